Background: an optimization exercise with open tools, aiming at small area, a short achievable clock period and few clock cycles. Do not read the settings as production practice.
RTL that was checked went through simulation tests only; none was proved equivalent to the original.
The runs stand in the order in which they began. Some may have run side by side, so a run need not build on the results above it, and the first need not be the original design.
The series may have gaps, and a smaller design here may also do less where the tests do not look.
Only the layout flow was run in runs 3 to 5, 9, 10, 12 to 17, 26, 28 and 33; the RTL was not checked for function there.
In runs 27 to 33 the design's own scripts or RTL, not TritonCTS, make the clock network.
No driver is modelled on the clock port, so clock power and skew are understated where the tree is cut down; a real chip needs a root buffer or a tree.

File: flow/config.mk
export PLATFORM = sky130hd
export DESIGN_NAME = HT_TOP
export DESIGN_NICKNAME = HT_TOP
export VERILOG_FILES = /design/flow/design.v
export SDC_FILE = /design/flow/constraint.sdc
export NUM_CORES = 4
export LEC_CHECK = 0
export CAP_MARGIN = 20
export CORE_MARGIN = 2
export CORE_UTILIZATION = 40
export SLEW_MARGIN = 20
File: flow/constraint.sdc
create_clock -name core_clock -period 32.0 [get_ports {clk}]
set_input_delay 6.4000 -clock core_clock [delete_from_list [all_inputs] [get_ports {clk}]]
set_output_delay 6.4000 -clock core_clock [all_outputs]
set_load 0.01 [all_outputs]
File: flow/design.v
module COMP2 #(
    parameter W_W = 7
)(
    input  [3:0]     A_char,
    input  [W_W-1:0] A_w,
    input  [3:0]     B_char,
    input  [W_W-1:0] B_w,
    output [3:0]     O0_char,
    output [W_W-1:0] O0_w,
    output [3:0]     O1_char,
    output [W_W-1:0] O1_w
);
    wire do_swap;
    assign do_swap = (A_w < B_w) ||
                     (A_w == B_w && A_char > B_char);
    assign O0_char = do_swap ? B_char : A_char;
    assign O0_w    = do_swap ? B_w    : A_w;
    assign O1_char = do_swap ? A_char : B_char;
    assign O1_w    = do_swap ? A_w    : B_w;
endmodule
module SORT_IP #(
    parameter IP_WIDTH = 8,
    parameter WEIGHT_W = 7
)(
    input  [IP_WIDTH*4-1:0]        IN_character,
    input  [IP_WIDTH*WEIGHT_W-1:0] IN_weight,
    output [IP_WIDTH*4-1:0]        OUT_character
);
    localparam PASSES = IP_WIDTH;
    localparam STAGES = PASSES + 1;
    wire [STAGES*IP_WIDTH*4-1:0]        S_CHAR;
    wire [STAGES*IP_WIDTH*WEIGHT_W-1:0] S_W;
    genvar s, i;
    generate
        for (i = 0; i < IP_WIDTH; i = i + 1) begin : UNPACK
            assign S_CHAR[(i*4) +: 4] =
                   IN_character[((IP_WIDTH-1-i)*4) +: 4];
            assign S_W[(i*WEIGHT_W) +: WEIGHT_W] =
                   IN_weight[((IP_WIDTH-1-i)*WEIGHT_W) +: WEIGHT_W];
        end
    endgenerate
    generate
        for (s = 0; s < STAGES-1; s = s + 1) begin : STAGE_LOOP
            if ((s & 1) == 0) begin : EVEN_STAGE
                for (i = 0; i < IP_WIDTH; i = i + 2) begin : EVEN_PAIR
                    if (i+1 < IP_WIDTH) begin
                        COMP2 #(.W_W(WEIGHT_W)) u_cmp (
                            .A_char(S_CHAR[((s*IP_WIDTH+i)*4) +: 4]),
                            .A_w   (S_W   [((s*IP_WIDTH+i)*WEIGHT_W) +: WEIGHT_W]),
                            .B_char(S_CHAR[((s*IP_WIDTH+i+1)*4) +: 4]),
                            .B_w   (S_W   [((s*IP_WIDTH+i+1)*WEIGHT_W) +: WEIGHT_W]),
                            .O0_char(S_CHAR[(((s+1)*IP_WIDTH+i)*4) +: 4]),
                            .O0_w   (S_W   [(((s+1)*IP_WIDTH+i)*WEIGHT_W) +: WEIGHT_W]),
                            .O1_char(S_CHAR[(((s+1)*IP_WIDTH+i+1)*4) +: 4]),
                            .O1_w   (S_W   [(((s+1)*IP_WIDTH+i+1)*WEIGHT_W) +: WEIGHT_W])
                        );
                    end
                    else begin
                        assign S_CHAR[(((s+1)*IP_WIDTH+i)*4) +: 4] =
                               S_CHAR[((s*IP_WIDTH+i)*4) +: 4];
                        assign S_W[(((s+1)*IP_WIDTH+i)*WEIGHT_W) +: WEIGHT_W] =
                               S_W[((s*IP_WIDTH+i)*WEIGHT_W) +: WEIGHT_W];
                    end
                end
            end
            else begin : ODD_STAGE
                assign S_CHAR[(((s+1)*IP_WIDTH)*4) +: 4] =
                       S_CHAR[((s*IP_WIDTH)*4) +: 4];
                assign S_W[(((s+1)*IP_WIDTH)*WEIGHT_W) +: WEIGHT_W] =
                       S_W[((s*IP_WIDTH)*WEIGHT_W) +: WEIGHT_W];
                for (i = 1; i < IP_WIDTH; i = i + 2) begin : ODD_PAIR
                    if (i+1 < IP_WIDTH) begin
                        COMP2 #(.W_W(WEIGHT_W)) u_cmp_o (
                            .A_char(S_CHAR[((s*IP_WIDTH+i)*4) +: 4]),
                            .A_w   (S_W   [((s*IP_WIDTH+i)*WEIGHT_W) +: WEIGHT_W]),
                            .B_char(S_CHAR[((s*IP_WIDTH+i+1)*4) +: 4]),
                            .B_w   (S_W   [((s*IP_WIDTH+i+1)*WEIGHT_W) +: WEIGHT_W]),
                            .O0_char(S_CHAR[(((s+1)*IP_WIDTH+i)*4) +: 4]),
                            .O0_w   (S_W   [(((s+1)*IP_WIDTH+i)*WEIGHT_W) +: WEIGHT_W]),
                            .O1_char(S_CHAR[(((s+1)*IP_WIDTH+i+1)*4) +: 4]),
                            .O1_w   (S_W   [(((s+1)*IP_WIDTH+i+1)*WEIGHT_W) +: WEIGHT_W])
                        );
                    end
                    else begin
                        assign S_CHAR[(((s+1)*IP_WIDTH+i)*4) +: 4] =
                               S_CHAR[((s*IP_WIDTH+i)*4) +: 4];
                        assign S_W[(((s+1)*IP_WIDTH+i)*WEIGHT_W) +: WEIGHT_W] =
                               S_W[((s*IP_WIDTH+i)*WEIGHT_W) +: WEIGHT_W];
                    end
                end
            end
        end
    endgenerate
    generate
        for (i = 0; i < IP_WIDTH; i = i + 1) begin : PACK
            assign OUT_character[((IP_WIDTH-1-i)*4) +: 4] =
                   S_CHAR[(((STAGES-1)*IP_WIDTH+i)*4) +: 4];
        end
    endgenerate
endmodule
`timescale 1ns/1ps
module HT_TOP #(
    parameter IP_WIDTH = 8,
    parameter W_W      = 7,
    parameter ID_W     = 4,
    parameter MAX_NODE = 15
)(
    input  wire            clk,
    input  wire            rst_n,
    input  wire            in_valid,
    input  wire [2:0]  in_weight,
    input  wire            out_mode,
    output reg             out_valid,
    output reg           out_code
);
localparam S_IDLE     = 4'd0,
           S_IN       = 4'd1,
           S_SORT     = 4'd2,
           S_PICK     = 4'd3,
           S_UPDATE   = 4'd4,
           S_DFS_INIT = 4'd5,
           S_DFS_RUN  = 4'd6,
           S_PREP_OUT = 4'd7,
           S_OUT      = 4'd8;
reg [3:0] state, next_state;
reg [W_W:0]  node_w     [0:MAX_NODE-1];
reg            node_valid [0:MAX_NODE-1];
reg [ID_W-1:0] node_l     [0:MAX_NODE-1];
reg [ID_W-1:0] node_r     [0:MAX_NODE-1];
reg [ID_W-1:0] next_node;
reg [ID_W-1:0] active_cnt;
reg out_done;
reg [ID_W-1:0] stack_node  [0:MAX_NODE-1];
reg [7:0]      stack_code  [0:MAX_NODE-1];
reg [3:0]      stack_depth [0:MAX_NODE-1];
reg [3:0]      sp;
reg [7:0] code_table [0:IP_WIDTH-1];
reg [3:0] code_len   [0:IP_WIDTH-1];
reg [3:0]      sp_next;
reg            dfs_pop;
reg            dfs_push;
reg            dfs_leaf;
reg [ID_W-1:0] cur_node;
reg [7:0]      cur_code;
reg [3:0]      cur_depth;
wire dfs_done;
assign dfs_done = (state == S_DFS_RUN) &&
                  dfs_pop &&
                  dfs_leaf &&
                  (sp == 1);
reg  [MAX_NODE*ID_W-1:0] si_char;
reg  [MAX_NODE*W_W-1:0]  si_weight;
wire [MAX_NODE*ID_W-1:0] so_char;
SORT_IP #(
    .IP_WIDTH (MAX_NODE),
    .WEIGHT_W (W_W)
) u_sort (
    .IN_character (si_char),
    .IN_weight    (si_weight),
    .OUT_character(so_char)
);
integer i;
always @(*) begin
    for (i = 0; i < MAX_NODE; i = i + 1) begin
        si_char[(MAX_NODE-1-i)*ID_W +: ID_W] = i[ID_W-1:0];
        if (i < next_node && node_valid[i])
            si_weight[(MAX_NODE-1-i)*W_W +: W_W] = node_w[i];
        else
            si_weight[(MAX_NODE-1-i)*W_W +: W_W] = {W_W{1'b1}};
    end
end
always @(*) begin
    next_state = state;
    case (state)
        S_IDLE     : if (in_valid)       next_state = S_IN;
        S_IN       : if (!in_valid)      next_state = S_SORT;
        S_SORT     :                     next_state = S_PICK;
        S_PICK     :                     next_state = S_UPDATE;
        S_UPDATE   : if (active_cnt > 1) next_state = S_SORT;
                     else                next_state = S_DFS_INIT;
        S_DFS_INIT :                     next_state = S_DFS_RUN;
        S_DFS_RUN  : if (dfs_done)         next_state = S_PREP_OUT;
        S_PREP_OUT :                     next_state = S_OUT;
        S_OUT      : if (out_done)        next_state = S_IDLE;
    endcase
end
always @(posedge clk or negedge rst_n)
    if (!rst_n) state <= S_IDLE;
    else        state <= next_state;
reg [ID_W-1:0] p0, p1;
always @(posedge clk)
    if (state == S_PICK) begin
        p0 <= so_char[ID_W-1:0];
        p1 <= so_char[2*ID_W-1:ID_W];
    end
wire p0_is_left =
    (node_w[p0] > node_w[p1]) ||
    ((node_w[p0] == node_w[p1]) && (p0 < p1));
reg [3:0] in_cnt;
always @(posedge clk or negedge rst_n) begin
    if (!rst_n) begin
        in_cnt <= 0;
        next_node <= 0;
        active_cnt <= 0;
        for (i = 0; i < MAX_NODE; i = i + 1) begin
            node_valid[i] <= 0;
            node_w[i] <= 0;
            node_l[i] <= {ID_W{1'b0}};
            node_r[i] <= {ID_W{1'b0}};
        end
    end
    else if (in_valid) begin
        node_w[in_cnt] <= in_weight;
        node_valid[in_cnt] <= 1'b1;
        in_cnt <= in_cnt + 1'b1;
    end
    else if (state == S_IDLE) begin
        for (i = 0; i < MAX_NODE; i = i + 1) begin
            node_valid[i] <= 0;
            node_w[i] <= 0;
            node_l[i] <= {ID_W{1'b0}};
            node_r[i] <= {ID_W{1'b0}};
        end
        in_cnt <= 0;
        next_node <= IP_WIDTH;
        active_cnt <= IP_WIDTH;
    end
    else if (state == S_UPDATE) begin
        node_valid[p0] <= 1'b0;
        node_valid[p1] <= 1'b0;
        node_valid[next_node] <= 1'b1;
        node_w[next_node] <= node_w[p0] + node_w[p1];
        if (p0_is_left) begin
            node_l[next_node] <= p0;
            node_r[next_node] <= p1;
        end else begin
            node_l[next_node] <= p1;
            node_r[next_node] <= p0;
        end
        if(next_node < MAX_NODE) begin
            next_node <= next_node + 1'b1;
        end
        active_cnt <= active_cnt - 1'b1;
    end
end
always @(*) begin
    dfs_pop  = 1'b0;
    dfs_push = 1'b0;
    dfs_leaf = 1'b0;
    sp_next  = sp;
    cur_node  = {ID_W{1'b0}};
    cur_code  = 8'd0;
    cur_depth = 4'd0;
    if (state == S_DFS_RUN && sp != 0) begin
        dfs_pop  = 1'b1;
        cur_node  = stack_node[sp-1];
        cur_code  = stack_code[sp-1];
        cur_depth = stack_depth[sp-1];
        if (cur_node < IP_WIDTH) begin
            dfs_leaf = 1'b1;
            sp_next  = sp - 1;           
        end
        else begin
            dfs_push = 1'b1;
            sp_next  = sp - 1 + 2;       
        end
    end
end
always @(posedge clk or negedge rst_n) begin
    if (!rst_n) begin
        sp <= 0;
    end
    else if (state == S_DFS_INIT) begin
        sp <= 1;
    end
    else if (state == S_IDLE) begin
        sp <= 0;
    end 
    else if (state == S_DFS_RUN && dfs_pop) begin
        sp <= sp_next;
    end
end
always @(posedge clk) begin
    if (state == S_DFS_INIT) begin
        stack_node[0]  <= next_node - 1;
        stack_code[0]  <= 8'd0;
        stack_depth[0] <= 4'd0;
    end
    else if (state == S_DFS_RUN && dfs_pop) begin
        if (dfs_leaf) begin
            code_table[cur_node] <= cur_code;
            code_len  [cur_node] <= cur_depth;
        end
        else if (dfs_push) begin
            stack_node[sp-1]  <= node_r[cur_node];
            stack_code[sp-1]  <= (cur_code << 1) | 1'b1;
            stack_depth[sp-1] <= cur_depth + 1;
            stack_node[sp]    <= node_l[cur_node];
            stack_code[sp]    <= (cur_code << 1);
            stack_depth[sp]   <= cur_depth + 1;
        end
    end
end
reg out_active;   
reg start_valid;
localparam IDX_A=0, IDX_B=1, IDX_C=2, IDX_E=3,
           IDX_I=4, IDX_L=5, IDX_O=6, IDX_V=7;
reg [2:0] out_char_idx;    
reg [3:0] out_bit_idx;
reg [3:0] cur_len;
reg [7:0] cur_code1;
wire [2:0] char_sel [0:4];
assign char_sel[0] = IDX_I;
assign char_sel[1] = out_mode ? IDX_C : IDX_L;
assign char_sel[2] = out_mode ? IDX_L : IDX_O;
assign char_sel[3] = out_mode ? IDX_A : IDX_V;
assign char_sel[4] = out_mode ? IDX_B : IDX_E;
wire last_bit  = (out_bit_idx  == cur_len - 1);
wire last_char = (out_char_idx == 3'd4);
always @(posedge clk or negedge rst_n) begin
    if (!rst_n) begin
        out_valid    <= 1'b0;
        out_active   <= 1'b0;
        out_code     <= 1'b0;
        out_done     <= 1'b0;
        out_char_idx <= 3'd0;
        out_bit_idx  <= 4'd0;
        cur_len      <= 4'd0;
        cur_code1    <= 8'd0;
        start_valid    <= 1'b0;
    end
    else if (state == S_PREP_OUT) begin
        out_char_idx <= 3'd0;
        out_bit_idx  <= 4'd0;
        cur_code1    <= code_table[char_sel[0]];
        cur_len      <= code_len  [char_sel[0]];
        out_active   <= 1'b1;   
        start_valid    <= 1'b1;
        out_done     <= 1'b0;
    end
    else if (state == S_OUT && out_active) begin
        out_code <= cur_code1[cur_len - 1 - out_bit_idx];
        if (start_valid)begin
            out_valid <= 1;
            end
        if (last_bit) begin
            out_bit_idx <= 4'd0;
            if (!last_char) begin
                out_char_idx <= out_char_idx + 1'b1;
                cur_code1    <= code_table[char_sel[out_char_idx + 1'b1]];
                cur_len      <= code_len  [char_sel[out_char_idx + 1'b1]];
            end
            else begin
                out_active <= 1'b0;  
                out_done   <= 1'b1;
            end
        end
        else begin
            out_bit_idx <= out_bit_idx + 1'b1;
        end
    end
    else begin
        out_valid <= out_active;  
        out_done  <= 1'b0;
        out_code <= 1'b0;
        start_valid    <= 1'b0;
            end
end      
endmodule    
File: flow/run.sh
#!/bin/bash
# synth_recipe.tcl (not shown) runs the flow's synth.tcl, then flattens the netlist and writes it again
# the make line also repeats each setting of config.mk as NAME=value (left out here)
make -C /OpenROAD-flow-scripts/flow DESIGN_CONFIG=/design/flow/config.mk WORK_HOME=/design/flow/orfs CLKGATE_MAP_FILE= SYNTH_SCRIPT=/design/flow/synth_recipe.tcl finish
==> summary.txt, run 1 <==
======================================================================================
Required @ worst endpoint                                                     32.41 ns
GP Congestion                                                                    0.989
Number of buffers inserted by hold repair at cts                                     0
Least-Margin Pin Slew                                                          1.18 ns
Synthesis-to-finish area growth                                                  12.8%
Total gr overflow                                                                    0
Top library cells by usage in the layout, fill and taps aside             nor2_1, nand2_1, o21ai_0
Setup violators final                                                                0
Iteration count of the initial detailed-routing pass                                 8
Core area                                                                   156000 um2
Cell area after layout                                                       70900 um2
Total number of yosys warnings                                                       5
Sequential area share after synthesis                                            0.280
Post-placement cell area                                                     67000 um2
I/O Pins                                                                             9
Routed vias                                                                      60700
Clock slew at the register clock pins of the worst setup and hold paths        0.06 ns
Die outline width                                                               401 um
Number of global-route vias before repair                                        56600
Share of synthesized registers carrying an async set or reset                    0.463
Share of post-route cells with drive strength above 1                            0.138
Synthesized instance count                                                        7557
Worst Hold Class                                                          flip-flop to flip-flop
Class of the most critical setup path                                     flip-flop to flip-flop
Stage delay of the slowest cell on the critical path                           0.69 ns
Placed cell count                                                                 9586
Worst-path fanout max                                                               22
Antenna violations before repair                                                     7
Critical Path AT                                                              30.60 ns
All-layer global routing usage                                                   0.285
Wire length per cell                                                           24.3 um
Kind of capture point of the worst setup path                                flip-flop
Tightest slew margin relative to the limit                                       0.212
Number of standard-cell rows in the floorplan                                      145
Element type at the critical path start                                      flip-flop
Maxcap violations                                                                    0
Max Transition Viols Final                                                           0
Clock Sink Count                                                                   640
Final Net Count                                                                   8309
Achievable Freq                                                               33.1 MHz
DRT antenna net count                                                                0
Worst skew pair latency                                                        0.66 ns
Cell mode on critical path                                                        ha_1
First-pass GRT wire length                                                   356000 um
Via density                                                                       6.21
Maximum buffer depth of the clock tree                                               3
Skew final                                                                   0.0325 ns
Status                                                                    complete, no violations
Post-synth cell types                                                              121
FF+latch count, synth                                                              640
Port buffer count                                                                    8
Clock buffer count from CTS                                                         70
Number of standard cells in the layout, taps in and fillers out                   9774
Post-synthesis instance area                                                 62900 um2
Crit-path slowest cell                                                         mux2i_1
DRT Wirelength                                                               238000 um
Vertical extent of the die                                                      401 um
Fin crit share                                                                   0.944
Floorplan die area                                                          160000 um2
Most used flip-flop cell after synthesis                                      edfxtp_1
Commonest non-fill, non-tap cell in the layout                                  nor2_1
Clock root buffer                                                            clkbuf_16
Final hold viol count                                                                0
Starting density of the core                                                     0.403
Drt first-iter violations                                                         6184
CTS H-tree depth                                                                     3
Largest net degree at the start of global routing                                   81
Mapped Avg Cell Area                                                          8.32 um2
TritonCTS clock tree                                                             built
Post-synth EDFFs                                                                   329
Number of remaining DRC errors                                                       0
HPWL after DPL                                                               184000 um
Fin crit period                                                               30.19 ns
======================================================================================
==> timing repair <==
item                                    4_1_cts  5_1_grt
gates cloned                                  0        2
pin swaps                                     0       22
buffers inserted                              0       54
resized for setup                             7      263
endpoints found under the setup margin        3        8
==> critical path: cells and delay by family, from the launching register on <==
kind                       cells  cell delay [ns]
muxes                          9             3.69
adders and majority gates     15             4.44
AOI/OAI and AO/OA             58            11.85
DFF                            1             0.44
buffers and inverters         19             3.43
and+or+nand+nor               36             6.07
==> registers in the layout, indices dropped and copies added (netlist names), 3 cells and up <==
name          flops
stack_node       60
out_bit_idx       4
stack_depth      60
p1                4
stack_code      120
code_table       64
node_r           57
next_node         4
sp                4
cur_code1         8
p0                4
state             4
node_valid       15
active_cnt        4
cur_len           4
out_char_idx      3
code_len         32
node_l           60
in_cnt            4
node_w          120
==> layer usage <==
| layer | part of all wire | GRT usage | vias up |
|---|---|---|---|
| met5 | 0.000055 | 0 | - |
| met4 | 0.031 | 0.0855 | 2 |
| met3 | 0.073 | 0.0383 | 379 |
| met2 | 0.43 | 0.432 | 2351 |
| met1 | 0.46 | 0.417 | 29700 |
| li1 | - | - | 28200 |
==> area by class of cell <==
cell class / instances / area (um2)
clock inverters: 39 / 403
diodes: 3 / 7.51
multi-input cells: 6087 / 43500
fillers: 15300 / 85300
clock buffers: 91 / 1960
well taps: 2058 / 2570
repair buffers: 405 / 3130
inverters: 451 / 1710
flip-flops and latches: 640 / 17600
==> synth_stat cells, drive strengths merged, types with 68 or more instances <==
library cell | instances | share of area
nor2 | 781 | 0.047
o21ai | 769 | 0.061
nand2 | 736 | 0.044
ha | 645 | 0.13
a21oi | 562 | 0.045
inv | 448 | 0.027
mux2i | 392 | 0.063
edfxtp | 329 | 0.16
clkbuf | 313 | 0.019
dfrtp | 296 | 0.12
nand3 | 166 | 0.013
o21a | 141 | 0.017
nor2b | 139 | 0.014
mux2 | 135 | 0.024
nand2b | 130 | 0.013
a22oi | 120 | 0.014
nor3 | 103 | 0.0084
nand4 | 99 | 0.0098
a211oi | 87 | 0.011
a21o | 84 | 0.010
mux4 | 76 | 0.027
buf | 68 | 0.0047
==> metrics by stage <==
stage / TNS, ns / setup WS, ns / util / hold slack [ns]
after floorplan: 0 / 0.0307 / - / 0.435
after detailed placement: -0.379 / -0.179 / 0.429 / 0.453
after CTS: 0 / 0.0143 / 0.444 / 0.467
after global routing: -0.255 / -0.150 / 0.454 / 0.478
final: 0 / 1.81 / 0.454 / 0.467
after global placement: -0.385 / -0.202 / 0.428 / 0.446
==> path summary, 6_finish.rpt <==
check	start	to	slack [ns]	depth (start not counted)
worst max register to register	next_node[1]	p1[2]	1.81	137
min in group asynchronous	rst_n	node_w[6][0]	5.76	1
worst min register to register	stack_code[1][0]	stack_code[1][0]	0.47	1
max in group asynchronous	rst_n	node_w[12][7]	23.89	3
worst max-delay path	next_node[1]	p1[2]	1.81	137
worst min-delay path	stack_code[1][0]	stack_code[1][0]	0.47	1
==> logic make-up (layout without fill, tap and decap cells) <==
group / count (synthesis) / after routing / share of synthesized area
other cells: 0 / 3 / 0
simple gates: 2396 / 2397 / 0.175
flops: 640 / 640 / 0.280
buf+inv: 832 / 986 / 0.0504
xor+xnor: 29 / 29 / 0.00404
compound gates: 2403 / 2404 / 0.247
fa+ha+maj: 654 / 654 / 0.130
mux: 603 / 603 / 0.114
Testbench counts, summed over its fixed seeds: cycles 22,225.
Power of run 1 is not shown: the default activity estimate is doubtful for this run.
==> inputs of run 2 (changes only) <==
==> flow/design.v (replaced) <==
module HT_OP (
    input         merge,
    input  [47:0] wl,
    input  [2:0]  xin,
    input  [4:0]  newslot,
    input  [14:0] pin,
    input  [39:0] cin,
    output [47:0] wo,
    output [14:0] po,
    output [39:0] co
);
    wire [5:0] w [0:7];
    wire [5:0] r [0:7];
    wire [7:0] c;
    wire [5:0] x;
    genvar i, s;
    generate
        for (i = 0; i < 8; i = i + 1) begin : UNP
            assign w[i] = wl[6*i +: 6];
        end
        for (i = 0; i < 8; i = i + 1) begin : REM
            if (i < 6) begin : SH
                assign r[i] = merge ? w[i+2] : w[i];
            end else begin : TL
                assign r[i] = merge ? 6'd63 : w[i];
            end
            assign c[i] = (r[i] < x);
        end
    endgenerate
    assign x = merge ? (w[0] + w[1]) : {3'b000, xin};
    wire [2:0] k;
    assign k[2] = c[3];
    assign k[1] = (c[1] & ~c[3]) | c[5];
    assign k[0] = (c[0] & ~c[1]) | (c[2] & ~c[3]) | (c[4] & ~c[5]) | c[6];
    generate
        for (i = 0; i < 8; i = i + 1) begin : INS
            if (i == 0) begin : F
                assign wo[6*i +: 6] = c[i] ? r[i] : x;
            end else begin : N
                assign wo[6*i +: 6] = c[i] ? r[i] : (c[i-1] ? x : r[i-1]);
            end
        end
        for (s = 0; s < 5; s = s + 1) begin : SLOT
            wire [2:0] p   = pin[3*s +: 3];
            wire [7:0] cd  = cin[8*s +: 8];
            wire [2:0] j   = merge ? (p - 3'd2) : p;
            wire       hit = merge ? (p[2:1] == 2'b00) : newslot[s];
            assign po[3*s +: 3] = hit ? k : (j + {2'b00, ~c[j]});
            assign co[8*s +: 8] = (merge & hit)     ? {cd[6:0], ~p[0]} :
                                  (~merge & newslot[s]) ? 8'd1 : cd;
        end
    endgenerate
endmodule
`timescale 1ns/1ps
module HT_TOP (
    input  wire       clk,
    input  wire       rst_n,
    input  wire       in_valid,
    input  wire [2:0] in_weight,
    input  wire       out_mode,
    output reg        out_valid,
    output reg        out_code
);
localparam S_IDLE = 2'd0,
           S_MRG  = 2'd1,
           S_OUT  = 2'd2;
reg  [1:0]  state;
reg  [1:0]  mcnt;
reg         pend;
reg  [2:0]  xq;
reg         mode_q;
reg  [2:0]  idx;
reg  [47:0] wl;
reg  [14:0] ptr;
reg  [39:0] code;
wire [4:0] newslot;
assign newslot[0] = (idx == 3'd4);
assign newslot[1] = mode_q ? (idx == 3'd2) : (idx == 3'd5);
assign newslot[2] = mode_q ? (idx == 3'd5) : (idx == 3'd6);
assign newslot[3] = mode_q ? (idx == 3'd0) : (idx == 3'd7);
assign newslot[4] = mode_q ? (idx == 3'd1) : (idx == 3'd3);
wire in_mrg = (state == S_MRG);
wire [47:0] wa, wb;
wire [14:0] pa, pb;
wire [39:0] ca, cb;
HT_OP u_a (
    .merge(in_mrg), .wl(wl), .xin(xq), .newslot(newslot),
    .pin(ptr), .cin(code), .wo(wa), .po(pa), .co(ca)
);
HT_OP u_b (
    .merge(1'b1), .wl(wa), .xin(3'd0), .newslot(5'd0),
    .pin(pa), .cin(ca), .wo(wb), .po(pb), .co(cb)
);
wire do_b = in_mrg | (idx == 3'd7);
wire [7:0] c0 = code[7:0];
wire       c0_last = (c0[7:2] == 6'd0);
wire       all_done = c0_last & (code[15:8] == 8'd0);
wire [39:0] code_sh = c0_last ? {8'd0, code[39:8]} : {code[39:8], 1'b0, c0[7:1]};
wire fin_mrg = in_mrg & (mcnt == 2'd2);
wire [39:0] code_d = (state == S_OUT) ? code_sh : (do_b ? cb : ca);
wire        ov_d   = fin_mrg | ((state == S_OUT) & ~all_done);
always @(posedge clk) begin
    xq     <= in_weight;
    mode_q <= out_mode;
    ptr    <= do_b ? pb : pa;
    code   <= code_d;
    if (state == S_IDLE && !pend) begin
        wl  <= {48{1'b1}};
        idx <= 3'd0;
    end else begin
        wl  <= do_b ? wb : wa;
        idx <= idx + 3'd1;
    end
end
always @(posedge clk or negedge rst_n) begin
    if (!rst_n) begin
        state     <= S_IDLE;
        mcnt      <= 2'd0;
        pend      <= 1'b0;
        out_valid <= 1'b0;
        out_code  <= 1'b0;
    end else begin
        pend      <= in_valid;
        out_valid <= ov_d;
        out_code  <= ov_d & code_d[0];
        case (state)
            S_IDLE: begin
                mcnt <= 2'd0;
                if (pend && idx == 3'd7) state <= S_MRG;
            end
            S_MRG: begin
                mcnt <= mcnt + 2'd1;
                if (fin_mrg) state <= S_OUT;
            end
            default: begin
                if (all_done) state <= S_IDLE;
            end
        endcase
    end
end
endmodule
==> run 2 against run 1 <==
  * Highest routed layer is now met4
  * Via count decreased by 82%
  * Maximum frequency increased to 3.1 times the previous value
  * Final cell count decreased by 82%
  * Sequential share of layout area decreased by 2.6 points
  * Utilization decreased by 1.3 points
  * Register-to-register slack improved by 21 ns
  * Worst setup slack improved by 21 ns
  * First-iteration DRC count decreased by 81%
  * Critical path type unchanged
  * Clock skew decreased by 0.023 ns
  * Non-clock buffer count decreased by 370
  * Count of clock-buffer cells in the layout decreased by 74
==> summary.txt, run 2 <==
======================================================================================
Status                                                                    complete, no violations
Storage cell area                                                             2700 um2   -85%
Synthesis-to-finish area growth                                                  9.25%
Port buffer count                                                                    8   unchanged
Max reg flops                                                                       48
Hold Path End                                                                   idx[0]
Clock slew at the register clock pins of the worst setup and hold paths        0.06 ns   about the same
Antenna violations before repair                                                     0   -7
Post-placement cell area                                                     11600 um2   -83%
Clock Sink Count                                                                   117   -82%
Number of standard cells in the layout, taps in and fillers out                   1733   -82%
Fin crit share                                                                   0.301   -0.643
Clock buffer count from CTS                                                         17   -76%
Combinational family with the most area after synthesis                   compound AO/OA/AOI/OAI gates
Sequential area share after synthesis                                            0.242   -0.0372
Clock root buffer                                                            clkbuf_16
Wire length per cell                                                           21.1 um   -13%
Largest net degree at the start of global routing                                   53   -35%
Least-Margin Pin Slew                                                          1.00 ns   -0.175 ns
CP delay by family, top                                                   compound AO/OA/AOI/OAI gates
Share of post-route cells with drive strength above 1                           0.0967   -0.0414
Synthesized instance count                                                        1364   -82%
FF+latch count, synth                                                              117   -82%
Achievable Freq                                                                104 MHz   +210%
XOR/XNOR Fraction of Synth Area                                                 0.0256   +0.0216
Kind of capture point of the worst setup path                                flip-flop
Vertical extent of the die                                                      171 um   -57%
Number of buffers inserted by hold repair at cts                                     0   unchanged
Fin crit period                                                                9.63 ns   -20.57 ns
Final hold viol count                                                                0   unchanged
Maximum buffer depth of the clock tree                                               2   -1
Routed vias                                                                      10800   -82%
Skew final                                                                  0.00914 ns   -0.0234 ns
Critical Path AT                                                               9.94 ns   -20.66 ns
Total buffers and inverters traversed by the critical path                           4   -15
Floorplan die area                                                           29200 um2   -82%
Iteration count of the initial detailed-routing pass                                 7   -1
Total negative setup slack                                                        0 ns   unchanged
Multiplexer share of the synthesized area                                        0.121   +0.00745
Top library cells by usage in the layout, fill and taps aside             a21oi_1, nand2_1, nor2_1
Count of filler cells inserted in the layout                                      2761   -82%
Crit-path slowest cell                                                          o31a_1
GP Congestion                                                                    0.931   -5.9%
Worst reg-to-reg setup slack                                                  22.37 ns   +20.57 ns
Worst-path fanout max                                                               48   +120%
Adder and majority cell fraction of the synthesized area                         0.113   -0.0174
Class of the most critical setup path                                     flip-flop to flip-flop
Cell depth of the worst min-delay path                                               1   unchanged
Post-synthesis instance area                                                 11100 um2   -82%
Placed cell count                                                                 1700   -82%
Stage delay of the slowest cell on the critical path                           0.78 ns   +0.09 ns
Setup violators final                                                                0   unchanged
List of most frequent post-synthesis cells                                a21oi_1, nand2_1, nor2_1
Required @ worst endpoint                                                     32.31 ns   -0.10 ns
Post-synth EDFFs                                                                    32   -90%
Total gr overflow                                                                    0   unchanged
Total number of yosys warnings                                                       2   -3
Area fraction in and, or, nand and nor cells after synthesis                     0.157   -0.0182
Number of global-route vias before repair                                         9917   -82%
DRT antenna net count                                                                0   unchanged
Drt first-iter violations                                                         1179   -81%
Core area                                                                    27600 um2   -82%
Commonest non-fill, non-tap cell in the layout                                 a21oi_1
I/O Pins                                                                             9   unchanged
HPWL after DPL                                                                27100 um   -85%
Final Net Count                                                                   1446   -83%
Mapped Avg Cell Area                                                          8.16 um2   -2.0%
TritonCTS clock tree                                                             built
Element type at the critical path start                                      flip-flop
Library cell with the largest summed area after synthesis                      dfxtp_1
Min-delay src                                                                   idx[0]
Max Transition Viols Final                                                           0   unchanged
Tightest slew margin relative to the limit                                       0.330   +0.118
Reg-to-reg critical path endpoint                                              ptr[11]
Number of buffers inserted to repair setup after CTS                                 0   unchanged
Hold Slack                                                                    0.472 ns   +0.00564 ns
Complex-gate fraction of the synthesized area                                    0.285   +0.0385
Most used flip-flop cell after synthesis                                       dfxtp_1
Number of remaining DRC errors                                                       0   unchanged
Share of synthesized registers carrying an async set or reset                   0.0598   -0.403
Worst Hold Class                                                          flip-flop to flip-flop
Starting density of the core                                                     0.404   +0.00115
Antenna cell count                                                                   0   -3
Top post-synthesis cells by area                                          dfxtp_1, ha_1, edfxtp_1, mux2i_1, a21oi_1
CTS H-tree depth                                                                     4   +1
Launching point of the worst reg2reg path                                     state[1]
Library cell with the highest instance count after synthesis                   a21oi_1
First-pass GRT wire length                                                    57300 um   -84%
Total of cells resized after clock tree synthesis                                    0   -7
Setup repair after global routing missed its margin                                 no
Via density                                                                       6.24   +0.56%
Post-synth cell types                                                               98   -19%
Register bank with the most flops                                                   wl
All-layer global routing usage                                                   0.255   -0.0292
Number of standard-cell rows in the floorplan                                       61   -58%
Maxcap violations                                                                    0   unchanged
DRT Wirelength                                                                36600 um   -85%
Worst skew pair latency                                                        0.44 ns   -0.22 ns
Area used by multi-input combinational logic                                  7850 um2   -82%
Cell mode on critical path                                                        ha_1
Length in cells of the worst reg-to-reg path                                        34   -75%
Fraction of post-synthesis cell area in the top cell type by area                0.140   -0.0167
Cell area after layout                                                       12200 um2   -83%
Die outline width                                                               171 um   -57%
======================================================================================
[run 2: cell types whose count changed in the layout (fill, tap and decap cells not counted), sizes merged, moves of 133 or more]
cell	change
o21ai	-679
nor2	-663
nand2	-603
ha	-550
a21oi	-423
buf	-371
inv	-367
mux2i	-302
edfxtp	-297
dfrtp	-289
nor2b	-133
[run 2: layout make-up]
cell class / instances / area share
multi-input cells: 1092 / 0.646
well taps: 378 / 0.0389
clock buffers: 17 / 0.0350
flip-flops and latches: 117 / 0.222
clock inverters: 15 / 0.0105
repair buffers: 35 / 0.0231
inverters: 79 / 0.0244
[run 2: cells by family (layout without fill, tap and decap cells)]
| family | after synthesis | in the layout |
|---|---|---|
| flip-flops | 117 | 117 |
| XOR/XNOR | 30 | 30 |
| buffers and inverters | 155 | 146 |
| AND/OR/NAND/NOR | 380 | 380 |
| adder cells (fa/ha/maj) | 99 | 99 |
| AO/OA/AOI/OAI | 464 | 464 |
| multiplexers | 119 | 119 |
[run 2: how the worst max path moves through the flow]
stage | slack [ns] | end | start | cells past startpoint
finish | 22.37 | ptr[11] | state[1] | 34
global route | 21.65 | ptr[5] | state[1] | 34
CTS | 22.42 | ptr[11] | state[0] | 33
detailed placement | 22.42 | ptr[11] | state[0] | 33
global placement | 22.75 | ptr[5] | state[1] | 34
floorplan | 23.43 | ptr[5] | state[1] | 40
[run 2: through the flow]
step / setup slack, ns / util
final: 22.37 / 0.441
after global routing: 21.65 / 0.441
after CTS: 22.42 / 0.441
after detailed placement: 22.42 / 0.421
after global placement: 22.75 / 0.421
after floorplan: 23.43 / -
[run 2: metal layers]
layer / wire length [um] / GRT usage
met3: 3250 / 0.0490
met4: 825 / 0.0829
met5: 0 / 0
met2: 15400 / 0.370
met1: 17100 / 0.377
Testbench counts for the RTL of run 2, summed over its fixed seeds: cycles 9,745.
Power of run 2 is left out: the tool's default activity adds up to more than one toggle a clock period on the data nets, which glitch-free logic cannot reach.
==> inputs of run 3 (changes only) <==
==> flow/design.v (replaced) <==
module HT_OP (
    input         merge,
    input  [47:0] wl,
    input  [2:0]  xin,
    input  [7:0]  vld,
    input  [4:0]  newslot,
    input  [14:0] pin,
    input  [39:0] cin,
    output [47:0] wo,
    output [14:0] po,
    output [39:0] co
);
    wire [5:0] w [0:7];
    wire [5:0] r [0:7];
    wire [7:0] c;
    wire [5:0] x;
    genvar i, s;
    generate
        for (i = 0; i < 8; i = i + 1) begin : UNP
            assign w[i] = wl[6*i +: 6];
        end
        for (i = 0; i < 8; i = i + 1) begin : REM
            if (i < 6) begin : SH
                assign r[i] = merge ? w[i+2] : {3'b000, w[i][2:0]};
            end else begin : TL
                assign r[i] = {3'b000, w[i][2:0]};
            end
            assign c[i] = vld[i] & (r[i] < x);
        end
    endgenerate
    assign x = merge ? (w[0] + w[1]) : {3'b000, xin};
    wire [2:0] k;
    assign k[2] = c[3];
    assign k[1] = (c[1] & ~c[3]) | c[5];
    assign k[0] = (c[0] & ~c[1]) | (c[2] & ~c[3]) | (c[4] & ~c[5]) | c[6];
    generate
        for (i = 0; i < 8; i = i + 1) begin : INS
            if (i == 0) begin : F
                assign wo[6*i +: 6] = c[i] ? r[i] : x;
            end else begin : N
                assign wo[6*i +: 6] = c[i] ? r[i] : (c[i-1] ? x : r[i-1]);
            end
        end
        for (s = 0; s < 5; s = s + 1) begin : SLOT
            wire [2:0] p   = pin[3*s +: 3];
            wire [7:0] cd  = cin[8*s +: 8];
            wire [2:0] j   = merge ? (p - 3'd2) : p;
            wire       hit = merge ? (p[2:1] == 2'b00) : newslot[s];
            assign po[3*s +: 3] = hit ? k : (j + {2'b00, ~c[j]});
            assign co[8*s +: 8] = (merge & hit) ? {cd[6:0], ~p[0]} : cd;
        end
    endgenerate
endmodule
`timescale 1ns/1ps
module HT_TOP (
    input  wire       clk,
    input  wire       rst_n,
    input  wire       in_valid,
    input  wire [2:0] in_weight,
    input  wire       out_mode,
    output reg        out_valid,
    output reg        out_code
);
reg  [3:0]  t;
reg         pend;
reg  [2:0]  xq;
reg         mode_q;
reg  [14:0] ptr;
reg  [39:0] code;
reg  [4:0]  w0, w1, w2;
reg  [3:0]  w3, w4, w5, w6;
reg  [2:0]  w7;
wire [47:0] wl = {3'd0, w7, 2'd0, w6, 2'd0, w5, 2'd0, w4, 2'd0, w3,
                  1'b0, w2, 1'b0, w1, 1'b0, w0};
wire       merge = t[3];
wire [2:0] u     = t[2:0];
wire [4:0] newslot;
assign newslot[0] = (u == 3'd4);
assign newslot[1] = mode_q ? (u == 3'd2) : (u == 3'd5);
assign newslot[2] = mode_q ? (u == 3'd5) : (u == 3'd6);
assign newslot[3] = mode_q ? (u == 3'd0) : (u == 3'd7);
assign newslot[4] = mode_q ? (u == 3'd1) : (u == 3'd3);
wire [7:0] vld;
genvar v;
generate
    for (v = 0; v < 8; v = v + 1) begin : VLD
        assign vld[v] = merge ? (u + v < 6) : (u > v);
    end
endgenerate
wire [47:0] wa;
wire [14:0] pa;
wire [39:0] ca;
HT_OP u_a (
    .merge(merge), .wl(wl), .xin(xq), .vld(vld), .newslot(newslot),
    .pin(ptr), .cin(code), .wo(wa), .po(pa), .co(ca)
);
wire [7:0]  c0       = code[7:0];
wire        c0_last  = (c0[7:2] == 6'd0);
wire        all_done = c0_last & (code[15:8] == 8'd0);
wire [39:0] code_sh  = c0_last ? {8'd0, code[39:8]} : {code[39:8], 1'b0, c0[7:1]};
wire idle   = ~merge & ~pend & ~out_valid;
wire fin    = (t == 4'd14);
wire ov_d   = fin | (out_valid & ~all_done);
wire [39:0] code_d = out_valid ? code_sh : idle ? {5{8'd1}} : ca;
always @(posedge clk) begin
    xq     <= in_weight;
    mode_q <= out_mode;
    ptr    <= pa;
    code   <= code_d;
    {w7, w6, w5, w4, w3, w2, w1, w0} <=
        {wa[44:42], wa[39:36], wa[33:30], wa[27:24], wa[21:18],
         wa[16:12], wa[10:6], wa[4:0]};
end
always @(posedge clk or negedge rst_n) begin
    if (!rst_n) begin
        t         <= 4'd0;
        pend      <= 1'b0;
        out_valid <= 1'b0;
        out_code  <= 1'b0;
    end else begin
        pend      <= in_valid;
        out_valid <= ov_d;
        out_code  <= ov_d & code_d[0];
        if (out_valid | idle)
            t <= 4'd0;
        else if (!fin)
            t <= t + 4'd1;
    end
end
endmodule
--- a/flow/config.mk
+++ b/flow/config.mk
@@ -5,6 +5,7 @@
 export SDC_FILE = /design/flow/constraint.sdc
 export NUM_CORES = 4
 export LEC_CHECK = 0
+export ABC_AREA = 1
 export CAP_MARGIN = 20
 export CORE_MARGIN = 2
 export CORE_UTILIZATION = 40
==> run 3 against run 2 <==
  * Still clean on timing, DRC and antenna
  * Non-clock buffer count down 25
  * Flip-flop and latch count decreased by 17
  * First-iteration DRC count down 69%
  * Synthesized cell count decreased by 41%
  * Count of clock-buffer cells in the layout fell by 8
  * Register-to-register slack improved by 5.7 ns
  * Largest cell class unchanged
  * Highest routed layer unchanged
==> summary.txt, run 3 <==
======================================================================================
Top post-synthesis cells by area                                          edfxtp_1, dfxtp_1, nand2_1, ha_1, inv_1
Share of post-route cells with drive strength above 1                           0.0646   -0.0321
Class of the most critical setup path                                     flip-flop to output pin
Commonest non-fill, non-tap cell in the layout                                 nand2_1
Mapped Avg Cell Area                                                          7.87 um2   -3.5%
GP Congestion                                                                    0.814   -13%
Core area                                                                    15700 um2   -43%
Clock root buffer                                                            clkbuf_16
Post-synth EDFFs                                                                    45   +41%
Worst slack at placement                                                      24.50 ns   +2.07 ns
Element type at the critical path start                                      flip-flop
First-pass GRT wire length                                                    22200 um   -61%
Core occupancy in the finished layout                                            0.434   -0.00757
Achievable Freq                                                                127 MHz   +22%
Synthesis-to-finish area growth                                                  7.02%
Maxcap violations                                                                    0   unchanged
Total number of yosys warnings                                                       2   unchanged
Register bank with the most flops                                                 code
Top library cells by usage in the layout, fill and taps aside             nand2_1, inv_1, o21ai_0
TritonCTS clock tree                                                             built
Skew final                                                                   0.0119 ns   +0.00281 ns
Count of filler cells inserted in the layout                                      1633   -41%
Synthesized instance count                                                         809   -41%
Sequential area share after synthesis                                            0.391   +0.148
Final Net Count                                                                    857   -41%
DRT Wirelength                                                                13900 um   -62%
Setup violators final                                                                0   unchanged
Worst-path fanout max                                                                9   -81%
Clock slew at the register clock pins of the worst setup and hold paths        0.08 ns   +0.02 ns
Chain of cells forming the critical path                                  clkdlybuf4s50_1
Final hold viol count                                                                0   unchanged
Total negative setup slack                                                        0 ns   unchanged
Required @ worst endpoint                                                     25.60 ns   -6.71 ns
Maximum buffer depth of the clock tree                                               2   unchanged
FF+latch count, synth                                                              100   -15%
Die outline width                                                               130 um   -24%
CTS H-tree depth                                                                     3   -1
Setup repair after global routing missed its margin                                 no
Starting density of the core                                                     0.405   +0.00133
Fraction of post-synthesis cell area in the top cell type by area                0.212   +0.0719
HPWL after DPL                                                                 9780 um   -64%
Max reg flops                                                                       40   -17%
Port buffer count                                                                    8   unchanged
Stage delay of the slowest cell on the critical path                           0.60 ns   -0.18 ns
Fin crit period                                                                7.89 ns   -1.74 ns
Worst skew pair latency                                                        0.36 ns   -0.08 ns
Total buffers and inverters traversed by the critical path                           1   -3
Drt first-iter violations                                                          365   -69%
Critical Path AT                                                               1.49 ns   -8.45 ns
Status                                                                    complete, no violations
Number of buffers inserted by hold repair at cts                                     0   unchanged
Wire length per cell                                                           13.6 um   -36%
Routed vias                                                                       5037   -53%
CP delay by family, top                                                   buffers and inverters
Worst-case setup margin in the final layout                                   24.11 ns   +1.74 ns
Most used flip-flop cell after synthesis                                       dfxtp_1
Number of standard-cell rows in the floorplan                                       46   -25%
Least-Margin Pin Slew                                                         0.856 ns   -0.144 ns
Fin crit share                                                                   0.247   -0.0543
Post-synth cell types                                                               53   -46%
Iteration count of the initial detailed-routing pass                                 5   -2
Antenna violations before repair                                                     1   +1
Largest net degree at the start of global routing                                   65   +23%
List of most frequent post-synthesis cells                                nand2_1, inv_1, o21ai_0
Number of global-route vias before repair                                         4419   -55%
Crit-path slowest cell                                                    clkdlybuf4s50_1
DRT antenna net count                                                                0   unchanged
Worst Hold Class                                                          flip-flop to flip-flop
Vertical extent of the die                                                      130 um   -24%
All-layer global routing usage                                                   0.170   -0.0857
Number of remaining DRC errors                                                       0   unchanged
Share of synthesized registers carrying an async set or reset                   0.0700   +0.0102
Antenna cell count                                                                   0   unchanged
Total gr overflow                                                                    0   unchanged
Number of buffers inserted to repair setup after CTS                                 0   unchanged
I/O Pins                                                                             9   unchanged
Max Transition Viols Final                                                           0   unchanged
Kind of capture point of the worst setup path                               output pin
Library cell with the highest instance count after synthesis                   nand2_1
Total of cells resized after clock tree synthesis                                    0   unchanged
Clock Sink Count                                                                   100   -15%
Floorplan die area                                                           16900 um2   -42%
Post-synthesis instance area                                                  6360 um2   -43%
Clock buffer count from CTS                                                          9   -8
Library cell with the largest summed area after synthesis                     edfxtp_1
Tightest slew margin relative to the limit                                       0.429   +0.0992
Via density                                                                       4.93   -21%
======================================================================================
## run 3: cell type report
class                      instances  area [um2]  share of cell area
clock buffer                       9         225              0.0331
clock inverter                     7        67.6             0.00992
inverter                         131         494              0.0726
multi-input combinational        548        3170               0.465
sequential                       100        2490               0.365
tap                              216         270              0.0397
timing repair buffer              10        95.1              0.0140
## run 3: path summary, 6_finish.rpt
path	start	depth (start not counted)	to	slack, ns
min reg2reg	w6[3]	2	w4[3]	0.50
max	out_valid	1	out_valid	24.11
min	w6[3]	2	w4[3]	0.50
max reg2reg	w1[0]	19	ptr[11]	28.08
max in group asynchronous	rst_n	1	t[3]	25.43
min in group asynchronous	rst_n	1	t[1]	6.30
## run 3: cells by family after synthesis
logic type	share of synthesized area
and+or+nand+nor	0.237
adders and majority gates	0.0995
muxes	0.00157
DFF	0.391
AOI/OAI and AO/OA	0.144
xor gates and xnor gates	0.0165
buffers and inverters	0.111
## run 3: routing by layer
metal	vias up	GRT usage	routed length [um]
met5	-	0	0
met4	0	0.0455	154
met1	2303	0.237	6880
met2	65	0.269	6320
li1	2656	-	-
met3	13	0.0324	558
## run 3: through the flow
step	std cells	hold slack (ns)	cell area [um2]
floorplan	809	0.463	6360
global placement	1005	0.494	6520
detailed placement	1005	0.492	6520
CTS	1021	0.500	6810
global route	1021	0.532	6810
finish	1021	0.505	6810
Power of run 3 is not shown: the default activity estimate is doubtful for this run.
==> inputs of run 4 (changes only) <==
--- a/flow/design.v
+++ b/flow/design.v
@@ -10,6 +10,17 @@
     output [14:0] po,
     output [39:0] co
 );
+    function lt6;
+        input [5:0] a, b;
+        integer n;
+        reg res;
+        begin
+            res = 1'b0;
+            for (n = 0; n < 6; n = n + 1)
+                res = (~a[n] & b[n]) | ((~a[n] | b[n]) & res);
+            lt6 = res;
+        end
+    endfunction
     wire [5:0] w [0:7];
     wire [5:0] r [0:7];
     wire [7:0] c;
@@ -25,7 +36,7 @@
             end else begin : TL
                 assign r[i] = {3'b000, w[i][2:0]};
             end
-            assign c[i] = vld[i] & (r[i] < x);
+            assign c[i] = vld[i] & lt6(r[i], x);
         end
     endgenerate
     assign x = merge ? (w[0] + w[1]) : {3'b000, xin};
@@ -98,10 +109,11 @@
 wire        c0_last  = (c0[7:2] == 6'd0);
 wire        all_done = c0_last & (code[15:8] == 8'd0);
 wire [39:0] code_sh  = c0_last ? {8'd0, code[39:8]} : {code[39:8], 1'b0, c0[7:1]};
-wire idle   = ~merge & ~pend & ~out_valid;
+wire snd    = (t == 4'd15);
+wire idle   = ~merge & ~pend;
 wire fin    = (t == 4'd14);
-wire ov_d   = fin | (out_valid & ~all_done);
-wire [39:0] code_d = out_valid ? code_sh : idle ? {5{8'd1}} : ca;
+wire ov_d   = fin | (snd & ~all_done);
+wire [39:0] code_d = snd ? code_sh : idle ? {5{8'd1}} : ca;
 always @(posedge clk) begin
     xq     <= in_weight;
     mode_q <= out_mode;
@@ -121,9 +133,9 @@
         pend      <= in_valid;
         out_valid <= ov_d;
         out_code  <= ov_d & code_d[0];
-        if (out_valid | idle)
+        if ((snd & all_done) | idle)
             t <= 4'd0;
-        else if (!fin)
+        else if (!snd)
             t <= t + 4'd1;
     end
 end
--- a/flow/config.mk
+++ b/flow/config.mk
@@ -9,4 +9,5 @@
 export CAP_MARGIN = 20
 export CORE_MARGIN = 2
 export CORE_UTILIZATION = 40
+export CTS_BUF_LIST = sky130_fd_sc_hd__clkbuf_8
 export SLEW_MARGIN = 20
==> run 4 against run 3 <==
  * Hold slack lost 0.0084 ns
  * Cell area fell by 3.9%
  * Non-clock buffer count is the same
  * Final cell count rose by 1.4%
  * Critical path type unchanged
  * Critical endpoint is now out_code
==> summary.txt, run 4 <==
======================================================================================
Total buffers and inverters traversed by the critical path                           1   unchanged
Max reg flops                                                                       40   unchanged
Crit-path slowest cell                                                    clkdlybuf4s50_1
Reg-to-reg critical path endpoint                                               ptr[5]
Share of synthesized registers carrying an async set or reset                   0.0700   unchanged
Fraction of post-synthesis cell area in the top cell type by area                0.215   +0.00236
Wire length per cell                                                           13.3 um   -2.7%
Vertical extent of the die                                                      129 um   -0.54%
Hold Path End                                                                    w0[4]
Clock Sink Count                                                                   100   unchanged
Cell depth of the worst min-delay path                                               2   unchanged
Most used flip-flop cell after synthesis                                       dfxtp_1
Worst reg-to-reg setup slack                                                  28.31 ns   +0.23 ns
Required @ worst endpoint                                                     25.60 ns   about the same
Iteration count of the initial detailed-routing pass                                 5   unchanged
Commonest non-fill, non-tap cell in the layout                                 nand2_1
First-pass GRT wire length                                                    22800 um   +2.7%
TritonCTS clock tree                                                             built
Largest net degree at the start of global routing                                   76   +17%
Fin crit period                                                                7.64 ns   -0.247 ns
Top library cells by usage in the layout, fill and taps aside             nand2_1, inv_1, nand3_1
Drt first-iter violations                                                          439   +20%
Least-Margin Pin Slew                                                         0.845 ns   -0.0109 ns
Tightest slew margin relative to the limit                                       0.437   +0.00729
GP Congestion                                                                    0.795   -2.3%
Critical Path AT                                                               1.24 ns   -0.25 ns
Launching point of the worst reg2reg path                                         t[3]
Total of cells resized after clock tree synthesis                                    0   unchanged
Number of global-route vias before repair                                         4580   +3.6%
Clock buffer count from CTS                                                          9   unchanged
Core occupancy in the finished layout                                            0.427   -0.00614
Antenna violations before repair                                                     0   -1
DRT antenna net count                                                                0   unchanged
Post-synthesis instance area                                                  6290 um2   -1.1%
Synthesis-to-finish area growth                                                  3.98%
Number of buffers inserted to repair setup after CTS                                 0   unchanged
Max Transition Viols Final                                                           0   unchanged
Maxcap violations                                                                    0   unchanged
Number of standard-cell rows in the floorplan                                       45   -2.2%
Clock slew at the register clock pins of the worst setup and hold paths        0.10 ns   +0.02 ns
Mapped Avg Cell Area                                                          7.55 um2   -4.1%
Fin crit share                                                                   0.239   -0.00771
All-layer global routing usage                                                   0.174   +0.00407
Worst Hold Class                                                          flip-flop to flip-flop
Worst skew pair latency                                                        0.39 ns   +0.03 ns
Final Net Count                                                                    854   -0.35%
FF+latch count, synth                                                              100   unchanged
Total number of yosys warnings                                                       2   unchanged
Antenna cell count                                                                   0   unchanged
Synthesized instance count                                                         834   +3.1%
Register bank with the most flops                                                 code
Via density                                                                       4.91   -0.55%
Area used by multi-input combinational logic                                  3080 um2   -2.9%
Starting density of the core                                                     0.411   +0.00595
Routed vias                                                                       5078   +0.81%
Status                                                                    complete, no violations
List of most frequent post-synthesis cells                                nand2_1, inv_1, nand3_1
I/O Pins                                                                             9   unchanged
Setup violators final                                                                0   unchanged
Class of the most critical setup path                                     flip-flop to output pin
DRT Wirelength                                                                13700 um   -1.4%
HPWL after DPL                                                                 9760 um   -0.26%
Stage delay of the slowest cell on the critical path                           0.52 ns   -0.08 ns
Post-synth cell types                                                               45   -15%
Chain of cells forming the critical path                                  clkdlybuf4s50_1
Count of filler cells inserted in the layout                                      1609   -1.5%
Die outline width                                                               129 um   -0.54%
Storage cell area                                                             2490 um2   unchanged
Min-delay src                                                                    w2[4]
Number of buffers inserted by hold repair at cts                                     0   unchanged
Number of remaining DRC errors                                                       0   unchanged
Total gr overflow                                                                    0   unchanged
Setup repair after global routing missed its margin                                 no
Kind of capture point of the worst setup path                               output pin
Port buffer count                                                                    8   unchanged
Sequential area share after synthesis                                            0.395   +0.00435
Share of post-route cells with drive strength above 1                           0.0692   +0.00458
Skew final                                                                   0.0116 ns   -0.000342 ns
Library cell with the largest summed area after synthesis                     edfxtp_1
Length in cells of the worst reg-to-reg path                                        17   -2
Top post-synthesis cells by area                                          edfxtp_1, dfxtp_1, nand2_1, inv_1, ha_1
Maximum buffer depth of the clock tree                                               2   unchanged
Achievable Freq                                                                131 MHz   +3.2%
Clock root buffer                                                             clkbuf_8
Core area                                                                    15300 um2   -2.5%
Worst-path fanout max                                                                1   -8
CP delay by family, top                                                   buffers and inverters
Total negative setup slack                                                        0 ns   unchanged
Element type at the critical path start                                      flip-flop
Floorplan die area                                                           16800 um2   -1.1%
Library cell with the highest instance count after synthesis                   nand2_1
CTS H-tree depth                                                                     3   unchanged
Final hold viol count                                                                0   unchanged
Post-synth EDFFs                                                                    45   unchanged
======================================================================================
[run 4: changes by cell type after synthesis, moves of 8 or more]
| cell | before | now |
|---|---|---|
| o21ai_0 | 53 | 45 |
| o21ai_1 | 21 | 47 |
| nor2_1 | 26 | 39 |
| nand2_2 | 4 | 14 |
| o211ai_1 | 11 | 1 |
| o22ai_1 | 19 | 5 |
| nand3_1 | 36 | 56 |
| inv_1 | 126 | 113 |
| a21oi_1 | 22 | 39 |
| ha_1 | 49 | 28 |
| or2_1 | 0 | 8 |
| o32ai_1 | 0 | 13 |
[run 4: kinds of logic after synthesis]
family,Yosys count,synth area share
AND/OR/NAND/NOR,360,0.245
buffers and inverters,156,0.116
AO/OA/AOI/OAI,180,0.175
flip-flops,100,0.395
adder cells (fa/ha/maj),28,0.0557
XOR/XNOR,10,0.0139
[run 4: final cells by class]
| cell class | count | area share |
|---|---|---|
| timing repair buffer | 10 | 0.0145 |
| inverter | 120 | 0.0692 |
| tap | 211 | 0.0403 |
| sequential | 100 | 0.380 |
| multi-input combinational | 578 | 0.470 |
| clock buffer | 9 | 0.0189 |
| clock inverter | 7 | 0.00650 |
[run 4: per-stage QoR]
step                      std cells  worst slack (ns)  hold WS, ns  instance area [um2]
after global placement         1019             24.78        0.494                 6380
after detailed placement       1019             24.78        0.496                 6380
after floorplan                 834             25.22        0.470                 6290
after global routing           1035             24.26        0.522                 6550
after CTS                      1035             24.34        0.501                 6550
final                          1035             24.36        0.496                 6550
[run 4: how the worst max path moves through the flow]
| stage | from | cells past startpoint | endpoint |
|---|---|---|---|
| after CTS | out_code | 1 | out_code |
| after detailed placement | out_code | 1 | out_code |
| final | out_code | 1 | out_code |
| after global routing | out_valid | 1 | out_valid |
| after floorplan | out_code | 0 | out_code |
| after global placement | out_valid | 1 | out_valid |
[run 4: layer usage]
metal | track usage | part of all wire
met5 | 0 | 0
met4 | 0.0531 | 0.016
met3 | 0.0450 | 0.027
met2 | 0.254 | 0.42
met1 | 0.251 | 0.54
[run 4: worst min-delay path, stage by stage, from the launching register on]
cell and delay, ns:
dfxtp_1 0.33, nand2_1 0.08, o21ai_1 0.06
Power of run 4 is not shown: the default activity estimate is doubtful for this run.
==> inputs of run 5 (changes only) <==
--- a/flow/config.mk
+++ b/flow/config.mk
@@ -5,7 +5,6 @@
 export SDC_FILE = /design/flow/constraint.sdc
 export NUM_CORES = 4
 export LEC_CHECK = 0
-export ABC_AREA = 1
 export CAP_MARGIN = 20
 export CORE_MARGIN = 2
 export CORE_UTILIZATION = 40
==> run 5 against run 4 <==
  * Die area decreased by 0.19%
  * Global-route usage increased by 2.1 points
  * First-iteration DRC count increased by 43%
  * Synthesized area decreased by 0.20%
  * Largest cell class unchanged
  * Highest routed layer unchanged
  * Still clean
  * Flip-flop and latch count unchanged
  * Register-to-register slack got worse by 1.1 ns
  * Critical path depth unchanged
==> summary.txt, run 5 <==
======================================================================================
Stage delay of the slowest cell on the critical path                           0.52 ns   about the same
Total gr overflow                                                                    0   unchanged
Tightest slew margin relative to the limit                                       0.318   -0.119
Required @ worst endpoint                                                     25.60 ns   about the same
Final hold viol count                                                                0   unchanged
Library cell with the highest instance count after synthesis                   a21oi_1
All-layer global routing usage                                                   0.195   +0.0211
Crit-path slowest cell                                                    clkdlybuf4s50_1
Setup repair after global routing missed its margin                                 no
GP Congestion                                                                    0.890   +12%
Final Net Count                                                                    685   -20%
Routed vias                                                                       5100   +0.43%
Count of filler cells inserted in the layout                                      1479   -8.1%
Clock root buffer                                                             clkbuf_8
Status                                                                    complete, no violations
Area fraction in and, or, nand and nor cells after synthesis                     0.140   -0.105
Floorplan die area                                                           16700 um2   -0.19%
Register bank with the most flops                                                 code
Post-synth cell types                                                               74   +64%
Vertical extent of the die                                                      129 um   about the same
Max reg flops                                                                       40   unchanged
Via density                                                                       5.89   +20%
Top post-synthesis cells by area                                          edfxtp_1, dfxtp_1, ha_1, mux2i_1, a21oi_1
Total of cells resized after clock tree synthesis                                    0   unchanged
Commonest non-fill, non-tap cell in the layout                                 a21oi_1
Wire length per cell                                                           18.2 um   +38%
Largest net degree at the start of global routing                                   57   -25%
Fin crit share                                                                   0.239   about the same
Multiplexer share of the synthesized area                                       0.0906   +0.0906
Top library cells by usage in the layout, fill and taps aside             a21oi_1, dfxtp_1, nor2_1
Iteration count of the initial detailed-routing pass                                 5   unchanged
Least-Margin Pin Slew                                                          1.02 ns   +0.176 ns
Worst Hold Class                                                          flip-flop to flip-flop
Number of buffers inserted by hold repair at cts                                     0   unchanged
Post-placement cell area                                                      6480 um2   +1.6%
Synthesis-to-finish area growth                                                  6.59%
Library cell with the largest summed area after synthesis                     edfxtp_1
DRT antenna net count                                                                0   unchanged
Length in cells of the worst reg-to-reg path                                        14   -3
Combinational family with the most area after synthesis                   compound AO/OA/AOI/OAI gates
Most used flip-flop cell after synthesis                                       dfxtp_1
Clock Sink Count                                                                   100   unchanged
FF+latch count, synth                                                              100   unchanged
Chain of cells forming the critical path                                  clkdlybuf4s50_1
Antenna violations before repair                                                     0   unchanged
Max Transition Viols Final                                                           0   unchanged
Clock slew at the register clock pins of the worst setup and hold paths        0.10 ns   about the same
I/O Pins                                                                             9   unchanged
Fraction of post-synthesis cell area in the top cell type by area                0.215   +0.000428
Adder and majority cell fraction of the synthesized area                        0.0737   +0.0180
Sequential area share after synthesis                                            0.396   +0.000787
Post-synth EDFFs                                                                    45   unchanged
Setup violators final                                                                0   unchanged
Number of remaining DRC errors                                                       0   unchanged
Maximum buffer depth of the clock tree                                               2   unchanged
Total number of yosys warnings                                                       2   unchanged
Worst skew pair latency                                                        0.39 ns   about the same
Kind of capture point of the worst setup path                               output pin
Drt first-iter violations                                                          628   +43%
Number of buffers inserted to repair setup after CTS                                 0   unchanged
Cell area after layout                                                        6700 um2   +2.3%
Port buffer count                                                                    8   unchanged
HPWL after DPL                                                                11100 um   +14%
CTS H-tree depth                                                                     3   unchanged
Critical Path AT                                                               1.24 ns   about the same
Post-synthesis instance area                                                  6280 um2   -0.20%
Antenna cell count                                                                   0   unchanged
Achievable Freq                                                                131 MHz   about the same
Element type at the critical path start                                      flip-flop
Maxcap violations                                                                    0   unchanged
Synthesized instance count                                                         667   -20%
Complex-gate fraction of the synthesized area                                    0.226   +0.0511
List of most frequent post-synthesis cells                                a21oi_1, dfxtp_1, nor2_1
Class of the most critical setup path                                     flip-flop to output pin
Share of synthesized registers carrying an async set or reset                   0.0700   unchanged
Total negative setup slack                                                        0 ns   unchanged
Die outline width                                                               129 um   about the same
Number of global-route vias before repair                                         4797   +4.7%
TritonCTS clock tree                                                             built
First-pass GRT wire length                                                    25300 um   +11%
Skew final                                                                   0.0139 ns   +0.00230 ns
Mapped Avg Cell Area                                                          9.42 um2   +25%
Total stage count of the critical path                                               1   unchanged
Share of post-route cells with drive strength above 1                           0.0992   +0.0301
Cell depth of the worst min-delay path                                               1   -1
Fin crit period                                                                7.64 ns   -0.00220 ns
Starting density of the core                                                     0.412   +0.000697
Number of standard-cell rows in the floorplan                                       45   unchanged
Clock buffer count from CTS                                                          9   unchanged
XOR/XNOR Fraction of Synth Area                                                 0.0223   +0.00839
Total buffers and inverters traversed by the critical path                           1   unchanged
DRT Wirelength                                                                15800 um   +15%
Worst-path fanout max                                                                1   unchanged
CP delay by family, top                                                   buffers and inverters
Core area                                                                    15300 um2   -0.37%
======================================================================================
## run 5: cell types whose count changed after synthesis, moves of 13 or more
cell / previous run / this run
a21oi_1: 39 / 55
a22o_1: 0 / 22
clkbuf_1: 3 / 24
inv_1: 113 / 26
mux2_2: 0 / 23
mux2i_1: 0 / 31
nand2_1: 225 / 39
nand2_2: 14 / 0
nand3_1: 56 / 28
o21ai_0: 45 / 32
o21ai_1: 47 / 1
## run 5: logic make-up (layout without fill, tap and decap cells)
logic type | after synthesis | after routing
adders and majority gates | 39 | 39
AOI/OAI and AO/OA | 208 | 208
muxes | 54 | 54
DFF | 100 | 100
xor gates and xnor gates | 16 | 16
and+or+nand+nor | 179 | 179
buffers and inverters | 71 | 59
## run 5: area by class of cell
| class | count | area (um2) | area share |
|---|---|---|---|
| sequential | 100 | 2490 | 0.372 |
| clock inverter | 7 | 92.6 | 0.0138 |
| tap | 211 | 264 | 0.0394 |
| multi-input combinational | 496 | 3480 | 0.520 |
| clock buffer | 9 | 124 | 0.0185 |
| timing repair buffer | 16 | 140 | 0.0209 |
| inverter | 27 | 101 | 0.0151 |
## run 5: path summary, 6_finish.rpt
kind | slack, ns | to | start
min reg2reg | 0.54 | code[31] | code[39]
max | 24.36 | out_code | out_code
max reg2reg | 27.24 | ptr[14] | t[3]
min in group asynchronous | 6.26 | out_code | rst_n
max in group asynchronous | 25.49 | t[3] | rst_n
min | 0.54 | code[31] | code[39]
## run 5: per-stage QoR
stage               hold WS, ns  instances  utilization  setup WS, ns
CTS                       0.546        866        0.439         24.33
global placement          0.519        850        0.425         24.77
floorplan                 0.484        667            -         25.22
finish                    0.542        866        0.439         24.36
detailed placement        0.522        850        0.425         24.76
global route              0.565        866        0.439         24.30
## run 5: metal layers
| metal | part of all wire | routed length, um | GRT usage | up-vias |
|---|---|---|---|---|
| met5 | 0 | 0 | 0 | - |
| met4 | 0.016 | 253 | 0.0748 | 0 |
| met3 | 0.055 | 874 | 0.0297 | 20 |
| met2 | 0.43 | 6720 | 0.286 | 187 |
| met1 | 0.50 | 7940 | 0.287 | 2431 |
| li1 | - | - | - | 2462 |
Power of run 5 is not shown: the default activity estimate is doubtful for this run.
==> inputs of run 6 (changes only) <==
--- a/flow/design.v
+++ b/flow/design.v
@@ -57,7 +57,7 @@
             wire [7:0] cd  = cin[8*s +: 8];
             wire [2:0] j   = merge ? (p - 3'd2) : p;
             wire       hit = merge ? (p[2:1] == 2'b00) : newslot[s];
-            assign po[3*s +: 3] = hit ? k : (j + {2'b00, ~c[j]});
+            assign po[3*s +: 3] = hit ? k : (j + {2'b00, (j >= k)});
             assign co[8*s +: 8] = (merge & hit) ? {cd[6:0], ~p[0]} : cd;
         end
     endgenerate
@@ -74,7 +74,6 @@
 );
 reg  [3:0]  t;
 reg         pend;
-reg  [2:0]  xq;
 reg         mode_q;
 reg  [14:0] ptr;
 reg  [39:0] code;
@@ -102,7 +101,7 @@
 wire [14:0] pa;
 wire [39:0] ca;
 HT_OP u_a (
-    .merge(merge), .wl(wl), .xin(xq), .vld(vld), .newslot(newslot),
+    .merge(merge), .wl(wl), .xin(w7), .vld(vld), .newslot(newslot),
     .pin(ptr), .cin(code), .wo(wa), .po(pa), .co(ca)
 );
 wire [7:0]  c0       = code[7:0];
@@ -115,12 +114,12 @@
 wire ov_d   = fin | (snd & ~all_done);
 wire [39:0] code_d = snd ? code_sh : idle ? {5{8'd1}} : ca;
 always @(posedge clk) begin
-    xq     <= in_weight;
     mode_q <= out_mode;
     ptr    <= pa;
     code   <= code_d;
-    {w7, w6, w5, w4, w3, w2, w1, w0} <=
-        {wa[44:42], wa[39:36], wa[33:30], wa[27:24], wa[21:18],
+    w7     <= in_valid ? in_weight : wa[44:42];
+    {w6, w5, w4, w3, w2, w1, w0} <=
+        {wa[39:36], wa[33:30], wa[27:24], wa[21:18],
          wa[16:12], wa[10:6], wa[4:0]};
 end
 always @(posedge clk or negedge rst_n) begin
--- a/flow/config.mk
+++ b/flow/config.mk
@@ -5,6 +5,7 @@
 export SDC_FILE = /design/flow/constraint.sdc
 export NUM_CORES = 4
 export LEC_CHECK = 0
+export ABC_AREA = 1
 export CAP_MARGIN = 20
 export CORE_MARGIN = 2
 export CORE_UTILIZATION = 40
==> run 6 against run 5 <==
  * Utilization shrank 1.1 points
  * Worst setup slack lost 0.0057 ns
  * Clock skew shrank 0.0012 ns
  * Cell area shrank 4.0%
  * Via count shrank 3.9%
  * Global-route usage shrank 2.1 points
  * Hold slack lost 0.016 ns
  * Critical path type unchanged
==> summary.txt, run 6 <==
======================================================================================
Total buffers and inverters traversed by the critical path                           1   unchanged
Max Transition Viols Final                                                           0   unchanged
Crit-path slowest cell                                                    clkdlybuf4s50_1
I/O Pins                                                                             9   unchanged
Area used by multi-input combinational logic                                  3020 um2   -13%
Total negative setup slack                                                        0 ns   unchanged
Routed vias                                                                       4902   -3.9%
Drt first-iter violations                                                          428   -32%
DRT antenna net count                                                                0   unchanged
Largest net degree at the start of global routing                                   65   +14%
Antenna violations before repair                                                     0   unchanged
Least-Margin Pin Slew                                                          1.07 ns   +0.0440 ns
Post-synth EDFFs                                                                    45   unchanged
Clock buffer count from CTS                                                          9   unchanged
Library cell with the highest instance count after synthesis                   nand2_1
Antenna cell count                                                                   0   unchanged
CTS H-tree depth                                                                     3   unchanged
Share of post-route cells with drive strength above 1                           0.0711   -0.0282
Register bank with the most flops                                                 code
All-layer global routing usage                                                   0.173   -0.0213
Critical Path AT                                                               1.25 ns   about the same
Min-delay src                                                                    w2[3]
Fin crit period                                                                7.65 ns   +0.00570 ns
Setup repair after global routing missed its margin                                 no
Synthesized instance count                                                         779   +17%
Iteration count of the initial detailed-routing pass                                 4   -1
Tightest slew margin relative to the limit                                       0.289   -0.0287
FF+latch count, synth                                                               97   -3.0%
Stage delay of the slowest cell on the critical path                           0.53 ns   about the same
Clock slew at the register clock pins of the worst setup and hold paths        0.10 ns   about the same
Worst skew pair latency                                                        0.39 ns   about the same
Count of filler cells inserted in the layout                                      1464   -1.0%
Maximum buffer depth of the clock tree                                               2   unchanged
Maxcap violations                                                                    0   unchanged
Via density                                                                       5.10   -13%
Sequential area share after synthesis                                            0.398   +0.00160
Clock root buffer                                                             clkbuf_8
Launching point of the worst reg2reg path                                         t[3]
Clock Sink Count                                                                    97   -3.0%
Multiplexer share of the synthesized area                                            0   -0.0906
Complex-gate fraction of the synthesized area                                    0.167   -0.0586
Combinational family with the most area after synthesis                   simple AND/OR/NAND/NOR gates
Top post-synthesis cells by area                                          edfxtp_1, dfxtp_1, nand2_1, ha_1, inv_1
Worst Hold Class                                                          flip-flop to flip-flop
Required @ worst endpoint                                                     25.60 ns   about the same
Port buffer count                                                                    8   unchanged
Top library cells by usage in the layout, fill and taps aside             nand2_1, inv_1, o21ai_0
Adder and majority cell fraction of the synthesized area                        0.0893   +0.0157
Post-synthesis instance area                                                  6110 um2   -2.8%
Wire length per cell                                                           13.7 um   -25%
Mapped Avg Cell Area                                                          7.84 um2   -17%
DRT Wirelength                                                                13200 um   -16%
Origin of the worst setup path                                               out_valid
Share of synthesized registers carrying an async set or reset                   0.0722   +0.00216
Achievable Freq                                                                131 MHz   about the same
Total gr overflow                                                                    0   unchanged
First-pass GRT wire length                                                    22700 um   -11%
Die outline width                                                               128 um   -1.4%
Number of buffers inserted to repair setup after CTS                                 0   unchanged
Element type at the critical path start                                      flip-flop
Commonest non-fill, non-tap cell in the layout                                 nand2_1
Library cell with the largest summed area after synthesis                     edfxtp_1
HPWL after DPL                                                                 9290 um   -17%
XOR/XNOR Fraction of Synth Area                                                 0.0158   -0.00653
Number of buffers inserted by hold repair at cts                                     0   unchanged
Fin crit share                                                                   0.239   about the same
Most used flip-flop cell after synthesis                                      edfxtp_1
Number of remaining DRC errors                                                       0   unchanged
Setup violators final                                                                0   unchanged
Chain of cells forming the critical path                                  clkdlybuf4s50_1
Floorplan die area                                                           16300 um2   -2.7%
Core area                                                                    15000 um2   -1.5%
Worst-path fanout max                                                                1   unchanged
Final Net Count                                                                    819   +20%
TritonCTS clock tree                                                             built
Final hold viol count                                                                0   unchanged
GP Congestion                                                                    0.854   -4.1%
Class of the most critical setup path                                     flip-flop to output pin
Status                                                                    complete, no violations
Kind of capture point of the worst setup path                               output pin
Max reg flops                                                                       40   unchanged
Storage cell area                                                             2430 um2   -2.5%
Starting density of the core                                                     0.406   -0.00557
Post-synth cell types                                                               40   -46%
List of most frequent post-synthesis cells                                nand2_1, inv_1, o21ai_0
Number of global-route vias before repair                                         4596   -4.2%
Synthesis-to-finish area growth                                                  5.25%
Vertical extent of the die                                                      128 um   -1.4%
Area fraction in and, or, nand and nor cells after synthesis                     0.222   +0.0821
Fraction of post-synthesis cell area in the top cell type by area                0.221   +0.00621
Post-placement cell area                                                      6220 um2   -4.0%
Number of standard-cell rows in the floorplan                                       45   unchanged
Total number of yosys warnings                                                       2   unchanged
Cell area after layout                                                        6430 um2   -4.0%
Total of cells resized after clock tree synthesis                                    0   unchanged
Skew final                                                                   0.0127 ns   -0.00119 ns
CP delay by family, top                                                   buffers and inverters
======================================================================================
-- run 6: cell types whose count changed in the layout (fill, tap and decap cells not counted), moves of 12 or more --
cell      before  now
a211oi_1      12    0
a21oi_1       54   23
a22o_1        22    0
ha_1          28   42
inv_1         27  115
mux2_2        23    0
mux2i_1       31    0
nand2_1       39  208
nand3_1       28   47
nor2_1        47   25
o21ai_0       32   55
o21ai_1        1   19
o32ai_1        1   18
-- run 6: metal layers --
metal / vias to the layer above / wire [um] / share of wire / GRT usage
li1: 2595 / - / - / -
met1: 2221 / 6780 / 0.51 / 0.252
met2: 72 / 5790 / 0.44 / 0.255
met3: 14 / 444 / 0.034 / 0.0327
met4: 0 / 196 / 0.015 / 0.0659
met5: - / 0 / 0 / 0
-- run 6: final cells by class --
cell class,count,area share
flip-flops and latches,97,0.378
clock buffers,9,0.0193
clock inverters,7,0.0125
multi-input cells,531,0.469
repair buffers,9,0.0136
inverters,121,0.0707
well taps,188,0.0366
-- run 6: final timing paths --
check | endpoint | slack (ns) | depth (start not counted)
hold reg to reg | w0[3] | 0.53 | 2
max in group asynchronous | t[3] | 25.36 | 1
hold / removal | w0[3] | 0.53 | 2
setup / recovery | out_valid | 24.35 | 1
setup reg to reg | ptr[8] | 27.57 | 18
min in group asynchronous | t[3] | 6.31 | 1
-- run 6: kinds of logic after synthesis --
logic type | after synthesis
adders and majority gates | 43
xor gates and xnor gates | 11
DFF | 97
buffers and inverters | 151
AOI/OAI and AO/OA | 163
and+or+nand+nor | 314
-- run 6: metrics by stage --
step | worst slack (ns) | std cells | hold slack, ns | utilization
floorplan | 25.15 | 779 | 0.480 | -
global placement | 24.46 | 946 | 0.516 | 0.414
detailed placement | 24.41 | 946 | 0.518 | 0.414
CTS | 24.32 | 962 | 0.525 | 0.427
global route | 24.30 | 962 | 0.543 | 0.427
finish | 24.35 | 962 | 0.526 | 0.427
Testbench counts for the RTL of run 6, summed over its fixed seeds: cycles 11,025.
Power of run 6 is not shown: the default activity estimate is doubtful for this run.
==> inputs of run 7 (changes only) <==
==> flow/flow/run.sh (new file) <==
#!/bin/bash
# Layout: the standard ORFS flow (standard.sh), with two changes:
#  - synthesis does not extract half/full adder cells (ADDER_MAP_FILE
#    empty), so ABC maps that logic with the rest;
#  - ports are buffered with buf_2 cells instead of the default choice.
# make's full output goes to standard.log; ORFS keeps each step's log under
# orfs/logs.
set -uo pipefail
bash standard.sh ADDER_MAP_FILE= \
    "BUFFER_PORTS_ARGS=-buffer_cell sky130_fd_sc_hd__buf_2" \
    finish > standard.log 2>&1
status=$?
tail -n 30 standard.log
exit $status
==> flow/standard.sh (new file) <==
#!/bin/bash
# synth_recipe.tcl (not shown) runs the flow's synth.tcl, then flattens the netlist and writes it again
# the make line also repeats each setting of config.mk as NAME=value (left out here)
make -C /OpenROAD-flow-scripts/flow DESIGN_CONFIG=/design/flow/config.mk WORK_HOME=/design/flow/orfs CLKGATE_MAP_FILE= SYNTH_SCRIPT=/design/flow/synth_recipe.tcl "${@:-finish}"
removed: flow/run.sh
==> run 7 against run 6 <==
  * Via count increased by 2.0%
  * First-iteration DRC count decreased by 23%
  * Count of clock-buffer cells in the layout unchanged
  * Critical path type unchanged
  * Critical path depth unchanged
  * Hold slack got worse by 0.028 ns
  * Sequential share of layout area increased by 1.2 points
  * Die area decreased by 3.6%
  * Synthesized area decreased by 3.7%
==> summary.txt, run 7 <==
======================================================================================
Post-synthesis instance area                                                  5880 um2   -3.7%
Synthesized instance count                                                         813   +4.4%
Routed length on met2                                                          5930 um   +2.3%
Fin crit period                                                                7.27 ns   -0.376 ns
TritonCTS clock tree                                                             built
Required @ worst endpoint                                                     25.60 ns   about the same
Core occupancy in the finished layout                                            0.432   +0.00426
Total number of yosys warnings                                                       2   unchanged
Starting density of the core                                                     0.408   +0.00137
Stage delay of the slowest cell on the critical path                           0.36 ns   -0.17 ns
Maximum buffer depth of the clock tree                                               2   unchanged
Met1 Wirelength                                                                6230 um   -8.1%
Antenna cell count                                                                   0   unchanged
Mapped Avg Cell Area                                                          7.23 um2   -7.8%
Max Transition Viols Final                                                           0   unchanged
Floorplan die area                                                           15700 um2   -3.6%
Status                                                                    complete, no violations
Top post-synthesis cells by area                                          edfxtp_1, dfxtp_1, nand2_1, inv_1, o21ai_0
FF+latch count, synth                                                               97   unchanged
Via density                                                                       4.99   -2.2%
Iteration count of the initial detailed-routing pass                                 5   +1
Class of the most critical setup path                                     flip-flop to output pin
Skew final                                                                   0.0132 ns   +0.000483 ns
All-layer global routing usage                                                   0.172   -0.00172
Max reg flops                                                                       40   unchanged
Core area                                                                    14400 um2   -4.1%
Number of standard-cell rows in the floorplan                                       44   -2.2%
Element type at the critical path start                                      flip-flop
Worst-path fanout max                                                                1   unchanged
Post-synth cell types                                                               42   +5.0%
Library cell with the highest instance count after synthesis                   nand2_1
Die outline width                                                               125 um   -1.8%
Routed vias                                                                       5000   +2.0%
Drt first-iter violations                                                          328   -23%
Total negative setup slack                                                        0 ns   unchanged
Final Net Count                                                                    821   +0.24%
DRT Wirelength                                                                12900 um   -2.3%
Count of filler cells inserted in the layout                                      1530   +4.5%
Number of buffers inserted by hold repair at cts                                     0   unchanged
DRT antenna net count                                                                0   unchanged
Wire length on met3                                                             571 um   +29%
Number of buffers inserted to repair setup after CTS                                 0   unchanged
First-pass GRT wire length                                                    21900 um   -3.2%
Wire length per cell                                                           12.9 um   -6.3%
Library cell with the largest summed area after synthesis                     edfxtp_1
Hold Slack                                                                    0.499 ns   -0.0277 ns
Fin crit share                                                                   0.227   -0.0117
Port buffer count                                                                    8   unchanged
Worst Hold Class                                                          flip-flop to flip-flop
Tightest slew margin relative to the limit                                       0.526   +0.237
Final hold viol count                                                                0   unchanged
Worst skew pair latency                                                        0.39 ns   about the same
Clock slew at the register clock pins of the worst setup and hold paths        0.10 ns   about the same
Length in cells of the worst reg-to-reg path                                        22   +4
CP delay by family, top                                                     flip-flops
Clock root buffer                                                             clkbuf_8
Total gr overflow                                                                    0   unchanged
I/O Pins                                                                             9   unchanged
Setup violators final                                                                0   unchanged
Clock Sink Count                                                                    97   unchanged
Total stage count of the critical path                                               1   unchanged
Total of cells resized after clock tree synthesis                                    0   unchanged
Crit-path slowest cell                                                         dfrtp_1
Setup repair after global routing missed its margin                                 no
Fraction of post-synthesis cell area in the top cell type by area                0.230   +0.00857
Post-synth EDFFs                                                                    45   unchanged
Synthesis-to-finish area growth                                                  5.94%
Commonest non-fill, non-tap cell in the layout                                 nand2_1
Achievable Freq                                                                138 MHz   +5.2%
Least-Margin Pin Slew                                                         0.709 ns   -0.357 ns
Most used flip-flop cell after synthesis                                      edfxtp_1
Kind of capture point of the worst setup path                               output pin
Total buffers and inverters traversed by the critical path                           1   unchanged
Top library cells by usage in the layout, fill and taps aside             nand2_1, inv_1, o21ai_0
CTS H-tree depth                                                                     3   unchanged
Register bank with the most flops                                                 code
Antenna violations before repair                                                     0   unchanged
HPWL after DPL                                                                 9280 um   -0.12%
Number of remaining DRC errors                                                       0   unchanged
Number of global-route vias before repair                                         4446   -3.3%
Share of synthesized registers carrying an async set or reset                   0.0722   unchanged
Chain of cells forming the critical path                                         buf_2
Clock buffer count from CTS                                                          9   unchanged
List of most frequent post-synthesis cells                                nand2_1, inv_1, o21ai_0
Critical Path AT                                                               0.87 ns   -0.38 ns
Uppermost routed layer                                                            met4
Largest net degree at the start of global routing                                   57   -12%
Sequential area share after synthesis                                            0.413   +0.0154
Vertical extent of the die                                                      125 um   -1.8%
Cell depth of the worst min-delay path                                               2   unchanged
Share of post-route cells with drive strength above 1                            0.122   +0.0510
Maxcap violations                                                                    0   unchanged
GP Congestion                                                                    0.781   -8.5%
======================================================================================
-- run 7: changes by cell type after synthesis, moves of 9 or more --
cell,previous run,this run
o22ai_1,8,21
ha_1,42,0
o21ai_0,55,85
o32ai_1,18,0
nor2_1,25,61
nand2_1,208,217
a21oi_1,23,34
o211ai_1,17,3
-- run 7: metal layers --
| layer | global-route usage | vias to the layer above |
|---|---|---|
| li1 | - | 2651 |
| met1 | 0.237 | 2255 |
| met2 | 0.275 | 81 |
| met3 | 0.0295 | 13 |
| met4 | 0.0556 | 0 |
| met5 | 0 | - |
-- run 7: cell families (layout without fill, tap and decap cells) --
kind of cell / after synthesis / in the layout / synth area share
AOI/OAI and AO/OA: 173 / 173 / 0.169
buffers and inverters: 150 / 154 / 0.107
other: 1 / 3 / 0.000638
muxes: 1 / 1 / 0.00170
DFF: 97 / 97 / 0.413
and+or+nand+nor: 384 / 384 / 0.297
xor gates and xnor gates: 7 / 7 / 0.0130
-- run 7: worst reg2reg max path, stage by stage, from the launching register on --
cell and delay [ns]:
dfrtp_2 0.35, buf_4 0.50, inv_2 0.39, nand2_1 0.17
nand2_2 0.19, nand2_1 0.11, nand2_1 0.05, nand2_1 0.06
nand2_1 0.06, nand2_1 0.06, nand2_1 0.05, nand2_1 0.07
nand2_2 0.07, nand2_4 0.23, clkinv_1 0.58, nor2_1 0.26
nor2_1 0.10, nand2_2 0.10, nand3_2 0.07, nand2_1 0.07
nand2_1 0.05, nand2_1 0.05, nand2_1 0.05
-- run 7: worst paths after layout --
check	start	endpoint	slack [ns]
worst max-delay path	out_valid	out_valid	24.73
worst min-delay path	w6[3]	w5[3]	0.50
worst max register to register	t[3]	ptr[2]	28.24
worst min register to register	w6[3]	w5[3]	0.50
max in group asynchronous	rst_n	t[3]	26.00
min in group asynchronous	rst_n	out_code	5.84
-- run 7: metrics by stage --
| stage | instances | cell area [um2] | setup slack, ns |
|---|---|---|---|
| detailed placement | 987 | 6030 | 24.96 |
| global placement | 987 | 6030 | 24.97 |
| global route | 1003 | 6230 | 24.68 |
| CTS | 1003 | 6230 | 24.70 |
| floorplan | 815 | 5890 | 25.21 |
| finish | 1003 | 6230 | 24.73 |
-- run 7: area by class of cell --
type | count | area, um2 | share of cell area
multi-input combinational | 568 | 2830 | 0.455
sequential | 97 | 2430 | 0.390
inverter | 128 | 480 | 0.0772
tap | 184 | 230 | 0.0370
clock buffer | 9 | 124 | 0.0199
clock inverter | 7 | 77.6 | 0.0125
timing repair buffer | 10 | 55.1 | 0.00884
Power of run 7 is not shown: the default activity estimate is doubtful for this run.
==> inputs of run 8 (changes only) <==
==> flow/flow/run.sh (replaced) <==
#!/bin/bash
# Layout: the standard ORFS flow (standard.sh), with these changes:
#  - synthesis: no half/full adder cell extraction (ADDER_MAP_FILE empty),
#    and ABC maps with flow/area.abc (see flow/own_synth.tcl);
#  - ports are buffered with buf_2 cells instead of the default choice.
# make's full output goes to standard.log; ORFS keeps each step's log under
# orfs/logs.
set -uo pipefail
export OWN_WORK_DIR=$PWD
export OWN_FLOW_DIR=$PWD/flow
bash standard.sh "SYNTH_SCRIPT=$OWN_FLOW_DIR/own_synth.tcl" ADDER_MAP_FILE= \
    "BUFFER_PORTS_ARGS=-buffer_cell sky130_fd_sc_hd__buf_2" \
    finish > standard.log 2>&1
status=$?
tail -n 30 standard.log
exit $status
==> flow/flow/area.abc (new file) <==
strash
&get -n
&fraig -x
&put
scorr
dc2
strash
&get -n
&dch -f
&nf -R 1000
&put
==> flow/flow/own_synth.tcl (new file) <==
# The standard flow's synthesis (synth_recipe.tcl in the work folder), with one change:
# ABC maps the logic with flow/area.abc instead of ORFS's abc_area.script.
# Registers are mapped before ABC runs, so they are the same as the standard flow's.
proc abc {args} {
  set i [lsearch -exact $args -script]
  if {$i >= 0} {
    lset args [expr {$i + 1}] [file join $::env(OWN_FLOW_DIR) area.abc]
  }
  yosys abc {*}$args
}
source [file join $::env(OWN_WORK_DIR) synth_recipe.tcl]
==> run 8 against run 7 <==
  * Still clean
  * Register-to-register slack got worse by 1.7 ns
  * Non-clock buffer count increased by 8
  * Clock skew increased by 0.0030 ns
  * Maximum frequency about the same
  * Critical path depth unchanged
  * Via count decreased by 19%
  * Critical path type unchanged
  * Critical endpoint is now out_code
==> summary.txt, run 8 <==
======================================================================================
Status                                                                    complete, no violations
Critical Path AT                                                               0.87 ns   about the same
Starting density of the core                                                     0.411   +0.00367
Largest net degree at the start of global routing                                   74   +30%
Total gr overflow                                                                    0   unchanged
Floorplan die area                                                           13300 um2   -15%
Wire length per cell                                                           15.3 um   +19%
Synthesized instance count                                                         525   -35%
Clock root buffer                                                             clkbuf_8
DRT antenna net count                                                                0   unchanged
Number of standard-cell rows in the floorplan                                       40   -9.1%
Achievable Freq                                                                137 MHz   about the same
Tightest slew margin relative to the limit                                       0.390   -0.136
Launching point of the worst reg2reg path                                         t[3]
Cell depth of the worst min-delay path                                               2   unchanged
I/O Pins                                                                             9   unchanged
Setup violators final                                                                0   unchanged
Port buffer count                                                                    8   unchanged
Commonest non-fill, non-tap cell in the layout                                 nand2_1
Iteration count of the initial detailed-routing pass                                 5   unchanged
Number of standard cells in the layout, taps in and fillers out                    729   -27%
Met1 Wirelength                                                                5670 um   -9.0%
Share of post-route cells with drive strength above 1                           0.0713   -0.0508
Number of global-route vias before repair                                         3747   -16%
TritonCTS clock tree                                                             built
Origin of the worst setup path                                                out_code
Routed length on met2                                                          4980 um   -16%
Library cell with the largest summed area after synthesis                     edfxtp_1
Worst-path fanout max                                                                1   unchanged
Wire length on met3                                                             351 um   -39%
Worst reg-to-reg setup slack                                                  26.52 ns   -1.72 ns
Post-synth EDFFs                                                                    45   unchanged
Maxcap violations                                                                    0   unchanged
Reg-to-reg critical path endpoint                                               ptr[2]
Share of synthesized registers carrying an async set or reset                   0.0722   unchanged
Sequential area share after synthesis                                            0.489   +0.0765
Crit-path slowest cell                                                         dfrtp_1
FF+latch count, synth                                                               97   unchanged
Register bank with the most flops                                                 code
GP Congestion                                                                    0.821   +5.1%
Fraction of post-synthesis cell area in the top cell type by area                0.272   +0.0426
Post-placement cell area                                                      5310 um2   -12%
Mapped Avg Cell Area                                                          9.45 um2   +31%
Fin crit period                                                                7.27 ns   +0.00280 ns
Worst Hold Class                                                          flip-flop to flip-flop
Clock slew at the register clock pins of the worst setup and hold paths        0.10 ns   about the same
Via density                                                                       5.55   +11%
Top post-synthesis cells by area                                          edfxtp_1, dfxtp_1, nand2_1, o21ai_0, a21oi_1
Chain of cells forming the critical path                                         buf_2
Clock buffer count from CTS                                                          9   unchanged
Final hold viol count                                                                0   unchanged
Number of buffers inserted to repair setup after CTS                                 0   unchanged
Max Transition Viols Final                                                           0   unchanged
Top library cells by usage in the layout, fill and taps aside             nand2_1, o21ai_0, a21oi_1
HPWL after DPL                                                                 7640 um   -18%
Antenna violations before repair                                                     0   unchanged
Vertical extent of the die                                                      115 um   -7.9%
Kind of capture point of the worst setup path                               output pin
Number of remaining DRC errors                                                       0   unchanged
Most used flip-flop cell after synthesis                                      edfxtp_1
Post-synthesis instance area                                                  4960 um2   -16%
Core area                                                                    12100 um2   -16%
Cell area after layout                                                        5520 um2   -11%
Total buffers and inverters traversed by the critical path                           1   unchanged
Max reg flops                                                                       40   unchanged
Drt first-iter violations                                                          351   +7.0%
Stage delay of the slowest cell on the critical path                           0.36 ns   about the same
Total of cells resized after clock tree synthesis                                    0   unchanged
Clock Sink Count                                                                    97   unchanged
Least-Margin Pin Slew                                                         0.912 ns   +0.204 ns
List of most frequent post-synthesis cells                                nand2_1, o21ai_0, a21oi_1
Placed cell count                                                                  713   -28%
All-layer global routing usage                                                   0.176   +0.00459
Post-synth cell types                                                               42   unchanged
Final Net Count                                                                    563   -31%
Total negative setup slack                                                        0 ns   unchanged
Skew final                                                                   0.0162 ns   +0.00301 ns
Routed vias                                                                       4048   -19%
Antenna cell count                                                                   0   unchanged
Maximum buffer depth of the clock tree                                               2   unchanged
DRT Wirelength                                                                11100 um   -14%
Synthesis-to-finish area growth                                                  11.2%
Setup repair after global routing missed its margin                                 no
Die outline width                                                               115 um   -7.9%
Number of buffers inserted by hold repair at cts                                     0   unchanged
Length in cells of the worst reg-to-reg path                                        20   -9.1%
CP delay by family, top                                                     flip-flops
Element type at the critical path start                                      flip-flop
CTS H-tree depth                                                                     3   unchanged
Fin crit share                                                                   0.227   about the same
Worst skew pair latency                                                        0.39 ns   about the same
Required @ worst endpoint                                                     25.60 ns   about the same
Hold Path End                                                                    w3[3]
Total number of yosys warnings                                                       2   unchanged
Uppermost routed layer                                                            met4
Library cell with the highest instance count after synthesis                   nand2_1
Min-delay src                                                                    w5[3]
First-pass GRT wire length                                                    18500 um   -16%
Class of the most critical setup path                                     flip-flop to output pin
Hold Slack                                                                    0.533 ns   +0.0342 ns
======================================================================================
run 8: how the worst max path moves through the flow:
stage	endpoint	slack [ns]	cells past startpoint
2_1_floorplan	out_code	25.22	0
3_3_place_gp	w7[1]	25.06	3
3_5_place_dp	w7[1]	25.03	3
4_1_cts	out_code	24.70	1
5_1_grt	out_code	24.66	1
6_report	out_code	24.73	1
run 8: final cells by class:
type | count | area [um2]
clock inverters | 7 | 77.6
well taps | 168 | 210
repair buffers | 18 | 115
multi-input cells | 415 | 2500
inverters | 15 | 56.3
clock buffers | 9 | 124
flip-flops and latches | 97 | 2430
fillers | 1151 | 6550
run 8: through the flow:
stage / setup WS (ns) / util
2_1_floorplan: 25.22 / -
5_1_grt: 24.66 / 0.457
4_1_cts: 24.70 / 0.457
3_5_place_dp: 25.03 / 0.440
6_report: 24.73 / 0.457
3_3_place_gp: 25.06 / 0.440
run 8: layer usage:
layer | up-vias | global-route usage
met4 | 0 | 0.0586
met5 | - | 0
met1 | 1950 | 0.263
li1 | 2022 | -
met3 | 10 | 0.0385
met2 | 66 | 0.253
run 8: kinds of logic (layout without fill, tap and decap cells):
group	Yosys count	after routing	synth area share
compound gates	187	187	0.240
xor+xnor	26	26	0.0459
fa+ha+maj	8	8	0.0161
buf+inv	15	49	0.0114
flops	97	97	0.489
mux	24	24	0.0492
other cells	1	3	0.000756
simple gates	167	167	0.148
Power of run 8 is not shown: the default activity estimate is doubtful for this run.
==> inputs of run 9 (changes only) <==
--- a/flow/design.v
+++ b/flow/design.v
@@ -5,10 +5,9 @@
     input  [7:0]  vld,
     input  [4:0]  newslot,
     input  [14:0] pin,
-    input  [39:0] cin,
     output [47:0] wo,
     output [14:0] po,
-    output [39:0] co
+    output [2:0]  k
 );
     function lt6;
         input [5:0] a, b;
@@ -40,7 +39,6 @@
         end
     endgenerate
     assign x = merge ? (w[0] + w[1]) : {3'b000, xin};
-    wire [2:0] k;
     assign k[2] = c[3];
     assign k[1] = (c[1] & ~c[3]) | c[5];
     assign k[0] = (c[0] & ~c[1]) | (c[2] & ~c[3]) | (c[4] & ~c[5]) | c[6];
@@ -53,14 +51,45 @@
             end
         end
         for (s = 0; s < 5; s = s + 1) begin : SLOT
-            wire [2:0] p   = pin[3*s +: 3];
-            wire [7:0] cd  = cin[8*s +: 8];
-            wire [2:0] j   = merge ? (p - 3'd2) : p;
-            wire       hit = merge ? (p[2:1] == 2'b00) : newslot[s];
-            assign po[3*s +: 3] = hit ? k : (j + {2'b00, (j >= k)});
-            assign co[8*s +: 8] = (merge & hit) ? {cd[6:0], ~p[0]} : cd;
+            wire [2:0] p = pin[3*s +: 3];
+            assign po[3*s +: 3] = newslot[s] ? k : (p + {2'b00, (p >= k)});
         end
     endgenerate
+endmodule
+module HT_PATH (
+    input  [2:0] p,
+    input  [2:0] k1, k2, k3,
+    input  [1:0] k4, k5,
+    input        k6,
+    output [7:1] h,
+    output [7:1] b
+);
+    function [2:0] step;
+        input [2:0] q, km;
+        reg   [2:0] j;
+        begin
+            j = q - 3'd2;
+            if (q[2:1] == 2'b00)
+                step = km;
+            else
+                step = j + {2'b00, (j >= km)};
+        end
+    endfunction
+    wire [2:0] q1 = p;
+    wire [2:0] q2 = step(q1, k1);
+    wire [2:0] q3 = step(q2, k2);
+    wire [2:0] q4 = step(q3, k3);
+    wire [1:0] q5 = step(q4, {1'b0, k4});
+    wire [1:0] q6 = step({1'b0, q5}, {1'b0, k5});
+    wire       q7 = step({1'b0, q6}, {2'b00, k6});
+    assign h[1] = (q1[2:1] == 2'b00);
+    assign h[2] = (q2[2:1] == 2'b00);
+    assign h[3] = (q3[2:1] == 2'b00);
+    assign h[4] = (q4[2:1] == 2'b00);
+    assign h[5] = ~q5[1];
+    assign h[6] = ~q6[1];
+    assign h[7] = 1'b1;
+    assign b = {~q7, ~q6[0], ~q5[0], ~q4[0], ~q3[0], ~q2[0], ~q1[0]};
 endmodule
 `timescale 1ns/1ps
 module HT_TOP (
@@ -76,7 +105,8 @@
 reg         pend;
 reg         mode_q;
 reg  [14:0] ptr;
-reg  [39:0] code;
+reg  [2:0]  sc;       
+reg  [2:0]  m;        
 reg  [4:0]  w0, w1, w2;
 reg  [3:0]  w3, w4, w5, w6;
 reg  [2:0]  w7;
@@ -99,28 +129,69 @@
 endgenerate
 wire [47:0] wa;
 wire [14:0] pa;
-wire [39:0] ca;
+wire [2:0]  ka;
 HT_OP u_a (
     .merge(merge), .wl(wl), .xin(w7), .vld(vld), .newslot(newslot),
-    .pin(ptr), .cin(code), .wo(wa), .po(pa), .co(ca)
-);
-wire [7:0]  c0       = code[7:0];
-wire        c0_last  = (c0[7:2] == 6'd0);
-wire        all_done = c0_last & (code[15:8] == 8'd0);
-wire [39:0] code_sh  = c0_last ? {8'd0, code[39:8]} : {code[39:8], 1'b0, c0[7:1]};
-wire snd    = (t == 4'd15);
-wire idle   = ~merge & ~pend;
-wire fin    = (t == 4'd14);
-wire ov_d   = fin | (snd & ~all_done);
-wire [39:0] code_d = snd ? code_sh : idle ? {5{8'd1}} : ca;
+    .pin(ptr), .wo(wa), .po(pa), .k(ka)
+);
+reg [2:0] ps;
+always @(*) begin
+    case (sc)
+        3'd0:    ps = ptr[2:0];
+        3'd1:    ps = ptr[5:3];
+        3'd2:    ps = ptr[8:6];
+        3'd3:    ps = ptr[11:9];
+        default: ps = ptr[14:12];
+    endcase
+end
+wire [7:1] h, b;
+HT_PATH u_path (.p(ps), .k1(w2[2:0]), .k2(w3[2:0]), .k3(w4[2:0]),
+                .k4(w5[1:0]), .k5(w6[1:0]), .k6(w7[0]), .h(h), .b(b));
+wire [7:1] rest = h & ((7'd1 << (m - 3'd1)) - 7'd1);
+reg  [2:0] mn;
+always @(*) begin
+    casez (rest)
+        7'b?1?????: mn = 3'd6;
+        7'b?01????: mn = 3'd5;
+        7'b?001???: mn = 3'd4;
+        7'b?0001??: mn = 3'd3;
+        7'b?00001?: mn = 3'd2;
+        7'b?000001: mn = 3'd1;
+        default:    mn = 3'd7;
+    endcase
+end
+wire more = (rest != 7'd0);
+wire bit_m = b[m];
+wire snd  = (t == 4'd15);
+wire keep = merge & u[2] & u[1];
+wire idle = ~merge & ~pend;
+wire fin  = (t == 4'd14);
+wire emit = fin | snd;
+wire last = ~more & (sc == 3'd4);
 always @(posedge clk) begin
     mode_q <= out_mode;
-    ptr    <= pa;
-    code   <= code_d;
-    w7     <= in_valid ? in_weight : wa[44:42];
-    {w6, w5, w4, w3, w2, w1, w0} <=
-        {wa[39:36], wa[33:30], wa[27:24], wa[21:18],
-         wa[16:12], wa[10:6], wa[4:0]};
+    if (!merge)
+        ptr <= pa;
+    if (emit) begin
+        m  <= mn;
+        sc <= more ? sc : sc + 3'd1;
+    end else begin
+        m  <= 3'd7;
+        sc <= 3'd0;
+    end
+    if (in_valid)
+        w7 <= in_weight;
+    else begin
+        w7[2:1] <= merge ? ka[2:1] : wa[44:43];
+        if (!keep)
+            w7[0] <= merge ? ka[0] : wa[42];
+    end
+    if (!keep)
+        {w6[1:0], w5[1:0], w4[2:0], w3[2:0], w2[2:0]} <=
+            {wa[37:36], wa[31:30], wa[26:24], wa[20:18], wa[14:12]};
+    {w6[3:2], w5[3:2], w4[3], w3[3], w2[4:3]} <=
+        {wa[39:38], wa[33:32], wa[27], wa[21], wa[16:15]};
+    {w1, w0} <= {wa[10:6], wa[4:0]};
 end
 always @(posedge clk or negedge rst_n) begin
     if (!rst_n) begin
@@ -130,9 +201,9 @@
         out_code  <= 1'b0;
     end else begin
         pend      <= in_valid;
-        out_valid <= ov_d;
-        out_code  <= ov_d & code_d[0];
-        if ((snd & all_done) | idle)
+        out_valid <= emit;
+        out_code  <= emit & bit_m;
+        if ((snd & last) | idle)
             t <= 4'd0;
         else if (!snd)
             t <= t + 4'd1;
==> run 9 against run 8 <==
  * Synthesized area decreased by 14%
  * Flip-flop and latch count is 34 lower
  * Global-route usage grew 3.4 points
  * Cell area down 14%
  * Highest routed layer unchanged
  * Utilization is 0.12 points higher
  * Critical path depth up 33
  * Sequential share of layout area shrank 9.9 points
  * Final cell count down 5.5%
  * Synthesized cell count is 0.76% lower
  * Via count fell by 1.2%
==> summary.txt, run 9 <==
======================================================================================
Maximum buffer depth of the clock tree                                               2   unchanged
First-pass GRT wire length                                                    18900 um   +2.1%
Sequential area share after synthesis                                            0.381   -0.108
Wire length per cell                                                           16.5 um   +8.3%
Length in cells of the worst reg-to-reg path                                        34   +70%
Tightest slew margin relative to the limit                                       0.257   -0.132
Worst skew pair latency                                                        0.36 ns   -0.03 ns
DRT Wirelength                                                                11400 um   +2.3%
Floorplan die area                                                           11400 um2   -14%
Antenna cell count                                                                   0   unchanged
Met3 routing resource usage after global routing                                0.0274   -0.0111
Global-route met1 utilization                                                    0.290   +0.0268
Library cell with the highest instance count after synthesis                   nand2_1
Stage delay of the slowest cell on the critical path                           0.54 ns   +0.18 ns
Global-route layer with the greatest usage                                        met2
Cell mode on critical path                                                      nor2_1
Starting density of the core                                                     0.411   about the same
All-layer global routing usage                                                   0.210   +0.0341
Clock slew at the register clock pins of the worst setup and hold paths        0.08 ns   -0.02 ns
Total of cells resized after clock tree synthesis                                    0   unchanged
Count of filler cells inserted in the layout                                      1029   -11%
Origin of the worst setup path                                                   sc[1]
Clock Sink Count                                                                    63   -35%
Total negative setup slack                                                        0 ns   unchanged
Status                                                                    complete, no violations
Die outline width                                                               107 um   -7.2%
Setup violators final                                                                0   unchanged
Number of global-route vias before repair                                         3672   -2.0%
Crit-path slowest cell                                                         a32oi_1
Maxcap violations                                                                    0   unchanged
Kind of capture point of the worst setup path                                flip-flop
Mapped Avg Cell Area                                                          8.14 um2   -14%
Fin crit period                                                                7.85 ns   +0.574 ns
Drt first-iter violations                                                          341   -2.8%
GR Util met2                                                                     0.328   +0.0758
Post-synth EDFFs                                                                    32   -29%
Register bank with the most flops                                                  ptr
Synthesis-to-finish area growth                                                  11.6%
Core area                                                                    10300 um2   -14%
Clock buffer count from CTS                                                          9   unchanged
Number of standard-cell rows in the floorplan                                       37   -7.5%
Largest net degree at the start of global routing                                   55   -26%
Antenna violations before repair                                                     0   unchanged
Final Net Count                                                                    555   -1.4%
Post-synth cell types                                                               45   +7.1%
Top post-synthesis cells by area                                          edfxtp_1, dfxtp_1, o21ai_0, nand2_1, mux2i_1
Class of the most critical setup path                                     flip-flop to flip-flop
Top library cells by usage in the layout, fill and taps aside             nand2_1, o21ai_0, nor2_1
GP Congestion                                                                    0.866   +5.5%
List of most frequent post-synthesis cells                                nand2_1, o21ai_0, nor2_1
End point of the critical path                                                   sc[2]
DRT antenna net count                                                                0   unchanged
Least-Margin Pin Slew                                                          1.11 ns   +0.202 ns
Total gr overflow                                                                    0   unchanged
Via density                                                                       5.81   +4.6%
Library cell with the largest summed area after synthesis                     edfxtp_1
Final hold viol count                                                                0   unchanged
Number of remaining DRC errors                                                       0   unchanged
I/O Pins                                                                             9   unchanged
Total number of yosys warnings                                                       3   +1
Achievable Freq                                                                127 MHz   -7.3%
Critical Path AT                                                               8.06 ns   +7.19 ns
TritonCTS clock tree                                                             built
Post-synthesis instance area                                                  4240 um2   -14%
Setup repair after global routing missed its margin                                 no
Worst reg-to-reg setup slack                                                  24.15 ns   -2.37 ns
Required @ worst endpoint                                                     32.21 ns   +6.61 ns
Iteration count of the initial detailed-routing pass                                 5   unchanged
Skew final                                                                   0.0127 ns   -0.00350 ns
Max Transition Viols Final                                                           0   unchanged
Element type at the critical path start                                      flip-flop
Number of buffers inserted by hold repair at cts                                     0   unchanged
Port buffer count                                                                    8   unchanged
Reg-to-reg critical path endpoint                                                sc[2]
Fraction of post-synthesis cell area in the top cell type by area                0.226   -0.0460
Commonest non-fill, non-tap cell in the layout                                 nand2_1
Max reg flops                                                                       15   -63%
Number of buffers inserted to repair setup after CTS                                 0   unchanged
Clock root buffer                                                             clkbuf_8
Worst-path fanout max                                                               11   +10
HPWL after DPL                                                                 8020 um   +5.0%
Routed vias                                                                       4001   -1.2%
Most used flip-flop cell after synthesis                                      edfxtp_1
Synthesized instance count                                                         521   -0.76%
FF+latch count, synth                                                               63   -35%
Worst Hold Class                                                          flip-flop to flip-flop
Launching point of the worst reg2reg path                                        sc[1]
Vertical extent of the die                                                      107 um   -7.2%
CTS H-tree depth                                                                     3   unchanged
Fin crit share                                                                   0.245   +0.0180
Share of synthesized registers carrying an async set or reset                    0.111   +0.0389
Share of post-route cells with drive strength above 1                           0.0561   -0.0152
======================================================================================
run 9: cell count changes after synthesis, moves of 7 or more:
cell,change
dfxtp_1,-21
mux2i_1,+7
o211ai_1,+12
nand3_1,+9
nor2_1,+9
and2_0,-7
xor2_1,-7
a22o_1,-23
nor3_1,+11
a21oi_1,-13
edfxtp_1,-13
o21ai_0,+16
run 9: cell type report:
| class | count | area (um2) | share of cell area |
|---|---|---|---|
| flip-flops and latches | 63 | 1620 | 0.342 |
| repair buffers | 15 | 92.6 | 0.0196 |
| clock inverters | 6 | 85.1 | 0.0180 |
| inverters | 16 | 60.1 | 0.0127 |
| clock buffers | 10 | 138 | 0.0291 |
| multi-input cells | 443 | 2570 | 0.543 |
| well taps | 136 | 170 | 0.0360 |
run 9: worst min-delay path by stage:
stage          start    end  slack [ns]  cells after the start
2_1_floorplan  w3[3]  w1[3]        0.48                      2
3_5_place_dp   w2[4]  w1[4]        0.52                      2
3_3_place_gp   w5[3]  w3[3]        0.51                      2
4_1_cts        w2[4]  w1[4]        0.53                      2
6_report       w6[3]  w5[3]        0.54                      2
5_1_grt        w3[3]  w1[3]        0.55                      2
run 9: kinds of logic (layout without fill, tap and decap cells):
kind of cell	Yosys count	after routing	share of synthesized area
simple gates	209	209	0.223
compound gates	175	175	0.251
flops	63	63	0.381
mux	31	31	0.0740
xor+xnor	19	19	0.0392
buf+inv	16	47	0.0142
fa+ha+maj	7	7	0.0165
other cells	1	2	0.000884
run 9: layer usage:
metal	vias to the layer above	share of wire
li1	2001	-
met1	1888	0.47
met2	95	0.47
met3	17	0.036
met4	0	0.021
met5	-	0
run 9: stage by stage:
step	worst slack (ns)	hold slack, ns	std cells	area, um2	utilization
global placement	24.75	0.510	672	4500	0.436
finish	24.15	0.538	689	4730	0.458
global route	23.14	0.555	689	4730	0.458
floorplan	25.06	0.477	522	4250	-
CTS	24.04	0.533	688	4730	0.458
detailed placement	24.14	0.516	672	4500	0.436
run 9: critical path, delay by kind of cell (launching register included):
kind            cells  cell delay, ns
compound gates     12            2.96
xor+xnor            3            0.67
mux                 1            0.28
flops               1            0.50
simple gates       16            2.81
fa+ha+maj           1            0.41
buf+inv             1            0.08
Power of run 9 is not shown: default switching activity piles up to over one toggle a cycle in this logic, so the estimate is an artifact.
==> inputs of run 10 (changes only) <==
--- a/flow/design.v
+++ b/flow/design.v
@@ -4,6 +4,7 @@
     input  [2:0]  xin,
     input  [7:0]  vld,
     input  [4:0]  newslot,
+    input         hold,
     input  [14:0] pin,
     output [47:0] wo,
     output [14:0] po,
@@ -52,7 +53,7 @@
         end
         for (s = 0; s < 5; s = s + 1) begin : SLOT
             wire [2:0] p = pin[3*s +: 3];
-            assign po[3*s +: 3] = newslot[s] ? k : (p + {2'b00, (p >= k)});
+            assign po[3*s +: 3] = newslot[s] ? k : (p + {2'b00, ~hold & (p >= k)});
         end
     endgenerate
 endmodule
@@ -112,26 +113,28 @@
 reg  [2:0]  w7;
 wire [47:0] wl = {3'd0, w7, 2'd0, w6, 2'd0, w5, 2'd0, w4, 2'd0, w3,
                   1'b0, w2, 1'b0, w1, 1'b0, w0};
-wire       merge = t[3];
 wire [2:0] u     = t[2:0];
+wire       merge = t[3] & ~(u[2] & u[1]);
+wire       keep  = t[3] & u[2] & u[1];
 wire [4:0] newslot;
-assign newslot[0] = (u == 3'd4);
-assign newslot[1] = mode_q ? (u == 3'd2) : (u == 3'd5);
-assign newslot[2] = mode_q ? (u == 3'd5) : (u == 3'd6);
-assign newslot[3] = mode_q ? (u == 3'd0) : (u == 3'd7);
-assign newslot[4] = mode_q ? (u == 3'd1) : (u == 3'd3);
+assign newslot[0] = ~t[3] & (u == 3'd4);
+assign newslot[1] = ~t[3] & (mode_q ? (u == 3'd2) : (u == 3'd5));
+assign newslot[2] = ~t[3] & (mode_q ? (u == 3'd5) : (u == 3'd6));
+assign newslot[3] = ~t[3] & (mode_q ? (u == 3'd0) : (u == 3'd7));
+assign newslot[4] = ~t[3] & (mode_q ? (u == 3'd1) : (u == 3'd3));
 wire [7:0] vld;
 genvar v;
 generate
     for (v = 0; v < 8; v = v + 1) begin : VLD
-        assign vld[v] = merge ? (u + v < 6) : (u > v);
+        assign vld[v] = keep | (merge ? (u + v < 6) : (u > v));
     end
 endgenerate
 wire [47:0] wa;
 wire [14:0] pa;
 wire [2:0]  ka;
 HT_OP u_a (
-    .merge(merge), .wl(wl), .xin(w7), .vld(vld), .newslot(newslot),
+    .merge(merge), .wl(wl), .xin(keep ? 3'd7 : w7), .vld(vld),
+    .newslot(newslot), .hold(t[3]),
     .pin(ptr), .wo(wa), .po(pa), .k(ka)
 );
 reg [2:0] ps;
@@ -163,15 +166,13 @@
 wire more = (rest != 7'd0);
 wire bit_m = b[m];
 wire snd  = (t == 4'd15);
-wire keep = merge & u[2] & u[1];
-wire idle = ~merge & ~pend;
+wire idle = ~t[3] & ~pend;
 wire fin  = (t == 4'd14);
 wire emit = fin | snd;
 wire last = ~more & (sc == 3'd4);
 always @(posedge clk) begin
     mode_q <= out_mode;
-    if (!merge)
-        ptr <= pa;
+    ptr <= pa;
     if (emit) begin
         m  <= mn;
         sc <= more ? sc : sc + 3'd1;
@@ -179,18 +180,9 @@
         m  <= 3'd7;
         sc <= 3'd0;
     end
-    if (in_valid)
-        w7 <= in_weight;
-    else begin
-        w7[2:1] <= merge ? ka[2:1] : wa[44:43];
-        if (!keep)
-            w7[0] <= merge ? ka[0] : wa[42];
-    end
-    if (!keep)
-        {w6[1:0], w5[1:0], w4[2:0], w3[2:0], w2[2:0]} <=
-            {wa[37:36], wa[31:30], wa[26:24], wa[20:18], wa[14:12]};
-    {w6[3:2], w5[3:2], w4[3], w3[3], w2[4:3]} <=
-        {wa[39:38], wa[33:32], wa[27], wa[21], wa[16:15]};
+    w7 <= in_valid ? in_weight : merge ? ka : wa[44:42];
+    {w6, w5, w4, w3, w2} <=
+        {wa[39:36], wa[33:30], wa[27:24], wa[21:18], wa[16:12]};
     {w1, w0} <= {wa[10:6], wa[4:0]};
 end
 always @(posedge clk or negedge rst_n) begin
==> run 10 against run 9 <==
  * Cell area fell by 4.7%
  * Clock skew shrank 0.0063 ns
  * Flip-flop and latch count is the same
  * Final cell count is 0.44% higher
  * Non-clock buffer count rose by 1
  * First-iteration DRC count fell by 21%
  * Utilization grew 0.11 points
  * Critical path type unchanged
==> summary.txt, run 10 <==
======================================================================================
Worst skew pair latency                                                        0.36 ns   about the same
Area used by multi-input combinational logic                                  2650 um2   +3.3%
Share of synthesized registers carrying an async set or reset                    0.111   unchanged
Clock buffer count from CTS                                                          9   unchanged
Starting density of the core                                                     0.413   +0.00161
First-pass GRT wire length                                                    18600 um   -1.4%
Max reg flops                                                                       15   unchanged
Required @ worst endpoint                                                     32.23 ns   +0.02 ns
Mapped Avg Cell Area                                                          7.69 um2   -5.6%
Post-synthesis instance area                                                  4050 um2   -4.5%
HPWL after DPL                                                                 7990 um   -0.33%
Maxcap violations                                                                    0   unchanged
Library cell with the largest summed area after synthesis                      dfxtp_1
Antenna cell count                                                                   0   unchanged
Floorplan die area                                                           10900 um2   -4.3%
Class of the most critical setup path                                     flip-flop to flip-flop
I/O Pins                                                                             9   unchanged
Skew final                                                                  0.00645 ns   -0.00625 ns
Via density                                                                       5.83   +0.41%
Fin crit period                                                                8.49 ns   +0.639 ns
Storage cell area                                                             1360 um2   -16%
Stage delay of the slowest cell on the critical path                           0.67 ns   +0.13 ns
Crit-path slowest cell                                                        a311oi_1
Post-synth EDFFs                                                                     6   -81%
Achievable Freq                                                                118 MHz   -7.5%
Top library cells by usage in the layout, fill and taps aside             nand2_1, o21ai_0, a21oi_1
Iteration count of the initial detailed-routing pass                                 4   -1
Total number of yosys warnings                                                       3   unchanged
Number of remaining DRC errors                                                       0   unchanged
Routed vias                                                                       4035   +0.85%
GP Congestion                                                                    0.861   -0.59%
Register bank with the most flops                                                  ptr
Clock slew at the register clock pins of the worst setup and hold paths        0.08 ns   about the same
Max Transition Viols Final                                                           0   unchanged
Tightest slew margin relative to the limit                                       0.387   +0.130
Setup repair after global routing missed its margin                                 no
Number of buffers inserted by hold repair at cts                                     0   unchanged
All-layer global routing usage                                                   0.208   -0.00267
Top post-synthesis cells by area                                          dfxtp_1, o21ai_0, a21oi_1, mux2i_1, nand2_1
Element type at the critical path start                                      flip-flop
Fraction of post-synthesis cell area in the top cell type by area                0.247   +0.0206
Number of buffers inserted to repair setup after CTS                                 0   unchanged
Largest net degree at the start of global routing                                   45   -18%
Sequential area share after synthesis                                            0.335   -0.0462
Most used flip-flop cell after synthesis                                       dfxtp_1
Maximum buffer depth of the clock tree                                               2   unchanged
FF+latch count, synth                                                               63   unchanged
Total of cells resized after clock tree synthesis                                    0   unchanged
CTS H-tree depth                                                                     3   unchanged
Synthesized instance count                                                         527   +1.2%
Post-synth cell types                                                               44   -2.2%
Worst-path fanout max                                                               10   -1
Setup violators final                                                                0   unchanged
Core area                                                                     9820 um2   -4.9%
Total gr overflow                                                                    0   unchanged
Share of post-route cells with drive strength above 1                           0.0572   +0.00119
Fin crit share                                                                   0.265   +0.0200
Cell mode on critical path                                                     o21ai_0
Clock Sink Count                                                                    63   unchanged
Kind of capture point of the worst setup path                                flip-flop
Die outline width                                                               105 um   -2.2%
DRT antenna net count                                                                0   unchanged
Synthesis-to-finish area growth                                                  11.4%
Wire length per cell                                                           16.0 um   -3.0%
Antenna violations before repair                                                     0   unchanged
DRT Wirelength                                                                11100 um   -2.6%
Total negative setup slack                                                        0 ns   unchanged
Count of filler cells inserted in the layout                                      1043   +1.4%
Number of standard-cell rows in the floorplan                                       36   -2.7%
Status                                                                    complete, no violations
Drt first-iter violations                                                          269   -21%
Port buffer count                                                                    8   unchanged
Worst Hold Class                                                          flip-flop to flip-flop
Clock root buffer                                                             clkbuf_8
Least-Margin Pin Slew                                                         0.907 ns   -0.207 ns
List of most frequent post-synthesis cells                                nand2_1, o21ai_0, a21oi_1
TritonCTS clock tree                                                             built
Final Net Count                                                                    561   +1.1%
Final hold viol count                                                                0   unchanged
Number of global-route vias before repair                                         3729   +1.6%
Vertical extent of the die                                                      105 um   -2.2%
Critical Path AT                                                               8.71 ns   +0.65 ns
======================================================================================
[run 10: worst max-delay path, delay by kind of cell, from the launching register on]
family / cells / cell delay [ns]
buf+inv: 2 / 0.31
xor+xnor: 4 / 0.79
mux: 2 / 0.64
fa+ha+maj: 1 / 0.38
simple gates: 13 / 2.29
compound gates: 14 / 3.40
flops: 1 / 0.53
[run 10: layout make-up]
type / count / area share
multi-input cells: 451 / 0.588
inverters: 13 / 0.0108
well taps: 133 / 0.0369
clock inverters: 7 / 0.0141
flip-flops and latches: 63 / 0.301
repair buffers: 16 / 0.0222
clock buffers: 9 / 0.0274
[run 10: cell families after synthesis]
group                    count (synthesis)  share of synthesized area
flip-flops                              63                      0.335
multiplexers                            26                     0.0645
AO/OA/AOI/OAI                          213                      0.317
adder cells (fa/ha/maj)                  9                     0.0222
buffers and inverters                   13                     0.0120
XOR/XNOR                                20                     0.0432
AND/OR/NAND/NOR                        183                      0.206
[run 10: routing by layer]
| metal | track usage | wire length (um) | vias up |
|---|---|---|---|
| met3 | 0.0405 | 517 | 18 |
| met2 | 0.332 | 5070 | 68 |
| li1 | - | - | 2054 |
| met5 | 0 | 0 | - |
| met1 | 0.279 | 5340 | 1895 |
| met4 | 0.0762 | 173 | 0 |
[run 10: worst paths after layout]
check / start / to / slack [ns] / cells after the start
worst max-delay path: sc[2] / t[1] / 23.51 / 36
min in group asynchronous: rst_n / pend / 5.86 / 1
max in group asynchronous: rst_n / t[3] / 25.98 / 1
worst min register to register: w2[3] / w0[3] / 0.52 / 2
worst max register to register: sc[2] / t[1] / 23.51 / 36
worst min-delay path: w2[3] / w0[3] / 0.52 / 2
[run 10: through the flow]
step	utilization	cells	hold slack, ns	setup slack [ns]	instance area, um2
6_report	0.460	692	0.521	23.51	4510
5_1_grt	0.460	692	0.537	22.55	4510
4_1_cts	0.459	692	0.518	23.62	4510
3_5_place_dp	0.440	676	0.504	23.65	4320
3_3_place_gp	0.440	676	0.502	24.16	4320
2_1_floorplan	-	527	0.469	24.81	4050
Power of run 10 is left out for the same reason.
==> inputs of run 11 (changes only) <==
--- a/flow/design.v
+++ b/flow/design.v
@@ -65,32 +65,49 @@
     output [7:1] h,
     output [7:1] b
 );
-    function [2:0] step;
-        input [2:0] q, km;
-        reg   [2:0] j;
-        begin
-            j = q - 3'd2;
-            if (q[2:1] == 2'b00)
-                step = km;
-            else
-                step = j + {2'b00, (j >= km)};
-        end
-    endfunction
-    wire [2:0] q1 = p;
-    wire [2:0] q2 = step(q1, k1);
-    wire [2:0] q3 = step(q2, k2);
-    wire [2:0] q4 = step(q3, k3);
-    wire [1:0] q5 = step(q4, {1'b0, k4});
-    wire [1:0] q6 = step({1'b0, q5}, {1'b0, k5});
-    wire       q7 = step({1'b0, q6}, {2'b00, k6});
-    assign h[1] = (q1[2:1] == 2'b00);
-    assign h[2] = (q2[2:1] == 2'b00);
-    assign h[3] = (q3[2:1] == 2'b00);
-    assign h[4] = (q4[2:1] == 2'b00);
-    assign h[5] = ~q5[1];
-    assign h[6] = ~q6[1];
-    assign h[7] = 1'b1;
-    assign b = {~q7, ~q6[0], ~q5[0], ~q4[0], ~q3[0], ~q2[0], ~q1[0]};
+    wire [7:0] q1 = 8'd1 << p;
+    wire [6:0] q2;
+    wire [5:0] q3;
+    wire [4:0] q4;
+    wire [3:0] q5;
+    wire [2:0] q6;
+    wire [1:0] q7;
+    genvar i;
+    generate
+        for (i = 0; i < 7; i = i + 1) begin : S1
+            wire gt = (i > k1);
+            wire eq = (i == k1);
+            assign q2[i] = eq ? (q1[0] | q1[1]) : gt ? q1[i+1] : q1[i+2];
+        end
+        for (i = 0; i < 6; i = i + 1) begin : S2
+            wire gt = (i > k2);
+            wire eq = (i == k2);
+            assign q3[i] = eq ? (q2[0] | q2[1]) : gt ? q2[i+1] : q2[i+2];
+        end
+        for (i = 0; i < 5; i = i + 1) begin : S3
+            wire gt = (i > k3);
+            wire eq = (i == k3);
+            assign q4[i] = eq ? (q3[0] | q3[1]) : gt ? q3[i+1] : q3[i+2];
+        end
+        for (i = 0; i < 4; i = i + 1) begin : S4
+            wire gt = (i > k4);
+            wire eq = (i == k4);
+            assign q5[i] = eq ? (q4[0] | q4[1]) : gt ? q4[i+1] : q4[i+2];
+        end
+        for (i = 0; i < 3; i = i + 1) begin : S5
+            wire gt = (i > k5);
+            wire eq = (i == k5);
+            assign q6[i] = eq ? (q5[0] | q5[1]) : gt ? q5[i+1] : q5[i+2];
+        end
+        for (i = 0; i < 2; i = i + 1) begin : S6
+            wire gt = (i > k6);
+            wire eq = (i == k6);
+            assign q7[i] = eq ? (q6[0] | q6[1]) : gt ? q6[i+1] : q6[i+2];
+        end
+    endgenerate
+    assign h = {1'b1, q6[0] | q6[1], q5[0] | q5[1], q4[0] | q4[1],
+                q3[0] | q3[1], q2[0] | q2[1], q1[0] | q1[1]};
+    assign b = {q7[0], q6[0], q5[0], q4[0], q3[0], q2[0], q1[0]};
 endmodule
 `timescale 1ns/1ps
 module HT_TOP (
==> run 11 against run 10 <==
  * Synthesized cell count rose by 5.3%
  * Largest cell class unchanged
  * Critical path type is now flip-flop to output pin
  * Worst setup slack improved by 1.2 ns
  * Final cell count rose by 4.8%
  * Clock skew rose by 0.0080 ns
  * Maximum frequency rose by 17%
  * Non-clock buffer count rose by 2
==> summary.txt, run 11 <==
======================================================================================
Complex-gate fraction of the synthesized area                                    0.273   -0.0447
Kind of capture point of the worst setup path                               output pin
Core area                                                                    10300 um2   +4.7%
Port buffer count                                                                    8   unchanged
Clock Sink Count                                                                    63   unchanged
Crit-path slowest cell                                                         dfrtp_1
Chain of cells forming the critical path                                         buf_2
Placed cell count                                                                  709   +4.9%
Commonest non-fill, non-tap cell in the layout                                  nor2_1
Status                                                                    complete, no violations
Total of cells resized after clock tree synthesis                                    0   unchanged
Clock slew at the register clock pins of the worst setup and hold paths        0.07 ns   about the same
Core occupancy in the finished layout                                            0.456   -0.00404
Stage delay of the slowest cell on the critical path                           0.37 ns   -0.30 ns
List of most frequent post-synthesis cells                                nor2_1, a21oi_1, nand2_1
Final Net Count                                                                    591   +5.3%
CP delay by family, top                                                     flip-flops
XOR/XNOR Fraction of Synth Area                                                 0.0311   -0.0121
Total buffers and inverters traversed by the critical path                           1   -1
Starting density of the core                                                     0.411   -0.00158
FF+latch count, synth                                                               63   unchanged
Routed vias                                                                       4111   +1.9%
Fin crit period                                                                7.25 ns   -1.24 ns
Number of buffers inserted to repair setup after CTS                                 0   unchanged
Number of global-route vias before repair                                         3700   -0.78%
Max reg flops                                                                       15   unchanged
Area fraction in and, or, nand and nor cells after synthesis                     0.251   +0.0449
Number of remaining DRC errors                                                       0   unchanged
Antenna violations before repair                                                     0   unchanged
Total gr overflow                                                                    0   unchanged
Fraction of post-synthesis cell area in the top cell type by area                0.237   -0.0101
Number of standard-cell rows in the floorplan                                       37   +2.8%
GP Congestion                                                                    0.834   -3.1%
Vertical extent of the die                                                      107 um   +2.0%
Synthesized instance count                                                         555   +5.3%
Element type at the critical path start                                      flip-flop
Library cell with the largest summed area after synthesis                      dfxtp_1
Origin of the worst setup path                                               out_valid
Fin crit share                                                                   0.227   -0.0387
Synthesis-to-finish area growth                                                  10.8%
Class of the most critical setup path                                     flip-flop to output pin
Setup repair after global routing missed its margin                                 no
I/O Pins                                                                             9   unchanged
Share of synthesized registers carrying an async set or reset                    0.111   unchanged
TritonCTS clock tree                                                             built
Critical Path AT                                                               0.85 ns   -7.86 ns
Number of buffers inserted by hold repair at cts                                     0   unchanged
Combinational family with the most area after synthesis                   compound AO/OA/AOI/OAI gates
First-pass GRT wire length                                                    18400 um   -0.89%
Worst slack at placement                                                      24.73 ns   +1.08 ns
Most used flip-flop cell after synthesis                                       dfxtp_1
Launching point of the worst reg2reg path                                        sc[0]
Drt first-iter violations                                                          350   +30%
Setup violators final                                                                0   unchanged
Top library cells by usage in the layout, fill and taps aside             nor2_1, a21oi_1, nand2_1
Share of post-route cells with drive strength above 1                           0.0577   +0.000480
Total number of yosys warnings                                                       8   +5
Post-synthesis instance area                                                  4220 um2   +4.3%
Min-delay src                                                                    w2[4]
Worst-path fanout max                                                                1   -9
Skew final                                                                   0.0144 ns   +0.00796 ns
Count of filler cells inserted in the layout                                      1061   +1.7%
Largest net degree at the start of global routing                                   42   -6.7%
Die outline width                                                               107 um   +2.0%
Area used by multi-input combinational logic                                  2820 um2   +6.4%
Antenna cell count                                                                   0   unchanged
CTS H-tree depth                                                                     3   unchanged
Least-Margin Pin Slew                                                         0.991 ns   +0.0837 ns
Number of standard cells in the layout, taps in and fillers out                    725   +4.8%
Sequential area share after synthesis                                            0.321   -0.0137
Clock buffer count from CTS                                                          9   unchanged
Register bank with the most flops                                                  ptr
Final hold viol count                                                                0   unchanged
DRT Wirelength                                                                11100 um   +0.35%
Via density                                                                       5.67   -2.8%
Storage cell area                                                             1360 um2   unchanged
Clock root buffer                                                             clkbuf_8
Required @ worst endpoint                                                     25.60 ns   -6.63 ns
Iteration count of the initial detailed-routing pass                                 5   +1
Top post-synthesis cells by area                                          dfxtp_1, a21oi_1, mux2i_1, nor2_1, o21ai_0
Tightest slew margin relative to the limit                                       0.339   -0.0479
Library cell with the highest instance count after synthesis                    nor2_1
Post-synth EDFFs                                                                     6   unchanged
Maximum buffer depth of the clock tree                                               2   unchanged
DRT antenna net count                                                                0   unchanged
Max Transition Viols Final                                                           0   unchanged
Floorplan die area                                                           11400 um2   +4.1%
Worst-case setup margin in the final layout                                   24.75 ns   +1.24 ns
Multiplexer share of the synthesized area                                       0.0844   +0.0199
Worst Hold Class                                                          flip-flop to flip-flop
All-layer global routing usage                                                   0.202   -0.00545
Maxcap violations                                                                    0   unchanged
Wire length per cell                                                           15.4 um   -4.2%
Worst skew pair latency                                                        0.35 ns   about the same
Total negative setup slack                                                        0 ns   unchanged
HPWL after DPL                                                                 8000 um   about the same
Achievable Freq                                                                138 MHz   +17%
Post-synth cell types                                                               45   +2.3%
Mapped Avg Cell Area                                                          7.61 um2   -1.0%
Adder and majority cell fraction of the synthesized area                        0.0284   +0.00620
======================================================================================
## run 11: cell type report
type / instances / area share
multi-input combinational: 479 / 0.603
sequential: 63 / 0.290
timing repair buffer: 18 / 0.0246
clock inverter: 6 / 0.00641
tap: 136 / 0.0363
inverter: 13 / 0.0104
clock buffer: 10 / 0.0294
## run 11: path summary, 6_finish.rpt
path,end,slack (ns),depth (start not counted)
setup / recovery,out_valid,24.75,1
hold / removal,w1[4],0.49,2
setup reg to reg,t[0],26.40,24
hold reg to reg,w1[4],0.49,2
max in group asynchronous,out_valid,25.91,1
min in group asynchronous,pend,5.90,1
## run 11: per-stage QoR
step | instance area, um2 | hold WS, ns
after detailed placement | 4510 | 0.484
after floorplan | 4220 | 0.460
after CTS | 4680 | 0.495
after global placement | 4510 | 0.484
after global routing | 4680 | 0.523
final | 4680 | 0.490
## run 11: layer usage
layer  vias up  global-route usage  wire (um)
met1      1893               0.284       5450
met5         -                   0          0
met4         0              0.0659        128
met2        82               0.320       5100
li1       2129                   -          -
met3         7              0.0286        453
## run 11: cells by family after synthesis
group	count (synthesis)
AND/OR/NAND/NOR	226
adder cells (fa/ha/maj)	12
flip-flops	63
XOR/XNOR	15
buffers and inverters	13
multiplexers	35
AO/OA/AOI/OAI	191
Testbench counts for the RTL of run 11, summed over its fixed seeds: cycles 11,025.
Power of run 11 is not shown: the default activity estimate is doubtful for this run.
==> inputs of run 12 (changes only) <==
--- a/flow/design.v
+++ b/flow/design.v
@@ -36,10 +36,15 @@
             end else begin : TL
                 assign r[i] = {3'b000, w[i][2:0]};
             end
-            assign c[i] = vld[i] & lt6(r[i], x);
+            if (i < 6) begin : CM
+                assign c[i] = vld[i] & lt6(r[i], x);
+            end else begin : CI
+                assign c[i] = vld[i] & lt6(r[i], {3'b000, xin});
+            end
         end
     endgenerate
-    assign x = merge ? (w[0] + w[1]) : {3'b000, xin};
+    wire [4:0] sum = w[0][4:0] + w[1][4:0];
+    assign x = merge ? {1'b0, sum} : {3'b000, xin};
     assign k[2] = c[3];
     assign k[1] = (c[1] & ~c[3]) | c[5];
     assign k[0] = (c[0] & ~c[1]) | (c[2] & ~c[3]) | (c[4] & ~c[5]) | c[6];
--- a/flow/config.mk
+++ b/flow/config.mk
@@ -6,8 +6,8 @@
 export NUM_CORES = 4
 export LEC_CHECK = 0
 export ABC_AREA = 1
-export CAP_MARGIN = 20
+export CAP_MARGIN = 0
 export CORE_MARGIN = 2
 export CORE_UTILIZATION = 40
 export CTS_BUF_LIST = sky130_fd_sc_hd__clkbuf_8
-export SLEW_MARGIN = 20
+export SLEW_MARGIN = 0
==> run 12 against run 11 <==
  * Still clean
  * Die area fell by 2.1%
  * Final cell count shrank 2.2%
  * Critical path depth unchanged
  * Sequential share of layout area up 0.80 points
  * Non-clock buffer count decreased by 3
  * Via count is 0.34% lower
  * Synthesized area down 2.2%
  * Flip-flop and latch count unchanged
  * Hold slack better by 0.010 ns
  * Utilization decreased by 0.81 points
  * Cell area is 2.7% lower
  * Count of clock-buffer cells in the layout is 1 higher
  * Highest routed layer unchanged
==> summary.txt, run 12 <==
======================================================================================
Number of remaining DRC errors                                                       0   unchanged
Required @ worst endpoint                                                     25.60 ns   about the same
Vertical extent of the die                                                      106 um   -1.1%
Total stage count of the critical path                                               1   unchanged
Routed length on met2                                                          5000 um   -2.1%
List of most frequent post-synthesis cells                                nor2_1, nand2_1, a21oi_1
Post-synth cell types                                                               46   +2.2%
Total number of yosys warnings                                                       8   unchanged
Routed vias                                                                       4097   -0.34%
Final Net Count                                                                    577   -2.4%
Share of synthesized registers carrying an async set or reset                    0.111   unchanged
Post-synth EDFFs                                                                     6   unchanged
DRT antenna net count                                                                0   unchanged
Commonest non-fill, non-tap cell in the layout                                  nor2_1
Most used flip-flop cell after synthesis                                       dfxtp_1
Maximum buffer depth of the clock tree                                               2   unchanged
Synthesis-to-finish area growth                                                  10.3%
Tightest slew margin relative to the limit                                       0.273   -0.0665
Skew final                                                                  0.00991 ns   -0.00450 ns
Setup violators final                                                                0   unchanged
Stage delay of the slowest cell on the critical path                           0.35 ns   -0.02 ns
All-layer global routing usage                                                   0.208   +0.00598
Max Transition Viols Final                                                           0   unchanged
Chain of cells forming the critical path                                         buf_2
Worst Hold Class                                                          flip-flop to flip-flop
Core area                                                                    10200 um2   -0.90%
Achievable Freq                                                                138 MHz   +0.38%
Cell depth of the worst min-delay path                                               2   unchanged
HPWL after DPL                                                                 8060 um   +0.73%
Floorplan die area                                                           11200 um2   -2.1%
Met1 Wirelength                                                                5420 um   -0.59%
FF+latch count, synth                                                               63   unchanged
Total buffers and inverters traversed by the critical path                           1   unchanged
Port buffer count                                                                    8   unchanged
DRT Wirelength                                                                11100 um   -0.59%
Iteration count of the initial detailed-routing pass                                 5   unchanged
Fin crit share                                                                   0.226   -0.000859
Setup repair after global routing missed its margin                                 no
Total negative setup slack                                                        0 ns   unchanged
Worst skew pair latency                                                        0.34 ns   about the same
I/O Pins                                                                             9   unchanged
GP Congestion                                                                    0.843   +1.1%
Top post-synthesis cells by area                                          dfxtp_1, mux2i_1, a21oi_1, o21ai_0, nor2_1
Library cell with the largest summed area after synthesis                      dfxtp_1
Status                                                                    complete, no violations
Die outline width                                                               106 um   -1.1%
Number of buffers inserted by hold repair at cts                                     0   unchanged
Number of standard-cell rows in the floorplan                                       37   unchanged
Wire length on met3                                                             475 um   +4.9%
Worst-path fanout max                                                                1   unchanged
Library cell with the highest instance count after synthesis                    nor2_1
Synthesized instance count                                                         544   -2.0%
Post-synthesis instance area                                                  4130 um2   -2.2%
Uppermost routed layer                                                            met4
Clock slew at the register clock pins of the worst setup and hold paths        0.07 ns   about the same
Clock buffer count from CTS                                                          9   unchanged
Length in cells of the worst reg-to-reg path                                        17   -29%
Kind of capture point of the worst setup path                               output pin
First-pass GRT wire length                                                    18800 um   +1.9%
Via density                                                                       5.78   +1.9%
Worst slack at placement                                                      24.80 ns   +0.0719 ns
TritonCTS clock tree                                                             built
Class of the most critical setup path                                     flip-flop to output pin
Number of global-route vias before repair                                         3833   +3.6%
CP delay by family, top                                                     flip-flops
Mapped Avg Cell Area                                                          7.59 um2   -0.24%
Largest net degree at the start of global routing                                   34   -19%
Least-Margin Pin Slew                                                          1.09 ns   +0.0998 ns
Top library cells by usage in the layout, fill and taps aside             nor2_1, nand2_1, a21oi_1
CTS H-tree depth                                                                     3   unchanged
Crit-path slowest cell                                                         dfrtp_1
Total of cells resized after clock tree synthesis                                    0   unchanged
Wire length per cell                                                           15.6 um   +1.7%
Final hold viol count                                                                0   unchanged
Register bank with the most flops                                                  ptr
Clock Sink Count                                                                    63   unchanged
Critical Path AT                                                               0.82 ns   -0.03 ns
Fraction of post-synthesis cell area in the top cell type by area                0.242   +0.00538
Worst-case setup margin in the final layout                                   24.78 ns   +0.0275 ns
Sequential area share after synthesis                                            0.328   +0.00730
Number of buffers inserted to repair setup after CTS                                 0   unchanged
Fin crit period                                                                7.22 ns   -0.0275 ns
Clock root buffer                                                             clkbuf_8
Drt first-iter violations                                                          245   -30%
Antenna cell count                                                                   0   unchanged
Maxcap violations                                                                    0   unchanged
Max reg flops                                                                       15   unchanged
Element type at the critical path start                                      flip-flop
Starting density of the core                                                     0.406   -0.00548
Antenna violations before repair                                                     0   unchanged
Share of post-route cells with drive strength above 1                           0.0471   -0.0106
Total gr overflow                                                                    0   unchanged
======================================================================================
## run 12: cell count changes in the layout (fill, tap and decap cells not counted), moves of 6 or more
cell,delta
nand2_1,+11
o21ai_0,+9
nor2b_1,-7
a21o_1,-6
a22oi_1,+6
maj3_1,-6
nor2_1,-6
## run 12: logic make-up after synthesis
logic type | synth area share
DFF | 0.328
buffers and inverters | 0.00818
AOI/OAI and AO/OA | 0.280
muxes | 0.0903
and+or+nand+nor | 0.238
xor gates and xnor gates | 0.0403
adders and majority gates | 0.0145
## run 12: layer usage
layer | global-route usage | vias up
met2 | 0.317 | 91
met5 | 0 | -
met4 | 0.0639 | 0
li1 | - | 2076
met1 | 0.299 | 1914
met3 | 0.0383 | 16
## run 12: path summary, 6_finish.rpt
path	from	to	slack (ns)
min	w3[3]	w1[3]	0.50
max reg2reg	t[1]	ptr[13]	26.50
max in group asynchronous	rst_n	t[2]	25.91
max	out_code	out_code	24.78
min reg2reg	w3[3]	w1[3]	0.50
min in group asynchronous	rst_n	t[1]	5.91
## run 12: per-stage QoR
stage / util / instance area [um2] / hold slack, ns / instances
2_1_floorplan: - / 4130 / 0.454 / 544
3_3_place_gp: 0.431 / 4390 / 0.477 / 695
3_5_place_dp: 0.431 / 4390 / 0.497 / 695
4_1_cts: 0.447 / 4560 / 0.505 / 709
5_1_grt: 0.447 / 4560 / 0.546 / 709
6_report: 0.447 / 4560 / 0.501 / 709
## run 12: area by class of cell
class | instances | area [um2]
clock buffers | 11 | 151
clock inverters | 3 | 12.5
fillers | 1063 | 5630
inverters | 9 | 33.8
multi-input cells | 472 | 2740
flip-flops and latches | 63 | 1360
well taps | 136 | 170
repair buffers | 15 | 92.6
Power of run 12 is not shown: the default activity estimate is doubtful for this run.
==> inputs of run 13 (changes only) <==
==> flow/flow/run.sh (replaced) <==
#!/bin/bash
# Layout: the standard ORFS flow (standard.sh), with these changes:
#  - synthesis: no half/full adder cell extraction (ADDER_MAP_FILE empty),
#    and ABC maps with flow/area.abc (see flow/own_synth.tcl);
#  - ports are buffered with buf_2 cells instead of the default choice;
#  - clock tree: clkbuf_8 buffers, up to 16 flip-flops per leaf buffer, and
#    no dummy loads.
# make's full output goes to standard.log; ORFS keeps each step's log under
# orfs/logs.
set -uo pipefail
export OWN_WORK_DIR=$PWD
export OWN_FLOW_DIR=$PWD/flow
bash standard.sh "SYNTH_SCRIPT=$OWN_FLOW_DIR/own_synth.tcl" ADDER_MAP_FILE= \
    "BUFFER_PORTS_ARGS=-buffer_cell sky130_fd_sc_hd__buf_2" \
    "CTS_ARGS=-sink_clustering_enable -repair_clock_nets -buf_list sky130_fd_sc_hd__clkbuf_8 -sink_clustering_size 16 -sink_clustering_max_diameter 100 -dont_use_dummy_load" \
    finish > standard.log 2>&1
status=$?
tail -n 30 standard.log
exit $status
--- a/flow/config.mk
+++ b/flow/config.mk
@@ -9,5 +9,5 @@
 export CAP_MARGIN = 0
 export CORE_MARGIN = 2
 export CORE_UTILIZATION = 40
-export CTS_BUF_LIST = sky130_fd_sc_hd__clkbuf_8
+export GPL_TIMING_DRIVEN = 0
 export SLEW_MARGIN = 0
==> run 13 against run 12 <==
  * Non-clock buffer count decreased by 5
  * Sequential share of layout area up 0.38 points
  * Final cell count shrank 1.4%
  * Critical path type unchanged
  * Global-route usage shrank 0.65 points
  * Routed wire length decreased by 0.67%
  * Still clean
  * Critical path depth is the same
  * Synthesized area unchanged
  * Cell area fell by 1.3%
==> summary.txt, run 13 <==
======================================================================================
Chain of cells forming the critical path                                         buf_2
All-layer global routing usage                                                   0.202   -0.00652
Share of synthesized registers carrying an async set or reset                    0.111   unchanged
Via density                                                                       5.88   +1.8%
Final Net Count                                                                    572   -0.87%
Library cell with the highest instance count after synthesis                    nor2_1
I/O Pins                                                                             9   unchanged
TritonCTS clock tree                                                             built
Synthesis-to-finish area growth                                                  8.94%
Wire length per cell                                                           15.7 um   +0.75%
Maxcap violations                                                                    0   unchanged
Top library cells by usage in the layout, fill and taps aside             nor2_1, nand2_1, a21oi_1
Vertical extent of the die                                                      106 um   unchanged
Number of standard-cell rows in the floorplan                                       37   unchanged
Routed vias                                                                       4111   +0.34%
Setup violators final                                                                0   unchanged
Share of post-route cells with drive strength above 1                           0.0337   -0.0134
DRT antenna net count                                                                0   unchanged
Total number of yosys warnings                                                       8   unchanged
Least-Margin Pin Slew                                                          1.29 ns   +0.195 ns
Achievable Freq                                                                138 MHz   -0.24%
Max Transition Viols Final                                                           0   unchanged
Tightest slew margin relative to the limit                                       0.143   -0.130
Origin of the worst setup path                                                out_code
HPWL after DPL                                                                 8030 um   -0.40%
CTS H-tree depth                                                                     3   unchanged
Worst Hold Class                                                          flip-flop to flip-flop
Reg-to-reg critical path endpoint                                               ptr[8]
Required @ worst endpoint                                                     25.60 ns   about the same
Number of remaining DRC errors                                                       0   unchanged
CP delay by family, top                                                     flip-flops
Fin crit share                                                                   0.226   +0.000553
Library cell with the largest summed area after synthesis                      dfxtp_1
Starting density of the core                                                     0.406   unchanged
Floorplan die area                                                           11200 um2   unchanged
Fraction of post-synthesis cell area in the top cell type by area                0.242   unchanged
Die outline width                                                               106 um   unchanged
Total of cells resized after clock tree synthesis                                    0   unchanged
Fin crit period                                                                7.24 ns   +0.0177 ns
Most used flip-flop cell after synthesis                                       dfxtp_1
Total buffers and inverters traversed by the critical path                           1   unchanged
Critical Path AT                                                               0.84 ns   +0.02 ns
Clock Sink Count                                                                    63   unchanged
Antenna violations before repair                                                     0   unchanged
Antenna cell count                                                                   0   unchanged
GP Congestion                                                                    0.843   about the same
List of most frequent post-synthesis cells                                nor2_1, nand2_1, a21oi_1
Drt first-iter violations                                                          284   +16%
FF+latch count, synth                                                               63   unchanged
Skew final                                                                   0.0208 ns   +0.0109 ns
Worst reg-to-reg setup slack                                                  24.90 ns   -1.60 ns
First-pass GRT wire length                                                    18000 um   -4.3%
Class of the most critical setup path                                     flip-flop to output pin
End point of the critical path                                                out_code
Storage cell area                                                             1360 um2   unchanged
Stage delay of the slowest cell on the critical path                           0.36 ns   about the same
Element type at the critical path start                                      flip-flop
Launching point of the worst reg2reg path                                         t[3]
Largest net degree at the start of global routing                                   31   -8.8%
Count of filler cells inserted in the layout                                      1077   +1.3%
Status                                                                    complete, no violations
Top post-synthesis cells by area                                          dfxtp_1, mux2i_1, a21oi_1, o21ai_0, nor2_1
Commonest non-fill, non-tap cell in the layout                                  nor2_1
Total stage count of the critical path                                               1   unchanged
Sequential area share after synthesis                                            0.328   unchanged
Total gr overflow                                                                    0   unchanged
Worst skew pair latency                                                        0.35 ns   about the same
Kind of capture point of the worst setup path                               output pin
Iteration count of the initial detailed-routing pass                                 5   unchanged
Maximum buffer depth of the clock tree                                               2   unchanged
Clock slew at the register clock pins of the worst setup and hold paths        0.07 ns   about the same
Post-synth EDFFs                                                                     6   unchanged
Worst-path fanout max                                                                1   unchanged
Max reg flops                                                                       15   unchanged
Length in cells of the worst reg-to-reg path                                        14   -3
Port buffer count                                                                    8   unchanged
Final hold viol count                                                                0   unchanged
Core area                                                                    10200 um2   unchanged
Number of buffers inserted by hold repair at cts                                     0   unchanged
Post-synth cell types                                                               46   unchanged
Clock buffer count from CTS                                                          9   unchanged
Total negative setup slack                                                        0 ns   unchanged
Synthesized instance count                                                         544   unchanged
Crit-path slowest cell                                                         dfrtp_1
Number of buffers inserted to repair setup after CTS                                 0   unchanged
Number of global-route vias before repair                                         3610   -5.8%
DRT Wirelength                                                                11000 um   -0.67%
Post-synthesis instance area                                                  4130 um2   unchanged
Mapped Avg Cell Area                                                          7.59 um2   unchanged
Clock root buffer                                                             clkbuf_8
Area used by multi-input combinational logic                                  2740 um2   unchanged
Register bank with the most flops                                                  ptr
Setup repair after global routing missed its margin                                 no
======================================================================================
run 13: metal layers:
metal,part of all wire,global-route usage,up-vias
li1,-,-,2066
met1,0.50,0.286,1945
met2,0.44,0.310,88
met3,0.042,0.0315,12
met4,0.014,0.0733,0
met5,0,0,-
run 13: area by class of cell:
cell class | count | share of cell area
inverters | 9 | 0.00751
flip-flops and latches | 63 | 0.301
well taps | 136 | 0.0378
repair buffers | 10 | 0.0167
clock buffers | 9 | 0.0275
multi-input cells | 472 | 0.609
run 13: per-stage QoR:
stage | cell area [um2] | setup slack [ns] | utilization | cells | hold WS, ns
after global placement | 4340 | 24.66 | 0.426 | 688 | 0.480
after detailed placement | 4380 | 24.79 | 0.430 | 690 | 0.493
after floorplan | 4130 | 25.00 | - | 544 | 0.454
final | 4500 | 24.76 | 0.442 | 699 | 0.491
after global routing | 4500 | 24.35 | 0.442 | 699 | 0.520
after CTS | 4500 | 24.74 | 0.442 | 699 | 0.499
run 13: worst min-delay path by stage:
stage	start	endpoint	slack, ns	depth (start not counted)
floorplan	w3[3]	w1[3]	0.45	2
global placement	ptr[14]	ptr[14]	0.48	1
detailed placement	w3[3]	w1[3]	0.49	2
CTS	w2[4]	w1[4]	0.50	2
global route	w2[4]	w0[4]	0.52	2
finish	w3[3]	w1[3]	0.49	2
run 13: cells by family after synthesis:
logic type / share of synthesized area
compound gates: 0.280
xor+xnor: 0.0403
fa+ha+maj: 0.0145
buf+inv: 0.00818
flops: 0.328
mux: 0.0903
simple gates: 0.238
Power of run 13 is not shown: the default activity estimate is doubtful for this run.
==> inputs of run 14 (changes only) <==
--- a/flow/design.v
+++ b/flow/design.v
@@ -82,32 +82,38 @@
         for (i = 0; i < 7; i = i + 1) begin : S1
             wire gt = (i > k1);
             wire eq = (i == k1);
-            assign q2[i] = eq ? (q1[0] | q1[1]) : gt ? q1[i+1] : q1[i+2];
+            assign q2[i] = eq ? (q1[0] | q1[1]) : gt ? q1[i+1] :
+                           (i + 2 < 8) ? q1[(i + 2) % 8] : 1'b0;
         end
         for (i = 0; i < 6; i = i + 1) begin : S2
             wire gt = (i > k2);
             wire eq = (i == k2);
-            assign q3[i] = eq ? (q2[0] | q2[1]) : gt ? q2[i+1] : q2[i+2];
+            assign q3[i] = eq ? (q2[0] | q2[1]) : gt ? q2[i+1] :
+                           (i + 2 < 7) ? q2[(i + 2) % 7] : 1'b0;
         end
         for (i = 0; i < 5; i = i + 1) begin : S3
             wire gt = (i > k3);
             wire eq = (i == k3);
-            assign q4[i] = eq ? (q3[0] | q3[1]) : gt ? q3[i+1] : q3[i+2];
+            assign q4[i] = eq ? (q3[0] | q3[1]) : gt ? q3[i+1] :
+                           (i + 2 < 6) ? q3[(i + 2) % 6] : 1'b0;
         end
         for (i = 0; i < 4; i = i + 1) begin : S4
             wire gt = (i > k4);
             wire eq = (i == k4);
-            assign q5[i] = eq ? (q4[0] | q4[1]) : gt ? q4[i+1] : q4[i+2];
+            assign q5[i] = eq ? (q4[0] | q4[1]) : gt ? q4[i+1] :
+                           (i + 2 < 5) ? q4[(i + 2) % 5] : 1'b0;
         end
         for (i = 0; i < 3; i = i + 1) begin : S5
             wire gt = (i > k5);
             wire eq = (i == k5);
-            assign q6[i] = eq ? (q5[0] | q5[1]) : gt ? q5[i+1] : q5[i+2];
+            assign q6[i] = eq ? (q5[0] | q5[1]) : gt ? q5[i+1] :
+                           (i + 2 < 4) ? q5[(i + 2) % 4] : 1'b0;
         end
         for (i = 0; i < 2; i = i + 1) begin : S6
             wire gt = (i > k6);
             wire eq = (i == k6);
-            assign q7[i] = eq ? (q6[0] | q6[1]) : gt ? q6[i+1] : q6[i+2];
+            assign q7[i] = eq ? (q6[0] | q6[1]) : gt ? q6[i+1] :
+                           (i + 2 < 3) ? q6[(i + 2) % 3] : 1'b0;
         end
     endgenerate
     assign h = {1'b1, q6[0] | q6[1], q5[0] | q5[1], q4[0] | q4[1],
@@ -126,7 +132,6 @@
 );
 reg  [3:0]  t;
 reg         pend;
-reg         mode_q;
 reg  [14:0] ptr;
 reg  [2:0]  sc;       
 reg  [2:0]  m;        
@@ -140,10 +145,10 @@
 wire       keep  = t[3] & u[2] & u[1];
 wire [4:0] newslot;
 assign newslot[0] = ~t[3] & (u == 3'd4);
-assign newslot[1] = ~t[3] & (mode_q ? (u == 3'd2) : (u == 3'd5));
-assign newslot[2] = ~t[3] & (mode_q ? (u == 3'd5) : (u == 3'd6));
-assign newslot[3] = ~t[3] & (mode_q ? (u == 3'd0) : (u == 3'd7));
-assign newslot[4] = ~t[3] & (mode_q ? (u == 3'd1) : (u == 3'd3));
+assign newslot[1] = ~t[3] & (out_mode ? (u == 3'd2) : (u == 3'd5));
+assign newslot[2] = ~t[3] & (out_mode ? (u == 3'd5) : (u == 3'd6));
+assign newslot[3] = ~t[3] & (out_mode ? (u == 3'd0) : (u == 3'd7));
+assign newslot[4] = ~t[3] & (out_mode ? (u == 3'd1) : (u == 3'd3));
 wire [7:0] vld;
 genvar v;
 generate
@@ -193,7 +198,6 @@
 wire emit = fin | snd;
 wire last = ~more & (sc == 3'd4);
 always @(posedge clk) begin
-    mode_q <= out_mode;
     ptr <= pa;
     if (emit) begin
         m  <= mn;
==> flow/flow/run.sh (replaced) <==
#!/bin/bash
# Layout: the standard ORFS flow (standard.sh), with these changes:
#  - synthesis: no half/full adder cell extraction (ADDER_MAP_FILE empty),
#    and ABC maps with flow/area.abc (see flow/own_synth.tcl);
#  - ports are buffered with buf_2 cells instead of the default choice.
# make's full output goes to standard.log; ORFS keeps each step's log under
# orfs/logs.
set -uo pipefail
export OWN_WORK_DIR=$PWD
export OWN_FLOW_DIR=$PWD/flow
bash standard.sh "SYNTH_SCRIPT=$OWN_FLOW_DIR/own_synth.tcl" ADDER_MAP_FILE= \
    "BUFFER_PORTS_ARGS=-buffer_cell sky130_fd_sc_hd__buf_2" \
    finish > standard.log 2>&1
status=$?
tail -n 30 standard.log
exit $status
--- a/flow/config.mk
+++ b/flow/config.mk
@@ -9,5 +9,5 @@
 export CAP_MARGIN = 0
 export CORE_MARGIN = 2
 export CORE_UTILIZATION = 40
-export GPL_TIMING_DRIVEN = 0
+export CTS_BUF_LIST = sky130_fd_sc_hd__clkbuf_8
 export SLEW_MARGIN = 0
==> run 14 against run 13 <==
  * First-iteration DRC count grew 4.9%
  * Register-to-register slack better by 1.6 ns
  * Count of clock-buffer cells in the layout grew 2
  * Via count rose by 0.49%
  * Synthesized area fell by 1.4%
  * Utilization increased by 2.5 points
  * Clock skew decreased by 0.011 ns
  * Routed wire length grew 1.6%
  * Flip-flop and latch count decreased by 1
  * Maximum frequency about the same
  * Critical path type unchanged
  * Highest routed layer unchanged
==> summary.txt, run 14 <==
======================================================================================
Worst Hold Class                                                          flip-flop to flip-flop
Die outline width                                                               105 um   -0.66%
Achievable Freq                                                                138 MHz   about the same
Chain of cells forming the critical path                                         buf_2
Worst slack at placement                                                      24.46 ns   -0.329 ns
Total buffers and inverters traversed by the critical path                           1   unchanged
All-layer global routing usage                                                   0.211   +0.00966
Mapped Avg Cell Area                                                          7.39 um2   -2.6%
Max Transition Viols Final                                                           0   unchanged
Wire length per cell                                                           15.5 um   -1.2%
Worst reg-to-reg setup slack                                                  26.48 ns   +1.58 ns
Count of filler cells inserted in the layout                                      1014   -5.8%
Hold Path End                                                                    w5[3]
Clock buffer count from CTS                                                          9   unchanged
Number of buffers inserted by hold repair at cts                                     0   unchanged
Class of the most critical setup path                                     flip-flop to output pin
Final Net Count                                                                    588   +2.8%
Maximum buffer depth of the clock tree                                               2   unchanged
Iteration count of the initial detailed-routing pass                                 5   unchanged
Max reg flops                                                                       15   unchanged
Skew final                                                                   0.0101 ns   -0.0107 ns
Vertical extent of the die                                                      105 um   -0.66%
Post-synthesis instance area                                                  4070 um2   -1.4%
Cell area after layout                                                        4580 um2   +1.8%
Final hold viol count                                                                0   unchanged
CTS H-tree depth                                                                     3   unchanged
Total number of yosys warnings                                                       2   -6
Library cell with the largest summed area after synthesis                      dfxtp_1
Critical Path AT                                                               0.83 ns   about the same
Launching point of the worst reg2reg path                                        sc[2]
Commonest non-fill, non-tap cell in the layout                                  nor2_1
Maxcap violations                                                                    0   unchanged
Element type at the critical path start                                      flip-flop
Stage delay of the slowest cell on the critical path                           0.36 ns   about the same
Post-synth cell types                                                               50   +8.7%
DRT antenna net count                                                                0   unchanged
Number of global-route vias before repair                                         3765   +4.3%
Number of remaining DRC errors                                                       0   unchanged
Worst-case setup margin in the final layout                                   24.77 ns   +0.00500 ns
Setup violators final                                                                0   unchanged
Port buffer count                                                                    8   unchanged
Post-synth EDFFs                                                                     6   unchanged
Floorplan die area                                                           11000 um2   -1.3%
Top library cells by usage in the layout, fill and taps aside             nor2_1, nand2_1, o21ai_0
Routed vias                                                                       4131   +0.49%
Total gr overflow                                                                    0   unchanged
TritonCTS clock tree                                                             built
Share of synthesized registers carrying an async set or reset                    0.113   +0.00179
Length in cells of the worst reg-to-reg path                                        21   +7
Synthesized instance count                                                         551   +1.3%
Sequential area share after synthesis                                            0.328   -0.000376
Required @ worst endpoint                                                     25.60 ns   about the same
GP Congestion                                                                    0.839   -0.47%
Crit-path slowest cell                                                         dfrtp_1
Worst skew pair latency                                                        0.34 ns   about the same
Status                                                                    complete, no violations
FF+latch count, synth                                                               62   -1.6%
Fraction of post-synthesis cell area in the top cell type by area                0.241   -0.00156
Synthesis-to-finish area growth                                                  12.4%
Antenna violations before repair                                                     0   unchanged
Antenna cell count                                                                   0   unchanged
Worst-path fanout max                                                                1   unchanged
Fin crit share                                                                   0.226   about the same
Library cell with the highest instance count after synthesis                    nor2_1
Starting density of the core                                                     0.415   +0.00935
Register bank with the most flops                                                  ptr
Post-placement cell area                                                      4370 um2   -0.14%
Number of standard-cell rows in the floorplan                                       36   -2.7%
Core area                                                                     9820 um2   -3.6%
Largest net degree at the start of global routing                                   34   +9.7%
Setup repair after global routing missed its margin                                 no
HPWL after DPL                                                                 8110 um   +1.0%
CP delay by family, top                                                     flip-flops
Fin crit period                                                                7.23 ns   -0.00500 ns
Reg-to-reg critical path endpoint                                                 t[1]
First-pass GRT wire length                                                    18700 um   +4.1%
Clock root buffer                                                             clkbuf_8
Tightest slew margin relative to the limit                                       0.347   +0.205
Total of cells resized after clock tree synthesis                                    0   unchanged
Clock slew at the register clock pins of the worst setup and hold paths        0.07 ns   about the same
Core occupancy in the finished layout                                            0.466   +0.0246
Min-delay src                                                                    w6[3]
Number of buffers inserted to repair setup after CTS                                 0   unchanged
Kind of capture point of the worst setup path                               output pin
DRT Wirelength                                                                11200 um   +1.6%
List of most frequent post-synthesis cells                                nor2_1, nand2_1, o21ai_0
Total negative setup slack                                                        0 ns   unchanged
Least-Margin Pin Slew                                                         0.979 ns   -0.307 ns
Via density                                                                       5.75   -2.3%
Share of post-route cells with drive strength above 1                           0.0614   +0.0277
Clock Sink Count                                                                    62   -1.6%
Cell depth of the worst min-delay path                                               2   unchanged
Most used flip-flop cell after synthesis                                       dfxtp_1
Drt first-iter violations                                                          298   +4.9%
Top post-synthesis cells by area                                          dfxtp_1, o21ai_0, nor2_1, a21oi_1, nand2_1
I/O Pins                                                                             9   unchanged
======================================================================================
run 14: how the worst max path moves through the flow:
stage                end  slack, ns  cells past startpoint  startpoint
3_3_place_gp     ptr[11]      24.51                      5    out_mode
2_1_floorplan    ptr[11]      24.68                      4    out_mode
5_1_grt           ptr[9]      24.62                      6    out_mode
4_1_cts        out_valid      24.74                      1   out_valid
3_5_place_dp     ptr[11]      24.46                      5    out_mode
6_report       out_valid      24.77                      1   out_valid
run 14: layer usage:
| layer | share of wire | global-route usage |
|---|---|---|
| met1 | 0.50 | 0.301 |
| met2 | 0.45 | 0.330 |
| met3 | 0.036 | 0.0368 |
| met4 | 0.014 | 0.0552 |
| met5 | 0 | 0 |
run 14: worst reg2reg max path, cell delays in order (launching register included):
cell and delay, ns:
dfxtp_1 0.52, nor3b_1 0.13, a22oi_1 0.21, nand2_1 0.07, mux2i_1 0.43, or3_1 0.21, nor2_1 0.04, a211oi_1 0.65
nand2_1 0.09, o21ai_0 0.10, and2_0 0.32, o311a_1 0.29, nor3b_1 0.07, a311oi_1 0.32, o21ai_0 0.16, a21oi_1 0.23
a211o_1 0.18, o31ai_1 0.10, nor4b_1 0.59, nand3_1 0.27, o21ai_0 0.23, o21ai_0 0.17
run 14: cell type report:
type | instances | area [um2] | share of cell area
Clock inverter | 5 | 58.8 | 0.0128
Multi-Input combinational cell | 474 | 2690 | 0.587
Timing Repair Buffer | 19 | 123 | 0.0268
Tap cell | 133 | 166 | 0.0363
Clock buffer | 11 | 151 | 0.0331
Sequential cell | 62 | 1340 | 0.292
Inverter | 15 | 56.3 | 0.0123
run 14: logic make-up (layout without fill, tap and decap cells):
family,count (synthesis),after routing,synth area share
AND/OR/NAND/NOR,227,227,0.250
AO/OA/AOI/OAI,196,196,0.288
flip-flops,62,62,0.328
multiplexers,26,26,0.0639
XOR/XNOR,17,17,0.0365
buffers and inverters,15,50,0.0138
adder cells (fa/ha/maj),8,8,0.0197
run 14: through the flow:
stage | instances | hold WS, ns
2_1_floorplan | 551 | 0.465
3_3_place_gp | 703 | 0.488
3_5_place_dp | 703 | 0.487
4_1_cts | 719 | 0.497
5_1_grt | 719 | 0.551
6_report | 719 | 0.498
Power of run 14 is not shown: the default activity estimate is doubtful for this run.
==> inputs of run 15 (changes only) <==
==> flow/flow/run.sh (replaced) <==
#!/bin/bash
# Layout: the standard ORFS flow (standard.sh), with these changes:
#  - synthesis: no half/full adder cell extraction (ADDER_MAP_FILE empty),
#    and ABC maps with flow/area.abc (see flow/own_synth.tcl);
#  - ports are buffered with buf_2 cells instead of the default choice;
#  - clock tree: clkbuf_8 buffers, up to 32 flip-flops per leaf buffer, and
#    no dummy loads.
# make's full output goes to standard.log; ORFS keeps each step's log under
# orfs/logs.
set -uo pipefail
export OWN_WORK_DIR=$PWD
export OWN_FLOW_DIR=$PWD/flow
bash standard.sh "SYNTH_SCRIPT=$OWN_FLOW_DIR/own_synth.tcl" ADDER_MAP_FILE= \
    "BUFFER_PORTS_ARGS=-buffer_cell sky130_fd_sc_hd__buf_2" \
    "CTS_ARGS=-sink_clustering_enable -repair_clock_nets -buf_list sky130_fd_sc_hd__clkbuf_8 -sink_clustering_size 32 -sink_clustering_max_diameter 200 -dont_use_dummy_load" \
    finish > standard.log 2>&1
status=$?
tail -n 30 standard.log
exit $status
--- a/flow/config.mk
+++ b/flow/config.mk
@@ -9,5 +9,4 @@
 export CAP_MARGIN = 0
 export CORE_MARGIN = 2
 export CORE_UTILIZATION = 40
-export CTS_BUF_LIST = sky130_fd_sc_hd__clkbuf_8
 export SLEW_MARGIN = 0
==> run 15 against run 14 <==
  * Still clean on timing, DRC and antenna
  * Utilization fell by 0.88 points
  * Final cell count fell by 0.97%
  * Count of clock-buffer cells in the layout fell by 2
  * Critical path depth did not move
  * Synthesized cell count did not move
  * Synthesized area did not move
  * Non-clock buffer count did not move
  * Sequential share of layout area rose by 0.56 points
  * Global-route usage fell by 0.29 points
  * Critical path type unchanged
==> summary.txt, run 15 <==
======================================================================================
Status                                                                    complete, no violations
Antenna violations before repair                                                     0   unchanged
Commonest non-fill, non-tap cell in the layout                                  nor2_1
HPWL after DPL                                                                 8110 um   unchanged
CP delay by family, top                                                     flip-flops
Starting density of the core                                                     0.415   unchanged
Length in cells of the worst reg-to-reg path                                        21   unchanged
List of most frequent post-synthesis cells                                nor2_1, nand2_1, o21ai_0
Maximum buffer depth of the clock tree                                               2   unchanged
Total buffers and inverters traversed by the critical path                           1   unchanged
Post-synth cell types                                                               50   unchanged
Max reg flops                                                                       15   unchanged
TritonCTS clock tree                                                             built
DRT antenna net count                                                                0   unchanged
Fraction of post-synthesis cell area in the top cell type by area                0.241   unchanged
Largest net degree at the start of global routing                                   34   unchanged
Clock buffer count from CTS                                                          9   unchanged
Worst reg-to-reg setup slack                                                  26.47 ns   about the same
Wire length per cell                                                           15.7 um   +0.83%
Achievable Freq                                                                138 MHz   about the same
Floorplan die area                                                           11000 um2   unchanged
Clock slew at the register clock pins of the worst setup and hold paths        0.07 ns   about the same
Number of remaining DRC errors                                                       0   unchanged
Element type at the critical path start                                      flip-flop
FF+latch count, synth                                                               62   unchanged
Worst-path fanout max                                                                1   unchanged
Critical Path AT                                                               0.83 ns   about the same
Number of global-route vias before repair                                         3712   -1.4%
Vertical extent of the die                                                      105 um   unchanged
Skew final                                                                   0.0279 ns   +0.0178 ns
Number of standard-cell rows in the floorplan                                       36   unchanged
Top post-synthesis cells by area                                          dfxtp_1, o21ai_0, nor2_1, a21oi_1, nand2_1
Most used flip-flop cell after synthesis                                       dfxtp_1
Clock root buffer                                                             clkbuf_8
Final hold viol count                                                                0   unchanged
Iteration count of the initial detailed-routing pass                                 5   unchanged
Core area                                                                     9820 um2   unchanged
I/O Pins                                                                             9   unchanged
Setup repair after global routing missed its margin                                 no
Hold Path End                                                                    w5[3]
Stage delay of the slowest cell on the critical path                           0.36 ns   about the same
Synthesized instance count                                                         551   unchanged
Launching point of the worst reg2reg path                                        sc[2]
Via density                                                                       5.80   +0.96%
Synthesis-to-finish area growth                                                  10.3%
Final Net Count                                                                    588   unchanged
Sequential area share after synthesis                                            0.328   unchanged
Die outline width                                                               105 um   unchanged
Post-synth EDFFs                                                                     6   unchanged
Min-delay src                                                                    w6[3]
Library cell with the largest summed area after synthesis                      dfxtp_1
Register bank with the most flops                                                  ptr
Setup violators final                                                                0   unchanged
Share of synthesized registers carrying an async set or reset                    0.113   unchanged
Fin crit period                                                                7.23 ns   -0.00710 ns
CTS H-tree depth                                                                     3   unchanged
Antenna cell count                                                                   0   unchanged
Cell depth of the worst min-delay path                                               2   unchanged
Tightest slew margin relative to the limit                                       0.346   -0.00126
Drt first-iter violations                                                          301   +1.0%
Share of post-route cells with drive strength above 1                           0.0518   -0.00962
Port buffer count                                                                    8   unchanged
Post-synthesis instance area                                                  4070 um2   unchanged
All-layer global routing usage                                                   0.209   -0.00289
Chain of cells forming the critical path                                         buf_2
Total negative setup slack                                                        0 ns   unchanged
Fin crit share                                                                   0.226   about the same
Top library cells by usage in the layout, fill and taps aside             nor2_1, nand2_1, o21ai_0
Total number of yosys warnings                                                       2   unchanged
Max Transition Viols Final                                                           0   unchanged
Worst Hold Class                                                          flip-flop to flip-flop
Least-Margin Pin Slew                                                         0.981 ns   +0.00189 ns
Total gr overflow                                                                    0   unchanged
Library cell with the highest instance count after synthesis                    nor2_1
Worst skew pair latency                                                        0.35 ns   about the same
Total of cells resized after clock tree synthesis                                    0   unchanged
Required @ worst endpoint                                                     25.60 ns   about the same
Number of buffers inserted to repair setup after CTS                                 0   unchanged
DRT Wirelength                                                                11200 um   -0.15%
Kind of capture point of the worst setup path                               output pin
Number of buffers inserted by hold repair at cts                                     0   unchanged
Crit-path slowest cell                                                         dfrtp_1
Routed vias                                                                       4130   -0.024%
Class of the most critical setup path                                     flip-flop to output pin
Mapped Avg Cell Area                                                          7.39 um2   unchanged
GP Congestion                                                                    0.839   unchanged
Reg-to-reg critical path endpoint                                                 t[1]
Clock Sink Count                                                                    62   unchanged
First-pass GRT wire length                                                    18500 um   -0.93%
Maxcap violations                                                                    0   unchanged
======================================================================================
## run 15: cell counts after synthesis
Identical to the previous run, type by type.
## run 15: how the worst max path moves through the flow
stage                 to  depth (start not counted)  startpoint
5_1_grt           ptr[9]                          6    out_mode
6_report       out_valid                          1   out_valid
3_3_place_gp     ptr[11]                          5    out_mode
3_5_place_dp     ptr[11]                          5    out_mode
4_1_cts        out_valid                          1   out_valid
2_1_floorplan    ptr[11]                          4    out_mode
## run 15: through the flow
step	instances	hold slack (ns)	utilization	setup slack, ns	cell area [um2]
finish	712	0.496	0.458	24.77	4490
global route	712	0.549	0.458	24.60	4490
CTS	712	0.496	0.458	24.76	4490
detailed placement	703	0.487	0.445	24.46	4370
global placement	703	0.488	0.445	24.51	4370
floorplan	551	0.465	-	24.68	4070
## run 15: cell type report
cell class                 instances  area (um2)
multi-input combinational        474        2690
inverter                          15        56.3
fill                            1026        5330
tap                              133         166
sequential                        62        1340
clock buffer                       9         124
timing repair buffer              19         123
## run 15: worst reg2reg max path: stages (launching register included)
cell      delay (ns)
dfxtp_1         0.52
nor3b_1         0.13
a22oi_1         0.21
nand2_1         0.07
mux2i_1         0.43
or3_1           0.21
nor2_1          0.04
a211oi_1        0.66
nand2_1         0.09
o21ai_0         0.10
and2_0          0.32
o311a_1         0.29
nor3b_1         0.07
a311oi_1        0.31
o21ai_0         0.15
a21oi_1         0.23
a211o_1         0.18
o31ai_1         0.10
nor4b_1         0.59
nand3_1         0.28
o21ai_0         0.23
o21ai_0         0.17
## run 15: logic make-up after synthesis
group / count (synthesis) / share of synthesized area
mux: 26 / 0.0639
xor+xnor: 17 / 0.0365
fa+ha+maj: 8 / 0.0197
buf+inv: 15 / 0.0138
compound gates: 196 / 0.288
flops: 62 / 0.328
simple gates: 227 / 0.250
## run 15: per-layer routing
layer  track usage  up-vias  share of wire
met5             0        -              0
met4        0.0495        0          0.010
met3        0.0331       12          0.051
met2         0.325       99           0.44
met1         0.302     1911           0.49
li1              -     2108              -
Power of run 15 is not shown: the default activity estimate is doubtful for this run.
==> inputs of run 16 (changes only) <==
==> flow/flow/run.sh (replaced) <==
#!/bin/bash
# Layout: the standard ORFS flow (standard.sh), with these changes:
#  - synthesis: no half/full adder cell extraction (ADDER_MAP_FILE empty),
#    and ABC maps with flow/area.abc (see flow/own_synth.tcl);
#  - ports are buffered with buf_2 cells instead of the default choice;
#  - clock tree: clkbuf_16 buffers, up to 64 flip-flops per leaf buffer, and
#    no dummy loads.
# make's full output goes to standard.log; ORFS keeps each step's log under
# orfs/logs.
set -uo pipefail
export OWN_WORK_DIR=$PWD
export OWN_FLOW_DIR=$PWD/flow
bash standard.sh "SYNTH_SCRIPT=$OWN_FLOW_DIR/own_synth.tcl" ADDER_MAP_FILE= \
    "BUFFER_PORTS_ARGS=-buffer_cell sky130_fd_sc_hd__buf_2" \
    "CTS_ARGS=-sink_clustering_enable -repair_clock_nets -buf_list sky130_fd_sc_hd__clkbuf_16 -sink_clustering_size 64 -sink_clustering_max_diameter 500 -dont_use_dummy_load" \
    finish > standard.log 2>&1
status=$?
tail -n 30 standard.log
exit $status
==> run 16 against run 15 <==
  * Critical endpoint is now ptr[10]
  * Via count shrank 1.0%
  * Maximum frequency shrank 0.42%
  * Still clean
  * Cell area grew 2.3%
  * Largest cell class unchanged
==> summary.txt, run 16 <==
======================================================================================
Clock root buffer                                                            clkbuf_16
Core area                                                                     9820 um2   unchanged
Synthesis-to-finish area growth                                                  12.8%
Max reg flops                                                                       15   unchanged
Element type at the critical path start                                     input port
Clock slew at the register clock pins of the worst setup and hold paths        0.05 ns   -0.02 ns
Count of filler cells inserted in the layout                                      1019   -0.68%
Final Net Count                                                                    588   unchanged
Skew final                                                                   0.0183 ns   -0.00969 ns
Share of post-route cells with drive strength above 1                           0.0518   unchanged
Number of standard cells in the layout, taps in and fillers out                    712   unchanged
Vertical extent of the die                                                      105 um   unchanged
Placed cell count                                                                  703   unchanged
Library cell with the highest instance count after synthesis                    nor2_1
Worst skew pair latency                                                        0.33 ns   -0.02 ns
Number of standard-cell rows in the floorplan                                       36   unchanged
Floorplan die area                                                           11000 um2   unchanged
Worst slack at placement                                                      24.46 ns   unchanged
Number of global-route vias before repair                                         3736   +0.65%
List of most frequent post-synthesis cells                                nor2_1, nand2_1, o21ai_0
Mapped Avg Cell Area                                                          7.39 um2   unchanged
Drt first-iter violations                                                          291   -3.3%
Worst-path fanout max                                                                5   +4
Total negative setup slack                                                        0 ns   unchanged
HPWL after DPL                                                                 8110 um   unchanged
Commonest non-fill, non-tap cell in the layout                                  nor2_1
GP Congestion                                                                    0.839   unchanged
Via density                                                                       5.74   -1.0%
Share of synthesized registers carrying an async set or reset                    0.113   unchanged
Fraction of post-synthesis cell area in the top cell type by area                0.241   unchanged
Starting density of the core                                                     0.415   unchanged
Sequential area share after synthesis                                            0.328   unchanged
FF+latch count, synth                                                               62   unchanged
Worst Hold Class                                                          flip-flop to flip-flop
Wire length per cell                                                           15.7 um   +0.28%
Largest net degree at the start of global routing                                   34   unchanged
Least-Margin Pin Slew                                                         0.994 ns   +0.0127 ns
Antenna violations before repair                                                     0   unchanged
Clock Sink Count                                                                    62   unchanged
Cell area after layout                                                        4590 um2   +2.3%
Post-synth cell types                                                               50   unchanged
Post-synthesis instance area                                                  4070 um2   unchanged
Max Transition Viols Final                                                           0   unchanged
Number of buffers inserted by hold repair at cts                                     0   unchanged
Total number of yosys warnings                                                       2   unchanged
Library cell with the largest summed area after synthesis                      dfxtp_1
Antenna cell count                                                                   0   unchanged
Iteration count of the initial detailed-routing pass                                 5   unchanged
Fin crit period                                                                7.26 ns   +0.0305 ns
Total of cells resized after clock tree synthesis                                    0   unchanged
DRT Wirelength                                                                11200 um   +0.28%
Worst-case setup margin in the final layout                                   24.74 ns   -0.0305 ns
First-pass GRT wire length                                                    18600 um   +0.56%
Achievable Freq                                                                138 MHz   -0.42%
Routed vias                                                                       4088   -1.0%
Top post-synthesis cells by area                                          dfxtp_1, o21ai_0, nor2_1, a21oi_1, nand2_1
Clock buffer count from CTS                                                          9   unchanged
Kind of capture point of the worst setup path                                flip-flop
DRT antenna net count                                                                0   unchanged
Critical Path AT                                                               7.51 ns   +6.68 ns
TritonCTS clock tree                                                             built
Tightest slew margin relative to the limit                                       0.338   -0.00848
Required @ worst endpoint                                                     32.25 ns   +6.65 ns
Maximum buffer depth of the clock tree                                               2   unchanged
Top library cells by usage in the layout, fill and taps aside             nor2_1, nand2_1, o21ai_0
Setup violators final                                                                0   unchanged
Die outline width                                                               105 um   unchanged
Post-placement cell area                                                      4370 um2   unchanged
Port buffer count                                                                    8   unchanged
Most used flip-flop cell after synthesis                                       dfxtp_1
Setup repair after global routing missed its margin                                 no
Maxcap violations                                                                    0   unchanged
Status                                                                    complete, no violations
Fin crit share                                                                   0.227   +0.000953
Number of remaining DRC errors                                                       0   unchanged
Post-synth EDFFs                                                                     6   unchanged
Number of buffers inserted to repair setup after CTS                                 0   unchanged
Final hold viol count                                                                0   unchanged
Total gr overflow                                                                    0   unchanged
I/O Pins                                                                             9   unchanged
All-layer global routing usage                                                   0.209   +0.000789
Synthesized instance count                                                         551   unchanged
Class of the most critical setup path                                     input port to flip-flop
CTS H-tree depth                                                                     3   unchanged
Register bank with the most flops                                                  ptr
======================================================================================
-- run 16: cell counts after synthesis --
Identical to the previous run, type by type.
-- run 16: critical path, stage by stage --
cell     delay (ns)
buf_2          0.12
nor2b_1        0.24
a21oi_1        0.06
nor3_1         0.45
nor2_1         0.11
a21oi_1        0.14
-- run 16: layout make-up --
| cell class | count | area, um2 | share of cell area |
|---|---|---|---|
| clock buffers | 9 | 225 | 0.0490 |
| flip-flops and latches | 62 | 1340 | 0.291 |
| well taps | 133 | 166 | 0.0362 |
| repair buffers | 19 | 123 | 0.0267 |
| inverters | 15 | 56.3 | 0.0123 |
| multi-input cells | 474 | 2690 | 0.585 |
-- run 16: stage by stage --
stage                     utilization  hold WS (ns)
after global routing            0.468         0.546
after floorplan                     -         0.465
after detailed placement        0.445         0.487
after global placement          0.445         0.488
final                           0.468         0.494
after CTS                       0.468         0.494
-- run 16: worst paths after layout --
check | start | to | slack [ns] | depth (start not counted)
setup / recovery | out_mode | ptr[10] | 24.74 | 6
min in group asynchronous | rst_n | t[3] | 5.91 | 1
max in group asynchronous | rst_n | out_code | 25.89 | 1
hold / removal | w6[3] | w5[3] | 0.49 | 2
setup reg to reg | sc[2] | t[1] | 26.50 | 21
hold reg to reg | w6[3] | w5[3] | 0.49 | 2
-- run 16: cells by family (layout without fill, tap and decap cells) --
| family | after synthesis | after routing | share of synthesized area |
|---|---|---|---|
| multiplexers | 26 | 26 | 0.0639 |
| XOR/XNOR | 17 | 17 | 0.0365 |
| buffers and inverters | 15 | 43 | 0.0138 |
| flip-flops | 62 | 62 | 0.328 |
| adder cells (fa/ha/maj) | 8 | 8 | 0.0197 |
| AND/OR/NAND/NOR | 227 | 227 | 0.250 |
| AO/OA/AOI/OAI | 196 | 196 | 0.288 |
-- run 16: per-layer routing --
layer / vias to the layer above / share of wire / track usage
met2: 72 / 0.44 / 0.325
met1: 1895 / 0.51 / 0.304
met4: 0 / 0.0094 / 0.0571
met3: 10 / 0.036 / 0.0281
li1: 2111 / - / -
met5: - / 0 / 0
Power of run 16 is not shown: the default activity estimate is doubtful for this run.
==> inputs of run 17 (changes only) <==
--- a/flow/design.v
+++ b/flow/design.v
@@ -43,7 +43,7 @@
             end
         end
     endgenerate
-    wire [4:0] sum = w[0][4:0] + w[1][4:0];
+    wire [4:0] sum = w[0][3:0] + w[1][3:0];
     assign x = merge ? {1'b0, sum} : {3'b000, xin};
     assign k[2] = c[3];
     assign k[1] = (c[1] & ~c[3]) | c[5];
@@ -132,23 +132,24 @@
 );
 reg  [3:0]  t;
 reg         pend;
+reg         mode_q;
 reg  [14:0] ptr;
 reg  [2:0]  sc;       
 reg  [2:0]  m;        
-reg  [4:0]  w0, w1, w2;
-reg  [3:0]  w3, w4, w5, w6;
+reg  [3:0]  w0, w1, w3, w4, w5, w6;
+reg  [4:0]  w2;
 reg  [2:0]  w7;
 wire [47:0] wl = {3'd0, w7, 2'd0, w6, 2'd0, w5, 2'd0, w4, 2'd0, w3,
-                  1'b0, w2, 1'b0, w1, 1'b0, w0};
+                  1'b0, w2, 2'd0, w1, 2'd0, w0};
 wire [2:0] u     = t[2:0];
 wire       merge = t[3] & ~(u[2] & u[1]);
 wire       keep  = t[3] & u[2] & u[1];
 wire [4:0] newslot;
 assign newslot[0] = ~t[3] & (u == 3'd4);
-assign newslot[1] = ~t[3] & (out_mode ? (u == 3'd2) : (u == 3'd5));
-assign newslot[2] = ~t[3] & (out_mode ? (u == 3'd5) : (u == 3'd6));
-assign newslot[3] = ~t[3] & (out_mode ? (u == 3'd0) : (u == 3'd7));
-assign newslot[4] = ~t[3] & (out_mode ? (u == 3'd1) : (u == 3'd3));
+assign newslot[1] = ~t[3] & (mode_q ? (u == 3'd2) : (u == 3'd5));
+assign newslot[2] = ~t[3] & (mode_q ? (u == 3'd5) : (u == 3'd6));
+assign newslot[3] = ~t[3] & (mode_q ? (u == 3'd0) : (u == 3'd7));
+assign newslot[4] = ~t[3] & (mode_q ? (u == 3'd1) : (u == 3'd3));
 wire [7:0] vld;
 genvar v;
 generate
@@ -198,6 +199,7 @@
 wire emit = fin | snd;
 wire last = ~more & (sc == 3'd4);
 always @(posedge clk) begin
+    mode_q <= out_mode;
     ptr <= pa;
     if (emit) begin
         m  <= mn;
@@ -209,22 +211,19 @@
     w7 <= in_valid ? in_weight : merge ? ka : wa[44:42];
     {w6, w5, w4, w3, w2} <=
         {wa[39:36], wa[33:30], wa[27:24], wa[21:18], wa[16:12]};
-    {w1, w0} <= {wa[10:6], wa[4:0]};
+    {w1, w0} <= {wa[9:6], wa[3:0]};
+end
+always @(posedge clk) begin
+    pend      <= in_valid;
+    out_valid <= emit;
+    out_code  <= emit & bit_m;
 end
 always @(posedge clk or negedge rst_n) begin
-    if (!rst_n) begin
-        t         <= 4'd0;
-        pend      <= 1'b0;
-        out_valid <= 1'b0;
-        out_code  <= 1'b0;
-    end else begin
-        pend      <= in_valid;
-        out_valid <= emit;
-        out_code  <= emit & bit_m;
-        if ((snd & last) | idle)
-            t <= 4'd0;
-        else if (!snd)
-            t <= t + 4'd1;
-    end
+    if (!rst_n)
+        t <= 4'd0;
+    else if ((snd & last) | idle)
+        t <= 4'd0;
+    else if (!snd)
+        t <= t + 4'd1;
 end
 endmodule
==> flow/flow/run.sh (replaced) <==
#!/bin/bash
# Layout: the standard ORFS flow (standard.sh), with these changes:
#  - synthesis: no half/full adder cell extraction (ADDER_MAP_FILE empty),
#    and ABC maps with flow/area.abc (see flow/own_synth.tcl);
#  - ports are buffered with buf_2 cells instead of the default choice;
#  - clock tree: clkbuf_8 buffers, up to 32 flip-flops per leaf buffer, and
#    no dummy loads.
# make's full output goes to standard.log; ORFS keeps each step's log under
# orfs/logs.
set -uo pipefail
export OWN_WORK_DIR=$PWD
export OWN_FLOW_DIR=$PWD/flow
bash standard.sh "SYNTH_SCRIPT=$OWN_FLOW_DIR/own_synth.tcl" ADDER_MAP_FILE= \
    "BUFFER_PORTS_ARGS=-buffer_cell sky130_fd_sc_hd__buf_2" \
    "CTS_ARGS=-sink_clustering_enable -repair_clock_nets -buf_list sky130_fd_sc_hd__clkbuf_8 -sink_clustering_size 32 -sink_clustering_max_diameter 200 -dont_use_dummy_load" \
    finish > standard.log 2>&1
status=$?
tail -n 30 standard.log
exit $status
==> run 17 against run 16 <==
  * Die area shrank 0.65%
  * Synthesized area is 0.68% lower
  * Routed wire length decreased by 4.2%
  * Worst setup slack better by 0.096 ns
  * Critical path depth is 5 lower
  * Clock skew about the same
  * Still clean on timing, DRC and antenna
  * Sequential share of layout area is 0.096 points higher
  * Cell area down 2.9%
  * Register-to-register slack got worse by 0.20 ns
==> summary.txt, run 17 <==
======================================================================================
Status                                                                    complete, no violations
Top library cells by usage in the layout, fill and taps aside             nor2_1, nand2_1, a21oi_1
Via density                                                                       5.84   +1.7%
Fraction of post-synthesis cell area in the top cell type by area                0.252   +0.0115
Hold Slack                                                                    0.508 ns   +0.0137 ns
Total gr overflow                                                                    0   unchanged
Element type at the critical path start                                      flip-flop
Crit-path slowest cell                                                         dfxtp_1
Stage delay of the slowest cell on the critical path                           0.30 ns   -0.15 ns
Final hold viol count                                                                0   unchanged
Clock slew at the register clock pins of the worst setup and hold paths        0.07 ns   +0.02 ns
CTS H-tree depth                                                                     3   unchanged
Die outline width                                                               105 um   -0.32%
Iteration count of the initial detailed-routing pass                                 5   unchanged
Antenna cell count                                                                   0   unchanged
Drt first-iter violations                                                          270   -7.2%
Wire length per cell                                                           15.7 um   +0.11%
CP delay by family, top                                                     flip-flops
Mapped Avg Cell Area                                                          7.78 um2   +5.2%
Setup repair after global routing missed its margin                                 no
Total negative setup slack                                                        0 ns   unchanged
Worst-path fanout max                                                                1   -4
All-layer global routing usage                                                   0.199   -0.0100
Post-synth cell types                                                               54   +8.0%
Max Transition Viols Final                                                           0   unchanged
DRT Wirelength                                                                10700 um   -4.2%
DRT antenna net count                                                                0   unchanged
Synthesized instance count                                                         520   -5.6%
First-pass GRT wire length                                                    17800 um   -4.5%
Number of buffers inserted to repair setup after CTS                                 0   unchanged
Chain of cells forming the critical path                                         buf_2
Total buffers and inverters traversed by the critical path                           1   unchanged
Fin crit period                                                                7.16 ns   -0.0959 ns
Most used flip-flop cell after synthesis                                       dfxtp_1
Number of remaining DRC errors                                                       0   unchanged
Clock root buffer                                                             clkbuf_8
Clock Sink Count                                                                    61   -1.6%
Critical Path AT                                                               0.76 ns   -6.75 ns
GP Congestion                                                                    0.819   -2.3%
Number of global-route vias before repair                                         3605   -3.5%
Final Net Count                                                                    557   -5.3%
HPWL after DPL                                                                 7650 um   -5.7%
Routed vias                                                                       3978   -2.7%
Core area                                                                     9820 um2   unchanged
Achievable Freq                                                                140 MHz   +1.3%
Vertical extent of the die                                                      105 um   -0.32%
Largest net degree at the start of global routing                                   30   -12%
Synthesis-to-finish area growth                                                  10.2%
Class of the most critical setup path                                     flip-flop to output pin
Worst Hold Class                                                          flip-flop to flip-flop
Number of standard-cell rows in the floorplan                                       36   unchanged
Worst skew pair latency                                                        0.34 ns   about the same
Maxcap violations                                                                    0   unchanged
Max reg flops                                                                       15   unchanged
Required @ worst endpoint                                                     25.60 ns   -6.65 ns
Top post-synthesis cells by area                                          dfxtp_1, mux2i_1, a21oi_1, o21ai_0, nor2_1
Floorplan die area                                                           10900 um2   -0.65%
Number of buffers inserted by hold repair at cts                                     0   unchanged
Total number of yosys warnings                                                       2   unchanged
Skew final                                                                   0.0180 ns   -0.000278 ns
Library cell with the highest instance count after synthesis                    nor2_1
Kind of capture point of the worst setup path                               output pin
Share of post-route cells with drive strength above 1                           0.0511   -0.000719
Post-synth EDFFs                                                                     6   unchanged
Library cell with the largest summed area after synthesis                      dfxtp_1
Fin crit share                                                                   0.224   -0.00300
Commonest non-fill, non-tap cell in the layout                                  nor2_1
Least-Margin Pin Slew                                                          1.07 ns   +0.0759 ns
Setup violators final                                                                0   unchanged
List of most frequent post-synthesis cells                                nor2_1, nand2_1, a21oi_1
Area used by multi-input combinational logic                                  2730 um2   +1.4%
Tightest slew margin relative to the limit                                       0.287   -0.0506
FF+latch count, synth                                                               61   -1.6%
Share of synthesized registers carrying an async set or reset                   0.0656   -0.0473
Maximum buffer depth of the clock tree                                               2   unchanged
Starting density of the core                                                     0.412   -0.00280
Sequential area share after synthesis                                            0.322   -0.00643
Post-synthesis instance area                                                  4050 um2   -0.68%
Antenna violations before repair                                                     0   unchanged
Register bank with the most flops                                                  ptr
I/O Pins                                                                             9   unchanged
Clock buffer count from CTS                                                          9   unchanged
Port buffer count                                                                    8   unchanged
Count of filler cells inserted in the layout                                      1022   +0.29%
TritonCTS clock tree                                                             built
Total of cells resized after clock tree synthesis                                    0   unchanged
Storage cell area                                                             1300 um2   -2.6%
======================================================================================
[run 17: cell count changes in the layout (fill, tap and decap cells not counted), sizes merged, moves of 4 or more]
cell    before  now
a21o         0    4
clkinv      15    5
mux2i       26   35
nand2       71   57
nand2b       4   11
nand3       12   20
nand3b       1    5
nor2        80   60
nor3        21   13
nor3b        3    7
o21ai       63   54
o22ai       15    9
[run 17: stage by stage]
stage / setup slack (ns) / cells / cell area, um2 / util
floorplan: 25.00 / 520 / 4050 / -
global placement: 24.81 / 672 / 4340 / 0.442
detailed placement: 24.80 / 672 / 4340 / 0.442
CTS: 24.82 / 681 / 4460 / 0.454
global route: 24.80 / 681 / 4460 / 0.454
finish: 24.84 / 681 / 4460 / 0.454
[run 17: path summary, 6_finish.rpt]
check | slack (ns) | startpoint | end | depth (start not counted)
max in group asynchronous | 26.04 | rst_n | t[1] | 1
worst max register to register | 26.30 | sc[0] | t[1] | 22
worst min register to register | 0.51 | w6[3] | w5[3] | 2
worst max-delay path | 24.84 | out_valid | out_valid | 1
worst min-delay path | 0.51 | w6[3] | w5[3] | 2
min in group asynchronous | 5.85 | rst_n | t[0] | 1
[run 17: kinds of logic after synthesis]
| logic type | Yosys count | share of synthesized area |
|---|---|---|
| AOI/OAI and AO/OA | 187 | 0.284 |
| buffers and inverters | 5 | 0.00464 |
| adders and majority gates | 7 | 0.0173 |
| xor gates and xnor gates | 16 | 0.0346 |
| muxes | 38 | 0.0949 |
| and+or+nand+nor | 206 | 0.243 |
| DFF | 61 | 0.322 |
[run 17: layout make-up]
type | instances | area share
multi-input combinational | 454 | 0.611
sequential | 61 | 0.292
tap | 133 | 0.0373
clock buffer | 9 | 0.0278
timing repair buffer | 19 | 0.0275
inverter | 5 | 0.00421
[run 17: routing by layer]
layer / wire length, um / up-vias / GRT usage
li1: - / 2039 / -
met1: 5350 / 1839 / 0.276
met2: 4850 / 90 / 0.319
met3: 432 / 10 / 0.0462
met4: 78 / 0 / 0.0410
met5: 0 / - / 0
Power of run 17 is not shown: the default activity estimate is doubtful for this run.
==> inputs of run 18 (changes only) <==
--- a/flow/design.v
+++ b/flow/design.v
@@ -70,55 +70,37 @@
     output [7:1] h,
     output [7:1] b
 );
-    wire [7:0] q1 = 8'd1 << p;
-    wire [6:0] q2;
-    wire [5:0] q3;
-    wire [4:0] q4;
-    wire [3:0] q5;
-    wire [2:0] q6;
-    wire [1:0] q7;
+    function [6:1] step;
+        input [7:1] g;
+        input [2:0] km;
+        integer i;
+        begin
+            step = 6'd0;
+            for (i = 1; i <= 6; i = i + 1)
+                step[i] = (i <= km) ? (~g[2] | ((i + 2 <= 7) ? g[(i + 2) % 8] : 1'b0))
+                                    : g[i + 1];
+        end
+    endfunction
+    wire [7:1] g1;
     genvar i;
     generate
-        for (i = 0; i < 7; i = i + 1) begin : S1
-            wire gt = (i > k1);
-            wire eq = (i == k1);
-            assign q2[i] = eq ? (q1[0] | q1[1]) : gt ? q1[i+1] :
-                           (i + 2 < 8) ? q1[(i + 2) % 8] : 1'b0;
-        end
-        for (i = 0; i < 6; i = i + 1) begin : S2
-            wire gt = (i > k2);
-            wire eq = (i == k2);
-            assign q3[i] = eq ? (q2[0] | q2[1]) : gt ? q2[i+1] :
-                           (i + 2 < 7) ? q2[(i + 2) % 7] : 1'b0;
-        end
-        for (i = 0; i < 5; i = i + 1) begin : S3
-            wire gt = (i > k3);
-            wire eq = (i == k3);
-            assign q4[i] = eq ? (q3[0] | q3[1]) : gt ? q3[i+1] :
-                           (i + 2 < 6) ? q3[(i + 2) % 6] : 1'b0;
-        end
-        for (i = 0; i < 4; i = i + 1) begin : S4
-            wire gt = (i > k4);
-            wire eq = (i == k4);
-            assign q5[i] = eq ? (q4[0] | q4[1]) : gt ? q4[i+1] :
-                           (i + 2 < 5) ? q4[(i + 2) % 5] : 1'b0;
-        end
-        for (i = 0; i < 3; i = i + 1) begin : S5
-            wire gt = (i > k5);
-            wire eq = (i == k5);
-            assign q6[i] = eq ? (q5[0] | q5[1]) : gt ? q5[i+1] :
-                           (i + 2 < 4) ? q5[(i + 2) % 4] : 1'b0;
-        end
-        for (i = 0; i < 2; i = i + 1) begin : S6
-            wire gt = (i > k6);
-            wire eq = (i == k6);
-            assign q7[i] = eq ? (q6[0] | q6[1]) : gt ? q6[i+1] :
-                           (i + 2 < 3) ? q6[(i + 2) % 3] : 1'b0;
+        for (i = 1; i <= 7; i = i + 1) begin : T1
+            assign g1[i] = (p >= i);
         end
     endgenerate
-    assign h = {1'b1, q6[0] | q6[1], q5[0] | q5[1], q4[0] | q4[1],
-                q3[0] | q3[1], q2[0] | q2[1], q1[0] | q1[1]};
-    assign b = {q7[0], q6[0], q5[0], q4[0], q3[0], q2[0], q1[0]};
+    wire [6:1] g2 = step(g1, k1);
+    wire [6:1] g3w = step({1'b0, g2}, k2);
+    wire [5:1] g3 = g3w[5:1];
+    wire [6:1] g4w = step({2'b00, g3}, k3);
+    wire [6:1] g5w = step({3'b000, g4w[4:1]}, {1'b0, k4});
+    wire [6:1] g6w = step({4'b0000, g5w[3:1]}, {1'b0, k5});
+    wire [6:1] g7w = step({5'b00000, g6w[2:1]}, {2'b00, k6});
+    wire [4:1] g4 = g4w[4:1];
+    wire [3:1] g5 = g5w[3:1];
+    wire [2:1] g6 = g6w[2:1];
+    wire       g7 = g7w[1];
+    assign h = {1'b1, ~g6[2], ~g5[2], ~g4[2], ~g3[2], ~g2[2], ~g1[2]};
+    assign b = {~g7, ~g6[1], ~g5[1], ~g4[1], ~g3[1], ~g2[1], ~g1[1]};
 endmodule
 `timescale 1ns/1ps
 module HT_TOP (
==> run 18 against run 17 <==
  * Still clean on timing, DRC and antenna
  * Worst setup slack worse by 0.0061 ns
  * Flip-flop and latch count stayed put
  * Global-route usage is 1.0 points higher
  * Synthesized cell count is 6.0% lower
  * Non-clock buffer count is 3 lower
  * Cell area is 5.4% lower
  * Final cell count is 5.6% lower
  * Critical path type unchanged
  * Critical endpoint is now out_code
  * Highest routed layer unchanged
==> summary.txt, run 18 <==
======================================================================================
Status                                                                    complete, no violations
Class of the most critical setup path                                     flip-flop to output pin
Least-Margin Pin Slew                                                         0.950 ns   -0.120 ns
DRT antenna net count                                                                0   unchanged
Core area                                                                     9280 um2   -5.5%
Synthesized instance count                                                         489   -6.0%
Antenna violations before repair                                                     0   unchanged
Clock slew at the register clock pins of the worst setup and hold paths        0.07 ns   about the same
FF+latch count, synth                                                               61   unchanged
Post-synth cell types                                                               45   -17%
Clock buffer count from CTS                                                          9   unchanged
Library cell with the highest instance count after synthesis                   nand2_1
Die outline width                                                               102 um   -2.6%
Total number of yosys warnings                                                       3   +1
Number of standard-cell rows in the floorplan                                       35   -2.8%
Number of remaining DRC errors                                                       0   unchanged
Clock Sink Count                                                                    61   unchanged
Number of buffers inserted by hold repair at cts                                     0   unchanged
Largest net degree at the start of global routing                                   28   -6.7%
Sequential area share after synthesis                                            0.340   +0.0182
Mapped Avg Cell Area                                                          7.83 um2   +0.65%
Setup violators final                                                                0   unchanged
Register bank with the most flops                                                  ptr
Commonest non-fill, non-tap cell in the layout                                 nand2_1
DRT Wirelength                                                                10300 um   -4.0%
Achievable Freq                                                                140 MHz   about the same
Post-synth EDFFs                                                                     6   unchanged
Fin crit period                                                                7.17 ns   +0.00610 ns
Critical Path AT                                                               0.77 ns   about the same
Skew final                                                                   0.0240 ns   +0.00606 ns
Stage delay of the slowest cell on the critical path                           0.30 ns   about the same
Fin crit share                                                                   0.224   about the same
Setup repair after global routing missed its margin                                 no
Final Net Count                                                                    523   -6.1%
Floorplan die area                                                           10400 um2   -5.2%
Maximum buffer depth of the clock tree                                               2   unchanged
Element type at the critical path start                                      flip-flop
CP delay by family, top                                                     flip-flops
Worst skew pair latency                                                        0.34 ns   about the same
Synthesis-to-finish area growth                                                  10.2%   about the same
Wire length per cell                                                           16.0 um   +1.6%
Total gr overflow                                                                    0   unchanged
Total of cells resized after clock tree synthesis                                    0   unchanged
TritonCTS clock tree                                                             built
Total buffers and inverters traversed by the critical path                           1   unchanged
Core occupancy in the finished layout                                            0.454   about the same
Required @ worst endpoint                                                     25.60 ns   about the same
Starting density of the core                                                     0.413   +0.000454
GP Congestion                                                                    0.824   +0.56%
Worst-path fanout max                                                                1   unchanged
Most used flip-flop cell after synthesis                                       dfxtp_1
Routed vias                                                                       3740   -6.0%
Share of post-route cells with drive strength above 1                           0.0506   -0.000511
Final hold viol count                                                                0   unchanged
First-pass GRT wire length                                                    17200 um   -3.5%
Vertical extent of the die                                                      102 um   -2.6%
Crit-path slowest cell                                                         dfxtp_1
Share of synthesized registers carrying an async set or reset                   0.0656   unchanged
HPWL after DPL                                                                 7490 um   -2.1%
Number of buffers inserted to repair setup after CTS                                 0   unchanged
List of most frequent post-synthesis cells                                nand2_1, nor2_1, o21ai_0
Chain of cells forming the critical path                                         buf_2
Top library cells by usage in the layout, fill and taps aside             nand2_1, nor2_1, o21ai_0
Top post-synthesis cells by area                                          dfxtp_1, mux2i_1, o21ai_0, nand2_1, nor2_1
Library cell with the largest summed area after synthesis                      dfxtp_1
All-layer global routing usage                                                   0.210   +0.0102
Max Transition Viols Final                                                           0   unchanged
Iteration count of the initial detailed-routing pass                                 5   unchanged
Maxcap violations                                                                    0   unchanged
Total negative setup slack                                                        0 ns   unchanged
Kind of capture point of the worst setup path                               output pin
I/O Pins                                                                             9   unchanged
Post-synthesis instance area                                                  3830 um2   -5.3%
Clock root buffer                                                             clkbuf_8
Number of global-route vias before repair                                         3369   -6.5%
Max reg flops                                                                       15   unchanged
Fraction of post-synthesis cell area in the top cell type by area                0.267   +0.0143
Worst Hold Class                                                          flip-flop to flip-flop
CTS H-tree depth                                                                     3   unchanged
Drt first-iter violations                                                          245   -9.3%
Port buffer count                                                                    8   unchanged
Tightest slew margin relative to the limit                                       0.360   +0.0732
Antenna cell count                                                                   0   unchanged
Via density                                                                       5.82   -0.43%
======================================================================================
## run 18: cell type report
type                            instances  area, um2
Sequential cell                        61       1300
Clock buffer                            9        124
Tap cell                              129        161
Inverter                                6       22.5
Multi-Input combinational cell        422       2510
Timing Repair Buffer                   16        100
Fill cell                             975       5060
## run 18: metal layers
layer | track usage | routed length, um | vias to the layer above
li1 | - | - | 1887
met1 | 0.290 | 5150 | 1784
met2 | 0.337 | 4710 | 57
met3 | 0.0424 | 297 | 12
met4 | 0.0513 | 130 | 0
met5 | 0 | 0 | -
## run 18: path summary, 6_finish.rpt
check,start,to,slack (ns),depth (start not counted)
max in group asynchronous,rst_n,t[1],26.04,1
min reg2reg,ptr[14],ptr[14],0.50,1
min,ptr[14],ptr[14],0.50,1
max reg2reg,t[3],ptr[5],26.47,17
min in group asynchronous,rst_n,t[3],5.85,1
max,out_code,out_code,24.83,1
## run 18: logic make-up after synthesis
kind of cell	synth area share
simple gates	0.212
compound gates	0.282
flops	0.340
mux	0.107
xor+xnor	0.0320
fa+ha+maj	0.0209
buf+inv	0.00588
## run 18: through the flow
| stage | setup WS, ns | std cells | cell area [um2] | hold slack [ns] |
|---|---|---|---|---|
| floorplan | 25.04 | 489 | 3830 | 0.455 |
| global placement | 24.87 | 634 | 4100 | 0.479 |
| detailed placement | 24.81 | 634 | 4100 | 0.493 |
| CTS | 24.82 | 643 | 4220 | 0.502 |
| global route | 24.80 | 643 | 4220 | 0.511 |
| finish | 24.83 | 643 | 4220 | 0.504 |
Testbench counts for the RTL of run 18, summed over its fixed seeds: cycles 11,025.
Power of run 18 is not shown: the default activity estimate is doubtful for this run.
==> inputs of run 19 (changes only) <==
==> flow/flow/area.abc (replaced) <==
strash
&get -n
&fraig -x
&put
scorr
dc2
strash
&get -n
&dch -f
&nf -R 1000
&st
&dch -f
&nf -R 1000
&st
&dch -f
&nf -R 1000
&put
==> run 19 against run 18 <==
  * Synthesized cell count rose by 4.5%
  * Critical path depth did not move
  * Final cell count rose by 3.4%
  * Hold slack got worse by 0.0025 ns
  * Synthesized area did not move
  * Via count rose by 4.3%
  * Utilization barely moved
  * Flip-flop and latch count did not move
  * Die area did not move
  * Global-route usage rose by 0.48 points
  * Count of clock-buffer cells in the layout did not move
  * Critical path type unchanged
  * Highest routed layer unchanged
==> summary.txt, run 19 <==
======================================================================================
Library cell with the highest instance count after synthesis                    nor2_1
DRT Wirelength                                                                10600 um   +3.3%
Worst skew pair latency                                                        0.34 ns   about the same
Number of standard-cell rows in the floorplan                                       35   unchanged
GP Congestion                                                                    0.865   +5.0%
Clock slew at the register clock pins of the worst setup and hold paths        0.08 ns   about the same
CP delay by family, top                                                     flip-flops
Share of post-route cells with drive strength above 1                           0.0466   -0.00394
TritonCTS clock tree                                                             built
Launching point of the worst reg2reg path                                         t[3]
Vertical extent of the die                                                      102 um   unchanged
Cell area after layout                                                        4220 um2   about the same
Total number of yosys warnings                                                       3   unchanged
Fin crit share                                                                   0.224   about the same
Synthesis-to-finish area growth                                                  10.1%   about the same
CTS H-tree depth                                                                     3   unchanged
Total buffers and inverters traversed by the critical path                           1   unchanged
Status                                                                    complete, no violations
DRT antenna net count                                                                0   unchanged
Library cell with the largest summed area after synthesis                      dfxtp_1
Total negative setup slack                                                        0 ns   unchanged
Achievable Freq                                                                139 MHz   about the same
Number of global-route vias before repair                                         3479   +3.3%
Routed vias                                                                       3901   +4.3%
Max reg flops                                                                       15   unchanged
Fin crit period                                                                7.17 ns   +0.00600 ns
Mapped Avg Cell Area                                                          7.49 um2   -4.3%
Antenna cell count                                                                   0   unchanged
Floorplan die area                                                           10400 um2   unchanged
Largest net degree at the start of global routing                                   40   +43%
Top library cells by usage in the layout, fill and taps aside             nor2_1, nand2_1, o21ai_0
Iteration count of the initial detailed-routing pass                                 5   unchanged
Final Net Count                                                                    545   +4.2%
Post-placement cell area                                                      4090 um2   about the same
Number of buffers inserted to repair setup after CTS                                 0   unchanged
Port buffer count                                                                    8   unchanged
Cell depth of the worst min-delay path                                               1   unchanged
Length in cells of the worst reg-to-reg path                                        16   -1
Max Transition Viols Final                                                           0   unchanged
Core area                                                                     9280 um2   unchanged
Least-Margin Pin Slew                                                         0.960 ns   +0.00980 ns
Crit-path slowest cell                                                         dfxtp_1
Number of buffers inserted by hold repair at cts                                     0   unchanged
Tightest slew margin relative to the limit                                       0.358   -0.00221
Hold Path End                                                                  ptr[14]
Stage delay of the slowest cell on the critical path                           0.31 ns   about the same
Critical Path AT                                                               0.77 ns   about the same
Total gr overflow                                                                    0   unchanged
Starting density of the core                                                     0.413   unchanged
Reg-to-reg critical path endpoint                                              ptr[14]
Clock buffer count from CTS                                                          9   unchanged
Total of cells resized after clock tree synthesis                                    0   unchanged
Fraction of post-synthesis cell area in the top cell type by area                0.267   unchanged
Chain of cells forming the critical path                                         buf_2
Element type at the critical path start                                      flip-flop
Post-synth EDFFs                                                                     6   unchanged
Worst reg-to-reg setup slack                                                  26.59 ns   +0.12 ns
Drt first-iter violations                                                          302   +23%
Synthesized instance count                                                         511   +4.5%
Commonest non-fill, non-tap cell in the layout                                  nor2_1
Clock Sink Count                                                                    61   unchanged
List of most frequent post-synthesis cells                                nor2_1, nand2_1, o21ai_0
FF+latch count, synth                                                               61   unchanged
Share of synthesized registers carrying an async set or reset                   0.0656   unchanged
Sequential area share after synthesis                                            0.340   unchanged
Register bank with the most flops                                                  ptr
Class of the most critical setup path                                     flip-flop to output pin
Setup violators final                                                                0   unchanged
Antenna violations before repair                                                     0   unchanged
Kind of capture point of the worst setup path                               output pin
Post-synth cell types                                                               50   +11%
Post-synthesis instance area                                                  3830 um2   unchanged
Count of filler cells inserted in the layout                                       989   +1.4%
Most used flip-flop cell after synthesis                                       dfxtp_1
Maximum buffer depth of the clock tree                                               2   unchanged
Clock root buffer                                                             clkbuf_8
Worst Hold Class                                                          flip-flop to flip-flop
Number of remaining DRC errors                                                       0   unchanged
I/O Pins                                                                             9   unchanged
Die outline width                                                               102 um   unchanged
Required @ worst endpoint                                                     25.60 ns   about the same
Via density                                                                       5.87   +0.85%
All-layer global routing usage                                                   0.214   +0.00476
Setup repair after global routing missed its margin                                 no
Worst-path fanout max                                                                1   unchanged
Min-delay src                                                                  ptr[14]
Skew final                                                                   0.0304 ns   +0.00633 ns
First-pass GRT wire length                                                    17400 um   +1.5%
Wire length per cell                                                           16.0 um   -0.12%
HPWL after DPL                                                                 7670 um   +2.4%
Maxcap violations                                                                    0   unchanged
Top post-synthesis cells by area                                          dfxtp_1, nor2_1, o21ai_0, nand2_1, mux2i_1
Final hold viol count                                                                0   unchanged
======================================================================================
## run 19: changes by cell type in the layout (fill, tap and decap cells not counted), moves of 4 or more
cell,change
xnor2_1,+4
mux2i_1,-15
o211ai_1,+6
nor2_1,+21
nor2b_1,-6
clkinv_1,+4
nand2_1,+5
maj3_1,-7
xor2_1,-5
## run 19: worst max-delay path by stage
stage / from / end / slack [ns] / depth (start not counted)
global route: out_valid / out_valid / 24.79 / 1
global placement: in_valid / w7[0] / 24.84 / 2
floorplan: in_valid / w7[0] / 25.04 / 1
finish: out_valid / out_valid / 24.83 / 1
detailed placement: in_valid / w7[2] / 24.83 / 2
CTS: out_valid / out_valid / 24.82 / 1
## run 19: stage by stage
step / std cells / util / setup WS (ns) / hold slack (ns)
4_1_cts: 665 / 0.454 / 24.82 / 0.501
3_5_place_dp: 656 / 0.441 / 24.83 / 0.489
6_report: 665 / 0.454 / 24.83 / 0.501
3_3_place_gp: 656 / 0.441 / 24.84 / 0.479
2_1_floorplan: 511 / - / 25.04 / 0.456
5_1_grt: 665 / 0.454 / 24.79 / 0.543
## run 19: logic make-up after synthesis
kind of cell	share of synthesized area
flip-flops	0.340
adder cells (fa/ha/maj)	0.00261
AO/OA/AOI/OAI	0.309
AND/OR/NAND/NOR	0.244
buffers and inverters	0.00980
multiplexers	0.0653
XOR/XNOR	0.0297
## run 19: layout make-up
| class | count | area (um2) | share of cell area |
|---|---|---|---|
| Clock buffer | 9 | 124 | 0.0294 |
| Sequential cell | 61 | 1300 | 0.309 |
| Multi-Input combinational cell | 440 | 2490 | 0.591 |
| Timing Repair Buffer | 16 | 100 | 0.0237 |
| Tap cell | 129 | 161 | 0.0383 |
| Inverter | 10 | 37.5 | 0.00890 |
## run 19: routing by layer
| layer | track usage | share of wire | vias to the layer above |
|---|---|---|---|
| met4 | 0.0472 | 0.0087 | 0 |
| met2 | 0.334 | 0.45 | 84 |
| li1 | - | - | 1969 |
| met3 | 0.0390 | 0.046 | 10 |
| met5 | 0 | 0 | - |
| met1 | 0.311 | 0.49 | 1838 |
## run 19: worst reg2reg max path: stages, from the launching register on
cell,delay [ns]
dfrtp_1,0.69
nand3_1,0.48
clkinv_1,0.35
nor2_1,0.29
nor2_1,0.09
a31oi_1,0.70
a211oi_1,0.19
o41ai_1,0.57
nor2_1,0.37
o2111a_1,0.55
o22a_1,0.27
a221oi_1,0.21
nor3_1,0.10
nand2_1,0.17
nor2_1,0.07
o21ai_0,0.15
a21oi_1,0.05
Power of run 19 is not shown: the default activity estimate is doubtful for this run.
==> inputs of run 20 (changes only) <==
==> flow/flow/area.abc (replaced) <==
strash
&get -n
&fraig -x
&put
scorr
dc2
strash
&get -n
&dch -f
&nf -R 1000
&put
--- a/flow/config.mk
+++ b/flow/config.mk
@@ -9,4 +9,5 @@
 export CAP_MARGIN = 0
 export CORE_MARGIN = 2
 export CORE_UTILIZATION = 40
+export GPL_TIMING_DRIVEN = 0
 export SLEW_MARGIN = 0
==> run 20 against run 19 <==
  * Critical path type unchanged
  * Worst setup slack better by 0.0073 ns
  * Register-to-register slack got worse by 0.42 ns
  * Synthesized area stayed put
  * Die area stayed put
==> summary.txt, run 20 <==
======================================================================================
Status                                                                    complete, no violations
Synthesized instance count                                                         489   -4.3%
Total gr overflow                                                                    0   unchanged
Antenna cell count                                                                   0   unchanged
Share of post-route cells with drive strength above 1                           0.0450   -0.00163
Core occupancy in the finished layout                                            0.453   -0.00148
Critical Path AT                                                               0.77 ns   about the same
All-layer global routing usage                                                   0.202   -0.0124
Required @ worst endpoint                                                     25.60 ns   about the same
Clock Sink Count                                                                    61   unchanged
Drt first-iter violations                                                          277   -8.3%
Setup violators final                                                                0   unchanged
HPWL after DPL                                                                 7110 um   -7.2%
Total number of yosys warnings                                                       3   unchanged
Fin crit period                                                                7.17 ns   -0.00730 ns
Maximum buffer depth of the clock tree                                               2   unchanged
Vertical extent of the die                                                      102 um   unchanged
Final hold viol count                                                                0   unchanged
Total buffers and inverters traversed by the critical path                           1   unchanged
Clock root buffer                                                             clkbuf_8
Cell depth of the worst min-delay path                                               1   unchanged
Post-synth cell types                                                               45   -10%
Post-placement cell area                                                      4070 um2   -0.43%
Clock buffer count from CTS                                                          9   unchanged
Register bank with the most flops                                                  ptr
Fraction of post-synthesis cell area in the top cell type by area                0.267   unchanged
Area used by multi-input combinational logic                                  2510 um2   +0.80%
Starting density of the core                                                     0.413   unchanged
DRT antenna net count                                                                0   unchanged
Number of standard-cell rows in the floorplan                                       35   unchanged
Crit-path slowest cell                                                         dfxtp_1
Worst-path fanout max                                                                1   unchanged
Number of global-route vias before repair                                         3338   -4.1%
Stage delay of the slowest cell on the critical path                           0.31 ns   about the same
Least-Margin Pin Slew                                                         0.972 ns   +0.0127 ns
Worst Hold Class                                                          flip-flop to flip-flop
Maxcap violations                                                                    0   unchanged
List of most frequent post-synthesis cells                                nand2_1, nor2_1, o21ai_0
Iteration count of the initial detailed-routing pass                                 5   unchanged
Library cell with the largest summed area after synthesis                      dfxtp_1
Mapped Avg Cell Area                                                          7.83 um2   +4.5%
Number of buffers inserted by hold repair at cts                                     0   unchanged
CP delay by family, top                                                     flip-flops
Largest net degree at the start of global routing                                   40   unchanged
Skew final                                                                   0.0205 ns   -0.00990 ns
Class of the most critical setup path                                     flip-flop to output pin
Routed vias                                                                       3702   -5.1%
Port buffer count                                                                    8   unchanged
DRT Wirelength                                                                 9930 um   -6.5%
Final Net Count                                                                    520   -4.6%
Sequential area share after synthesis                                            0.340   unchanged
Via density                                                                       5.78   -1.4%
I/O Pins                                                                             9   unchanged
Number of buffers inserted to repair setup after CTS                                 0   unchanged
Clock slew at the register clock pins of the worst setup and hold paths        0.06 ns   -0.02 ns
Post-synth EDFFs                                                                     6   unchanged
Core area                                                                     9280 um2   unchanged
Storage cell area                                                             1300 um2   unchanged
Total of cells resized after clock tree synthesis                                    0   unchanged
Total negative setup slack                                                        0 ns   unchanged
Worst skew pair latency                                                        0.35 ns   about the same
Die outline width                                                               102 um   unchanged
Antenna violations before repair                                                     0   unchanged
Count of filler cells inserted in the layout                                       950   -3.9%
Number of remaining DRC errors                                                       0   unchanged
Share of synthesized registers carrying an async set or reset                   0.0656   unchanged
Max Transition Viols Final                                                           0   unchanged
Cell area after layout                                                        4200 um2   -0.33%
Achievable Freq                                                                140 MHz   +0.10%
Setup repair after global routing missed its margin                                 no
Tightest slew margin relative to the limit                                       0.352   -0.00610
Wire length per cell                                                           15.5 um   -2.8%
FF+latch count, synth                                                               61   unchanged
Max reg flops                                                                       15   unchanged
Top library cells by usage in the layout, fill and taps aside             nand2_1, nor2_1, o21ai_0
First-pass GRT wire length                                                    16600 um   -5.0%
Kind of capture point of the worst setup path                               output pin
Floorplan die area                                                           10400 um2   unchanged
Commonest non-fill, non-tap cell in the layout                                 nand2_1
Most used flip-flop cell after synthesis                                       dfxtp_1
Fin crit share                                                                   0.224   -0.000228
Library cell with the highest instance count after synthesis                   nand2_1
Element type at the critical path start                                      flip-flop
GP Congestion                                                                    0.863   -0.25%
Top post-synthesis cells by area                                          dfxtp_1, mux2i_1, o21ai_0, nand2_1, nor2_1
TritonCTS clock tree                                                             built
CTS H-tree depth                                                                     3   unchanged
Total stage count of the critical path                                               1   unchanged
Synthesis-to-finish area growth                                                  9.70%
Length in cells of the worst reg-to-reg path                                        16   unchanged
Chain of cells forming the critical path                                         buf_2
Post-synthesis instance area                                                  3830 um2   unchanged
======================================================================================
-- run 20: final timing paths --
check	from	endpoint	slack [ns]
worst max register to register	t[3]	ptr[8]	26.17
max in group asynchronous	rst_n	t[3]	26.04
min in group asynchronous	rst_n	t[1]	5.84
worst min register to register	ptr[14]	ptr[14]	0.50
worst max-delay path	out_code	out_code	24.83
worst min-delay path	ptr[14]	ptr[14]	0.50
-- run 20: kinds of logic after synthesis --
family,count (synthesis),synth area share
AOI/OAI and AO/OA,176,0.282
xor gates and xnor gates,14,0.0320
adders and majority gates,8,0.0209
buffers and inverters,6,0.00588
DFF,61,0.340
muxes,41,0.107
and+or+nand+nor,183,0.212
-- run 20: routing by layer --
layer / up-vias / wire (um) / global-route usage
met2: 80 / 4580 / 0.321
met5: - / 0 / 0
met3: 7 / 375 / 0.0472
met1: 1728 / 4890 / 0.274
met4: 0 / 83 / 0.0605
li1: 1887 / - / -
-- run 20: worst register-to-register path: cells and delay by family (launching register included) --
family	cells	cell delay, ns
AO/OA/AOI/OAI	5	1.82
AND/OR/NAND/NOR	5	1.53
flip-flops	1	0.85
adder cells (fa/ha/maj)	2	0.77
buffers and inverters	2	0.54
XOR/XNOR	1	0.13
multiplexers	1	0.08
-- run 20: per-stage QoR --
| stage | worst slack, ns | cells | hold slack [ns] |
|---|---|---|---|
| 6_report | 24.83 | 640 | 0.498 |
| 5_1_grt | 24.79 | 640 | 0.517 |
| 4_1_cts | 24.80 | 639 | 0.505 |
| 3_5_place_dp | 24.86 | 630 | 0.496 |
| 3_3_place_gp | 22.32 | 626 | 0.484 |
| 2_1_floorplan | 25.04 | 489 | 0.455 |
-- run 20: cell type report --
| cell class | instances | area share |
|---|---|---|
| multi-input cells | 422 | 0.598 |
| well taps | 129 | 0.0384 |
| flip-flops and latches | 61 | 0.310 |
| clock buffers | 9 | 0.0295 |
| inverters | 6 | 0.00536 |
| repair buffers | 13 | 0.0194 |
Power of run 20 is not shown: the default activity estimate is doubtful for this run.
==> inputs of run 21 (changes only) <==
--- a/flow/config.mk
+++ b/flow/config.mk
@@ -8,6 +8,6 @@
 export ABC_AREA = 1
 export CAP_MARGIN = 0
 export CORE_MARGIN = 2
-export CORE_UTILIZATION = 40
+export CORE_UTILIZATION = 75
 export GPL_TIMING_DRIVEN = 0
 export SLEW_MARGIN = 0
==> run 21 against run 20 <==
  * Sequential share of layout area grew 0.64 points
  * Highest routed layer unchanged
  * Utilization grew 37 points
  * Routed wire length up 3.8%
  * Still clean on timing, DRC and antenna
==> summary.txt, run 21 <==
======================================================================================
Status                                                                    complete, no violations
I/O Pins                                                                             9   unchanged
Count of filler cells inserted in the layout                                       346   -64%
CP delay by family, top                                                     flip-flops
HPWL after DPL                                                                 7090 um   -0.30%
Worst Hold Class                                                          flip-flop to flip-flop
Worst-path fanout max                                                                1   unchanged
Skew final                                                                   0.0275 ns   +0.00700 ns
Total gr overflow                                                                    0   unchanged
Starting density of the core                                                     0.764   +0.352
Number of remaining DRC errors                                                       0   unchanged
Stage delay of the slowest cell on the critical path                           0.31 ns   about the same
Maximum buffer depth of the clock tree                                               2   unchanged
Synthesized instance count                                                         489   unchanged
Share of synthesized registers carrying an async set or reset                   0.0656   unchanged
Total buffers and inverters traversed by the critical path                           1   unchanged
Number of global-route vias before repair                                         3484   +4.4%
Antenna violations before repair                                                     0   unchanged
Antenna cell count                                                                   0   unchanged
Post-synthesis instance area                                                  3830 um2   unchanged
Commonest non-fill, non-tap cell in the layout                                 nand2_1
Total stage count of the critical path                                               1   unchanged
Number of buffers inserted to repair setup after CTS                                 0   unchanged
Worst skew pair latency                                                        0.36 ns   about the same
Library cell with the highest instance count after synthesis                   nand2_1
Final Net Count                                                                    518   -0.38%
Fraction of post-synthesis cell area in the top cell type by area                0.267   unchanged
Wire length per cell                                                           17.8 um   +15%
Least-Margin Pin Slew                                                          1.23 ns   +0.253 ns
DRT antenna net count                                                                0   unchanged
Total negative setup slack                                                        0 ns   unchanged
Sequential area share after synthesis                                            0.340   unchanged
Largest net degree at the start of global routing                                   40   unchanged
Element type at the critical path start                                      flip-flop
Die outline width                                                              75.5 um   -26%
Max Transition Viols Final                                                           0   unchanged
Clock buffer count from CTS                                                          9   unchanged
Number of standard-cell rows in the floorplan                                       26   -26%
Cell depth of the worst min-delay path                                               1   unchanged
All-layer global routing usage                                                   0.375   +0.173
Share of post-route cells with drive strength above 1                           0.0432   -0.00179
Crit-path slowest cell                                                         dfxtp_1
Max reg flops                                                                       15   unchanged
Length in cells of the worst reg-to-reg path                                        16   unchanged
Achievable Freq                                                                140 MHz   about the same
GP Congestion                                                                    0.912   +5.7%
Class of the most critical setup path                                     flip-flop to output pin
Drt first-iter violations                                                          379   +37%
Clock root buffer                                                             clkbuf_8
Via density                                                                       6.97   +20%
Number of buffers inserted by hold repair at cts                                     0   unchanged
Required @ worst endpoint                                                     25.60 ns   about the same
Post-synth cell types                                                               45   unchanged
Synthesis-to-finish area growth                                                  7.48%
Chain of cells forming the critical path                                         buf_2
DRT Wirelength                                                                10300 um   +3.8%
CTS H-tree depth                                                                     3   unchanged
Total of cells resized after clock tree synthesis                                    0   unchanged
Library cell with the largest summed area after synthesis                      dfxtp_1
Kind of capture point of the worst setup path                               output pin
Maxcap violations                                                                    0   unchanged
Routed vias                                                                       4034   +9.0%
TritonCTS clock tree                                                             built
FF+latch count, synth                                                               61   unchanged
Iteration count of the initial detailed-routing pass                                 5   unchanged
List of most frequent post-synthesis cells                                nand2_1, nor2_1, o21ai_0
Port buffer count                                                                    8   unchanged
Fin crit share                                                                   0.224   about the same
Post-synth EDFFs                                                                     6   unchanged
Floorplan die area                                                            5690 um2   -45%
Clock Sink Count                                                                    61   unchanged
Final hold viol count                                                                0   unchanged
Vertical extent of the die                                                     75.5 um   -26%
Area used by multi-input combinational logic                                  2510 um2   unchanged
Clock slew at the register clock pins of the worst setup and hold paths        0.05 ns   about the same
Fin crit period                                                                7.17 ns   -0.00170 ns
Setup violators final                                                                0   unchanged
Setup repair after global routing missed its margin                                 no
Critical Path AT                                                               0.77 ns   about the same
Top post-synthesis cells by area                                          dfxtp_1, mux2i_1, o21ai_0, nand2_1, nor2_1
Register bank with the most flops                                                  ptr
Total number of yosys warnings                                                       3   unchanged
Mapped Avg Cell Area                                                          7.83 um2   unchanged
Storage cell area                                                             1300 um2   unchanged
Most used flip-flop cell after synthesis                                       dfxtp_1
Top library cells by usage in the layout, fill and taps aside             nand2_1, nor2_1, o21ai_0
Tightest slew margin relative to the limit                                       0.162   -0.190
Core area                                                                     5010 um2   -46%
First-pass GRT wire length                                                    16100 um   -2.5%
======================================================================================
-- run 21: cell counts after synthesis --
Identical to the previous run, type by type.
-- run 21: cell type report --
class | instances | share of cell area
multi-input cells | 422 | 0.610
flip-flops and latches | 61 | 0.316
clock buffers | 9 | 0.0301
well taps | 70 | 0.0213
repair buffers | 11 | 0.0170
inverters | 6 | 0.00547
-- run 21: metal layers --
metal / global-route usage / routed length (um) / up-vias
li1: - / - / 1880
met1: 0.449 / 4060 / 1890
met2: 0.650 / 5080 / 222
met3: 0.0992 / 844 / 42
met4: 0.129 / 310 / 0
met5: 0 / 0 / -
-- run 21: stage by stage --
step	cell area, um2	cells	setup slack, ns	hold WS (ns)	utilization
after floorplan	3830	489	25.04	0.455	-
after global placement	3960	567	22.52	0.477	0.790
after detailed placement	3990	570	24.85	0.492	0.797
after CTS	4120	579	24.81	0.502	0.822
after global routing	4120	579	24.78	0.531	0.822
final	4120	579	24.83	0.498	0.822
-- run 21: path summary, 6_finish.rpt --
check / start / endpoint / slack, ns
setup / recovery: out_code / out_code / 24.83
hold / removal: ptr[14] / ptr[14] / 0.50
setup reg to reg: t[3] / ptr[8] / 26.02
hold reg to reg: ptr[14] / ptr[14] / 0.50
max in group asynchronous: rst_n / t[0] / 26.03
min in group asynchronous: rst_n / t[1] / 5.84
-- run 21: cell families (layout without fill, tap and decap cells) --
kind of cell	Yosys count	count (layout)	synth area share
AND/OR/NAND/NOR	183	183	0.212
AO/OA/AOI/OAI	176	176	0.282
flip-flops	61	61	0.340
multiplexers	41	41	0.107
XOR/XNOR	14	14	0.0320
adder cells (fa/ha/maj)	8	8	0.0209
buffers and inverters	6	26	0.00588
Power of run 21 is not shown: the default activity estimate is doubtful for this run.
==> inputs of run 22 (changes only) <==
--- a/flow/config.mk
+++ b/flow/config.mk
@@ -8,6 +8,6 @@
 export ABC_AREA = 1
 export CAP_MARGIN = 0
 export CORE_MARGIN = 2
-export CORE_UTILIZATION = 75
+export CORE_UTILIZATION = 60
 export GPL_TIMING_DRIVEN = 0
 export SLEW_MARGIN = 0
==> run 22 against run 21 <==
  * Flip-flop and latch count unchanged
  * Synthesized cell count is the same
  * First-iteration DRC count shrank 13%
  * Utilization fell by 16 points
  * Maximum frequency grew 0.46%
  * Final cell count rose by 1.4%
  * Die area up 24%
  * Routed wire length fell by 5.6%
  * Critical path depth unchanged
  * Highest routed layer unchanged
==> summary.txt, run 22 <==
======================================================================================
Status                                                                    complete, no violations
CTS H-tree depth                                                                     3   unchanged
Count of filler cells inserted in the layout                                       566   +64%
Post-synthesis instance area                                                  3830 um2   unchanged
Number of buffers inserted to repair setup after CTS                                 0   unchanged
Worst slack at placement                                                      24.85 ns   -0.00300 ns
Critical Path AT                                                               0.73 ns   -0.04 ns
Die outline width                                                              83.9 um   +11%
Wire length per cell                                                           16.6 um   -6.8%
Commonest non-fill, non-tap cell in the layout                                 nand2_1
Synthesized instance count                                                         489   unchanged
Maximum buffer depth of the clock tree                                               2   unchanged
TritonCTS clock tree                                                             built
Share of post-route cells with drive strength above 1                           0.0451   +0.00188
Fraction of post-synthesis cell area in the top cell type by area                0.267   unchanged
Min-delay src                                                                    w3[3]
Mapped Avg Cell Area                                                          7.83 um2   unchanged
HPWL after DPL                                                                 7000 um   -1.3%
All-layer global routing usage                                                   0.287   -0.0872
Max reg flops                                                                       15   unchanged
Total gr overflow                                                                    0   unchanged
Top post-synthesis cells by area                                          dfxtp_1, mux2i_1, o21ai_0, nand2_1, nor2_1
Class of the most critical setup path                                     flip-flop to output pin
Chain of cells forming the critical path                                         buf_2
Stage delay of the slowest cell on the critical path                           0.29 ns   -0.02 ns
Cell depth of the worst min-delay path                                               2   +1
FF+latch count, synth                                                               61   unchanged
Clock Sink Count                                                                    61   unchanged
Total number of yosys warnings                                                       3   unchanged
Largest net degree at the start of global routing                                   40   unchanged
Sequential area share after synthesis                                            0.340   unchanged
Most used flip-flop cell after synthesis                                       dfxtp_1
Post-synth EDFFs                                                                     6   unchanged
I/O Pins                                                                             9   unchanged
Core area                                                                     6280 um2   +25%
Clock slew at the register clock pins of the worst setup and hold paths        0.07 ns   +0.02 ns
Iteration count of the initial detailed-routing pass                                 5   unchanged
Worst Hold Class                                                          flip-flop to flip-flop
Area used by multi-input combinational logic                                  2510 um2   about the same
Worst-path fanout max                                                                1   unchanged
List of most frequent post-synthesis cells                                nand2_1, nor2_1, o21ai_0
Tightest slew margin relative to the limit                                       0.345   +0.183
Share of synthesized registers carrying an async set or reset                   0.0656   unchanged
Launching point of the worst reg2reg path                                         t[3]
Starting density of the core                                                     0.610   -0.154
Routed vias                                                                       3777   -6.4%
Library cell with the highest instance count after synthesis                   nand2_1
Least-Margin Pin Slew                                                         0.980 ns   -0.245 ns
GP Congestion                                                                    0.873   -4.3%
Kind of capture point of the worst setup path                               output pin
Worst skew pair latency                                                        0.33 ns   -0.03 ns
Hold Path End                                                                    w1[3]
Required @ worst endpoint                                                     25.60 ns   about the same
Top library cells by usage in the layout, fill and taps aside             nand2_1, nor2_1, o21ai_0
DRT Wirelength                                                                 9730 um   -5.6%
Storage cell area                                                             1300 um2   unchanged
Maxcap violations                                                                    0   unchanged
CP delay by family, top                                                     flip-flops
Library cell with the largest summed area after synthesis                      dfxtp_1
Achievable Freq                                                                140 MHz   +0.46%
Number of remaining DRC errors                                                       0   unchanged
Via density                                                                       6.43   -7.6%
Skew final                                                                   0.0171 ns   -0.0104 ns
Floorplan die area                                                            7040 um2   +24%
Post-synth cell types                                                               45   unchanged
Length in cells of the worst reg-to-reg path                                        16   unchanged
Clock buffer count from CTS                                                          9   unchanged
Setup repair after global routing missed its margin                                 no
Final Net Count                                                                    519   +0.19%
Number of global-route vias before repair                                         3443   -1.2%
Number of standard-cell rows in the floorplan                                       29   +12%
Total buffers and inverters traversed by the critical path                           1   unchanged
Vertical extent of the die                                                     83.9 um   +11%
Number of buffers inserted by hold repair at cts                                     0   unchanged
Drt first-iter violations                                                          331   -13%
Register bank with the most flops                                                  ptr
Worst-case setup margin in the final layout                                   24.87 ns   +0.0328 ns
Crit-path slowest cell                                                         dfxtp_1
Fin crit period                                                                7.13 ns   -0.0328 ns
Final hold viol count                                                                0   unchanged
Clock root buffer                                                             clkbuf_8
Antenna cell count                                                                   0   unchanged
Total of cells resized after clock tree synthesis                                    0   unchanged
Port buffer count                                                                    8   unchanged
Synthesis-to-finish area growth                                                  7.94%
Reg-to-reg critical path endpoint                                               ptr[8]
First-pass GRT wire length                                                    16500 um   +2.3%
Worst reg-to-reg setup slack                                                  25.93 ns   -0.09 ns
Setup violators final                                                                0   unchanged
DRT antenna net count                                                                0   unchanged
Max Transition Viols Final                                                           0   unchanged
Element type at the critical path start                                      flip-flop
Fin crit share                                                                   0.223   -0.00102
Total negative setup slack                                                        0 ns   unchanged
Antenna violations before repair                                                     0   unchanged
======================================================================================
## run 22: worst max path at each step
stage,start,to,slack (ns),depth (start not counted)
detailed placement,in_valid,w7[0],24.85,2
global placement,t[3],ptr[8],22.44,12
floorplan,in_valid,w7[0],25.04,1
CTS,out_code,out_code,24.86,1
global route,out_code,out_code,24.84,1
finish,out_valid,out_valid,24.87,1
## run 22: through the flow
| step | utilization | hold WS, ns | std cells | cell area [um2] |
|---|---|---|---|---|
| 6_report | 0.659 | 0.495 | 587 | 4130 |
| 5_1_grt | 0.659 | 0.533 | 587 | 4130 |
| 4_1_cts | 0.658 | 0.498 | 587 | 4130 |
| 3_5_place_dp | 0.639 | 0.487 | 578 | 4010 |
| 3_3_place_gp | 0.632 | 0.481 | 574 | 3970 |
| 2_1_floorplan | - | 0.455 | 489 | 3830 |
## run 22: cells by family (layout without fill, tap and decap cells)
family | count (synthesis) | in the layout | share of synthesized area
and+or+nand+nor | 183 | 183 | 0.212
AOI/OAI and AO/OA | 176 | 176 | 0.282
DFF | 61 | 61 | 0.340
muxes | 41 | 41 | 0.107
xor gates and xnor gates | 14 | 14 | 0.0320
adders and majority gates | 8 | 8 | 0.0209
buffers and inverters | 6 | 27 | 0.00588
## run 22: final cells by class
type / count / share of cell area
Multi-Input combinational cell: 422 / 0.608
Sequential cell: 61 / 0.315
Inverter: 6 / 0.00545
Clock buffer: 9 / 0.0300
Tap cell: 77 / 0.0233
Timing Repair Buffer: 12 / 0.0188
## run 22: metal layers
| metal | wire length (um) | up-vias | track usage |
|---|---|---|---|
| li1 | - | 1880 | - |
| met1 | 4490 | 1771 | 0.385 |
| met2 | 4640 | 108 | 0.473 |
| met3 | 422 | 18 | 0.0415 |
| met4 | 184 | 0 | 0.104 |
| met5 | 0 | - | 0 |
Power of run 22 is not shown: the default activity estimate is doubtful for this run.
==> inputs of run 23 (changes only) <==
==> flow/flow/area.abc (replaced) <==
strash
&get -n
&st
&dch -f
&nf -a -R 1000
&put
==> run 23 against run 22 <==
  * Register-to-register slack lost 0.56 ns
  * Clock skew shrank 0.0015 ns
  * Die area shrank 0.25%
  * Largest cell class unchanged
  * Synthesized cell count rose by 4.1%
  * Cell area up 0.85%
  * Count of clock-buffer cells in the layout unchanged
  * Still clean on timing, DRC and antenna
  * Flip-flop and latch count did not move
  * Critical path type unchanged
  * Via count is 3.8% higher
==> summary.txt, run 23 <==
======================================================================================
Status                                                                    complete, no violations
Top post-synthesis cells by area                                          dfxtp_1, a21oi_1, nand2_1, mux2i_1, o21ai_0
Chain of cells forming the critical path                                         buf_2
Post-synth cell types                                                               40   -11%
Floorplan die area                                                            7020 um2   -0.25%
Clock slew at the register clock pins of the worst setup and hold paths        0.07 ns   about the same
Skew final                                                                   0.0156 ns   -0.00151 ns
Library cell with the largest summed area after synthesis                      dfxtp_1
Setup violators final                                                                0   unchanged
Max Transition Viols Final                                                           0   unchanged
Core occupancy in the finished layout                                            0.668   +0.00944
Worst Hold Class                                                          flip-flop to flip-flop
Number of standard-cell rows in the floorplan                                       29   unchanged
Port buffer count                                                                    8   unchanged
Top library cells by usage in the layout, fill and taps aside             nand2_1, nor2_1, a21oi_1
Total gr overflow                                                                    0   unchanged
Core area                                                                     6240 um2   -0.58%
Register bank with the most flops                                                  ptr
Commonest non-fill, non-tap cell in the layout                                 nand2_1
Maximum buffer depth of the clock tree                                               2   unchanged
Most used flip-flop cell after synthesis                                       dfxtp_1
Fin crit period                                                                7.17 ns   +0.0366 ns
Post-synth EDFFs                                                                     6   unchanged
Clock Sink Count                                                                    61   unchanged
Kind of capture point of the worst setup path                               output pin
CTS H-tree depth                                                                     3   unchanged
Required @ worst endpoint                                                     25.60 ns   about the same
CP delay by family, top                                                     flip-flops
Via density                                                                       6.44   about the same
Post-synthesis instance area                                                  3820 um2   -0.26%
Total buffers and inverters traversed by the critical path                           1   unchanged
Synthesized instance count                                                         509   +4.1%
Reg-to-reg critical path endpoint                                              ptr[11]
Vertical extent of the die                                                     83.8 um   -0.13%
HPWL after DPL                                                                 7250 um   +3.6%
Fin crit share                                                                   0.224   +0.00114
Final hold viol count                                                                0   unchanged
Die outline width                                                              83.8 um   -0.13%
Synthesis-to-finish area growth                                                  9.14%
Stage delay of the slowest cell on the critical path                           0.31 ns   +0.02 ns
Routed vias                                                                       3922   +3.8%
Count of filler cells inserted in the layout                                       575   +1.6%
Crit-path slowest cell                                                         dfxtp_1
Critical Path AT                                                               0.77 ns   +0.04 ns
Cell depth of the worst min-delay path                                               1   -1
Length in cells of the worst reg-to-reg path                                        16   unchanged
Max reg flops                                                                       15   unchanged
I/O Pins                                                                             9   unchanged
Total of cells resized after clock tree synthesis                                    0   unchanged
Antenna cell count                                                                   0   unchanged
Achievable Freq                                                                139 MHz   -0.51%
Clock root buffer                                                             clkbuf_8
Share of post-route cells with drive strength above 1                           0.0508   +0.00565
Fraction of post-synthesis cell area in the top cell type by area                0.267   +0.000699
Antenna violations before repair                                                     0   unchanged
Origin of the worst setup path                                               out_valid
Element type at the critical path start                                      flip-flop
Worst-case setup margin in the final layout                                   24.83 ns   -0.0366 ns
Drt first-iter violations                                                          339   +2.4%
Tightest slew margin relative to the limit                                       0.153   -0.193
Iteration count of the initial detailed-routing pass                                 6   +1
Number of buffers inserted by hold repair at cts                                     0   unchanged
Least-Margin Pin Slew                                                          1.26 ns   +0.278 ns
Number of global-route vias before repair                                         3393   -1.5%
Final Net Count                                                                    541   +4.2%
Worst slack at placement                                                      24.87 ns   +0.0182 ns
Min-delay src                                                                  ptr[14]
Mapped Avg Cell Area                                                          7.50 um2   -4.2%
Starting density of the core                                                     0.612   +0.00194
Number of remaining DRC errors                                                       0   unchanged
Sequential area share after synthesis                                            0.341   +0.000890
Total number of yosys warnings                                                       3   unchanged
TritonCTS clock tree                                                             built
Setup repair after global routing missed its margin                                 no
Library cell with the highest instance count after synthesis                   nand2_1
Total negative setup slack                                                        0 ns   unchanged
Worst-path fanout max                                                                1   unchanged
Launching point of the worst reg2reg path                                         t[3]
Number of buffers inserted to repair setup after CTS                                 0   unchanged
Share of synthesized registers carrying an async set or reset                   0.0656   unchanged
Largest net degree at the start of global routing                                   26   -35%
DRT Wirelength                                                                 9950 um   +2.3%
Clock buffer count from CTS                                                          9   unchanged
GP Congestion                                                                    0.895   +2.5%
DRT antenna net count                                                                0   unchanged
Worst skew pair latency                                                        0.34 ns   about the same
First-pass GRT wire length                                                    16400 um   -0.79%
List of most frequent post-synthesis cells                                nand2_1, nor2_1, a21oi_1
All-layer global routing usage                                                   0.291   +0.00340
Hold Path End                                                                  ptr[14]
Worst reg-to-reg setup slack                                                  25.37 ns   -0.56 ns
Wire length per cell                                                           16.3 um   -1.4%
Maxcap violations                                                                    0   unchanged
Class of the most critical setup path                                     flip-flop to output pin
FF+latch count, synth                                                               61   unchanged
======================================================================================
[run 23: changes by cell type in the layout (fill, tap and decap cells not counted), sizes merged, moves of 5 or more]
cell / change
a21oi: +19
a31oi: -7
clkinv: +5
mux2i: -11
nand2: +13
nor2: +6
nor2b: -5
nor3b: +5
o21ai: -6
o22ai: +12
[run 23: logic make-up (layout without fill, tap and decap cells)]
logic type | Yosys count | in the layout | synth area share
simple gates | 200 | 200 | 0.231
compound gates | 188 | 188 | 0.294
flops | 61 | 61 | 0.341
mux | 29 | 29 | 0.0760
xor+xnor | 16 | 16 | 0.0367
buf+inv | 11 | 34 | 0.0108
fa+ha+maj | 4 | 4 | 0.0105
[run 23: worst register-to-register path, delay by kind of cell (launching register included)]
| kind | cells | cell delay, ns |
|---|---|---|
| AOI/OAI and AO/OA | 10 | 3.75 |
| and+or+nand+nor | 4 | 0.99 |
| DFF | 1 | 0.86 |
| buffers and inverters | 2 | 0.87 |
[run 23: per-layer routing]
| metal | routed length (um) | global-route usage | vias to the layer above |
|---|---|---|---|
| li1 | - | - | 1949 |
| met4 | 258 | 0.111 | 0 |
| met1 | 4710 | 0.426 | 1811 |
| met3 | 647 | 0.0386 | 21 |
| met5 | 0 | 0 | - |
| met2 | 4340 | 0.436 | 141 |
[run 23: metrics by stage]
step | instance area [um2] | cells | hold slack (ns)
2_1_floorplan | 3820 | 509 | 0.456
3_3_place_gp | 3960 | 594 | 0.477
3_5_place_dp | 4040 | 600 | 0.488
4_1_cts | 4170 | 609 | 0.498
5_1_grt | 4170 | 609 | 0.519
6_report | 4170 | 609 | 0.490
[run 23: worst max-delay path by stage]
stage                end  slack, ns  depth (start not counted)
2_1_floorplan    ptr[11]      25.11                         16
3_3_place_gp      ptr[5]      22.07                         16
3_5_place_dp       w7[2]      24.87                          3
4_1_cts        out_valid      24.82                          1
5_1_grt           ptr[2]      24.79                         16
6_report       out_valid      24.83                          1
[run 23: final cells by class]
class / instances / area [um2] / area share
sequential: 61 / 1300 / 0.312
clock buffer: 9 / 124 / 0.0297
multi-input combinational: 437 / 2500 / 0.599
tap: 77 / 96.3 / 0.0231
inverter: 11 / 41.3 / 0.00990
timing repair buffer: 14 / 110 / 0.0264
Power of run 23 is not shown: the default activity estimate is doubtful for this run.
==> inputs of run 24 (changes only) <==
==> flow/flow/area.abc (replaced) <==
strash
&get -n
&fraig -x
&put
scorr
dc2
strash
&get -n
&st
&dc2
&dch -f
&nf -R 1000
&st
&dc2
&dch -f
&nf -R 1000
&st
&dc2
&dch -f
&nf -R 1000
&put
==> run 24 against run 23 <==
  * Final cell count is 1.1% lower
  * Die area is 0.66% higher
  * First-iteration DRC count is 19% lower
==> summary.txt, run 24 <==
======================================================================================
CP delay by family, top                                                     flip-flops
Port buffer count                                                                    8   unchanged
Setup violators final                                                                0   unchanged
Floorplan die area                                                            7070 um2   +0.66%
Worst skew pair latency                                                        0.34 ns   about the same
I/O Pins                                                                             9   unchanged
Max Transition Viols Final                                                           0   unchanged
Sequential area share after synthesis                                            0.338   -0.00233
Worst reg-to-reg setup slack                                                  25.50 ns   +0.13 ns
Class of the most critical setup path                                     flip-flop to output pin
Total buffers and inverters traversed by the critical path                           1   unchanged
Top library cells by usage in the layout, fill and taps aside             nand2_1, nor2_1, a21oi_1
Status                                                                    complete, no violations
Number of standard-cell rows in the floorplan                                       29   unchanged
FF+latch count, synth                                                               61   unchanged
Maximum buffer depth of the clock tree                                               2   unchanged
Stage delay of the slowest cell on the critical path                           0.30 ns   about the same
Launching point of the worst reg2reg path                                         t[3]
Cell area after layout                                                        4130 um2   -0.93%
Via density                                                                       6.45   about the same
Least-Margin Pin Slew                                                          1.37 ns   +0.117 ns
Worst-case setup margin in the final layout                                   24.84 ns   +0.00920 ns
First-pass GRT wire length                                                    16800 um   +2.2%
Share of post-route cells with drive strength above 1                           0.0400   -0.0108
Total stage count of the critical path                                               1   unchanged
Critical Path AT                                                               0.76 ns   about the same
Die outline width                                                              84.1 um   +0.33%
Worst slack at placement                                                      24.84 ns   -0.0280 ns
Final Net Count                                                                    534   -1.3%
Count of filler cells inserted in the layout                                       560   -2.6%
End point of the critical path                                               out_valid
Antenna cell count                                                                   0   unchanged
Kind of capture point of the worst setup path                               output pin
GP Congestion                                                                    0.877   -2.0%
Library cell with the largest summed area after synthesis                      dfxtp_1
Skew final                                                                   0.0130 ns   -0.00261 ns
Library cell with the highest instance count after synthesis                   nand2_1
Clock root buffer                                                             clkbuf_8
Commonest non-fill, non-tap cell in the layout                                 nand2_1
Crit-path slowest cell                                                         dfxtp_1
Element type at the critical path start                                      flip-flop
Number of global-route vias before repair                                         3410   +0.50%
Total negative setup slack                                                        0 ns   unchanged
Chain of cells forming the critical path                                         buf_2
Reg-to-reg critical path endpoint                                              ptr[13]
Register bank with the most flops                                                  ptr
TritonCTS clock tree                                                             built
All-layer global routing usage                                                   0.293   +0.00241
Origin of the worst setup path                                               out_valid
DRT Wirelength                                                                 9890 um   -0.58%
Starting density of the core                                                     0.613   +0.000648
DRT antenna net count                                                                0   unchanged
Drt first-iter violations                                                          273   -19%
Total number of yosys warnings                                                       3   unchanged
Max reg flops                                                                       15   unchanged
Largest net degree at the start of global routing                                   36   +38%
HPWL after DPL                                                                 7110 um   -1.9%
Share of synthesized registers carrying an async set or reset                   0.0656   unchanged
Core occupancy in the finished layout                                            0.658   -0.0100
Total gr overflow                                                                    0   unchanged
Total of cells resized after clock tree synthesis                                    0   unchanged
Fin crit period                                                                7.16 ns   -0.00920 ns
Clock Sink Count                                                                    61   unchanged
Iteration count of the initial detailed-routing pass                                 5   -1
Number of remaining DRC errors                                                       0   unchanged
Worst Hold Class                                                          flip-flop to flip-flop
Core area                                                                     6280 um2   +0.58%
Required @ worst endpoint                                                     25.60 ns   about the same
Number of buffers inserted to repair setup after CTS                                 0   unchanged
Final hold viol count                                                                0   unchanged
CTS H-tree depth                                                                     3   unchanged
Synthesized instance count                                                         506   -0.59%
Post-placement cell area                                                      4000 um2   -0.99%
Wire length per cell                                                           16.4 um   +0.57%
Most used flip-flop cell after synthesis                                       dfxtp_1
Worst-path fanout max                                                                1   unchanged
Length in cells of the worst reg-to-reg path                                        16   unchanged
Achievable Freq                                                                140 MHz   +0.13%
Tightest slew margin relative to the limit                                      0.0837   -0.0690
Post-synthesis instance area                                                  3850 um2   +0.69%
Fin crit share                                                                   0.224   -0.000287
Synthesis-to-finish area growth                                                  7.38%
Clock slew at the register clock pins of the worst setup and hold paths        0.07 ns   about the same
Post-synth EDFFs                                                                     6   unchanged
Top post-synthesis cells by area                                          dfxtp_1, a21oi_1, mux2i_1, nand2_1, o21ai_0
Vertical extent of the die                                                     84.1 um   +0.33%
Setup repair after global routing missed its margin                                 no
Number of buffers inserted by hold repair at cts                                     0   unchanged
Mapped Avg Cell Area                                                          7.60 um2   +1.3%
Antenna violations before repair                                                     0   unchanged
List of most frequent post-synthesis cells                                nand2_1, nor2_1, a21oi_1
Maxcap violations                                                                    0   unchanged
Clock buffer count from CTS                                                          9   unchanged
Routed vias                                                                       3880   -1.1%
Fraction of post-synthesis cell area in the top cell type by area                0.265   -0.00183
Post-synth cell types                                                               46   +15%
======================================================================================
==> run 24: cell families (layout without fill, tap and decap cells) <==
kind of cell,count (synthesis),in the layout,share of synthesized area
buffers and inverters,9,28,0.00878
AND/OR/NAND/NOR,194,194,0.221
adder cells (fa/ha/maj),7,7,0.0182
AO/OA/AOI/OAI,187,187,0.293
multiplexers,33,33,0.0872
XOR/XNOR,15,15,0.0342
flip-flops,61,61,0.338
==> run 24: stage by stage <==
stage               instances  hold WS [ns]
floorplan                 506         0.466
global placement          591         0.488
detailed placement        592         0.493
CTS                       601         0.505
global route              602         0.546
finish                    602         0.509
==> run 24: how the worst min path moves through the flow <==
stage	start	to	slack (ns)	depth (start not counted)
5_1_grt	w4[3]	w3[3]	0.55	2
4_1_cts	w3[3]	w1[3]	0.50	2
3_5_place_dp	w3[3]	w1[3]	0.49	2
2_1_floorplan	w6[3]	w5[3]	0.47	2
6_report	w3[3]	w1[3]	0.51	2
3_3_place_gp	w3[3]	w1[3]	0.49	2
==> run 24: final cells by class <==
type	instances	area [um2]	share of cell area
multi-input cells	436	2510	0.609
flip-flops and latches	61	1300	0.315
clock buffers	9	124	0.0300
well taps	77	96.3	0.0233
repair buffers	10	60.1	0.0145
inverters	9	33.8	0.00818
==> run 24: per-layer routing <==
layer,track usage,share of wire,vias to the layer above,wire length [um]
li1,-,-,1927,-
met1,0.420,0.48,1815,4780
met2,0.459,0.46,122,4520
met3,0.0504,0.048,16,470
met4,0.0748,0.012,0,120
met5,0,0,-,0
Power of run 24 is not shown: the default activity estimate is doubtful for this run.
==> inputs of run 25 (changes only) <==
--- a/flow/design.v
+++ b/flow/design.v
@@ -8,7 +8,8 @@
     input  [14:0] pin,
     output [47:0] wo,
     output [14:0] po,
-    output [2:0]  k
+    output [2:0]  k,
+    output [4:0]  sum
 );
     function lt6;
         input [5:0] a, b;
@@ -43,7 +44,7 @@
             end
         end
     endgenerate
-    wire [4:0] sum = w[0][3:0] + w[1][3:0];
+    assign sum = w[0][3:0] + w[1][3:0];
     assign x = merge ? {1'b0, sum} : {3'b000, xin};
     assign k[2] = c[3];
     assign k[1] = (c[1] & ~c[3]) | c[5];
@@ -124,8 +125,8 @@
 wire [47:0] wl = {3'd0, w7, 2'd0, w6, 2'd0, w5, 2'd0, w4, 2'd0, w3,
                   1'b0, w2, 2'd0, w1, 2'd0, w0};
 wire [2:0] u     = t[2:0];
-wire       merge = t[3] & ~(u[2] & u[1]);
-wire       keep  = t[3] & u[2] & u[1];
+wire       merge = t[3] & ~(u[2] & (u[1] | u[0]));
+wire       keep  = t[3] & u[2] & (u[1] | u[0]);
 wire [4:0] newslot;
 assign newslot[0] = ~t[3] & (u == 3'd4);
 assign newslot[1] = ~t[3] & (mode_q ? (u == 3'd2) : (u == 3'd5));
@@ -142,11 +143,13 @@
 wire [47:0] wa;
 wire [14:0] pa;
 wire [2:0]  ka;
+wire [4:0]  sa;
 HT_OP u_a (
     .merge(merge), .wl(wl), .xin(keep ? 3'd7 : w7), .vld(vld),
     .newslot(newslot), .hold(t[3]),
-    .pin(ptr), .wo(wa), .po(pa), .k(ka)
-);
+    .pin(ptr), .wo(wa), .po(pa), .k(ka), .sum(sa)
+);
+wire fin  = (t == 4'd13);
 reg [2:0] ps;
 always @(*) begin
     case (sc)
@@ -157,9 +160,11 @@
         default: ps = ptr[14:12];
     endcase
 end
+wire k6a = (w2 < sa);
+wire k6  = fin ? k6a : w0[0];
 wire [7:1] h, b;
-HT_PATH u_path (.p(ps), .k1(w2[2:0]), .k2(w3[2:0]), .k3(w4[2:0]),
-                .k4(w5[1:0]), .k5(w6[1:0]), .k6(w7[0]), .h(h), .b(b));
+HT_PATH u_path (.p(ps), .k1(w3[2:0]), .k2(w4[2:0]), .k3(w5[2:0]),
+                .k4(w6[1:0]), .k5(w7[1:0]), .k6(k6), .h(h), .b(b));
 wire [7:1] rest = h & ((7'd1 << (m - 3'd1)) - 7'd1);
 reg  [2:0] mn;
 always @(*) begin
@@ -175,9 +180,8 @@
 end
 wire more = (rest != 7'd0);
 wire bit_m = b[m];
-wire snd  = (t == 4'd15);
+wire snd  = (t == 4'd14);
 wire idle = ~t[3] & ~pend;
-wire fin  = (t == 4'd14);
 wire emit = fin | snd;
 wire last = ~more & (sc == 3'd4);
 always @(posedge clk) begin
@@ -193,7 +197,8 @@
     w7 <= in_valid ? in_weight : merge ? ka : wa[44:42];
     {w6, w5, w4, w3, w2} <=
         {wa[39:36], wa[33:30], wa[27:24], wa[21:18], wa[16:12]};
-    {w1, w0} <= {wa[9:6], wa[3:0]};
+    {w1, w0[3:1]} <= {wa[9:6], wa[3:1]};
+    w0[0] <= fin ? k6a : wa[0];
 end
 always @(posedge clk) begin
     pend      <= in_valid;
==> flow/flow/area.abc (replaced) <==
strash
&get -n
&fraig -x
&put
scorr
dc2
strash
&get -n
&dch -f
&nf -R 1000
&put
==> run 25 against run 24 <==
  * Non-clock buffer count unchanged
  * Utilization increased by 0.098 points
  * Count of clock-buffer cells in the layout unchanged
  * Maximum frequency about the same
  * First-iteration DRC count decreased by 7.7%
==> summary.txt, run 25 <==
======================================================================================
Length in cells of the worst reg-to-reg path                                        14   -2
Final hold viol count                                                                0   unchanged
Post-synth EDFFs                                                                     6   unchanged
Total gr overflow                                                                    0   unchanged
CTS H-tree depth                                                                     3   unchanged
Cell area after layout                                                        4160 um2   +0.73%
Sequential area share after synthesis                                            0.336   -0.00240
Reg-to-reg critical path endpoint                                               ptr[5]
Final Net Count                                                                    531   -0.56%
Antenna violations before repair                                                     0   unchanged
Worst reg-to-reg setup slack                                                  25.50 ns   about the same
Fin crit share                                                                   0.224   about the same
Chain of cells forming the critical path                                         buf_2
Antenna cell count                                                                   0   unchanged
Die outline width                                                              84.4 um   +0.34%
Maximum buffer depth of the clock tree                                               2   unchanged
TritonCTS clock tree                                                             built
Clock Sink Count                                                                    61   unchanged
Critical Path AT                                                               0.76 ns   about the same
Total buffers and inverters traversed by the critical path                           1   unchanged
Worst slack at placement                                                      24.90 ns   +0.0555 ns
Core area                                                                     6310 um2   +0.58%
Clock root buffer                                                             clkbuf_8
Library cell with the highest instance count after synthesis                    nor2_1
Placed cell count                                                                  590   -0.34%
Share of synthesized registers carrying an async set or reset                   0.0656   unchanged
Status                                                                    complete, no violations
Total stage count of the critical path                                               1   unchanged
DRT Wirelength                                                                 9890 um   about the same
DRT antenna net count                                                                0   unchanged
First-pass GRT wire length                                                    16700 um   -0.45%
Element type at the critical path start                                      flip-flop
Number of standard-cell rows in the floorplan                                       29   unchanged
Floorplan die area                                                            7110 um2   +0.68%
Drt first-iter violations                                                          252   -7.7%
Worst Hold Class                                                          flip-flop to flip-flop
Clock buffer count from CTS                                                          9   unchanged
Crit-path slowest cell                                                         dfxtp_1
Mapped Avg Cell Area                                                          7.70 um2   +1.3%
Stage delay of the slowest cell on the critical path                           0.30 ns   about the same
Top post-synthesis cells by area                                          dfxtp_1, a21oi_1, mux2i_1, nor2_1, o21ai_0
Routed vias                                                                       3857   -0.59%
All-layer global routing usage                                                   0.292   -0.000938
Max Transition Viols Final                                                           0   unchanged
Maxcap violations                                                                    0   unchanged
Number of global-route vias before repair                                         3394   -0.47%
Launching point of the worst reg2reg path                                         t[3]
Largest net degree at the start of global routing                                   31   -14%
HPWL after DPL                                                                 7010 um   -1.5%
Post-synthesis instance area                                                  3870 um2   +0.72%
Total number of yosys warnings                                                       3   unchanged
Most used flip-flop cell after synthesis                                       dfxtp_1
Required @ worst endpoint                                                     25.60 ns   about the same
End point of the critical path                                                out_code
Number of remaining DRC errors                                                       0   unchanged
Library cell with the largest summed area after synthesis                      dfxtp_1
Skew final                                                                   0.0133 ns   +0.000381 ns
Worst skew pair latency                                                        0.34 ns   about the same
Starting density of the core                                                     0.614   +0.000838
Commonest non-fill, non-tap cell in the layout                                  nor2_1
Setup violators final                                                                0   unchanged
Number of buffers inserted to repair setup after CTS                                 0   unchanged
Share of post-route cells with drive strength above 1                           0.0383   -0.00169
FF+latch count, synth                                                               61   unchanged
Class of the most critical setup path                                     flip-flop to output pin
Achievable Freq                                                                140 MHz   about the same
Worst-path fanout max                                                                1   unchanged
Clock slew at the register clock pins of the worst setup and hold paths        0.07 ns   about the same
List of most frequent post-synthesis cells                                nor2_1, a21oi_1, nand2_1
Kind of capture point of the worst setup path                               output pin
I/O Pins                                                                             9   unchanged
Total negative setup slack                                                        0 ns   unchanged
Post-placement cell area                                                      4040 um2   +0.88%
Register bank with the most flops                                                  ptr
Origin of the worst setup path                                                out_code
Top library cells by usage in the layout, fill and taps aside             nor2_1, a21oi_1, nand2_1
Fin crit period                                                                7.16 ns   +0.00390 ns
Worst-case setup margin in the final layout                                   24.84 ns   -0.00390 ns
Fraction of post-synthesis cell area in the top cell type by area                0.264   -0.00189
Least-Margin Pin Slew                                                          1.36 ns   -0.0156 ns
Iteration count of the initial detailed-routing pass                                 5   unchanged
Tightest slew margin relative to the limit                                      0.0941   +0.0104
Vertical extent of the die                                                     84.4 um   +0.34%
Wire length per cell                                                           16.5 um   +0.49%
Post-synth cell types                                                               51   +11%
Port buffer count                                                                    8   unchanged
Via density                                                                       6.44   about the same
Max reg flops                                                                       15   unchanged
CP delay by family, top                                                     flip-flops
Synthesis-to-finish area growth                                                  7.40%   about the same
Synthesized instance count                                                         503   -0.59%
Total of cells resized after clock tree synthesis                                    0   unchanged
GP Congestion                                                                    0.850   -3.1%
Setup repair after global routing missed its margin                                 no
Number of buffers inserted by hold repair at cts                                     0   unchanged
Number of standard cells in the layout, taps in and fillers out                    599   -0.50%
======================================================================================
-- run 25: final cells by class --
cell class | instances | area [um2]
clock buffer | 9 | 124
fill | 565 | 2150
inverter | 8 | 30.0
multi-input combinational | 434 | 2550
sequential | 61 | 1300
tap | 77 | 96.3
timing repair buffer | 10 | 60.1
-- run 25: metal layers --
metal	global-route usage	vias to the layer above	share of wire
met5	0	-	0
met4	0.105	0	0.016
met3	0.0472	16	0.058
met2	0.429	124	0.43
met1	0.435	1801	0.49
li1	-	1916	-
-- run 25: how the worst min path moves through the flow --
stage / from / endpoint / cells past startpoint
after floorplan: ptr[14] / ptr[14] / 1
after detailed placement: ptr[14] / ptr[14] / 1
after global routing: w6[3] / w4[3] / 2
after CTS: w6[3] / w4[3] / 2
after global placement: ptr[14] / ptr[14] / 1
final: w6[3] / w4[3] / 2
-- run 25: logic make-up (layout without fill, tap and decap cells) --
logic type / after synthesis / in the layout / share of synthesized area
muxes: 28 / 28 / 0.0727
buffers and inverters: 8 / 27 / 0.00775
adders and majority gates: 10 / 10 / 0.0258
DFF: 61 / 61 / 0.336
AOI/OAI and AO/OA: 184 / 184 / 0.291
and+or+nand+nor: 194 / 194 / 0.226
xor gates and xnor gates: 18 / 18 / 0.0407
-- run 25: stage by stage --
| stage | hold slack (ns) | utilization |
|---|---|---|
| final | 0.493 | 0.659 |
| after global routing | 0.538 | 0.659 |
| after CTS | 0.495 | 0.659 |
| after detailed placement | 0.487 | 0.639 |
| after global placement | 0.478 | 0.635 |
| after floorplan | 0.455 | - |
-- run 25: worst min-delay path: stages (launching register included) --
cell     delay (ns)
dfxtp_1        0.32
nand2_1        0.07
a21oi_1        0.06
Testbench counts for the RTL of run 25, summed over its fixed seeds: cycles 10,705.
Power of run 25 is not shown: the default activity estimate is doubtful for this run.
==> inputs of run 26 (changes only) <==
--- a/flow/design.v
+++ b/flow/design.v
@@ -114,7 +114,6 @@
     output reg        out_code
 );
 reg  [3:0]  t;
-reg         pend;
 reg         mode_q;
 reg  [14:0] ptr;
 reg  [2:0]  sc;       
@@ -181,7 +180,7 @@
 wire more = (rest != 7'd0);
 wire bit_m = b[m];
 wire snd  = (t == 4'd14);
-wire idle = ~t[3] & ~pend;
+wire idle = (t == 4'd15);
 wire emit = fin | snd;
 wire last = ~more & (sc == 3'd4);
 always @(posedge clk) begin
@@ -201,16 +200,13 @@
     w0[0] <= fin ? k6a : wa[0];
 end
 always @(posedge clk) begin
-    pend      <= in_valid;
     out_valid <= emit;
     out_code  <= emit & bit_m;
 end
 always @(posedge clk or negedge rst_n) begin
     if (!rst_n)
-        t <= 4'd0;
-    else if ((snd & last) | idle)
-        t <= 4'd0;
-    else if (!snd)
+        t <= 4'd15;
+    else if (idle ? in_valid : snd ? last : 1'b1)
         t <= t + 4'd1;
 end
 endmodule
==> run 26 against run 25 <==
  * Global-route usage is 0.16 points higher
  * Non-clock buffer count is 1 higher
  * Register-to-register slack better by 0.15 ns
  * Routed wire length is 0.76% higher
  * Cell area is 0.66% higher
  * Final cell count is 2.0% higher
  * Synthesized area is 0.52% lower
  * Via count is 1.4% higher
  * Count of clock-buffer cells in the layout stayed put
  * Maximum frequency is 0.35% higher
  * Die area is 0.50% lower
  * Critical path type unchanged
  * Largest cell class unchanged
==> summary.txt, run 26 <==
======================================================================================
DRT Wirelength                                                                 9970 um   +0.76%
Number of global-route vias before repair                                         3688   +8.7%
Post-synthesis instance area                                                  3850 um2   -0.52%
Library cell with the largest summed area after synthesis                      dfxtp_1
Tightest slew margin relative to the limit                                      0.0824   -0.0117
Total buffers and inverters traversed by the critical path                           1   unchanged
Setup violators final                                                                0   unchanged
All-layer global routing usage                                                   0.294   +0.00161
List of most frequent post-synthesis cells                                a21oi_1, nand2_1, nor2_1
Clock slew at the register clock pins of the worst setup and hold paths        0.06 ns   about the same
FF+latch count, synth                                                               60   -1.6%
Critical Path AT                                                               0.74 ns   -0.02 ns
Global-route met1 utilization                                                    0.369   -0.0658
Most used flip-flop cell after synthesis                                       dfxtp_1
Kind of capture point of the worst setup path                               output pin
Worst Hold Class                                                          flip-flop to flip-flop
Fraction of post-synthesis cell area in the top cell type by area                0.260   -0.00383
Starting density of the core                                                     0.614   about the same
DRT antenna net count                                                                0   unchanged
Skew final                                                                   0.0212 ns   +0.00785 ns
Sequential area share after synthesis                                            0.334   -0.00215
TritonCTS clock tree                                                             built
Total of cells resized after clock tree synthesis                                    0   unchanged
Antenna cell count                                                                   0   unchanged
Share of synthesized registers carrying an async set or reset                   0.0667   +0.00109
Maximum buffer depth of the clock tree                                               2   unchanged
Share of post-route cells with drive strength above 1                           0.0524   +0.0141
Total number of yosys warnings                                                       3   unchanged
Via density                                                                       6.40   -0.62%
Least-Margin Pin Slew                                                          1.38 ns   +0.0175 ns
Synthesis-to-finish area growth                                                  8.67%
Setup repair after global routing missed its margin                                 no
Vertical extent of the die                                                     84.1 um   -0.25%
I/O Pins                                                                             9   unchanged
GP Congestion                                                                    0.885   +4.1%
Mapped Avg Cell Area                                                          7.50 um2   -2.6%
Clock root buffer                                                             clkbuf_8
Number of remaining DRC errors                                                       0   unchanged
HPWL after DPL                                                                 7330 um   +4.5%
Floorplan die area                                                            7080 um2   -0.50%
Routed vias                                                                       3910   +1.4%
Required @ worst endpoint                                                     25.60 ns   about the same
First-pass GRT wire length                                                    16900 um   +1.1%
Placed cell count                                                                  602   +2.0%
Top post-synthesis cells by area                                          dfxtp_1, a21oi_1, o21ai_0, nand2_1, nor2_1
Status                                                                    complete, no violations
Total gr overflow                                                                    0   unchanged
Number of buffers inserted by hold repair at cts                                     0   unchanged
Number of standard-cell rows in the floorplan                                       29   unchanged
Number of standard cells in the layout, taps in and fillers out                    611   +2.0%
Global-route layer with the greatest usage                                        met2
Core area                                                                     6280 um2   -0.57%
Drt first-iter violations                                                          177   -30%
Post-synth EDFFs                                                                     6   unchanged
Port buffer count                                                                    8   unchanged
Total negative setup slack                                                        0 ns   unchanged
Die outline width                                                              84.1 um   -0.25%
Register bank with the most flops                                                  ptr
Post-synth cell types                                                               45   -12%
Fin crit period                                                                7.14 ns   -0.0246 ns
Max Transition Viols Final                                                           0   unchanged
Chain of cells forming the critical path                                         buf_2
Fin crit share                                                                   0.223   -0.000769
Synthesized instance count                                                         514   +2.2%
Iteration count of the initial detailed-routing pass                                 5   unchanged
Largest net degree at the start of global routing                                   29   -6.5%
Final Net Count                                                                    543   +2.3%
CTS H-tree depth                                                                     3   unchanged
GR Util met2                                                                     0.491   +0.0620
Hold Slack                                                                    0.530 ns   +0.0369 ns
Top library cells by usage in the layout, fill and taps aside             nand2_1, a21oi_1, nor2_1
Element type at the critical path start                                      flip-flop
Crit-path slowest cell                                                         dfxtp_1
Worst-path fanout max                                                                1   unchanged
CP delay by family, top                                                     flip-flops
Final hold viol count                                                                0   unchanged
Met3 routing resource usage after global routing                                0.0501   +0.00295
Maxcap violations                                                                    0   unchanged
Number of buffers inserted to repair setup after CTS                                 0   unchanged
Max reg flops                                                                       15   unchanged
Clock Sink Count                                                                    60   -1.6%
Worst skew pair latency                                                        0.34 ns   about the same
Wire length per cell                                                           16.3 um   -1.2%
Class of the most critical setup path                                     flip-flop to output pin
Clock buffer count from CTS                                                          9   unchanged
Stage delay of the slowest cell on the critical path                           0.29 ns   about the same
Antenna violations before repair                                                     0   unchanged
Achievable Freq                                                                140 MHz   +0.35%
======================================================================================
==> run 26: cell types whose count changed after synthesis, sizes merged, moves of 4 or more <==
cell    previous run  this run
nor3              15        22
maj3              10         5
nand3             12        17
a211oi            14        18
nor2              69        64
o22ai             14        18
dfrtp              4         0
dfstp              0         4
nand2b             9         4
nand2             55        65
a21oi             57        65
mux2i             27        21
==> run 26: path summary, 6_finish.rpt <==
kind                            from        end  slack [ns]  cells after the start
setup / recovery           out_valid  out_valid       24.86                      1
hold / removal                 w4[3]      w2[3]        0.53                      2
setup reg to reg                t[2]    ptr[13]       25.65                     16
hold reg to reg                w4[3]      w2[3]        0.53                      2
max in group asynchronous      rst_n       t[2]       25.94                      1
min in group asynchronous      rst_n       t[0]        6.04                      1
==> run 26: area by class of cell <==
| type | instances | area [um2] |
|---|---|---|
| fillers | 550 | 2090 |
| multi-input cells | 443 | 2550 |
| clock buffers | 9 | 124 |
| repair buffers | 11 | 93.8 |
| flip-flops and latches | 60 | 1290 |
| well taps | 77 | 96.3 |
| inverters | 11 | 41.3 |
==> run 26: per-layer routing <==
layer / routed length [um] / up-vias
li1: - / 1967
met1: 4490 / 1825
met2: 4800 / 90
met3: 402 / 28
met4: 276 / 0
met5: 0 / -
==> run 26: cell families (layout without fill, tap and decap cells) <==
logic type,Yosys count,in the layout,share of synthesized area
flip-flops,60,60,0.334
adder cells (fa/ha/maj),5,5,0.0130
multiplexers,23,23,0.0604
AND/OR/NAND/NOR,197,197,0.226
XOR/XNOR,20,20,0.0455
buffers and inverters,11,31,0.0107
AO/OA/AOI/OAI,198,198,0.311
==> run 26: through the flow <==
step / instance area, um2 / setup slack [ns] / utilization
2_1_floorplan: 3850 / 24.89 / -
3_3_place_gp: 3990 / 24.04 / 0.636
3_5_place_dp: 4060 / 24.59 / 0.647
4_1_cts: 4190 / 24.85 / 0.667
5_1_grt: 4190 / 24.78 / 0.667
6_report: 4190 / 24.86 / 0.667
Power of run 26 is not shown: default switching activity piles up to over one toggle a cycle in this logic, so the estimate is an artifact.
==> inputs of run 27 (changes only) <==
--- a/flow/design.v
+++ b/flow/design.v
@@ -114,6 +114,7 @@
     output reg        out_code
 );
 reg  [3:0]  t;
+reg         pend;
 reg         mode_q;
 reg  [14:0] ptr;
 reg  [2:0]  sc;       
@@ -180,7 +181,7 @@
 wire more = (rest != 7'd0);
 wire bit_m = b[m];
 wire snd  = (t == 4'd14);
-wire idle = (t == 4'd15);
+wire idle = ~t[3] & ~pend;
 wire emit = fin | snd;
 wire last = ~more & (sc == 3'd4);
 always @(posedge clk) begin
@@ -200,13 +201,16 @@
     w0[0] <= fin ? k6a : wa[0];
 end
 always @(posedge clk) begin
+    pend      <= in_valid;
     out_valid <= emit;
     out_code  <= emit & bit_m;
 end
 always @(posedge clk or negedge rst_n) begin
     if (!rst_n)
-        t <= 4'd15;
-    else if (idle ? in_valid : snd ? last : 1'b1)
+        t <= 4'd0;
+    else if ((snd & last) | idle)
+        t <= 4'd0;
+    else if (!snd)
         t <= t + 4'd1;
 end
 endmodule
==> flow/flow/run.sh (replaced) <==
#!/bin/bash
# Layout: the standard ORFS flow (standard.sh), with these changes:
#  - synthesis: no half/full adder cell extraction (ADDER_MAP_FILE empty),
#    and ABC maps with flow/area.abc (see flow/own_synth.tcl);
#  - ports are buffered with buf_2 cells instead of the default choice;
#  - clock tree: four clkbuf_16 cells fed by the clock port, one per
#    cluster of flip-flops (flow/own_cts.tcl, flow/own_clock.tcl), in place
#    of TritonCTS's H-tree.
# make's full output goes to standard.log; ORFS keeps each step's log under
# orfs/logs.
set -uo pipefail
export OWN_WORK_DIR=$PWD
export OWN_FLOW_DIR=$PWD/flow
bash standard.sh "SYNTH_SCRIPT=$OWN_FLOW_DIR/own_synth.tcl" ADDER_MAP_FILE= \
    "BUFFER_PORTS_ARGS=-buffer_cell sky130_fd_sc_hd__buf_2" \
    "PRE_CTS_TCL=$OWN_FLOW_DIR/own_cts.tcl" \
    finish > standard.log 2>&1
status=$?
tail -n 30 standard.log
exit $status
==> flow/flow/own_clock.tcl (new file) <==
# Clock tree of n buffers, each driving the flip-flops of one cluster
# (k-means on their placed locations), all fed from the clock port directly.
proc own_clock_tree {cell n} {
  set block [ord::get_db_block]
  set dbu [$block getDbUnitsPerMicron]
  set net [$block findNet clk]
  set pins {}
  foreach it [$net getITerms] {
    set inst [$it getInst]
    set loc [$inst getLocation]
    lappend pins [list [$inst getName] [[$it getMTerm] getName] [lindex $loc 0] [lindex $loc 1]]
  }
  # k-means on the sink locations, started from sinks spread along x+y
  set sorted [lsort -integer -index 2 [lmap p $pins {list [lindex $p 0] [lindex $p 1] [expr {[lindex $p 2] + [lindex $p 3]}] [lindex $p 2] [lindex $p 3]}]]
  set m [llength $sorted]
  set cx {}; set cy {}
  for {set c 0} {$c < $n} {incr c} {
    set p [lindex $sorted [expr {($m * (2 * $c + 1)) / (2 * $n)}]]
    lappend cx [lindex $p 3]; lappend cy [lindex $p 4]
  }
  for {set iter 0} {$iter < 20} {incr iter} {
    set groups {}
    for {set c 0} {$c < $n} {incr c} { lappend groups {} }
    foreach p $pins {
      set best 0; set bd -1
      for {set c 0} {$c < $n} {incr c} {
        set d [expr {abs([lindex $p 2] - [lindex $cx $c]) + abs([lindex $p 3] - [lindex $cy $c])}]
        if {$bd < 0 || $d < $bd} { set bd $d; set best $c }
      }
      lset groups $best [concat [lindex $groups $best] [list $p]]
    }
    set ncx {}; set ncy {}
    for {set c 0} {$c < $n} {incr c} {
      set g [lindex $groups $c]
      if {[llength $g] == 0} { lappend ncx [lindex $cx $c]; lappend ncy [lindex $cy $c]; continue }
      set sx 0; set sy 0
      foreach p $g { incr sx [lindex $p 2]; incr sy [lindex $p 3] }
      lappend ncx [expr {$sx / [llength $g]}]; lappend ncy [expr {$sy / [llength $g]}]
    }
    set cx $ncx; set cy $ncy
  }
  for {set c 0} {$c < $n} {incr c} {
    set g [lindex $groups $c]
    if {[llength $g] == 0} { continue }
    set loads [lmap p $g {get_pins "[lindex $p 0]/[lindex $p 1]"}]
    set x [expr {[lindex $cx $c] / double($dbu)}]
    set y [expr {[lindex $cy $c] / double($dbu)}]
    set b [insert_buffer -buffer_cell $cell -net clk -load_pins $loads \
             -location [list $x $y] -buffer_name clkleaf -net_name clkleaf]
    set binst [$block findInst [get_full_name $b]]
    foreach it [$binst getITerms] {
      if {[[$it getMTerm] getName] eq "X"} { [$it getNet] setSigType CLOCK }
    }
    puts "clock leaf [get_full_name $b]: [llength $g] sinks at $x $y"
  }
}
==> flow/flow/own_cts.tcl (new file) <==
# Runs before ORFS's cts.tcl (as PRE_CTS_TCL) and takes the place of
# TritonCTS: the clock port drives four clkbuf_16 cells directly, each
# driving one cluster of the flip-flops (see own_clock.tcl).  The rest of
# cts.tcl (legalisation, timing repair, writing the results) runs as usual.
source [file join $::env(OWN_FLOW_DIR) own_clock.tcl]
own_clock_tree sky130_fd_sc_hd__clkbuf_16 4
proc clock_tree_synthesis {args} {
  puts "clock tree made by flow/own_cts.tcl instead of clock_tree_synthesis $args"
}
==> run 27 against run 26 <==
  * Still clean on timing, DRC and antenna
  * Die area increased by 0.50%
  * Synthesized area grew 0.52%
  * Final cell count shrank 2.8%
  * Utilization shrank 1.2 points
  * Sequential share of layout area is 0.74 points higher
  * Hold slack lost 0.025 ns
  * Cell area down 1.2%
  * Critical path type is now input port to flip-flop
==> summary.txt, run 27 <==
======================================================================================
Routed vias                                                                       3775   -3.5%
Fraction of post-synthesis cell area in the top cell type by area                0.264   +0.00383
Maxcap violations                                                                    0   unchanged
Required @ worst endpoint                                                     31.87 ns   +6.27 ns
Achievable Freq                                                                144 MHz   +2.5%
Count of filler cells inserted in the layout                                       562   +2.2%
Iteration count of the initial detailed-routing pass                                 5   unchanged
Least-Margin Pin Slew                                                          1.29 ns   -0.0817 ns
Post-synth EDFFs                                                                     6   unchanged
Max Transition Viols Final                                                           0   unchanged
Fin crit period                                                                6.97 ns   -0.171 ns
Worst Hold Class                                                          flip-flop to flip-flop
Via density                                                                       6.36   -0.69%
Largest net degree at the start of global routing                                   31   +6.9%
Worst-path fanout max                                                                8   +7
Chain of cells forming the critical path                                  buf_2 -> a31oi_1 -> nand2_1
DRT Wirelength                                                                 9700 um   -2.7%
Worst skew pair latency                                                        0.14 ns   -0.20 ns
All-layer global routing usage                                                   0.274   -0.0200
Post-synthesis instance area                                                  3870 um2   +0.52%
Commonest non-fill, non-tap cell in the layout                                  nor2_1
Stage delay of the slowest cell on the critical path                           0.15 ns   -0.14 ns
Tightest slew margin relative to the limit                                       0.137   +0.0545
I/O Pins                                                                             9   unchanged
Sequential area share after synthesis                                            0.336   +0.00215
HPWL after DPL                                                                 7010 um   -4.3%
Status                                                                    complete, no violations
GP Congestion                                                                    0.850   -3.9%
Critical Path AT                                                               6.84 ns   +6.10 ns
Total gr overflow                                                                    0   unchanged
List of most frequent post-synthesis cells                                nor2_1, a21oi_1, nand2_1
DRT antenna net count                                                                0   unchanged
Most used flip-flop cell after synthesis                                       dfxtp_1
Number of buffers inserted by hold repair at cts                                     0   unchanged
Fin crit share                                                                   0.218   -0.00536
Register bank with the most flops                                                  ptr
Worst reg-to-reg setup slack                                                  25.57 ns   -0.08 ns
Total negative setup slack                                                        0 ns   unchanged
Core area                                                                     6310 um2   +0.58%
Skew final                                                                   0.0154 ns   -0.00581 ns
Share of post-route cells with drive strength above 1                           0.0290   -0.0234
Drt first-iter violations                                                          238   +34%
Vertical extent of the die                                                     84.4 um   +0.25%
Setup repair after global routing missed its margin                                 no
Max reg flops                                                                       15   unchanged
Setup violators final                                                                0   unchanged
Top post-synthesis cells by area                                          dfxtp_1, a21oi_1, mux2i_1, nor2_1, o21ai_0
Clock slew at the register clock pins of the worst setup and hold paths        0.06 ns   about the same
Post-synth cell types                                                               51   +13%
Number of buffers inserted to repair setup after CTS                                 0   unchanged
Starting density of the core                                                     0.614   about the same
Final hold viol count                                                                0   unchanged
Antenna cell count                                                                   0   unchanged
Top library cells by usage in the layout, fill and taps aside             nor2_1, a21oi_1, nand2_1
Share of synthesized registers carrying an async set or reset                   0.0656   -0.00109
Library cell with the highest instance count after synthesis                    nor2_1
Number of remaining DRC errors                                                       0   unchanged
Total number of yosys warnings                                                       3   unchanged
Floorplan die area                                                            7110 um2   +0.50%
Synthesis-to-finish area growth                                                  6.78%
Die outline width                                                              84.4 um   +0.25%
Antenna violations before repair                                                     0   unchanged
Library cell with the largest summed area after synthesis                      dfxtp_1
First-pass GRT wire length                                                    16400 um   -2.7%
Mapped Avg Cell Area                                                          7.70 um2   +2.7%
Final Net Count                                                                    526   -3.1%
Port buffer count                                                                    8   unchanged
Synthesized instance count                                                         503   -2.1%
Number of standard-cell rows in the floorplan                                       29   unchanged
Wire length per cell                                                           16.3 um   about the same
Element type at the critical path start                                     input port
Crit-path slowest cell                                                           buf_2
Number of global-route vias before repair                                         3379   -8.4%
Class of the most critical setup path                                     input port to flip-flop
Total of cells resized after clock tree synthesis                                    0   unchanged
FF+latch count, synth                                                               61   +1.7%
Kind of capture point of the worst setup path                                flip-flop
======================================================================================
==> run 27: path summary, 6_finish.rpt <==
kind,depth (start not counted),to,startpoint
max,3,w7[1],in_valid
min,2,w4[3],w6[3]
max reg2reg,14,ptr[5],t[3]
min reg2reg,2,w4[3],w6[3]
max in group asynchronous,1,t[3],rst_n
min in group asynchronous,1,t[1],rst_n
==> run 27: metrics by stage <==
stage               cells   util  instance area (um2)  hold slack, ns  setup slack (ns)
finish                594  0.655                 4140           0.505             25.03
floorplan             503      -                 3870           0.455             25.11
detailed placement    590  0.639                 4040           0.487             24.90
CTS                   594  0.655                 4140           0.497             24.89
global route          594  0.655                 4140           0.551             25.00
global placement      588  0.635                 4010           0.478             24.13
==> run 27: worst max-delay path: cells and delay by family <==
kind	cells	cell delay, ns
buffers and inverters	1	0.15
AND/OR/NAND/NOR	1	0.13
AO/OA/AOI/OAI	1	0.15
==> run 27: layout make-up, clock buffers not listed <==
class,instances,area [um2],share of cell area
inverters,8,30.0,0.00726
multi-input cells,434,2550,0.616
flip-flops and latches,61,1300,0.315
well taps,77,96.3,0.0233
repair buffers,10,60.1,0.0145
==> run 27: cell families (layout without fill, tap and decap cells) <==
logic type                 after synthesis  count (layout)  share of synthesized area
AOI/OAI and AO/OA                      184             184                      0.291
and+or+nand+nor                        194             194                      0.226
DFF                                     61              61                      0.336
adders and majority gates               10              10                     0.0258
buffers and inverters                    8              22                    0.00775
muxes                                   28              28                     0.0727
xor gates and xnor gates                18              18                     0.0407
==> run 27: per-layer routing <==
metal | GRT usage | routed length, um | share of wire | vias to the layer above
li1 | - | - | - | 1907
met4 | 0.0519 | 134 | 0.014 | 0
met3 | 0.0206 | 554 | 0.057 | 11
met5 | 0 | 0 | 0 | -
met1 | 0.422 | 4700 | 0.49 | 1749
met2 | 0.426 | 4300 | 0.44 | 108
Testbench counts for the RTL of run 27, summed over its fixed seeds: cycles 10,705.
Power of run 27 is not shown: the default activity estimate is doubtful for this run.
==> inputs of run 28 (changes only) <==
--- a/flow/design.v
+++ b/flow/design.v
@@ -114,7 +114,6 @@
     output reg        out_code
 );
 reg  [3:0]  t;
-reg         pend;
 reg         mode_q;
 reg  [14:0] ptr;
 reg  [2:0]  sc;       
@@ -181,7 +180,7 @@
 wire more = (rest != 7'd0);
 wire bit_m = b[m];
 wire snd  = (t == 4'd14);
-wire idle = ~t[3] & ~pend;
+wire idle = (t == 4'd15);
 wire emit = fin | snd;
 wire last = ~more & (sc == 3'd4);
 always @(posedge clk) begin
@@ -201,16 +200,13 @@
     w0[0] <= fin ? k6a : wa[0];
 end
 always @(posedge clk) begin
-    pend      <= in_valid;
     out_valid <= emit;
     out_code  <= emit & bit_m;
 end
 always @(posedge clk or negedge rst_n) begin
     if (!rst_n)
-        t <= 4'd0;
-    else if ((snd & last) | idle)
-        t <= 4'd0;
-    else if (!snd)
+        t <= 4'd15;
+    else if (idle ? in_valid : snd ? last : 1'b1)
         t <= t + 4'd1;
 end
 endmodule
==> run 28 against run 27 <==
  * Via count rose by 3.3%
  * Synthesized area down 0.52%
  * Critical endpoint is now t[2]
  * Utilization increased by 0.82 points
==> summary.txt, run 28 <==
======================================================================================
Post-synthesis instance area                                                  3850 um2   -0.52%
Status                                                                    complete, no violations
Chain of cells forming the critical path                                  buf_2 -> clkinv_1 -> o21ai_0 -> nor2_1 -> o21ai_0 -> a21bo_1
Clock slew at the register clock pins of the worst setup and hold paths        0.06 ns   about the same
Critical Path AT                                                               7.36 ns   +0.52 ns
Post-placement cell area                                                      4060 um2   +0.68%
Total negative setup slack                                                        0 ns   unchanged
Setup violators final                                                                0   unchanged
Worst skew pair latency                                                        0.15 ns   about the same
Top library cells by usage in the layout, fill and taps aside             nand2_1, a21oi_1, nor2_1
Total gr overflow                                                                    0   unchanged
Share of synthesized registers carrying an async set or reset                   0.0667   +0.00109
Drt first-iter violations                                                          174   -27%
Element type at the critical path start                                     input port
Skew final                                                                   0.0207 ns   +0.00535 ns
Wire length per cell                                                           16.3 um   +0.12%
Achievable Freq                                                                137 MHz   -4.5%
Required @ worst endpoint                                                     32.07 ns   +0.20 ns
Kind of capture point of the worst setup path                                flip-flop
Cell mode on critical path                                                     o21ai_0
Total of cells resized after clock tree synthesis                                    0   unchanged
Number of buffers inserted to repair setup after CTS                                 0   unchanged
Number of standard-cell rows in the floorplan                                       29   unchanged
Iteration count of the initial detailed-routing pass                                 4   -1
I/O Pins                                                                             9   unchanged
First-pass GRT wire length                                                    16700 um   +1.7%
Vertical extent of the die                                                     84.1 um   -0.25%
DRT Wirelength                                                                 9910 um   +2.1%
Number of remaining DRC errors                                                       0   unchanged
GP Congestion                                                                    0.885   +4.1%
Library cell with the largest summed area after synthesis                      dfxtp_1
Count of filler cells inserted in the layout                                       556   -1.1%
Core area                                                                     6280 um2   -0.57%
Maxcap violations                                                                    0   unchanged
Fin crit share                                                                   0.228   +0.0102
Routed vias                                                                       3898   +3.3%
Most used flip-flop cell after synthesis                                       dfxtp_1
DRT antenna net count                                                                0   unchanged
Starting density of the core                                                     0.614   about the same
List of most frequent post-synthesis cells                                a21oi_1, nand2_1, nor2_1
Synthesized instance count                                                         514   +2.2%
Mapped Avg Cell Area                                                          7.50 um2   -2.6%
Number of standard cells in the layout, taps in and fillers out                    606   +2.0%
HPWL after DPL                                                                 7330 um   +4.5%
Fin crit period                                                                7.30 ns   +0.328 ns
Floorplan die area                                                            7080 um2   -0.50%
Final Net Count                                                                    538   +2.3%
Placed cell count                                                                  602   +2.0%
Total number of yosys warnings                                                       3   unchanged
Number of global-route vias before repair                                         3633   +7.5%
FF+latch count, synth                                                               60   -1.6%
Class of the most critical setup path                                     input port to flip-flop
Hold Slack                                                                    0.541 ns   +0.0362 ns
Share of post-route cells with drive strength above 1                           0.0435   +0.0145
All-layer global routing usage                                                   0.277   +0.00353
Fraction of post-synthesis cell area in the top cell type by area                0.260   -0.00383
Antenna cell count                                                                   0   unchanged
Register bank with the most flops                                                  ptr
Post-synth cell types                                                               45   -12%
Setup repair after global routing missed its margin                                 no
Antenna violations before repair                                                     0   unchanged
Worst reg-to-reg setup slack                                                  25.62 ns   +0.05 ns
Max Transition Viols Final                                                           0   unchanged
Post-synth EDFFs                                                                     6   unchanged
Die outline width                                                              84.1 um   -0.25%
Stage delay of the slowest cell on the critical path                           0.24 ns   +0.09 ns
Least-Margin Pin Slew                                                          1.36 ns   +0.0668 ns
Worst Hold Class                                                          flip-flop to flip-flop
Port buffer count                                                                    8   unchanged
Top post-synthesis cells by area                                          dfxtp_1, a21oi_1, o21ai_0, nand2_1, nor2_1
Sequential area share after synthesis                                            0.334   -0.00215
Synthesis-to-finish area growth                                                  8.05%
Final hold viol count                                                                0   unchanged
Number of buffers inserted by hold repair at cts                                     0   unchanged
Max reg flops                                                                       15   unchanged
Via density                                                                       6.43   +1.2%
Crit-path slowest cell                                                         a21bo_1
Largest net degree at the start of global routing                                   29   -6.5%
Worst-path fanout max                                                                7   -1
Cell area after layout                                                        4160 um2   +0.67%
Tightest slew margin relative to the limit                                      0.0923   -0.0445
======================================================================================
-- run 28: area by class of cell, clock buffers not listed --
cell class	count	area, um2	area share
tap	77	96.3	0.0231
sequential	60	1290	0.309
timing repair buffer	11	93.8	0.0225
multi-input combinational	443	2550	0.611
inverter	11	41.3	0.00992
-- run 28: path summary, 6_finish.rpt --
| kind | startpoint | endpoint | depth (start not counted) |
|---|---|---|---|
| worst min register to register | w4[3] | w2[3] | 2 |
| max in group asynchronous | rst_n | t[0] | 1 |
| worst max-delay path | in_valid | t[2] | 6 |
| worst min-delay path | w4[3] | w2[3] | 2 |
| worst max register to register | t[2] | ptr[13] | 16 |
| min in group asynchronous | rst_n | t[1] | 1 |
-- run 28: through the flow --
step                      utilization  worst slack [ns]
after global placement          0.636             24.04
after CTS                       0.663             24.57
after detailed placement        0.647             24.59
after floorplan                     -             24.89
final                           0.663             24.70
after global routing            0.663             24.57
-- run 28: kinds of logic (layout without fill, tap and decap cells) --
group,Yosys count,count (layout),synth area share
mux,23,23,0.0604
compound gates,198,198,0.311
buf+inv,11,26,0.0107
flops,60,60,0.334
simple gates,197,197,0.226
xor+xnor,20,20,0.0455
fa+ha+maj,5,5,0.0130
-- run 28: layer usage --
metal,global-route usage,part of all wire,up-vias
met2,0.496,0.49,99
met3,0.0206,0.044,24
met1,0.362,0.44,1814
met4,0.0748,0.027,0
li1,-,-,1961
met5,0,0,-
-- run 28: worst max-delay path: cells and delay by family --
kind | cells | cell delay (ns)
AND/OR/NAND/NOR | 1 | 0.08
AO/OA/AOI/OAI | 3 | 0.60
buffers and inverters | 2 | 0.28
Power of run 28 is left out: the tool's default activity adds up to more than one toggle a clock period on the data nets, which glitch-free logic cannot reach.
==> inputs of run 29 (changes only) <==
--- a/flow/design.v
+++ b/flow/design.v
@@ -114,6 +114,7 @@
     output reg        out_code
 );
 reg  [3:0]  t;
+reg         pend;
 reg         mode_q;
 reg  [14:0] ptr;
 reg  [2:0]  sc;       
@@ -180,7 +181,7 @@
 wire more = (rest != 7'd0);
 wire bit_m = b[m];
 wire snd  = (t == 4'd14);
-wire idle = (t == 4'd15);
+wire idle = ~t[3] & ~pend;
 wire emit = fin | snd;
 wire last = ~more & (sc == 3'd4);
 always @(posedge clk) begin
@@ -200,13 +201,16 @@
     w0[0] <= fin ? k6a : wa[0];
 end
 always @(posedge clk) begin
+    pend      <= in_valid;
     out_valid <= emit;
     out_code  <= emit & bit_m;
 end
 always @(posedge clk or negedge rst_n) begin
     if (!rst_n)
-        t <= 4'd15;
-    else if (idle ? in_valid : snd ? last : 1'b1)
+        t <= 4'd0;
+    else if ((snd & last) | idle)
+        t <= 4'd0;
+    else if (!snd)
         t <= t + 4'd1;
 end
 endmodule
==> flow/flow/area.abc (replaced) <==
strash
&get -n
&fraig -x
&put
scorr
dc2
strash
dch -f
amap -F 4 -A 10 -x
==> run 29 against run 28 <==
  * Utilization is 0.73 points higher
  * Global-route usage is 1.8 points higher
  * Synthesized cell count is 3.5% higher
  * Still clean on timing, DRC and antenna
  * Critical path depth is 11 higher
  * Synthesized area is 2.4% lower
  * Critical path type is now flip-flop to flip-flop
  * Maximum frequency is 6.9% lower
  * Critical endpoint is now ptr[11]
  * Routed wire length is 9.6% higher
  * Sequential share of layout area is 1.5 points higher
==> summary.txt, run 29 <==
======================================================================================
Status                                                                    complete, no violations
CP delay by family, top                                                   compound AO/OA/AOI/OAI gates
Die outline width                                                              83.2 um   -1.2%
Element type at the critical path start                                      flip-flop
Total buffers and inverters traversed by the critical path                           5   +3
Register bank with the most flops                                                  ptr
Storage cell area                                                             1300 um2   +1.2%
Starting density of the core                                                     0.628   +0.0137
Number of remaining DRC errors                                                       0   unchanged
Post-synth cell types                                                               33   -27%
Worst Hold Class                                                          flip-flop to flip-flop
Core area                                                                     5990 um2   -4.6%
Number of global-route vias before repair                                         3668   +0.96%
Count of filler cells inserted in the layout                                       548   -1.4%
HPWL after DPL                                                                 8120 um   +11%
Cell mode on critical path                                                    clkinv_1
Top post-synthesis cells by area                                          dfxtp_1, o22ai_1, clkinv_1, o21ai_0, nor2_1
Fin crit share                                                                   0.245   +0.0170
Setup repair after global routing missed its margin                                 no
Port buffer count                                                                    8   unchanged
Final Net Count                                                                    554   +3.0%
All-layer global routing usage                                                   0.295   +0.0179
Skew final                                                                   0.0165 ns   -0.00424 ns
Maxcap violations                                                                    0   unchanged
Mapped Avg Cell Area                                                          7.07 um2   -5.7%
Worst skew pair latency                                                        0.14 ns   about the same
Number of buffers inserted to repair setup after CTS                                 0   unchanged
Clock slew at the register clock pins of the worst setup and hold paths        0.08 ns   +0.02 ns
Library cell with the highest instance count after synthesis                  clkinv_1
List of most frequent post-synthesis cells                                clkinv_1, o22ai_1, nor2_1, o21ai_0, dfxtp_1
Required @ worst endpoint                                                     31.99 ns   -0.08 ns
Area used by multi-input combinational logic                                  2110 um2   -17%
Stage delay of the slowest cell on the critical path                           1.00 ns   +0.76 ns
Number of buffers inserted by hold repair at cts                                     0   unchanged
Chain of cells forming the critical path                                  clkinv_1 -> nor2_2 -> clkinv_1 -> o22ai_1 -> clkinv_1 -> o221ai_1 -> o21ai_0 -> o221ai_2 -> clkinv_1 -> o21ai_1 -> a22oi_1 -> o221ai_1 -> nor2_1 -> nand2_1 -> clkinv_1 -> o221ai_1 -> o21ai_0
Kind of capture point of the worst setup path                                flip-flop
Number of standard-cell rows in the floorplan                                       28   -3.4%
Most used flip-flop cell after synthesis                                       dfxtp_1
Largest net degree at the start of global routing                                   27   -6.9%
Post-synth EDFFs                                                                     6   unchanged
Routed vias                                                                       4256   +9.2%
Total of cells resized after clock tree synthesis                                    0   unchanged
Commonest non-fill, non-tap cell in the layout                                clkinv_1
Crit-path slowest cell                                                         o21ai_1
Antenna cell count                                                                   0   unchanged
Total gr overflow                                                                    0   unchanged
Drt first-iter violations                                                          443   +150%
Fin crit period                                                                7.84 ns   +0.545 ns
Worst-path fanout max                                                               26   +19
Least-Margin Pin Slew                                                          1.12 ns   -0.240 ns
Synthesized instance count                                                         532   +3.5%
Library cell with the largest summed area after synthesis                      dfxtp_1
Class of the most critical setup path                                     flip-flop to flip-flop
Fraction of post-synthesis cell area in the top cell type by area                0.272   +0.0118
Max reg flops                                                                       15   unchanged
Total negative setup slack                                                        0 ns   unchanged
Via density                                                                       6.86   +6.7%
Hold Slack                                                                    0.502 ns   -0.0395 ns
DRT Wirelength                                                                10900 um   +9.6%
First-pass GRT wire length                                                    17500 um   +4.8%
Share of synthesized registers carrying an async set or reset                   0.0656   -0.00109
Vertical extent of the die                                                     83.2 um   -1.2%
Core occupancy in the finished layout                                            0.671   +0.00729
I/O Pins                                                                             9   unchanged
Top library cells by usage in the layout, fill and taps aside             clkinv_1, o22ai_1, nor2_1, o21ai_0, dfxtp_1
GP Congestion                                                                    0.941   +6.3%
Tightest slew margin relative to the limit                                       0.250   +0.158
Antenna violations before repair                                                     0   unchanged
Total number of yosys warnings                                                       3   unchanged
Critical Path AT                                                               7.84 ns   +0.48 ns
Synthesis-to-finish area growth                                                  6.86%
Max Transition Viols Final                                                           0   unchanged
Achievable Freq                                                                128 MHz   -6.9%
Post-synthesis instance area                                                  3760 um2   -2.4%
Sequential area share after synthesis                                            0.346   +0.0123
Setup violators final                                                                0   unchanged
Share of post-route cells with drive strength above 1                           0.0275   -0.0160
Floorplan die area                                                            6920 um2   -2.3%
Iteration count of the initial detailed-routing pass                                 6   +2
DRT antenna net count                                                                0   unchanged
Wire length per cell                                                           17.5 um   +7.2%
Final hold viol count                                                                0   unchanged
FF+latch count, synth                                                               61   +1.7%
======================================================================================
[run 29: worst paths after layout]
check	from	endpoint	slack [ns]	depth (start not counted)
worst min register to register	ptr[14]	ptr[14]	0.50	1
worst max-delay path	t[3]	ptr[11]	24.16	17
max in group asynchronous	rst_n	t[3]	25.83	1
min in group asynchronous	rst_n	t[1]	6.05	1
worst min-delay path	ptr[14]	ptr[14]	0.50	1
worst max register to register	t[3]	ptr[11]	24.16	17
[run 29: layout make-up, clock buffers not listed]
class	instances	area share
sequential	61	0.324
timing repair buffer	9	0.0137
tap	75	0.0234
inverter	94	0.0878
multi-input combinational	377	0.526
[run 29: per-stage QoR]
stage | cells | setup slack (ns) | instance area [um2]
after floorplan | 532 | 24.82 | 3760
after global placement | 615 | 21.73 | 3890
after detailed placement | 616 | 23.99 | 3920
after CTS | 620 | 24.04 | 4020
after global routing | 620 | 23.67 | 4020
final | 620 | 24.16 | 4020
[run 29: logic make-up after synthesis]
| group | after synthesis | share of synthesized area |
|---|---|---|
| buf+inv | 94 | 0.0938 |
| compound gates | 247 | 0.416 |
| flops | 61 | 0.346 |
| simple gates | 130 | 0.144 |
[run 29: layer usage]
metal | wire [um] | GRT usage
met5 | 0 | 0
met4 | 194 | 0.0507
met3 | 878 | 0.0258
met2 | 4920 | 0.487
met1 | 4870 | 0.429
Testbench counts for the RTL of run 29, summed over its fixed seeds: cycles 10,705.
Power of run 29 is not shown: the default activity estimate is doubtful for this run.
==> inputs of run 30 (changes only) <==
==> flow/flow/area.abc (replaced) <==
strash
&get -n
&fraig -x
&put
scorr
dc2
dc2
strash
dch -f
amap -F 4 -A 10 -m -x
==> run 30 against run 29 <==
  * Die area down 0.56%
  * Cell area about the same
  * Maximum frequency down 2.7%
  * Highest routed layer unchanged
  * Synthesized area down 0.60%
  * Flip-flop and latch count unchanged
  * Final cell count down 0.16%
  * First-iteration DRC count down 24%
  * Synthesized cell count down 0.75%
  * Critical path depth up 3
  * Global-route usage down 0.45 points
  * Register-to-register slack worse by 0.22 ns
  * Hold slack better by 0.024 ns
  * Largest cell class unchanged
==> summary.txt, run 30 <==
======================================================================================
Status                                                                    complete, no violations
Clock slew at the register clock pins of the worst setup and hold paths        0.09 ns   about the same
FF+latch count, synth                                                               61   unchanged
Total gr overflow                                                                    0   unchanged
Largest net degree at the start of global routing                                   27   unchanged
Commonest non-fill, non-tap cell in the layout                                  nor2_1
Achievable Freq                                                                124 MHz   -2.7%
Max reg flops                                                                       15   unchanged
Library cell with the highest instance count after synthesis                    nor2_1
Share of synthesized registers carrying an async set or reset                   0.0656   unchanged
Register bank with the most flops                                                  ptr
Fraction of post-synthesis cell area in the top cell type by area                0.273   +0.00164
Post-synth cell types                                                               36   +9.1%
Total number of yosys warnings                                                       3   unchanged
Skew final                                                                   0.0280 ns   +0.0115 ns
Setup repair after global routing missed its margin                                 no
Tightest slew margin relative to the limit                                       0.231   -0.0192
Number of global-route vias before repair                                         3655   -0.35%
Wire length per cell                                                           17.1 um   -2.3%
Worst Hold Class                                                          flip-flop to flip-flop
Total negative setup slack                                                        0 ns   unchanged
First-pass GRT wire length                                                    17100 um   -2.4%
Library cell with the largest summed area after synthesis                      dfxtp_1
Synthesis-to-finish area growth                                                  7.47%
Iteration count of the initial detailed-routing pass                                 8   +2
Mapped Avg Cell Area                                                          7.08 um2   +0.15%
Number of standard-cell rows in the floorplan                                       28   unchanged
Cell area after layout                                                        4020 um2   about the same
Drt first-iter violations                                                          337   -24%
Port buffer count                                                                    8   unchanged
Class of the most critical setup path                                     flip-flop to flip-flop
HPWL after DPL                                                                 7920 um   -2.4%
Critical Path AT                                                               8.08 ns   +0.24 ns
Die outline width                                                              82.9 um   -0.28%
Least-Margin Pin Slew                                                          1.15 ns   +0.0322 ns
Most used flip-flop cell after synthesis                                       dfxtp_1
DRT Wirelength                                                                10600 um   -2.4%
Top post-synthesis cells by area                                          dfxtp_1, o22ai_1, nor2_1, clkinv_1, o21ai_0
Final hold viol count                                                                0   unchanged
Required @ worst endpoint                                                     32.02 ns   +0.03 ns
Met3 routing resource usage after global routing                                0.0398   +0.0139
Maxcap violations                                                                    0   unchanged
Post-synthesis instance area                                                  3740 um2   -0.60%
Starting density of the core                                                     0.628   about the same
Core area                                                                     5960 um2   -0.58%
Fin crit share                                                                   0.252   +0.00680
Vertical extent of the die                                                     82.9 um   -0.28%
Number of buffers inserted by hold repair at cts                                     0   unchanged
Worst-path fanout max                                                               26   unchanged
Antenna violations before repair                                                     0   unchanged
Sequential area share after synthesis                                            0.348   +0.00209
DRT antenna net count                                                                0   unchanged
Post-placement cell area                                                      3910 um2   -0.32%
Routed vias                                                                       4183   -1.7%
GP Congestion                                                                    0.975   +3.6%
Post-synth EDFFs                                                                     6   unchanged
List of most frequent post-synthesis cells                                nor2_1, clkinv_1, o22ai_1
All-layer global routing usage                                                   0.291   -0.00445
Element type at the critical path start                                      flip-flop
Core occupancy in the finished layout                                            0.674   +0.00374
GR Util met2                                                                     0.486   -0.000733
Synthesized instance count                                                         528   -0.75%
Global-route layer with the greatest usage                                        met2
Via density                                                                       6.76   -1.6%
Count of filler cells inserted in the layout                                       530   -3.3%
Worst skew pair latency                                                        0.15 ns   about the same
Fin crit period                                                                8.06 ns   +0.218 ns
Antenna cell count                                                                   0   unchanged
Number of buffers inserted to repair setup after CTS                                 0   unchanged
Setup violators final                                                                0   unchanged
Max Transition Viols Final                                                           0   unchanged
Number of remaining DRC errors                                                       0   unchanged
I/O Pins                                                                             9   unchanged
Share of post-route cells with drive strength above 1                           0.0313   +0.00373
Total of cells resized after clock tree synthesis                                    0   unchanged
Global-route met1 utilization                                                    0.390   -0.0386
Top library cells by usage in the layout, fill and taps aside             nor2_1, clkinv_1, o22ai_1
Final Net Count                                                                    553   -0.18%
Kind of capture point of the worst setup path                                flip-flop
Floorplan die area                                                            6880 um2   -0.56%
======================================================================================
[run 30: cell type report, clock buffers not listed]
type	count	area, um2	share of cell area
flip-flops and latches	61	1300	0.324
repair buffers	12	75.1	0.0187
well taps	75	93.8	0.0234
multi-input cells	383	2130	0.531
inverters	84	315	0.0785
[run 30: per-layer routing]
layer	wire, um	vias up	share of wire
li1	-	2032	-
met1	4400	1877	0.41
met2	4870	235	0.46
met3	963	39	0.091
met4	372	0	0.035
met5	0	-	0
[run 30: logic make-up after synthesis]
family / count (synthesis) / share of synthesized area
AO/OA/AOI/OAI: 236 / 0.409
buffers and inverters: 84 / 0.0844
flip-flops: 61 / 0.348
AND/OR/NAND/NOR: 147 / 0.159
[run 30: final timing paths]
| kind | cells past startpoint | from | slack, ns | to |
|---|---|---|---|---|
| max in group asynchronous | 1 | rst_n | 25.81 | t[3] |
| hold / removal | 1 | ptr[14] | 0.53 | ptr[14] |
| hold reg to reg | 1 | ptr[14] | 0.53 | ptr[14] |
| setup / recovery | 20 | t[3] | 23.94 | ptr[5] |
| min in group asynchronous | 1 | rst_n | 6.07 | t[1] |
| setup reg to reg | 20 | t[3] | 23.94 | ptr[5] |
[run 30: per-stage QoR]
step | worst slack (ns) | std cells | hold WS [ns]
finish | 23.94 | 619 | 0.526
detailed placement | 24.32 | 614 | 0.499
global route | 23.42 | 619 | 0.566
global placement | 22.22 | 611 | 0.476
floorplan | 25.04 | 528 | 0.450
CTS | 24.34 | 618 | 0.499
[run 30: critical path, cell delays in order, from the launching register on]
cell,delay (ns)
dfrtp_1,0.62
clkinv_1,0.47
nor2_2,0.67
buf_8,0.24
clkinv_1,0.58
o22ai_1,1.07
clkinv_1,0.55
o21ai_0,0.27
o21ai_0,0.14
a31oi_1,0.68
clkinv_1,0.38
o21ai_0,0.53
clkinv_1,0.59
o22ai_1,0.30
o221ai_1,0.14
o211ai_1,0.17
nor2_1,0.10
nand2_1,0.12
clkinv_1,0.07
o221ai_1,0.16
o21ai_0,0.10
Power of run 30 is not shown: the default activity estimate is doubtful for this run.
==> inputs of run 31 (changes only) <==
==> flow/flow/area.abc (replaced) <==
strash
&get -n
&fraig -x
&put
scorr
dc2
strash
dch -f
amap -F 4 -A 10 -x
--- a/flow/config.mk
+++ b/flow/config.mk
@@ -10,4 +10,4 @@
 export CORE_MARGIN = 2
 export CORE_UTILIZATION = 60
 export GPL_TIMING_DRIVEN = 0
-export SLEW_MARGIN = 0
+export SLEW_MARGIN = 50
==> run 31 against run 30 <==
  * First-iteration DRC count rose by 45%
  * Routed wire length rose by 5.8%
  * Die area rose by 0.57%
  * Still clean on timing, DRC and antenna
  * Sequential share of layout area fell by 0.76 points
  * Clock skew fell by 0.018 ns
  * Critical endpoint is now w7[1]
  * Synthesized cell count rose by 0.76%
  * Highest routed layer unchanged
  * Cell area rose by 2.4%
==> summary.txt, run 31 <==
======================================================================================
Library cell with the highest instance count after synthesis                  clkinv_1
Share of post-route cells with drive strength above 1                           0.0494   +0.0181
Most used flip-flop cell after synthesis                                       dfxtp_1
Worst Hold Class                                                          flip-flop to flip-flop
Largest net degree at the start of global routing                                   27   unchanged
Multiplexer share of the synthesized area                                            0   unchanged
All-layer global routing usage                                                   0.304   +0.0135
Fin crit share                                                                   0.221   -0.0312
Crit-path slowest cell                                                        o311ai_1
Status                                                                    complete, no violations
Adder and majority cell fraction of the synthesized area                             0   unchanged
Number of buffers inserted by hold repair at cts                                     0   unchanged
Area fraction in and, or, nand and nor cells after synthesis                     0.144   -0.0149
Total of cells resized after clock tree synthesis                                    0   unchanged
Routed vias                                                                       4246   +1.5%
First-pass GRT wire length                                                    17900 um   +4.8%
Post-synth EDFFs                                                                     6   unchanged
Sequential area share after synthesis                                            0.346   -0.00209
Share of synthesized registers carrying an async set or reset                   0.0656   unchanged
Total gr overflow                                                                    0   unchanged
Wire length per cell                                                           18.0 um   +5.3%
Post-synthesis instance area                                                  3760 um2   +0.60%
Antenna cell count                                                                   0   unchanged
Chain of cells forming the critical path                                  buf_2 -> clkinv_1 -> o311ai_1
Number of standard cells in the layout, taps in and fillers out                    622   +0.48%
Critical Path AT                                                               6.84 ns   -1.24 ns
Placed cell count                                                                  617   +0.49%
Number of global-route vias before repair                                         3805   +4.1%
Final Net Count                                                                    556   +0.54%
Port buffer count                                                                    8   unchanged
Drt first-iter violations                                                          490   +45%
Mapped Avg Cell Area                                                          7.07 um2   -0.15%
Iteration count of the initial detailed-routing pass                                 5   -3
Total number of yosys warnings                                                       3   unchanged
Synthesis-to-finish area growth                                                  9.38%
Element type at the critical path start                                     input port
Max Transition Viols Final                                                           0   unchanged
Final hold viol count                                                                0   unchanged
Clock slew at the register clock pins of the worst setup and hold paths        0.07 ns   -0.02 ns
Library cell with the largest summed area after synthesis                      dfxtp_1
DRT antenna net count                                                                0   unchanged
Fraction of post-synthesis cell area in the top cell type by area                0.272   -0.00164
Required @ worst endpoint                                                     31.78 ns   -0.24 ns
Stage delay of the slowest cell on the critical path                           0.17 ns   -0.90 ns
Core area                                                                     5990 um2   +0.59%
Achievable Freq                                                                142 MHz   +14%
Total negative setup slack                                                        0 ns   unchanged
Top library cells by usage in the layout, fill and taps aside             clkinv_1, o22ai_1, nor2_1
Worst slack at placement                                                      24.81 ns   +0.495 ns
Skew final                                                                   0.0100 ns   -0.0179 ns
Setup violators final                                                                0   unchanged
DRT Wirelength                                                                11200 um   +5.8%
Vertical extent of the die                                                     83.2 um   +0.28%
Number of remaining DRC errors                                                       0   unchanged
Antenna violations before repair                                                     0   unchanged
Count of filler cells inserted in the layout                                       524   -1.1%
List of most frequent post-synthesis cells                                clkinv_1, o22ai_1, nor2_1, o21ai_0, dfxtp_1
Die outline width                                                              83.2 um   +0.28%
Number of buffers inserted to repair setup after CTS                                 0   unchanged
Setup repair after global routing missed its margin                                 no
Max reg flops                                                                       15   unchanged
Class of the most critical setup path                                     input port to flip-flop
Combinational family with the most area after synthesis                   compound AO/OA/AOI/OAI gates
Complex-gate fraction of the synthesized area                                    0.416   +0.00753
I/O Pins                                                                             9   unchanged
Via density                                                                       6.83   +1.0%
Maxcap violations                                                                    0   unchanged
HPWL after DPL                                                                 8280 um   +4.5%
Synthesized instance count                                                         532   +0.76%
Starting density of the core                                                     0.628   about the same
Worst-path fanout max                                                                6   -77%
Register bank with the most flops                                                  ptr
Commonest non-fill, non-tap cell in the layout                                clkinv_1
Kind of capture point of the worst setup path                                flip-flop
Top post-synthesis cells by area                                          dfxtp_1, o22ai_1, clkinv_1, o21ai_0, nor2_1
Worst-case setup margin in the final layout                                   24.94 ns   +1.00 ns
GP Congestion                                                                    0.941   -3.5%
Least-Margin Pin Slew                                                         0.687 ns   -0.466 ns
Worst skew pair latency                                                        0.14 ns   about the same
Post-synth cell types                                                               33   -8.3%
FF+latch count, synth                                                               61   unchanged
Number of standard-cell rows in the floorplan                                       28   unchanged
Floorplan die area                                                            6920 um2   +0.57%
Fin crit period                                                                7.06 ns   -1.00 ns
XOR/XNOR Fraction of Synth Area                                                      0   unchanged
Tightest slew margin relative to the limit                                       0.540   +0.309
======================================================================================
==> run 31: changes by cell type after synthesis, sizes merged, moves of 3 or more <==
cell / previous run / this run
nor2: 89 / 62
clkinv: 84 / 94
a21oi: 31 / 39
o21ai: 54 / 62
a22oi: 11 / 17
o211ai: 9 / 3
a211oi: 6 / 2
nor3: 13 / 17
a31oi: 6 / 9
nand2: 34 / 37
o22ai: 70 / 67
or3: 0 / 3
==> run 31: layout make-up, clock buffers not listed <==
cell class | instances | area (um2) | share of cell area
sequential | 61 | 1300 | 0.316
inverter | 94 | 354 | 0.0861
multi-input combinational | 377 | 2180 | 0.530
tap | 75 | 93.8 | 0.0228
timing repair buffer | 11 | 83.8 | 0.0204
==> run 31: worst paths after layout <==
kind | from | cells after the start | slack [ns] | end
max | in_valid | 3 | 24.94 | w7[1]
min | ptr[14] | 1 | 0.52 | ptr[14]
max reg2reg | t[3] | 18 | 25.64 | ptr[11]
min reg2reg | ptr[14] | 1 | 0.52 | ptr[14]
max in group asynchronous | rst_n | 1 | 25.84 | t[3]
min in group asynchronous | rst_n | 1 | 6.05 | t[1]
==> run 31: kinds of logic (layout without fill, tap and decap cells) <==
| logic type | count (synthesis) | count (layout) |
|---|---|---|
| simple gates | 130 | 130 |
| flops | 61 | 61 |
| compound gates | 247 | 247 |
| buf+inv | 94 | 109 |
==> run 31: worst max-delay path, delay by kind of cell <==
kind	cells	cell delay (ns)
buffers and inverters	2	0.27
AO/OA/AOI/OAI	1	0.17
==> run 31: through the flow <==
step / util / hold WS (ns) / instance area, um2
5_1_grt: 0.687 / 0.527 / 4110
2_1_floorplan: - / 0.455 / 3760
3_5_place_dp: 0.666 / 0.493 / 3990
6_report: 0.687 / 0.516 / 4110
4_1_cts: 0.683 / 0.498 / 4090
3_3_place_gp: 0.650 / 0.482 / 3890
==> run 31: layer usage <==
metal	vias up	GRT usage	wire length (um)
li1	2036	-	-
met1	1954	0.421	4860
met2	229	0.506	5150
met3	27	0.0368	924
met4	0	0.0775	285
met5	-	0	0
Power of run 31 is not shown: the default activity estimate is doubtful for this run.
==> inputs of run 32 (changes only) <==
--- a/flow/config.mk
+++ b/flow/config.mk
@@ -10,4 +10,4 @@
 export CORE_MARGIN = 2
 export CORE_UTILIZATION = 60
 export GPL_TIMING_DRIVEN = 0
-export SLEW_MARGIN = 50
+export SLEW_MARGIN = 70
==> run 32 against run 31 <==
  * Still clean
  * Hold slack better by 0.0046 ns
  * Utilization increased by 5.2 points
  * Sequential share of layout area fell by 2.2 points
==> summary.txt, run 32 <==
======================================================================================
Area used by multi-input combinational logic                                  2460 um2   +13%
Floorplan die area                                                            6920 um2   unchanged
Cell depth of the worst min-delay path                                               1   unchanged
Wire length per cell                                                           18.5 um   +2.9%
List of most frequent post-synthesis cells                                clkinv_1, o22ai_1, nor2_1, o21ai_0, dfxtp_1
Met1 Wirelength                                                                4880 um   +0.51%
Clock slew at the register clock pins of the worst setup and hold paths        0.08 ns   about the same
Drt first-iter violations                                                          424   -13%
Port buffer count                                                                    8   unchanged
Library cell with the largest summed area after synthesis                      dfxtp_1
Largest net degree at the start of global routing                                   27   unchanged
Total gr overflow                                                                    0   unchanged
Number of buffers inserted to repair setup after CTS                                 0   unchanged
Routed length on met2                                                          5240 um   +1.7%
Synthesis-to-finish area growth                                                  17.6%
Number of standard-cell rows in the floorplan                                       28   unchanged
Share of synthesized registers carrying an async set or reset                   0.0656   unchanged
GP Congestion                                                                    0.941   unchanged
Antenna violations before repair                                                     0   unchanged
Maxcap violations                                                                    0   unchanged
Total of cells resized after clock tree synthesis                                    0   unchanged
Class of the most critical setup path                                     input port to flip-flop
Kind of capture point of the worst setup path                                flip-flop
Synthesized instance count                                                         532   unchanged
Element type at the critical path start                                     input port
Total buffers and inverters traversed by the critical path                           2   unchanged
Number of remaining DRC errors                                                       0   unchanged
Worst-path fanout max                                                                6   unchanged
Uppermost routed layer                                                            met4
Iteration count of the initial detailed-routing pass                                 7   +2
FF+latch count, synth                                                               61   unchanged
CP delay by family, top                                                   buffers and inverters
Length in cells of the worst reg-to-reg path                                        20   +2
Chain of cells forming the critical path                                  buf_2 -> clkinv_1 -> o311ai_2
Number of global-route vias before repair                                         3923   +3.1%
Final Net Count                                                                    561   +0.90%
First-pass GRT wire length                                                    18600 um   +4.0%
Wire length on met3                                                            1000 um   +8.4%
Total negative setup slack                                                        0 ns   unchanged
Required @ worst endpoint                                                     31.82 ns   +0.04 ns
Fraction of post-synthesis cell area in the top cell type by area                0.272   unchanged
Stage delay of the slowest cell on the critical path                           0.14 ns   -0.03 ns
Mapped Avg Cell Area                                                          7.07 um2   unchanged
DRT antenna net count                                                                0   unchanged
Post-synth cell types                                                               33   unchanged
I/O Pins                                                                             9   unchanged
Achievable Freq                                                                143 MHz   +1.2%
Skew final                                                                   0.0166 ns   +0.00656 ns
Total number of yosys warnings                                                       3   unchanged
Worst skew pair latency                                                        0.14 ns   about the same
Tightest slew margin relative to the limit                                       0.704   +0.165
Number of buffers inserted by hold repair at cts                                     0   unchanged
Library cell with the highest instance count after synthesis                  clkinv_1
Total stage count of the critical path                                               3   unchanged
Storage cell area                                                             1300 um2   +0.19%
Setup violators final                                                                0   unchanged
Post-synth EDFFs                                                                     6   unchanged
Vertical extent of the die                                                     83.2 um   unchanged
HPWL after DPL                                                                 8690 um   +4.9%
Core area                                                                     5990 um2   unchanged
Max Transition Viols Final                                                           0   unchanged
Via density                                                                       6.92   +1.3%
Die outline width                                                              83.2 um   unchanged
Top post-synthesis cells by area                                          dfxtp_1, o22ai_1, clkinv_1, o21ai_0, nor2_1
Crit-path slowest cell                                                           buf_2
Antenna cell count                                                                   0   unchanged
Worst Hold Class                                                          flip-flop to flip-flop
Routed vias                                                                       4337   +2.1%
Final hold viol count                                                                0   unchanged
Sequential area share after synthesis                                            0.346   unchanged
Register bank with the most flops                                                  ptr
Count of filler cells inserted in the layout                                       479   -8.6%
Top library cells by usage in the layout, fill and taps aside             clkinv_1, nor2_1, o21ai_0
Post-synthesis instance area                                                  3760 um2   unchanged
Setup repair after global routing missed its margin                                 no
Critical Path AT                                                               6.79 ns   -0.05 ns
Most used flip-flop cell after synthesis                                       dfxtp_1
Fin crit share                                                                   0.218   -0.00268
Max reg flops                                                                       15   unchanged
Starting density of the core                                                     0.628   unchanged
Share of post-route cells with drive strength above 1                            0.130   +0.0811
Worst reg-to-reg setup slack                                                  26.01 ns   +0.37 ns
Reg-to-reg critical path endpoint                                               ptr[8]
Least-Margin Pin Slew                                                         0.442 ns   -0.245 ns
Hold Slack                                                                    0.521 ns   +0.00465 ns
Min-delay src                                                                  ptr[14]
Hold Path End                                                                  ptr[14]
DRT Wirelength                                                                11600 um   +3.7%
Status                                                                    complete, no violations
Launching point of the worst reg2reg path                                         t[3]
Commonest non-fill, non-tap cell in the layout                                clkinv_1
All-layer global routing usage                                                   0.318   +0.0136
Fin crit period                                                                6.97 ns   -0.0859 ns
======================================================================================
-- run 32: changes by cell type in the layout (fill, tap and decap cells not counted), moves of 3 or more --
cell and change:
o22ai_2 +15, a21oi_4 +3, o22ai_1 -18, o22ai_4 +3
buf_4 +5, nor3_2 +3, o21ai_0 -5, nor3_1 -3
o21ai_1 +3, clkinv_1 -3
-- run 32: cell families after synthesis --
family,count (synthesis),synth area share
AND/OR/NAND/NOR,130,0.144
flip-flops,61,0.346
AO/OA/AOI/OAI,247,0.416
buffers and inverters,94,0.0938
-- run 32: worst max path at each step --
stage	start	endpoint	slack (ns)
3_5_place_dp	in_valid	w7[1]	24.88
2_1_floorplan	t[3]	ptr[11]	24.82
4_1_cts	in_valid	w7[1]	24.87
6_report	in_valid	w7[1]	25.03
5_1_grt	out_code	out_code	25.00
3_3_place_gp	t[3]	ptr[11]	21.73
-- run 32: metrics by stage --
step                      utilization  setup WS [ns]  cells  instance area (um2)
after floorplan                     -          24.82    532                 3760
after global placement          0.650          21.73    615                 3890
after detailed placement        0.716          24.88    622                 4290
after CTS                       0.733          24.87    626                 4390
after global routing            0.738          25.00    627                 4420
final                           0.738          25.03    627                 4420
-- run 32: layer usage --
layer / vias to the layer above / GRT usage
li1: 2055 / -
met5: - / 0
met1: 1981 / 0.438
met3: 52 / 0.0288
met2: 249 / 0.518
met4: 0 / 0.124
-- run 32: worst register-to-register path, stage by stage (launching register included) --
cell and delay, ns:
dfrtp_2 0.60, clkinv_2 0.34, nor2_4 0.33, buf_4 0.25
buf_4 0.24, buf_6 0.18, clkinv_4 0.25, o22ai_4 0.41
clkinv_1 0.38, o221ai_1 0.32, o21ai_0 0.14, o22ai_2 0.33
clkinv_1 0.39, a21oi_1 0.36, o221ai_4 0.23, a22oi_1 0.22
o221ai_1 0.20, nor3_1 0.39, nand2_1 0.11, o21ai_0 0.11
o22ai_1 0.10
-- run 32: cell type report, clock buffers not listed --
cell class,count,area share
Inverter,94,0.0826
Tap cell,75,0.0212
Sequential cell,61,0.295
Multi-Input combinational cell,377,0.556
Timing Repair Buffer,16,0.0224
Power of run 32 is not shown: the default activity estimate is doubtful for this run.
==> inputs of run 33 (changes only) <==
--- a/flow/design.v
+++ b/flow/design.v
@@ -194,7 +194,7 @@
         m  <= 3'd7;
         sc <= 3'd0;
     end
-    w7 <= in_valid ? in_weight : merge ? ka : wa[44:42];
+    w7 <= (~t[3] & (u != 3'd7)) ? in_weight : merge ? ka : wa[44:42];
     {w6, w5, w4, w3, w2} <=
         {wa[39:36], wa[33:30], wa[27:24], wa[21:18], wa[16:12]};
     {w1, w0[3:1]} <= {wa[9:6], wa[3:1]};
==> flow/flow/area.abc (replaced) <==
strash
&get -n
&fraig -x
&put
scorr
dc2
strash
&get -n
&dch -f
&nf -R 1000
&put
--- a/flow/config.mk
+++ b/flow/config.mk
@@ -10,4 +10,4 @@
 export CORE_MARGIN = 2
 export CORE_UTILIZATION = 60
 export GPL_TIMING_DRIVEN = 0
-export SLEW_MARGIN = 70
+export SLEW_MARGIN = 0
==> run 33 against run 32 <==
  * Via count decreased by 12%
  * Critical path depth shrank 2
  * Register-to-register slack worse by 0.84 ns
  * Sequential share of layout area grew 1.8 points
  * Synthesized area up 3.3%
  * Maximum frequency increased by 0.37%
  * Hold slack improved by 0.0084 ns
  * Highest routed layer unchanged
  * Utilization decreased by 7.8 points
  * First-iteration DRC count fell by 4.2%
  * Clock skew decreased by 0.00073 ns
  * Cell area fell by 5.8%
  * Final cell count down 3.7%
==> summary.txt, run 33 <==
======================================================================================
Status                                                                    complete, no violations
Count of filler cells inserted in the layout                                       557   +16%
Achievable Freq                                                                144 MHz   +0.37%
Total buffers and inverters traversed by the critical path                           1   -1
Required @ worst endpoint                                                     25.60 ns   -6.22 ns
Total negative setup slack                                                        0 ns   unchanged
Drt first-iter violations                                                          406   -4.2%
Worst reg-to-reg setup slack                                                  25.17 ns   -0.84 ns
Share of post-route cells with drive strength above 1                           0.0285   -0.102
Library cell with the highest instance count after synthesis                    nor2_1
Total of cells resized after clock tree synthesis                                    0   unchanged
Cell depth of the worst min-delay path                                               2   +1
Fin crit period                                                                6.95 ns   -0.0256 ns
Number of global-route vias before repair                                         3467   -12%
Port buffer count                                                                    8   unchanged
Clock slew at the register clock pins of the worst setup and hold paths        0.06 ns   -0.02 ns
Synthesized instance count                                                         513   -3.6%
Antenna cell count                                                                   0   unchanged
Sequential area share after synthesis                                            0.335   -0.0109
Stage delay of the slowest cell on the critical path                           0.29 ns   +0.15 ns
Number of remaining DRC errors                                                       0   unchanged
Total number of yosys warnings                                                       3   unchanged
List of most frequent post-synthesis cells                                nor2_1, nand2_1, dfxtp_1, o21ai_0, a21oi_1
Library cell with the largest summed area after synthesis                      dfxtp_1
Fin crit share                                                                   0.217   -0.000800
Class of the most critical setup path                                     flip-flop to output pin
Top library cells by usage in the layout, fill and taps aside             nor2_1, nand2_1, o21ai_0, dfxtp_1, a21oi_1
Synthesis-to-finish area growth                                                  7.28%
Tightest slew margin relative to the limit                                       0.118   -0.586
DRT Wirelength                                                                 9850 um   -15%
Register bank with the most flops                                                  ptr
DRT antenna net count                                                                0   unchanged
Die outline width                                                              84.4 um   +1.5%
Kind of capture point of the worst setup path                               output pin
Least-Margin Pin Slew                                                          1.32 ns   +0.881 ns
Post-placement cell area                                                      4070 um2   -5.2%
All-layer global routing usage                                                   0.279   -0.0391
Post-synth EDFFs                                                                     6   unchanged
Post-synth cell types                                                               48   +45%
GP Congestion                                                                    0.871   -7.4%
Share of synthesized registers carrying an async set or reset                   0.0656   unchanged
Length in cells of the worst reg-to-reg path                                        17   -15%
Min-delay src                                                                    w2[3]
Number of buffers inserted by hold repair at cts                                     0   unchanged
Vertical extent of the die                                                     84.4 um   +1.5%
Worst skew pair latency                                                        0.14 ns   about the same
Final hold viol count                                                                0   unchanged
I/O Pins                                                                             9   unchanged
Maxcap violations                                                                    0   unchanged
Chain of cells forming the critical path                                         buf_2
Fraction of post-synthesis cell area in the top cell type by area                0.263   -0.00858
Mapped Avg Cell Area                                                          7.57 um2   +7.1%
Starting density of the core                                                     0.615   -0.0127
Antenna violations before repair                                                     0   unchanged
Setup repair after global routing missed its margin                                 no
Worst-path fanout max                                                                1   -5
Critical Path AT                                                               0.55 ns   -6.24 ns
Iteration count of the initial detailed-routing pass                                 5   -2
Most used flip-flop cell after synthesis                                       dfxtp_1
Final Net Count                                                                    536   -4.5%
FF+latch count, synth                                                               61   unchanged
Wire length per cell                                                           16.3 um   -12%
Post-synthesis instance area                                                  3880 um2   +3.3%
Floorplan die area                                                            7130 um2   +3.1%
Routed vias                                                                       3836   -12%
Number of standard-cell rows in the floorplan                                       29   +3.6%
Commonest non-fill, non-tap cell in the layout                                  nor2_1
First-pass GRT wire length                                                    16800 um   -9.5%
Setup violators final                                                                0   unchanged
Via density                                                                       6.35   -8.2%
HPWL after DPL                                                                 7250 um   -17%
Number of buffers inserted to repair setup after CTS                                 0   unchanged
Launching point of the worst reg2reg path                                         t[3]
Hold Slack                                                                    0.529 ns   +0.00837 ns
Max Transition Viols Final                                                           0   unchanged
Largest net degree at the start of global routing                                   27   unchanged
Element type at the critical path start                                      flip-flop
Reg-to-reg critical path endpoint                                              ptr[10]
Total gr overflow                                                                    0   unchanged
Crit-path slowest cell                                                         dfxtp_1
Max reg flops                                                                       15   unchanged
Worst Hold Class                                                          flip-flop to flip-flop
Core area                                                                     6310 um2   +5.4%
Cell area after layout                                                        4170 um2   -5.8%
CP delay by family, top                                                     flip-flops
Skew final                                                                   0.0159 ns   -0.000731 ns
Top post-synthesis cells by area                                          dfxtp_1, nor2_1, mux2i_1, o21ai_0, a21oi_1
Hold Path End                                                                    w0[3]
======================================================================================
[run 33: changes by cell type in the layout (fill, tap and decap cells not counted), sizes merged, moves of 13 or more]
cell    delta
nand2     +24
o32ai     -13
nor2      +16
mux2i     +28
clkinv    -83
o22ai     -56
[run 33: cells by family after synthesis]
| logic type | share of synthesized area |
|---|---|
| xor+xnor | 0.0316 |
| simple gates | 0.249 |
| fa+ha+maj | 0.0284 |
| compound gates | 0.270 |
| flops | 0.335 |
| mux | 0.0751 |
| buf+inv | 0.0106 |
[run 33: worst max-delay path by stage]
stage | endpoint | startpoint | slack (ns) | depth (start not counted)
global route | ptr[4] | t[3] | 24.51 | 17
CTS | w7[1] | in_weight[1] | 25.03 | 2
global placement | w7[1] | in_weight[1] | 25.04 | 2
floorplan | w7[1] | in_weight[1] | 25.17 | 1
detailed placement | w7[1] | in_weight[1] | 25.03 | 2
finish | out_valid | out_valid | 25.05 | 1
[run 33: per-layer routing]
layer	vias up	track usage	share of wire	routed length [um]
li1	1944	-	-	-
met5	-	0	0	0
met4	0	0.0361	0.0082	81
met1	1780	0.432	0.51	4980
met3	5	0.0187	0.051	498
met2	107	0.442	0.44	4290
[run 33: layout make-up, clock buffers not listed]
| cell class | count | area (um2) | share of cell area |
|---|---|---|---|
| inverters | 11 | 41.3 | 0.00991 |
| multi-input cells | 441 | 2550 | 0.612 |
| flip-flops and latches | 61 | 1300 | 0.312 |
| repair buffers | 10 | 78.8 | 0.0189 |
| well taps | 77 | 96.3 | 0.0231 |
[run 33: worst min-delay path: cells and delay by family, from the launching register on]
kind / cells / cell delay [ns]
compound gates: 1 / 0.07
flops: 1 / 0.34
simple gates: 1 / 0.07
[run 33: through the flow]
stage / setup WS [ns] / util / std cells
4_1_cts: 25.03 / 0.660 / 604
3_5_place_dp: 25.03 / 0.644 / 600
2_1_floorplan: 25.17 / - / 513
5_1_grt: 24.51 / 0.660 / 604
6_report: 25.05 / 0.660 / 604
3_3_place_gp: 25.04 / 0.637 / 598
Power of run 33 is not shown: the default activity estimate is doubtful for this run.

[afterwards: timing with drivers on the ports]
Ports are ideal in the flow. The routed layouts listed here were re-timed in OpenROAD.
Step 1: set_driving_cell puts a clkbuf_16 on clk and a buf_2 on each other input, an assumption about the parent block.
Step 2 times the ports against the registers' clock, not the clock port: input delays grow and output delays shrink by t, the midpoint of the rising clock arrivals with the driver on.
Slacks: ideal ports / drivers / drivers and shift; pairs: ideal ports / drivers.
| run | t, ns | slack for setup (ns) | hold slack, ns | latest minus earliest clock arrival (ns) |
|---|---|---|---|---|
| run 1 | 0.736 | 1.806 / 1.806 / 1.806 | 0.467 / 0.467 / 0.467 | 0.032 / 0.032 |
| run 2 | 0.478 | 22.371 / 22.371 / 22.371 | 0.472 / 0.472 / 0.472 | 0.009 / 0.009 |
| run 3 | 0.398 | 24.110 / 24.069 / 24.467 | 0.505 / 0.505 / 0.505 | 0.016 / 0.016 |
| run 4 | 0.426 | 24.357 / 24.318 / 24.744 | 0.496 / 0.496 / 0.496 | 0.013 / 0.014 |
| run 5 | 0.414 | 24.359 / 24.325 / 24.740 | 0.542 / 0.542 / 0.542 | 0.014 / 0.015 |
| run 6 | 0.424 | 24.353 / 24.315 / 24.425 | 0.526 / 0.526 / 0.526 | 0.013 / 0.013 |
| run 7 | 0.418 | 24.729 / 24.693 / 24.978 | 0.499 / 0.499 / 0.499 | 0.013 / 0.014 |
| run 8 | 0.415 | 24.726 / 24.694 / 25.035 | 0.533 / 0.533 / 0.533 | 0.016 / 0.017 |
| run 9 | 0.390 | 24.152 / 24.152 / 24.152 | 0.538 / 0.538 / 0.538 | 0.012 / 0.013 |
| run 10 | 0.385 | 23.513 / 23.513 / 23.513 | 0.521 / 0.521 / 0.521 | 0.007 / 0.006 |
| run 11 | 0.372 | 24.750 / 24.719 / 24.730 | 0.490 / 0.490 / 0.490 | 0.014 / 0.014 |
| run 12 | 0.370 | 24.778 / 24.744 / 24.797 | 0.501 / 0.501 / 0.501 | 0.010 / 0.010 |
| run 13 | 0.378 | 24.760 / 24.724 / 24.803 | 0.491 / 0.491 / 0.491 | 0.021 / 0.021 |
| run 14 | 0.372 | 24.765 / 24.730 / 24.427 | 0.498 / 0.498 / 0.498 | 0.011 / 0.010 |
| run 15 | 0.367 | 24.772 / 24.737 / 24.426 | 0.496 / 0.496 / 0.496 | 0.028 / 0.028 |
| run 16 | 0.358 | 24.742 / 24.755 / 24.401 | 0.494 / 0.494 / 0.494 | 0.018 / 0.018 |
| run 17 | 0.363 | 24.838 / 24.809 / 24.782 | 0.508 / 0.508 / 0.508 | 0.018 / 0.018 |
| run 18 | 0.364 | 24.832 / 24.800 / 24.750 | 0.504 / 0.504 / 0.504 | 0.024 / 0.024 |
| run 19 | 0.360 | 24.826 / 24.793 / 24.822 | 0.501 / 0.501 / 0.501 | 0.030 / 0.031 |
| run 20 | 0.370 | 24.833 / 24.802 / 24.823 | 0.498 / 0.498 / 0.498 | 0.020 / 0.020 |
| run 21 | 0.374 | 24.835 / 24.804 / 24.820 | 0.498 / 0.498 / 0.498 | 0.028 / 0.028 |
| run 22 | 0.355 | 24.867 / 24.837 / 24.837 | 0.495 / 0.495 / 0.495 | 0.018 / 0.017 |
| run 23 | 0.364 | 24.831 / 24.799 / 24.863 | 0.490 / 0.490 / 0.490 | 0.016 / 0.015 |
| run 24 | 0.368 | 24.840 / 24.809 / 24.825 | 0.509 / 0.509 / 0.509 | 0.013 / 0.013 |
| run 25 | 0.367 | 24.836 / 24.806 / 24.882 | 0.493 / 0.493 / 0.493 | 0.013 / 0.013 |
| run 26 | 0.362 | 24.861 / 24.830 / 24.541 | 0.530 / 0.530 / 0.530 | 0.021 / 0.022 |
| run 27 | 0.221 | 25.032 / 24.969 / 24.871 | 0.505 / 0.505 / 0.505 | 0.015 / 0.015 |
| run 28 | 0.214 | 24.704 / 24.762 / 24.549 | 0.541 / 0.541 / 0.541 | 0.020 / 0.021 |
| run 29 | 0.214 | 24.159 / 24.159 / 24.159 | 0.502 / 0.502 / 0.502 | 0.017 / 0.017 |
| run 30 | 0.216 | 23.942 / 23.942 / 23.942 | 0.526 / 0.526 / 0.526 | 0.028 / 0.028 |
| run 31 | 0.220 | 24.942 / 24.953 / 24.784 | 0.516 / 0.516 / 0.516 | 0.010 / 0.010 |
| run 32 | 0.223 | 25.027 / 24.942 / 24.863 | 0.521 / 0.521 / 0.521 | 0.016 / 0.016 |
| run 33 | 0.216 | 25.053 / 24.972 / 25.040 | 0.529 / 0.529 / 0.529 | 0.016 / 0.016 |
After both steps every run listed still meets setup and hold. The setup slack of run 15, which loses most, moves by -0.035 ns with the drivers and by -0.346 ns with both steps.
